From an optimization exercise on the open Yosys and OpenROAD flow, aimed at small area and a short achievable clock period; shortcuts taken in it are not production practice. RTL that was checked went through simulation tests only; none was proved equivalent to the original. Runs are listed by start time; runs that overlapped did not see each other's results, and the first one shown may already differ from the original design. Some runs may be left out. An edit can pass the tests and still lose a function that they never use. Only the layout flow was run in runs 2 to 12, 17, 24, 27, 29, 30, 33, 35 to 41, 44 and 56 to 58; the RTL was not checked for function there. Power is estimated from default activity; no workload was simulated.

`design.v`:
```
module fp_normalizer (
  input [24:0] mantissa_temp,
  input [7:0] exp,
  output reg [22:0] normalized_mantissa,
  output reg [7:0] normalized_exp
);
  reg [22:0] zero_count;
  always @(*) begin
        if (mantissa_temp[24]) zero_count = 25;
        else if (mantissa_temp[23]) zero_count = 0;
        else if (mantissa_temp[22]) zero_count = 1;
        else if (mantissa_temp[21]) zero_count = 2;
        else if (mantissa_temp[20]) zero_count = 3;
        else if (mantissa_temp[19]) zero_count = 4;
        else if (mantissa_temp[18]) zero_count = 5;
        else if (mantissa_temp[17]) zero_count = 6;
        else if (mantissa_temp[16]) zero_count = 7;
        else if (mantissa_temp[15]) zero_count = 8;
        else if (mantissa_temp[14]) zero_count = 9;
        else if (mantissa_temp[13]) zero_count = 10;
        else if (mantissa_temp[12]) zero_count = 11;
        else if (mantissa_temp[11]) zero_count = 12;
        else if (mantissa_temp[10]) zero_count = 13;
        else if (mantissa_temp[9]) zero_count = 14;
        else if (mantissa_temp[8]) zero_count = 15;
        else if (mantissa_temp[7]) zero_count = 16;
        else if (mantissa_temp[6]) zero_count = 17;
        else if (mantissa_temp[5]) zero_count = 18;
        else if (mantissa_temp[4]) zero_count = 19;
        else if (mantissa_temp[3]) zero_count = 20;
        else if (mantissa_temp[2]) zero_count = 21;
        else if (mantissa_temp[1]) zero_count = 22;
        else if (mantissa_temp[0]) zero_count = 23;
        else zero_count = 24;  
    end
    always @(*) begin
      if (zero_count == 24) begin
        normalized_mantissa = 0;
        normalized_exp = 0;
      end
      else if (zero_count == 25) begin
        normalized_mantissa = mantissa_temp[23:1];
        normalized_exp = exp + 1;
      end
      else begin 
        normalized_mantissa = mantissa_temp << zero_count;
        normalized_exp = exp - zero_count;  
      end
    end
endmodule
`timescale 1ns / 1ps
module fpadd_pipelined (input clk,
                     input reset,
                     input [31:0]reg_A, 
                     input [31:0]reg_B,  
		     output reg[31:0] out);
	reg [31:0] A, B, result;						 
	reg max_num_sign, min_num_sign;					 
	reg [7:0] temp_exp_A, temp_exp_B;				 
	reg [7:0] max_num_exp, min_num_exp, exp;		 
	reg [22:0] temp_mantissa_A, temp_mantissa_B;	 
	reg [24:0] mantissa_temp, max_num_mantissa, min_num_mantissa, mantissa_B_shifted;	 
	reg [31:0] pipeline_A, pipeline_B;						 
	reg pipeline_max_num_sign, pipeline_min_num_sign;		 
	reg [7:0] pipeline_max_num_exp, pipeline_min_num_exp;	 
	reg [24:0] pipeline_mantissa_B_shifted, pipeline_max_num_mantissa;
	wire [22:0] normalized_mantissa;
	wire [7:0] normalized_exp;
	always @ (posedge clk or posedge reset)
		begin
			if (reset == 1'b1)
				begin
					A <= 32'b0;
					B <= 32'b0;
					out <= 32'b0;
				end
			else 
				begin
					A <= reg_A;
					B <= reg_B;
					out <= result;
				end
		end
	always@ (*)
		begin
			temp_exp_A = A[30:23];
			temp_exp_B = B[30:23];
	        temp_mantissa_A = A[22:0];
		    temp_mantissa_B = B[22:0];
			if (temp_exp_A > temp_exp_B || (temp_exp_A == temp_exp_B && temp_mantissa_A >= temp_mantissa_B)) 
				begin	 
					max_num_sign = A[31];
					min_num_sign = B[31];
					max_num_exp = A[30:23];
					min_num_exp = B[30:23];
					max_num_mantissa = {2'b01, A[22:0]};
					min_num_mantissa = {2'b01, B[22:0]};
				end
			else 
				begin																							 
					max_num_sign = B[31];
					min_num_sign = A[31];
					max_num_exp = B[30:23];
					min_num_exp = A[30:23];
					max_num_mantissa = {2'b01, B[22:0]};
					min_num_mantissa = {2'b01, A[22:0]};
				end
		end
	always @(*)
		begin
			mantissa_B_shifted = (min_num_mantissa >> (max_num_exp - min_num_exp));
		end
	always @(posedge clk or posedge reset)
		begin
			if (reset == 1'b1)
				begin
					pipeline_A <= 32'b0;
					pipeline_B <= 32'b0;
					pipeline_mantissa_B_shifted <= 25'b0;
					pipeline_max_num_mantissa <= 25'b0;
					pipeline_max_num_sign <= 1'b0;
					pipeline_min_num_sign <= 1'b0;
					pipeline_max_num_exp <= 8'b0;
					pipeline_min_num_exp <= 8'b0;
				end
			else
				begin
					pipeline_A <= A;
					pipeline_B <= B;
					pipeline_mantissa_B_shifted <= mantissa_B_shifted;
					pipeline_max_num_mantissa <= max_num_mantissa;
					pipeline_max_num_sign <= max_num_sign;
					pipeline_min_num_sign <= min_num_sign;
					pipeline_max_num_exp <= max_num_exp;
					pipeline_min_num_exp <= min_num_exp;
				end
		end
	always @(*)
		begin
			if (pipeline_max_num_sign == pipeline_min_num_sign)
				mantissa_temp = pipeline_max_num_mantissa + pipeline_mantissa_B_shifted;
			else
				mantissa_temp = pipeline_max_num_mantissa - pipeline_mantissa_B_shifted;
		end
	fp_normalizer fp_normalizer(.mantissa_temp(mantissa_temp),
								.exp(pipeline_max_num_exp),
								.normalized_mantissa(normalized_mantissa),
								.normalized_exp(normalized_exp));
	always @(*)
		begin
		 	if ((!pipeline_A && !pipeline_B) || (pipeline_max_num_exp == pipeline_min_num_exp && mantissa_temp == 0 && pipeline_max_num_sign != pipeline_min_num_sign))   
				result = 32'b0;
			else
				result = {pipeline_max_num_sign, normalized_exp, normalized_mantissa};
		end
endmodule
```
`constraint.sdc`:
```
create_clock -name core_clock -period 6.5 [get_ports {clk}]
set_input_delay 1.3000 -clock core_clock [delete_from_list [all_inputs] [get_ports {clk}]]
set_output_delay 1.3000 -clock core_clock [all_outputs]
set_load 0.01 [all_outputs]
```
`run.sh`:
```
#!/bin/bash
# synth_recipe.tcl (not shown) runs the flow's synth.tcl, then flattens the netlist and writes it again
# the make line also repeats each setting of config.mk as NAME=value (left out here)
make -C /OpenROAD-flow-scripts/flow DESIGN_CONFIG=/design/flow/config.mk WORK_HOME=/design/flow/orfs CLKGATE_MAP_FILE= SYNTH_SCRIPT=/design/flow/synth_recipe.tcl finish
```
`config.mk`:
```
export PLATFORM = sky130hd
export DESIGN_NAME = fpadd_pipelined
export DESIGN_NICKNAME = fpadd_pipelined
export VERILOG_FILES = /design/flow/design.v
export SDC_FILE = /design/flow/constraint.sdc
export NUM_CORES = 4
export LEC_CHECK = 0
export CAP_MARGIN = 20
export CORE_MARGIN = 2
export CORE_UTILIZATION = 40
export SLEW_MARGIN = 20
```
==> results of run 1 <==
-- cells in the mapped netlist (all sizes together), types with 13 or more instances --
cell / instances
dfrtp: 226
xnor2: 36
o21a: 13
a21oi: 96
a21o: 31
o22ai: 17
ha: 66
nand4: 15
or2: 15
a211oi: 21
o21ai: 44
a22oi: 13
nand2b: 15
mux2: 36
buf: 32
o211ai: 16
and2: 20
nor3: 41
nand3: 18
nor2: 116
xor2: 28
inv: 56
nor4: 22
mux2i: 97
clkbuf: 30
nand2: 76
-- layer usage --
layer	routed length, µm	share of wire [%]
met1	16800	44
met2	18100	48
met3	1440	3.8
met4	1640	4.3
met5	0	0
-- critical path: cells and delay by family (launching register included) --
family / cells / cell delay (ns)
compound gates: 11 / 2.04
buf+inv: 3 / 0.33
flops: 1 / 0.40
simple gates: 12 / 1.96
xor+xnor: 2 / 0.28
fa+ha+maj: 4 / 1.18
-- registers in the layout, indices dropped and copies added, names as in the netlist --
name,cells
A,32
B,32
out,32
pipeline_A,32
pipeline_B,32
pipeline_mantissa_B_shifted,24
pipeline_max_num_exp,8
pipeline_max_num_mantissa,24
pipeline_max_num_sign,1
pipeline_min_num_exp,8
pipeline_min_num_sign,1
-- worst paths after layout --
kind                                                startpoint        endpoint  cells past startpoint
worst min-delay path                                     B[13]  pipeline_B[13]                      0
min in group asynchronous                                reset          out[5]                      2
worst max-delay path            pipeline_mantissa_B_shifted[5]         out[29]                     32
max in group asynchronous                                reset   pipeline_B[7]                      3
worst max register to register  pipeline_mantissa_B_shifted[5]         out[29]                     32
worst min register to register                           B[13]  pipeline_B[13]                      0
-- layout make-up --
cell class	count	share of cell area, %
Timing Repair Buffer	187	10.1
Tap cell	448	3.38
Clock inverter	10	1.01
Inverter	56	1.29
Multi-Input combinational cell	999	46.2
Sequential cell	226	34.1
Clock buffer	32	3.91
-- cells in the final DEF (no fill, tap or decap), types with 15 or more instances in the layout --
cell type	instances
xor2_1	25
ha_1	63
and2_1	17
nand2_1	73
a21oi_1	88
clkbuf_16	23
nand3_1	17
inv_1	54
o21ai_0	32
nor3_1	37
o22ai_1	16
nor4_1	21
mux2_2	33
dfrtp_1	226
clkdlybuf4s50_1	97
a21o_1	30
a211oi_1	18
buf_4	85
nor2_1	112
nand2b_1	15
mux2i_1	97
xnor2_1	34
-- metrics by stage --
step | util [%] | setup WS, ns | hold WS, ns
4_1_cts | 48.5 | 0.00220 | 0.409
3_5_place_dp | 46.0 | -0.0611 | 0.390
3_3_place_gp | 46.0 | 0.101 | 0.381
2_1_floorplan | - | 0.00791 | 0.365
6_report | 49.6 | 0.214 | 0.403
5_1_grt | 49.6 | -0.0619 | 0.419
-- kinds of logic after synthesis --
family / Yosys count / share of synthesized area (%)
adders and majority gates: 68 / 6.38
xor gates and xnor gates: 64 / 4.38
AOI/OAI and AO/OA: 345 / 18.0
other: 1 / 0.0276
muxes: 140 / 11.3
and+or+nand+nor: 381 / 14.4
buffers and inverters: 118 / 3.76
DFF: 226 / 41.7
-- timing repair --
| action | in CTS | in global routing |
|---|---|---|
| hold endpoints to repair | 0 | 0 |
| setup endpoints to repair | 1 | 4 |
| setup buffers | 1 | 16 |
| pin swaps | 1 | 37 |
| resized for setup | 2 | 50 |
==> metrics.cfg, run 1 <==
[global_route]
grt_antenna_before_repair = 0
grt_max_degree = 122
grt_usage_pct = 21.4
grt_pass1_vias = 10900
grt_pass1_wl_um = 59700
busiest_layer = met2
grt_util_met3_pct = 2.34
grtUsageMet2_pct = 35.9
gr-total-overflow = 0
grt_use_met1_pct = 28.1

[timing]
post-route-min-period_ns = 6.29
max_freq_mhz = 159
slew_headroom_pct = 44.1
setup_violations = 0
final_max_slew_viol_count = 0
worst_pin_slew_ns = 0.838
hold_viol_final = 0
fin_crit_sh_pct = 96.7
fin_setup_tns_ns = 0
rsz0062_at_grt = yes
skew_ns = 0.0208

[placement]
placed_cells = 1899
port_buffers = 97
dpl.hpwl_um = 29700
place_area_um2 = 15400
gp_congestion = 0.932

[routing]
viasPerCell = 5.57
num_vias = 10900
finalWirelength_um = 37900
drt_iter0_drc = 654
antenna_left = 0
dr.pass1.iters = 5
drc = 0
wl_per_cell_um = 19.4

[critical_path]
reg2reg_slack_ns = 0.21
crit_top_cell = a21o_1
start_kind = flip-flop
required_ns = 6.92
cp-end-kind = flip-flop
max_stage_delay_ns = 0.41
cp_data_arrival_time_ns = 6.70
critPathKind = flip-flop to flip-flop
cp_max_fo = 6
cpMaxStageDelayCell = fa_1

[synthesis]
synth_top_area_share_pct = 41.7
synth_edf_count = 0
synthesis.area_um2 = 13600
synth_cell_types = 106
ys_warn_count = 2
ys_seq_elements = 226
netlist_instances = 1343
seq_area_frac_synth_pct = 41.7
synth_area_leader_cell = dfrtp_1
synthFlopType = dfrtp_1
ys_top_cells_by_area = dfrtp_1 (42%), mux2i_1 (7.2%), ha_1 (6.1%), a21oi_1 (3.5%), nor2_1 (3.2%)
async_reset_ff_share_pct = 100
post_synth.cell_area_avg_um2 = 10.1

[final_layout]
instances_no_fill = 1958
multi_input_area_um2 = 7670
seqCellArea_um2 = 5660
design_area_um2 = 16600
area_growth_pct = 22.3
layout-drive-gt1-share_pct = 17.2
fillers = 3030
antenna_cells = 0
nets = 1627

[clocking]
clkSinkCount = 226
cts-root-buf = clkbuf_16
cts.path.max_buffers = 3
clk_pin_slew_worst_paths_ns = 0.06
cts_buffers = 23
ctsHoldBuffers = 0
clk_latency_ns = 0.54
tritoncts = done
h-tree-depth = 1

[flow_run]
cap_violations = 0

[run_status]
status = no timing/DRC/antenna violations

[die]
io_pins = 98
die_area_um2 = 35400
core_area_um2 = 33400
die_h_um = 188
std_cell_rows = 67
start_util_pct = 40.6
die_w_um = 188

[hold_path]
hold_class = flip-flop to flip-flop

Power of run 1 is not shown: the default activity estimate is doubtful for this run.
==> run 2, diff against run 1 <==
==> design.v (replaced) <==
module fp_normalizer (
  input  [24:0] mantissa_temp,
  input  [7:0]  exp,
  output [22:0] normalized_mantissa,
  output [7:0]  normalized_exp
);
  reg [4:0] zero_count;
  integer i;
  always @(*) begin
    zero_count = 5'd0;
    for (i = 0; i < 25; i = i + 1)
      if (mantissa_temp[i]) zero_count = 5'd24 - i;
  end
  wire [24:0] shifted = mantissa_temp << zero_count;
  assign normalized_mantissa = shifted[23:1];
  assign normalized_exp = exp + 8'd1 - {3'b0, zero_count};
endmodule
module fpadd_pipelined (input clk,
                        input reset,
                        input [31:0] reg_A,
                        input [31:0] reg_B,
                        output reg [31:0] out);
  wire a_ge_b = reg_A[30:0] >= reg_B[30:0];
  wire [7:0] ea = reg_A[30:23];
  wire [7:0] eb = reg_B[30:23];
  wire [8:0] dab = {1'b0, ea} - {1'b0, eb};
  wire [7:0] dba = eb - ea;
  wire [7:0] d = dab[8] ? dba : dab[7:0];
  wire [4:0] s = d[4:0] | {5{|d[7:5]}};
  wire both_zero = ~|{reg_A, reg_B};
  reg        s0_sign, s0_sub, s0_zero;
  reg [7:0]  s0_exp;
  reg [22:0] s0_fmx, s0_fmn;
  reg [4:0]  s0_shift;
  always @(posedge clk or posedge reset)
    if (reset) s0_zero <= 1'b1;
    else       s0_zero <= both_zero;
  always @(posedge clk) begin
    s0_sign  <= a_ge_b ? reg_A[31] : reg_B[31];
    s0_sub   <= reg_A[31] ^ reg_B[31];
    s0_exp   <= a_ge_b ? ea : eb;
    s0_fmx   <= a_ge_b ? reg_A[22:0] : reg_B[22:0];
    s0_fmn   <= a_ge_b ? reg_B[22:0] : reg_A[22:0];
    s0_shift <= s;
  end
  wire [24:0] M = {2'b01, s0_fmx};
  wire [24:0] m = {2'b01, s0_fmn} >> s0_shift;
  wire [24:0] t = s0_sub ? M - m : M + m;
  reg        s1_sign, s1_zero;
  reg [7:0]  s1_exp;
  reg [24:0] s1_t;
  always @(posedge clk or posedge reset)
    if (reset) s1_zero <= 1'b1;
    else       s1_zero <= s0_zero;
  always @(posedge clk) begin
    s1_sign <= s0_sign;
    s1_exp  <= s0_exp;
    s1_t    <= t;
  end
  wire [22:0] frac;
  wire [7:0]  nexp;
  fp_normalizer fp_normalizer(.mantissa_temp(s1_t),
                              .exp(s1_exp),
                              .normalized_mantissa(frac),
                              .normalized_exp(nexp));
  wire res_zero = s1_zero | ~|s1_t;
  always @(posedge clk or posedge reset)
    if (reset)         out <= 32'b0;
    else if (res_zero) out <= 32'b0;
    else               out <= {s1_sign, nexp, frac};
endmodule
==> run 2 against run 1 <==
Net effect: still clean; critical path type unchanged; wire length fell by 35%; sequential cell count fell by 97; synthesized cell count fell by 23%.
==> metrics.cfg, run 2 <==
[routing]
antenna_left = 0  ; unchanged
drt_iter0_drc = 405  ; -38%
finalWirelength_um = 24800  ; -35%
num_vias = 7824  ; -28%
viasPerCell = 5.41  ; -2.9%
wl_per_cell_um = 17.1  ; -11%
drc = 0  ; unchanged
dr.pass1.iters = 5  ; unchanged

[critical_path]
timing.critical_path.buf_inv = 1  ; -2
r2r-end = s1_t[21]
start_kind = flip-flop
reg2reg_slack_ns = 1.00  ; +0.79 ns
cp_max_fo = 41  ; +35
crit_start = s0_shift[1]
cp_cell_sequence = mux2_2, mux4_2, nand2_1, o221ai_1, inv_1, ha_1, o21ai_0, ha_1, nor2b_1, o21a_1, o21ai_0, nand4bb_1, a41o_1, a21bo_2, o41a_1, a21o_1, a21oi_1, xnor2_1
cp-end-kind = flip-flop
cp_data_arrival_time_ns = 5.84  ; -0.86 ns
r2r-start = s0_shift[1]
worstRegToRegCells = 18  ; -44%
cpMaxStageDelayCell = dfxtp_2
path_delay_family = compound AO/OA/AOI/OAI gates
max_stage_delay_ns = 0.95  ; +0.54 ns
required_ns = 6.85  ; -0.07 ns
critPathKind = flip-flop to flip-flop

[global_route]
grt_antenna_before_repair = 0  ; unchanged
grt_usage_pct = 20.1  ; -1.3 points
grt_pass1_wl_um = 39200  ; -34%
gr-total-overflow = 0  ; unchanged
grt_max_degree = 51  ; -58%
grt_pass1_vias = 7359  ; -33%

[timing]
setup_violations = 0  ; unchanged
post-route-min-period_ns = 5.50  ; -0.787 ns
worst_pin_slew_ns = 0.981  ; +0.143 ns
fin_setup_tns_ns = 0  ; unchanged
fin_crit_sh_pct = 84.6  ; -12 points
rsz0062_at_grt = no
final_max_slew_viol_count = 0  ; unchanged
worst_slack_ns = 1.00  ; +0.787 ns
max_freq_mhz = 182  ; +14%
hold_viol_final = 0  ; unchanged
slew_headroom_pct = 34.5  ; -9.6 points
fin_hold_ws_ns = 0.328  ; -0.0749 ns
skew_ns = 0.0144  ; -0.00633 ns

[power_and_ir_drop]
p_leak_nw = 4.90

[clocking]
cts-resized-gates = 0  ; -2
h-tree-depth = 4  ; +3
clk_latency_ns = 0.42  ; -0.12 ns
clk_pin_slew_worst_paths_ns = 0.06  ; about the same
ctsHoldBuffers = 0  ; unchanged
cts_buffers = 17  ; -26%
clkSinkCount = 129  ; -43%
cts_setup_buffers = 0  ; -1
cts.path.max_buffers = 2  ; -1
cts-root-buf = clkbuf_16
tritoncts = done

[synthesis]
post_synth.cell_area_avg_um2 = 9.18  ; -9.1%
synth_edf_count = 0  ; unchanged
synth_cell_types = 78  ; -26%
synthesis.area_um2 = 9480  ; -30%
async_reset_ff_share_pct = 26.4  ; -74 points
ys_top_cells_by_area = dfxtp_1 (20%), ha_1 (9.6%), dfrtp_1 (8.4%), mux2_2 (8.0%), mux2i_1 (7.3%)
yosysMostFrequentCell = dfxtp_1
synth_common_cells = dfxtp_1 (95), nor2_1 (85), ha_1 (73), mux2i_1 (69), inv_1 (68)
synthFlopType = dfxtp_1
ys_warn_count = 2  ; unchanged
ys_seq_elements = 129  ; -43%
seq_area_frac_synth_pct = 29.1  ; -13 points
netlist_instances = 1032  ; -23%
synth_area_leader_cell = dfxtp_1
synth_top_area_share_pct = 20.1  ; -22 points

[hold_path]
hp-start = s0_sign
hold_class = flip-flop to flip-flop
min_to = s1_sign
worstHoldPathCells = 0  ; unchanged

[final_layout]
antenna_cells = 0  ; unchanged
final_cell_mix = clkdlybuf4s50_1 (97), dfxtp_1 (94), nor2_1 (85)
top_regs = out: 32 flops, s1_t: 25 flops
final_util_pct = 48.6  ; -1.0 points
largest_reg_flops = 32
top_register = out
instances_no_fill = 1445  ; -26%
nets = 1256  ; -23%
fillers = 2202  ; -27%
final_common_cell = clkdlybuf4s50_1
area_growth_pct = 19.6
layout-drive-gt1-share_pct = 13.8  ; -3.5 points
design_area_um2 = 11300  ; -32%

[die]
die_h_um = 158  ; -16%
die_w_um = 158  ; -16%
std_cell_rows = 56  ; -16%
die_area_um2 = 24900  ; -30%
io_pins = 98  ; unchanged
core_area_um2 = 23300  ; -30%
start_util_pct = 40.6  ; +0.059 points

[placement]
port_buffers = 97  ; unchanged
placed_cells = 1413  ; -26%
gp_congestion = 0.953  ; +2.3%
place_area_um2 = 10700  ; -30%
dpl.hpwl_um = 19900  ; -33%
dp_slack_ns = 1.05  ; +1.11 ns

[run_status]
status = no timing/DRC/antenna violations

[flow_run]
cap_violations = 0  ; unchanged

run 2: area by class of cell:
class,instances,area (µm²),area share [%]
clock buffer,18,450,3.97
clock inverter,14,159,1.40
inverter,73,274,2.42
multi-input combinational,785,6250,55.1
sequential,129,2760,24.3
tap,319,399,3.52
timing repair buffer,107,1050,9.23
run 2: cell families (layout without fill, tap and decap cells):
logic type	Yosys count	count (layout)	share of synthesized area (%)
xor+xnor	49	49	4.53
fa+ha+maj	77	77	10.5
compound gates	240	240	16.8
flops	129	129	29.1
simple gates	260	260	13.9
buf+inv	118	212	5.14
mux	159	159	20.1
run 2: report_power, final:
group          internal [mW]  switching, mW
logic                   1.23           1.31
registers               1.05          0.196
clock network          0.570          0.403
run 2: worst reg2reg max path: stages (launching register included):
cell	delay, ns
dfxtp_2	0.95
mux2_2	0.44
mux4_2	0.54
nand2_1	0.09
o221ai_1	0.15
inv_1	0.17
ha_1	0.24
o21ai_0	0.41
ha_1	0.32
nor2b_1	0.13
o21a_1	0.17
o21ai_0	0.27
nand4bb_1	0.17
a41o_1	0.30
a21bo_2	0.22
o41a_1	0.36
a21o_1	0.20
a21oi_1	0.17
xnor2_1	0.13
run 2: worst max path at each step:
stage / end / slack (ns) / depth (start not counted)
floorplan: s1_t[21] / 1.90 / 19
global placement: s1_t[21] / 1.12 / 18
finish: s1_t[21] / 1.00 / 18
global route: s1_t[22] / 0.63 / 18
detailed placement: s1_t[21] / 1.05 / 17
CTS: s1_t[21] / 1.0 / 17
run 2: layer usage:
metal | wire, µm | GRT usage [%]
met1 | 11800 | 26.9
met5 | 0 | 0
met3 | 1050 | 3.37
met4 | 292 | 4.76
met2 | 11700 | 33.7
==> run 3, diff against run 2 <==
--- a/config.mk
+++ b/config.mk
@@ -7,2 +7,3 @@
 export LEC_CHECK = 0
+export ABC_CLOCK_PERIOD_IN_PS = 3500
 export CAP_MARGIN = 20
@@ -10,2 +11,3 @@
 export CORE_UTILIZATION = 40
+export SETUP_SLACK_MARGIN = 2.5
 export SLEW_MARGIN = 20
==> run 3 against run 2 <==
Net effect: sequential share of layout area fell by 1.6 points; global-route usage rose by 0.95 points; register-to-register slack better by 0.92 ns; core utilization rose by 3.6 points; sequential power is essentially flat; area after synthesis unchanged; hold slack better by 0.0018 ns; non-clock buffer count grew 52; first-iteration DRC count increased by 40%; clock power down 3.4%; sequential cell count stayed put; highest routed layer unchanged.
==> metrics.cfg, run 3 <==
[run_status]
status = no timing/DRC/antenna violations

[routing]
finalWirelength_um = 26200  ; +5.7%
wl_per_cell_um = 17.5  ; +2.0%
antenna_left = 0  ; unchanged
viasPerCell = 5.53  ; +2.1%

[power_and_ir_drop]
p_leak_nw = 5.27  ; +7.7%
pg_seq_mw = 1.25  ; about the same
sw_frac_of_total_pct = 40.6  ; +0.44 points
combinationalPower_mw = 2.92  ; +15%
p_switching_mw = 2.07  ; +8.6%
combPwrFrac_pct = 57.2  ; +3.8 points
power.group.top = combinational cells
intPower_mw = 3.04  ; +6.6%

[final_layout]
nets = 1309  ; +4.2%
final_common_cell = dfxtp_1
top_regs = out: 32 flops, s1_t: 25 flops
layout-drive-gt1-share_pct = 23.1  ; +9.3 points
antenna_cells = 0  ; unchanged
instances_no_fill = 1498  ; +3.7%
seqCellArea_um2 = 2770  ; +0.45%
top_register = out
final_util_pct = 52.1  ; +3.6 points
largest_reg_flops = 32  ; unchanged

[global_route]
grt_pass1_wl_um = 41100  ; +4.9%
gr-total-overflow = 0  ; unchanged
grt_antenna_before_repair = 0  ; unchanged
grt_max_degree = 51  ; unchanged

[critical_path]
critPathKind = flip-flop to flip-flop
cpMaxStageDelayCell = mux4_2
r2r-start = s0_shift[1]
timing.critical_path.buf_inv = 2  ; +1
start_kind = flip-flop
cp_data_arrival_time_ns = 4.91  ; -0.93 ns
cp_max_fo = 7  ; -83%
path_delay_family = compound AO/OA/AOI/OAI gates
max_stage_delay_ns = 0.48  ; -0.47 ns

[die]
start_util_pct = 40.6  ; unchanged
core_area_um2 = 23300  ; unchanged

[synthesis]
seq_area_frac_synth_pct = 29.1  ; unchanged
ys_seq_elements = 129  ; unchanged
async_reset_ff_share_pct = 26.4  ; unchanged
synth_common_cells = dfxtp_1 (95), nor2_1 (85), ha_1 (73), mux2i_1 (69), inv_1 (68)
synth_area_leader_cell = dfxtp_1
ys_warn_count = 2  ; unchanged
synth_cell_types = 78  ; unchanged
post_synth.cell_area_avg_um2 = 9.18  ; unchanged
synth_mux_area_share_pct = 20.1  ; unchanged
synth_top_area_share_pct = 20.1  ; unchanged
synth_top_family_by_area = multiplexers
synth_compound_area_share_pct = 16.8  ; unchanged
synth_simple_gate_area_share_pct = 13.9  ; unchanged
synthesis.area_um2 = 9480  ; unchanged

[timing]
hold_viol_final = 0  ; unchanged
max_freq_mhz = 218  ; +20%
fin_setup_tns_ns = 0  ; unchanged
fin_crit_sh_pct = 70.4  ; -14 points
slew_headroom_pct = 52.0  ; +18 points
worst_slack_ns = 1.92  ; +0.921 ns

[placement]
dpl.hpwl_um = 19400  ; -2.3%
port_buffers = 97  ; unchanged
gp_congestion = 0.912  ; -4.2%
dp_slack_ns = 1.18  ; +0.131 ns

[clocking]
clk_pin_slew_worst_paths_ns = 0.07  ; about the same
h-tree-depth = 4  ; unchanged
clkSinkCount = 129  ; unchanged
clk_latency_ns = 0.42  ; about the same
tritoncts = done
ctsHoldBuffers = 0  ; unchanged
cts-root-buf = clkbuf_16

[hold_path]
hold_class = flip-flop to flip-flop
hp-start = s0_exp[4]

==> run 3: cell counts after synthesis <==
Identical to the previous run, type by type.
==> run 3: cell type report <==
class                           count  share of cell area [%]
Clock buffer                       18                    3.70
Tap cell                          319                    3.28
Timing Repair Buffer              159                    12.6
Inverter                           73                    2.31
Clock inverter                     14                    1.14
Timing Repair inverter              1                  0.0411
Multi-Input combinational cell    785                    54.1
Sequential cell                   129                    22.8
==> run 3: worst reg2reg max path: stages (launching register included) <==
cell and delay [ns]:
dfxtp_4 0.41, buf_6 0.16, mux2_1 0.38, mux4_2 0.48
nand2_1 0.14, o311ai_4 0.14, nand4bb_4 0.31, nor3_4 0.20
buf_4 0.15, a21oi_2 0.05, xor2_1 0.15, ha_1 0.31
o21a_1 0.14, o21ai_1 0.11, nand2b_1 0.09, a41o_1 0.25
a21bo_2 0.21, o41a_1 0.35, a21o_1 0.18, a21oi_2 0.14
xnor2_1 0.15
==> run 3: final timing paths <==
path	to	slack, ns	cells after the start
hold / removal	s1_exp[4]	0.33	0
hold reg to reg	s1_exp[4]	0.33	0
min in group asynchronous	out[29]	1.26	3
setup / recovery	s1_t[21]	1.92	20
max in group asynchronous	s0_zero	4.91	3
setup reg to reg	s1_t[21]	1.92	20
==> run 3: cell families (layout without fill, tap and decap cells) <==
| family | count (synthesis) | in the layout |
|---|---|---|
| buffers and inverters | 118 | 265 |
| XOR/XNOR | 49 | 49 |
| AND/OR/NAND/NOR | 260 | 260 |
| adder cells (fa/ha/maj) | 77 | 77 |
| multiplexers | 159 | 159 |
| flip-flops | 129 | 129 |
| AO/OA/AOI/OAI | 240 | 240 |
==> run 3: routing by layer <==
layer | up-vias | part of all wire [%] | global-route usage, %
li1 | 4026 | - | -
met1 | 3947 | 45 | 27.8
met2 | 277 | 48 | 34.5
met3 | 35 | 4.4 | 3.64
met4 | 0 | 2.2 | 7.53
met5 | - | 0 | 0
==> run 4, diff against run 3 <==
--- a/config.mk
+++ b/config.mk
@@ -7,3 +7,3 @@
 export LEC_CHECK = 0
-export ABC_CLOCK_PERIOD_IN_PS = 3500
+export ABC_AREA = 1
 export CAP_MARGIN = 20
@@ -11,3 +11,2 @@
 export CORE_UTILIZATION = 40
-export SETUP_SLACK_MARGIN = 2.5
 export SLEW_MARGIN = 20
==> run 4 against run 3 <==
Net effect: cell count grew 15%; clock skew down 0.00084 ns; count of clock-buffer cells in the layout up 1; power fell by 2.7%; sequential share of layout area rose by 2.3 points; sequential cell count unchanged; highest routed layer unchanged; largest cell class unchanged; cell area down 9.8%; synthesized cell count grew 31%.
==> metrics.cfg, run 4 <==
[timing]
final_max_slew_viol_count = 0
hold_viol_final = 0  ; unchanged
rsz0062_at_grt = no
fin_hold_ws_ns = 0.328
fin_crit_sh_pct = 82.1  ; +12 points
slew_headroom_pct = 33.5  ; -19 points
worst_pin_slew_ns = 0.997
post-route-min-period_ns = 5.34
setup_violations = 0
worst_slack_ns = 1.16  ; -0.761 ns
fin_setup_tns_ns = 0  ; unchanged
max_freq_mhz = 187  ; -14%

[critical_path]
required_ns = 6.80
start_kind = flip-flop
cp-end-kind = flip-flop
r2r-start = s0_shift[0]
max_stage_delay_ns = 0.97  ; +0.49 ns
r2r-end = s1_t[24]
critPathKind = flip-flop to flip-flop
reg2reg_slack_ns = 1.16  ; -0.76 ns
path_delay_family = compound AO/OA/AOI/OAI gates
timing.critical_path.buf_inv = 2  ; unchanged
cpMaxStageDelayCell = dfxtp_1
cp_max_fo = 25  ; +18
cp_data_arrival_time_ns = 5.64  ; +0.73 ns
crit_top_cell = nand2_1
worstRegToRegCells = 28  ; +40%

[power_and_ir_drop]
power.total_mw = 4.97
sw_frac_of_total_pct = 45.8  ; +5.2 points
seqPwrFrac_pct = 24.1
ir_worst_vdd_uv = 198
p_switching_mw = 2.28  ; +9.8%
combPwrFrac_pct = 57.3  ; about the same
pg_clk_mw = 0.926
intPower_mw = 2.69  ; -11%
p_leak_nw = 5.39  ; +2.2%
clkPwrFrac_pct = 18.6
pg_seq_mw = 1.20  ; -4%
power_density_nw_per_um2 = 453
power.group.top = combinational cells
combinationalPower_mw = 2.85  ; -2%

[routing]
wl_per_cell_um = 14.6  ; -16%
dr.pass1.iters = 5
finalWirelength_um = 25300  ; -3.3%
viasPerCell = 5.22  ; -5.6%
antenna_left = 0  ; unchanged

[synthesis]
synthesis.area_um2 = 9230  ; -2.6%
async_reset_ff_share_pct = 26.4  ; unchanged
netlist_instances = 1353
post_synth.cell_area_avg_um2 = 6.82  ; -26%
synth_edf_count = 0
synth_common_cells = nand2_1 (340), inv_1 (159), nand3_1 (125), nor2_1 (110), dfxtp_1 (95)
yosysMostFrequentCell = nand2_1
seq_area_frac_synth_pct = 29.9  ; +0.78 points
synth_top_area_share_pct = 20.6  ; +0.54 points
ys_seq_elements = 129  ; unchanged
ys_warn_count = 2  ; unchanged
ys_top_cells_by_area = dfxtp_1 (21%), nand2_1 (14%), ha_1 (9.9%), dfrtp_1 (8.7%), nand3_1 (6.8%)
synth_cell_types = 54  ; -31%
synthFlopType = dfxtp_1
synth_area_leader_cell = dfxtp_1

[global_route]
grt_max_degree = 101  ; +98%
grt_antenna_before_repair = 0  ; unchanged
grt_pass1_vias = 8239
grt_usage_pct = 21.3
grt_pass1_wl_um = 41100  ; about the same
gr-total-overflow = 0  ; unchanged

[clocking]
cts_setup_buffers = 0
clk_pin_slew_worst_paths_ns = 0.07  ; about the same
h-tree-depth = 4  ; unchanged
cts.path.max_buffers = 2
clkSinkCount = 129  ; unchanged
tritoncts = done
cts-resized-gates = 0
cts-root-buf = clkbuf_16
clk_latency_ns = 0.42  ; about the same
cts_buffers = 17
ctsHoldBuffers = 0  ; unchanged

[final_layout]
nets = 1573  ; +20%
layout-drive-gt1-share_pct = 4.99  ; -18 points
antenna_cells = 0  ; unchanged
final_util_pct = 48.5  ; -3.7 points
final_common_cell = nand2_1
top_regs = out: 32 flops, s1_t: 25 flops
top_register = out
largest_reg_flops = 32  ; unchanged

[run_status]
status = no timing/DRC/antenna violations

[hold_path]
hp-start = s0_exp[5]
hold_class = flip-flop to flip-flop
worstHoldPathCells = 0  ; unchanged
min_to = s1_exp[5]

[die]
die_w_um = 156
io_pins = 98
start_util_pct = 40.8  ; +0.15 points
std_cell_rows = 55
die_h_um = 156
core_area_um2 = 22600  ; -3.0%

[placement]
dp_slack_ns = 1.31  ; +0.127 ns
port_buffers = 97  ; unchanged
dpl.hpwl_um = 20500  ; +5.5%
gp_congestion = 0.913  ; about the same

[flow_run]
cap_violations = 0

-- run 4: cell types whose count changed in the layout (fill, tap and decap cells not counted), sizes merged, moves of 28 or more --
cell and delta:
buf -53, inv +91, mux2 -72, mux2i -61, nand2 +289, nand3 +117
nor2 +28, o21ai +66
-- run 4: per-stage QoR --
step | std cells | instance area, µm²
2_1_floorplan | 1353 | 9230
3_3_place_gp | 1696 | 10400
3_5_place_dp | 1696 | 10400
4_1_cts | 1728 | 11000
5_1_grt | 1728 | 11000
6_report | 1728 | 11000
-- run 4: logic make-up (layout without fill, tap and decap cells) --
logic type / Yosys count / count (layout) / synth area share, %
AO/OA/AOI/OAI: 240 / 240 / 14.6
multiplexers: 10 / 10 / 1.10
flip-flops: 129 / 129 / 29.9
adder cells (fa/ha/maj): 77 / 77 / 10.8
XOR/XNOR: 51 / 51 / 4.92
buffers and inverters: 211 / 301 / 9.38
AND/OR/NAND/NOR: 635 / 635 / 29.4
-- run 4: metal layers --
layer | global-route usage, % | part of all wire, % | routed length [µm] | vias to the layer above
li1 | - | - | - | 4614
met1 | 29.3 | 47 | 11900 | 4141
met2 | 35.4 | 47 | 11900 | 241
met3 | 3.47 | 4.9 | 1240 | 23
met4 | 4.63 | 1.0 | 256 | 0
met5 | 0 | 0 | 0 | -
-- run 4: worst max-delay path by stage --
| stage | start | end | slack (ns) | depth (start not counted) |
|---|---|---|---|---|
| detailed placement | s0_shift[0] | s1_t[24] | 1.31 | 28 |
| CTS | s0_shift[0] | s1_t[24] | 1.27 | 28 |
| floorplan | s0_shift[0] | s1_t[24] | 2.42 | 30 |
| global placement | s0_shift[0] | s1_t[24] | 1.43 | 28 |
| global route | s0_shift[0] | s1_t[24] | 0.67 | 30 |
| finish | s0_shift[0] | s1_t[24] | 1.16 | 28 |
-- run 4: layout make-up --
type                    count  area (µm²)
fillers                  2296       11700
clock inverters            13         115
inverters                 164         618
clock buffers              19         464
well taps                 285         357
flip-flops and latches    129        2760
repair buffers            105        1040
multi-input cells        1013        5620
==> run 5, diff against run 4 <==
--- a/design.v
+++ b/design.v
@@ -22,2 +22,3 @@
                         output reg [31:0] out);
+  localparam FINE = 3;
   wire a_ge_b = reg_A[30:0] >= reg_B[30:0];
@@ -30,6 +31,9 @@
   wire both_zero = ~|{reg_A, reg_B};
+  wire [22:0] fmn = a_ge_b ? reg_B[22:0] : reg_A[22:0];
+  wire [23:0] m0 = {1'b1, fmn} >> {s[4:FINE], {FINE{1'b0}}};
   reg        s0_sign, s0_sub, s0_zero;
   reg [7:0]  s0_exp;
-  reg [22:0] s0_fmx, s0_fmn;
-  reg [4:0]  s0_shift;
+  reg [22:0] s0_fmx;
+  reg [23:0] s0_m;
+  reg [FINE-1:0] s0_shift;
   always @(posedge clk or posedge reset)
@@ -42,8 +46,8 @@
     s0_fmx   <= a_ge_b ? reg_A[22:0] : reg_B[22:0];
-    s0_fmn   <= a_ge_b ? reg_B[22:0] : reg_A[22:0];
-    s0_shift <= s;
+    s0_m     <= m0;
+    s0_shift <= s[FINE-1:0];
   end
-  wire [24:0] M = {2'b01, s0_fmx};
-  wire [24:0] m = {2'b01, s0_fmn} >> s0_shift;
-  wire [24:0] t = s0_sub ? M - m : M + m;
+  wire [23:0] m = s0_m >> s0_shift;
+  wire [25:0] sum = {2'b01, s0_fmx, 1'b1} + {s0_sub, m ^ {24{s0_sub}}, s0_sub};
+  wire [24:0] t = sum[25:1];
   reg        s1_sign, s1_zero;
--- a/config.mk
+++ b/config.mk
@@ -7,3 +7,3 @@
 export LEC_CHECK = 0
-export ABC_AREA = 1
+export ABC_CLOCK_PERIOD_IN_PS = 3500
 export CAP_MARGIN = 20
@@ -11,2 +11,3 @@
 export CORE_UTILIZATION = 40
+export SETUP_SLACK_MARGIN = 2.5
 export SLEW_MARGIN = 20
==> run 5 against run 4 <==
Net effect: cell area up 4.7%; critical path depth shrank 13; sequential share of layout area is 1.3 points lower; sequential cell count shrank 1; combinational power is 14% lower; die area shrank 2.3%; wire length rose by 2.3%; core utilization up 3.9 points; via count is 12% lower; clock power increased by 3.5%.
==> metrics.cfg, run 5 <==
[run_status]
status = no timing/DRC/antenna violations

[final_layout]
largest_reg_flops = 32  ; unchanged
nets = 1293  ; -18%
top_register = out
layout-drive-gt1-share_pct = 13.0  ; +8.1 points
top_regs = out: 32 flops, s1_t: 25 flops, s0_m: 24 flops

[die]
start_util_pct = 41.0  ; +0.27 points
die_h_um = 154  ; -1.2%
core_area_um2 = 22000  ; -3.0%
io_pins = 98  ; unchanged

[flow_run]
cap_violations = 0  ; unchanged

[timing]
fin_crit_sh_pct = 61.3  ; -21 points
hold_viol_final = 0  ; unchanged
slew_headroom_pct = 51.9  ; +18 points
post-route-min-period_ns = 3.98  ; -1.36 ns
max_freq_mhz = 251  ; +34%
fin_setup_tns_ns = 0  ; unchanged
worst_pin_slew_ns = 0.714  ; -0.282 ns
final_max_slew_viol_count = 0  ; unchanged
rsz0062_at_grt = no

[placement]
port_buffers = 97  ; unchanged
placed_cells = 1386  ; -18%

[routing]
dr_wl_met2_um = 12000  ; +1.2%
finalWirelength_um = 25900  ; +2.3%
wl_per_cell_um = 17.9  ; +22%
dr_wl_met3_um = 1690  ; +36%
highest_layer = met5
dr.pass1.iters = 5  ; unchanged

[synthesis]
ys_seq_elements = 128  ; -0.78%
netlist_instances = 1040  ; -23%
ys_top_cells_by_area = dfxtp_1 (21%), mux2i_1 (11%), ha_1 (10%), dfrtp_1 (8.9%), a21oi_1 (4.0%)
synth_top_family_by_area = compound AO/OA/AOI/OAI gates
synth_mux_area_share_pct = 13.1  ; +12 points
synth_edf_count = 0  ; unchanged
synth_top_area_share_pct = 20.9  ; +0.28 points
synthXorXnorAreaFrac_pct = 5.87  ; +0.95 points
async_reset_ff_share_pct = 26.6  ; +0.21 points
synth_simple_gate_area_share_pct = 15.0  ; -14 points
post_synth.cell_area_avg_um2 = 8.66  ; +27%
synth_cell_types = 75  ; +39%
synthesis.area_um2 = 9010  ; -2.4%
ys_warn_count = 2  ; unchanged
seq_area_frac_synth_pct = 30.4  ; +0.50 points

[power_and_ir_drop]
ir_worst_vdd_uv = 184  ; -7.3%
power_density_nw_per_um2 = 401  ; -12%

[critical_path]
critPathKind = input port to flip-flop
max_stage_delay_ns = 0.52  ; -0.45 ns
cp_data_arrival_time_ns = 4.28  ; -1.36 ns
cpMaxStageDelayCell = clkdlybuf4s50_1
cp-end-kind = flip-flop
crit_top_cell = buf_4
cp_max_fo = 7  ; -72%

[global_route]
grt_antenna_before_repair = 1  ; +1
grt_max_degree = 40  ; -60%
grt_pass1_vias = 7534  ; -8.6%
grt_usage_pct = 21.5  ; +0.12 points
busiest_layer = met2
gr-total-overflow = 0  ; unchanged
grt_pass1_wl_um = 40200  ; -2.2%
grtUsageMet2_pct = 34.7  ; -0.72 points
grt_use_met1_pct = 27.9  ; -1.4 points

[clocking]
clkSinkCount = 128  ; -0.78%
cts-resized-gates = 33  ; +33
cts.path.max_buffers = 2  ; unchanged
h-tree-depth = 4  ; unchanged
clk_latency_ns = 0.43  ; about the same
cts_setup_buffers = 10  ; +10
tritoncts = done
clk_pin_slew_worst_paths_ns = 0.06  ; about the same
cts_buffers = 17  ; unchanged

[hold_path]
hold_class = flip-flop to flip-flop

## run 5: changes by cell type after synthesis, moves of 14 or more
cell | previous run | this run
nor2b_1 | 0 | 14
nor2_1 | 110 | 64
inv_1 | 159 | 66
xnor2_1 | 12 | 38
a21o_1 | 2 | 27
nand2_1 | 340 | 94
xor2_1 | 38 | 18
o21ai_1 | 27 | 2
and2_1 | 1 | 15
o21ai_0 | 85 | 64
nand3_1 | 125 | 15
mux2i_1 | 9 | 95
a211oi_1 | 6 | 29
## run 5: kinds of logic after synthesis
kind of cell | Yosys count
xor gates and xnor gates | 58
AOI/OAI and AO/OA | 269
and+or+nand+nor | 285
DFF | 128
buffers and inverters | 113
muxes | 112
adders and majority gates | 75
## run 5: where the power goes
| group | leakage [nW] | internal [mW] | switching (mW) |
|---|---|---|---|
| Sequential | 1.18 | 1.04 | 0.166 |
| Clock | 0.291 | 0.572 | 0.386 |
| Combinational | 3.73 | 1.12 | 1.32 |
| Total | 5.20 | 2.73 | 1.87 |
## run 5: metrics by stage
stage / worst slack [ns] / area, µm² / utilization, % / hold WS (ns)
after floorplan: 2.65 / 9010 / - / 0.310
after global placement: 1.62 / 10200 / 46.6 / 0.311
after detailed placement: 1.51 / 10200 / 46.6 / 0.312
after CTS: 2.51 / 11100 / 50.4 / 0.322
after global routing: 2.44 / 11500 / 52.3 / 0.330
final: 2.52 / 11500 / 52.3 / 0.323
## run 5: worst paths after layout
check	from	endpoint	slack, ns	cells after the start
max in group asynchronous	reset	s0_zero	4.91	3
setup reg to reg	s0_shift[0]	s1_t[23]	2.75	14
hold / removal	s0_exp[0]	s1_exp[0]	0.32	0
setup / recovery	reg_B[30]	s0_m[11]	2.52	15
hold reg to reg	s0_exp[0]	s1_exp[0]	0.32	0
min in group asynchronous	reset	out[30]	1.26	3
## run 5: final cells by class
cell class	count	area, µm²
Sequential cell	128	2740
Inverter	67	260
Multi-Input combinational cell	803	6200
Tap cell	280	350
Timing Repair Buffer	135	1340
Clock inverter	13	138
Fill cell	2045	10500
Clock buffer	19	464
==> run 6, diff against run 5 <==
--- a/design.v
+++ b/design.v
@@ -22,18 +22,15 @@
                         output reg [31:0] out);
-  localparam FINE = 3;
-  wire a_ge_b = reg_A[30:0] >= reg_B[30:0];
+  wire [31:0] cmp = {1'b0, reg_A[30:0]} - {1'b0, reg_B[30:0]};
+  wire a_ge_b = ~cmp[31];
   wire [7:0] ea = reg_A[30:23];
   wire [7:0] eb = reg_B[30:23];
-  wire [8:0] dab = {1'b0, ea} - {1'b0, eb};
-  wire [7:0] dba = eb - ea;
-  wire [7:0] d = dab[8] ? dba : dab[7:0];
+  wire [7:0] emx = a_ge_b ? ea : eb;
+  wire [7:0] emn = a_ge_b ? eb : ea;
+  wire [7:0] d = emx - emn;
   wire [4:0] s = d[4:0] | {5{|d[7:5]}};
   wire both_zero = ~|{reg_A, reg_B};
-  wire [22:0] fmn = a_ge_b ? reg_B[22:0] : reg_A[22:0];
-  wire [23:0] m0 = {1'b1, fmn} >> {s[4:FINE], {FINE{1'b0}}};
   reg        s0_sign, s0_sub, s0_zero;
   reg [7:0]  s0_exp;
-  reg [22:0] s0_fmx;
-  reg [23:0] s0_m;
-  reg [FINE-1:0] s0_shift;
+  reg [22:0] s0_fmx, s0_fmn;
+  reg [4:0]  s0_shift;
   always @(posedge clk or posedge reset)
@@ -44,8 +41,8 @@
     s0_sub   <= reg_A[31] ^ reg_B[31];
-    s0_exp   <= a_ge_b ? ea : eb;
+    s0_exp   <= emx;
     s0_fmx   <= a_ge_b ? reg_A[22:0] : reg_B[22:0];
-    s0_m     <= m0;
-    s0_shift <= s[FINE-1:0];
+    s0_fmn   <= a_ge_b ? reg_B[22:0] : reg_A[22:0];
+    s0_shift <= s;
   end
-  wire [23:0] m = s0_m >> s0_shift;
+  wire [23:0] m = {1'b1, s0_fmn} >> s0_shift;
   wire [25:0] sum = {2'b01, s0_fmx, 1'b1} + {s0_sub, m ^ {24{s0_sub}}, s0_sub};
==> run 6 against run 5 <==
Net effect: via count rose by 9.3%; count of clock-buffer cells in the layout unchanged; register-to-register slack got worse by 0.38 ns; critical path type is now flip-flop to flip-flop; critical endpoint is now s1_t[23].
==> metrics.cfg, run 6 <==
[run_status]
status = no timing/DRC/antenna violations

[synthesis]
netlist_instances = 1086  ; +4.4%
seq_area_frac_synth_pct = 30.1  ; -0.25 points
synth_simple_gate_area_share_pct = 17.7  ; +2.7 points
ys_seq_elements = 129  ; +0.78%
synthXorXnorAreaFrac_pct = 5.82  ; -0.050 points
synthesis.area_um2 = 9150  ; +1.6%
synth_edf_count = 0  ; unchanged
synth_top_family_by_area = compound AO/OA/AOI/OAI gates
ys_warn_count = 2  ; unchanged
synth_top_area_share_pct = 20.8  ; -0.10 points
post_synth.cell_area_avg_um2 = 8.43  ; -2.7%
ys_top_cells_by_area = dfxtp_1 (21%), ha_1 (8.9%), dfrtp_1 (8.7%), mux2_2 (5.5%), mux2i_1 (4.4%)

[power_and_ir_drop]
seqPwrFrac_pct = 26.6  ; +0.5 points
combPwrFrac_pct = 53.0  ; about the same
clkPwrFrac_pct = 20.4  ; -0.4 points
sw_frac_of_total_pct = 41.5  ; +0.77 points
power_density_nw_per_um2 = 389  ; -3.0%
p_switching_mw = 1.95  ; +4.3%
intPower_mw = 2.76  ; +1.1%

[clocking]
clk_pin_slew_worst_paths_ns = 0.06  ; about the same
clkSinkCount = 129  ; +0.78%
tritoncts = done
clk_latency_ns = 0.43  ; about the same
cts.path.max_buffers = 2  ; unchanged
h-tree-depth = 4  ; unchanged
cts_buffers = 17  ; unchanged

[global_route]
grt_pass1_vias = 8292  ; +10%
grt_use_met1_pct = 29.7  ; +1.8 points
grt_antenna_before_repair = 1  ; unchanged
grt_pass1_wl_um = 43000  ; +6.9%
busiest_layer = met2
grtUsageMet2_pct = 38.2  ; +3.5 points
grt_usage_pct = 22.5  ; +1.0 points

[routing]
highest_layer = met4
dr.pass1.iters = 5  ; unchanged
finalWirelength_um = 28000  ; +8.0%
dr_wl_met3_um = 1670  ; -0.89%

[timing]
rsz0062_at_grt = yes
slew_headroom_pct = 38.0  ; -14 points
final_max_slew_viol_count = 0  ; unchanged
post-route-min-period_ns = 4.13  ; +0.145 ns
worst_pin_slew_ns = 0.922  ; +0.208 ns
max_freq_mhz = 242  ; -3.5%
fin_hold_ws_ns = 0.319  ; -0.00420 ns
fin_crit_sh_pct = 63.5  ; +2.2 points
worst_slack_ns = 2.37  ; -0.145 ns
hold_viol_final = 0  ; unchanged

[die]
io_pins = 98  ; unchanged
core_area_um2 = 22600  ; +2.8%
start_util_pct = 40.5  ; -0.49 points
die_h_um = 155  ; +0.76%

[critical_path]
max_stage_delay_ns = 0.39  ; -0.13 ns
cp-end-kind = flip-flop
cpMaxStageDelayCell = or3_4
cp_data_arrival_time_ns = 4.43  ; +0.15 ns
cp_max_fo = 5  ; -2
reg2reg_slack_ns = 2.37  ; -0.38 ns
critPathKind = flip-flop to flip-flop

[final_layout]
largest_reg_flops = 32  ; unchanged
nets = 1355  ; +4.8%
fillers = 2088  ; +2.1%
top_register = out
design_area_um2 = 12100  ; +5.5%
seqCellArea_um2 = 2760  ; +0.96%
layout-drive-gt1-share_pct = 24.8  ; +12 points
area_growth_pct = 32.5

[placement]
place_area_um2 = 10300  ; +1.0%
port_buffers = 97  ; unchanged

[hold_path]
hold_class = flip-flop to flip-flop

[flow_run]
cap_violations = 0  ; unchanged

## run 6: cell types whose count changed after synthesis, moves of 8 or more
cell and change:
a211oi_1 +9, a21o_1 -8, clkbuf_1 +8, mux2_2 +35
mux2i_1 -55, nand2b_1 +9, nor2_1 +28, nor3_1 +9
o211ai_1 +11, o22a_1 -8, o22ai_1 +13, xor2_1 +10
## run 6: cells by family after synthesis
family	Yosys count
compound gates	291
buf+inv	114
xor+xnor	60
mux	92
flops	129
fa+ha+maj	66
simple gates	334
## run 6: worst paths after layout
| kind | startpoint | end | cells after the start |
|---|---|---|---|
| setup / recovery | s0_shift[0] | s1_t[23] | 18 |
| hold / removal | s0_exp[0] | s1_exp[0] | 0 |
| setup reg to reg | s0_shift[0] | s1_t[23] | 18 |
| hold reg to reg | s0_exp[0] | s1_exp[0] | 0 |
| max in group asynchronous | reset | s1_zero | 3 |
| min in group asynchronous | reset | out[9] | 3 |
## run 6: area by class of cell
type | count | share of cell area [%]
timing repair buffer | 165 | 12.7
sequential | 129 | 22.8
inverter | 64 | 2.16
tap | 285 | 2.94
multi-input combinational | 844 | 54.4
clock buffer | 19 | 3.92
clock inverter | 13 | 1.05
timing repair inverter | 2 | 0.103
## run 6: power groups by stage
| stage | clock network, mW | registers [mW] | logic, mW |
|---|---|---|---|
| floorplan | 0 | 1.24 | 1.57 |
| global placement | 0 | 1.27 | 2.22 |
| detailed placement | 0 | 1.27 | 2.22 |
| CTS | 0.982 | 1.25 | 2.34 |
| global route | 1.02 | 1.29 | 2.73 |
| finish | 0.961 | 1.26 | 2.50 |
## run 6: repair_timing
| item | CTS | global route |
|---|---|---|
| gates resized for setup | 117 | 181 |
| hold buffers | 0 | 0 |
| gates cloned | 3 | 2 |
| buffers inserted | 30 | 26 |
| pin swaps | 27 | 58 |
| setup endpoints to repair | 73 | 32 |
==> run 7, diff against run 6 <==
--- a/design.v
+++ b/design.v
@@ -22,18 +22,20 @@
                         output reg [31:0] out);
-  wire [31:0] cmp = {1'b0, reg_A[30:0]} - {1'b0, reg_B[30:0]};
-  wire a_ge_b = ~cmp[31];
+  localparam FINE = 3;
+  wire a_ge_b = reg_A[30:0] >= reg_B[30:0];
   wire [7:0] ea = reg_A[30:23];
   wire [7:0] eb = reg_B[30:23];
-  wire [7:0] emx = a_ge_b ? ea : eb;
-  wire [7:0] emn = a_ge_b ? eb : ea;
-  wire [7:0] d = emx - emn;
+  wire [8:0] dab = {1'b0, ea} - {1'b0, eb};
+  wire [7:0] dba = eb - ea;
+  wire [7:0] d = dab[8] ? dba : dab[7:0];
   wire [4:0] s = d[4:0] | {5{|d[7:5]}};
-  wire both_zero = ~|{reg_A, reg_B};
-  reg        s0_sign, s0_sub, s0_zero;
+  wire [22:0] fmn = a_ge_b ? reg_B[22:0] : reg_A[22:0];
+  wire [23:0] m0 = {1'b1, fmn} >> {s[4:FINE], {FINE{1'b0}}};
+  reg        s0_sign, s0_sub, s0_valid;
   reg [7:0]  s0_exp;
-  reg [22:0] s0_fmx, s0_fmn;
-  reg [4:0]  s0_shift;
+  reg [22:0] s0_fmx;
+  reg [23:0] s0_m;
+  reg [FINE-1:0] s0_shift;
   always @(posedge clk or posedge reset)
-    if (reset) s0_zero <= 1'b1;
-    else       s0_zero <= both_zero;
+    if (reset) s0_valid <= 1'b0;
+    else       s0_valid <= 1'b1;
   always @(posedge clk) begin
@@ -41,11 +43,11 @@
     s0_sub   <= reg_A[31] ^ reg_B[31];
-    s0_exp   <= emx;
+    s0_exp   <= a_ge_b ? ea : eb;
     s0_fmx   <= a_ge_b ? reg_A[22:0] : reg_B[22:0];
-    s0_fmn   <= a_ge_b ? reg_B[22:0] : reg_A[22:0];
-    s0_shift <= s;
+    s0_m     <= m0;
+    s0_shift <= s[FINE-1:0];
   end
-  wire [23:0] m = {1'b1, s0_fmn} >> s0_shift;
+  wire [23:0] m = s0_m >> s0_shift;
   wire [25:0] sum = {2'b01, s0_fmx, 1'b1} + {s0_sub, m ^ {24{s0_sub}}, s0_sub};
   wire [24:0] t = sum[25:1];
-  reg        s1_sign, s1_zero;
+  reg        s1_sign, s1_valid;
   reg [7:0]  s1_exp;
@@ -53,4 +55,4 @@
   always @(posedge clk or posedge reset)
-    if (reset) s1_zero <= 1'b1;
-    else       s1_zero <= s0_zero;
+    if (reset) s1_valid <= 1'b0;
+    else       s1_valid <= s0_valid;
   always @(posedge clk) begin
@@ -66,7 +68,11 @@
                               .normalized_exp(nexp));
-  wire res_zero = s1_zero | ~|s1_t;
+  wire low_zero = ~|s1_t[23:0];
+  wire res_zero = low_zero & (~s1_t[24] | (~s1_sign & ~|s1_exp));
+  wire se_zero  = ~s1_valid | res_zero;
   always @(posedge clk or posedge reset)
-    if (reset)         out <= 32'b0;
-    else if (res_zero) out <= 32'b0;
-    else               out <= {s1_sign, nexp, frac};
+    if (reset) out <= 32'b0;
+    else begin
+      out[31:23] <= se_zero ? 9'b0 : {s1_sign, nexp};
+      out[22:0]  <= s1_valid ? frac : 23'b0;
+    end
 endmodule
--- a/config.mk
+++ b/config.mk
@@ -7,3 +7,2 @@
 export LEC_CHECK = 0
-export ABC_CLOCK_PERIOD_IN_PS = 3500
 export CAP_MARGIN = 20
@@ -11,3 +10,3 @@
 export CORE_UTILIZATION = 40
-export SETUP_SLACK_MARGIN = 2.5
+export SETUP_SLACK_MARGIN = 3.0
 export SLEW_MARGIN = 20
==> run 7 against run 6 <==
Net effect: fmax increased by 11%; wire length increased by 5.5%; global-route usage increased by 1.3 points; first-iteration DRC count decreased by 13%; combinational power increased by 11%; cell area increased by 6.6%; area after synthesis increased by 0.87%; setup slack improved by 0.40 ns; non-clock buffer count increased by 20; synthesized cell count increased by 1.2%; sequential cell count decreased by 1; sequential power about the same; largest power group unchanged.
==> metrics.cfg, run 7 <==
[flow_run]
cap_violations = 0  ; unchanged

[placement]
placed_cells = 1434
port_buffers = 97  ; unchanged
gp_congestion = 0.910

[critical_path]
reg2reg_slack_ns = 2.78  ; +0.40 ns
worstRegToRegCells = 17  ; -1
critPathKind = flip-flop to flip-flop
cpMaxStageDelayCell = or3_4
crit_start = s0_shift[1]
endpoint = s1_t[23]
cp_max_fo = 5  ; unchanged
max_stage_delay_ns = 0.40  ; about the same
cp_data_arrival_time_ns = 4.02  ; -0.41 ns
cp-end-kind = flip-flop
r2r-start = s0_shift[1]
r2r-end = s1_t[23]

[global_route]
grt_antenna_before_repair = 0  ; -1
busiest_layer = met2
grt_util_met3_pct = 3.19
grt_pass1_vias = 8761  ; +5.7%
grt_usage_pct = 23.8  ; +1.3 points
grt_pass1_wl_um = 45700  ; +6.5%
grt_use_met1_pct = 28.1  ; -1.5 points

[clocking]
clk_latency_ns = 0.42  ; about the same
cts.path.max_buffers = 2  ; unchanged
clk_pin_slew_worst_paths_ns = 0.06  ; about the same
clkSinkCount = 128  ; -0.78%
cts_buffers = 17  ; unchanged
tritoncts = done

[timing]
fin_crit_sh_pct = 57.3  ; -6.2 points
hold_viol_final = 0  ; unchanged
slew_headroom_pct = 52.7  ; +15 points
rsz0062_at_grt = yes
post-route-min-period_ns = 3.72  ; -0.404 ns
final_max_slew_viol_count = 0  ; unchanged
worst_pin_slew_ns = 0.701  ; -0.221 ns
max_freq_mhz = 269  ; +11%

[power_and_ir_drop]
clkPwrFrac_pct = 19.2  ; -1.2 points
p_switching_mw = 2.07  ; +6.1%
combinationalPower_mw = 2.77  ; +11%
intPower_mw = 2.88  ; +4.5%
pg_clk_mw = 0.953  ; -0.8%
power.group.top = combinational cells
combPwrFrac_pct = 55.9  ; +2.9 points
pg_seq_mw = 1.23  ; about the same
sw_frac_of_total_pct = 41.8  ; +0.37 points
seqPwrFrac_pct = 24.9  ; -1.7 points

[run_status]
status = no timing/DRC/antenna violations

[synthesis]
ys_seq_elements = 128  ; -0.78%
synth_edf_count = 0  ; unchanged
synthesis.area_um2 = 9230  ; +0.87%
synth_top_area_share_pct = 20.4  ; -0.40 points
post_synth.cell_area_avg_um2 = 8.40  ; -0.32%
seq_area_frac_synth_pct = 29.6  ; -0.51 points
synth_cell_types = 78
ys_top_cells_by_area = dfxtp_1 (20%), ha_1 (9.9%), dfrtp_1 (9.2%), mux2i_1 (6.8%), o21ai_0 (4.1%)
netlist_instances = 1099  ; +1.2%
ys_warn_count = 2  ; unchanged

[routing]
finalWirelength_um = 29500  ; +5.5%
dr.pass1.iters = 6  ; +1

[final_layout]
area_growth_pct = 40.0
largest_reg_flops = 32  ; unchanged
top_register = out
layout-drive-gt1-share_pct = 28.1  ; +3.3 points
nets = 1402  ; +3.5%

[hold_path]
hp-start = s0_exp[2]
min_to = s1_exp[2]

[die]
core_area_um2 = 22600  ; +0.31%
start_util_pct = 40.8  ; +0.23 points
io_pins = 98  ; unchanged
die_h_um = 156  ; +0.43%

-- run 7: changes by cell type in the layout (fill, tap and decap cells not counted), moves of 8 or more --
cell / before / now
and3_1: 7 / 16
xor2_1: 28 / 15
buf_4: 60 / 69
nor2_1: 89 / 77
buf_2: 0 / 14
nor4_1: 22 / 9
dlymetal6s2s_1: 18 / 7
mux2i_1: 30 / 50
ha_2: 3 / 11
mux2_2: 41 / 19
a211oi_1: 32 / 22
-- run 7: layout make-up --
cell class | count | area (µm²)
fillers | 1971 | 9720
multi-input cells | 857 | 7250
flip-flops and latches | 128 | 2750
repair buffers | 185 | 1670
clock buffers | 22 | 507
well taps | 285 | 357
inverters | 71 | 289
clock inverters | 9 | 92.6
-- run 7: stage by stage --
stage	utilization, %	hold slack (ns)	instance area (µm²)	setup WS (ns)
final	57.1	0.325	12900	2.78
after CTS	55.3	0.326	12500	2.76
after global routing	57.1	0.331	12900	2.61
after global placement	46.5	0.312	10500	1.28
after detailed placement	46.5	0.312	10500	1.20
after floorplan	-	0.310	9440	2.62
-- run 7: cell families (layout without fill, tap and decap cells) --
logic type	Yosys count	count (layout)	synth area share (%)
xor gates and xnor gates	57	58	5.64
buffers and inverters	127	287	5.47
AOI/OAI and AO/OA	300	308	21.5
adders and majority gates	76	76	10.5
muxes	91	91	10.9
and+or+nand+nor	319	323	16.3
DFF	128	128	29.6
other	1	1	0.0406
-- run 7: per-layer routing --
layer  part of all wire (%)  wire length, µm
met1                     41            12100
met2                     50            14600
met3                    4.6             1370
met4                    4.7             1390
met5                      0                0
-- run 7: worst max-delay path, delay by kind of cell (launching register included) --
family	cells	cell delay [ns]
multiplexers	1	0.20
AND/OR/NAND/NOR	4	1.01
flip-flops	1	0.36
buffers and inverters	2	0.25
adder cells (fa/ha/maj)	1	0.21
AO/OA/AOI/OAI	7	1.24
XOR/XNOR	2	0.31
-- run 7: what timing repair did --
item                                    in CTS  in global routing
gates resized for setup                    261                122
hold buffers                                 0                  0
endpoints found under the setup margin      82                 60
pin swaps                                   72                 57
hold endpoints to repair                     0                  0
gates cloned                                14                  1
buffers inserted                            60                 17
==> run 8, diff against run 7 <==
--- a/design.v
+++ b/design.v
@@ -30,5 +30,6 @@
   wire [4:0] s = d[4:0] | {5{|d[7:5]}};
+  wire both_zero = ~|{reg_A, reg_B};
   wire [22:0] fmn = a_ge_b ? reg_B[22:0] : reg_A[22:0];
   wire [23:0] m0 = {1'b1, fmn} >> {s[4:FINE], {FINE{1'b0}}};
-  reg        s0_sign, s0_sub, s0_valid;
+  reg        s0_sign, s0_sub, s0_zero;
   reg [7:0]  s0_exp;
@@ -38,4 +39,4 @@
   always @(posedge clk or posedge reset)
-    if (reset) s0_valid <= 1'b0;
-    else       s0_valid <= 1'b1;
+    if (reset) s0_zero <= 1'b1;
+    else       s0_zero <= both_zero;
   always @(posedge clk) begin
@@ -51,3 +52,3 @@
   wire [24:0] t = sum[25:1];
-  reg        s1_sign, s1_valid;
+  reg        s1_sign, s1_zero;
   reg [7:0]  s1_exp;
@@ -55,4 +56,4 @@
   always @(posedge clk or posedge reset)
-    if (reset) s1_valid <= 1'b0;
-    else       s1_valid <= s0_valid;
+    if (reset) s1_zero <= 1'b1;
+    else       s1_zero <= s0_zero;
   always @(posedge clk) begin
@@ -68,11 +69,7 @@
                               .normalized_exp(nexp));
-  wire low_zero = ~|s1_t[23:0];
-  wire res_zero = low_zero & (~s1_t[24] | (~s1_sign & ~|s1_exp));
-  wire se_zero  = ~s1_valid | res_zero;
+  wire res_zero = s1_zero | ~|s1_t;
   always @(posedge clk or posedge reset)
-    if (reset) out <= 32'b0;
-    else begin
-      out[31:23] <= se_zero ? 9'b0 : {s1_sign, nexp};
-      out[22:0]  <= s1_valid ? frac : 23'b0;
-    end
+    if (reset)         out <= 32'b0;
+    else if (res_zero) out <= 32'b0;
+    else               out <= {s1_sign, nexp, frac};
 endmodule
==> run 8 against run 7 <==
Net effect: wire length is 2.5% lower; sequential cell count unchanged; via count down 5.5%; non-clock buffer count down 19; cell area fell by 3.6%; fmax grew 4.3%; sequential share of layout area is 0.73 points higher; combinational power fell by 2%; die area is 2.3% lower; critical path type is now input port to flip-flop; highest routed layer unchanged.
==> metrics.cfg, run 8 <==
[placement]
port_buffers = 97  ; unchanged
dpl.hpwl_um = 19700

[synthesis]
synth_cell_types = 75  ; -3.8%
synth_top_area_share_pct = 20.9  ; +0.50 points
netlist_instances = 1040  ; -5.4%
post_synth.cell_area_avg_um2 = 8.66  ; +3.1%
ys_seq_elements = 128  ; unchanged
ys_warn_count = 2  ; unchanged
synthesis.area_um2 = 9010  ; -2.4%
synth_edf_count = 0  ; unchanged
seq_area_frac_synth_pct = 30.4  ; +0.76 points
ys_top_cells_by_area = dfxtp_1 (21%), mux2i_1 (11%), ha_1 (10%), dfrtp_1 (8.9%), a21oi_1 (4.0%)

[critical_path]
critPathKind = input port to flip-flop
worstRegToRegCells = 16  ; -1
timing.critical_path.buf_inv = 3  ; +1
cp-end-kind = flip-flop
cpMaxStageDelayCell = o31a_1
max_stage_delay_ns = 0.41  ; about the same
required_ns = 6.81
path_delay_family = compound AO/OA/AOI/OAI gates
cp_data_arrival_time_ns = 3.88  ; -0.14 ns
critical_path_cell_count = 11  ; -6

[global_route]
grt_antenna_before_repair = 0  ; unchanged
gr-total-overflow = 0
grt_pass1_vias = 8030  ; -8.3%
busiest_layer = met2
grt_pass1_wl_um = 43300  ; -5.3%
grt_use_met1_pct = 29.9  ; +1.7 points
grt_util_met3_pct = 3.35  ; +0.16 points

[timing]
slew_headroom_pct = 48.8  ; -3.9 points
fin_crit_sh_pct = 55.0  ; -2.3 points
worst_pin_slew_ns = 0.761  ; +0.0597 ns
fin_hold_ws_ns = 0.326  ; +0.000856 ns
rsz0062_at_grt = yes
post-route-min-period_ns = 3.57  ; -0.152 ns
final_max_slew_viol_count = 0  ; unchanged

[power_and_ir_drop]
intPower_mw = 2.90  ; +0.72%
seqPwrFrac_pct = 25.0  ; about the same
clkPwrFrac_pct = 19.7  ; +0.5 points
power_density_nw_per_um2 = 395
sw_frac_of_total_pct = 41.0  ; -0.80 points
power.total_mw = 4.92
p_switching_mw = 2.02  ; -2.6%

[clocking]
cts-root-buf = clkbuf_16
clkSinkCount = 128  ; unchanged
clk_latency_ns = 0.42  ; about the same
cts.path.max_buffers = 2  ; unchanged
clk_pin_slew_worst_paths_ns = 0.06  ; about the same
h-tree-depth = 4
tritoncts = done
ctsHoldBuffers = 0  ; unchanged

[routing]
wl_met1_um = 12400  ; +2.3%
dr_wl_met2_um = 14100  ; -3.8%
finalWirelength_um = 28800  ; -2.5%
highest_layer = met4
dr_wl_met3_um = 1450  ; +5.8%
antenna_left = 0
dr.pass1.iters = 5  ; -1
drt_iter0_drc = 546

[final_layout]
top_register = out
final_util_pct = 56.7  ; -0.33 points
layout-drive-gt1-share_pct = 23.2  ; -4.9 points
area_growth_pct = 38.3
fillers = 1874  ; -4.9%

[die]
core_area_um2 = 22000  ; -3.0%
start_util_pct = 41.0  ; +0.26 points
io_pins = 98  ; unchanged
die_h_um = 154  ; -1.2%

[hold_path]
worstHoldPathCells = 0

[run_status]
status = no timing/DRC/antenna violations

[flow_run]
cap_violations = 0  ; unchanged

run 8: what timing repair did:
item                                    CTS  global route
resized for setup                       162           115
endpoints found under the setup margin   89            52
setup buffers                            38            14
pin swaps                                30            46
cloned                                   11             3
run 8: cell type report:
class	instances	area, µm²	share of cell area (%)
Clock buffer	19	454	3.65
Clock inverter	13	149	1.20
Inverter	67	274	2.20
Multi-Input combinational cell	808	6810	54.7
Sequential cell	128	2740	22.0
Tap cell	280	350	2.81
Timing Repair Buffer	166	1670	13.4
Timing Repair inverter	1	5.00	0.0402
run 8: kinds of logic (layout without fill, tap and decap cells):
| group | Yosys count | after routing | synth area share [%] |
|---|---|---|---|
| AND/OR/NAND/NOR | 285 | 288 | 15.0 |
| flip-flops | 128 | 128 | 30.4 |
| buffers and inverters | 113 | 266 | 5.28 |
| AO/OA/AOI/OAI | 269 | 274 | 19.7 |
| XOR/XNOR | 58 | 59 | 5.87 |
| adder cells (fa/ha/maj) | 75 | 75 | 10.7 |
| multiplexers | 112 | 112 | 13.1 |
run 8: power groups by stage:
stage          Combinational [mW]  Clock, mW  Sequential, mW
2_1_floorplan                1.66          0            1.22
3_3_place_gp                 2.32          0            1.22
3_5_place_dp                 2.33          0            1.22
4_1_cts                      2.52      0.984            1.21
5_1_grt                      2.95       1.01            1.26
6_report                     2.72      0.971            1.23
run 8: stage by stage:
step | instances | instance area [µm²] | setup WS [ns]
2_1_floorplan | 1040 | 9230 | 2.90
3_3_place_gp | 1384 | 10400 | 1.38
3_5_place_dp | 1384 | 10400 | 1.39
4_1_cts | 1465 | 11800 | 2.94
5_1_grt | 1482 | 12500 | 2.82
6_report | 1482 | 12500 | 2.93
run 8: worst paths after layout:
path	start	to	slack [ns]
max	reg_B[16]	s0_m[2]	2.93
min	s0_exp[2]	s1_exp[2]	0.33
max reg2reg	s0_shift[2]	s1_t[24]	2.97
min reg2reg	s0_exp[2]	s1_exp[2]	0.33
max in group asynchronous	reset	s0_zero	4.89
min in group asynchronous	reset	out[27]	1.27
==> run 9, diff against run 8 <==
--- a/config.mk
+++ b/config.mk
@@ -7,2 +7,3 @@
 export LEC_CHECK = 0
+export ABC_AREA = 1
 export CAP_MARGIN = 20
==> run 9 against run 8 <==
Net effect: sequential share of layout area rose by 0.82 points; register-to-register slack improved by 0.23 ns; largest power group unchanged; combinational power fell by 7%; highest routed layer unchanged; setup slack improved by 0.024 ns; wire length fell by 5.9%; still clean on timing, DRC and antenna.
==> metrics.cfg, run 9 <==
[critical_path]
reg2reg_slack_ns = 3.20  ; +0.23 ns
endpoint = s0_m[4]
max_stage_delay_ns = 0.38  ; -0.03 ns
path_delay_family = simple AND/OR/NAND/NOR gates
crit_start = reg_A[23]
timing.critical_path.buf_inv = 3  ; unchanged
r2r-start = s1_t[22]
worstRegToRegCells = 17  ; +1
critPathKind = input port to flip-flop
r2r-end = out[30]
cpMaxStageDelayCell = fa_2
critical_path_cell_count = 17  ; +6
cp-end-kind = flip-flop
required_ns = 6.83  ; +0.02 ns
cp_data_arrival_time_ns = 3.87  ; about the same

[power_and_ir_drop]
p_switching_mw = 2.01  ; -0.30%
seqPwrFrac_pct = 24.7  ; -0.3 points
power.total_mw = 4.61  ; -6.3%
sw_frac_of_total_pct = 43.7  ; +2.6 points
power_density_nw_per_um2 = 385  ; -2.7%
clkPwrFrac_pct = 20.5  ; +0.8 points

[clocking]
clk_latency_ns = 0.42  ; about the same
cts-root-buf = clkbuf_16
tritoncts = done
clk_pin_slew_worst_paths_ns = 0.07  ; about the same
cts.path.max_buffers = 2  ; unchanged
h-tree-depth = 4  ; unchanged
ctsHoldBuffers = 0  ; unchanged

[timing]
worst_slack_ns = 2.95  ; +0.0241 ns
post-route-min-period_ns = 3.55  ; -0.0241 ns
final_max_slew_viol_count = 0  ; unchanged
fin_setup_tns_ns = 0
fin_hold_ws_ns = 0.329  ; +0.00317 ns
worst_pin_slew_ns = 0.766  ; +0.00511 ns
rsz0062_at_grt = yes

[routing]
antenna_left = 0  ; unchanged
finalWirelength_um = 27100  ; -5.9%
drt_iter0_drc = 654  ; +20%
dr.pass1.iters = 5  ; unchanged

[global_route]
gr-total-overflow = 0  ; unchanged
grt_pass1_wl_um = 42600  ; -1.7%
grt_pass1_vias = 8661  ; +7.9%
grt_antenna_before_repair = 0  ; unchanged

[hold_path]
hp-start = s0_exp[7]
worstHoldPathCells = 0  ; unchanged
min_to = s1_exp[7]

[synthesis]
netlist_instances = 1278  ; +23%
ys_seq_elements = 128  ; unchanged
ys_warn_count = 2  ; unchanged
synthesis.area_um2 = 8870  ; -1.6%
ys_top_cells_by_area = dfxtp_1 (21%), nand2_1 (14%), ha_1 (10%), dfrtp_1 (9.0%), nand3_1 (6.9%)
post_synth.cell_area_avg_um2 = 6.94  ; -20%
synth_edf_count = 0  ; unchanged
synth_cell_types = 47  ; -37%

[die]
die_h_um = 153  ; -0.78%
io_pins = 98  ; unchanged
core_area_um2 = 21800  ; -0.62%

[final_layout]
final_common_cell = nand2_1
top_register = out
multi_input_area_um2 = 6100  ; -10%
layout-drive-gt1-share_pct = 17.9  ; -5.4 points
final_util_pct = 55.0  ; -1.8 points
design_area_um2 = 12000  ; -3.7%
instances_no_fill = 1719  ; +16%
fillers = 2054  ; +9.6%

[placement]
place_area_um2 = 10100  ; -2.7%
dp_slack_ns = 1.44  ; +0.0555 ns
placed_cells = 1615  ; +17%
dpl.hpwl_um = 19800  ; +0.23%

[flow_run]
cap_violations = 0  ; unchanged

[run_status]
status = no timing/DRC/antenna violations

## run 9: changes by cell type in the layout (fill, tap and decap cells not counted), moves of 13 or more
| cell | before | now |
|---|---|---|
| a211oi_1 | 23 | 1 |
| a21o_1 | 27 | 2 |
| and2_1 | 15 | 0 |
| inv_1 | 55 | 106 |
| mux2i_1 | 82 | 6 |
| nand2_1 | 91 | 311 |
| nand3_1 | 12 | 120 |
| o21ai_0 | 53 | 66 |
| o21ai_1 | 8 | 42 |
| xnor2_1 | 37 | 10 |
| xor2_1 | 17 | 46 |
## run 9: power by group through the flow
stage | sequential [mW] | clock, mW | combinational [mW]
global route | 1.16 | 0.987 | 2.82
floorplan | 1.18 | 0 | 1.53
global placement | 1.15 | 0 | 2.23
finish | 1.14 | 0.944 | 2.53
CTS | 1.14 | 0.954 | 2.40
detailed placement | 1.16 | 0 | 2.23
## run 9: logic make-up (layout without fill, tap and decap cells)
logic type | after synthesis | in the layout | share of synthesized area [%]
adder cells (fa/ha/maj) | 75 | 75 | 10.8
buffers and inverters | 181 | 336 | 8.07
multiplexers | 7 | 7 | 0.790
XOR/XNOR | 56 | 56 | 5.53
AND/OR/NAND/NOR | 582 | 588 | 28.2
flip-flops | 128 | 128 | 30.8
AO/OA/AOI/OAI | 249 | 249 | 15.7
## run 9: final cells by class
| type | instances | share of cell area (%) |
|---|---|---|
| repair inverters | 6 | 0.344 |
| repair buffers | 167 | 13.8 |
| clock buffers | 17 | 3.55 |
| inverters | 131 | 4.30 |
| clock inverters | 15 | 1.36 |
| well taps | 280 | 2.92 |
| multi-input cells | 975 | 50.9 |
| flip-flops and latches | 128 | 22.8 |
## run 9: routing by layer
metal | GRT usage [%] | routed length, µm | vias to the layer above
met5 | 0 | 0 | -
met4 | 7.14 | 578 | 0
met3 | 3.09 | 1150 | 41
met2 | 39.3 | 13500 | 261
met1 | 28.3 | 11800 | 4246
li1 | - | - | 4608
## run 9: timing repair
item                       in CTS  in global routing
pin swaps                      40                 48
setup endpoints to repair      86                 73
gates cloned                   14                  2
resized for setup             172                119
buffers inserted               37                 19
==> run 10, diff against run 9 <==
--- a/config.mk
+++ b/config.mk
@@ -7,3 +7,2 @@
 export LEC_CHECK = 0
-export ABC_AREA = 1
 export CAP_MARGIN = 20
@@ -11,3 +10,3 @@
 export CORE_UTILIZATION = 40
-export SETUP_SLACK_MARGIN = 3.0
+export SETUP_SLACK_MARGIN = 3.5
 export SLEW_MARGIN = 20
==> run 10 against run 9 <==
Net effect: via count shrank 0.14%; critical endpoint unchanged; fmax shrank 1.7%; core utilization grew 9.6 points; non-clock buffer count grew 75; still clean on timing, DRC and antenna; sequential cell count is the same.
==> metrics.cfg, run 10 <==
[global_route]
grt_pass1_wl_um = 46500  ; +9.3%
gr-total-overflow = 0  ; unchanged
grt_pass1_vias = 8900  ; +2.8%

[placement]
place_area_um2 = 10600  ; +4.5%
dp_slack_ns = 1.42  ; -0.0273 ns
placed_cells = 1381  ; -14%
dpl.hpwl_um = 19600  ; -0.97%

[clocking]
cts.path.max_buffers = 2  ; unchanged
h-tree-depth = 4  ; unchanged
ctsHoldBuffers = 0  ; unchanged
clk_pin_slew_worst_paths_ns = 0.06  ; about the same
clk_latency_ns = 0.42  ; about the same
tritoncts = done
cts-root-buf = clkbuf_16

[run_status]
status = no timing/DRC/antenna violations

[synthesis]
netlist_instances = 1040  ; -19%
synth_common_cells = mux2i_1 (95), dfxtp_1 (94), nand2_1 (94), a21oi_1 (72), ha_1 (72)
yosysMostFrequentCell = mux2i_1
synth_cell_types = 75  ; +60%
synth_edf_count = 0  ; unchanged
synthesis.area_um2 = 9010  ; +1.6%
post_synth.cell_area_avg_um2 = 8.66  ; +25%
ys_seq_elements = 128  ; unchanged
ys_warn_count = 2  ; unchanged
ys_top_cells_by_area = dfxtp_1 (21%), mux2i_1 (11%), ha_1 (10%), dfrtp_1 (8.9%), a21oi_1 (4.0%)

[critical_path]
path_delay_family = buffers and inverters
r2r-start = s0_shift[0]
start_kind = input port
required_ns = 6.81  ; -0.02 ns
worstRegToRegCells = 14  ; -3
reg2reg_slack_ns = 3.07  ; -0.13 ns
timing.critical_path.buf_inv = 5  ; +2
critPathKind = input port to flip-flop
cp-end-kind = flip-flop
cp_data_arrival_time_ns = 3.91  ; +0.04 ns
r2r-end = s1_t[23]
crit_start = reg_B[26]
max_stage_delay_ns = 0.30  ; -0.08 ns
cpMaxStageDelayCell = ha_1

[hold_path]
worstHoldPathCells = 0  ; unchanged
hold_class = flip-flop to flip-flop
hp-start = s0_exp[5]
min_to = s1_exp[5]

[timing]
worst_pin_slew_ns = 0.715  ; -0.0502 ns
fin_hold_ws_ns = 0.328  ; -0.000808 ns
fin_setup_tns_ns = 0  ; unchanged
rsz0062_at_grt = yes
final_max_slew_viol_count = 0  ; unchanged
fin_crit_sh_pct = 55.5
post-route-min-period_ns = 3.61  ; +0.0601 ns
worst_slack_ns = 2.89  ; -0.0601 ns

[final_layout]
instances_no_fill = 1558  ; -9.4%
top_register = out
final_util_pct = 64.5  ; +9.6 points
fillers = 1640  ; -20%
design_area_um2 = 14200  ; +18%
final_common_cell = buf_4
nets = 1406
layout-drive-gt1-share_pct = 40.7  ; +23 points
antenna_cells = 0

[power_and_ir_drop]
power.total_mw = 5.65  ; +22%
power_density_nw_per_um2 = 398  ; +3.6%

[die]
core_area_um2 = 22000  ; +0.62%
io_pins = 98  ; unchanged
die_h_um = 154  ; +0.78%

[routing]
drc = 0
dr.pass1.iters = 5  ; unchanged
finalWirelength_um = 32200  ; +19%
drt_iter0_drc = 625  ; -4.4%
antenna_left = 0  ; unchanged

[flow_run]
cap_violations = 0  ; unchanged

[run 10: cell count changes after synthesis, moves of 15 or more]
| cell | before | now |
|---|---|---|
| o21ai_0 | 116 | 64 |
| xnor2_1 | 10 | 38 |
| xor2_1 | 46 | 18 |
| nor2_1 | 81 | 64 |
| inv_1 | 127 | 66 |
| nand2_1 | 321 | 94 |
| and2_1 | 0 | 15 |
| mux2i_1 | 7 | 95 |
| a21o_1 | 2 | 27 |
| nand3_1 | 123 | 15 |
| a211oi_1 | 1 | 29 |
[run 10: layout make-up]
class	instances	area (µm²)	area share (%)
well taps	280	350	2.47
inverters	67	293	2.07
multi-input cells	808	7680	54.2
repair buffers	242	2450	17.3
flip-flops and latches	128	2770	19.5
clock buffers	18	429	3.03
repair inverters	1	6.26	0.0441
clock inverters	14	195	1.38
[run 10: worst max path at each step]
stage / depth (start not counted) / end / slack [ns]
detailed placement: 13 / s0_m[9] / 1.42
floorplan: 14 / s0_m[7] / 2.90
CTS: 15 / s0_m[9] / 3.09
global placement: 13 / s0_m[8] / 1.65
global route: 13 / s0_m[9] / 2.87
finish: 14 / s0_m[4] / 2.89
[run 10: timing repair]
item / 4_1_cts / 5_1_grt
cloned: 16 / 3
buffers inserted: 88 / 38
gates resized for setup: 401 / 173
setup endpoints to repair: 101 / 88
pin swaps: 76 / 76
[run 10: cell families after synthesis]
group	Yosys count	share of synthesized area, %
compound gates	269	19.7
fa+ha+maj	75	10.7
simple gates	285	15.0
flops	128	30.4
xor+xnor	58	5.87
buf+inv	113	5.28
mux	112	13.1
[run 10: where the power goes]
part	switching [mW]	leakage, nW	internal (mW)	total, mW
Combinational	1.71	4.64	1.66	3.37
Clock	0.395	0.306	0.620	1.01
Sequential	0.211	1.18	1.05	1.26
Total	2.31	6.13	3.33	5.65
[run 10: layer usage]
metal,vias to the layer above,part of all wire [%],global-route usage (%)
met5,-,0,0
met4,0,5.8,15.4
met3,139,6.0,3.75
met2,460,49,42.6
met1,4324,39,29.3
li1,4220,-,-
==> run 11, diff against run 10 <==
==> flow/run.sh (new file) <==
#!/bin/bash
# Standard layout with smaller port buffers, no CTS dummy loads and
# area/power recovery on non-critical gates after global routing.
bash standard.sh \
  "BUFFER_PORTS_ARGS=-buffer_cell sky130_fd_sc_hd__buf_1" \
  "CTS_ARGS=-sink_clustering_enable -repair_clock_nets -dont_use_dummy_load" \
  RECOVER_POWER=100 \
  finish > standard.log 2>&1
==> standard.sh (new file) <==
#!/bin/bash
# synth_recipe.tcl (not shown) runs the flow's synth.tcl, then flattens the netlist and writes it again
# the make line also repeats each setting of config.mk as NAME=value (left out here)
make -C /OpenROAD-flow-scripts/flow DESIGN_CONFIG=/design/flow/config.mk WORK_HOME=/design/flow/orfs CLKGATE_MAP_FILE= SYNTH_SCRIPT=/design/flow/synth_recipe.tcl "${@:-finish}"
--- a/config.mk
+++ b/config.mk
@@ -7,2 +7,3 @@
 export LEC_CHECK = 0
+export ABC_AREA = 1
 export CAP_MARGIN = 20
@@ -10,3 +11,3 @@
 export CORE_UTILIZATION = 40
-export SETUP_SLACK_MARGIN = 3.5
+export SETUP_SLACK_MARGIN = 3.0
 export SLEW_MARGIN = 20
removed: run.sh
==> run 11 against run 10 <==
Net effect: now fails the layout checks on max-capacitance violations, max-slew violations; largest power group unchanged; global-route usage is 3.8 points lower; via count is 2.5% lower; synthesized cell count is 23% higher; register-to-register slack worse by 1.2 ns; core utilization is 16 points lower; setup slack worse by 1.2 ns; hold slack worse by 0.0024 ns; cell count is 8.1% higher; critical endpoint is now s0_fmx[21].
==> metrics.cfg, run 11 <==
[placement]
gp_congestion = 0.986
placed_cells = 1614  ; +17%
port_buffers = 97
place_area_um2 = 9510  ; -10%
dpl.hpwl_um = 19500  ; -0.45%

[critical_path]
cp_data_arrival_time_ns = 4.93  ; +1.02 ns
start_kind = input port
cpMaxStageDelayCell = clkbuf_1
timing.critical_path.buf_inv = 4  ; -1
cp-end-kind = flip-flop
max_stage_delay_ns = 1.15  ; +0.85 ns
critPathKind = input port to flip-flop
cp_max_fo = 46
required_ns = 6.64  ; -0.17 ns
cp_cell_sequence = clkbuf_1, inv_1, ha_4, inv_1, nor3_1, nor3b_2, a21oi_1, nand3_1, clkbuf_1, o21ai_0
path_delay_family = buffers and inverters

[timing]
post-route-min-period_ns = 4.78  ; +1.18 ns
max_freq_mhz = 209
fin_hold_ws_ns = 0.326  ; -0.00242 ns
final_max_slew_viol_count = 35  ; +35
worst_pin_slew_ns = 1.74  ; +1.03 ns
setup_violations = 0
skew_ns = 0.0244
fin_crit_sh_pct = 73.6  ; +18 points
slew_headroom_pct = -16.2
rsz0062_at_grt = yes
hold_viol_final = 0
fin_setup_tns_ns = 0  ; unchanged

[synthesis]
synth_common_cells = nand2_1 (321), inv_1 (127), nand3_1 (123), o21ai_0 (116), dfxtp_1 (94)
post_synth.cell_area_avg_um2 = 6.94  ; -20%
synthesis.area_um2 = 8870  ; -1.6%
seq_area_frac_synth_pct = 30.8
synth_edf_count = 0  ; unchanged
synth_top_area_share_pct = 21.2
async_reset_ff_share_pct = 26.6
yosysMostFrequentCell = nand2_1
ys_seq_elements = 128  ; unchanged
synth_cell_types = 47  ; -37%
ys_warn_count = 2  ; unchanged
ys_top_cells_by_area = dfxtp_1 (21%), nand2_1 (14%), ha_1 (10%), dfrtp_1 (9.0%), nand3_1 (6.9%)
synthFlopType = dfxtp_1
netlist_instances = 1278  ; +23%
synth_area_leader_cell = dfxtp_1

[routing]
drc = 0  ; unchanged
dr.pass1.iters = 5  ; unchanged
viasPerCell = 5.29
highest_layer = met4
num_vias = 8912
dr_wl_met3_um = 1240  ; -36%
wl_per_cell_um = 15.1
dr_wl_met2_um = 11700  ; -27%
antenna_left = 0  ; unchanged
finalWirelength_um = 25400  ; -21%
wl_met1_um = 11500  ; -7.9%
drt_iter0_drc = 502  ; -20%

[die]
core_area_um2 = 21800  ; -0.62%
std_cell_rows = 54
die_w_um = 153
die_h_um = 153  ; -0.78%
io_pins = 98  ; unchanged
start_util_pct = 40.6
die_area_um2 = 23400

[final_layout]
design_area_um2 = 10500  ; -26%
largest_reg_flops = 32
final_cell_mix = nand2_1 (318), nand3_1 (122), inv_1 (121)
nets = 1547  ; +10%
instances_no_fill = 1684  ; +8.1%
top_register = out
antenna_cells = 0  ; unchanged
fillers = 2283  ; +39%
final_common_cell = nand2_1
area_growth_pct = 18.9
top_regs = out: 32 flops, s1_t: 25 flops, s0_m: 24 flops
layout-drive-gt1-share_pct = 10.1  ; -31 points

[global_route]
grt_pass1_vias = 8100  ; -9.0%
grt_max_degree = 93
gr-total-overflow = 0  ; unchanged
grt_usage_pct = 21.0
grt_antenna_before_repair = 1
grt_pass1_wl_um = 39900  ; -14%

[power_and_ir_drop]
power_density_nw_per_um2 = 392  ; -1.6%
p_leak_nw = 4.91
power.total_mw = 4.13  ; -27%
ir_worst_vdd_uv = 144

[clocking]
clk_pin_slew_worst_paths_ns = 0.05  ; about the same
cts_buffers = 17
ctsHoldBuffers = 0  ; unchanged
cts.path.max_buffers = 2  ; unchanged
h-tree-depth = 4  ; unchanged
clk_latency_ns = 0.42  ; about the same
clkSinkCount = 128
tritoncts = done
cts-root-buf = clkbuf_16

[run_status]
status = complete, but fails checks
violations = max-capacitance violations, max-slew violations

[flow_run]
cap_violations = 2  ; +2

[hold_path]
hold_class = flip-flop to flip-flop

## run 11: final cells by class
class | instances | area (µm²) | share of cell area, %
Timing Repair inverter | 6 | 40.0 | 0.380
Tap cell | 280 | 350 | 3.32
Timing Repair Buffer | 151 | 836 | 7.93
Multi-Input combinational cell | 971 | 5640 | 53.5
Sequential cell | 128 | 2740 | 25.9
Inverter | 131 | 512 | 4.85
Clock buffer | 17 | 425 | 4.04
## run 11: cells by family after synthesis
| kind of cell | after synthesis | synth area share [%] |
|---|---|---|
| buf+inv | 181 | 8.07 |
| simple gates | 582 | 28.2 |
| mux | 7 | 0.790 |
| fa+ha+maj | 75 | 10.8 |
| flops | 128 | 30.8 |
| compound gates | 249 | 15.7 |
| xor+xnor | 56 | 5.53 |
## run 11: stage by stage
step	worst slack, ns	utilization [%]
floorplan	2.89	-
detailed placement	1.97	43.6
finish	1.72	48.3
CTS	2.95	47.0
global route	1.39	48.3
global placement	1.98	43.6
## run 11: path summary, 6_finish.rpt
kind / from / to / slack (ns) / cells after the start
worst max-delay path: reg_A[29] / s0_fmx[21] / 1.72 / 10
worst min-delay path: s0_sign / s1_sign / 0.33 / 0
worst max register to register: s0_shift[0] / s1_t[24] / 1.88 / 19
worst min register to register: s0_sign / s1_sign / 0.33 / 0
max in group asynchronous: reset / out[18] / 4.01 / 3
min in group asynchronous: reset / out[29] / 1.45 / 3
## run 11: routing by layer
layer	GRT usage, %	vias to the layer above
li1	-	4531
met1	27.9	4036
met2	33.7	279
met3	3.29	66
met4	9.79	0
met5	0	-
## run 11: worst register-to-register path, delay by kind of cell (launching register included)
kind            cells  cell delay [ns]
simple gates        5             0.64
buf+inv             3             1.17
compound gates      9             1.70
fa+ha+maj           1             0.36
xor+xnor            1             0.20
flops               1             0.44
## run 11: where the power goes
group	internal, mW	total, mW	switching [mW]
clock network	0.449	0.733	0.284
registers	1.04	1.14	0.0945
logic	0.806	2.26	1.46
## run 11: what timing repair did
action	in CTS	in global routing
pin swaps	10	28
cloned	6	5
buffers inserted	14	28
setup endpoints to repair	77	63
gates resized for setup	51	71
==> run 12, diff against run 11 <==
==> flow/run.sh (replaced) <==
#!/bin/bash
# Standard layout with the smallest buffer on the ports and no CTS dummy loads.
bash standard.sh \
  "BUFFER_PORTS_ARGS=-buffer_cell sky130_fd_sc_hd__buf_1" \
  "CTS_ARGS=-sink_clustering_enable -repair_clock_nets -dont_use_dummy_load" \
  finish > standard.log 2>&1
==> run 12 against run 11 <==
Net effect: critical path depth is 8 higher; largest power group unchanged; via count is 0.17% lower; register-to-register slack better by 1.3 ns; the run now finishes clean; clock skew is 0.0010 ns higher; hold slack hardly changed; combinational power is 3% higher; sequential share of layout area is 0.45 points lower; area after synthesis stayed put; highest routed layer unchanged.
==> metrics.cfg, run 12 <==
[run_status]
status = no timing/DRC/antenna violations

[global_route]
grt_pass1_vias = 8100  ; unchanged
grt_pass1_wl_um = 39900  ; unchanged
grt_max_degree = 93  ; unchanged
gr-total-overflow = 0  ; unchanged

[critical_path]
cp-end-kind = flip-flop
reg2reg_slack_ns = 3.14  ; +1.26 ns
cp_cell_sequence = buf_8, inv_4, ha_4, fa_2, o21ai_4, nand2_2, nand2_4, nor2_2, a21oi_4, a31oi_2, xor2_1, nor3_2, inv_2, nor2_8, o211ai_1, o21ai_1, nand2_1, o31ai_1
critPathKind = input port to flip-flop
max_stage_delay_ns = 0.41  ; -0.74 ns
timing.critical_path.buf_inv = 3  ; -1

[final_layout]
final_common_cell = nand2_1
layout-drive-gt1-share_pct = 12.1  ; +2.0 points
top_register = out
antenna_cells = 0  ; unchanged
area_growth_pct = 21.2
largest_reg_flops = 32  ; unchanged
nets = 1547  ; unchanged
top_regs = out: 32 flops, s1_t: 25 flops, s0_m: 24 flops
final_cell_mix = nand2_1 (313), nand3_1 (121), inv_1 (120)

[synthesis]
ys_seq_elements = 128  ; unchanged
ys_top_cells_by_area = dfxtp_1 (21%), nand2_1 (14%), ha_1 (10%), dfrtp_1 (9.0%), nand3_1 (6.9%)
synth_mux_area_share_pct = 0.790  ; unchanged
seq_area_frac_synth_pct = 30.8  ; unchanged
synthesis.area_um2 = 8870  ; unchanged
synth_top_family_by_area = simple AND/OR/NAND/NOR gates
synth_compound_area_share_pct = 15.7  ; unchanged
synth_cell_types = 47  ; unchanged
synth_area_leader_cell = dfxtp_1
synth_simple_gate_area_share_pct = 28.2  ; unchanged
ys_warn_count = 2  ; unchanged
post_synth.cell_area_avg_um2 = 6.94  ; unchanged
synth_top_area_share_pct = 21.2  ; unchanged
synth_edf_count = 0  ; unchanged
netlist_instances = 1278  ; unchanged
yosysMostFrequentCell = nand2_1

[hold_path]
hp-start = s0_sign
hold_class = flip-flop to flip-flop

[clocking]
clkSinkCount = 128  ; unchanged
clk_pin_slew_worst_paths_ns = 0.04  ; about the same
tritoncts = done
cts.path.max_buffers = 2  ; unchanged
h-tree-depth = 4  ; unchanged
clk_latency_ns = 0.42  ; about the same

[placement]
dpl.hpwl_um = 19500  ; unchanged
gp_congestion = 0.986  ; unchanged
port_buffers = 97  ; unchanged
place_area_um2 = 9510  ; unchanged

[die]
io_pins = 98  ; unchanged
std_cell_rows = 54  ; unchanged
start_util_pct = 40.6  ; unchanged
die_area_um2 = 23400  ; unchanged
die_w_um = 153  ; unchanged
die_h_um = 153  ; unchanged
core_area_um2 = 21800  ; unchanged

[flow_run]
cap_violations = 0  ; -2

[timing]
rsz0062_at_grt = yes
max_freq_mhz = 280  ; +34%
skew_ns = 0.0255  ; +0.00103 ns
fin_setup_tns_ns = 0  ; unchanged
worst_pin_slew_ns = 0.768  ; -0.975 ns
fin_crit_sh_pct = 55.0  ; -19 points
post-route-min-period_ns = 3.58  ; -1.21 ns

[power_and_ir_drop]
power_density_nw_per_um2 = 390  ; -0.50%

[routing]
wl_per_cell_um = 15.1  ; about the same
viasPerCell = 5.28  ; -0.17%
drc = 0  ; unchanged
drt_iter0_drc = 517  ; +3.0%
dr.pass1.iters = 5  ; unchanged
antenna_left = 0  ; unchanged
num_vias = 8897  ; -0.17%

## run 12: final timing paths
kind	to	cells past startpoint
min in group asynchronous	out[29]	3
max	s0_m[2]	18
min reg2reg	s1_sign	0
min	s1_sign	0
max reg2reg	out[30]	22
max in group asynchronous	out[10]	3
## run 12: metal layers
metal  vias up  routed length (µm)  global-route usage, %
met5         -                   0                      0
met4         0                 950                   9.79
met1      4008               11500                   27.9
met3        65                1260                   3.29
met2       293               11700                   33.7
li1       4531                   -                      -
## run 12: final cells by class
cell class                 count  area, µm²  share of cell area [%]
clock buffer                  17        425                    3.96
inverter                     131        514                    4.79
multi-input combinational    971       5770                    53.7
sequential                   128       2740                    25.5
tap                          280        350                    3.26
timing repair buffer         151        905                    8.42
timing repair inverter         6       40.0                   0.373
## run 12: cell families (layout without fill, tap and decap cells)
| logic type | after synthesis | in the layout |
|---|---|---|
| flip-flops | 128 | 128 |
| multiplexers | 7 | 7 |
| buffers and inverters | 181 | 305 |
| XOR/XNOR | 56 | 56 |
| AND/OR/NAND/NOR | 582 | 584 |
| AO/OA/AOI/OAI | 249 | 249 |
| adder cells (fa/ha/maj) | 75 | 75 |
## run 12: report_power, final
group	internal (mW)	switching, mW
clock network	0.449	0.284
registers	1.04	0.0950
logic	0.832	1.49
total	2.32	1.87
## run 12: timing repair
action | 4_1_cts | 5_1_grt
hold endpoints to repair | 0 | 0
pin swaps | 10 | 28
resized for setup | 51 | 71
endpoints found under the setup margin | 77 | 63
cloned | 6 | 5
buffers inserted | 14 | 28
## run 12: per-stage QoR
stage          hold WS, ns  instances  total power, mW  setup slack, ns
6_report             0.326       1684             4.19             2.92
5_1_grt              0.330       1684             4.57             2.76
4_1_cts              0.327       1651             4.06             2.95
3_5_place_dp         0.312       1614             3.23             1.97
3_3_place_gp         0.310       1614             3.23             1.98
2_1_floorplan        0.310       1278             2.71             2.89
==> run 13, diff against run 12 <==
--- a/design.v
+++ b/design.v
@@ -3,3 +3,4 @@
   input  [7:0]  exp,
-  output [22:0] normalized_mantissa,
+  output [23:0] coarse_mantissa,
+  output        fine_shift,
   output [7:0]  normalized_exp
@@ -13,4 +14,5 @@
   end
-  wire [24:0] shifted = mantissa_temp << zero_count;
-  assign normalized_mantissa = shifted[23:1];
+  wire [24:0] shifted = mantissa_temp << {zero_count[4:1], 1'b0};
+  assign coarse_mantissa = shifted[23:0];
+  assign fine_shift = zero_count[0];
   assign normalized_exp = exp + 8'd1 - {3'b0, zero_count};
@@ -21,3 +23,3 @@
                         input [31:0] reg_B,
-                        output reg [31:0] out);
+                        output [31:0] out);
   localparam FINE = 3;
@@ -30,6 +32,5 @@
   wire [4:0] s = d[4:0] | {5{|d[7:5]}};
-  wire both_zero = ~|{reg_A, reg_B};
   wire [22:0] fmn = a_ge_b ? reg_B[22:0] : reg_A[22:0];
   wire [23:0] m0 = {1'b1, fmn} >> {s[4:FINE], {FINE{1'b0}}};
-  reg        s0_sign, s0_sub, s0_zero;
+  reg        s0_sign, s0_sub, s0_valid;
   reg [7:0]  s0_exp;
@@ -39,4 +40,4 @@
   always @(posedge clk or posedge reset)
-    if (reset) s0_zero <= 1'b1;
-    else       s0_zero <= both_zero;
+    if (reset) s0_valid <= 1'b0;
+    else       s0_valid <= 1'b1;
   always @(posedge clk) begin
@@ -52,3 +53,3 @@
   wire [24:0] t = sum[25:1];
-  reg        s1_sign, s1_zero;
+  reg        s1_sign, s1_valid;
   reg [7:0]  s1_exp;
@@ -56,4 +57,4 @@
   always @(posedge clk or posedge reset)
-    if (reset) s1_zero <= 1'b1;
-    else       s1_zero <= s0_zero;
+    if (reset) s1_valid <= 1'b0;
+    else       s1_valid <= s0_valid;
   always @(posedge clk) begin
@@ -63,3 +64,4 @@
   end
-  wire [22:0] frac;
+  wire [23:0] coarse;
+  wire        fine;
   wire [7:0]  nexp;
@@ -67,9 +69,25 @@
                               .exp(s1_exp),
-                              .normalized_mantissa(frac),
+                              .coarse_mantissa(coarse),
+                              .fine_shift(fine),
                               .normalized_exp(nexp));
-  wire res_zero = s1_zero | ~|s1_t;
+  wire low_zero = ~|s1_t[23:0];
+  wire res_zero = low_zero & (~s1_t[24] | (~s1_sign & ~|s1_exp));
+  wire se_zero  = ~s1_valid | res_zero;
+  reg        r2_sign, r2_fine;
+  reg [7:0]  r2_exp;
+  reg [23:0] r2_man;
   always @(posedge clk or posedge reset)
-    if (reset)         out <= 32'b0;
-    else if (res_zero) out <= 32'b0;
-    else               out <= {s1_sign, nexp, frac};
+    if (reset) begin
+      r2_sign <= 1'b0;
+      r2_exp  <= 8'b0;
+      r2_man  <= 24'b0;
+      r2_fine <= 1'b0;
+    end else begin
+      r2_sign <= se_zero ? 1'b0 : s1_sign;
+      r2_exp  <= se_zero ? 8'b0 : nexp;
+      r2_man  <= s1_valid ? coarse : 24'b0;
+      r2_fine <= fine;
+    end
+  wire [22:0] frac = r2_fine ? r2_man[22:0] : r2_man[23:1];
+  assign out = {r2_sign, r2_exp, frac};
 endmodule
==> flow/run.sh (replaced) <==
#!/bin/bash
# Standard layout (standard.sh) with the smallest buffer on the ports and
# no CTS dummy loads.
bash standard.sh \
  "BUFFER_PORTS_ARGS=-buffer_cell sky130_fd_sc_hd__buf_1" \
  "CTS_ARGS=-sink_clustering_enable -repair_clock_nets -dont_use_dummy_load " \
  finish > standard.log 2>&1
==> run 13 against run 12 <==
Net effect: largest cell class unchanged; cell count is 2.3% higher; sequential share of layout area is 0.44 points higher; non-clock buffer count is 16 lower; synthesized cell count is 3.8% higher; register-to-register slack better by 0.05 ns; setup slack better by 0.20 ns; largest power group unchanged.
==> metrics.cfg, run 13 <==
[global_route]
grt_pass1_wl_um = 40400  ; +1.2%
grt_util_met3_pct = 2.83  ; -0.46 points
busiest_layer = met2
grt_pass1_vias = 8165  ; +0.80%
grt_max_degree = 46  ; -51%
gr-total-overflow = 0  ; unchanged
grtUsageMet2_pct = 34.0  ; +0.32 points

[timing]
fin_setup_tns_ns = 0  ; unchanged
post-route-min-period_ns = 3.37  ; -0.204 ns
fin_crit_sh_pct = 51.9  ; -3.1 points
rsz0062_at_grt = yes
max_freq_mhz = 297  ; +6.1%
worst_pin_slew_ns = 0.701  ; -0.0676 ns

[routing]
num_vias = 8929  ; +0.36%
drt_iter0_drc = 653  ; +26%
wl_per_cell_um = 14.8  ; -1.6%
dr_wl_met2_um = 11800  ; +1.6%
highest_layer = met4
drc = 0  ; unchanged
dr.pass1.iters = 6  ; +1
dr_wl_met3_um = 1290  ; +1.7%

[final_layout]
final_cell_mix = nand2_1 (316), inv_1 (137), nand3_1 (108)
nets = 1581  ; +2.2%
area_growth_pct = 18.5
antenna_cells = 0  ; unchanged
top_regs = s1_t: 25 flops, r2_man: 24 flops, s0_m: 24 flops
instances_no_fill = 1722  ; +2.3%
top_register = s1_t

[die]
std_cell_rows = 55  ; +1.9%
core_area_um2 = 22400  ; +2.8%
io_pins = 98  ; unchanged
die_w_um = 155  ; +1.2%
start_util_pct = 40.5  ; -0.16 points

[power_and_ir_drop]
combPwrFrac_pct = 52.8  ; -2.6 points
intPower_mw = 2.33  ; +0.12%
pg_seq_mw = 1.23  ; +8%
sw_frac_of_total_pct = 44.4  ; -0.20 points
pg_clk_mw = 0.743  ; +1%
seqPwrFrac_pct = 29.4  ; +2.3 points
combinationalPower_mw = 2.21  ; -5%
p_switching_mw = 1.86  ; -0.69%
power_density_nw_per_um2 = 389  ; -0.38%

[synthesis]
synth_area_leader_cell = dfxtp_1
ys_seq_elements = 130  ; +1.6%
synthesis.area_um2 = 9080  ; +2.4%
synth_cell_types = 49  ; +4.3%
netlist_instances = 1327  ; +3.8%
ys_top_cells_by_area = dfxtp_1 (21%), nand2_1 (13%), ha_1 (10%), dfrtp_1 (9.9%), o21ai_0 (6.4%)
ys_warn_count = 2  ; unchanged
yosysMostFrequentCell = nand2_1

[run_status]
status = no timing/DRC/antenna violations

[hold_path]
hp-start = s0_exp[0]
hold_class = flip-flop to flip-flop
min_to = s1_exp[0]
worstHoldPathCells = 0  ; unchanged

[clocking]
clk_pin_slew_worst_paths_ns = 0.05  ; about the same
clk_latency_ns = 0.42  ; about the same
tritoncts = done
h-tree-depth = 4  ; unchanged

[placement]
dpl.hpwl_um = 19600  ; +0.55%
placed_cells = 1666  ; +3.2%
port_buffers = 97  ; unchanged
gp_congestion = 0.920  ; -6.6%

[critical_path]
max_stage_delay_ns = 0.41  ; about the same
critPathKind = input port to flip-flop
timing.critical_path.buf_inv = 4  ; +1
reg2reg_slack_ns = 3.19  ; +0.05 ns
r2r-end = s1_t[22]
worstRegToRegCells = 15  ; -32%
cp_cell_sequence = buf_1, inv_1, ha_1, nand2_2, inv_1, nand4_1, buf_4, a31oi_4, nor2_4, nand2_4, o21ai_0, o21ai_1, and2_1

[flow_run]
cap_violations = 0  ; unchanged

==> run 13: cell types whose count changed in the layout (fill, tap and decap cells not counted), moves of 7 or more <==
cell     previous run  this run
a21oi_1            56        81
buf_1              87        96
buf_2               7         0
buf_4              44        34
inv_1             120       137
nand3_1           121       108
nor2_1             77        98
nor3_1              6        14
nor4_1             20         6
o21ai_0            89       107
o22ai_1             8         0
==> run 13: stage by stage <==
stage / setup slack, ns / total power, mW / hold slack, ns / area (µm²)
floorplan: 3.00 / 2.67 / 0.310 / 9090
global placement: 1.48 / 3.20 / 0.311 / 9660
detailed placement: 1.47 / 3.20 / 0.313 / 9660
CTS: 3.00 / 4.02 / 0.327 / 10300
global route: 2.97 / 4.53 / 0.333 / 10800
finish: 3.13 / 4.18 / 0.324 / 10800
==> run 13: final cells by class <==
type	count	area [µm²]	share of cell area [%]
Inverter	148	578	5.37
Timing Repair inverter	5	32.5	0.302
Tap cell	285	357	3.31
Multi-Input combinational cell	1002	5890	54.7
Clock buffer	17	425	3.95
Timing Repair Buffer	135	687	6.39
Sequential cell	130	2790	25.9
==> run 13: kinds of logic after synthesis <==
family                   count (synthesis)  share of synthesized area [%]
AO/OA/AOI/OAI                          258                           15.4
XOR/XNOR                                57                           5.58
adder cells (fa/ha/maj)                 76                           10.7
buffers and inverters                  199                           8.46
flip-flops                             130                           30.6
multiplexers                            11                           1.25
other                                    1                         0.0413
AND/OR/NAND/NOR                        595                           27.9
==> run 13: how the worst max path moves through the flow <==
stage / startpoint / endpoint / slack (ns) / cells after the start
CTS: reg_A[23] / s0_m[9] / 3.00 / 16
finish: reg_A[24] / s0_m[1] / 3.13 / 13
global placement: reg_A[27] / s0_m[5] / 1.48 / 14
detailed placement: reg_A[27] / s0_m[6] / 1.47 / 14
floorplan: s0_shift[0] / s1_t[24] / 3.00 / 23
global route: s1_t[2] / r2_exp[7] / 2.97 / 36
==> run 13: repair_timing <==
item | 4_1_cts | 5_1_grt
gates cloned | 5 | 4
buffers inserted | 11 | 19
endpoints found under the setup margin | 75 | 27
pin swaps | 7 | 21
gates resized for setup | 31 | 62
==> run 14, diff against run 13 <==
==> flow/run.sh (replaced) <==
#!/bin/bash
# Standard layout (standard.sh) with the smallest buffer on the ports and
# no CTS dummy loads.
bash standard.sh \
  "BUFFER_PORTS_ARGS=-buffer_cell sky130_fd_sc_hd__buf_1" \
  "CTS_ARGS=-sink_clustering_enable -repair_clock_nets -dont_use_dummy_load -buf_list sky130_fd_sc_hd__clkbuf_4 -sink_clustering_size 10 -sink_clustering_max_diameter 40" \
  finish > standard.log 2>&1
==> run 14 against run 13 <==
Net effect: cell count unchanged; synthesized cell count did not move; hold slack better by 0.0098 ns; count of clock-buffer cells in the layout stayed put; power down 10%.
==> metrics.cfg, run 14 <==
[clocking]
clk_pin_slew_worst_paths_ns = 0.09  ; +0.04 ns
clk_latency_ns = 0.54  ; +0.12 ns
h-tree-depth = 4  ; unchanged
tritoncts = done

[placement]
placed_cells = 1666  ; unchanged
dp_slack_ns = 1.47  ; unchanged
gp_congestion = 0.920  ; unchanged
dpl.hpwl_um = 19600  ; unchanged
port_buffers = 97  ; unchanged
place_area_um2 = 9660  ; unchanged

[power_and_ir_drop]
combPwrFrac_pct = 57.5  ; +4.7 points
sw_frac_of_total_pct = 47.6  ; +3.3 points
clkPwrFrac_pct = 9.8
power_density_nw_per_um2 = 364  ; -6.3%
p_switching_mw = 1.79  ; -3.6%
ir_worst_vdd_uv = 132
intPower_mw = 1.97  ; -15%
seqPwrFrac_pct = 32.7  ; +3.3 points
power.total_mw = 3.75  ; -10%

[run_status]
status = no timing/DRC/antenna violations

[final_layout]
final_cell_mix = nand2_1 (320), inv_1 (139), nand3_1 (109)
fillers = 2377
area_growth_pct = 13.5
instances_no_fill = 1722  ; unchanged
nets = 1580  ; -0.063%
design_area_um2 = 10300  ; -4.2%
layout-drive-gt1-share_pct = 8.98
top_register = s1_t
top_regs = s1_t: 25 flops, r2_man: 24 flops, s0_m: 24 flops

[routing]
wl_per_cell_um = 14.7  ; -0.88%
dr.pass1.iters = 5  ; -1
finalWirelength_um = 25300
drc = 0  ; unchanged
num_vias = 8865  ; -0.72%
drt_iter0_drc = 605  ; -7.4%

[synthesis]
post_synth.cell_area_avg_um2 = 6.84
ys_seq_elements = 130  ; unchanged
synthXorXnorAreaFrac_pct = 5.58  ; unchanged
synth_top_family_by_area = simple AND/OR/NAND/NOR gates
synth_simple_gate_area_share_pct = 27.9  ; unchanged
ys_top_cells_by_area = dfxtp_1 (21%), nand2_1 (13%), ha_1 (10%), dfrtp_1 (9.9%), o21ai_0 (6.4%)
ys_warn_count = 2  ; unchanged
synth_mux_area_share_pct = 1.25  ; unchanged
synth_compound_area_share_pct = 15.4  ; unchanged
synth_fa_ha_area_share_pct = 10.7  ; unchanged
synth_area_leader_cell = dfxtp_1
synthesis.area_um2 = 9080  ; unchanged
synthFlopType = dfxtp_1
yosysMostFrequentCell = nand2_1

[timing]
worst_pin_slew_ns = 0.691  ; -0.00979 ns
rsz0062_at_grt = yes
worst_slack_ns = 3.11  ; -0.0221 ns
post-route-min-period_ns = 3.39  ; +0.0221 ns
fin_hold_ws_ns = 0.334  ; +0.00977 ns
fin_crit_sh_pct = 52.2  ; +0.34 points

[die]
start_util_pct = 40.5  ; unchanged
std_cell_rows = 55  ; unchanged
io_pins = 98  ; unchanged
die_w_um = 155  ; unchanged

[global_route]
grt_pass1_wl_um = 40200  ; -0.58%
gr-total-overflow = 0  ; unchanged
grt_pass1_vias = 8164  ; -0.012%
grt_max_degree = 46  ; unchanged

[critical_path]
worstRegToRegCells = 21  ; +6
endpoint = s0_m[9]
crit_start = reg_A[23]
critPathKind = input port to flip-flop
reg2reg_slack_ns = 3.19  ; about the same
r2r-end = s1_t[24]

[hold_path]
hold_class = flip-flop to flip-flop

[flow_run]
cap_violations = 0  ; unchanged

run 14: cell counts after synthesis:
Identical to the previous run, type by type.
run 14: worst min-delay path by stage:
stage / startpoint / end / slack, ns / cells past startpoint
after global routing: s0_exp[0] / s1_exp[0] / 0.35 / 0
after global placement: s0_exp[4] / s1_exp[4] / 0.31 / 0
after floorplan: s0_exp[0] / s1_exp[0] / 0.31 / 0
final: s0_exp[0] / s1_exp[0] / 0.33 / 0
after detailed placement: s0_exp[6] / s1_exp[6] / 0.31 / 0
after CTS: s0_exp[0] / s1_exp[0] / 0.34 / 0
run 14: cell type report:
class / count / area, µm² / area share (%)
repair buffers: 134 / 666 / 6.46
flip-flops and latches: 130 / 2790 / 27.1
repair inverters: 5 / 32.5 / 0.316
inverters: 148 / 577 / 5.60
multi-input cells: 1002 / 5760 / 55.8
clock buffers: 17 / 128 / 1.24
well taps: 285 / 357 / 3.46
diodes: 1 / 2.50 / 0.0243
run 14: worst max-delay path, stage by stage:
cell and delay, ns:
buf_1 0.16, inv_1 0.06, ha_1 0.25, fa_2 0.39, o21ai_2 0.18, nand2_2 0.14, nand2_4 0.15, nor2_2 0.05
o21a_1 0.20, nor3_2 0.21, nand2_4 0.14, nor2_8 0.18, nand2_4 0.13, clkinv_2 0.13, nand2_1 0.07, o21ai_1 0.09
run 14: what timing repair did:
| item | in CTS | in global routing |
|---|---|---|
| setup buffers | 11 | 18 |
| pin swaps | 7 | 19 |
| gates resized for setup | 29 | 34 |
| setup endpoints to repair | 75 | 24 |
| gates cloned | 6 | 3 |
run 14: power by group through the flow:
stage / sequential, mW / combinational (mW) / clock, mW
2_1_floorplan: 1.16 / 1.51 / 0
3_3_place_gp: 1.24 / 1.96 / 0
3_5_place_dp: 1.24 / 1.96 / 0
4_1_cts: 1.23 / 2.03 / 0.383
5_1_grt: 1.26 / 2.43 / 0.412
6_report: 1.23 / 2.16 / 0.368
run 14: routing by layer:
layer,track usage [%],up-vias,part of all wire [%]
li1,-,4565,-
met1,28.2,3974,47
met2,34.5,289,46
met3,2.91,37,5.4
met4,6.79,0,2.1
met5,0,-,0
==> run 15, diff against run 14 <==
==> flow/run.sh (replaced) <==
#!/bin/bash
# Standard layout (standard.sh) with the smallest buffer on the ports and
# no CTS dummy loads.
bash standard.sh \
  "BUFFER_PORTS_ARGS=-buffer_cell sky130_fd_sc_hd__buf_1" \
  "CTS_ARGS=-sink_clustering_enable -repair_clock_nets -dont_use_dummy_load -buf_list sky130_fd_sc_hd__clkbuf_8" \
  finish > standard.log 2>&1
==> run 15 against run 14 <==
Net effect: still clean; global-route usage is 0.066 points higher; count of clock-buffer cells in the layout stayed put; core utilization is 1.0 points higher; critical path depth stayed put; via count is 0.27% higher; setup slack better by 0.0025 ns; sequential share of layout area is 0.58 points lower; critical endpoint unchanged; largest cell class unchanged.
==> metrics.cfg, run 15 <==
[critical_path]
r2r-end = s1_t[24]
max_stage_delay_ns = 0.40  ; about the same
cp_cell_sequence = buf_1, inv_1, ha_1, fa_2, o21ai_4, nand2_4, nand2_4, nor2_2, o21a_1, nor3_2, nand2_4, nor2_8, nand2_4, clkinv_2, nand2_1, o21ai_1
path_delay_family = simple AND/OR/NAND/NOR gates
worstRegToRegCells = 21  ; unchanged
crit_top_cell = nand2_4
reg2reg_slack_ns = 3.21  ; +0.02 ns
timing.critical_path.buf_inv = 3  ; unchanged
critPathKind = input port to flip-flop
cpMaxStageDelayCell = fa_2

[hold_path]
min_to = s1_exp[0]
worstHoldPathCells = 0  ; unchanged
hold_class = flip-flop to flip-flop
hp-start = s0_exp[0]

[routing]
drt_iter0_drc = 678  ; +12%
dr.pass1.iters = 5  ; unchanged
wl_per_cell_um = 14.7  ; about the same
dr_wl_met3_um = 1330  ; -2.9%
finalWirelength_um = 25300  ; about the same
dr_wl_met2_um = 11600  ; -0.23%
num_vias = 8889  ; +0.27%
wl_met1_um = 11800  ; -0.15%
drc = 0  ; unchanged

[synthesis]
synthXorXnorAreaFrac_pct = 5.58  ; unchanged
synth_mux_area_share_pct = 1.25  ; unchanged
synth_top_family_by_area = simple AND/OR/NAND/NOR gates
yosysMostFrequentCell = nand2_1
synth_fa_ha_area_share_pct = 10.7  ; unchanged
ys_top_cells_by_area = dfxtp_1 (21%), nand2_1 (13%), ha_1 (10%), dfrtp_1 (9.9%), o21ai_0 (6.4%)
ys_seq_elements = 130  ; unchanged
synth_compound_area_share_pct = 15.4  ; unchanged
synth_cell_types = 49
synth_area_leader_cell = dfxtp_1
ys_warn_count = 2  ; unchanged
synthFlopType = dfxtp_1
synth_simple_gate_area_share_pct = 27.9  ; unchanged
post_synth.cell_area_avg_um2 = 6.84  ; unchanged

[timing]
worst_pin_slew_ns = 0.682  ; -0.00850 ns
fin_hold_ws_ns = 0.327  ; -0.00666 ns
post-route-min-period_ns = 3.39  ; -0.00247 ns
rsz0062_at_grt = yes

[final_layout]
top_regs = s1_t: 25 flops, r2_man: 24 flops, s0_m: 24 flops
layout-drive-gt1-share_pct = 9.88  ; +0.90 points
top_register = s1_t
fillers = 2364  ; -0.55%
final_cell_mix = nand2_1 (318), inv_1 (139), nand3_1 (109)
area_growth_pct = 16.0
nets = 1581  ; +0.063%
antenna_cells = 0  ; -1

[die]
die_w_um = 155  ; unchanged
std_cell_rows = 55  ; unchanged
start_util_pct = 40.5  ; unchanged
io_pins = 98  ; unchanged

[power_and_ir_drop]
power_density_nw_per_um2 = 372  ; +2.2%
ir_worst_vdd_uv = 158  ; +20%
power.total_mw = 3.92  ; +4.5%

[global_route]
busiest_layer = met2
grt_util_met3_pct = 2.83  ; -0.084 points
grt_pass1_vias = 8146  ; -0.22%
grt_pass1_wl_um = 40300  ; +0.22%
grt_use_met1_pct = 28.5  ; +0.23 points
gr-total-overflow = 0  ; unchanged

[clocking]
tritoncts = done
h-tree-depth = 4  ; unchanged
clk_latency_ns = 0.44  ; -0.10 ns
clk_pin_slew_worst_paths_ns = 0.06  ; -0.03 ns

[placement]
port_buffers = 97  ; unchanged
dpl.hpwl_um = 19600  ; unchanged
gp_congestion = 0.920  ; unchanged

[run_status]
status = no timing/DRC/antenna violations

[flow_run]
cap_violations = 0  ; unchanged

run 15: area by class of cell:
type	count	area (µm²)	share of cell area [%]
sequential	130	2790	26.5
tap	285	357	3.39
multi-input combinational	1001	5840	55.5
inverter	148	577	5.48
timing repair buffer	136	698	6.63
timing repair inverter	5	32.5	0.309
clock buffer	17	234	2.22
run 15: cell families after synthesis:
| group | Yosys count |
|---|---|
| XOR/XNOR | 57 |
| flip-flops | 130 |
| AND/OR/NAND/NOR | 595 |
| other | 1 |
| AO/OA/AOI/OAI | 258 |
| multiplexers | 11 |
| buffers and inverters | 199 |
| adder cells (fa/ha/maj) | 76 |
run 15: through the flow:
step	cells	setup slack, ns	cell area (µm²)
2_1_floorplan	1327	3.00	9090
3_3_place_gp	1666	1.48	9660
3_5_place_dp	1666	1.47	9660
4_1_cts	1699	3.01	10100
5_1_grt	1722	2.95	10500
6_report	1722	3.11	10500
run 15: how the worst max path moves through the flow:
stage | startpoint | endpoint | slack, ns | depth (start not counted)
floorplan | s0_shift[0] | s1_t[24] | 3.00 | 23
global route | s1_t[2] | r2_exp[7] | 2.95 | 36
detailed placement | reg_A[27] | s0_m[6] | 1.47 | 14
finish | reg_A[23] | s0_m[9] | 3.11 | 16
CTS | s0_shift[2] | s1_t[24] | 3.01 | 21
global placement | reg_A[27] | s0_m[5] | 1.48 | 14
run 15: report_power, final:
part           switching [mW]  total, mW  internal, mW  leakage, nW
Combinational            1.36       2.20         0.834         3.62
Clock                   0.266      0.496         0.230        0.122
Sequential              0.188       1.23          1.04         1.25
Total                    1.82       3.92          2.10         4.98
run 15: repair_timing:
| action | 4_1_cts | 5_1_grt |
|---|---|---|
| gates cloned | 5 | 3 |
| buffers inserted | 11 | 20 |
| resized for setup | 30 | 57 |
| setup endpoints to repair | 74 | 24 |
| pin swaps | 7 | 19 |
==> run 16, diff against run 15 <==
==> flow/run.sh (replaced) <==
#!/bin/bash
# Standard layout (standard.sh) with the smallest buffer on the ports and
# no CTS dummy loads.
bash standard.sh \
  "BUFFER_PORTS_ARGS=-buffer_cell sky130_fd_sc_hd__buf_1" \
  "CTS_ARGS=-sink_clustering_enable -repair_clock_nets -dont_use_dummy_load -buf_list sky130_fd_sc_hd__clkbuf_4 -sink_clustering_size 10 -sink_clustering_max_diameter 40" \
  finish > standard.log 2>&1
--- a/config.mk
+++ b/config.mk
@@ -10,3 +10,3 @@
 export CORE_MARGIN = 2
-export CORE_UTILIZATION = 40
+export CORE_UTILIZATION = 60
 export SETUP_SLACK_MARGIN = 3.0
==> run 16 against run 15 <==
Net effect: area after synthesis is the same; combinational power decreased by 3%; critical path depth unchanged; largest power group unchanged; highest routed layer unchanged; sequential share of layout area up 1.1 points; setup slack worse by 0.031 ns; critical path type unchanged.
==> metrics.cfg, run 16 <==
[hold_path]
hold_class = flip-flop to flip-flop
min_to = s1_exp[1]
hp-start = s0_exp[1]
worstHoldPathCells = 0  ; unchanged

[timing]
worst_pin_slew_ns = 0.868  ; +0.186 ns
fin_hold_ws_ns = 0.317  ; -0.0103 ns
rsz0062_at_grt = yes
hold_viol_final = 0
post-route-min-period_ns = 3.42  ; +0.0307 ns

[final_layout]
seqCellArea_um2 = 2800  ; +0.18%
final_cell_mix = nand2_1 (320), inv_1 (139), nand3_1 (110)
area_growth_pct = 11.5
top_register = s1_t
top_regs = s1_t: 25 flops, r2_man: 24 flops, s0_m: 24 flops
multi_input_area_um2 = 5700  ; -2.5%
layout-drive-gt1-share_pct = 8.74  ; -1.1 points
fillers = 1395  ; -41%

[power_and_ir_drop]
combPwrFrac_pct = 57.5  ; +1.5 points
sw_frac_of_total_pct = 47.2  ; +0.83 points
ir_worst_vdd_uv = 159  ; +0.50%
clkPwrFrac_pct = 9.4  ; -3.2 points
seqPwrFrac_pct = 33.1  ; +1.8 points
intPower_mw = 1.97  ; -6.5%
p_switching_mw = 1.76  ; -3.3%

[synthesis]
synth_top_family_by_area = simple AND/OR/NAND/NOR gates
post_synth.cell_area_avg_um2 = 6.84  ; unchanged
synth_simple_gate_area_share_pct = 27.9  ; unchanged
synth_cell_types = 49  ; unchanged
yosysMostFrequentCell = nand2_1
synth_mux_area_share_pct = 1.25  ; unchanged
ys_seq_elements = 130  ; unchanged
synth_area_leader_cell = dfxtp_1
synth_compound_area_share_pct = 15.4  ; unchanged
ys_top_cells_by_area = dfxtp_1 (21%), nand2_1 (13%), ha_1 (10%), dfrtp_1 (9.9%), o21ai_0 (6.4%)
ys_warn_count = 2  ; unchanged
synthFlopType = dfxtp_1
synth_fa_ha_area_share_pct = 10.7  ; unchanged
synthXorXnorAreaFrac_pct = 5.58  ; unchanged

[flow_run]
cap_violations = 0  ; unchanged

[clocking]
clk_latency_ns = 0.54  ; +0.10 ns
clk_pin_slew_worst_paths_ns = 0.09  ; +0.03 ns
h-tree-depth = 4  ; unchanged

[critical_path]
r2r-end = s1_t[24]
endpoint = s0_m[11]
cp_data_arrival_time_ns = 3.87
max_stage_delay_ns = 0.44  ; +0.04 ns
cpMaxStageDelayCell = ha_1
cp_cell_sequence = buf_1, inv_1, ha_1, nand2_1, nor2_2, nand2_2, nand2_4, nor2_2, o21a_1, nor3_2, nand2_4, nor2_8, nand2_4, clkinv_2, nand2_1, o21ai_1
crit_top_cell = nand2_4
reg2reg_slack_ns = 3.13  ; -0.08 ns
critPathKind = input port to flip-flop
worstRegToRegCells = 22  ; +4.8%
crit_start = reg_A[27]

[global_route]
grt_use_met1_pct = 39.0  ; +11 points
grt_util_met3_pct = 4.69  ; +1.9 points
grt_pass1_wl_um = 36700  ; -8.8%
gr-total-overflow = 0  ; unchanged
grt_pass1_vias = 7792  ; -4.3%
busiest_layer = met2

[routing]
finalWirelength_um = 23700  ; -6.3%
drt_iter0_drc = 720  ; +6.2%
num_vias = 8931  ; +0.47%
dr.pass1.iters = 6  ; +1
drc = 0  ; unchanged

[die]
io_pins = 98  ; unchanged
std_cell_rows = 44  ; -20%
die_w_um = 127  ; -18%

[placement]
dpl.hpwl_um = 18500  ; -5.8%
gp_congestion = 0.952  ; +3.5%
port_buffers = 97  ; unchanged

[run_status]
status = no timing/DRC/antenna violations

## run 16: cell families (layout without fill, tap and decap cells)
kind of cell / count (synthesis) / in the layout
AOI/OAI and AO/OA: 258 / 258
xor gates and xnor gates: 57 / 57
adders and majority gates: 76 / 76
buffers and inverters: 199 / 300
DFF: 130 / 130
muxes: 11 / 11
other: 1 / 2
and+or+nand+nor: 595 / 598
## run 16: layer usage
metal / wire, µm / vias up
li1: - / 4566
met1: 10800 / 3999
met2: 10900 / 320
met3: 1440 / 46
met4: 549 / 0
met5: 0 / -
## run 16: area by class of cell
cell class / count / share of cell area, %
multi-input cells: 1001 / 56.3
inverters: 148 / 5.71
repair buffers: 128 / 6.47
diodes: 1 / 0.0247
flip-flops and latches: 130 / 27.6
well taps: 184 / 2.27
clock buffers: 17 / 1.26
repair inverters: 7 / 0.395
## run 16: stage by stage
stage | power [mW] | worst slack, ns | area [µm²] | util, % | std cells
global route | 4.05 | 2.93 | 10100 | 69.2 | 1616
finish | 3.73 | 3.08 | 10100 | 69.2 | 1616
floorplan | 2.67 | 3.00 | 9090 | - | 1327
global placement | 3.14 | 2.10 | 9530 | 65.0 | 1564
detailed placement | 3.16 | 2.06 | 9530 | 65.0 | 1564
CTS | 3.54 | 2.93 | 9760 | 66.6 | 1590
## run 16: worst max-delay path, delay by kind of cell
kind / cells / cell delay, ns
fa+ha+maj: 1 / 0.44
compound gates: 2 / 0.31
simple gates: 10 / 1.49
buf+inv: 3 / 0.34
## run 16: timing repair
action / in CTS / in global routing
pin swaps: 2 / 13
setup buffers: 5 / 18
hold endpoints to repair: 0 / 0
endpoints found under the setup margin: 47 / 39
hold buffers: 0 / 0
resized for setup: 18 / 53
gates cloned: 4 / 7
## run 16: power groups by stage
stage	registers, mW	logic (mW)	clock network, mW
finish	1.23	2.14	0.350
global route	1.26	2.39	0.391
CTS	1.23	1.95	0.361
detailed placement	1.24	1.92	0
global placement	1.24	1.90	0
floorplan	1.16	1.51	0
==> run 17, diff against run 16 <==
--- a/design.v
+++ b/design.v
@@ -2,3 +2,3 @@
   input  [24:0] mantissa_temp,
-  input  [7:0]  exp,
+  input  [7:0]  exp1,
   output [23:0] coarse_mantissa,
@@ -17,3 +17,210 @@
   assign fine_shift = zero_count[0];
-  assign normalized_exp = exp + 8'd1 - {3'b0, zero_count};
+  assign normalized_exp = exp1 - {3'b0, zero_count};
+endmodule
+module fp_add8(input [7:0] a, input [7:0] b, input cin, output [7:0] s, output cout);
+  wire [8:0] g0, p0;
+  assign g0[0] = cin; assign p0[0] = 1'b0;
+  assign g0[8:1] = a & b; assign p0[8:1] = a ^ b;
+  wire g_0 = g0[1] | (p0[1] & g0[0]);
+  wire p_0 = p0[1] & p0[0];
+  wire g_1 = g0[3] | (p0[3] & g0[2]);
+  wire p_1 = p0[3] & p0[2];
+  wire g_2 = g0[5] | (p0[5] & g0[4]);
+  wire p_2 = p0[5] & p0[4];
+  wire g_3 = g0[7] | (p0[7] & g0[6]);
+  wire p_3 = p0[7] & p0[6];
+  wire g_4 = g_1 | (p_1 & g_0);
+  wire p_4 = p_1 & p_0;
+  wire g_5 = g_3 | (p_3 & g_2);
+  wire p_5 = p_3 & p_2;
+  wire g_6 = g_5 | (p_5 & g_4);
+  wire p_6 = p_5 & p_4;
+  wire g_7 = g_2 | (p_2 & g_4);
+  wire p_7 = p_2 & p_4;
+  wire g_8 = g0[2] | (p0[2] & g_0);
+  wire p_8 = p0[2] & p_0;
+  wire g_9 = g0[4] | (p0[4] & g_4);
+  wire p_9 = p0[4] & p_4;
+  wire g_10 = g0[6] | (p0[6] & g_7);
+  wire p_10 = p0[6] & p_7;
+  wire g_11 = g0[8] | (p0[8] & g_6);
+  wire p_11 = p0[8] & p_6;
+  assign s[0] = p0[1] ^ g0[0];
+  assign s[1] = p0[2] ^ g_0;
+  assign s[2] = p0[3] ^ g_8;
+  assign s[3] = p0[4] ^ g_4;
+  assign s[4] = p0[5] ^ g_9;
+  assign s[5] = p0[6] ^ g_7;
+  assign s[6] = p0[7] ^ g_10;
+  assign s[7] = p0[8] ^ g_6;
+  assign cout = g_11;
+endmodule
+module fp_cmp23(input [22:0] a, input [22:0] b, output ge, output eq);
+  wire [22:0] g0 = a & ~b;
+  wire [22:0] p0 = ~(a ^ b);
+  wire g_0 = g0[1] | (p0[1] & g0[0]);
+  wire p_0 = p0[1] & p0[0];
+  wire g_1 = g0[3] | (p0[3] & g0[2]);
+  wire p_1 = p0[3] & p0[2];
+  wire g_2 = g0[5] | (p0[5] & g0[4]);
+  wire p_2 = p0[5] & p0[4];
+  wire g_3 = g0[7] | (p0[7] & g0[6]);
+  wire p_3 = p0[7] & p0[6];
+  wire g_4 = g0[9] | (p0[9] & g0[8]);
+  wire p_4 = p0[9] & p0[8];
+  wire g_5 = g0[11] | (p0[11] & g0[10]);
+  wire p_5 = p0[11] & p0[10];
+  wire g_6 = g0[13] | (p0[13] & g0[12]);
+  wire p_6 = p0[13] & p0[12];
+  wire g_7 = g0[15] | (p0[15] & g0[14]);
+  wire p_7 = p0[15] & p0[14];
+  wire g_8 = g0[17] | (p0[17] & g0[16]);
+  wire p_8 = p0[17] & p0[16];
+  wire g_9 = g0[19] | (p0[19] & g0[18]);
+  wire p_9 = p0[19] & p0[18];
+  wire g_10 = g0[21] | (p0[21] & g0[20]);
+  wire p_10 = p0[21] & p0[20];
+  wire g_11 = g_1 | (p_1 & g_0);
+  wire p_11 = p_1 & p_0;
+  wire g_12 = g_3 | (p_3 & g_2);
+  wire p_12 = p_3 & p_2;
+  wire g_13 = g_5 | (p_5 & g_4);
+  wire p_13 = p_5 & p_4;
+  wire g_14 = g_7 | (p_7 & g_6);
+  wire p_14 = p_7 & p_6;
+  wire g_15 = g_9 | (p_9 & g_8);
+  wire p_15 = p_9 & p_8;
+  wire g_16 = g0[22] | (p0[22] & g_10);
+  wire p_16 = p0[22] & p_10;
+  wire g_17 = g_12 | (p_12 & g_11);
+  wire p_17 = p_12 & p_11;
+  wire g_18 = g_14 | (p_14 & g_13);
+  wire p_18 = p_14 & p_13;
+  wire g_19 = g_16 | (p_16 & g_15);
+  wire p_19 = p_16 & p_15;
+  wire g_20 = g_18 | (p_18 & g_17);
+  wire p_20 = p_18 & p_17;
+  wire g_21 = g_19 | (p_19 & g_20);
+  wire p_21 = p_19 & p_20;
+  assign ge = g_21 | p_21;
+  assign eq = p_21;
+endmodule
+module fp_add25(input [24:0] a, input [24:0] b, input cin, output [24:0] s, output cout);
+  wire [25:0] g0, p0;
+  assign g0[0] = cin; assign p0[0] = 1'b0;
+  assign g0[25:1] = a & b; assign p0[25:1] = a ^ b;
+  wire g_0 = g0[1] | (p0[1] & g0[0]);
+  wire p_0 = p0[1] & p0[0];
+  wire g_1 = g0[3] | (p0[3] & g0[2]);
+  wire p_1 = p0[3] & p0[2];
+  wire g_2 = g0[5] | (p0[5] & g0[4]);
+  wire p_2 = p0[5] & p0[4];
+  wire g_3 = g0[7] | (p0[7] & g0[6]);
+  wire p_3 = p0[7] & p0[6];
+  wire g_4 = g0[9] | (p0[9] & g0[8]);
+  wire p_4 = p0[9] & p0[8];
+  wire g_5 = g0[11] | (p0[11] & g0[10]);
+  wire p_5 = p0[11] & p0[10];
+  wire g_6 = g0[13] | (p0[13] & g0[12]);
+  wire p_6 = p0[13] & p0[12];
+  wire g_7 = g0[15] | (p0[15] & g0[14]);
+  wire p_7 = p0[15] & p0[14];
+  wire g_8 = g0[17] | (p0[17] & g0[16]);
+  wire p_8 = p0[17] & p0[16];
+  wire g_9 = g0[19] | (p0[19] & g0[18]);
+  wire p_9 = p0[19] & p0[18];
+  wire g_10 = g0[21] | (p0[21] & g0[20]);
+  wire p_10 = p0[21] & p0[20];
+  wire g_11 = g0[23] | (p0[23] & g0[22]);
+  wire p_11 = p0[23] & p0[22];
+  wire g_12 = g0[25] | (p0[25] & g0[24]);
+  wire p_12 = p0[25] & p0[24];
+  wire g_13 = g_1 | (p_1 & g_0);
+  wire p_13 = p_1 & p_0;
+  wire g_14 = g_3 | (p_3 & g_2);
+  wire p_14 = p_3 & p_2;
+  wire g_15 = g_5 | (p_5 & g_4);
+  wire p_15 = p_5 & p_4;
+  wire g_16 = g_7 | (p_7 & g_6);
+  wire p_16 = p_7 & p_6;
+  wire g_17 = g_9 | (p_9 & g_8);
+  wire p_17 = p_9 & p_8;
+  wire g_18 = g_11 | (p_11 & g_10);
+  wire p_18 = p_11 & p_10;
+  wire g_19 = g_14 | (p_14 & g_13);
+  wire p_19 = p_14 & p_13;
+  wire g_20 = g_16 | (p_16 & g_15);
+  wire p_20 = p_16 & p_15;
+  wire g_21 = g_18 | (p_18 & g_17);
+  wire p_21 = p_18 & p_17;
+  wire g_22 = g_20 | (p_20 & g_19);
+  wire p_22 = p_20 & p_19;
+  wire g_23 = g_21 | (p_21 & g_22);
+  wire p_23 = p_21 & p_22;
+  wire g_24 = g_15 | (p_15 & g_19);
+  wire p_24 = p_15 & p_19;
+  wire g_25 = g_17 | (p_17 & g_22);
+  wire p_25 = p_17 & p_22;
+  wire g_26 = g_2 | (p_2 & g_13);
+  wire p_26 = p_2 & p_13;
+  wire g_27 = g_4 | (p_4 & g_19);
+  wire p_27 = p_4 & p_19;
+  wire g_28 = g_6 | (p_6 & g_24);
+  wire p_28 = p_6 & p_24;
+  wire g_29 = g_8 | (p_8 & g_22);
+  wire p_29 = p_8 & p_22;
+  wire g_30 = g_10 | (p_10 & g_25);
+  wire p_30 = p_10 & p_25;
+  wire g_31 = g_12 | (p_12 & g_23);
+  wire p_31 = p_12 & p_23;
+  wire g_32 = g0[2] | (p0[2] & g_0);
+  wire p_32 = p0[2] & p_0;
+  wire g_33 = g0[4] | (p0[4] & g_13);
+  wire p_33 = p0[4] & p_13;
+  wire g_34 = g0[6] | (p0[6] & g_26);
+  wire p_34 = p0[6] & p_26;
+  wire g_35 = g0[8] | (p0[8] & g_19);
+  wire p_35 = p0[8] & p_19;
+  wire g_36 = g0[10] | (p0[10] & g_27);
+  wire p_36 = p0[10] & p_27;
+  wire g_37 = g0[12] | (p0[12] & g_24);
+  wire p_37 = p0[12] & p_24;
+  wire g_38 = g0[14] | (p0[14] & g_28);
+  wire p_38 = p0[14] & p_28;
+  wire g_39 = g0[16] | (p0[16] & g_22);
+  wire p_39 = p0[16] & p_22;
+  wire g_40 = g0[18] | (p0[18] & g_29);
+  wire p_40 = p0[18] & p_29;
+  wire g_41 = g0[20] | (p0[20] & g_25);
+  wire p_41 = p0[20] & p_25;
+  wire g_42 = g0[22] | (p0[22] & g_30);
+  wire p_42 = p0[22] & p_30;
+  wire g_43 = g0[24] | (p0[24] & g_23);
+  wire p_43 = p0[24] & p_23;
+  assign s[0] = p0[1] ^ g0[0];
+  assign s[1] = p0[2] ^ g_0;
+  assign s[2] = p0[3] ^ g_32;
+  assign s[3] = p0[4] ^ g_13;
+  assign s[4] = p0[5] ^ g_33;
+  assign s[5] = p0[6] ^ g_26;
+  assign s[6] = p0[7] ^ g_34;
+  assign s[7] = p0[8] ^ g_19;
+  assign s[8] = p0[9] ^ g_35;
+  assign s[9] = p0[10] ^ g_27;
+  assign s[10] = p0[11] ^ g_36;
+  assign s[11] = p0[12] ^ g_24;
+  assign s[12] = p0[13] ^ g_37;
+  assign s[13] = p0[14] ^ g_28;
+  assign s[14] = p0[15] ^ g_38;
+  assign s[15] = p0[16] ^ g_22;
+  assign s[16] = p0[17] ^ g_39;
+  assign s[17] = p0[18] ^ g_29;
+  assign s[18] = p0[19] ^ g_40;
+  assign s[19] = p0[20] ^ g_25;
+  assign s[20] = p0[21] ^ g_41;
+  assign s[21] = p0[22] ^ g_30;
+  assign s[22] = p0[23] ^ g_42;
+  assign s[23] = p0[24] ^ g_23;
+  assign s[24] = p0[25] ^ g_43;
+  assign cout = g_31;
 endmodule
@@ -25,8 +232,13 @@
   localparam FINE = 3;
-  wire a_ge_b = reg_A[30:0] >= reg_B[30:0];
   wire [7:0] ea = reg_A[30:23];
   wire [7:0] eb = reg_B[30:23];
-  wire [8:0] dab = {1'b0, ea} - {1'b0, eb};
-  wire [7:0] dba = eb - ea;
-  wire [7:0] d = dab[8] ? dba : dab[7:0];
+  wire [7:0] dab, dba;
+  wire cab, cba;
+  fp_add8 sub_ab(.a(ea), .b(~eb), .cin(1'b1), .s(dab), .cout(cab));
+  fp_add8 sub_ba(.a(eb), .b(~ea), .cin(1'b1), .s(dba), .cout(cba));
+  wire exp_eq = cab & cba;
+  wire frac_ge, frac_eq;
+  fp_cmp23 cmp_f(.a(reg_A[22:0]), .b(reg_B[22:0]), .ge(frac_ge), .eq(frac_eq));
+  wire a_ge_b = exp_eq ? frac_ge : cab;
+  wire [7:0] d = cab ? dab : dba;
   wire [4:0] s = d[4:0] | {5{|d[7:5]}};
@@ -51,6 +263,8 @@
   wire [23:0] m = s0_m >> s0_shift;
-  wire [25:0] sum = {2'b01, s0_fmx, 1'b1} + {s0_sub, m ^ {24{s0_sub}}, s0_sub};
-  wire [24:0] t = sum[25:1];
-  reg        s1_sign, s1_valid;
-  reg [7:0]  s1_exp;
+  wire [24:0] t;
+  wire t_cout;
+  fp_add25 add_t(.a({2'b01, s0_fmx}), .b({s0_sub, m ^ {24{s0_sub}}}), .cin(s0_sub),
+                 .s(t), .cout(t_cout));
+  reg        s1_sign, s1_valid, s1_ezero;
+  reg [7:0]  s1_exp1;
   reg [24:0] s1_t;
@@ -60,5 +274,6 @@
   always @(posedge clk) begin
-    s1_sign <= s0_sign;
-    s1_exp  <= s0_exp;
-    s1_t    <= t;
+    s1_sign  <= s0_sign;
+    s1_exp1  <= s0_exp + 8'd1;
+    s1_ezero <= ~|s0_exp;
+    s1_t     <= t;
   end
@@ -68,3 +283,3 @@
   fp_normalizer fp_normalizer(.mantissa_temp(s1_t),
-                              .exp(s1_exp),
+                              .exp1(s1_exp1),
                               .coarse_mantissa(coarse),
@@ -73,3 +288,3 @@
   wire low_zero = ~|s1_t[23:0];
-  wire res_zero = low_zero & (~s1_t[24] | (~s1_sign & ~|s1_exp));
+  wire res_zero = low_zero & (~s1_t[24] | (~s1_sign & s1_ezero));
   wire se_zero  = ~s1_valid | res_zero;
--- a/config.mk
+++ b/config.mk
@@ -10,3 +10,3 @@
 export CORE_MARGIN = 2
-export CORE_UTILIZATION = 60
+export CORE_UTILIZATION = 40
 export SETUP_SLACK_MARGIN = 3.0
==> run 17 against run 16 <==
Net effect: still clean; area after synthesis down 2.3%; cell area decreased by 0.32%; sequential power hardly changed; setup slack gained 0.010 ns; hold slack improved by 0.029 ns; critical path type unchanged; largest cell class unchanged; largest power group unchanged.
==> metrics.cfg, run 17 <==
[final_layout]
area_share_nonclk_buffers_pct = 6.07  ; -0.40 points
top_regs = s1_t: 25 flops, r2_man: 24 flops, s0_m: 24 flops
multi_input_area_um2 = 5460  ; -4.1%
antenna_cells = 1  ; unchanged
seqCellArea_um2 = 2820  ; +1.0%
area_growth_pct = 13.7
final_cell_mix = nand2_1 (290), inv_1 (156), buf_1 (93)
design_area_um2 = 10100  ; -0.32%
final_util_pct = 46.3  ; -23 points
clkCellAreaFrac_pct = 1.26  ; +0.0041 points
instances_no_fill = 1620  ; +0.25%
clkbuf_count = 17  ; unchanged
nets = 1494
inv_count = 179  ; +15%
layout-drive-gt1-share_pct = 10.2  ; +1.5 points
multi_input_gates = 889  ; -11%
dominant-cell-class = multi-input combinational cells
design.seq.count = 131  ; +0.77%
multi_input_area_share_pct = 54.1  ; -2.1 points

[power_and_ir_drop]
power.group.top = combinational cells
pg_seq_mw = 1.24  ; about the same
intPower_mw = 1.82  ; -7.6%
power_density_nw_per_um2 = 335
ir_worst_vdd_uv = 112  ; -30%
clkPwrFrac_pct = 11.1  ; +1.7 points
combinationalPower_mw = 1.77  ; -17%
combPwrFrac_pct = 52.4  ; -5.1 points
sw_frac_of_total_pct = 46.2  ; -0.93 points
seqPwrFrac_pct = 36.5  ; +3.4 points

[critical_path]
max_stage_delay_ns = 0.44  ; about the same
path_delay_family = simple AND/OR/NAND/NOR gates
critPathKind = input port to flip-flop
cp_data_arrival_time_ns = 3.86  ; about the same
cpMaxStageDelayCell = fa_2
cp_cell_sequence = buf_1, inv_1, ha_2, nand2_1, nor2_2, a2111oi_4, fa_2, nor2_2, nand4_1, nand2_8, buf_4, nand2_1, o21ai_1, o22ai_1, nand2_1, o21ai_1
crit_top_cell = nand2_1

[clocking]
h-tree-depth = 4  ; unchanged
clk_latency_ns = 0.55  ; about the same
ctsHoldBuffers = 0  ; unchanged
cts_setup_buffers = 8  ; +3

[die]
std_cell_rows = 54  ; +23%
die_w_um = 153  ; +20%
nWellTaps = 280  ; +52%
io_pins = 98  ; unchanged

[placement]
placed_cells = 1577  ; +0.83%
place_area_um2 = 9490  ; -0.37%
port_buffers = 97  ; unchanged
gp_congestion = 0.897  ; -5.8%
dp_slack_ns = 1.86  ; -0.205 ns

[timing]
worst_pin_slew_ns = 0.754  ; -0.114 ns
fin_hold_ws_ns = 0.345  ; +0.0289 ns
hold_viol_final = 0  ; unchanged
worst_slack_ns = 3.09  ; +0.0103 ns
rsz0062_at_grt = yes
post-route-min-period_ns = 3.41  ; -0.0103 ns

[global_route]
grt_pass1_wl_um = 36800  ; about the same
grt_pass1_vias = 7539  ; -3.2%

[synthesis]
synthFlopType = dfxtp_1
synth_cell_types = 51  ; +4.1%
ys_seq_elements = 131  ; +0.77%
ys_top_cells_by_area = dfxtp_1 (21%), nand2_1 (12%), dfrtp_1 (10%), ha_1 (9.4%), inv_1 (7.1%)
yosysMostFrequentCell = nand2_1
post_synth.cell_area_avg_um2 = 7.15  ; +4.5%
ys_warn_count = 2  ; unchanged
synth_area_leader_cell = dfxtp_1

[routing]
drt_iter0_drc = 452  ; -37%
dr.pass1.iters = 5  ; -1
drc = 0  ; unchanged
num_vias = 8258  ; -7.5%

[run_status]
status = no timing/DRC/antenna violations

[hold_path]
hold_class = flip-flop to flip-flop

## run 17: cell count changes after synthesis, moves of 8 or more
cell / previous run / this run
a21oi_1: 89 / 60
o21ai_1: 18 / 4
inv_1: 144 / 168
or2_2: 9 / 1
fa_1: 3 / 20
buf_1: 10 / 1
buf_2: 5 / 18
nor2_1: 100 / 85
nand3_1: 110 / 91
o22ai_1: 0 / 14
clkbuf_1: 33 / 23
nand2_1: 325 / 295
## run 17: path summary, 6_finish.rpt
check                           slack (ns)        start  cells after the start    endpoint
worst max register to register        3.19  s0_shift[0]                     23    s1_t[22]
min in group asynchronous             0.79        reset                      3   r2_man[1]
worst min-delay path                  0.35      s0_sign                      0     s1_sign
worst max-delay path                  3.09    reg_A[29]                     16     s0_m[4]
max in group asynchronous             5.37        reset                      3  r2_man[23]
worst min register to register        0.35      s0_sign                      0     s1_sign
## run 17: cells by family (layout without fill, tap and decap cells)
family | Yosys count | in the layout | share of synthesized area, %
xor+xnor | 48 | 48 | 4.74
buf+inv | 223 | 319 | 10.1
fa+ha+maj | 87 | 87 | 14.0
simple gates | 518 | 520 | 24.8
other cells | 1 | 2 | 0.0423
mux | 6 | 6 | 0.691
compound gates | 227 | 227 | 14.1
flops | 131 | 131 | 31.6
## run 17: worst reg2reg max path, stage by stage, from the launching register on
cell	delay, ns
dfxtp_4	0.45
buf_4	0.16
buf_4	0.13
nand2_1	0.05
nand2_1	0.08
inv_1	0.04
nand2_1	0.04
o21ai_0	0.11
o21ai_0	0.21
xor2_1	0.17
buf_4	0.15
inv_1	0.04
ha_1	0.28
nand2_1	0.05
nor2_1	0.14
nand2_2	0.08
nand3_4	0.09
nand2_2	0.08
nand2_4	0.09
nand2_1	0.06
nand2_1	0.09
a21oi_2	0.07
fa_1	0.40
xnor2_1	0.13
## run 17: per-layer routing
layer	vias up	GRT usage, %	share of wire [%]
li1	4205	-	-
met1	3763	24.9	44
met2	257	33.2	49
met3	33	3.01	4.7
met4	0	6.35	1.9
met5	-	0	0
==> run 18: too many edits to list; what changed since run 17 <==
design.v: 308 -> 436 lines; modules unchanged: 3
  fp_add8: edited, 38 -> 56 lines
  fp_add25: edited, 119 -> 229 lines, shown in part
==> module fp_add8 as of run 18 <==
module fp_add8(input [7:0] a, input [7:0] b, input cin, output [7:0] s, output cout);
  wire [8:0] g0, p0;
  assign g0[0] = cin; assign p0[0] = 1'b0;
  assign g0[8:1] = a & b; assign p0[8:1] = a ^ b;
  wire g_0 = g0[1] | (p0[1] & g0[0]);
  wire p_0 = p0[1] & p0[0];
  wire g_1 = g0[2] | (p0[2] & g0[1]);
  wire p_1 = p0[2] & p0[1];
  wire g_2 = g0[3] | (p0[3] & g0[2]);
  wire p_2 = p0[3] & p0[2];
  wire g_3 = g0[4] | (p0[4] & g0[3]);
  wire p_3 = p0[4] & p0[3];
  wire g_4 = g0[5] | (p0[5] & g0[4]);
  wire p_4 = p0[5] & p0[4];
  wire g_5 = g0[6] | (p0[6] & g0[5]);
  wire p_5 = p0[6] & p0[5];
  wire g_6 = g0[7] | (p0[7] & g0[6]);
  wire p_6 = p0[7] & p0[6];
  wire g_7 = g0[8] | (p0[8] & g0[7]);
  wire p_7 = p0[8] & p0[7];
  wire g_8 = g_1 | (p_1 & g0[0]);
  wire p_8 = p_1 & p0[0];
  wire g_9 = g_2 | (p_2 & g_0);
  wire p_9 = p_2 & p_0;
  wire g_10 = g_3 | (p_3 & g_1);
  wire p_10 = p_3 & p_1;
  wire g_11 = g_4 | (p_4 & g_2);
  wire p_11 = p_4 & p_2;
  wire g_12 = g_5 | (p_5 & g_3);
  wire p_12 = p_5 & p_3;
  wire g_13 = g_6 | (p_6 & g_4);
  wire p_13 = p_6 & p_4;
  wire g_14 = g_7 | (p_7 & g_5);
  wire p_14 = p_7 & p_5;
  wire g_15 = g_10 | (p_10 & g0[0]);
  wire p_15 = p_10 & p0[0];
  wire g_16 = g_11 | (p_11 & g_0);
  wire p_16 = p_11 & p_0;
  wire g_17 = g_12 | (p_12 & g_8);
  wire p_17 = p_12 & p_8;
  wire g_18 = g_13 | (p_13 & g_9);
  wire p_18 = p_13 & p_9;
  wire g_19 = g_14 | (p_14 & g_10);
  wire p_19 = p_14 & p_10;
  wire g_20 = g_19 | (p_19 & g0[0]);
  wire p_20 = p_19 & p0[0];
  assign s[0] = p0[1] ^ g0[0];
  assign s[1] = p0[2] ^ g_0;
  assign s[2] = p0[3] ^ g_8;
  assign s[3] = p0[4] ^ g_9;
  assign s[4] = p0[5] ^ g_15;
  assign s[5] = p0[6] ^ g_16;
  assign s[6] = p0[7] ^ g_17;
  assign s[7] = p0[8] ^ g_18;
  assign cout = g_20;
endmodule
==> module fp_add25 as of run 18, first 49 of 229 lines <==
module fp_add25(input [24:0] a, input [24:0] b, input cin, output [24:0] s, output cout);
  wire [25:0] g0, p0;
  assign g0[0] = cin; assign p0[0] = 1'b0;
  assign g0[25:1] = a & b; assign p0[25:1] = a ^ b;
  wire g_0 = g0[1] | (p0[1] & g0[0]);
  wire p_0 = p0[1] & p0[0];
  wire g_1 = g0[2] | (p0[2] & g0[1]);
  wire p_1 = p0[2] & p0[1];
  wire g_2 = g0[3] | (p0[3] & g0[2]);
  wire p_2 = p0[3] & p0[2];
  wire g_3 = g0[4] | (p0[4] & g0[3]);
  wire p_3 = p0[4] & p0[3];
  wire g_4 = g0[5] | (p0[5] & g0[4]);
  wire p_4 = p0[5] & p0[4];
  wire g_5 = g0[6] | (p0[6] & g0[5]);
  wire p_5 = p0[6] & p0[5];
  wire g_6 = g0[7] | (p0[7] & g0[6]);
  wire p_6 = p0[7] & p0[6];
  wire g_7 = g0[8] | (p0[8] & g0[7]);
  wire p_7 = p0[8] & p0[7];
  wire g_8 = g0[9] | (p0[9] & g0[8]);
  wire p_8 = p0[9] & p0[8];
  wire g_9 = g0[10] | (p0[10] & g0[9]);
  wire p_9 = p0[10] & p0[9];
  wire g_10 = g0[11] | (p0[11] & g0[10]);
  wire p_10 = p0[11] & p0[10];
  wire g_11 = g0[12] | (p0[12] & g0[11]);
  wire p_11 = p0[12] & p0[11];
  wire g_12 = g0[13] | (p0[13] & g0[12]);
  wire p_12 = p0[13] & p0[12];
  wire g_13 = g0[14] | (p0[14] & g0[13]);
  wire p_13 = p0[14] & p0[13];
  wire g_14 = g0[15] | (p0[15] & g0[14]);
  wire p_14 = p0[15] & p0[14];
  wire g_15 = g0[16] | (p0[16] & g0[15]);
  wire p_15 = p0[16] & p0[15];
  wire g_16 = g0[17] | (p0[17] & g0[16]);
  wire p_16 = p0[17] & p0[16];
  wire g_17 = g0[18] | (p0[18] & g0[17]);
  wire p_17 = p0[18] & p0[17];
  wire g_18 = g0[19] | (p0[19] & g0[18]);
  wire p_18 = p0[19] & p0[18];
  wire g_19 = g0[20] | (p0[20] & g0[19]);
  wire p_19 = p0[20] & p0[19];
  wire g_20 = g0[21] | (p0[21] & g0[20]);
  wire p_20 = p0[21] & p0[20];
  wire g_21 = g0[22] | (p0[22] & g0[21]);
  wire p_21 = p0[22] & p0[21];
  wire g_22 = g0[23] | (p0[23] & g0[22]);
==> run 18 against run 17 <==
Net effect: sequential cell count did not move; first-iteration DRC count up 16%; via count grew 3.8%; count of clock-buffer cells in the layout stayed put; core utilization fell by 1.6 points; cell area fell by 0.22%; largest cell class unchanged; largest power group unchanged.
==> metrics.cfg, run 18 <==
[clocking]
clk_pin_slew_worst_paths_ns = 0.10
h-tree-depth = 4  ; unchanged
clkSinkCount = 131
cts_buffers = 17
clk_latency_ns = 0.53  ; -0.02 ns
cts.path.max_buffers = 2
ctsHoldBuffers = 0  ; unchanged
cts-root-buf = clkbuf_4
tritoncts = done

[synthesis]
synth_area_leader_cell = dfxtp_1
ys_top_cells_by_area = dfxtp_1 (21%), nand2_1 (13%), dfrtp_1 (9.8%), ha_1 (9.4%), o21ai_0 (7.0%)
synth_edf_count = 0
yosysMostFrequentCell = nand2_1
netlist_instances = 1337
synthesis.area_um2 = 9180
synth_top_area_share_pct = 20.7
synth_common_cells = nand2_1 (330), inv_1 (156), o21ai_0 (129), nor2_1 (98)
ys_seq_elements = 131  ; unchanged
ys_warn_count = 2  ; unchanged
post_synth.cell_area_avg_um2 = 6.86  ; -4.0%
seq_area_frac_synth_pct = 30.5
async_reset_ff_share_pct = 27.5
synthFlopType = dfxtp_1
synth_cell_types = 51  ; unchanged

[global_route]
grt_pass1_vias = 8033  ; +6.6%
gr-total-overflow = 0
grt_usage_pct = 19.3
grt_max_degree = 93
grt_pass1_wl_um = 37800  ; +2.8%
grtUsageMet2_pct = 34.5  ; +1.3 points
grt_antenna_before_repair = 1
busiest_layer = met2
grt_use_met1_pct = 24.0  ; -0.89 points
grt_util_met3_pct = 3.09  ; +0.087 points

[critical_path]
required_ns = 6.93
r2r-start = s0_shift[0]
critPathKind = input port to flip-flop
start_kind = input port
r2r-end = s1_t[24]
cp_max_fo = 8
reg2reg_slack_ns = 3.25  ; +0.06 ns
cp_data_arrival_time_ns = 3.79  ; -0.07 ns
worstRegToRegCells = 16  ; -30%
cp-end-kind = flip-flop

[timing]
max_freq_mhz = 298
setup_violations = 0
skew_ns = 0.0408
fin_hold_ws_ns = 0.333  ; -0.0126 ns
fin_setup_tns_ns = 0
rsz0062_at_grt = yes
hold_viol_final = 0  ; unchanged
worst_slack_ns = 3.14  ; +0.0571 ns
final_max_slew_viol_count = 0
fin_crit_sh_pct = 51.6
post-route-min-period_ns = 3.36  ; -0.0571 ns
worst_pin_slew_ns = 0.855  ; +0.101 ns
slew_headroom_pct = 42.8

[routing]
viasPerCell = 5.03
num_vias = 8569  ; +3.8%
dr_wl_met3_um = 957  ; -11%
drc = 0  ; unchanged
wl_met1_um = 10400  ; +2.4%
dr_wl_met2_um = 11500  ; +1.2%
drt_iter0_drc = 524  ; +16%
finalWirelength_um = 23300
highest_layer = met4
wl_per_cell_um = 13.7
antenna_left = 0
dr.pass1.iters = 7  ; +2

[power_and_ir_drop]
power_density_nw_per_um2 = 369  ; +10%
ir_worst_vdd_uv = 106  ; -5.8%
p_leak_nw = 4.92

[final_layout]
area_growth_pct = 9.76
top_register = s1_t
nets = 1559  ; +4.4%
final_common_cell = nand2_1
final_cell_mix = nand2_1 (329), inv_1 (153), o21ai_0 (124)
largest_reg_flops = 25
layout-drive-gt1-share_pct = 6.48  ; -3.7 points
final_util_pct = 44.6  ; -1.6 points
top_regs = s1_t: 25 flops, r2_man: 24 flops, s0_m: 24 flops

[hold_path]
hold_class = flip-flop to flip-flop
worstHoldPathCells = 0  ; unchanged
min_to = s1_sign
hp-start = s0_sign

[die]
start_util_pct = 40.7
core_area_um2 = 22600
die_area_um2 = 24200
die_h_um = 155
std_cell_rows = 55  ; +1.9%
die_w_um = 155  ; +1.6%
io_pins = 98  ; unchanged

[placement]
port_buffers = 97  ; unchanged
gp_congestion = 0.864  ; -3.7%
dp_slack_ns = 1.92  ; +0.0638 ns
dpl.hpwl_um = 18400

[run_status]
status = no timing/DRC/antenna violations

[flow_run]
cap_violations = 0

-- run 18: power by group --
group | total (mW) | switching (mW) | internal [mW] | leakage (nW)
Sequential | 1.25 | 0.196 | 1.05 | 1.25
Combinational | 2.11 | 1.35 | 0.763 | 3.59
Clock | 0.361 | 0.242 | 0.119 | 0.0782
-- run 18: critical path, stage by stage --
cell and delay, ns:
buf_1 0.10, inv_1 0.06, ha_1 0.21, inv_1 0.07, fa_1 0.37, inv_1 0.11, a21oi_2 0.07, o21ai_2 0.11
a21oi_4 0.14, inv_4 0.12, nand2_1 0.07, nand2_2 0.11, xor2_4 0.23, inv_2 0.14, nor2_8 0.17, inv_2 0.13
o31ai_1 0.27
-- run 18: layout make-up --
type	instances	area, µm²
diodes	1	2.50
flip-flops and latches	131	2820
repair inverters	3	20.0
inverters	160	614
clock buffers	17	128
repair buffers	114	538
well taps	285	357
fillers	2423	12500
multi-input cells	994	5600
-- run 18: repair_timing --
| action | in CTS | in global routing |
|---|---|---|
| gates resized for setup | 12 | 30 |
| setup endpoints to repair | 60 | 32 |
| buffers inserted | 3 | 7 |
| cloned | 2 | 3 |
| pin swaps | 1 | 7 |
-- run 18: metrics by stage --
stage | instance area (µm²) | power [mW] | std cells
5_1_grt | 10100 | 4.09 | 1705
3_5_place_dp | 9690 | 3.29 | 1672
2_1_floorplan | 9180 | 2.77 | 1337
4_1_cts | 9880 | 3.67 | 1694
6_report | 10100 | 3.72 | 1705
3_3_place_gp | 9690 | 3.28 | 1672
-- run 18: cells by family after synthesis --
logic type	Yosys count	share of synthesized area, %
and+or+nand+nor	561	25.6
DFF	131	30.5
other	1	0.0409
buffers and inverters	213	9.29
adders and majority gates	72	10.1
xor gates and xnor gates	63	6.22
AOI/OAI and AO/OA	286	17.1
muxes	10	1.13
-- run 18: worst max path at each step --
stage | from | end | cells past startpoint
floorplan | reg_A[26] | s0_m[0] | 16
global placement | reg_B[23] | s0_m[1] | 15
detailed placement | reg_B[23] | s0_m[1] | 15
CTS | s0_shift[0] | s1_t[20] | 19
global route | s1_t[2] | r2_exp[6] | 33
finish | reg_B[23] | s0_m[6] | 17
==> run 19, diff against run 18 <==
--- a/config.mk
+++ b/config.mk
@@ -11,3 +11,3 @@
 export CORE_UTILIZATION = 40
-export SETUP_SLACK_MARGIN = 3.0
+export SETUP_SLACK_MARGIN = 2.8
 export SLEW_MARGIN = 20
==> run 19 against run 18 <==
Net effect: register-to-register slack worse by 0.18 ns; area after synthesis unchanged; core utilization down 0.65 points; cell count down 0.41%.
==> metrics.cfg, run 19 <==
[power_and_ir_drop]
power_density_nw_per_um2 = 369  ; -0.16%
seqPwrFrac_pct = 34.0  ; +0.4 points
p_leak_nw = 4.88  ; -0.81%
combPwrFrac_pct = 56.2  ; -0.5 points
intPower_mw = 1.90  ; -1.6%

[synthesis]
seq_area_frac_synth_pct = 30.5  ; unchanged
ys_warn_count = 2  ; unchanged
yosysMostFrequentCell = nand2_1
synthesis.area_um2 = 9180  ; unchanged
synth_edf_count = 0  ; unchanged
async_reset_ff_share_pct = 27.5  ; unchanged
synth_mux_area_share_pct = 1.13  ; unchanged
synth_top_area_share_pct = 20.7  ; unchanged
synth_top_family_by_area = simple AND/OR/NAND/NOR gates
synthXorXnorAreaFrac_pct = 6.22  ; unchanged
synth_simple_gate_area_share_pct = 25.6  ; unchanged
netlist_instances = 1337  ; unchanged
synth_compound_area_share_pct = 17.1  ; unchanged
synth_common_cells = nand2_1 (330), inv_1 (156), o21ai_0 (129), nor2_1 (98)
synthFlopType = dfxtp_1
ys_seq_elements = 131  ; unchanged

[routing]
wl_per_cell_um = 13.5  ; -1.7%
viasPerCell = 5.01  ; -0.38%
antenna_left = 0  ; unchanged
finalWirelength_um = 22800  ; -2.1%
dr.pass1.iters = 7  ; unchanged

[final_layout]
seq_area_share_pct = 28.3  ; +0.32 points
final_util_pct = 44.0  ; -0.65 points
area_share_nonclk_buffers_pct = 4.66  ; -0.68 points
inv_count = 163  ; unchanged
clkCellAreaFrac_pct = 1.29  ; +0.019 points
nets = 1552  ; -0.45%
final_common_cell = nand2_1
design_area_um2 = 9930  ; -1.5%
area_growth_pct = 8.17
seqCellArea_um2 = 2810  ; -0.31%
top_register = s1_t
multi_input_gates = 993  ; -0.10%
top_regs = s1_t: 25 flops, r2_man: 24 flops, s0_m: 24 flops
dominant-cell-class = multi-input combinational cells

[timing]
setup_violations = 0  ; unchanged
fin_crit_sh_pct = 53.7  ; +2.0 points
fin_hold_ws_ns = 0.333  ; -0.0000140 ns
final_max_slew_viol_count = 0  ; unchanged
max_freq_mhz = 287  ; -3.8%
post-route-min-period_ns = 3.49  ; +0.132 ns

[clocking]
tritoncts = done
clkSinkCount = 131  ; unchanged
clk_pin_slew_worst_paths_ns = 0.10  ; about the same
cts_buffers = 17  ; unchanged
cts-root-buf = clkbuf_4
cts.path.max_buffers = 2  ; unchanged

[die]
core_area_um2 = 22600  ; unchanged
die_w_um = 155  ; unchanged
die_area_um2 = 24200  ; unchanged
start_util_pct = 40.7  ; unchanged
nWellTaps = 285  ; unchanged

[placement]
dpl.hpwl_um = 18400  ; unchanged
gp_congestion = 0.864  ; unchanged

[critical_path]
reg2reg_slack_ns = 3.07  ; -0.18 ns
required_ns = 6.93  ; about the same
cp_max_fo = 15  ; +7
start_kind = input port
cp_data_arrival_time_ns = 3.92  ; +0.13 ns
critPathKind = input port to flip-flop
cp-end-kind = flip-flop

[global_route]
grt_pass1_wl_um = 37700  ; -0.35%
grt_antenna_before_repair = 1  ; unchanged
grt_max_degree = 93  ; unchanged
grt_pass1_vias = 7997  ; -0.45%

[run_status]
status = no timing/DRC/antenna violations

-- run 19: layer usage --
metal / GRT usage (%) / wire length, µm / vias up
met5: 0 / 0 / -
met4: 5.11 / 411 / 0
met3: 3.04 / 851 / 30
met2: 34.3 / 11200 / 201
met1: 24.0 / 10400 / 3765
li1: - / - / 4505
-- run 19: metrics by stage --
step / cells / power [mW] / setup WS (ns)
6_report: 1698 / 3.66 / 3.01
5_1_grt: 1698 / 4.03 / 2.79
3_5_place_dp: 1672 / 3.29 / 1.92
2_1_floorplan: 1337 / 2.77 / 3.07
4_1_cts: 1690 / 3.67 / 2.80
3_3_place_gp: 1672 / 3.28 / 1.99
-- run 19: cells by family after synthesis --
family	count (synthesis)
AND/OR/NAND/NOR	561
flip-flops	131
adder cells (fa/ha/maj)	72
XOR/XNOR	63
multiplexers	10
buffers and inverters	213
AO/OA/AOI/OAI	286
other	1
-- run 19: critical path: stages --
cell and delay [ns]:
buf_1 0.10, inv_1 0.06, ha_1 0.39, a21o_1 0.25, a21oi_2 0.12, o21ai_2 0.11, a21oi_4 0.32, inv_4 0.11
nand2_1 0.09, nand2_2 0.08, xor2_4 0.22, inv_2 0.10, nor2_8 0.24, inv_2 0.15, o31ai_1 0.27
-- run 19: path summary, 6_finish.rpt --
kind | startpoint | end | cells past startpoint
max | reg_A[26] | s0_m[6] | 15
min reg2reg | s0_sign | s1_sign | 0
max in group asynchronous | reset | r2_man[23] | 3
min | s0_sign | s1_sign | 0
max reg2reg | s0_shift[0] | s1_t[20] | 19
min in group asynchronous | reset | r2_man[8] | 3
-- run 19: timing repair --
item	in CTS	in global routing
setup endpoints to repair	33	28
resized for setup	8	12
gates cloned	1	2
pin swaps	0	1
buffers inserted	0	5
-- run 19: power by group through the flow --
stage	registers, mW	clock network (mW)	logic [mW]
4_1_cts	1.24	0.378	2.05
6_report	1.24	0.360	2.05
3_3_place_gp	1.26	0	2.02
5_1_grt	1.28	0.417	2.34
3_5_place_dp	1.26	0	2.03
2_1_floorplan	1.17	0	1.60
==> run 20, diff against run 19 <==
==> flow/run.sh (replaced) <==
#!/bin/bash
# Standard layout (standard.sh) with the smallest buffer on the ports and
# no CTS dummy loads.
bash standard.sh \
  "BUFFER_PORTS_ARGS=-buffer_cell sky130_fd_sc_hd__buf_1" \
  "CTS_ARGS=-sink_clustering_enable -repair_clock_nets -dont_use_dummy_load -buf_list sky130_fd_sc_hd__clkbuf_4 -sink_clustering_size 8 -sink_clustering_max_diameter 30" \
  finish > standard.log 2>&1
--- a/config.mk
+++ b/config.mk
@@ -11,3 +11,3 @@
 export CORE_UTILIZATION = 40
-export SETUP_SLACK_MARGIN = 2.8
+export SETUP_SLACK_MARGIN = 3.0
 export SLEW_MARGIN = 20
==> run 20 against run 19 <==
Net effect: cell count up 0.41%; first-iteration DRC count rose by 16%; core utilization up 0.65 points; sequential power hardly changed; power increased by 1.6%; critical path type unchanged; highest routed layer unchanged.
==> metrics.cfg, run 20 <==
[critical_path]
cp_cell_sequence = buf_1, inv_1, ha_1, inv_1, fa_1, inv_1, a21oi_2, o21ai_2, a21oi_4, inv_4, nand2_1, nand2_2, xor2_4, inv_2, nor2_8, inv_2, o31ai_1
timing.critical_path.buf_inv = 7  ; +2
path_delay_family = buffers and inverters
cp-end-kind = flip-flop
crit_top_cell = inv_1
max_stage_delay_ns = 0.37  ; -0.02 ns
cpMaxStageDelayCell = fa_1
start_kind = input port
cp_max_fo = 8  ; -7

[synthesis]
synth_top_area_share_pct = 20.7  ; unchanged
yosysMostFrequentCell = nand2_1
synthesis.area_um2 = 9180  ; unchanged
ys_seq_elements = 131  ; unchanged
synth_common_cells = nand2_1 (330), inv_1 (156), o21ai_0 (129), nor2_1 (98)
async_reset_ff_share_pct = 27.5  ; unchanged
netlist_instances = 1337  ; unchanged
ys_warn_count = 2  ; unchanged
seq_area_frac_synth_pct = 30.5  ; unchanged

[routing]
dr_wl_met3_um = 957  ; +12%
viasPerCell = 5.03  ; +0.39%
highest_layer = met4
antenna_left = 0  ; unchanged
wl_met1_um = 10400  ; +0.28%
finalWirelength_um = 23300  ; +2.1%
dr.pass1.iters = 7  ; unchanged
dr_wl_met2_um = 11500  ; +2.7%

[final_layout]
area_growth_pct = 9.76
instances_no_fill = 1705  ; +0.41%
top_regs = s1_t: 25 flops, r2_man: 24 flops, s0_m: 24 flops
design_area_um2 = 10100  ; +1.5%
seqCellArea_um2 = 2820  ; +0.31%
final_util_pct = 44.6  ; +0.65 points

[power_and_ir_drop]
power.group.top = combinational cells
power_density_nw_per_um2 = 369  ; +0.16%
intPower_mw = 1.94  ; +1.7%
p_leak_nw = 4.92  ; +0.81%
power.total_mw = 3.72  ; +1.6%
combPwrFrac_pct = 56.7  ; +0.5 points
seqPwrFrac_pct = 33.6  ; -0.4 points
pg_seq_mw = 1.25  ; about the same
pg_clk_mw = 0.361  ; about the same
combinationalPower_mw = 2.11  ; +3%

[global_route]
grt_util_met3_pct = 3.09  ; +0.056 points
grt_use_met1_pct = 24.0  ; unchanged
grt_pass1_wl_um = 37800  ; +0.35%
grt_pass1_vias = 8033  ; +0.45%
busiest_layer = met2
grtUsageMet2_pct = 34.5  ; +0.19 points
grt_max_degree = 93  ; unchanged
grt_antenna_before_repair = 1  ; unchanged

[clocking]
cts-root-buf = clkbuf_4
tritoncts = done
clkSinkCount = 131  ; unchanged
cts_buffers = 17  ; unchanged
clk_pin_slew_worst_paths_ns = 0.10  ; about the same
cts.path.max_buffers = 2  ; unchanged

[timing]
post-route-min-period_ns = 3.36  ; -0.132 ns
final_max_slew_viol_count = 0  ; unchanged
max_freq_mhz = 298  ; +3.9%
worst_slack_ns = 3.14  ; +0.132 ns
fin_hold_ws_ns = 0.333  ; +0.0000140 ns
setup_violations = 0  ; unchanged
fin_crit_sh_pct = 51.6  ; -2.0 points

[die]
core_area_um2 = 22600  ; unchanged
start_util_pct = 40.7  ; unchanged
die_area_um2 = 24200  ; unchanged
die_w_um = 155  ; unchanged

[placement]
placed_cells = 1672  ; unchanged
gp_congestion = 0.864  ; unchanged
dpl.hpwl_um = 18400  ; unchanged

[run_status]
status = no timing/DRC/antenna violations

==> run 20: cell counts after synthesis <==
No cell type changed its count.
==> run 20: worst reg2reg max path, stage by stage (launching register included) <==
cell and delay [ns]:
dfxtp_4 0.37, buf_12 0.14, clkinvlp_4 0.16, buf_4 0.18, nand2_1 0.07, nand2_1 0.04, o21ai_0 0.25, mux2i_1 0.14
xor2_1 0.17, ha_1 0.40, nand2_1 0.11, nor4_1 0.47, nand3_1 0.14, nand3_1 0.14, a21oi_1 0.08, mux2_2 0.29
inv_1 0.05
==> run 20: repair_timing <==
| action | in CTS | in global routing |
|---|---|---|
| endpoints found under the setup margin | 60 | 32 |
| pin swaps | 1 | 7 |
| setup buffers | 3 | 7 |
| resized for setup | 12 | 30 |
| cloned | 2 | 3 |
| hold buffers | 0 | 0 |
==> run 20: layout make-up <==
class,instances,area share [%]
multi-input combinational,994,55.6
sequential,131,28.0
inverter,160,6.10
timing repair buffer,114,5.34
tap,285,3.54
clock buffer,17,1.27
timing repair inverter,3,0.199
antenna,1,0.0248
==> run 20: cells by family (layout without fill, tap and decap cells) <==
kind of cell | after synthesis | in the layout | synth area share (%)
buf+inv | 213 | 294 | 9.29
simple gates | 561 | 562 | 25.6
mux | 10 | 10 | 1.13
compound gates | 286 | 286 | 17.1
xor+xnor | 63 | 63 | 6.22
fa+ha+maj | 72 | 72 | 10.1
flops | 131 | 131 | 30.5
other cells | 1 | 2 | 0.0409
==> run 20: worst paths after layout <==
| check | start | to | slack, ns | depth (start not counted) |
|---|---|---|---|---|
| setup reg to reg | s0_shift[0] | s1_t[24] | 3.25 | 16 |
| hold / removal | s0_sign | s1_sign | 0.33 | 0 |
| hold reg to reg | s0_sign | s1_sign | 0.33 | 0 |
| min in group asynchronous | reset | r2_man[8] | 0.81 | 3 |
| setup / recovery | reg_B[23] | s0_m[6] | 3.14 | 17 |
| max in group asynchronous | reset | r2_man[23] | 5.33 | 3 |
==> run 21, diff against run 20 <==
==> flow/run.sh (replaced) <==
#!/bin/bash
# Standard layout (standard.sh) with the smallest buffer on the ports and
# no CTS dummy loads.
bash standard.sh \
  "BUFFER_PORTS_ARGS=-buffer_cell sky130_fd_sc_hd__buf_1" \
  "CTS_ARGS=-sink_clustering_enable -repair_clock_nets -dont_use_dummy_load -buf_list sky130_fd_sc_hd__clkbuf_4 -root_buf sky130_fd_sc_hd__clkbuf_8" \
  finish > standard.log 2>&1
==> run 21 against run 20 <==
Net effect: sequential share of layout area shrank 0.24 points; area after synthesis unchanged; register-to-register slack better by 0.02 ns; wire length is 1.4% higher; via count grew 0.64%; clock skew is 0.0023 ns lower; power rose by 0.87%; still clean; setup slack got worse by 0.052 ns; cell area up 0.87%; global-route usage about the same; hold slack barely moved; combinational power hardly changed.
==> metrics.cfg, run 21 <==
[final_layout]
final_cell_mix = nand2_1 (329), inv_1 (153), o21ai_0 (121)
top_regs = s1_t: 25 flops, r2_man: 24 flops, s0_m: 24 flops
instances_no_fill = 1709  ; +0.23%
final_util_pct = 45.0  ; +0.39 points
top_register = s1_t
final_common_cell = nand2_1
antenna_cells = 0  ; -1
largest_reg_flops = 25
layout-drive-gt1-share_pct = 6.88
fillers = 2418
nets = 1564
area_growth_pct = 10.7

[synthesis]
synth_cell_types = 51
synth_top_area_share_pct = 20.7  ; unchanged
ys_seq_elements = 131  ; unchanged
synth_area_leader_cell = dfxtp_1
post_synth.cell_area_avg_um2 = 6.86
synthFlopType = dfxtp_1
seq_area_frac_synth_pct = 30.5  ; unchanged
synthesis.area_um2 = 9180  ; unchanged
ys_top_cells_by_area = dfxtp_1 (21%), nand2_1 (13%), dfrtp_1 (9.8%), ha_1 (9.4%), o21ai_0 (7.0%)
netlist_instances = 1337  ; unchanged
async_reset_ff_share_pct = 27.5  ; unchanged
synth_common_cells = nand2_1 (330), inv_1 (156), o21ai_0 (129), nor2_1 (98)
synth_edf_count = 0
ys_warn_count = 2  ; unchanged
yosysMostFrequentCell = nand2_1

[global_route]
grt_antenna_before_repair = 0  ; -1
grt_usage_pct = 19.3
grt_pass1_wl_um = 37800  ; about the same
grt_max_degree = 93  ; unchanged
grt_pass1_vias = 8030  ; -0.037%
gr-total-overflow = 0

[clocking]
tritoncts = done
clk_latency_ns = 0.43
cts.path.max_buffers = 2  ; unchanged
clkSinkCount = 131  ; unchanged
clk_pin_slew_worst_paths_ns = 0.09  ; about the same
cts-root-buf = clkbuf_8
cts_buffers = 17  ; unchanged
h-tree-depth = 4

[placement]
port_buffers = 97
dp_slack_ns = 1.92
placed_cells = 1672  ; unchanged
gp_congestion = 0.864  ; unchanged
dpl.hpwl_um = 18400  ; unchanged

[timing]
post-route-min-period_ns = 3.41  ; +0.0523 ns
worst_slack_ns = 3.09  ; -0.0523 ns
hold_viol_final = 0
final_max_slew_viol_count = 0  ; unchanged
fin_crit_sh_pct = 52.4  ; +0.80 points
worst_pin_slew_ns = 0.830
setup_violations = 0  ; unchanged
rsz0062_at_grt = yes
skew_ns = 0.0385
max_freq_mhz = 293  ; -1.5%
slew_headroom_pct = 44.5
fin_setup_tns_ns = 0

[power_and_ir_drop]
power_density_nw_per_um2 = 369  ; about the same
sw_frac_of_total_pct = 47.8
p_switching_mw = 1.79
combPwrFrac_pct = 56.8  ; about the same
p_leak_nw = 4.96  ; +0.73%
clkPwrFrac_pct = 9.9
intPower_mw = 1.96  ; +1.1%
power.total_mw = 3.75  ; +0.87%
ir_worst_vdd_uv = 106
seqPwrFrac_pct = 33.3  ; -0.3 points

[hold_path]
min_to = s1_sign
hold_class = flip-flop to flip-flop
worstHoldPathCells = 0  ; unchanged
hp-start = s0_sign

[critical_path]
cp-end-kind = flip-flop
cp_max_fo = 23  ; +15
crit_start = reg_B[19]
r2r-start = s0_shift[0]
reg2reg_slack_ns = 3.27  ; +0.02 ns
worstRegToRegCells = 18  ; +2
critPathKind = input port to flip-flop
required_ns = 6.76
start_kind = input port
cp_data_arrival_time_ns = 3.67
r2r-end = s1_t[20]
endpoint = s0_m[10]

[die]
std_cell_rows = 55
die_w_um = 155  ; unchanged
core_area_um2 = 22600  ; unchanged
die_area_um2 = 24200  ; unchanged
die_h_um = 155
start_util_pct = 40.7  ; unchanged
io_pins = 98

[routing]
wl_per_cell_um = 13.8
drt_iter0_drc = 498
num_vias = 8624
drc = 0
viasPerCell = 5.05  ; +0.41%
antenna_left = 0  ; unchanged
dr.pass1.iters = 6  ; -1
finalWirelength_um = 23700  ; +1.4%

[flow_run]
cap_violations = 0

[run_status]
status = no timing/DRC/antenna violations

run 21: routing by layer:
metal | routed length [µm] | up-vias | track usage [%]
li1 | - | 4532 | -
met5 | 0 | - | 0
met3 | 974 | 32 | 3.04
met4 | 393 | 0 | 5.33
met2 | 11800 | 212 | 34.5
met1 | 10500 | 3848 | 24.0
run 21: cell families after synthesis:
family / Yosys count / synth area share [%]
multiplexers: 10 / 1.13
AND/OR/NAND/NOR: 561 / 25.6
buffers and inverters: 213 / 9.29
AO/OA/AOI/OAI: 286 / 17.1
flip-flops: 131 / 30.5
adder cells (fa/ha/maj): 72 / 10.1
other: 1 / 0.0409
XOR/XNOR: 63 / 6.22
run 21: area by class of cell:
| cell class | instances | area [µm²] | area share [%] |
|---|---|---|---|
| repair buffers | 119 | 611 | 6.01 |
| multi-input cells | 994 | 5610 | 55.2 |
| flip-flops and latches | 131 | 2820 | 27.7 |
| inverters | 160 | 614 | 6.05 |
| repair inverters | 3 | 20.0 | 0.197 |
| well taps | 285 | 357 | 3.51 |
| clock buffers | 17 | 134 | 1.32 |
run 21: power groups by stage:
stage / combinational (mW) / sequential (mW) / clock, mW
floorplan: 1.60 / 1.17 / 0
global placement: 2.02 / 1.26 / 0
detailed placement: 2.03 / 1.26 / 0
CTS: 2.06 / 1.24 / 0.387
global route: 2.41 / 1.28 / 0.425
finish: 2.13 / 1.25 / 0.372
run 21: through the flow:
stage / hold slack (ns) / area (µm²)
finish: 0.333 / 10200
global route: 0.353 / 10200
CTS: 0.333 / 9900
detailed placement: 0.312 / 9690
global placement: 0.314 / 9690
floorplan: 0.310 / 9180
run 21: critical path: stages:
cell and delay, ns:
buf_1 0.11, inv_1 0.06, ha_1 0.28, a21oi_1 0.15, o21ai_0 0.10, a211oi_1 0.44
nand3_1 0.25, o21ai_4 0.35, buf_12 0.21, nand2_1 0.05, o21ai_0 0.19, o22ai_1 0.16
run 21: timing repair:
item                                    CTS  global route
buffers inserted                          4             9
gates cloned                              2             5
hold endpoints to repair                  0             0
hold buffers                              0             0
endpoints found under the setup margin   59            35
pin swaps                                 3             7
resized for setup                        13            33
==> run 22, diff against run 21 <==
==> flow/run.sh (replaced) <==
#!/bin/bash
# Standard layout (standard.sh) with the smallest buffer on the ports and
# no CTS dummy loads.
bash standard.sh \
  "BUFFER_PORTS_ARGS=-buffer_cell sky130_fd_sc_hd__buf_1" \
  "CTS_ARGS=-sink_clustering_enable -repair_clock_nets -dont_use_dummy_load -buf_list sky130_fd_sc_hd__clkbuf_4 sky130_fd_sc_hd__clkbuf_8" \
  finish > standard.log 2>&1
==> run 22 against run 21 <==
Net effect: the flow now stops in 4_1_cts; synthesized cell count did not move; area after synthesis did not move.
==> metrics.cfg, run 22 <==
[synthesis]
post_synth.cell_area_avg_um2 = 6.86  ; unchanged
synth_common_cells = nand2_1 (330), inv_1 (156), o21ai_0 (129), nor2_1 (98)
seq_area_frac_synth_pct = 30.5  ; unchanged
ys_top_cells_by_area = dfxtp_1 (21%), nand2_1 (13%), dfrtp_1 (9.8%), ha_1 (9.4%), o21ai_0 (7.0%)
ys_warn_count = 2  ; unchanged
synth_area_leader_cell = dfxtp_1
synth_cell_types = 51  ; unchanged
synthesis.area_um2 = 9180  ; unchanged
async_reset_ff_share_pct = 27.5  ; unchanged
netlist_instances = 1337  ; unchanged
synth_top_area_share_pct = 20.7  ; unchanged
yosysMostFrequentCell = nand2_1
synthFlopType = dfxtp_1
ys_seq_elements = 131  ; unchanged
synth_edf_count = 0  ; unchanged

[die]
die_h_um = 155  ; unchanged
start_util_pct = 40.7  ; unchanged
io_pins = 98  ; unchanged
std_cell_rows = 55  ; unchanged
die_w_um = 155  ; unchanged

[placement]
port_buffers = 97  ; unchanged
dpl.hpwl_um = 18400  ; unchanged
gp_congestion = 0.864  ; unchanged

[run_status]
haltStage = 4_1_cts
status = did not finish
error_line = [ERROR STA-0564] clock_tree_synthesis positional arguments not supported.

## run 22: cell counts after synthesis
Identical to the previous run, type by type.
## run 22: kinds of logic after synthesis
group,after synthesis,synth area share [%]
AOI/OAI and AO/OA,286,17.1
xor gates and xnor gates,63,6.22
adders and majority gates,72,10.1
buffers and inverters,213,9.29
DFF,131,30.5
muxes,10,1.13
other,1,0.0409
and+or+nand+nor,561,25.6
## run 22: through the flow
step / utilization (%) / cell area (µm²) / hold slack [ns] / instances / setup slack (ns)
floorplan: - / 9180 / 0.310 / 1337 / 3.07
global placement: 42.9 / 9690 / 0.314 / 1672 / 1.99
detailed placement: 42.9 / 9690 / 0.312 / 1672 / 1.92
## run 22: worst min-delay path by stage
| stage | endpoint | cells past startpoint |
|---|---|---|
| after floorplan | s1_sign | 0 |
| after global placement | s1_sign | 0 |
| after detailed placement | s1_sign | 0 |
==> run 23, diff against run 22 <==
==> flow/run.sh (replaced) <==
#!/bin/bash
# Standard layout (standard.sh) with the smallest buffer on the ports and
# no CTS dummy loads.
bash standard.sh \
  "BUFFER_PORTS_ARGS=-buffer_cell sky130_fd_sc_hd__buf_1" \
  "CTS_ARGS=-sink_clustering_enable -repair_clock_nets -dont_use_dummy_load -buf_list sky130_fd_sc_hd__clkbuf_4 -root_buf sky130_fd_sc_hd__clkbuf_8" \
  finish > standard.log 2>&1
--- a/config.mk
+++ b/config.mk
@@ -11,2 +11,3 @@
 export CORE_UTILIZATION = 40
+export PLACE_DENSITY = 0.75
 export SETUP_SLACK_MARGIN = 3.0
==> run 23 against run 22 <==
Net effect: now clean on timing, DRC and antenna; area after synthesis is the same; synthesized cell count is the same.
==> metrics.cfg, run 23 <==
[run_status]
status = no timing/DRC/antenna violations

[critical_path]
timing.critical_path.buf_inv = 7
cp_cell_sequence = buf_1, inv_2, ha_4, inv_1, fa_1, inv_2, a21oi_2, o21ai_2, a21oi_4, buf_4, buf_4, nand2_1, nand2_1, nor2_2, nand2_4, nor2_8, inv_2, o31ai_1
reg2reg_slack_ns = 3.18
cp_max_fo = 8
crit_top_cell = inv_2
worstRegToRegCells = 20
critPathKind = input port to flip-flop
path_delay_family = buffers and inverters
required_ns = 6.81
start_kind = input port
cp-end-kind = flip-flop
r2r-end = s1_t[20]
cpMaxStageDelayCell = fa_1
max_stage_delay_ns = 0.38
cp_data_arrival_time_ns = 3.72
r2r-start = s0_shift[0]

[die]
die_h_um = 155  ; unchanged
core_area_um2 = 22600
io_pins = 98  ; unchanged
std_cell_rows = 55  ; unchanged
start_util_pct = 40.7  ; unchanged
die_area_um2 = 24200
die_w_um = 155  ; unchanged

[final_layout]
final_common_cell = nand2_1
final_cell_mix = nand2_1 (329), inv_1 (151), o21ai_0 (120)
antenna_cells = 0
area_growth_pct = 12.0
multi_input_area_um2 = 5640
final_util_pct = 45.5
top_register = s1_t
seqCellArea_um2 = 2820
instances_no_fill = 1719
fillers = 2284
layout-drive-gt1-share_pct = 8.44
top_regs = s1_t: 25 flops, r2_man: 24 flops, s0_m: 24 flops
largest_reg_flops = 25
nets = 1574

[routing]
wl_met1_um = 10100
antenna_left = 0
num_vias = 8747
viasPerCell = 5.09
highest_layer = met4
dr_wl_met3_um = 1050
dr_wl_met2_um = 10600
drc = 0
finalWirelength_um = 22500
wl_per_cell_um = 13.1
drt_iter0_drc = 602
dr.pass1.iters = 6

[global_route]
busiest_layer = met2
grt_use_met1_pct = 23.9
grt_max_degree = 50
gr-total-overflow = 0
grt_usage_pct = 18.5
grt_antenna_before_repair = 0
grt_pass1_wl_um = 36800
grt_pass1_vias = 7965
grtUsageMet2_pct = 31.1
grt_util_met3_pct = 2.92

[synthesis]
synth_common_cells = nand2_1 (330), inv_1 (156), o21ai_0 (129), nor2_1 (98)
seq_area_frac_synth_pct = 30.5  ; unchanged
yosysMostFrequentCell = nand2_1
synth_top_area_share_pct = 20.7  ; unchanged
synthesis.area_um2 = 9180  ; unchanged
ys_warn_count = 2  ; unchanged
synth_area_leader_cell = dfxtp_1
ys_seq_elements = 131  ; unchanged
synth_edf_count = 0  ; unchanged
post_synth.cell_area_avg_um2 = 6.86  ; unchanged
ys_top_cells_by_area = dfxtp_1 (21%), nand2_1 (13%), dfrtp_1 (9.8%), ha_1 (9.4%), o21ai_0 (7.0%)
synthFlopType = dfxtp_1
netlist_instances = 1337  ; unchanged
synth_cell_types = 51  ; unchanged
async_reset_ff_share_pct = 27.5  ; unchanged

[timing]
fin_crit_sh_pct = 52.3
setup_violations = 0
hold_viol_final = 0
final_max_slew_viol_count = 0
fin_setup_tns_ns = 0
post-route-min-period_ns = 3.40
skew_ns = 0.0420
max_freq_mhz = 294
slew_headroom_pct = 53.0
worst_pin_slew_ns = 0.703
rsz0062_at_grt = yes

[clocking]
clkSinkCount = 131
clk_pin_slew_worst_paths_ns = 0.10
cts_buffers = 17
cts.path.max_buffers = 2
h-tree-depth = 4
tritoncts = done
cts-root-buf = clkbuf_8
clk_latency_ns = 0.43

[flow_run]
cap_violations = 0

[placement]
port_buffers = 97  ; unchanged
gp_congestion = 0.915  ; +5.9%
dpl.hpwl_um = 17200  ; -6.6%
placed_cells = 1672  ; unchanged

[power_and_ir_drop]
p_leak_nw = 5.02
power_density_nw_per_um2 = 367
ir_worst_vdd_uv = 145
power.total_mw = 3.77

[hold_path]
hp-start = s0_sign
min_to = s1_sign
worstHoldPathCells = 0
hold_class = flip-flop to flip-flop

run 23: cell counts after synthesis:
Identical to the previous run, type by type.
run 23: logic make-up after synthesis:
group | count (synthesis) | share of synthesized area (%)
flip-flops | 131 | 30.5
other | 1 | 0.0409
AND/OR/NAND/NOR | 561 | 25.6
adder cells (fa/ha/maj) | 72 | 10.1
multiplexers | 10 | 1.13
XOR/XNOR | 63 | 6.22
AO/OA/AOI/OAI | 286 | 17.1
buffers and inverters | 213 | 9.29
run 23: worst max-delay path by stage:
stage / end / depth (start not counted) / slack [ns] / from
floorplan: s0_m[0] / 16 / 3.07 / reg_A[26]
global placement: s0_m[0] / 15 / 2.16 / reg_B[23]
detailed placement: s0_m[0] / 15 / 2.02 / reg_B[23]
CTS: s1_t[24] / 19 / 3.01 / s0_shift[0]
global route: s1_t[20] / 20 / 2.89 / s0_shift[0]
finish: s0_m[0] / 18 / 3.10 / reg_B[23]
run 23: repair_timing:
item                       4_1_cts  5_1_grt
hold buffers                     0        0
setup endpoints to repair       62       33
gates cloned                     3        5
setup buffers                    4       18
pin swaps                        2       15
gates resized for setup         12       46
run 23: report_power, final:
part	leakage (nW)	switching, mW	total (mW)	internal (mW)
Clock	0.0808	0.245	0.373	0.128
Combinational	3.69	1.35	2.15	0.800
Sequential	1.25	0.191	1.25	1.05
run 23: cell type report:
class,instances,share of cell area [%]
Clock buffer,17,1.30
Inverter,160,5.98
Multi-Input combinational cell,994,54.8
Sequential cell,131,27.4
Tap cell,285,3.47
Timing Repair Buffer,128,6.78
Timing Repair inverter,4,0.243
run 23: stage by stage:
| step | instance area [µm²] | setup WS, ns | hold WS (ns) |
|---|---|---|---|
| 3_5_place_dp | 9690 | 2.02 | 0.316 |
| 4_1_cts | 9930 | 3.01 | 0.341 |
| 2_1_floorplan | 9180 | 3.07 | 0.310 |
| 6_report | 10300 | 3.10 | 0.341 |
| 3_3_place_gp | 9690 | 2.16 | 0.318 |
| 5_1_grt | 10300 | 2.89 | 0.351 |
==> run 24, diff against run 23 <==
--- a/design.v
+++ b/design.v
@@ -360,2 +360,4 @@
   localparam FINE = 3;
+  localparam DSEL = 0;
+  localparam [7:0] EXP_ADJ = 8'd1;
   wire [7:0] ea = reg_A[30:23];
@@ -370,3 +372,3 @@
   wire a_ge_b = exp_eq ? frac_ge : cab;
-  wire [7:0] d = cab ? dab : dba;
+  wire [7:0] d = (DSEL ? a_ge_b : cab) ? dab : dba;
   wire [4:0] s = d[4:0] | {5{|d[7:5]}};
@@ -403,3 +405,3 @@
     s1_sign  <= s0_sign;
-    s1_exp1  <= s0_exp + 8'd1;
+    s1_exp1  <= s0_exp + EXP_ADJ;
     s1_ezero <= ~|s0_exp;
@@ -418,19 +420,11 @@
   wire se_zero  = ~s1_valid | res_zero;
-  reg        r2_sign, r2_fine;
-  reg [7:0]  r2_exp;
-  reg [23:0] r2_man;
+  wire [22:0] frac = fine ? coarse[22:0] : coarse[23:1];
+  reg [31:0] out_r;
   always @(posedge clk or posedge reset)
-    if (reset) begin
-      r2_sign <= 1'b0;
-      r2_exp  <= 8'b0;
-      r2_man  <= 24'b0;
-      r2_fine <= 1'b0;
-    end else begin
-      r2_sign <= se_zero ? 1'b0 : s1_sign;
-      r2_exp  <= se_zero ? 8'b0 : nexp;
-      r2_man  <= s1_valid ? coarse : 24'b0;
-      r2_fine <= fine;
+    if (reset) out_r <= 32'b0;
+    else begin
+      out_r[31:23] <= se_zero ? 9'b0 : {s1_sign, nexp};
+      out_r[22:0]  <= s1_valid ? frac : 23'b0;
     end
-  wire [22:0] frac = r2_fine ? r2_man[22:0] : r2_man[23:1];
-  assign out = {r2_sign, r2_exp, frac};
+  assign out = out_r;
 endmodule
==> flow/run.sh (replaced) <==
#!/bin/bash
# Standard layout (standard.sh) with the smallest buffer on the ports and
# no CTS dummy loads.
bash standard.sh \
  "BUFFER_PORTS_ARGS=-buffer_cell sky130_fd_sc_hd__buf_1" \
  "CTS_ARGS=-sink_clustering_enable -repair_clock_nets -dont_use_dummy_load -buf_list {sky130_fd_sc_hd__clkbuf_4 sky130_fd_sc_hd__clkbuf_8}" \
  finish > standard.log 2>&1
--- a/config.mk
+++ b/config.mk
@@ -11,3 +11,2 @@
 export CORE_UTILIZATION = 40
-export PLACE_DENSITY = 0.75
 export SETUP_SLACK_MARGIN = 3.0
==> run 24 against run 23 <==
Net effect: non-clock buffer count grew 10; hold slack lost 0.0064 ns; cell area grew 4.7%; die area grew 1.5%.
==> metrics.cfg, run 24 <==
[synthesis]
synthFlopType = dfxtp_1
netlist_instances = 1399  ; +4.6%
synth_simple_gate_area_share_pct = 28.9  ; +3.3 points
synthesis.area_um2 = 9320  ; +1.5%
synth_cell_types = 51  ; unchanged
yosysMostFrequentCell = nand2_1
ys_top_cells_by_area = dfxtp_1 (20%), nand2_1 (15%), ha_1 (9.3%), dfrtp_1 (9.1%), inv_1 (6.7%)
async_reset_ff_share_pct = 26.4  ; -1.1 points
post_synth.cell_area_avg_um2 = 6.66  ; -3.0%
synth_mux_area_share_pct = 0.980  ; -0.15 points
synth_top_family_by_area = simple AND/OR/NAND/NOR gates
synth_top_area_share_pct = 20.4  ; -0.31 points
synth_common_cells = nand2_1 (382), inv_1 (166), nand3_1 (122), o21ai_0 (116), dfxtp_1 (95)
synth_compound_area_share_pct = 15.0  ; -2.1 points
synth_fa_ha_area_share_pct = 9.91  ; -0.15 points

[power_and_ir_drop]
ir_worst_vdd_uv = 130  ; -11%
power.total_mw = 3.99  ; +5.7%
power_density_nw_per_um2 = 370  ; +0.96%

[clocking]
cts-root-buf = clkbuf_8
tritoncts = done
h-tree-depth = 4  ; unchanged

[timing]
worst_slack_ns = 3.04  ; -0.0581 ns
post-route-min-period_ns = 3.46  ; +0.0581 ns
slew_headroom_pct = 28.1  ; -25 points
setup_violations = 0  ; unchanged
hold_viol_final = 0  ; unchanged
fin_crit_sh_pct = 53.2  ; +0.89 points
rsz0062_at_grt = yes
worst_pin_slew_ns = 1.07  ; +0.367 ns
skew_ns = 0.0367  ; -0.00536 ns

[routing]
drt_iter0_drc = 420  ; -30%
drc = 0  ; unchanged
finalWirelength_um = 24200  ; +7.8%
viasPerCell = 5.01  ; -1.5%
num_vias = 9115  ; +4.2%
wl_per_cell_um = 13.3  ; +2.0%

[placement]
dpl.hpwl_um = 18500  ; +7.3%
placed_cells = 1762  ; +5.4%
dp_slack_ns = 1.99  ; -0.0273 ns
port_buffers = 97  ; unchanged
gp_congestion = 0.915  ; about the same

[final_layout]
layout-drive-gt1-share_pct = 9.57  ; +1.1 points
area_growth_pct = 15.6
instances_no_fill = 1818  ; +5.8%
final_common_cell = nand2_1
top_register = out_r
final_cell_mix = nand2_1 (377), inv_1 (157), nand3_1 (121)
largest_reg_flops = 32  ; +28%
nets = 1645  ; +4.5%
top_regs = out_r: 32 flops, s1_t: 25 flops, s0_m: 24 flops
final_util_pct = 47.3  ; +1.7 points
antenna_cells = 0  ; unchanged

[die]
std_cell_rows = 55  ; unchanged
core_area_um2 = 22800  ; +0.91%
io_pins = 98  ; unchanged
die_w_um = 157  ; +0.74%
die_h_um = 157  ; +0.74%
die_area_um2 = 24500  ; +1.5%

[critical_path]
critPathKind = input port to flip-flop
cp_max_fo = 30  ; +22
crit_start = reg_A[23]
required_ns = 6.83  ; +0.02 ns
start_kind = input port
cp-end-kind = flip-flop

[global_route]
grt_antenna_before_repair = 0  ; unchanged
grt_pass1_wl_um = 38500  ; +4.6%
gr-total-overflow = 0  ; unchanged
grt_usage_pct = 19.4  ; +0.89 points

[flow_run]
cap_violations = 0  ; unchanged

[hold_path]
hold_class = flip-flop to flip-flop

[run_status]
status = no timing/DRC/antenna violations

run 24: metal layers:
metal  share of wire (%)  up-vias  track usage [%]
li1                    -     4752                -
met1                  45     4070             24.8
met2                  48      251             33.5
met3                 4.4       42             3.10
met4                 2.4        0             6.33
met5                   0        -                0
run 24: kinds of logic after synthesis:
logic type	after synthesis
AOI/OAI and AO/OA	254
xor gates and xnor gates	62
adders and majority gates	72
buffers and inverters	229
DFF	129
muxes	9
other	1
and+or+nand+nor	643
run 24: final cells by class:
cell class                 count  area, µm²  share of cell area, %
timing repair buffer         138        762                   7.08
multi-input combinational   1044       5910                   54.9
sequential                   129       2760                   25.7
tap                          313        392                   3.64
timing repair inverter         6       42.5                  0.395
inverter                     171        657                   6.10
clock buffer                  17        234                   2.17
run 24: power by group:
| group | switching (mW) | internal (mW) |
|---|---|---|
| logic | 1.49 | 0.847 |
| clock network | 0.254 | 0.229 |
| registers | 0.134 | 1.03 |
run 24: worst paths after layout:
check | end | slack, ns | cells past startpoint
setup / recovery | s0_m[1] | 3.04 | 17
setup reg to reg | s1_t[24] | 3.11 | 21
hold / removal | s1_sign | 0.33 | 0
hold reg to reg | s1_sign | 0.33 | 0
min in group asynchronous | out_r[28] | 0.92 | 3
max in group asynchronous | out_r[31] | 5.27 | 3
run 24: through the flow:
step,instance area (µm²),hold slack [ns]
after floorplan,9320,0.310
after global placement,9900,0.317
after detailed placement,9900,0.323
after CTS,10300,0.337
after global routing,10800,0.341
final,10800,0.334
run 24: timing repair:
action / in CTS / in global routing
cloned: 5 / 6
hold buffers: 0 / 0
buffers inserted: 4 / 24
pin swaps: 4 / 22
gates resized for setup: 21 / 75
hold endpoints to repair: 0 / 0
setup endpoints to repair: 52 / 35
run 24: worst max-delay path, cell delays in order:
cell	delay (ns)
clkbuf_2	0.12
inv_2	0.06
ha_2	0.17
inv_1	0.05
fa_1	0.37
nand2_1	0.07
inv_1	0.06
o211ai_1	0.24
nand2_1	0.09
o211ai_1	0.10
nand4_1	0.28
nand2_8	0.19
buf_16	0.17
nand2_1	0.06
o21ai_0	0.19
or2_0	0.18
nand2_1	0.07
==> run 25, diff against run 24 <==
--- a/design.v
+++ b/design.v
@@ -360,4 +360,2 @@
   localparam FINE = 3;
-  localparam DSEL = 0;
-  localparam [7:0] EXP_ADJ = 8'd1;
   wire [7:0] ea = reg_A[30:23];
@@ -372,3 +370,3 @@
   wire a_ge_b = exp_eq ? frac_ge : cab;
-  wire [7:0] d = (DSEL ? a_ge_b : cab) ? dab : dba;
+  wire [7:0] d = cab ? dab : dba;
   wire [4:0] s = d[4:0] | {5{|d[7:5]}};
@@ -405,3 +403,3 @@
     s1_sign  <= s0_sign;
-    s1_exp1  <= s0_exp + EXP_ADJ;
+    s1_exp1  <= s0_exp + 8'd1;
     s1_ezero <= ~|s0_exp;
@@ -420,11 +418,19 @@
   wire se_zero  = ~s1_valid | res_zero;
-  wire [22:0] frac = fine ? coarse[22:0] : coarse[23:1];
-  reg [31:0] out_r;
+  reg        r2_sign, r2_fine;
+  reg [7:0]  r2_exp;
+  reg [23:0] r2_man;
   always @(posedge clk or posedge reset)
-    if (reset) out_r <= 32'b0;
-    else begin
-      out_r[31:23] <= se_zero ? 9'b0 : {s1_sign, nexp};
-      out_r[22:0]  <= s1_valid ? frac : 23'b0;
+    if (reset) begin
+      r2_sign <= 1'b0;
+      r2_exp  <= 8'b0;
+      r2_man  <= 24'b0;
+      r2_fine <= 1'b0;
+    end else begin
+      r2_sign <= se_zero ? 1'b0 : s1_sign;
+      r2_exp  <= se_zero ? 8'b0 : nexp;
+      r2_man  <= s1_valid ? coarse : 24'b0;
+      r2_fine <= fine;
     end
-  assign out = out_r;
+  wire [22:0] frac = r2_fine ? r2_man[22:0] : r2_man[23:1];
+  assign out = {r2_sign, r2_exp, frac};
 endmodule
--- a/flow/run.sh
+++ b/flow/run.sh
@@ -1,5 +1,8 @@
 #!/bin/bash
-# Standard layout (standard.sh) with the smallest buffer on the ports and
-# no CTS dummy loads.
+# Standard layout (standard.sh) with three changes: the synthesis uses
+# flow/abc.script for ABC, the ports get the smallest buffer, and CTS adds
+# no dummy loads.
+export MY_ABC_SCRIPT=$PWD/flow/abc.script
 bash standard.sh \
+  SYNTH_SCRIPT=$PWD/flow/synth.tcl \
   "BUFFER_PORTS_ARGS=-buffer_cell sky130_fd_sc_hd__buf_1" \
==> flow/abc.script (new file) <==
strash
dch -f
map -a
topo
stime -c
buffer -c
upsize -c
dnsize -c
==> flow/synth.tcl (new file) <==
# synth_recipe.tcl (the standard synthesis) with ABC's script replaced by
# flow/abc.script; everything else, registers included, is unchanged.
proc synth {args} { yosys synth -nofsm -noshare {*}$args }
rename source _orig_source
proc source {args} {
  set r [uplevel 1 [list _orig_source {*}$args]]
  if {[string match *synth_preamble.tcl [lindex $args end]]} {
    set i [lsearch -exact $::abc_args -script]
    lset ::abc_args [expr {$i + 1}] $::env(MY_ABC_SCRIPT)
    puts "ABC script replaced: $::abc_args"
  }
  return $r
}
source $::env(SCRIPTS_DIR)/synth.tcl
rename source {}
rename _orig_source source
# left out here: clear keep_hierarchy, flatten, clean up, hide names made inside functions, write 1_2_yosys.v
==> run 25 against run 24 <==
Net effect: still clean; area after synthesis shrank 7.0%; core utilization is 3.8 points higher; hold slack better by 0.012 ns; critical path type unchanged; critical endpoint is now s0_m[9].
==> metrics.cfg, run 25 <==
[run_status]
status = no timing/DRC/antenna violations

[die]
die_area_um2 = 22900  ; -6.8%
std_cell_rows = 53  ; -3.6%
start_util_pct = 41.0
io_pins = 98  ; unchanged
die_h_um = 151  ; -3.5%
core_area_um2 = 21200  ; -7.1%
die_w_um = 151  ; -3.5%

[global_route]
grt_util_met3_pct = 3.98  ; +0.87 points
busiest_layer = met2
grt_max_degree = 50
gr-total-overflow = 0  ; unchanged
grtUsageMet2_pct = 35.0  ; +1.6 points
grt_pass1_vias = 7627
grt_usage_pct = 20.2  ; +0.74 points
grt_pass1_wl_um = 36200  ; -6.1%
grt_use_met1_pct = 25.0  ; +0.25 points
grt_antenna_before_repair = 0  ; unchanged

[final_layout]
final_common_cell = nand2_1
final_util_pct = 51.1  ; +3.8 points
largest_reg_flops = 25  ; -22%
design_area_um2 = 10800  ; +0.38%
layout-drive-gt1-share_pct = 17.8  ; +8.2 points
top_regs = s1_t: 25 flops, r2_man: 24 flops, s0_m: 24 flops
nets = 1527  ; -7.2%
area_growth_pct = 24.7
top_register = s1_t
antenna_cells = 0  ; unchanged
final_cell_mix = nand2_1 (224), inv_1 (135), nor2_1 (131)

[routing]
antenna_left = 0
drt_iter0_drc = 328  ; -22%
wl_met1_um = 10600  ; -2.6%
num_vias = 8331  ; -8.6%
dr_wl_met3_um = 820  ; -24%
highest_layer = met4
drc = 0  ; unchanged
dr.pass1.iters = 5
viasPerCell = 5.01  ; about the same
wl_per_cell_um = 14.1  ; +5.4%
dr_wl_met2_um = 11600  ; -1.5%
finalWirelength_um = 23400  ; -3.6%

[timing]
setup_violations = 0  ; unchanged
fin_crit_sh_pct = 58.7  ; +5.5 points
skew_ns = 0.0340  ; -0.00266 ns
max_freq_mhz = 262
slew_headroom_pct = 56.9  ; +29 points
final_max_slew_viol_count = 0
post-route-min-period_ns = 3.82  ; +0.356 ns
hold_viol_final = 0  ; unchanged
rsz0062_at_grt = yes
worst_pin_slew_ns = 0.647  ; -0.423 ns
fin_setup_tns_ns = 0
fin_hold_ws_ns = 0.346  ; +0.0122 ns

[clocking]
cts-root-buf = clkbuf_8
clkSinkCount = 131
clk_latency_ns = 0.45
h-tree-depth = 4  ; unchanged
tritoncts = done
cts.path.max_buffers = 2
clk_pin_slew_worst_paths_ns = 0.08
ctsHoldBuffers = 0  ; unchanged
cts_buffers = 17

[synthesis]
yosysMostFrequentCell = nand2_1
synth_edf_count = 0
synthFlopType = dfxtp_1
ys_seq_elements = 131
ys_warn_count = 2
synth_area_leader_cell = dfxtp_1
synth_cell_types = 55  ; +7.8%
synthesis.area_um2 = 8670  ; -7.0%
async_reset_ff_share_pct = 27.5  ; +1.1 points
netlist_instances = 1232  ; -12%
ys_top_cells_by_area = dfxtp_1 (22%), nand2_1 (11%), dfrtp_1 (10%), ha_1 (10%), nor2_1 (6.3%)
synth_top_area_share_pct = 21.9  ; +1.5 points
seq_area_frac_synth_pct = 32.3
synth_common_cells = nand2_1 (247), nor2_1 (146), inv_1 (143), o21ai_0 (108), dfxtp_1 (95)
post_synth.cell_area_avg_um2 = 7.03  ; +5.6%

[critical_path]
critPathKind = input port to flip-flop
crit_top_cell = nand2_1
start_kind = input port
cpMaxStageDelayCell = fa_2
cp_data_arrival_time_ns = 4.18
max_stage_delay_ns = 0.33  ; -0.04 ns
required_ns = 6.86  ; +0.03 ns
cp-end-kind = flip-flop
cp_max_fo = 6  ; -80%

[hold_path]
hold_class = flip-flop to flip-flop

[power_and_ir_drop]
power_density_nw_per_um2 = 365  ; -1.6%
power.total_mw = 3.94  ; -1.2%
ir_worst_vdd_uv = 145  ; +12%
p_leak_nw = 5.02

[placement]
dpl.hpwl_um = 17300  ; -6.3%
port_buffers = 97  ; unchanged
place_area_um2 = 9290  ; -6.1%
gp_congestion = 0.921  ; +0.68%

[flow_run]
cap_violations = 0  ; unchanged

==> run 25: logic make-up (layout without fill, tap and decap cells) <==
family,Yosys count,after routing,share of synthesized area (%)
other,1,1,0.0433
buffers and inverters,201,356,9.04
XOR/XNOR,61,61,6.17
AO/OA/AOI/OAI,289,289,19.2
AND/OR/NAND/NOR,475,475,22.3
adder cells (fa/ha/maj),72,72,10.7
multiplexers,2,2,0.245
flip-flops,131,131,32.3
==> run 25: worst max-delay path: cells and delay by family <==
kind / cells / cell delay, ns
AO/OA/AOI/OAI: 4 / 0.60
XOR/XNOR: 1 / 0.20
adder cells (fa/ha/maj): 2 / 0.45
buffers and inverters: 7 / 0.56
AND/OR/NAND/NOR: 11 / 1.05
==> run 25: what timing repair did <==
item,in CTS,in global routing
setup buffers,51,21
endpoints found under the setup margin,64,47
gates cloned,7,1
resized for setup,87,100
pin swaps,23,51
hold endpoints to repair,0,0
==> run 25: final timing paths <==
path                             start        end  slack, ns  depth (start not counted)
setup / recovery             reg_B[23]    s0_m[9]       2.68                         25
hold / removal                 s0_sign    s1_sign       0.35                          0
setup reg to reg           s0_shift[1]   s1_t[24]       2.88                         33
hold reg to reg                s0_sign    s1_sign       0.35                          0
max in group asynchronous        reset    r2_fine       5.25                          3
min in group asynchronous        reset  r2_man[4]       0.91                          3
==> run 25: report_power, final <==
part / leakage (nW) / switching (mW) / total [mW] / internal (mW)
clock network: 0.122 / 0.259 / 0.488 / 0.229
registers: 1.25 / 0.178 / 1.23 / 1.05
logic: 3.64 / 1.30 / 2.22 / 0.921
==> run 25: final cells by class <==
class                           count  area [µm²]
Tap cell                          275         344
Sequential cell                   131        2820
Clock buffer                       17         234
Inverter                          152         624
Timing Repair inverter              5        33.8
Fill cell                        2073       10300
Multi-Input combinational cell    900        5550
Timing Repair Buffer              182        1210
==> run 25: stage by stage <==
step | instances | setup WS, ns
after floorplan | 1232 | 2.74
after global placement | 1565 | 1.95
after detailed placement | 1565 | 1.84
after CTS | 1640 | 2.81
after global routing | 1662 | 2.51
final | 1662 | 2.68
==> run 26, diff against run 25 <==
==> flow/run.sh (replaced) <==
#!/bin/bash
# Standard layout (standard.sh) with the smallest buffer on the ports and
# no CTS dummy loads.
bash standard.sh \
  "BUFFER_PORTS_ARGS=-buffer_cell sky130_fd_sc_hd__buf_1" \
  "CTS_ARGS=-sink_clustering_enable -repair_clock_nets -dont_use_dummy_load -buf_list {sky130_fd_sc_hd__clkbuf_4 sky130_fd_sc_hd__clkbuf_8}" \
  finish > standard.log 2>&1
removed: flow/abc.script
removed: flow/synth.tcl
==> run 26 against run 25 <==
Net effect: still clean on timing, DRC and antenna; critical path depth fell by 8; fmax up 14%; first-iteration DRC count increased by 33%; setup slack better by 0.46 ns; synthesized cell count is 8.5% higher; via count increased by 2.8%; non-clock buffer count is 66 lower; critical path type unchanged.
==> metrics.cfg, run 26 <==
[synthesis]
synth_area_leader_cell = dfxtp_1
ys_seq_elements = 131  ; unchanged
synthFlopType = dfxtp_1
synth_top_area_share_pct = 20.7  ; -1.2 points
ys_top_cells_by_area = dfxtp_1 (21%), nand2_1 (13%), dfrtp_1 (9.8%), ha_1 (9.4%), o21ai_0 (7.0%)
netlist_instances = 1337  ; +8.5%
synth_edf_count = 0  ; unchanged
synthesis.area_um2 = 9180  ; +5.9%
synth_common_cells = nand2_1 (330), inv_1 (156), o21ai_0 (129), nor2_1 (98)
ys_warn_count = 2  ; unchanged
seq_area_frac_synth_pct = 30.5  ; -1.8 points

[critical_path]
crit_top_cell = inv_1
timing.critical_path.buf_inv = 5  ; -2
required_ns = 6.85  ; about the same
path_delay_family = simple AND/OR/NAND/NOR gates
cp_max_fo = 7  ; +1
cp_data_arrival_time_ns = 3.70  ; -0.48 ns
critPathKind = input port to flip-flop

[clocking]
h-tree-depth = 4  ; unchanged
ctsHoldBuffers = 0  ; unchanged
clk_pin_slew_worst_paths_ns = 0.06  ; -0.02 ns
tritoncts = done
clkSinkCount = 131  ; unchanged
cts.path.max_buffers = 2  ; unchanged

[die]
io_pins = 98  ; unchanged
die_area_um2 = 24200  ; +5.7%
start_util_pct = 40.7  ; -0.31 points
die_h_um = 155  ; +2.8%
std_cell_rows = 55  ; +3.8%
core_area_um2 = 22600  ; +6.7%

[final_layout]
layout-drive-gt1-share_pct = 6.54  ; -11 points
final_util_pct = 45.3  ; -5.8 points
final_cell_mix = nand2_1 (329), inv_1 (153), o21ai_0 (123)
fillers = 2408  ; +16%
antenna_cells = 0  ; unchanged
final_common_cell = nand2_1
top_register = s1_t
seqCellArea_um2 = 2810  ; -0.18%
top_regs = s1_t: 25 flops, r2_man: 24 flops, s0_m: 24 flops

[global_route]
gr-total-overflow = 0  ; unchanged
grt_use_met1_pct = 24.0  ; -1.0 points
grt_pass1_wl_um = 38000  ; +5.0%
grtUsageMet2_pct = 34.5  ; -0.57 points
grt_util_met3_pct = 3.06  ; -0.91 points
grt_max_degree = 93  ; +86%

[power_and_ir_drop]
sw_frac_of_total_pct = 46.8  ; +2.7 points
seqPwrFrac_pct = 32.3  ; +1.1 points
power.group.top = combinational cells
intPower_mw = 2.06  ; -6.4%
p_leak_nw = 4.98  ; -0.68%
pg_seq_mw = 1.25  ; about the same
combinationalPower_mw = 2.13  ; -4%
power_density_nw_per_um2 = 378  ; +3.8%

[timing]
rsz0062_at_grt = yes
final_max_slew_viol_count = 0  ; unchanged
fin_crit_sh_pct = 51.6  ; -7.1 points
setup_violations = 0  ; unchanged
fin_setup_tns_ns = 0  ; unchanged
hold_viol_final = 0  ; unchanged
fin_hold_ws_ns = 0.326  ; -0.0200 ns
slew_headroom_pct = 44.0  ; -13 points
skew_ns = 0.0258  ; -0.00824 ns

[placement]
gp_congestion = 0.864  ; -6.3%

[flow_run]
cap_violations = 0  ; unchanged

[run_status]
status = no timing/DRC/antenna violations

[routing]
dr.pass1.iters = 5  ; unchanged
drc = 0  ; unchanged
num_vias = 8565  ; +2.8%
finalWirelength_um = 23700  ; +1.6%
viasPerCell = 5.02  ; +0.16%

[hold_path]
hp-start = s0_sign

==> run 26: cell count changes in the layout (fill, tap and decap cells not counted), moves of 21 or more <==
cell | previous run | this run
o21ai_0 | 86 | 123
nand2_1 | 224 | 329
nand3_1 | 26 | 84
a31oi_1 | 27 | 6
buf_4 | 60 | 13
nor2_1 | 131 | 98
==> run 26: cell families after synthesis <==
family          Yosys count  share of synthesized area (%)
xor+xnor                 63                           6.22
fa+ha+maj                72                           10.1
other cells               1                         0.0409
flops                   131                           30.5
compound gates          286                           17.1
simple gates            561                           25.6
mux                      10                           1.13
buf+inv                 213                           9.29
==> run 26: repair_timing <==
action,in CTS,in global routing
gates cloned,2,5
gates resized for setup,12,30
buffers inserted,4,6
endpoints found under the setup margin,59,36
pin swaps,2,7
==> run 26: routing by layer <==
| layer | share of wire (%) | vias up |
|---|---|---|
| met3 | 4.0 | 33 |
| met5 | 0 | - |
| li1 | - | 4521 |
| met2 | 49 | 201 |
| met4 | 1.8 | 0 |
| met1 | 45 | 3810 |
==> run 26: worst paths after layout <==
kind / end / slack, ns / cells after the start
worst max-delay path: s0_m[10] / 3.15 / 17
max in group asynchronous: r2_man[23] / 5.26 / 3
min in group asynchronous: r2_man[8] / 0.91 / 3
worst min-delay path: s1_sign / 0.33 / 0
worst max register to register: s1_t[20] / 3.21 / 16
worst min register to register: s1_sign / 0.33 / 0
==> run 26: stage by stage <==
step / power, mW / area [µm²] / setup WS [ns] / instances
finish: 3.87 / 10200 / 3.15 / 1706
global route: 4.24 / 10200 / 2.94 / 1706
CTS: 3.81 / 10000 / 2.98 / 1695
detailed placement: 3.29 / 9690 / 1.92 / 1672
global placement: 3.28 / 9690 / 1.99 / 1672
floorplan: 2.77 / 9180 / 3.07 / 1337
==> run 26: layout make-up <==
class	instances	area share [%]
tap	285	3.48
timing repair inverter	3	0.196
inverter	160	6.03
multi-input combinational	994	54.8
clock buffer	17	2.29
timing repair buffer	116	5.75
sequential	131	27.5
==> run 27, diff against run 26 <==
--- a/design.v
+++ b/design.v
@@ -359,3 +359,4 @@
                         output [31:0] out);
-  localparam FINE = 3;
+  localparam FINE = 4;
+  localparam DSEL = 0;
   wire [7:0] ea = reg_A[30:23];
@@ -370,3 +371,3 @@
   wire a_ge_b = exp_eq ? frac_ge : cab;
-  wire [7:0] d = cab ? dab : dba;
+  wire [7:0] d = (DSEL ? a_ge_b : cab) ? dab : dba;
   wire [4:0] s = d[4:0] | {5{|d[7:5]}};
==> run 27 against run 26 <==
Net effect: critical path type is now flip-flop to flip-flop; sequential cell count increased by 1; die area increased by 1.9%; area after synthesis increased by 2.0%; clock skew increased by 0.016 ns; combinational power increased by 2%; still clean on timing, DRC and antenna.
==> metrics.cfg, run 27 <==
[synthesis]
post_synth.cell_area_avg_um2 = 6.76
ys_top_cells_by_area = dfxtp_1 (21%), nand2_1 (14%), dfrtp_1 (9.6%), ha_1 (9.2%), o21ai_0 (6.4%)
synthesis.area_um2 = 9360  ; +2.0%
ys_warn_count = 2  ; unchanged
synthFlopType = dfxtp_1
ys_seq_elements = 132  ; +0.76%
synth_common_cells = nand2_1 (358), inv_1 (155), o21ai_0 (120), nor2_1 (115), nand3_1 (108)
async_reset_ff_share_pct = 27.3
synth_cell_types = 59
netlist_instances = 1384  ; +3.5%
yosysMostFrequentCell = nand2_1
seq_area_frac_synth_pct = 30.2  ; -0.38 points
synth_edf_count = 0  ; unchanged
synth_top_area_share_pct = 20.5  ; -0.19 points
synth_area_leader_cell = dfxtp_1

[final_layout]
design_area_um2 = 10600  ; +3.2%
top_register = s1_t
nets = 1612
layout-drive-gt1-share_pct = 8.15  ; +1.6 points
antenna_cells = 0  ; unchanged
final_common_cell = nand2_1
largest_reg_flops = 25
final_cell_mix = nand2_1 (355), inv_1 (152), nor2_1 (114)
fillers = 2398  ; -0.42%
final_util_pct = 46.4  ; +1.0 points
area_growth_pct = 12.9
instances_no_fill = 1785  ; +4.6%
top_regs = s1_t: 25 flops, r2_man: 24 flops, s0_m: 24 flops

[routing]
viasPerCell = 5.00  ; -0.35%
wl_per_cell_um = 13.9
finalWirelength_um = 24800  ; +4.6%
antenna_left = 0
drt_iter0_drc = 569
dr.pass1.iters = 5  ; unchanged
num_vias = 8930  ; +4.3%
drc = 0  ; unchanged

[power_and_ir_drop]
p_leak_nw = 5.09  ; +2.1%
power.group.top = combinational cells
combinationalPower_mw = 2.18  ; +2%
clkPwrFrac_pct = 12.6
combPwrFrac_pct = 55.1
power.total_mw = 3.95  ; +2.1%
ir_worst_vdd_uv = 146
pg_clk_mw = 0.499
sw_frac_of_total_pct = 47.4  ; +0.56 points
p_switching_mw = 1.87
intPower_mw = 2.08  ; +1.0%
pg_seq_mw = 1.27  ; about the same
seqPwrFrac_pct = 32.2  ; about the same
power_density_nw_per_um2 = 374  ; -1.1%

[clocking]
clk_latency_ns = 0.45
clk_pin_slew_worst_paths_ns = 0.07  ; about the same
clkSinkCount = 132  ; +0.76%
ctsHoldBuffers = 0  ; unchanged
cts_buffers = 17
cts-resized-gates = 22  ; +10
cts_setup_buffers = 4  ; unchanged
h-tree-depth = 4  ; unchanged
cts-root-buf = clkbuf_8
cts.path.max_buffers = 2  ; unchanged
tritoncts = done

[timing]
fin_hold_ws_ns = 0.346  ; +0.0197 ns
rsz0062_at_grt = yes
setup_violations = 0  ; unchanged
worst_slack_ns = 3.19  ; +0.0406 ns
hold_viol_final = 0  ; unchanged
post-route-min-period_ns = 3.31
max_freq_mhz = 302
worst_pin_slew_ns = 0.743
skew_ns = 0.0418  ; +0.0160 ns
fin_setup_tns_ns = 0  ; unchanged
fin_crit_sh_pct = 50.9  ; -0.63 points
slew_headroom_pct = 50.0  ; +6.0 points
final_max_slew_viol_count = 0  ; unchanged

[critical_path]
critPathKind = flip-flop to flip-flop
cp_max_fo = 29  ; +22
required_ns = 6.82  ; -0.03 ns
cp_data_arrival_time_ns = 3.63  ; -0.07 ns
start_kind = flip-flop
cp-end-kind = flip-flop

[placement]
place_area_um2 = 9920  ; +2.3%
dp_slack_ns = 2.06  ; +0.144 ns
port_buffers = 97
dpl.hpwl_um = 19700
placed_cells = 1747  ; +4.5%
gp_congestion = 0.897  ; +3.9%

[die]
die_w_um = 157
std_cell_rows = 55  ; unchanged
die_h_um = 157  ; +0.96%
start_util_pct = 41.1  ; +0.43 points
die_area_um2 = 24600  ; +1.9%
io_pins = 98  ; unchanged
core_area_um2 = 22800  ; +0.91%

[global_route]
grt_pass1_wl_um = 40300  ; +6.2%
grt_antenna_before_repair = 0
grt_pass1_vias = 8208
grt_usage_pct = 20.5
grt_max_degree = 46  ; -51%
gr-total-overflow = 0  ; unchanged

[hold_path]
hold_class = flip-flop to flip-flop

[run_status]
status = no timing/DRC/antenna violations

[flow_run]
cap_violations = 0  ; unchanged

[run 27: worst max-delay path, cell delays in order (launching register included)]
cell and delay [ns]:
dfxtp_1 0.34, buf_8 0.21, clkinvlp_4 0.18, o21ai_0 0.28, o21ai_0 0.15, o21ai_1 0.24
xor2_1 0.18, ha_2 0.35, a21oi_1 0.17, inv_1 0.08, a31oi_4 0.20, o21ai_4 0.11
nand3_1 0.09, nand3_1 0.14, a21oi_1 0.20, o21ai_0 0.11, o21ai_0 0.09, inv_1 0.05
[run 27: final timing paths]
| kind | from | endpoint | slack [ns] | cells past startpoint |
|---|---|---|---|---|
| worst max register to register | s0_shift[1] | s1_t[24] | 3.19 | 17 |
| worst min-delay path | s0_valid | s1_valid | 0.35 | 0 |
| min in group asynchronous | reset | r2_man[20] | 0.91 | 3 |
| worst max-delay path | s0_shift[1] | s1_t[24] | 3.19 | 17 |
| max in group asynchronous | reset | r2_fine | 5.24 | 3 |
| worst min register to register | s0_valid | s1_valid | 0.35 | 0 |
[run 27: per-layer routing]
| layer | global-route usage (%) | wire (µm) |
|---|---|---|
| met1 | 26.7 | 11400 |
| met2 | 34.8 | 12000 |
| met3 | 2.70 | 837 |
| met4 | 7.43 | 582 |
| met5 | 0 | 0 |
[run 27: cell families after synthesis]
family / count (synthesis) / synth area share [%]
simple gates: 634 / 28.6
compound gates: 258 / 15.4
buf+inv: 219 / 9.41
flops: 132 / 30.2
fa+ha+maj: 72 / 9.87
xor+xnor: 61 / 5.71
mux: 7 / 0.815
other cells: 1 / 0.0401
[run 27: area by class of cell]
| cell class | count | area [µm²] | share of cell area (%) |
|---|---|---|---|
| timing repair buffer | 121 | 576 | 5.45 |
| clock buffer | 17 | 234 | 2.22 |
| tap | 313 | 392 | 3.71 |
| sequential | 132 | 2840 | 26.9 |
| multi-input combinational | 1035 | 5860 | 55.4 |
| timing repair inverter | 3 | 22.5 | 0.213 |
| inverter | 164 | 644 | 6.10 |
==> run 28, diff against run 27 <==
--- a/design.v
+++ b/design.v
@@ -359,4 +359,3 @@
                         output [31:0] out);
-  localparam FINE = 4;
-  localparam DSEL = 0;
+  localparam FINE = 3;
   wire [7:0] ea = reg_A[30:23];
@@ -371,3 +370,3 @@
   wire a_ge_b = exp_eq ? frac_ge : cab;
-  wire [7:0] d = (DSEL ? a_ge_b : cab) ? dab : dba;
+  wire [7:0] d = cab ? dab : dba;
   wire [4:0] s = d[4:0] | {5{|d[7:5]}};
--- a/config.mk
+++ b/config.mk
@@ -13 +13,2 @@
 export SLEW_MARGIN = 20
+export TNS_END_PERCENT = 10
==> run 28 against run 27 <==
Net effect: still clean on timing, DRC and antenna; setup slack worse by 0.035 ns; sequential power about the same; cell count down 4.5%; critical path type is now input port to flip-flop; critical endpoint is now s0_m[10]; largest power group unchanged.
==> metrics.cfg, run 28 <==
[clocking]
cts-root-buf = clkbuf_8
cts_buffers = 17  ; unchanged
clk_pin_slew_worst_paths_ns = 0.06  ; about the same
cts.path.max_buffers = 2  ; unchanged
tritoncts = done
clkSinkCount = 131  ; -0.76%

[timing]
skew_ns = 0.0252  ; -0.0165 ns
max_freq_mhz = 299  ; -1.0%
slew_headroom_pct = 43.9  ; -6.1 points
worst_pin_slew_ns = 0.839  ; +0.0957 ns
setup_violations = 0  ; unchanged
post-route-min-period_ns = 3.35  ; +0.0350 ns
rsz0062_at_grt = yes

[critical_path]
max_stage_delay_ns = 0.42  ; +0.07 ns
reg2reg_slack_ns = 3.20  ; about the same
r2r-end = s1_t[20]
crit_start = reg_B[19]
critical_path_cell_count = 12  ; -5
cp_data_arrival_time_ns = 3.64  ; about the same
cp-end-kind = flip-flop
worstRegToRegCells = 16  ; -1
crit_top_cell = o21ai_0
critPathKind = input port to flip-flop
start_kind = input port
cp_cell_sequence = buf_1, inv_1, ha_1, a21oi_1, o21ai_0, a211oi_1, nand3_1, o21ai_4, buf_12, nand2_1, o21ai_0, o22ai_1
endpoint = s0_m[10]
r2r-start = s0_shift[2]

[final_layout]
largest_reg_flops = 25  ; unchanged
fillers = 2412  ; +0.58%
final_cell_mix = nand2_1 (329), inv_1 (153), o21ai_0 (123)
final_common_cell = nand2_1
layout-drive-gt1-share_pct = 6.34  ; -1.8 points
seqCellArea_um2 = 2810  ; -0.88%
area_growth_pct = 11.1

[synthesis]
synth_common_cells = nand2_1 (330), inv_1 (156), o21ai_0 (129), nor2_1 (98)
synth_cell_types = 51  ; -14%
seq_area_frac_synth_pct = 30.5  ; +0.38 points
synth_edf_count = 0  ; unchanged
synth_compound_area_share_pct = 17.1  ; +1.7 points
yosysMostFrequentCell = nand2_1
synthXorXnorAreaFrac_pct = 6.22  ; +0.51 points
post_synth.cell_area_avg_um2 = 6.86  ; +1.5%
netlist_instances = 1337  ; -3.4%
synth_top_family_by_area = simple AND/OR/NAND/NOR gates
ys_top_cells_by_area = dfxtp_1 (21%), nand2_1 (13%), dfrtp_1 (9.8%), ha_1 (9.4%), o21ai_0 (7.0%)
synthesis.area_um2 = 9180  ; -2.0%
async_reset_ff_share_pct = 27.5  ; +0.21 points
ys_warn_count = 2  ; unchanged
synthFlopType = dfxtp_1
synth_simple_gate_area_share_pct = 25.6  ; -3.0 points
synth_mux_area_share_pct = 1.13  ; +0.32 points

[run_status]
status = no timing/DRC/antenna violations

[routing]
drc = 0  ; unchanged
finalWirelength_um = 23500  ; -5.4%
antenna_left = 0  ; unchanged
wl_per_cell_um = 13.8  ; -0.95%
num_vias = 8590  ; -3.8%
viasPerCell = 5.04  ; +0.71%

[placement]
port_buffers = 97  ; unchanged
dpl.hpwl_um = 18400  ; -6.4%

[global_route]
grt_pass1_vias = 8058  ; -1.8%
grt_antenna_before_repair = 0  ; unchanged
grt_usage_pct = 19.4  ; -1.2 points
gr-total-overflow = 0  ; unchanged

[die]
start_util_pct = 40.7  ; -0.43 points
std_cell_rows = 55  ; unchanged
die_w_um = 155  ; -0.96%
die_h_um = 155  ; -0.96%
die_area_um2 = 24200  ; -1.9%

[power_and_ir_drop]
power.total_mw = 3.85  ; -2.5%

[hold_path]
hold_class = flip-flop to flip-flop

run 28: repair_timing:
item	4_1_cts	5_1_grt
buffers inserted	4	6
resized for setup	12	26
endpoints found under the setup margin	59	36
gates cloned	2	4
hold buffers	0	0
pin swaps	2	7
run 28: worst min-delay path by stage:
| stage | startpoint | to | cells after the start |
|---|---|---|---|
| after detailed placement | s0_sign | s1_sign | 0 |
| after global placement | s0_sign | s1_sign | 0 |
| final | s0_sign | s1_sign | 0 |
| after floorplan | s0_sign | s1_sign | 0 |
| after CTS | s0_sign | s1_sign | 0 |
| after global routing | s0_valid | s1_valid | 0 |
run 28: power breakdown:
group / leakage, nW / internal [mW] / total, mW / switching, mW
Combinational: 3.60 / 0.768 / 2.11 / 1.35
Clock: 0.122 / 0.229 / 0.487 / 0.258
Sequential: 1.25 / 1.05 / 1.25 / 0.196
run 28: cell type report:
type,instances,area share [%]
Inverter,160,6.05
Multi-Input combinational cell,994,54.8
Sequential cell,131,27.6
Clock buffer,17,2.30
Tap cell,285,3.50
Timing Repair inverter,3,0.196
Timing Repair Buffer,115,5.52
run 28: stage by stage:
step	cell area [µm²]	cells	hold slack [ns]	utilization [%]	setup slack, ns
global route	10200	1705	0.349	45.1	2.94
floorplan	9180	1337	0.310	-	3.07
detailed placement	9690	1672	0.312	42.9	1.92
global placement	9690	1672	0.314	42.9	1.99
finish	10200	1705	0.326	45.1	3.15
CTS	10000	1695	0.327	44.3	2.98
run 28: logic make-up (layout without fill, tap and decap cells):
kind of cell               count (synthesis)  in the layout
buffers and inverters                    213            295
DFF                                      131            131
other                                      1              1
adders and majority gates                 72             72
and+or+nand+nor                          561            562
muxes                                     10             10
AOI/OAI and AO/OA                        286            286
xor gates and xnor gates                  63             63
run 28: per-layer routing:
layer  global-route usage (%)  vias to the layer above  wire length [µm]
met5                        0                        -                 0
met4                     6.07                        0               480
met3                     3.06                       38              1060
met2                     34.5                      236             11500
met1                     24.0                     3794             10500
li1                         -                     4522                 -
==> run 29, diff against run 28 <==
--- a/design.v
+++ b/design.v
@@ -360,2 +360,4 @@
   localparam FINE = 3;
+  localparam DSEL = 0;
+  localparam [7:0] EXP_ADJ = 8'd1;
   wire [7:0] ea = reg_A[30:23];
@@ -371,3 +373,4 @@
   wire [7:0] d = cab ? dab : dba;
-  wire [4:0] s = d[4:0] | {5{|d[7:5]}};
+  wire [4:0] s = d[4:0];
+  wire big = |d[7:5];
   wire [22:0] fmn = a_ge_b ? reg_B[22:0] : reg_A[22:0];
@@ -379,2 +382,3 @@
   reg [FINE-1:0] s0_shift;
+  reg        s0_big;
   always @(posedge clk or posedge reset)
@@ -389,4 +393,5 @@
     s0_shift <= s[FINE-1:0];
+    s0_big   <= big;
   end
-  wire [23:0] m = s0_m >> s0_shift;
+  wire [23:0] m = (s0_m >> s0_shift) & {24{~s0_big}};
   wire [24:0] t;
@@ -403,3 +408,3 @@
     s1_sign  <= s0_sign;
-    s1_exp1  <= s0_exp + 8'd1;
+    s1_exp1  <= s0_exp + EXP_ADJ;
     s1_ezero <= ~|s0_exp;
==> run 29 against run 28 <==
Net effect: power is 3.0% higher; sequential share of layout area is 0.45 points lower; hold slack better by 0.0072 ns; wire length is 1.8% higher; clock skew is 0.0019 ns higher; setup slack worse by 0.073 ns; cell area is 2.3% higher; count of clock-buffer cells in the layout stayed put; die area is 0.34% lower; largest power group unchanged.
==> metrics.cfg, run 29 <==
[final_layout]
design_area_um2 = 10400  ; +2.3%
final_common_cell = nand2_1
layout-drive-gt1-share_pct = 9.27  ; +2.9 points
fillers = 2393  ; -0.79%
largest_reg_flops = 25  ; unchanged
instances_no_fill = 1719  ; +0.82%
seqCellArea_um2 = 2830  ; +0.67%
area_growth_pct = 14.1

[clocking]
cts_buffers = 17  ; unchanged
clk_pin_slew_worst_paths_ns = 0.07  ; about the same
tritoncts = done
cts-root-buf = clkbuf_8
ctsHoldBuffers = 0  ; unchanged
cts.path.max_buffers = 2  ; unchanged
clkSinkCount = 132  ; +0.76%

[timing]
slew_headroom_pct = 43.6  ; -0.26 points
rsz0062_at_grt = yes
fin_hold_ws_ns = 0.334  ; +0.00717 ns
post-route-min-period_ns = 3.42  ; +0.0734 ns
worst_slack_ns = 3.08  ; -0.0734 ns
max_freq_mhz = 292  ; -2.1%

[synthesis]
yosysMostFrequentCell = nand2_1
synthesis.area_um2 = 9140  ; -0.35%
netlist_instances = 1325  ; -0.90%
seq_area_frac_synth_pct = 30.9  ; +0.33 points
synthFlopType = dfxtp_1
async_reset_ff_share_pct = 27.3  ; -0.21 points
synth_cell_types = 59  ; +16%
ys_top_cells_by_area = dfxtp_1 (21%), nand2_1 (14%), dfrtp_1 (9.9%), ha_1 (9.4%), inv_1 (6.9%)
synth_common_cells = nand2_1 (335), inv_1 (169), o21ai_0 (126), dfxtp_1 (96), nand3_1 (85)
post_synth.cell_area_avg_um2 = 6.90  ; +0.55%
synth_edf_count = 0  ; unchanged

[routing]
dr_wl_met3_um = 1320  ; +25%
dr_wl_met2_um = 11300  ; -2.0%
finalWirelength_um = 23900  ; +1.8%
wl_per_cell_um = 13.9  ; +1.0%
highest_layer = met4
viasPerCell = 5.11  ; +1.5%
antenna_left = 0  ; unchanged
num_vias = 8790  ; +2.3%
drc = 0  ; unchanged

[power_and_ir_drop]
sw_frac_of_total_pct = 46.6  ; -0.099 points
seqPwrFrac_pct = 33.1  ; +0.6 points
combPwrFrac_pct = 54.4  ; -0.5 points
intPower_mw = 2.12  ; +3.1%
clkPwrFrac_pct = 12.4  ; -0.2 points
power.total_mw = 3.97  ; +3.0%

[critical_path]
cp_cell_sequence = buf_1, inv_1, ha_2, inv_1, fa_1, and2_1, nor2_1, nor2_2, nand2_2, nand2_2, nand2_4, nand2_1, inv_1, nand4_1, buf_4, nand2_8, buf_4, clkinvlp_4, o21ai_0
max_stage_delay_ns = 0.34  ; -0.08 ns
start_kind = input port
cp_data_arrival_time_ns = 3.77  ; +0.13 ns
crit_top_cell = inv_1
critPathKind = input port to flip-flop
cp-end-kind = flip-flop

[global_route]
grt_util_met3_pct = 3.01  ; -0.056 points
grt_antenna_before_repair = 1  ; +1
grt_pass1_vias = 8033  ; -0.31%
grtUsageMet2_pct = 32.7  ; -1.8 points
grt_usage_pct = 19.6  ; +0.28 points
busiest_layer = met2
grt_use_met1_pct = 26.3  ; +2.4 points

[die]
start_util_pct = 40.5  ; -0.14 points
die_h_um = 155  ; -0.17%
die_area_um2 = 24100  ; -0.34%

[placement]
placed_cells = 1661  ; -0.66%
dpl.hpwl_um = 18300  ; -0.53%
dp_slack_ns = 1.85  ; -0.0685 ns
port_buffers = 97  ; unchanged
place_area_um2 = 9650  ; -0.45%

[run_status]
status = no timing/DRC/antenna violations

[hold_path]
hold_class = flip-flop to flip-flop

-- run 29: cell types whose count changed after synthesis, moves of 5 or more --
cell / previous run / this run
nand2_1: 330 / 335
o21a_1: 3 / 9
clkbuf_1: 27 / 20
o31ai_1: 9 / 2
inv_1: 156 / 169
o22ai_1: 7 / 21
nor2_1: 98 / 78
a21oi_1: 95 / 84
mux2i_1: 7 / 2
-- run 29: cell type report --
class,instances,share of cell area [%]
timing repair inverter,4,0.264
sequential,132,27.2
clock buffer,17,2.24
multi-input combinational,971,53.8
inverter,173,6.49
tap,285,3.42
timing repair buffer,137,6.65
-- run 29: what timing repair did --
item / 4_1_cts / 5_1_grt
endpoints found under the setup margin: 71 / 63
pin swaps: 3 / 12
buffers inserted: 13 / 22
gates cloned: 5 / 1
resized for setup: 17 / 57
-- run 29: power by group through the flow --
| stage | registers [mW] | clock network [mW] | logic (mW) |
|---|---|---|---|
| floorplan | 1.22 | 0 | 1.56 |
| global placement | 1.32 | 0 | 1.96 |
| detailed placement | 1.32 | 0 | 1.97 |
| CTS | 1.31 | 0.508 | 2.03 |
| global route | 1.35 | 0.536 | 2.44 |
| finish | 1.31 | 0.492 | 2.16 |
-- run 29: cells by family (layout without fill, tap and decap cells) --
family	after synthesis	count (layout)	share of synthesized area, %
AO/OA/AOI/OAI	289	289	17.7
XOR/XNOR	60	60	6.03
adder cells (fa/ha/maj)	72	72	10.1
buffers and inverters	224	331	10.0
flip-flops	132	132	30.9
multiplexers	3	3	0.342
other	1	1	0.0410
AND/OR/NAND/NOR	544	546	24.9
-- run 29: path summary, 6_finish.rpt --
check | from | slack [ns] | endpoint | cells after the start
min reg2reg | s0_sign | 0.33 | s1_sign | 0
max | reg_B[23] | 3.08 | s0_fmx[6] | 19
min in group asynchronous | reset | 0.91 | r2_man[9] | 3
min | s0_sign | 0.33 | s1_sign | 0
max in group asynchronous | reset | 5.24 | r2_fine | 3
max reg2reg | s0_shift[0] | 3.18 | s1_t[24] | 16
==> run 30, diff against run 29 <==
--- a/design.v
+++ b/design.v
@@ -75,2 +75,22 @@
 endmodule
+module fp_cmp8(input [7:0] a, input [7:0] b, output ge, output eq);
+  wire [7:0] g0 = a & ~b;
+  wire [7:0] p0 = ~(a ^ b);
+  wire g_0 = g0[1] | (p0[1] & g0[0]);
+  wire p_0 = p0[1] & p0[0];
+  wire g_1 = g0[3] | (p0[3] & g0[2]);
+  wire p_1 = p0[3] & p0[2];
+  wire g_2 = g0[5] | (p0[5] & g0[4]);
+  wire p_2 = p0[5] & p0[4];
+  wire g_3 = g0[7] | (p0[7] & g0[6]);
+  wire p_3 = p0[7] & p0[6];
+  wire g_4 = g_1 | (p_1 & g_0);
+  wire p_4 = p_1 & p_0;
+  wire g_5 = g_3 | (p_3 & g_2);
+  wire p_5 = p_3 & p_2;
+  wire g_6 = g_5 | (p_5 & g_4);
+  wire p_6 = p_5 & p_4;
+  assign ge = g_6 | p_6;
+  assign eq = p_6;
+endmodule
 module fp_cmp23(input [22:0] a, input [22:0] b, output ge, output eq);
@@ -368,9 +388,12 @@
   fp_add8 sub_ba(.a(eb), .b(~ea), .cin(1'b1), .s(dba), .cout(cba));
-  wire exp_eq = cab & cba;
+  wire exp_ge, exp_eq;
+  fp_cmp8 cmp_e(.a(ea), .b(eb), .ge(exp_ge), .eq(exp_eq));
   wire frac_ge, frac_eq;
   fp_cmp23 cmp_f(.a(reg_A[22:0]), .b(reg_B[22:0]), .ge(frac_ge), .eq(frac_eq));
-  wire a_ge_b = exp_eq ? frac_ge : cab;
-  wire [7:0] d = cab ? dab : dba;
+  wire a_ge_b = exp_eq ? frac_ge : exp_ge;
+  wire [7:0] d = exp_ge ? dab : dba;
   wire [4:0] s = d[4:0];
   wire big = |d[7:5];
+  wire [7:0] d_hi = exp_le ? dba : dab;
+  wire exp_le = ~exp_ge | exp_eq;
   wire [22:0] fmn = a_ge_b ? reg_B[22:0] : reg_A[22:0];
@@ -383,2 +406,4 @@
   reg        s0_big;
+  reg [FINE-1:0] s0_shift_hi;
+  reg        s0_big_hi;
   always @(posedge clk or posedge reset)
@@ -394,4 +419,9 @@
     s0_big   <= big;
+    s0_shift_hi <= d_hi[FINE-1:0];
+    s0_big_hi <= |d_hi[7:5];
   end
-  wire [23:0] m = (s0_m >> s0_shift) & {24{~s0_big}};
+  wire [23:0] m_lo = s0_m >> s0_shift;
+  wire [23:0] m_hi = s0_m >> s0_shift_hi;
+  wire [23:0] m_sh = {m_hi[23:12], m_lo[11:0]};
+  wire [23:0] m = m_sh & {{12{~s0_big_hi}}, {12{~s0_big}}};
   wire [24:0] t;
==> run 30 against run 29 <==
Net effect: still clean on timing, DRC and antenna; sequential power about the same; register-to-register slack better by 0.11 ns; clock power grew 3%; synthesized cell count increased by 3.6%; sequential share of layout area is 0.70 points higher; count of clock-buffer cells in the layout stayed put; power is 3.2% lower; non-clock buffer count fell by 29; hold slack worse by 0.0055 ns; first-iteration DRC count is 7.8% lower; clock skew grew 0.0081 ns; critical endpoint is now s0_m[2]; largest cell class unchanged.
==> metrics.cfg, run 30 <==
[run_status]
status = no timing/DRC/antenna violations

[die]
die_area_um2 = 24700  ; +2.6%
std_cell_rows = 56
start_util_pct = 40.4  ; -0.15 points
die_h_um = 157  ; +1.3%

[global_route]
grt_antenna_before_repair = 0  ; -1
busiest_layer = met2
grtUsageMet2_pct = 35.6  ; +2.9 points
grt_usage_pct = 20.4  ; +0.74 points
grt_use_met1_pct = 25.3  ; -1.0 points
grt_util_met3_pct = 2.78  ; -0.23 points
grt_pass1_vias = 8162  ; +1.6%

[synthesis]
synthFlopType = dfxtp_1
synth_area_leader_cell = dfxtp_1
seq_area_frac_synth_pct = 30.7  ; -0.16 points
ys_top_cells_by_area = dfxtp_1 (21%), nand2_1 (13%), dfrtp_1 (9.6%), ha_1 (9.1%), inv_1 (6.9%)
netlist_instances = 1373  ; +3.6%
synth_common_cells = nand2_1 (326), inv_1 (172), nand3_1 (124), o21ai_0 (108)
async_reset_ff_share_pct = 26.7  ; -0.61 points
synthesis.area_um2 = 9390  ; +2.7%
synth_edf_count = 0  ; unchanged
post_synth.cell_area_avg_um2 = 6.84  ; -0.92%
synth_cell_types = 57  ; -3.4%
yosysMostFrequentCell = nand2_1

[placement]
dp_slack_ns = 2.30  ; +0.451 ns
port_buffers = 97  ; unchanged
placed_cells = 1748  ; +5.2%
dpl.hpwl_um = 19800  ; +8.2%

[critical_path]
critPathKind = input port to flip-flop
cp-end-kind = flip-flop
cp_data_arrival_time_ns = 3.72  ; -0.05 ns
start_kind = input port
r2r-start = s1_t[1]
crit_start = reg_A[26]

[timing]
final_max_slew_viol_count = 0
worst_slack_ns = 3.14  ; +0.0623 ns
fin_hold_ws_ns = 0.328  ; -0.00547 ns
rsz0062_at_grt = yes
post-route-min-period_ns = 3.36  ; -0.0623 ns
slew_headroom_pct = 49.8  ; +6.2 points

[power_and_ir_drop]
combinationalPower_mw = 2.00  ; -7%
pg_seq_mw = 1.33  ; about the same
ir_worst_vdd_uv = 140
clkPwrFrac_pct = 13.2  ; +0.8 points
combPwrFrac_pct = 52.2  ; -2.2 points
power.group.top = combinational cells
power.total_mw = 3.84  ; -3.2%
intPower_mw = 2.03  ; -3.9%
pg_clk_mw = 0.505  ; +3%
sw_frac_of_total_pct = 47.0  ; +0.36 points
seqPwrFrac_pct = 34.6  ; +1.5 points

[clocking]
cts_setup_buffers = 0  ; -13
ctsHoldBuffers = 0  ; unchanged
cts-root-buf = clkbuf_8
cts-resized-gates = 4  ; -13
cts_buffers = 17  ; unchanged
clkSinkCount = 135  ; +2.3%
cts.path.max_buffers = 2  ; unchanged
clk_pin_slew_worst_paths_ns = 0.06  ; about the same

[routing]
finalWirelength_um = 24500  ; +2.5%
viasPerCell = 4.97  ; -2.8%
drc = 0  ; unchanged
num_vias = 8793  ; +0.034%
antenna_left = 0  ; unchanged

[hold_path]
hp-start = s0_sign
hold_class = flip-flop to flip-flop

[final_layout]
layout-drive-gt1-share_pct = 4.96  ; -4.3 points
instances_no_fill = 1770  ; +3.0%
area_growth_pct = 10.4
final_common_cell = nand2_1
largest_reg_flops = 25  ; unchanged

==> run 30: cell types whose count changed after synthesis, moves of 5 or more <==
cell,delta
inv_2,+6
nor2_1,+21
o211ai_1,+12
o21ai_0,-18
a21oi_1,+15
nand3_1,+39
o22ai_1,-13
o21a_1,-5
xor2_1,+5
nand2_1,-9
==> run 30: worst max-delay path, stage by stage <==
cell	delay, ns
buf_1	0.10
inv_1	0.06
ha_1	0.40
a21oi_1	0.19
o21ai_1	0.12
nand2_1	0.09
o211ai_2	0.09
nor2_2	0.13
clkinv_2	0.23
o21ai_4	0.30
inv_2	0.08
nor2_4	0.23
buf_4	0.18
nand3_1	0.12
nand3_1	0.11
==> run 30: final cells by class <==
| class | instances | area, µm² |
|---|---|---|
| multi-input combinational | 1010 | 5690 |
| sequential | 135 | 2890 |
| inverter | 181 | 689 |
| fill | 2515 | 12900 |
| tap | 319 | 399 |
| timing repair buffer | 108 | 470 |
| clock buffer | 17 | 234 |
==> run 30: metal layers <==
metal	vias to the layer above	routed length [µm]
met5	-	0
met4	0	824
met3	49	817
met2	193	11900
met1	3916	11000
li1	4635	-
==> run 30: path summary, 6_finish.rpt <==
path                         endpoint  slack [ns]  cells after the start
min                           s1_sign        0.33                      0
max in group asynchronous     r2_fine        5.24                      3
max                           s0_m[2]        3.14                     15
min reg2reg                   s1_sign        0.33                      0
max reg2reg                 r2_exp[6]        3.29                     32
min in group asynchronous  r2_man[23]        0.91                      3
==> run 30: cell families (layout without fill, tap and decap cells) <==
| logic type | Yosys count | in the layout | share of synthesized area (%) |
|---|---|---|---|
| AO/OA/AOI/OAI | 273 | 273 | 16.3 |
| XOR/XNOR | 64 | 64 | 5.97 |
| adder cells (fa/ha/maj) | 71 | 71 | 9.70 |
| buffers and inverters | 229 | 306 | 9.88 |
| flip-flops | 135 | 135 | 30.7 |
| multiplexers | 7 | 7 | 0.760 |
| other | 1 | 1 | 0.0399 |
| AND/OR/NAND/NOR | 593 | 594 | 26.6 |
==> run 31, diff against run 30 <==
--- a/design.v
+++ b/design.v
@@ -75,22 +75,2 @@
 endmodule
-module fp_cmp8(input [7:0] a, input [7:0] b, output ge, output eq);
-  wire [7:0] g0 = a & ~b;
-  wire [7:0] p0 = ~(a ^ b);
-  wire g_0 = g0[1] | (p0[1] & g0[0]);
-  wire p_0 = p0[1] & p0[0];
-  wire g_1 = g0[3] | (p0[3] & g0[2]);
-  wire p_1 = p0[3] & p0[2];
-  wire g_2 = g0[5] | (p0[5] & g0[4]);
-  wire p_2 = p0[5] & p0[4];
-  wire g_3 = g0[7] | (p0[7] & g0[6]);
-  wire p_3 = p0[7] & p0[6];
-  wire g_4 = g_1 | (p_1 & g_0);
-  wire p_4 = p_1 & p_0;
-  wire g_5 = g_3 | (p_3 & g_2);
-  wire p_5 = p_3 & p_2;
-  wire g_6 = g_5 | (p_5 & g_4);
-  wire p_6 = p_5 & p_4;
-  assign ge = g_6 | p_6;
-  assign eq = p_6;
-endmodule
 module fp_cmp23(input [22:0] a, input [22:0] b, output ge, output eq);
@@ -380,4 +360,2 @@
   localparam FINE = 3;
-  localparam DSEL = 0;
-  localparam [7:0] EXP_ADJ = 8'd1;
   wire [7:0] ea = reg_A[30:23];
@@ -388,12 +366,8 @@
   fp_add8 sub_ba(.a(eb), .b(~ea), .cin(1'b1), .s(dba), .cout(cba));
-  wire exp_ge, exp_eq;
-  fp_cmp8 cmp_e(.a(ea), .b(eb), .ge(exp_ge), .eq(exp_eq));
+  wire exp_eq = cab & cba;
   wire frac_ge, frac_eq;
   fp_cmp23 cmp_f(.a(reg_A[22:0]), .b(reg_B[22:0]), .ge(frac_ge), .eq(frac_eq));
-  wire a_ge_b = exp_eq ? frac_ge : exp_ge;
-  wire [7:0] d = exp_ge ? dab : dba;
-  wire [4:0] s = d[4:0];
-  wire big = |d[7:5];
-  wire [7:0] d_hi = exp_le ? dba : dab;
-  wire exp_le = ~exp_ge | exp_eq;
+  wire a_ge_b = exp_eq ? frac_ge : cab;
+  wire [7:0] d = cab ? dab : dba;
+  wire [4:0] s = d[4:0] | {5{|d[7:5]}};
   wire [22:0] fmn = a_ge_b ? reg_B[22:0] : reg_A[22:0];
@@ -405,5 +379,2 @@
   reg [FINE-1:0] s0_shift;
-  reg        s0_big;
-  reg [FINE-1:0] s0_shift_hi;
-  reg        s0_big_hi;
   always @(posedge clk or posedge reset)
@@ -418,10 +389,4 @@
     s0_shift <= s[FINE-1:0];
-    s0_big   <= big;
-    s0_shift_hi <= d_hi[FINE-1:0];
-    s0_big_hi <= |d_hi[7:5];
   end
-  wire [23:0] m_lo = s0_m >> s0_shift;
-  wire [23:0] m_hi = s0_m >> s0_shift_hi;
-  wire [23:0] m_sh = {m_hi[23:12], m_lo[11:0]};
-  wire [23:0] m = m_sh & {{12{~s0_big_hi}}, {12{~s0_big}}};
+  wire [23:0] m = s0_m >> s0_shift;
   wire [24:0] t;
@@ -438,3 +403,3 @@
     s1_sign  <= s0_sign;
-    s1_exp1  <= s0_exp + EXP_ADJ;
+    s1_exp1  <= s0_exp + 8'd1;
     s1_ezero <= ~|s0_exp;
--- a/config.mk
+++ b/config.mk
@@ -8,2 +8,3 @@
 export ABC_AREA = 1
+export ABC_CLOCK_PERIOD_IN_PS = 3000
 export CAP_MARGIN = 20
==> run 31 against run 30 <==
Net effect: critical path type unchanged; non-clock buffer count is 7 higher; power rose by 0.38%; still clean on timing, DRC and antenna; clock power down 4%; via count down 2.3%.
==> metrics.cfg, run 31 <==
[routing]
antenna_left = 0  ; unchanged
wl_per_cell_um = 13.8
viasPerCell = 5.04  ; +1.4%
finalWirelength_um = 23500  ; -4.2%
num_vias = 8590  ; -2.3%

[timing]
worst_slack_ns = 3.15  ; +0.0111 ns
rsz0062_at_grt = yes
post-route-min-period_ns = 3.35  ; -0.0111 ns
worst_pin_slew_ns = 0.839
fin_hold_ws_ns = 0.326  ; -0.00169 ns
setup_violations = 0
final_max_slew_viol_count = 0  ; unchanged
slew_headroom_pct = 43.9  ; -5.9 points

[critical_path]
cp_cell_sequence = buf_1, inv_1, ha_1, a21oi_1, o21ai_0, a211oi_1, nand3_1, o21ai_4, buf_12, nand2_1, o21ai_0, o22ai_1
r2r-end = s1_t[20]
max_stage_delay_ns = 0.42  ; +0.02 ns
start_kind = input port
cp-end-kind = flip-flop
cp_data_arrival_time_ns = 3.64  ; -0.08 ns
crit_top_cell = o21ai_0
cpMaxStageDelayCell = a211oi_1
reg2reg_slack_ns = 3.20  ; -0.09 ns
r2r-start = s0_shift[2]
worstRegToRegCells = 16  ; -50%

[final_layout]
fillers = 2412  ; -4.1%
area_growth_pct = 11.1
layout-drive-gt1-share_pct = 6.34  ; +1.4 points
largest_reg_flops = 25  ; unchanged
nets = 1560
instances_no_fill = 1705  ; -3.7%
final_common_cell = nand2_1

[clocking]
clkSinkCount = 131  ; -3.0%
cts_buffers = 17  ; unchanged
cts-root-buf = clkbuf_8
cts.path.max_buffers = 2  ; unchanged

[synthesis]
seq_area_frac_synth_pct = 30.5  ; -0.17 points
synth_simple_gate_area_share_pct = 25.6  ; -0.98 points
synthesis.area_um2 = 9180  ; -2.3%
synthFlopType = dfxtp_1
post_synth.cell_area_avg_um2 = 6.86  ; +0.38%
synth_top_family_by_area = simple AND/OR/NAND/NOR gates
synth_compound_area_share_pct = 17.1  ; +0.76 points
async_reset_ff_share_pct = 27.5  ; +0.81 points
synthXorXnorAreaFrac_pct = 6.22  ; +0.25 points
synth_cell_types = 51  ; -11%
yosysMostFrequentCell = nand2_1
synth_top_area_share_pct = 20.7
synth_common_cells = nand2_1 (330), inv_1 (156), o21ai_0 (129), nor2_1 (98)
ys_top_cells_by_area = dfxtp_1 (21%), nand2_1 (13%), dfrtp_1 (9.8%), ha_1 (9.4%), o21ai_0 (7.0%)
synth_edf_count = 0  ; unchanged
synth_area_leader_cell = dfxtp_1
synth_mux_area_share_pct = 1.13  ; +0.37 points
synth_fa_ha_area_share_pct = 10.1  ; +0.36 points

[global_route]
grt_antenna_before_repair = 0  ; unchanged
grt_pass1_vias = 8058  ; -1.3%
grt_usage_pct = 19.4  ; -1.0 points

[hold_path]
min_to = s1_sign
worstHoldPathCells = 0  ; unchanged
hold_class = flip-flop to flip-flop
hp-start = s0_sign

[die]
die_area_um2 = 24200  ; -2.2%
std_cell_rows = 55  ; -1.8%
start_util_pct = 40.7  ; +0.30 points
die_h_um = 155  ; -1.1%

[placement]
placed_cells = 1672  ; -4.3%
port_buffers = 97  ; unchanged
dp_slack_ns = 1.92  ; -0.383 ns
dpl.hpwl_um = 18400  ; -7.1%

[power_and_ir_drop]
power.total_mw = 3.85  ; +0.38%
ir_worst_vdd_uv = 106  ; -24%

[run_status]
status = no timing/DRC/antenna violations

[run 31: power breakdown]
group	leakage (nW)	switching [mW]	internal (mW)	total, mW
sequential	1.25	0.196	1.05	1.25
clock	0.122	0.258	0.229	0.487
combinational	3.60	1.35	0.768	2.11
total	4.97	1.80	2.05	3.85
[run 31: cell type report]
| cell class | count | area, µm² | area share [%] |
|---|---|---|---|
| clock buffers | 17 | 234 | 2.30 |
| flip-flops and latches | 131 | 2810 | 27.6 |
| repair inverters | 3 | 20.0 | 0.196 |
| well taps | 285 | 357 | 3.50 |
| multi-input cells | 994 | 5590 | 54.8 |
| inverters | 160 | 617 | 6.05 |
| repair buffers | 115 | 563 | 5.52 |
[run 31: metal layers]
layer  GRT usage [%]  up-vias  part of all wire, %
met2            34.5      236                   49
met4            6.07        0                  2.0
met5               0        -                    0
li1                -     4522                    -
met3            3.06       38                  4.5
met1            24.0     3794                   45
[run 31: critical path, delay by kind of cell]
kind | cells | cell delay (ns)
adder cells (fa/ha/maj) | 1 | 0.28
buffers and inverters | 3 | 0.39
AO/OA/AOI/OAI | 6 | 1.33
AND/OR/NAND/NOR | 2 | 0.30
[run 31: logic make-up after synthesis]
group	Yosys count
compound gates	286
buf+inv	213
mux	10
xor+xnor	63
other cells	1
simple gates	561
fa+ha+maj	72
flops	131
[run 31: what timing repair did]
| action | 4_1_cts | 5_1_grt |
|---|---|---|
| endpoints found under the setup margin | 59 | 36 |
| buffers inserted | 4 | 6 |
| hold endpoints to repair | 0 | 0 |
| hold buffers | 0 | 0 |
| pin swaps | 2 | 7 |
| gates resized for setup | 12 | 26 |
| cloned | 2 | 4 |
[run 31: worst max-delay path by stage]
stage	cells after the start	start	endpoint
global route	20	s0_shift[0]	s1_t[20]
finish	12	reg_B[19]	s0_m[10]
CTS	17	s0_shift[0]	s1_t[20]
global placement	15	reg_B[23]	s0_m[1]
floorplan	16	reg_A[26]	s0_m[0]
detailed placement	15	reg_B[23]	s0_m[1]
==> run 32, diff against run 31 <==
--- a/config.mk
+++ b/config.mk
@@ -8,3 +8,2 @@
 export ABC_AREA = 1
-export ABC_CLOCK_PERIOD_IN_PS = 3000
 export CAP_MARGIN = 20
@@ -12,3 +11,3 @@
 export CORE_UTILIZATION = 40
-export SETUP_SLACK_MARGIN = 3.0
+export SETUP_SLACK_MARGIN = 3.1
 export SLEW_MARGIN = 20
==> run 32 against run 31 <==
Net effect: cell area grew 2.0%; sequential cell count is the same; highest routed layer unchanged; synthesized cell count is the same; combinational power grew 5%; wire length shrank 0.33%.
==> metrics.cfg, run 32 <==
[run_status]
status = no timing/DRC/antenna violations

[timing]
setup_violations = 0  ; unchanged
final_max_slew_viol_count = 0  ; unchanged
fin_hold_ws_ns = 0.322  ; -0.00428 ns
rsz0062_at_grt = yes
slew_headroom_pct = 50.2  ; +6.3 points
max_freq_mhz = 299
fin_setup_tns_ns = 0
fin_crit_sh_pct = 51.4
worst_pin_slew_ns = 0.744  ; -0.0948 ns
skew_ns = 0.0262
post-route-min-period_ns = 3.34  ; -0.00729 ns
hold_viol_final = 0

[placement]
port_buffers = 97  ; unchanged
gp_congestion = 0.891
placed_cells = 1672  ; unchanged
dpl.hpwl_um = 18200  ; -1.4%

[final_layout]
top_register = s1_t
top_regs = s1_t: 25 flops, r2_man: 24 flops, s0_m: 24 flops
antenna_cells = 0
final_cell_mix = nand2_1 (329), inv_1 (153), o21ai_0 (112)
final_util_pct = 46.1
largest_reg_flops = 25  ; unchanged
final_common_cell = nand2_1
instances_no_fill = 1716  ; +0.65%
area_growth_pct = 13.3
nets = 1571  ; +0.71%
layout-drive-gt1-share_pct = 8.39  ; +2.0 points

[critical_path]
required_ns = 6.84
r2r-start = s0_shift[0]
crit_top_cell = inv_1
start_kind = input port
path_delay_family = buffers and inverters
cp_max_fo = 8
reg2reg_slack_ns = 3.26  ; +0.06 ns
critPathKind = input port to flip-flop
timing.critical_path.buf_inv = 7  ; +4
max_stage_delay_ns = 0.35  ; -0.07 ns
cpMaxStageDelayCell = fa_1
cp_cell_sequence = buf_1, inv_1, ha_2, inv_1, fa_1, inv_1, a21oi_2, o21ai_2, a21oi_4, inv_4, nand2_1, nand2_2, xor2_4, inv_2, nor2_8, inv_2, o31ai_1
cp_data_arrival_time_ns = 3.68  ; +0.04 ns
cp-end-kind = flip-flop
r2r-end = s1_t[24]
worstRegToRegCells = 18  ; +2

[hold_path]
hp-start = s0_sign
min_to = s1_sign
worstHoldPathCells = 0  ; unchanged
hold_class = flip-flop to flip-flop

[die]
die_area_um2 = 24200  ; unchanged
die_w_um = 155
core_area_um2 = 22600
die_h_um = 155  ; unchanged
start_util_pct = 40.7  ; unchanged
std_cell_rows = 55  ; unchanged
io_pins = 98

[clocking]
clkSinkCount = 131  ; unchanged
clk_pin_slew_worst_paths_ns = 0.07
clk_latency_ns = 0.45
cts.path.max_buffers = 2  ; unchanged
ctsHoldBuffers = 0  ; unchanged
cts-root-buf = clkbuf_8
h-tree-depth = 4
tritoncts = done
cts_buffers = 17  ; unchanged

[synthesis]
seq_area_frac_synth_pct = 30.5  ; unchanged
netlist_instances = 1337
yosysMostFrequentCell = nand2_1
synth_cell_types = 51  ; unchanged
async_reset_ff_share_pct = 27.5  ; unchanged
synth_common_cells = nand2_1 (330), inv_1 (156), o21ai_0 (129), nor2_1 (98)
synth_simple_gate_area_share_pct = 25.6  ; unchanged
synth_area_leader_cell = dfxtp_1
synth_mux_area_share_pct = 1.13  ; unchanged
synth_fa_ha_area_share_pct = 10.1  ; unchanged
synthXorXnorAreaFrac_pct = 6.22  ; unchanged
synth_top_area_share_pct = 20.7  ; unchanged
ys_seq_elements = 131
synth_compound_area_share_pct = 17.1  ; unchanged
ys_top_cells_by_area = dfxtp_1 (21%), nand2_1 (13%), dfrtp_1 (9.8%), ha_1 (9.4%), o21ai_0 (7.0%)
synth_edf_count = 0  ; unchanged
synthFlopType = dfxtp_1
post_synth.cell_area_avg_um2 = 6.86  ; unchanged
synthesis.area_um2 = 9180  ; unchanged
synth_top_family_by_area = simple AND/OR/NAND/NOR gates
ys_warn_count = 2

[routing]
dr.pass1.iters = 6
drt_iter0_drc = 449
antenna_left = 0  ; unchanged
num_vias = 8597  ; +0.081%
wl_per_cell_um = 13.6  ; -0.97%
finalWirelength_um = 23400  ; -0.33%
drc = 0
viasPerCell = 5.01  ; -0.56%

[global_route]
grt_pass1_vias = 7986  ; -0.89%
gr-total-overflow = 0
grt_max_degree = 80
grt_pass1_wl_um = 37600
grt_antenna_before_repair = 0  ; unchanged
grt_usage_pct = 19.1  ; -0.22 points

[power_and_ir_drop]
p_leak_nw = 5.05
ir_worst_vdd_uv = 127  ; +20%
power.total_mw = 3.94  ; +2.4%
power_density_nw_per_um2 = 379

[flow_run]
cap_violations = 0

==> run 32: logic make-up after synthesis <==
group / after synthesis
AOI/OAI and AO/OA: 286
xor gates and xnor gates: 63
adders and majority gates: 72
buffers and inverters: 213
DFF: 131
muxes: 10
other: 1
and+or+nand+nor: 561
==> run 32: per-layer routing <==
layer	wire length, µm	global-route usage (%)	part of all wire [%]
met1	10600	23.8	45
met2	11400	33.2	49
met3	741	2.92	3.2
met5	0	0	0
met4	677	7.60	2.9
==> run 32: worst max-delay path by stage <==
stage | from | to | slack, ns | depth (start not counted)
after floorplan | reg_B[23] | s0_m[0] | 3.12 | 18
final | reg_B[23] | s0_m[4] | 3.16 | 17
after global placement | reg_A[23] | s0_m[8] | 2.20 | 15
after detailed placement | reg_B[23] | s0_m[8] | 2.14 | 16
after CTS | s1_t[1] | r2_exp[6] | 3.08 | 32
after global routing | s1_t[2] | r2_exp[6] | 2.92 | 33
==> run 32: power by group <==
part           internal, mW  switching, mW  leakage, nW
Clock                 0.229          0.261        0.122
Sequential             1.06          0.192         1.25
Combinational         0.812           1.39         3.68
Total                  2.10           1.85         5.05
==> run 32: metrics by stage <==
| stage | instance area, µm² | worst slack [ns] |
|---|---|---|
| after floorplan | 9200 | 3.12 |
| after global placement | 9730 | 2.20 |
| after detailed placement | 9730 | 2.14 |
| after CTS | 10100 | 3.08 |
| after global routing | 10400 | 2.92 |
| final | 10400 | 3.16 |
==> run 32: layout make-up <==
cell class,count,area [µm²]
tap,285,357
clock buffer,17,234
fill,2369,12200
inverter,160,614
sequential,131,2820
timing repair inverter,3,20.0
timing repair buffer,126,646
multi-input combinational,994,5710
==> run 32: what timing repair did <==
item	in CTS	in global routing
resized for setup	16	51
gates cloned	3	3
endpoints found under the hold margin	0	0
buffers inserted	4	17
setup endpoints to repair	57	41
pin swaps	4	14
==> run 33, diff against run 32 <==
--- a/design.v
+++ b/design.v
@@ -75,5 +75,5 @@
 endmodule
-module fp_cmp23(input [22:0] a, input [22:0] b, output ge, output eq);
-  wire [22:0] g0 = a & ~b;
-  wire [22:0] p0 = ~(a ^ b);
+module fp_cmp31(input [30:0] a, input [30:0] b, output ge, output ge_hi);
+  wire [30:0] g0 = a & ~b;
+  wire [30:0] p0 = a | ~b;
   wire g_0 = g0[1] | (p0[1] & g0[0]);
@@ -122,4 +122,18 @@
   wire p_21 = p_19 & p_20;
-  assign ge = g_21 | p_21;
-  assign eq = p_21;
+  wire g_22 = g0[24] | (p0[24] & g0[23]);
+  wire p_22 = p0[24] & p0[23];
+  wire g_23 = g0[26] | (p0[26] & g0[25]);
+  wire p_23 = p0[26] & p0[25];
+  wire g_24 = g0[28] | (p0[28] & g0[27]);
+  wire p_24 = p0[28] & p0[27];
+  wire g_25 = g0[30] | (p0[30] & g0[29]);
+  wire p_25 = p0[30] & p0[29];
+  wire g_26 = g_23 | (p_23 & g_22);
+  wire p_26 = p_23 & p_22;
+  wire g_27 = g_25 | (p_25 & g_24);
+  wire p_27 = p_25 & p_24;
+  wire g_28 = g_27 | (p_27 & g_26);
+  wire p_28 = p_27 & p_26;
+  assign ge_hi = g_28 | p_28;
+  assign ge = g_28 | (p_28 & (g_21 | p_21));
 endmodule
@@ -360,2 +374,4 @@
   localparam FINE = 3;
+  localparam DSEL = 0;
+  localparam [7:0] EXP_ADJ = 8'd1;
   wire [7:0] ea = reg_A[30:23];
@@ -366,8 +382,7 @@
   fp_add8 sub_ba(.a(eb), .b(~ea), .cin(1'b1), .s(dba), .cout(cba));
-  wire exp_eq = cab & cba;
-  wire frac_ge, frac_eq;
-  fp_cmp23 cmp_f(.a(reg_A[22:0]), .b(reg_B[22:0]), .ge(frac_ge), .eq(frac_eq));
-  wire a_ge_b = exp_eq ? frac_ge : cab;
-  wire [7:0] d = cab ? dab : dba;
-  wire [4:0] s = d[4:0] | {5{|d[7:5]}};
+  wire a_ge_b, exp_ge;
+  fp_cmp31 cmp_ab(.a(reg_A[30:0]), .b(reg_B[30:0]), .ge(a_ge_b), .ge_hi(exp_ge));
+  wire [7:0] d = exp_ge ? dab : dba;
+  wire [4:0] s = d[4:0];
+  wire big = |d[7:5];
   wire [22:0] fmn = a_ge_b ? reg_B[22:0] : reg_A[22:0];
@@ -379,2 +394,3 @@
   reg [FINE-1:0] s0_shift;
+  reg        s0_big;
   always @(posedge clk or posedge reset)
@@ -389,4 +405,5 @@
     s0_shift <= s[FINE-1:0];
+    s0_big   <= big;
   end
-  wire [23:0] m = s0_m >> s0_shift;
+  wire [23:0] m = (s0_m >> s0_shift) & {24{~s0_big}};
   wire [24:0] t;
@@ -403,3 +420,3 @@
     s1_sign  <= s0_sign;
-    s1_exp1  <= s0_exp + 8'd1;
+    s1_exp1  <= s0_exp + EXP_ADJ;
     s1_ezero <= ~|s0_exp;
--- a/config.mk
+++ b/config.mk
@@ -11,3 +11,3 @@
 export CORE_UTILIZATION = 40
-export SETUP_SLACK_MARGIN = 3.1
+export SETUP_SLACK_MARGIN = 3.0
 export SLEW_MARGIN = 20
==> run 33 against run 32 <==
Net effect: die area decreased by 1.9%; highest routed layer unchanged; still clean; power shrank 1.3%; synthesized cell count rose by 0.52%; clock power grew 0.8%; core utilization fell by 0.51 points.
==> metrics.cfg, run 33 <==
[timing]
hold_viol_final = 0  ; unchanged
post-route-min-period_ns = 3.35  ; +0.0124 ns
slew_headroom_pct = 56.5  ; +6.3 points
rsz0062_at_grt = yes
setup_violations = 0  ; unchanged
fin_crit_sh_pct = 51.6  ; +0.19 points
final_max_slew_viol_count = 0  ; unchanged
fin_setup_tns_ns = 0  ; unchanged

[routing]
dr_wl_met2_um = 11000  ; -3.5%
dr.pass1.iters = 5  ; -1
wl_per_cell_um = 14.1  ; +3.3%
viasPerCell = 5.09  ; +1.7%
finalWirelength_um = 24200  ; +3.2%
wl_met1_um = 11600  ; +9.7%
dr_wl_met3_um = 1230  ; +66%
antenna_left = 0  ; unchanged
drt_iter0_drc = 563  ; +25%

[global_route]
grt_usage_pct = 20.7  ; +1.5 points
grtUsageMet2_pct = 33.5  ; +0.34 points
grt_pass1_vias = 8132  ; +1.8%
busiest_layer = met2
gr-total-overflow = 0  ; unchanged
grt_util_met3_pct = 3.07  ; +0.15 points
grt_use_met1_pct = 28.8  ; +4.9 points
grt_max_degree = 67  ; -16%

[critical_path]
timing.critical_path.buf_inv = 3  ; -4
required_ns = 6.78  ; -0.06 ns
crit_top_cell = nand2_1
max_stage_delay_ns = 0.52  ; +0.17 ns
r2r-end = s1_t[18]
cp_data_arrival_time_ns = 3.63  ; -0.05 ns
start_kind = input port
critical_path_cell_count = 15  ; -2
r2r-start = s0_shift[0]
cp-end-kind = flip-flop

[placement]
dpl.hpwl_um = 19000  ; +4.8%
port_buffers = 97  ; unchanged

[die]
die_area_um2 = 23700  ; -1.9%
start_util_pct = 41.0  ; +0.32 points
io_pins = 98  ; unchanged
std_cell_rows = 54  ; -1.8%
core_area_um2 = 22000  ; -2.7%

[run_status]
status = no timing/DRC/antenna violations

[clocking]
cts.path.max_buffers = 2  ; unchanged
cts-root-buf = clkbuf_8
clk_pin_slew_worst_paths_ns = 0.06  ; about the same
h-tree-depth = 4  ; unchanged
cts_setup_buffers = 1  ; -3
clkSinkCount = 132  ; +0.76%

[power_and_ir_drop]
sw_frac_of_total_pct = 47.4  ; +0.56 points
seqPwrFrac_pct = 33.9  ; +2.3 points
p_leak_nw = 4.87  ; -3.6%
combPwrFrac_pct = 53.4  ; -2.5 points
power_density_nw_per_um2 = 389  ; +2.6%

[hold_path]
hold_class = flip-flop to flip-flop
worstHoldPathCells = 0  ; unchanged

[final_layout]
final_common_cell = nand2_1
top_register = s1_t
nets = 1551  ; -1.3%
fillers = 2283  ; -3.6%
top_regs = s1_t: 25 flops, r2_man: 24 flops, s0_m: 24 flops
final_cell_mix = nand2_1 (355), inv_1 (147), buf_1 (97)
layout-drive-gt1-share_pct = 7.18  ; -1.2 points

[synthesis]
synth_top_area_share_pct = 21.4  ; +0.63 points
synthesis.area_um2 = 9000  ; -1.9%
yosysMostFrequentCell = nand2_1
synth_edf_count = 0  ; unchanged
post_synth.cell_area_avg_um2 = 6.69  ; -2.5%
ys_seq_elements = 132  ; +0.76%
synthFlopType = dfxtp_1

[flow_run]
cap_violations = 0  ; unchanged

-- run 33: cell types whose count changed in the layout (fill, tap and decap cells not counted), sizes merged, moves of 6 or more --
cell / previous run / this run
nand2: 338 / 366
ha: 69 / 46
o21ai: 146 / 128
buf: 123 / 117
o31ai: 9 / 2
o22ai: 7 / 28
nand3: 84 / 96
-- run 33: final cells by class --
cell class,instances,area [µm²],area share [%]
Timing Repair Buffer,117,524,5.24
Multi-Input combinational cell,997,5380,53.8
Tap cell,280,350,3.50
Clock buffer,17,234,2.34
Inverter,165,642,6.42
Timing Repair inverter,6,37.5,0.375
Sequential cell,132,2830,28.3
-- run 33: per-stage QoR --
| stage | power, mW | setup WS (ns) | hold slack (ns) | cells | area, µm² |
|---|---|---|---|---|---|
| final | 3.89 | 3.15 | 0.332 | 1714 | 10000 |
| after global routing | 4.27 | 2.91 | 0.340 | 1714 | 10000 |
| after CTS | 3.84 | 2.91 | 0.332 | 1697 | 9780 |
| after detailed placement | 3.32 | 2.26 | 0.317 | 1676 | 9490 |
| after global placement | 3.33 | 2.24 | 0.316 | 1676 | 9490 |
| after floorplan | 2.80 | 3.15 | 0.310 | 1344 | 9000 |
-- run 33: logic make-up (layout without fill, tap and decap cells) --
logic type | after synthesis | count (layout) | synth area share [%]
AND/OR/NAND/NOR | 597 | 597 | 27.8
AO/OA/AOI/OAI | 284 | 284 | 17.4
buffers and inverters | 215 | 305 | 9.80
flip-flops | 132 | 132 | 31.4
XOR/XNOR | 63 | 63 | 6.13
adder cells (fa/ha/maj) | 49 | 49 | 7.06
multiplexers | 3 | 3 | 0.348
other | 1 | 1 | 0.0417
-- run 33: power groups by stage --
stage | logic (mW) | registers, mW | clock network [mW]
finish | 2.08 | 1.32 | 0.494
global route | 2.37 | 1.36 | 0.540
CTS | 2.01 | 1.32 | 0.511
detailed placement | 1.99 | 1.33 | 0
global placement | 2.00 | 1.33 | 0
floorplan | 1.58 | 1.22 | 0
==> run 34, diff against run 33 <==
--- a/design.v
+++ b/design.v
@@ -387,2 +387,4 @@
   wire big = |d[7:5];
+  wire [7:0] d_hi = exp_le ? dba : dab;
+  wire exp_le = cba;
   wire [22:0] fmn = a_ge_b ? reg_B[22:0] : reg_A[22:0];
@@ -395,2 +397,4 @@
   reg        s0_big;
+  reg [FINE-1:0] s0_shift_hi;
+  reg        s0_big_hi;
   always @(posedge clk or posedge reset)
@@ -406,4 +410,9 @@
     s0_big   <= big;
+    s0_shift_hi <= d_hi[FINE-1:0];
+    s0_big_hi <= |d_hi[7:5];
   end
-  wire [23:0] m = (s0_m >> s0_shift) & {24{~s0_big}};
+  wire [23:0] m_lo = s0_m >> s0_shift;
+  wire [23:0] m_hi = s0_m >> s0_shift_hi;
+  wire [23:0] m_sh = {m_hi[23:12], m_lo[11:0]};
+  wire [23:0] m = m_sh & {{12{~s0_big_hi}}, {12{~s0_big}}};
   wire [24:0] t;
==> run 34 against run 33 <==
Net effect: still clean on timing, DRC and antenna; power is 2.9% higher; clock skew rose by 0.0033 ns; sequential cell count rose by 3; first-iteration DRC count shrank 31%; area after synthesis rose by 2.1%; clock power is 4% higher; fmax grew 0.86%; synthesized cell count is 1.8% higher; combinational power grew 2%; register-to-register slack improved by 0.03 ns; sequential power up 4%; critical path type is now flip-flop to flip-flop; largest cell class unchanged; highest routed layer unchanged.
==> metrics.cfg, run 34 <==
[run_status]
status = no timing/DRC/antenna violations

[critical_path]
cp-end-kind = flip-flop
required_ns = 6.84  ; +0.06 ns
cp_max_fo = 5
cpMaxStageDelayCell = dfxtp_1
max_stage_delay_ns = 0.50  ; -0.02 ns
crit_top_cell = nand2_1
cp_data_arrival_time_ns = 3.66  ; +0.03 ns
start_kind = flip-flop
critPathKind = flip-flop to flip-flop

[synthesis]
synth_edf_count = 0  ; unchanged
seq_area_frac_synth_pct = 31.4
netlist_instances = 1368
ys_warn_count = 2
synth_common_cells = nand2_1 (352), inv_1 (159), o21ai_0 (112), nor2_1 (103), dfxtp_1 (99)
ys_seq_elements = 135  ; +2.3%
synthFlopType = dfxtp_1
async_reset_ff_share_pct = 26.7
yosysMostFrequentCell = nand2_1
synthesis.area_um2 = 9190  ; +2.1%
ys_top_cells_by_area = dfxtp_1 (22%), nand2_1 (14%), dfrtp_1 (9.8%), inv_1 (6.5%), ha_1 (6.3%)
synth_cell_types = 53
synth_top_area_share_pct = 21.6  ; +0.21 points
post_synth.cell_area_avg_um2 = 6.72  ; +0.32%
synth_area_leader_cell = dfxtp_1

[routing]
drc = 0
wl_per_cell_um = 14.1  ; -0.11%
dr.pass1.iters = 5  ; unchanged
antenna_left = 0  ; unchanged
num_vias = 8764
drt_iter0_drc = 387  ; -31%
viasPerCell = 5.07  ; -0.53%
finalWirelength_um = 24400  ; +0.82%

[final_layout]
final_util_pct = 44.7
layout-drive-gt1-share_pct = 5.33  ; -1.9 points
largest_reg_flops = 25
antenna_cells = 0
top_regs = s1_t: 25 flops, r2_man: 24 flops, s0_m: 24 flops
final_cell_mix = nand2_1 (351), inv_1 (157), o21ai_0 (108)
final_common_cell = nand2_1
top_register = s1_t
nets = 1562  ; +0.71%
area_growth_pct = 9.78

[global_route]
grt_max_degree = 50  ; -25%
grtUsageMet2_pct = 33.6  ; +0.039 points
busiest_layer = met2
grt_pass1_wl_um = 38900
grt_antenna_before_repair = 0
gr-total-overflow = 0  ; unchanged
grt_use_met1_pct = 26.0  ; -2.8 points
grt_pass1_vias = 7928  ; -2.5%
grt_usage_pct = 20.1  ; -0.57 points
grt_util_met3_pct = 3.19  ; +0.12 points

[power_and_ir_drop]
p_leak_nw = 4.83  ; -0.85%
power.total_mw = 4.01  ; +2.9%
power_density_nw_per_um2 = 397  ; +2.0%
ir_worst_vdd_uv = 136

[placement]
dpl.hpwl_um = 19800  ; +4.1%
port_buffers = 97  ; unchanged
dp_slack_ns = 2.58  ; +0.320 ns
gp_congestion = 0.916

[timing]
worst_pin_slew_ns = 0.670
skew_ns = 0.0301
setup_violations = 0  ; unchanged
fin_setup_tns_ns = 0  ; unchanged
slew_headroom_pct = 55.3  ; -1.3 points
rsz0062_at_grt = yes
fin_crit_sh_pct = 51.1  ; -0.44 points
worst_slack_ns = 3.18  ; +0.0284 ns
post-route-min-period_ns = 3.32  ; -0.0284 ns
fin_hold_ws_ns = 0.347  ; +0.0155 ns
max_freq_mhz = 301
final_max_slew_viol_count = 0  ; unchanged
hold_viol_final = 0  ; unchanged

[hold_path]
hold_class = flip-flop to flip-flop

[die]
die_h_um = 156
io_pins = 98  ; unchanged
start_util_pct = 40.7  ; -0.27 points
die_w_um = 156
die_area_um2 = 24200  ; +2.1%
core_area_um2 = 22600  ; +2.8%
std_cell_rows = 55  ; +1.9%

[clocking]
cts-root-buf = clkbuf_8
clkSinkCount = 135  ; +2.3%
clk_pin_slew_worst_paths_ns = 0.07  ; about the same
cts_buffers = 17
h-tree-depth = 4  ; unchanged
clk_latency_ns = 0.44
ctsHoldBuffers = 0
tritoncts = done
cts.path.max_buffers = 2  ; unchanged

[flow_run]
cap_violations = 0  ; unchanged

## run 34: worst paths after layout
kind,from,endpoint,slack (ns),depth (start not counted)
max in group asynchronous,reset,s0_valid,5.25,3
max,s1_t[1],r2_exp[6],3.18,32
min,s0_valid,s1_valid,0.35,0
min reg2reg,s0_valid,s1_valid,0.35,0
min in group asynchronous,reset,r2_sign,0.92,3
max reg2reg,s1_t[1],r2_exp[6],3.18,32
## run 34: kinds of logic after synthesis
family,after synthesis,share of synthesized area (%)
AO/OA/AOI/OAI,305,18.8
XOR/XNOR,63,6.01
adder cells (fa/ha/maj),49,6.92
buffers and inverters,222,9.59
flip-flops,135,31.4
multiplexers,5,0.558
other,1,0.0408
AND/OR/NAND/NOR,588,26.7
## run 34: cell type report
cell class	instances	area, µm²
inverter	172	656
clock buffer	17	234
timing repair inverter	1	5.00
fill	2392	12500
sequential	135	2890
timing repair buffer	109	467
multi-input combinational	1011	5480
tap	285	357
## run 34: routing by layer
layer	up-vias	part of all wire, %
met5	-	0
met3	42	3.9
met1	3880	47
met4	0	3.0
met2	220	46
li1	4622	-
## run 34: power by group
part / leakage (nW) / switching [mW] / internal, mW / total (mW)
registers: 1.29 / 0.262 / 1.11 / 1.37
clock network: 0.122 / 0.282 / 0.230 / 0.512
logic: 3.41 / 1.37 / 0.754 / 2.13
total: 4.83 / 1.92 / 2.09 / 4.01
## run 34: worst max-delay path, delay by kind of cell (launching register included)
| family | cells | cell delay (ns) |
|---|---|---|
| buf+inv | 1 | 0.06 |
| compound gates | 4 | 0.58 |
| flops | 1 | 0.50 |
| simple gates | 25 | 1.50 |
| fa+ha+maj | 2 | 0.60 |
## run 34: repair_timing
action                     CTS  global route
buffers inserted             0             6
setup endpoints to repair   15            40
resized for setup            4            18
gates cloned                 0             1
pin swaps                    0             1
## run 34: through the flow
stage | instances | cell area, µm²
after floorplan | 1368 | 9190
after global placement | 1706 | 9720
after global routing | 1730 | 10100
after CTS | 1723 | 9970
after detailed placement | 1706 | 9720
final | 1730 | 10100
==> run 35, diff against run 34 <==
--- a/design.v
+++ b/design.v
@@ -2,3 +2,3 @@
   input  [24:0] mantissa_temp,
-  input  [7:0]  exp1,
+  input  [7:0]  exp1m31,
   output [23:0] coarse_mantissa,
@@ -17,3 +17,3 @@
   assign fine_shift = zero_count[0];
-  assign normalized_exp = exp1 - {3'b0, zero_count};
+  assign normalized_exp = exp1m31 + {3'b0, ~zero_count};
 endmodule
@@ -375,3 +375,3 @@
   localparam DSEL = 0;
-  localparam [7:0] EXP_ADJ = 8'd1;
+  localparam [7:0] EXP_ADJ = 8'd1 - 8'd31;
   wire [7:0] ea = reg_A[30:23];
@@ -437,3 +437,3 @@
   fp_normalizer fp_normalizer(.mantissa_temp(s1_t),
-                              .exp1(s1_exp1),
+                              .exp1m31(s1_exp1),
                               .coarse_mantissa(coarse),
==> run 35 against run 34 <==
Net effect: fmax shrank 2.8%; sequential cell count is the same; critical path type is now input port to flip-flop; setup slack lost 0.094 ns; highest routed layer unchanged; critical endpoint is now s0_m[6]; core utilization shrank 0.34 points; still clean on timing, DRC and antenna; hold slack lost 0.0054 ns; via count shrank 2.7%; global-route usage shrank 1.4 points; wire length shrank 8.5%; count of clock-buffer cells in the layout is the same; cell count shrank 0.52%; largest power group unchanged; non-clock buffer count shrank 4; area after synthesis shrank 0.16%.
==> metrics.cfg, run 35 <==
[power_and_ir_drop]
power.total_mw = 3.83  ; -4.5%
power_density_nw_per_um2 = 382  ; -3.8%

[timing]
max_freq_mhz = 293  ; -2.8%
fin_hold_ws_ns = 0.342  ; -0.00544 ns
post-route-min-period_ns = 3.42  ; +0.0943 ns
fin_setup_tns_ns = 0  ; unchanged
setup_violations = 0  ; unchanged
hold_viol_final = 0  ; unchanged
skew_ns = 0.0212  ; -0.00885 ns
worst_slack_ns = 3.08  ; -0.0943 ns
fin_crit_sh_pct = 52.6  ; +1.5 points
worst_pin_slew_ns = 0.599  ; -0.0710 ns
final_max_slew_viol_count = 0  ; unchanged

[placement]
port_buffers = 97  ; unchanged
dpl.hpwl_um = 18400  ; -7.1%
dp_slack_ns = 2.26  ; -0.329 ns

[clocking]
cts-root-buf = clkbuf_8
clkSinkCount = 135  ; unchanged
tritoncts = done
cts.path.max_buffers = 2  ; unchanged
cts_buffers = 17  ; unchanged
clk_pin_slew_worst_paths_ns = 0.07  ; about the same
ctsHoldBuffers = 0  ; unchanged
clk_latency_ns = 0.45  ; about the same
h-tree-depth = 4  ; unchanged

[synthesis]
netlist_instances = 1363  ; -0.37%
ys_top_cells_by_area = dfxtp_1 (22%), nand2_1 (15%), dfrtp_1 (9.8%), o21ai_0 (6.9%), inv_1 (6.5%)
synth_fa_ha_area_share_pct = 6.79  ; -0.13 points
synthesis.area_um2 = 9170  ; -0.16%
post_synth.cell_area_avg_um2 = 6.73  ; +0.20%
synth_edf_count = 0  ; unchanged
synth_compound_area_share_pct = 19.5  ; +0.64 points
synth_mux_area_share_pct = 0.682  ; +0.12 points
synthFlopType = dfxtp_1
seq_area_frac_synth_pct = 31.4  ; +0.051 points
yosysMostFrequentCell = nand2_1
ys_seq_elements = 135  ; unchanged
synthXorXnorAreaFrac_pct = 5.54  ; -0.47 points
synth_simple_gate_area_share_pct = 26.2  ; -0.53 points
synth_top_area_share_pct = 21.6  ; +0.035 points
async_reset_ff_share_pct = 26.7  ; unchanged
synth_common_cells = nand2_1 (359), inv_1 (159), o21ai_0 (126), nor2_1 (124), dfxtp_1 (99)
synth_top_family_by_area = simple AND/OR/NAND/NOR gates

[routing]
drt_iter0_drc = 329  ; -15%
viasPerCell = 4.96  ; -2.2%
num_vias = 8528  ; -2.7%
finalWirelength_um = 22300  ; -8.5%
antenna_left = 0  ; unchanged

[global_route]
grt_pass1_wl_um = 36300  ; -6.6%
grt_usage_pct = 18.7  ; -1.4 points
gr-total-overflow = 0  ; unchanged
grt_antenna_before_repair = 0  ; unchanged
grt_pass1_vias = 7708  ; -2.8%

[final_layout]
top_register = s1_t
design_area_um2 = 10000  ; -0.77%
top_regs = s1_t: 25 flops, r2_man: 24 flops, s0_m: 24 flops
largest_reg_flops = 25  ; unchanged
fillers = 2416  ; +1.0%
nets = 1552  ; -0.64%
antenna_cells = 0  ; unchanged

[hold_path]
hold_class = flip-flop to flip-flop
worstHoldPathCells = 0  ; unchanged

[die]
die_w_um = 155  ; about the same
start_util_pct = 40.6  ; -0.067 points
die_h_um = 155  ; about the same
die_area_um2 = 24200  ; -0.16%

[flow_run]
cap_violations = 0  ; unchanged

[critical_path]
worstRegToRegCells = 19  ; -41%
cp-end-kind = flip-flop
start_kind = input port

[run_status]
status = no timing/DRC/antenna violations

==> run 35: timing repair <==
item,4_1_cts,5_1_grt
setup buffers,0,3
endpoints found under the setup margin,36,28
gates resized for setup,4,17
pin swaps,0,1
==> run 35: cell type report <==
cell class	count	area, µm²	share of cell area (%)
Multi-Input combinational cell	1005	5430	54.3
Sequential cell	135	2890	28.9
Inverter	174	659	6.59
Timing Repair Buffer	105	432	4.31
Tap cell	285	357	3.56
Clock buffer	17	234	2.34
==> run 35: critical path, cell delays in order <==
cell and delay [ns]:
buf_1 0.20, inv_1 0.12, fa_1 0.46, o221ai_1 0.30, a21oi_4 0.15, nand2_2 0.17
inv_2 0.06, o21ai_1 0.07, nand2_1 0.18, nand2_4 0.22, inv_2 0.12, o211ai_1 0.21
nand3_1 0.16
==> run 35: routing by layer <==
metal	track usage, %	wire length [µm]	up-vias
met5	0	0	-
met2	33.0	10800	174
li1	-	-	4575
met1	23.0	10200	3746
met4	6.51	508	0
met3	3.12	736	33
==> run 35: final timing paths <==
check | start | endpoint | slack (ns)
setup reg to reg | s0_shift_hi[0] | s1_t[21] | 3.33
setup / recovery | reg_A[24] | s0_m[6] | 3.08
hold / removal | s0_valid | s1_valid | 0.34
hold reg to reg | s0_valid | s1_valid | 0.34
max in group asynchronous | reset | r2_fine | 5.26
min in group asynchronous | reset | r2_man[16] | 0.91
==> run 35: power breakdown <==
part	internal, mW	switching, mW	total [mW]
Clock	0.229	0.269	0.498
Combinational	0.716	1.29	2.00
Sequential	1.11	0.218	1.32
Total	2.05	1.78	3.83
==> run 35: metrics by stage <==
step / util (%) / std cells
2_1_floorplan: - / 1363
3_3_place_gp: 42.9 / 1701
3_5_place_dp: 42.9 / 1701
4_1_cts: 44.0 / 1718
5_1_grt: 44.3 / 1721
6_report: 44.3 / 1721
==> run 36, diff against run 35 <==
--- a/design.v
+++ b/design.v
@@ -2,3 +2,3 @@
   input  [24:0] mantissa_temp,
-  input  [7:0]  exp1m31,
+  input  [7:0]  exp1,
   output [23:0] coarse_mantissa,
@@ -7,9 +7,5 @@
 );
-  reg [4:0] zero_count;
-  integer i;
-  always @(*) begin
-    zero_count = 5'd0;
-    for (i = 0; i < 25; i = i + 1)
-      if (mantissa_temp[i]) zero_count = 5'd24 - i;
-  end
+  wire [4:0] zero_count;
+  wire any_one;
+  fp_lzc32 lzc(.x({mantissa_temp, 7'h7f}), .z(zero_count), .v(any_one));
   wire [24:0] shifted = mantissa_temp << {zero_count[4:1], 1'b0};
@@ -17,3 +13,3 @@
   assign fine_shift = zero_count[0];
-  assign normalized_exp = exp1m31 + {3'b0, ~zero_count};
+  assign normalized_exp = exp1 - {3'b0, zero_count};
 endmodule
@@ -368,2 +364,68 @@
 endmodule
+module fp_lzc32(input [31:0] x, output [4:0] z, output v);
+  wire v0_0 = x[1] | x[0];
+  wire [0:0] z0_0 = ~x[1];
+  wire v0_1 = x[3] | x[2];
+  wire [0:0] z0_1 = ~x[3];
+  wire v0_2 = x[5] | x[4];
+  wire [0:0] z0_2 = ~x[5];
+  wire v0_3 = x[7] | x[6];
+  wire [0:0] z0_3 = ~x[7];
+  wire v0_4 = x[9] | x[8];
+  wire [0:0] z0_4 = ~x[9];
+  wire v0_5 = x[11] | x[10];
+  wire [0:0] z0_5 = ~x[11];
+  wire v0_6 = x[13] | x[12];
+  wire [0:0] z0_6 = ~x[13];
+  wire v0_7 = x[15] | x[14];
+  wire [0:0] z0_7 = ~x[15];
+  wire v0_8 = x[17] | x[16];
+  wire [0:0] z0_8 = ~x[17];
+  wire v0_9 = x[19] | x[18];
+  wire [0:0] z0_9 = ~x[19];
+  wire v0_10 = x[21] | x[20];
+  wire [0:0] z0_10 = ~x[21];
+  wire v0_11 = x[23] | x[22];
+  wire [0:0] z0_11 = ~x[23];
+  wire v0_12 = x[25] | x[24];
+  wire [0:0] z0_12 = ~x[25];
+  wire v0_13 = x[27] | x[26];
+  wire [0:0] z0_13 = ~x[27];
+  wire v0_14 = x[29] | x[28];
+  wire [0:0] z0_14 = ~x[29];
+  wire v0_15 = x[31] | x[30];
+  wire [0:0] z0_15 = ~x[31];
+  wire v1_0 = v0_1 | v0_0;
+  wire [1:0] z1_0 = v0_1 ? {1'b0, z0_1} : {1'b1, z0_0};
+  wire v1_1 = v0_3 | v0_2;
+  wire [1:0] z1_1 = v0_3 ? {1'b0, z0_3} : {1'b1, z0_2};
+  wire v1_2 = v0_5 | v0_4;
+  wire [1:0] z1_2 = v0_5 ? {1'b0, z0_5} : {1'b1, z0_4};
+  wire v1_3 = v0_7 | v0_6;
+  wire [1:0] z1_3 = v0_7 ? {1'b0, z0_7} : {1'b1, z0_6};
+  wire v1_4 = v0_9 | v0_8;
+  wire [1:0] z1_4 = v0_9 ? {1'b0, z0_9} : {1'b1, z0_8};
+  wire v1_5 = v0_11 | v0_10;
+  wire [1:0] z1_5 = v0_11 ? {1'b0, z0_11} : {1'b1, z0_10};
+  wire v1_6 = v0_13 | v0_12;
+  wire [1:0] z1_6 = v0_13 ? {1'b0, z0_13} : {1'b1, z0_12};
+  wire v1_7 = v0_15 | v0_14;
+  wire [1:0] z1_7 = v0_15 ? {1'b0, z0_15} : {1'b1, z0_14};
+  wire v2_0 = v1_1 | v1_0;
+  wire [2:0] z2_0 = v1_1 ? {1'b0, z1_1} : {1'b1, z1_0};
+  wire v2_1 = v1_3 | v1_2;
+  wire [2:0] z2_1 = v1_3 ? {1'b0, z1_3} : {1'b1, z1_2};
+  wire v2_2 = v1_5 | v1_4;
+  wire [2:0] z2_2 = v1_5 ? {1'b0, z1_5} : {1'b1, z1_4};
+  wire v2_3 = v1_7 | v1_6;
+  wire [2:0] z2_3 = v1_7 ? {1'b0, z1_7} : {1'b1, z1_6};
+  wire v3_0 = v2_1 | v2_0;
+  wire [3:0] z3_0 = v2_1 ? {1'b0, z2_1} : {1'b1, z2_0};
+  wire v3_1 = v2_3 | v2_2;
+  wire [3:0] z3_1 = v2_3 ? {1'b0, z2_3} : {1'b1, z2_2};
+  wire v4_0 = v3_1 | v3_0;
+  wire [4:0] z4_0 = v3_1 ? {1'b0, z3_1} : {1'b1, z3_0};
+  assign z = z4_0;
+  assign v = v4_0;
+endmodule
 module fpadd_pipelined (input clk,
@@ -375,3 +437,3 @@
   localparam DSEL = 0;
-  localparam [7:0] EXP_ADJ = 8'd1 - 8'd31;
+  localparam [7:0] EXP_ADJ = 8'd1;
   wire [7:0] ea = reg_A[30:23];
@@ -437,3 +499,3 @@
   fp_normalizer fp_normalizer(.mantissa_temp(s1_t),
-                              .exp1m31(s1_exp1),
+                              .exp1(s1_exp1),
                               .coarse_mantissa(coarse),
==> run 36 against run 35 <==
Net effect: critical path depth up 6; area after synthesis rose by 2.7%; fmax is 3.9% higher; synthesized cell count increased by 5.5%; clock power rose by 1%; cell area is 3.0% higher; setup slack improved by 0.13 ns; hold slack gained 0.034 ns; critical endpoint is now s0_m[2]; largest cell class unchanged.
==> metrics.cfg, run 36 <==
[timing]
setup_violations = 0  ; unchanged
post-route-min-period_ns = 3.29  ; -0.127 ns
hold_viol_final = 0  ; unchanged
max_freq_mhz = 304  ; +3.9%
skew_ns = 0.0404  ; +0.0192 ns
worst_slack_ns = 3.21  ; +0.127 ns
final_max_slew_viol_count = 0  ; unchanged
fin_setup_tns_ns = 0  ; unchanged
fin_crit_sh_pct = 50.6  ; -2.0 points
worst_pin_slew_ns = 0.869  ; +0.269 ns

[critical_path]
cpMaxStageDelayCell = nand2_4
cp_cell_sequence = buf_1, inv_1, ha_1, inv_1, fa_1, inv_1, nand2_1, nand2_1, nand2_1, nand2_1, nor2_2, nand2_4, inv_2, nand2_1, nand2_2, nand2_1, inv_1, nand3_1, nand3_1
r2r-start = s1_t[22]
endpoint = s0_m[2]
cp-end-kind = flip-flop
crit_start = reg_B[23]
r2r-end = r2_exp[7]
max_stage_delay_ns = 0.24  ; -0.22 ns
worstRegToRegCells = 15  ; -4
reg2reg_slack_ns = 3.27  ; -0.06 ns
crit_top_cell = nand2_1
start_kind = input port

[synthesis]
synthesis.area_um2 = 9420  ; +2.7%
synthFlopType = dfxtp_1
ys_top_cells_by_area = dfxtp_1 (21%), nand2_1 (14%), dfrtp_1 (9.6%), nand3_1 (8.4%), inv_1 (7.0%)
synth_common_cells = nand2_1 (363), inv_1 (175), nand3_1 (159), o21ai_0 (113), nor2_1 (107)
seq_area_frac_synth_pct = 30.6  ; -0.82 points
async_reset_ff_share_pct = 26.7  ; unchanged
synth_top_area_share_pct = 21.0  ; -0.56 points
post_synth.cell_area_avg_um2 = 6.55  ; -2.7%
ys_seq_elements = 135  ; unchanged

[final_layout]
area_share_nonclk_buffers_pct = 4.23  ; -0.079 points
multi_input_gates = 1068  ; +6.3%
largest_reg_flops = 25  ; unchanged
multi_input_area_um2 = 5660  ; +4.1%
top_regs = s1_t: 25 flops, r2_man: 24 flops, s0_m: 24 flops
design.seq.count = 135  ; unchanged
clkCellAreaFrac_pct = 2.27  ; -0.069 points
seqCellArea_um2 = 2890  ; -0.22%
num-nonclk-buffers = 104  ; -0.95%
seq_area_share_pct = 28.0  ; -0.91 points
dominant-cell-class = multi-input combinational cells
clkbuf_count = 17  ; unchanged
fillers = 2564  ; +6.1%
design_area_um2 = 10300  ; +3.0%
top_register = s1_t
final_util_pct = 44.3  ; about the same
multi_input_area_share_pct = 54.9  ; +0.57 points

[global_route]
grt_util_met3_pct = 3.22  ; +0.10 points
grt_antenna_before_repair = 0  ; unchanged
gr-total-overflow = 0  ; unchanged
grt_usage_pct = 20.5  ; +1.9 points
grt_use_met1_pct = 26.0  ; +3.0 points
busiest_layer = met2

[clocking]
clk_latency_ns = 0.46  ; about the same
clkSinkCount = 135  ; unchanged
tritoncts = done
cts-root-buf = clkbuf_8
ctsHoldBuffers = 0  ; unchanged
h-tree-depth = 4  ; unchanged
clk_pin_slew_worst_paths_ns = 0.08  ; about the same
cts.path.max_buffers = 2  ; unchanged

[die]
die_area_um2 = 24800  ; +2.6%
start_util_pct = 40.5  ; -0.15 points
nWellTaps = 319  ; +12%

[routing]
viasPerCell = 5.03  ; +1.5%
antenna_left = 0  ; unchanged

[hold_path]
hp-start = s0_valid
hold_class = flip-flop to flip-flop

[run_status]
status = no timing/DRC/antenna violations

[power_and_ir_drop]
power_density_nw_per_um2 = 401  ; +4.9%

[run 36: cell count changes in the layout (fill, tap and decap cells not counted), moves of 8 or more]
cell,previous run,this run
nand3_1,45,159
a21oi_1,79,99
nor2_1,124,105
inv_1,158,175
o21ai_0,124,109
o21ai_1,29,14
o211ai_1,21,8
nand3b_1,0,10
o22ai_1,19,9
nor3_1,11,19
[run 36: per-layer routing]
metal	part of all wire (%)	wire (µm)
met5	0	0
met4	2.6	654
met3	3.7	917
met2	48	11900
met1	46	11300
[run 36: cell families after synthesis]
| logic type | Yosys count | synth area share [%] |
|---|---|---|
| adder cells (fa/ha/maj) | 49 | 6.75 |
| other | 1 | 0.0398 |
| AND/OR/NAND/NOR | 690 | 31.6 |
| buffers and inverters | 239 | 10.2 |
| XOR/XNOR | 59 | 5.49 |
| multiplexers | 4 | 0.438 |
| AO/OA/AOI/OAI | 261 | 14.9 |
| flip-flops | 135 | 30.6 |
[run 36: through the flow]
stage	power, mW	cells
floorplan	3.03	1438
global placement	3.58	1803
finish	4.13	1828
detailed placement	3.59	1803
CTS	4.14	1826
global route	4.54	1828
[run 36: report_power, final]
part / switching [mW] / internal, mW
Sequential: 0.247 / 1.12
Clock: 0.275 / 0.230
Combinational: 1.47 / 0.789
Total: 1.99 / 2.14
[run 36: critical path, delay by kind of cell]
family / cells / cell delay (ns)
and+or+nand+nor: 11 / 1.34
adders and majority gates: 2 / 0.38
buffers and inverters: 6 / 0.66
[run 36: timing repair]
item                                   CTS  global route
resized for setup                        7            15
pin swaps                                3             2
endpoints found under the hold margin    0             0
setup endpoints to repair               60            27
gates cloned                             2             2
buffers inserted                         4             0
[run 36: how the worst min path moves through the flow]
stage,endpoint,slack (ns),cells after the start
2_1_floorplan,s1_sign,0.31,0
4_1_cts,s1_valid,0.38,0
3_5_place_dp,s1_valid,0.34,0
3_3_place_gp,s1_valid,0.33,0
6_report,s1_valid,0.38,0
5_1_grt,s1_valid,0.38,0
==> run 37, diff against run 36 <==
--- a/design.v
+++ b/design.v
@@ -2,3 +2,3 @@
   input  [24:0] mantissa_temp,
-  input  [7:0]  exp1,
+  input  [7:0]  exp1m31,
   output [23:0] coarse_mantissa,
@@ -13,3 +13,3 @@
   assign fine_shift = zero_count[0];
-  assign normalized_exp = exp1 - {3'b0, zero_count};
+  assign normalized_exp = exp1m31 + {3'b0, ~zero_count};
 endmodule
@@ -437,3 +437,3 @@
   localparam DSEL = 0;
-  localparam [7:0] EXP_ADJ = 8'd1;
+  localparam [7:0] EXP_ADJ = 8'd1 - 8'd31;
   wire [7:0] ea = reg_A[30:23];
@@ -499,3 +499,3 @@
   fp_normalizer fp_normalizer(.mantissa_temp(s1_t),
-                              .exp1(s1_exp1),
+                              .exp1m31(s1_exp1),
                               .coarse_mantissa(coarse),
==> run 37 against run 36 <==
Net effect: still clean on timing, DRC and antenna; count of clock-buffer cells in the layout stayed put; cell count increased by 1.8%; clock skew fell by 0.0024 ns; non-clock buffer count grew 4; register-to-register slack hardly changed.
==> metrics.cfg, run 37 <==
[die]
start_util_pct = 40.4  ; -0.041 points
die_h_um = 158
core_area_um2 = 23300
std_cell_rows = 56
io_pins = 98
die_w_um = 158
die_area_um2 = 24800  ; +0.20%

[clocking]
cts_buffers = 17
clk_latency_ns = 0.45  ; about the same
clkSinkCount = 135  ; unchanged
cts-root-buf = clkbuf_8
ctsHoldBuffers = 0  ; unchanged
cts.path.max_buffers = 2  ; unchanged
h-tree-depth = 4  ; unchanged
tritoncts = done
clk_pin_slew_worst_paths_ns = 0.08  ; about the same

[global_route]
grt_usage_pct = 20.5  ; -0.065 points
gr-total-overflow = 0  ; unchanged
grt_pass1_wl_um = 40300
grt_antenna_before_repair = 0  ; unchanged
grt_pass1_vias = 8422
grt_max_degree = 80

[final_layout]
layout-drive-gt1-share_pct = 5.06
design_area_um2 = 10400  ; +0.85%
multi_input_area_um2 = 5610  ; -0.88%
seqCellArea_um2 = 2890  ; unchanged
antenna_cells = 0
top_regs = s1_t: 25 flops, r2_man: 24 flops, s0_m: 24 flops
instances_no_fill = 1861  ; +1.8%
final_cell_mix = nand2_1 (399), inv_1 (185), nor2_1 (145)
fillers = 2530  ; -1.3%
area_growth_pct = 10.2
top_register = s1_t
nets = 1658
final_common_cell = nand2_1
largest_reg_flops = 25  ; unchanged
final_util_pct = 44.6  ; +0.24 points

[critical_path]
cp_cell_sequence = buf_1, inv_1, ha_1, inv_1, fa_1, inv_1, nand2_1, a21oi_1, nor2_1, nand2_1, buf_8, inv_1, o21ai_1, nand2_2, nor2_4, buf_4, nand3_1, nand2_1, nor2_1
worstRegToRegCells = 16  ; +1
max_stage_delay_ns = 0.38  ; +0.14 ns
cpMaxStageDelayCell = fa_1
path_delay_family = simple AND/OR/NAND/NOR gates
start_kind = input port
r2r-end = s1_t[19]
cp_max_fo = 31
r2r-start = s0_shift_hi[0]
reg2reg_slack_ns = 3.28  ; about the same
timing.critical_path.buf_inv = 7  ; +1
cp-end-kind = flip-flop
crit_top_cell = inv_1
critPathKind = input port to flip-flop
required_ns = 6.83

[timing]
hold_viol_final = 0  ; unchanged
post-route-min-period_ns = 3.33  ; +0.0373 ns
fin_hold_ws_ns = 0.312
fin_crit_sh_pct = 51.2  ; +0.57 points
setup_violations = 0  ; unchanged
final_max_slew_viol_count = 0  ; unchanged
rsz0062_at_grt = yes
fin_setup_tns_ns = 0  ; unchanged
worst_pin_slew_ns = 0.811  ; -0.0573 ns
skew_ns = 0.0380  ; -0.00238 ns
slew_headroom_pct = 45.7
worst_slack_ns = 3.17  ; -0.0373 ns
max_freq_mhz = 301  ; -1.1%

[power_and_ir_drop]
power.total_mw = 4.17  ; +0.96%
power_density_nw_per_um2 = 401  ; +0.11%
p_leak_nw = 5.19

[routing]
dr.pass1.iters = 9
highest_layer = met4
wl_per_cell_um = 13.5
dr_wl_met3_um = 809  ; -12%
dr_wl_met2_um = 12600  ; +5.8%
viasPerCell = 4.95  ; -1.6%
drt_iter0_drc = 431
wl_met1_um = 11400  ; +0.32%
antenna_left = 0  ; unchanged
num_vias = 9210

[placement]
placed_cells = 1835  ; +1.8%
gp_congestion = 0.915
dp_slack_ns = 2.54
port_buffers = 97
place_area_um2 = 9990
dpl.hpwl_um = 20500

[synthesis]
synth_edf_count = 0
post_synth.cell_area_avg_um2 = 6.46  ; -1.4%
yosysMostFrequentCell = nand2_1
async_reset_ff_share_pct = 26.7  ; unchanged
ys_top_cells_by_area = dfxtp_1 (21%), nand2_1 (16%), dfrtp_1 (9.5%), inv_1 (7.4%), o21ai_0 (7.3%)
synth_common_cells = nand2_1 (399), inv_1 (187), nor2_1 (145), o21ai_0 (137), dfxtp_1 (99)
synth_area_leader_cell = dfxtp_1
seq_area_frac_synth_pct = 30.5  ; -0.061 points
ys_seq_elements = 135  ; unchanged
synthFlopType = dfxtp_1
synth_top_area_share_pct = 21.0  ; -0.042 points
synth_cell_types = 50
synthesis.area_um2 = 9440  ; +0.20%

[hold_path]
min_to = s1_sign
hold_class = flip-flop to flip-flop
worstHoldPathCells = 0  ; unchanged
hp-start = s0_sign

[run_status]
status = no timing/DRC/antenna violations

## run 37: changes by cell type after synthesis, sizes merged, moves of 4 or more
cell / change
a21oi: -25
nand2: +40
clkbuf: -4
nor2: +39
inv: +13
nor3: -8
o21ai: +34
nand3: -65
a31oi: +5
nand3b: -8
o31ai: -4
## run 37: worst max-delay path by stage
stage,start,to,slack [ns],cells past startpoint
final,reg_B[23],s0_m[3],3.17,19
after global routing,s1_t[7],r2_exp[7],2.94,13
after CTS,s0_shift[1],s1_t[16],2.98,14
after detailed placement,reg_B[23],s0_m[5],2.54,20
after global placement,reg_B[23],s0_m[5],2.59,18
after floorplan,reg_A[23],s0_m[7],3.30,14
## run 37: what timing repair did
action,in CTS,in global routing
setup buffers,0,6
gates cloned,1,2
gates resized for setup,4,26
endpoints found under the setup margin,8,54
pin swaps,0,3
## run 37: routing by layer
metal | global-route usage (%) | vias to the layer above
met4 | 7.53 | 0
met5 | 0 | -
met2 | 36.6 | 194
li1 | - | 4839
met1 | 25.3 | 4152
met3 | 2.44 | 25
## run 37: cell type report
type,instances,area share [%]
multi-input combinational,1079,53.9
sequential,135,27.8
inverter,200,7.29
timing repair buffer,108,4.73
tap,319,3.84
clock buffer,17,2.25
timing repair inverter,3,0.217
## run 37: where the power goes
| part | leakage, nW | switching [mW] | internal [mW] | total [mW] |
|---|---|---|---|---|
| Sequential | 1.29 | 0.240 | 1.12 | 1.36 |
| Combinational | 3.78 | 1.50 | 0.804 | 2.30 |
| Clock | 0.122 | 0.279 | 0.230 | 0.509 |
## run 37: logic make-up after synthesis
| group | count (synthesis) | share of synthesized area (%) |
|---|---|---|
| simple gates | 689 | 30.5 |
| xor+xnor | 59 | 5.48 |
| compound gates | 279 | 16.0 |
| mux | 3 | 0.331 |
| flops | 135 | 30.5 |
| buf+inv | 247 | 10.5 |
| fa+ha+maj | 48 | 6.60 |
| other cells | 1 | 0.0397 |
==> run 38, diff against run 37 <==
--- a/design.v
+++ b/design.v
@@ -2,3 +2,3 @@
   input  [24:0] mantissa_temp,
-  input  [7:0]  exp1m31,
+  input  [7:0]  exp1,
   output [23:0] coarse_mantissa,
@@ -7,5 +7,9 @@
 );
-  wire [4:0] zero_count;
-  wire any_one;
-  fp_lzc32 lzc(.x({mantissa_temp, 7'h7f}), .z(zero_count), .v(any_one));
+  reg [4:0] zero_count;
+  integer i;
+  always @(*) begin
+    zero_count = 5'd0;
+    for (i = 0; i < 25; i = i + 1)
+      if (mantissa_temp[i]) zero_count = 5'd24 - i;
+  end
   wire [24:0] shifted = mantissa_temp << {zero_count[4:1], 1'b0};
@@ -13,3 +17,3 @@
   assign fine_shift = zero_count[0];
-  assign normalized_exp = exp1m31 + {3'b0, ~zero_count};
+  assign normalized_exp = exp1 - {3'b0, zero_count};
 endmodule
@@ -364,68 +368,2 @@
 endmodule
-module fp_lzc32(input [31:0] x, output [4:0] z, output v);
-  wire v0_0 = x[1] | x[0];
-  wire [0:0] z0_0 = ~x[1];
-  wire v0_1 = x[3] | x[2];
-  wire [0:0] z0_1 = ~x[3];
-  wire v0_2 = x[5] | x[4];
-  wire [0:0] z0_2 = ~x[5];
-  wire v0_3 = x[7] | x[6];
-  wire [0:0] z0_3 = ~x[7];
-  wire v0_4 = x[9] | x[8];
-  wire [0:0] z0_4 = ~x[9];
-  wire v0_5 = x[11] | x[10];
-  wire [0:0] z0_5 = ~x[11];
-  wire v0_6 = x[13] | x[12];
-  wire [0:0] z0_6 = ~x[13];
-  wire v0_7 = x[15] | x[14];
-  wire [0:0] z0_7 = ~x[15];
-  wire v0_8 = x[17] | x[16];
-  wire [0:0] z0_8 = ~x[17];
-  wire v0_9 = x[19] | x[18];
-  wire [0:0] z0_9 = ~x[19];
-  wire v0_10 = x[21] | x[20];
-  wire [0:0] z0_10 = ~x[21];
-  wire v0_11 = x[23] | x[22];
-  wire [0:0] z0_11 = ~x[23];
-  wire v0_12 = x[25] | x[24];
-  wire [0:0] z0_12 = ~x[25];
-  wire v0_13 = x[27] | x[26];
-  wire [0:0] z0_13 = ~x[27];
-  wire v0_14 = x[29] | x[28];
-  wire [0:0] z0_14 = ~x[29];
-  wire v0_15 = x[31] | x[30];
-  wire [0:0] z0_15 = ~x[31];
-  wire v1_0 = v0_1 | v0_0;
-  wire [1:0] z1_0 = v0_1 ? {1'b0, z0_1} : {1'b1, z0_0};
-  wire v1_1 = v0_3 | v0_2;
-  wire [1:0] z1_1 = v0_3 ? {1'b0, z0_3} : {1'b1, z0_2};
-  wire v1_2 = v0_5 | v0_4;
-  wire [1:0] z1_2 = v0_5 ? {1'b0, z0_5} : {1'b1, z0_4};
-  wire v1_3 = v0_7 | v0_6;
-  wire [1:0] z1_3 = v0_7 ? {1'b0, z0_7} : {1'b1, z0_6};
-  wire v1_4 = v0_9 | v0_8;
-  wire [1:0] z1_4 = v0_9 ? {1'b0, z0_9} : {1'b1, z0_8};
-  wire v1_5 = v0_11 | v0_10;
-  wire [1:0] z1_5 = v0_11 ? {1'b0, z0_11} : {1'b1, z0_10};
-  wire v1_6 = v0_13 | v0_12;
-  wire [1:0] z1_6 = v0_13 ? {1'b0, z0_13} : {1'b1, z0_12};
-  wire v1_7 = v0_15 | v0_14;
-  wire [1:0] z1_7 = v0_15 ? {1'b0, z0_15} : {1'b1, z0_14};
-  wire v2_0 = v1_1 | v1_0;
-  wire [2:0] z2_0 = v1_1 ? {1'b0, z1_1} : {1'b1, z1_0};
-  wire v2_1 = v1_3 | v1_2;
-  wire [2:0] z2_1 = v1_3 ? {1'b0, z1_3} : {1'b1, z1_2};
-  wire v2_2 = v1_5 | v1_4;
-  wire [2:0] z2_2 = v1_5 ? {1'b0, z1_5} : {1'b1, z1_4};
-  wire v2_3 = v1_7 | v1_6;
-  wire [2:0] z2_3 = v1_7 ? {1'b0, z1_7} : {1'b1, z1_6};
-  wire v3_0 = v2_1 | v2_0;
-  wire [3:0] z3_0 = v2_1 ? {1'b0, z2_1} : {1'b1, z2_0};
-  wire v3_1 = v2_3 | v2_2;
-  wire [3:0] z3_1 = v2_3 ? {1'b0, z2_3} : {1'b1, z2_2};
-  wire v4_0 = v3_1 | v3_0;
-  wire [4:0] z4_0 = v3_1 ? {1'b0, z3_1} : {1'b1, z3_0};
-  assign z = z4_0;
-  assign v = v4_0;
-endmodule
 module fpadd_pipelined (input clk,
@@ -437,3 +375,3 @@
   localparam DSEL = 0;
-  localparam [7:0] EXP_ADJ = 8'd1 - 8'd31;
+  localparam [7:0] EXP_ADJ = 8'd1;
   wire [7:0] ea = reg_A[30:23];
@@ -452,3 +390,3 @@
   wire [22:0] fmn = a_ge_b ? reg_B[22:0] : reg_A[22:0];
-  wire [23:0] m0 = {1'b1, fmn} >> {s[4:FINE], {FINE{1'b0}}};
+  wire [23:0] m0 = {1'b1, fmn} >> s[4-FINE:0];
   reg        s0_sign, s0_sub, s0_valid;
@@ -470,9 +408,9 @@
     s0_m     <= m0;
-    s0_shift <= s[FINE-1:0];
+    s0_shift <= s[4:5-FINE];
     s0_big   <= big;
-    s0_shift_hi <= d_hi[FINE-1:0];
+    s0_shift_hi <= d_hi[4:5-FINE];
     s0_big_hi <= |d_hi[7:5];
   end
-  wire [23:0] m_lo = s0_m >> s0_shift;
-  wire [23:0] m_hi = s0_m >> s0_shift_hi;
+  wire [23:0] m_lo = s0_m >> {s0_shift, {5-FINE{1'b0}}};
+  wire [23:0] m_hi = s0_m >> {s0_shift_hi, {5-FINE{1'b0}}};
   wire [23:0] m_sh = {m_hi[23:12], m_lo[11:0]};
@@ -499,3 +437,3 @@
   fp_normalizer fp_normalizer(.mantissa_temp(s1_t),
-                              .exp1m31(s1_exp1),
+                              .exp1(s1_exp1),
                               .coarse_mantissa(coarse),
==> run 38 against run 37 <==
Net effect: register-to-register slack got worse by 0.07 ns; cell count fell by 6.1%; hold slack improved by 0.020 ns; sequential share of layout area rose by 0.59 points; count of clock-buffer cells in the layout did not move; cell area fell by 1.3%; area after synthesis fell by 1.9%; power fell by 4.9%; sequential cell count rose by 1; first-iteration DRC count rose by 17%; clock skew rose by 0.0084 ns; wire length fell by 4.4%.
==> metrics.cfg, run 38 <==
[run_status]
status = no timing/DRC/antenna violations

[synthesis]
synth_edf_count = 0  ; unchanged
yosysMostFrequentCell = nand2_1
async_reset_ff_share_pct = 26.5  ; -0.20 points
synth_top_area_share_pct = 21.6  ; +0.61 points
synth_fa_ha_area_share_pct = 6.86  ; +0.26 points
synth_mux_area_share_pct = 0.567  ; +0.24 points
synth_compound_area_share_pct = 15.2  ; -0.79 points
ys_top_cells_by_area = dfxtp_1 (22%), nand2_1 (12%), nand3_1 (11%), dfrtp_1 (9.7%), inv_1 (6.6%)
synthFlopType = dfxtp_1
synthXorXnorAreaFrac_pct = 6.24  ; +0.77 points
synth_simple_gate_area_share_pct = 30.2  ; -0.25 points
synth_common_cells = nand2_1 (306), nand3_1 (196), inv_1 (164), nor2_1 (103), o21ai_0 (103)
synth_top_family_by_area = simple AND/OR/NAND/NOR gates
synth_area_leader_cell = dfxtp_1
ys_seq_elements = 136  ; +0.74%

[critical_path]
timing.critical_path.buf_inv = 4  ; -3
max_stage_delay_ns = 0.38  ; about the same
cp_cell_sequence = buf_1, inv_1, ha_1, fa_1, nand2_1, nand2_1, a2111oi_4, buf_12, nand3_1, nand2_8, clkinv_8, nor2_1, nand3_1, nand3_1
cp-end-kind = flip-flop
reg2reg_slack_ns = 3.21  ; -0.07 ns
cp_max_fo = 26  ; -16%
crit_start = reg_B[23]
start_kind = input port
worstRegToRegCells = 17  ; +1
path_delay_family = simple AND/OR/NAND/NOR gates
crit_top_cell = nand3_1
r2r-end = s1_t[21]

[routing]
num_vias = 9011  ; -2.2%
drt_iter0_drc = 504  ; +17%
highest_layer = met4
antenna_left = 0  ; unchanged

[timing]
max_freq_mhz = 295  ; -1.7%
worst_pin_slew_ns = 0.740  ; -0.0711 ns
final_max_slew_viol_count = 0  ; unchanged
skew_ns = 0.0465  ; +0.00843 ns
fin_crit_sh_pct = 52.1  ; +0.90 points
rsz0062_at_grt = yes
slew_headroom_pct = 50.6  ; +4.9 points

[final_layout]
antenna_cells = 0  ; unchanged
final_cell_mix = nand2_1 (305), nand3_1 (196), inv_1 (163)
layout-drive-gt1-share_pct = 4.92  ; -0.14 points
nets = 1580  ; -4.7%
multi_input_area_um2 = 5560  ; -0.83%
seqCellArea_um2 = 2910  ; +0.78%
top_regs = s1_t: 25 flops, r2_man: 24 flops, s0_m: 24 flops
area_growth_pct = 10.8
final_common_cell = nand2_1
fillers = 2431  ; -3.9%

[clocking]
clk_pin_slew_worst_paths_ns = 0.07  ; about the same
clk_latency_ns = 0.45  ; about the same
h-tree-depth = 4  ; unchanged
cts.path.max_buffers = 2  ; unchanged
clkSinkCount = 136  ; +0.74%

[placement]
dp_slack_ns = 1.94  ; -0.606 ns
gp_congestion = 0.920  ; +0.61%

[die]
core_area_um2 = 22700  ; -2.7%
std_cell_rows = 55  ; -1.8%
die_w_um = 156  ; -0.91%
die_h_um = 156  ; -0.91%

[power_and_ir_drop]
power_density_nw_per_um2 = 387  ; -3.7%
seqPwrFrac_pct = 34.1  ; +1.4 points
p_switching_mw = 1.86  ; -7.9%
intPower_mw = 2.11  ; -2.2%
combPwrFrac_pct = 53.5  ; -1.6 points
p_leak_nw = 4.94  ; -4.9%

[global_route]
busiest_layer = met2
grt_pass1_wl_um = 38700  ; -3.9%
gr-total-overflow = 0  ; unchanged
grt_antenna_before_repair = 1  ; +1

[hold_path]
hold_class = flip-flop to flip-flop

[run 38: repair_timing]
| action | CTS | global route |
|---|---|---|
| buffers inserted | 0 | 13 |
| gates cloned | 1 | 1 |
| resized for setup | 9 | 22 |
| setup endpoints to repair | 61 | 36 |
| pin swaps | 1 | 1 |
[run 38: worst register-to-register path, cell delays in order, from the launching register on]
cell and delay (ns):
dfxtp_1 0.31, buf_4 0.27, clkinvlp_4 0.21, buf_4 0.17, buf_4 0.13, o21ai_0 0.14, o22ai_1 0.09, nand2_1 0.07
o21ai_0 0.11, xor2_1 0.16, ha_1 0.34, a21oi_1 0.22, o21ai_0 0.10, o21bai_2 0.22, a31oi_1 0.33, nor3_1 0.09
nor2_1 0.15, xnor2_1 0.12
[run 38: power by group through the flow]
stage	clock (mW)	sequential [mW]	combinational, mW
floorplan	0	1.25	1.61
global placement	0	1.36	2.04
detailed placement	0	1.36	2.04
CTS	0.510	1.35	2.06
global route	0.543	1.39	2.41
finish	0.493	1.35	2.12
[run 38: how the worst min path moves through the flow]
stage	endpoint	from	cells past startpoint
global placement	s1_sign	s0_sign	0
CTS	s1_sign	s0_sign	0
detailed placement	s1_sign	s0_sign	0
finish	s1_sign	s0_sign	0
floorplan	s1_sign	s0_sign	0
global route	s1_sign	s0_sign	0
[run 38: metrics by stage]
step           utilization [%]  instances  area [µm²]  hold slack (ns)  total power [mW]
6_report                  45.2       1748       10300            0.332              3.97
5_1_grt                   45.2       1748       10300            0.350              4.34
4_1_cts                   44.4       1734       10100            0.336              3.91
3_5_place_dp              43.2       1716        9800            0.319              3.40
3_3_place_gp              43.2       1716        9800            0.313              3.40
2_1_floorplan                -       1377        9260            0.310              2.86
[run 38: final cells by class]
type	instances	area share, %
clock buffers	17	2.28
inverters	172	6.46
repair inverters	1	0.0488
flip-flops and latches	136	28.3
well taps	285	3.47
repair buffers	117	5.21
multi-input cells	1020	54.2
==> run 39, diff against run 38 <==
--- a/design.v
+++ b/design.v
@@ -7,9 +7,5 @@
 );
-  reg [4:0] zero_count;
-  integer i;
-  always @(*) begin
-    zero_count = 5'd0;
-    for (i = 0; i < 25; i = i + 1)
-      if (mantissa_temp[i]) zero_count = 5'd24 - i;
-  end
+  wire [4:0] zero_count;
+  wire any_one;
+  fp_lzc32 lzc(.x({mantissa_temp, 7'h7f}), .z(zero_count), .v(any_one));
   wire [24:0] shifted = mantissa_temp << {zero_count[4:1], 1'b0};
@@ -368,2 +364,68 @@
 endmodule
+module fp_lzc32(input [31:0] x, output [4:0] z, output v);
+  wire v0_0 = x[1] | x[0];
+  wire [0:0] z0_0 = ~x[1];
+  wire v0_1 = x[3] | x[2];
+  wire [0:0] z0_1 = ~x[3];
+  wire v0_2 = x[5] | x[4];
+  wire [0:0] z0_2 = ~x[5];
+  wire v0_3 = x[7] | x[6];
+  wire [0:0] z0_3 = ~x[7];
+  wire v0_4 = x[9] | x[8];
+  wire [0:0] z0_4 = ~x[9];
+  wire v0_5 = x[11] | x[10];
+  wire [0:0] z0_5 = ~x[11];
+  wire v0_6 = x[13] | x[12];
+  wire [0:0] z0_6 = ~x[13];
+  wire v0_7 = x[15] | x[14];
+  wire [0:0] z0_7 = ~x[15];
+  wire v0_8 = x[17] | x[16];
+  wire [0:0] z0_8 = ~x[17];
+  wire v0_9 = x[19] | x[18];
+  wire [0:0] z0_9 = ~x[19];
+  wire v0_10 = x[21] | x[20];
+  wire [0:0] z0_10 = ~x[21];
+  wire v0_11 = x[23] | x[22];
+  wire [0:0] z0_11 = ~x[23];
+  wire v0_12 = x[25] | x[24];
+  wire [0:0] z0_12 = ~x[25];
+  wire v0_13 = x[27] | x[26];
+  wire [0:0] z0_13 = ~x[27];
+  wire v0_14 = x[29] | x[28];
+  wire [0:0] z0_14 = ~x[29];
+  wire v0_15 = x[31] | x[30];
+  wire [0:0] z0_15 = ~x[31];
+  wire v1_0 = v0_1 | v0_0;
+  wire [1:0] z1_0 = v0_1 ? {1'b0, z0_1} : {1'b1, z0_0};
+  wire v1_1 = v0_3 | v0_2;
+  wire [1:0] z1_1 = v0_3 ? {1'b0, z0_3} : {1'b1, z0_2};
+  wire v1_2 = v0_5 | v0_4;
+  wire [1:0] z1_2 = v0_5 ? {1'b0, z0_5} : {1'b1, z0_4};
+  wire v1_3 = v0_7 | v0_6;
+  wire [1:0] z1_3 = v0_7 ? {1'b0, z0_7} : {1'b1, z0_6};
+  wire v1_4 = v0_9 | v0_8;
+  wire [1:0] z1_4 = v0_9 ? {1'b0, z0_9} : {1'b1, z0_8};
+  wire v1_5 = v0_11 | v0_10;
+  wire [1:0] z1_5 = v0_11 ? {1'b0, z0_11} : {1'b1, z0_10};
+  wire v1_6 = v0_13 | v0_12;
+  wire [1:0] z1_6 = v0_13 ? {1'b0, z0_13} : {1'b1, z0_12};
+  wire v1_7 = v0_15 | v0_14;
+  wire [1:0] z1_7 = v0_15 ? {1'b0, z0_15} : {1'b1, z0_14};
+  wire v2_0 = v1_1 | v1_0;
+  wire [2:0] z2_0 = v1_1 ? {1'b0, z1_1} : {1'b1, z1_0};
+  wire v2_1 = v1_3 | v1_2;
+  wire [2:0] z2_1 = v1_3 ? {1'b0, z1_3} : {1'b1, z1_2};
+  wire v2_2 = v1_5 | v1_4;
+  wire [2:0] z2_2 = v1_5 ? {1'b0, z1_5} : {1'b1, z1_4};
+  wire v2_3 = v1_7 | v1_6;
+  wire [2:0] z2_3 = v1_7 ? {1'b0, z1_7} : {1'b1, z1_6};
+  wire v3_0 = v2_1 | v2_0;
+  wire [3:0] z3_0 = v2_1 ? {1'b0, z2_1} : {1'b1, z2_0};
+  wire v3_1 = v2_3 | v2_2;
+  wire [3:0] z3_1 = v2_3 ? {1'b0, z2_3} : {1'b1, z2_2};
+  wire v4_0 = v3_1 | v3_0;
+  wire [4:0] z4_0 = v3_1 ? {1'b0, z3_1} : {1'b1, z3_0};
+  assign z = z4_0;
+  assign v = v4_0;
+endmodule
 module fpadd_pipelined (input clk,
==> run 39 against run 38 <==
Net effect: combinational power increased by 5%; sequential share of layout area decreased by 0.32 points; first-iteration DRC count is 22% higher; clock skew decreased by 0.017 ns; critical path depth fell by 1; fmax is 1.8% higher; setup slack gained 0.060 ns; die area grew 2.1%; synthesized cell count grew 3.8%; critical endpoint is now s0_sign.
==> metrics.cfg, run 39 <==
[timing]
skew_ns = 0.0298  ; -0.0167 ns
fin_crit_sh_pct = 51.2  ; -0.92 points
fin_hold_ws_ns = 0.331  ; -0.00138 ns
final_max_slew_viol_count = 0  ; unchanged
rsz0062_at_grt = yes
max_freq_mhz = 301  ; +1.8%
worst_pin_slew_ns = 0.904  ; +0.164 ns
slew_headroom_pct = 39.1  ; -12 points

[synthesis]
synthesis.area_um2 = 9460
synthFlopType = dfxtp_1
async_reset_ff_share_pct = 26.5  ; unchanged
synth_common_cells = nand2_1 (355), nand3_1 (200), inv_1 (156), nor2_1 (116), o21ai_0 (107)
ys_seq_elements = 136  ; unchanged
ys_top_cells_by_area = dfxtp_1 (21%), nand2_1 (14%), nand3_1 (11%), dfrtp_1 (9.5%), inv_1 (6.2%)
synth_area_leader_cell = dfxtp_1
synth_top_area_share_pct = 21.2  ; -0.46 points
synth_edf_count = 0  ; unchanged
yosysMostFrequentCell = nand2_1

[power_and_ir_drop]
p_leak_nw = 4.98  ; +0.85%
p_switching_mw = 1.98  ; +6.5%
intPower_mw = 2.13  ; +1.0%
power_density_nw_per_um2 = 396  ; +2.5%
combPwrFrac_pct = 54.3  ; +0.8 points
seqPwrFrac_pct = 33.6  ; -0.5 points
ir_worst_vdd_uv = 119
clkPwrFrac_pct = 12.1

[critical_path]
reg2reg_slack_ns = 3.20  ; about the same
max_stage_delay_ns = 0.37  ; about the same
cp_max_fo = 23  ; -12%
timing.critical_path.buf_inv = 4  ; unchanged
start_kind = input port
r2r-end = s1_t[24]
worstRegToRegCells = 20  ; +3
crit_start = reg_B[23]
cp_cell_sequence = buf_1, inv_1, ha_1, fa_1, inv_1, o21ai_0, nand2_1, nand3_1, a21oi_4, nand2_4, nand2_8, buf_4, mux2_2
path_delay_family = simple AND/OR/NAND/NOR gates

[final_layout]
final_common_cell = nand2_1
fillers = 2533  ; +4.2%
top_regs = s1_t: 25 flops, r2_man: 24 flops, s0_m: 24 flops
final_cell_mix = nand2_1 (354), nand3_1 (200), inv_1 (154)
instances_no_fill = 1822  ; +4.2%
seqCellArea_um2 = 2910  ; about the same
nets = 1620  ; +2.5%
layout-drive-gt1-share_pct = 4.39  ; -0.53 points
area_growth_pct = 9.64
final_util_pct = 44.5  ; -0.74 points
multi_input_area_um2 = 5760  ; +3.5%
antenna_cells = 0  ; unchanged

[hold_path]
hold_class = flip-flop to flip-flop
hp-start = s0_sign
worstHoldPathCells = 0  ; unchanged
min_to = s1_sign

[clocking]
clkSinkCount = 136  ; unchanged
clk_pin_slew_worst_paths_ns = 0.07  ; about the same
h-tree-depth = 4  ; unchanged
clk_latency_ns = 0.46  ; about the same
cts.path.max_buffers = 2  ; unchanged

[placement]
gp_congestion = 0.950  ; +3.3%
placed_cells = 1797  ; +4.7%

[die]
die_w_um = 158  ; +1.1%
die_h_um = 158  ; +1.1%
std_cell_rows = 56  ; +1.8%
core_area_um2 = 23300  ; +2.7%

[routing]
num_vias = 9259  ; +2.8%
antenna_left = 0  ; unchanged
wl_per_cell_um = 13.9
drt_iter0_drc = 614  ; +22%

[global_route]
grt_antenna_before_repair = 0  ; -1
grt_pass1_wl_um = 40400  ; +4.3%
gr-total-overflow = 0  ; unchanged

[run_status]
status = no timing/DRC/antenna violations

[run 39: cell count changes in the layout (fill, tap and decap cells not counted), moves of 6 or more]
cell     change
nor2_1      +14
buf_4       -10
nand2_1     +49
inv_1        -9
o21ai_0      +6
o21ai_1      -6
a21oi_1      +7
[run 39: per-stage QoR]
| step | power [mW] | instance area (µm²) | setup WS, ns |
|---|---|---|---|
| floorplan | 3.00 | 9460 | 3.37 |
| detailed placement | 3.57 | 10000 | 2.15 |
| global placement | 3.57 | 10000 | 2.18 |
| global route | 4.49 | 10400 | 2.90 |
| finish | 4.11 | 10400 | 3.17 |
| CTS | 4.09 | 10300 | 2.93 |
[run 39: kinds of logic after synthesis]
| kind of cell | after synthesis | share of synthesized area, % |
|---|---|---|
| XOR/XNOR | 63 | 5.83 |
| AND/OR/NAND/NOR | 719 | 33.0 |
| multiplexers | 5 | 0.555 |
| other | 1 | 0.0396 |
| flip-flops | 136 | 30.7 |
| AO/OA/AOI/OAI | 241 | 14.0 |
| buffers and inverters | 215 | 9.24 |
| adder cells (fa/ha/maj) | 49 | 6.72 |
[run 39: layer usage]
metal	share of wire, %	track usage [%]	vias to the layer above	routed length, µm
met2	48	34.4	261	12100
met1	45	26.5	4137	11400
li1	-	-	4823	-
met4	2.5	7.45	0	631
met3	4.5	3.01	38	1130
met5	0	0	-	0
[run 39: cell type report]
cell class                      count  area share, %
Multi-Input combinational cell   1080           55.5
Sequential cell                   136           28.0
Inverter                          160           5.86
Timing Repair Buffer              109           4.46
Tap cell                          319           3.85
Clock buffer                       17           2.26
Timing Repair inverter              1         0.0724
[run 39: power by group through the flow]
stage	sequential [mW]	clock (mW)	combinational, mW
global placement	1.40	0	2.17
global route	1.41	0.549	2.53
detailed placement	1.40	0	2.17
CTS	1.38	0.518	2.20
finish	1.38	0.499	2.23
floorplan	1.28	0	1.72
[run 39: what timing repair did]
item | in CTS | in global routing
pin swaps | 0 | 2
gates resized for setup | 4 | 15
buffers inserted | 1 | 4
cloned | 1 | 2
setup endpoints to repair | 49 | 58
==> run 40, diff against run 39 <==
==> design.v (replaced) <==
module fp_normalizer (
  input  [24:0] mantissa_temp,
  input  [7:0]  exp1,
  output [23:0] coarse_mantissa,
  output        fine_shift,
  output [7:0]  normalized_exp
);
  reg [4:0] zero_count;
  integer i;
  always @(*) begin
    zero_count = 5'd0;
    for (i = 0; i < 25; i = i + 1)
      if (mantissa_temp[i]) zero_count = 5'd24 - i;
  end
  wire [24:0] shifted = mantissa_temp << {zero_count[4:1], 1'b0};
  assign coarse_mantissa = shifted[23:0];
  assign fine_shift = zero_count[0];
  assign normalized_exp = exp1 - {3'b0, zero_count};
endmodule
module fp_add8(input [7:0] a, input [7:0] b, input cin, output [7:0] s, output cout);
  wire [8:0] g0, p0;
  assign g0[0] = cin; assign p0[0] = 1'b0;
  assign g0[8:1] = a & b; assign p0[8:1] = a ^ b;
  wire g_0 = g0[1] | (p0[1] & g0[0]);
  wire p_0 = p0[1] & p0[0];
  wire g_1 = g0[2] | (p0[2] & g0[1]);
  wire p_1 = p0[2] & p0[1];
  wire g_2 = g0[3] | (p0[3] & g0[2]);
  wire p_2 = p0[3] & p0[2];
  wire g_3 = g0[4] | (p0[4] & g0[3]);
  wire p_3 = p0[4] & p0[3];
  wire g_4 = g0[5] | (p0[5] & g0[4]);
  wire p_4 = p0[5] & p0[4];
  wire g_5 = g0[6] | (p0[6] & g0[5]);
  wire p_5 = p0[6] & p0[5];
  wire g_6 = g0[7] | (p0[7] & g0[6]);
  wire p_6 = p0[7] & p0[6];
  wire g_7 = g0[8] | (p0[8] & g0[7]);
  wire p_7 = p0[8] & p0[7];
  wire g_8 = g_1 | (p_1 & g0[0]);
  wire p_8 = p_1 & p0[0];
  wire g_9 = g_2 | (p_2 & g_0);
  wire p_9 = p_2 & p_0;
  wire g_10 = g_3 | (p_3 & g_1);
  wire p_10 = p_3 & p_1;
  wire g_11 = g_4 | (p_4 & g_2);
  wire p_11 = p_4 & p_2;
  wire g_12 = g_5 | (p_5 & g_3);
  wire p_12 = p_5 & p_3;
  wire g_13 = g_6 | (p_6 & g_4);
  wire p_13 = p_6 & p_4;
  wire g_14 = g_7 | (p_7 & g_5);
  wire p_14 = p_7 & p_5;
  wire g_15 = g_10 | (p_10 & g0[0]);
  wire p_15 = p_10 & p0[0];
  wire g_16 = g_11 | (p_11 & g_0);
  wire p_16 = p_11 & p_0;
  wire g_17 = g_12 | (p_12 & g_8);
  wire p_17 = p_12 & p_8;
  wire g_18 = g_13 | (p_13 & g_9);
  wire p_18 = p_13 & p_9;
  wire g_19 = g_14 | (p_14 & g_10);
  wire p_19 = p_14 & p_10;
  wire g_20 = g_19 | (p_19 & g0[0]);
  wire p_20 = p_19 & p0[0];
  assign s[0] = p0[1] ^ g0[0];
  assign s[1] = p0[2] ^ g_0;
  assign s[2] = p0[3] ^ g_8;
  assign s[3] = p0[4] ^ g_9;
  assign s[4] = p0[5] ^ g_15;
  assign s[5] = p0[6] ^ g_16;
  assign s[6] = p0[7] ^ g_17;
  assign s[7] = p0[8] ^ g_18;
  assign cout = g_20;
endmodule
module fp_cmp31(input [30:0] a, input [30:0] b, output ge, output ge_hi);
  wire [30:0] g0 = a & ~b;
  wire [30:0] p0 = a | ~b;
  wire g_0 = g0[1] | (p0[1] & g0[0]);
  wire p_0 = p0[1] & p0[0];
  wire g_1 = g0[3] | (p0[3] & g0[2]);
  wire p_1 = p0[3] & p0[2];
  wire g_2 = g0[5] | (p0[5] & g0[4]);
  wire p_2 = p0[5] & p0[4];
  wire g_3 = g0[7] | (p0[7] & g0[6]);
  wire p_3 = p0[7] & p0[6];
  wire g_4 = g0[9] | (p0[9] & g0[8]);
  wire p_4 = p0[9] & p0[8];
  wire g_5 = g0[11] | (p0[11] & g0[10]);
  wire p_5 = p0[11] & p0[10];
  wire g_6 = g0[13] | (p0[13] & g0[12]);
  wire p_6 = p0[13] & p0[12];
  wire g_7 = g0[15] | (p0[15] & g0[14]);
  wire p_7 = p0[15] & p0[14];
  wire g_8 = g0[17] | (p0[17] & g0[16]);
  wire p_8 = p0[17] & p0[16];
  wire g_9 = g0[19] | (p0[19] & g0[18]);
  wire p_9 = p0[19] & p0[18];
  wire g_10 = g0[21] | (p0[21] & g0[20]);
  wire p_10 = p0[21] & p0[20];
  wire g_11 = g_1 | (p_1 & g_0);
  wire p_11 = p_1 & p_0;
  wire g_12 = g_3 | (p_3 & g_2);
  wire p_12 = p_3 & p_2;
  wire g_13 = g_5 | (p_5 & g_4);
  wire p_13 = p_5 & p_4;
  wire g_14 = g_7 | (p_7 & g_6);
  wire p_14 = p_7 & p_6;
  wire g_15 = g_9 | (p_9 & g_8);
  wire p_15 = p_9 & p_8;
  wire g_16 = g0[22] | (p0[22] & g_10);
  wire p_16 = p0[22] & p_10;
  wire g_17 = g_12 | (p_12 & g_11);
  wire p_17 = p_12 & p_11;
  wire g_18 = g_14 | (p_14 & g_13);
  wire p_18 = p_14 & p_13;
  wire g_19 = g_16 | (p_16 & g_15);
  wire p_19 = p_16 & p_15;
  wire g_20 = g_18 | (p_18 & g_17);
  wire p_20 = p_18 & p_17;
  wire g_21 = g_19 | (p_19 & g_20);
  wire p_21 = p_19 & p_20;
  wire g_22 = g0[24] | (p0[24] & g0[23]);
  wire p_22 = p0[24] & p0[23];
  wire g_23 = g0[26] | (p0[26] & g0[25]);
  wire p_23 = p0[26] & p0[25];
  wire g_24 = g0[28] | (p0[28] & g0[27]);
  wire p_24 = p0[28] & p0[27];
  wire g_25 = g0[30] | (p0[30] & g0[29]);
  wire p_25 = p0[30] & p0[29];
  wire g_26 = g_23 | (p_23 & g_22);
  wire p_26 = p_23 & p_22;
  wire g_27 = g_25 | (p_25 & g_24);
  wire p_27 = p_25 & p_24;
  wire g_28 = g_27 | (p_27 & g_26);
  wire p_28 = p_27 & p_26;
  assign ge_hi = g_28 | p_28;
  assign ge = g_28 | (p_28 & (g_21 | p_21));
endmodule
module fp_add25(input [24:0] a, input [24:0] b, input cin, output [24:0] s, output cout);
  wire [25:0] g0, p0;
  assign g0[0] = cin; assign p0[0] = 1'b0;
  assign g0[25:1] = a & b; assign p0[25:1] = a ^ b;
  wire g_0 = g0[1] | (p0[1] & g0[0]);
  wire p_0 = p0[1] & p0[0];
  wire g_1 = g0[3] | (p0[3] & g0[2]);
  wire p_1 = p0[3] & p0[2];
  wire g_2 = g0[5] | (p0[5] & g0[4]);
  wire p_2 = p0[5] & p0[4];
  wire g_3 = g0[7] | (p0[7] & g0[6]);
  wire p_3 = p0[7] & p0[6];
  wire g_4 = g0[9] | (p0[9] & g0[8]);
  wire p_4 = p0[9] & p0[8];
  wire g_5 = g0[11] | (p0[11] & g0[10]);
  wire p_5 = p0[11] & p0[10];
  wire g_6 = g0[13] | (p0[13] & g0[12]);
  wire p_6 = p0[13] & p0[12];
  wire g_7 = g0[15] | (p0[15] & g0[14]);
  wire p_7 = p0[15] & p0[14];
  wire g_8 = g0[17] | (p0[17] & g0[16]);
  wire p_8 = p0[17] & p0[16];
  wire g_9 = g0[19] | (p0[19] & g0[18]);
  wire p_9 = p0[19] & p0[18];
  wire g_10 = g0[21] | (p0[21] & g0[20]);
  wire p_10 = p0[21] & p0[20];
  wire g_11 = g0[23] | (p0[23] & g0[22]);
  wire p_11 = p0[23] & p0[22];
  wire g_12 = g0[25] | (p0[25] & g0[24]);
  wire p_12 = p0[25] & p0[24];
  wire g_13 = g0[2] | (p0[2] & g_0);
  wire p_13 = p0[2] & p_0;
  wire g_14 = g_1 | (p_1 & g_0);
  wire p_14 = p_1 & p_0;
  wire g_15 = g0[6] | (p0[6] & g_2);
  wire p_15 = p0[6] & p_2;
  wire g_16 = g_3 | (p_3 & g_2);
  wire p_16 = p_3 & p_2;
  wire g_17 = g0[10] | (p0[10] & g_4);
  wire p_17 = p0[10] & p_4;
  wire g_18 = g_5 | (p_5 & g_4);
  wire p_18 = p_5 & p_4;
  wire g_19 = g0[14] | (p0[14] & g_6);
  wire p_19 = p0[14] & p_6;
  wire g_20 = g_7 | (p_7 & g_6);
  wire p_20 = p_7 & p_6;
  wire g_21 = g0[18] | (p0[18] & g_8);
  wire p_21 = p0[18] & p_8;
  wire g_22 = g_9 | (p_9 & g_8);
  wire p_22 = p_9 & p_8;
  wire g_23 = g0[22] | (p0[22] & g_10);
  wire p_23 = p0[22] & p_10;
  wire g_24 = g_11 | (p_11 & g_10);
  wire p_24 = p_11 & p_10;
  wire g_25 = g0[4] | (p0[4] & g_14);
  wire p_25 = p0[4] & p_14;
  wire g_26 = g_2 | (p_2 & g_14);
  wire p_26 = p_2 & p_14;
  wire g_27 = g_15 | (p_15 & g_14);
  wire p_27 = p_15 & p_14;
  wire g_28 = g_16 | (p_16 & g_14);
  wire p_28 = p_16 & p_14;
  wire g_29 = g0[12] | (p0[12] & g_18);
  wire p_29 = p0[12] & p_18;
  wire g_30 = g_6 | (p_6 & g_18);
  wire p_30 = p_6 & p_18;
  wire g_31 = g_19 | (p_19 & g_18);
  wire p_31 = p_19 & p_18;
  wire g_32 = g_20 | (p_20 & g_18);
  wire p_32 = p_20 & p_18;
  wire g_33 = g0[20] | (p0[20] & g_22);
  wire p_33 = p0[20] & p_22;
  wire g_34 = g_10 | (p_10 & g_22);
  wire p_34 = p_10 & p_22;
  wire g_35 = g_23 | (p_23 & g_22);
  wire p_35 = p_23 & p_22;
  wire g_36 = g_24 | (p_24 & g_22);
  wire p_36 = p_24 & p_22;
  wire g_37 = g0[8] | (p0[8] & g_28);
  wire p_37 = p0[8] & p_28;
  wire g_38 = g_4 | (p_4 & g_28);
  wire p_38 = p_4 & p_28;
  wire g_39 = g_17 | (p_17 & g_28);
  wire p_39 = p_17 & p_28;
  wire g_40 = g_18 | (p_18 & g_28);
  wire p_40 = p_18 & p_28;
  wire g_41 = g_29 | (p_29 & g_28);
  wire p_41 = p_29 & p_28;
  wire g_42 = g_30 | (p_30 & g_28);
  wire p_42 = p_30 & p_28;
  wire g_43 = g_31 | (p_31 & g_28);
  wire p_43 = p_31 & p_28;
  wire g_44 = g_32 | (p_32 & g_28);
  wire p_44 = p_32 & p_28;
  wire g_45 = g0[24] | (p0[24] & g_36);
  wire p_45 = p0[24] & p_36;
  wire g_46 = g_12 | (p_12 & g_36);
  wire p_46 = p_12 & p_36;
  wire g_47 = g0[16] | (p0[16] & g_44);
  wire p_47 = p0[16] & p_44;
  wire g_48 = g_8 | (p_8 & g_44);
  wire p_48 = p_8 & p_44;
  wire g_49 = g_21 | (p_21 & g_44);
  wire p_49 = p_21 & p_44;
  wire g_50 = g_22 | (p_22 & g_44);
  wire p_50 = p_22 & p_44;
  wire g_51 = g_33 | (p_33 & g_44);
  wire p_51 = p_33 & p_44;
  wire g_52 = g_34 | (p_34 & g_44);
  wire p_52 = p_34 & p_44;
  wire g_53 = g_35 | (p_35 & g_44);
  wire p_53 = p_35 & p_44;
  wire g_54 = g_36 | (p_36 & g_44);
  wire p_54 = p_36 & p_44;
  wire g_55 = g_45 | (p_45 & g_44);
  wire p_55 = p_45 & p_44;
  wire g_56 = g_46 | (p_46 & g_44);
  wire p_56 = p_46 & p_44;
  assign s[0] = p0[1] ^ g0[0];
  assign s[1] = p0[2] ^ g_0;
  assign s[2] = p0[3] ^ g_13;
  assign s[3] = p0[4] ^ g_14;
  assign s[4] = p0[5] ^ g_25;
  assign s[5] = p0[6] ^ g_26;
  assign s[6] = p0[7] ^ g_27;
  assign s[7] = p0[8] ^ g_28;
  assign s[8] = p0[9] ^ g_37;
  assign s[9] = p0[10] ^ g_38;
  assign s[10] = p0[11] ^ g_39;
  assign s[11] = p0[12] ^ g_40;
  assign s[12] = p0[13] ^ g_41;
  assign s[13] = p0[14] ^ g_42;
  assign s[14] = p0[15] ^ g_43;
  assign s[15] = p0[16] ^ g_44;
  assign s[16] = p0[17] ^ g_47;
  assign s[17] = p0[18] ^ g_48;
  assign s[18] = p0[19] ^ g_49;
  assign s[19] = p0[20] ^ g_50;
  assign s[20] = p0[21] ^ g_51;
  assign s[21] = p0[22] ^ g_52;
  assign s[22] = p0[23] ^ g_53;
  assign s[23] = p0[24] ^ g_54;
  assign s[24] = p0[25] ^ g_55;
  assign cout = g_56;
endmodule
module fpadd_pipelined (input clk,
                        input reset,
                        input [31:0] reg_A,
                        input [31:0] reg_B,
                        output [31:0] out);
  localparam FINE = 3;
  localparam DSEL = 0;
  localparam [7:0] EXP_ADJ = 8'd1;
  wire [7:0] ea = reg_A[30:23];
  wire [7:0] eb = reg_B[30:23];
  wire [7:0] dab, dba;
  wire cab, cba;
  fp_add8 sub_ab(.a(ea), .b(~eb), .cin(1'b1), .s(dab), .cout(cab));
  fp_add8 sub_ba(.a(eb), .b(~ea), .cin(1'b1), .s(dba), .cout(cba));
  wire a_ge_b, exp_ge;
  fp_cmp31 cmp_ab(.a(reg_A[30:0]), .b(reg_B[30:0]), .ge(a_ge_b), .ge_hi(exp_ge));
  wire [7:0] d = exp_ge ? dab : dba;
  wire [4:0] s = d[4:0];
  wire big = |d[7:5];
  wire [7:0] d_hi = exp_le ? dba : dab;
  wire exp_le = cba;
  wire [22:0] fmn = a_ge_b ? reg_B[22:0] : reg_A[22:0];
  wire [23:0] m0 = {1'b1, fmn} >> {s[4:FINE], {FINE{1'b0}}};
  reg        s0_sign, s0_sub, s0_valid;
  reg [7:0]  s0_exp;
  reg [22:0] s0_fmx;
  reg [23:0] s0_m;
  reg [FINE-1:0] s0_shift;
  reg        s0_big;
  reg [FINE-1:0] s0_shift_hi;
  reg        s0_big_hi;
  always @(posedge clk or posedge reset)
    if (reset) s0_valid <= 1'b0;
    else       s0_valid <= 1'b1;
  always @(posedge clk) begin
    s0_sign  <= a_ge_b ? reg_A[31] : reg_B[31];
    s0_sub   <= reg_A[31] ^ reg_B[31];
    s0_exp   <= a_ge_b ? ea : eb;
    s0_fmx   <= a_ge_b ? reg_A[22:0] : reg_B[22:0];
    s0_m     <= m0;
    s0_shift <= s[FINE-1:0];
    s0_big   <= big;
    s0_shift_hi <= d_hi[FINE-1:0];
    s0_big_hi <= |d_hi[7:5];
  end
  wire [23:0] m_lo = s0_m >> s0_shift;
  wire [23:0] m_hi = s0_m >> s0_shift_hi;
  wire [23:0] m_sh = {m_hi[23:12], m_lo[11:0]};
  wire [23:0] m = m_sh & {{12{~s0_big_hi}}, {12{~s0_big}}};
  wire [24:0] t;
  wire t_cout;
  fp_add25 add_t(.a({2'b01, s0_fmx}), .b({s0_sub, m ^ {24{s0_sub}}}), .cin(s0_sub),
                 .s(t), .cout(t_cout));
  reg        s1_sign, s1_valid, s1_ezero;
  reg [7:0]  s1_exp1;
  reg [24:0] s1_t;
  always @(posedge clk or posedge reset)
    if (reset) s1_valid <= 1'b0;
    else       s1_valid <= s0_valid;
  always @(posedge clk) begin
    s1_sign  <= s0_sign;
    s1_exp1  <= s0_exp + EXP_ADJ;
    s1_ezero <= ~|s0_exp;
    s1_t     <= t;
  end
  wire [23:0] coarse;
  wire        fine;
  wire [7:0]  nexp;
  fp_normalizer fp_normalizer(.mantissa_temp(s1_t),
                              .exp1(s1_exp1),
                              .coarse_mantissa(coarse),
                              .fine_shift(fine),
                              .normalized_exp(nexp));
  wire low_zero = ~|s1_t[23:0];
  wire res_zero = low_zero & (~s1_t[24] | (~s1_sign & s1_ezero));
  wire se_zero  = ~s1_valid | res_zero;
  reg        r2_sign, r2_fine;
  reg [7:0]  r2_exp;
  reg [23:0] r2_man;
  always @(posedge clk or posedge reset)
    if (reset) begin
      r2_sign <= 1'b0;
      r2_exp  <= 8'b0;
      r2_man  <= 24'b0;
      r2_fine <= 1'b0;
    end else begin
      r2_sign <= se_zero ? 1'b0 : s1_sign;
      r2_exp  <= se_zero ? 8'b0 : nexp;
      r2_man  <= s1_valid ? coarse : 24'b0;
      r2_fine <= fine;
    end
  wire [22:0] frac = r2_fine ? r2_man[22:0] : r2_man[23:1];
  assign out = {r2_sign, r2_exp, frac};
endmodule
==> run 40 against run 39 <==
Net effect: still clean; core utilization about the same; clock power decreased by 1%; synthesized cell count decreased by 7.1%; count of clock-buffer cells in the layout unchanged; largest power group unchanged; first-iteration DRC count decreased by 11%.
==> metrics.cfg, run 40 <==
[synthesis]
synth_common_cells = nand2_1 (346), inv_1 (161), o21ai_0 (121), nor2_1 (111), dfxtp_1 (99)
synth_area_leader_cell = dfxtp_1
ys_warn_count = 2
synthesis.area_um2 = 9060  ; -4.2%
post_synth.cell_area_avg_um2 = 6.83
ys_top_cells_by_area = dfxtp_1 (22%), nand2_1 (14%), dfrtp_1 (9.9%), o21ai_0 (6.7%), inv_1 (6.7%)
async_reset_ff_share_pct = 26.7  ; +0.20 points
synth_edf_count = 0  ; unchanged
synthFlopType = dfxtp_1
synth_cell_types = 56
synth_top_area_share_pct = 21.9  ; +0.71 points
ys_seq_elements = 135  ; -0.74%
seq_area_frac_synth_pct = 31.8
yosysMostFrequentCell = nand2_1

[final_layout]
top_regs = s1_t: 25 flops, r2_man: 24 flops, s0_m: 24 flops
layout-drive-gt1-share_pct = 6.26  ; +1.9 points
final_util_pct = 44.5  ; about the same
fillers = 2364  ; -6.7%
nets = 1525  ; -5.9%
area_growth_pct = 10.1
instances_no_fill = 1690  ; -7.2%
design_area_um2 = 9980  ; -3.8%
top_register = s1_t
final_common_cell = nand2_1
antenna_cells = 0  ; unchanged
largest_reg_flops = 25
final_cell_mix = nand2_1 (346), inv_1 (161), o21ai_0 (119)

[critical_path]
start_kind = input port
worstRegToRegCells = 11  ; -45%
cp_max_fo = 8  ; -65%
max_stage_delay_ns = 0.48  ; +0.11 ns
crit_top_cell = nand2_2
crit_start = reg_A[24]
cp_data_arrival_time_ns = 3.75
timing.critical_path.buf_inv = 4  ; unchanged
r2r-start = s0_sub
cp_cell_sequence = buf_1, inv_1, fa_1, o31ai_2, a21oi_4, nand2_2, clkinv_2, nand2_1, nand2_2, nor2_4, inv_2, o22ai_1
endpoint = s0_m[11]
reg2reg_slack_ns = 3.23  ; +0.03 ns
cpMaxStageDelayCell = fa_1
path_delay_family = simple AND/OR/NAND/NOR gates
critical_path_cell_count = 12
r2r-end = s1_t[16]

[clocking]
ctsHoldBuffers = 0
tritoncts = done
h-tree-depth = 4  ; unchanged
cts.path.max_buffers = 2  ; unchanged
clk_latency_ns = 0.44  ; -0.02 ns
clkSinkCount = 135  ; -0.74%
clk_pin_slew_worst_paths_ns = 0.06  ; about the same

[power_and_ir_drop]
intPower_mw = 2.05  ; -4.0%
power.total_mw = 3.85  ; -6.4%
ir_worst_vdd_uv = 139  ; +16%
p_switching_mw = 1.80  ; -8.9%
power_density_nw_per_um2 = 386  ; -2.6%
clkPwrFrac_pct = 12.8  ; +0.7 points
p_leak_nw = 4.83  ; -3.1%
seqPwrFrac_pct = 34.4  ; +0.8 points
combPwrFrac_pct = 52.7  ; -1.6 points

[routing]
wl_per_cell_um = 13.2  ; -5.3%
finalWirelength_um = 22200
highest_layer = met4
dr_wl_met3_um = 932  ; -17%
antenna_left = 0  ; unchanged
num_vias = 8447  ; -8.8%
dr_wl_met2_um = 10400  ; -15%
drt_iter0_drc = 547  ; -11%
wl_met1_um = 10500  ; -8.0%

[global_route]
grt_antenna_before_repair = 0  ; unchanged
grt_max_degree = 123
grt_pass1_wl_um = 35400  ; -12%
grt_pass1_vias = 7430
gr-total-overflow = 0  ; unchanged
grt_usage_pct = 18.4

[timing]
max_freq_mhz = 295  ; -1.8%
slew_headroom_pct = 61.3  ; +22 points
setup_violations = 0
rsz0062_at_grt = yes
hold_viol_final = 0
final_max_slew_viol_count = 0  ; unchanged
fin_crit_sh_pct = 52.1  ; +0.92 points
worst_pin_slew_ns = 0.581  ; -0.323 ns
post-route-min-period_ns = 3.39
fin_hold_ws_ns = 0.329  ; -0.00207 ns
skew_ns = 0.0198  ; -0.0100 ns
worst_slack_ns = 3.11  ; -0.0597 ns

[placement]
gp_congestion = 0.864  ; -9.1%
placed_cells = 1667  ; -7.2%
port_buffers = 97
dp_slack_ns = 2.38  ; +0.229 ns
place_area_um2 = 9570  ; -4.3%

[die]
core_area_um2 = 22400  ; -3.9%
die_h_um = 155  ; -2.1%
die_w_um = 155  ; -2.1%
io_pins = 98
std_cell_rows = 55  ; -1.8%
die_area_um2 = 23900

[run_status]
status = no timing/DRC/antenna violations

[hold_path]
worstHoldPathCells = 0  ; unchanged
min_to = s1_sign
hp-start = s0_sign
hold_class = flip-flop to flip-flop

==> run 40: cell types whose count changed in the layout (fill, tap and decap cells not counted), sizes merged, moves of 4 or more <==
cell	change
a211oi	+4
a21oi	-25
buf	-4
fa	+4
inv	+17
nand2	-4
nand3	-120
nand4	-8
nor2	-5
o211ai	+22
o21ai	+22
o22ai	+11
xor2	-7
==> run 40: per-layer routing <==
metal,GRT usage (%),vias up
met3,2.86,35
met2,31.3,227
met4,6.31,0
met1,23.7,3721
met5,0,-
li1,-,4464
==> run 40: repair_timing <==
item                       in CTS  in global routing
pin swaps                       0                  3
gates resized for setup         4                 26
setup endpoints to repair      43                 29
cloned                          0                  1
buffers inserted                0                  5
==> run 40: power groups by stage <==
stage / Sequential, mW / Clock, mW / Combinational [mW]
after floorplan: 1.23 / 0 / 1.60
after global placement: 1.34 / 0 / 1.94
after detailed placement: 1.34 / 0 / 1.96
after CTS: 1.33 / 0.511 / 1.97
after global routing: 1.37 / 0.540 / 2.32
final: 1.33 / 0.493 / 2.03
==> run 40: final cells by class <==
type / count / area, µm² / share of cell area (%)
Multi-Input combinational cell: 973 / 5410 / 54.2
Sequential cell: 135 / 2890 / 29.0
Inverter: 175 / 663 / 6.65
Timing Repair Buffer: 105 / 424 / 4.25
Tap cell: 285 / 357 / 3.57
Clock buffer: 17 / 234 / 2.35
==> run 40: logic make-up after synthesis <==
| group | after synthesis | synth area share, % |
|---|---|---|
| buf+inv | 221 | 9.91 |
| fa+ha+maj | 52 | 7.76 |
| simple gates | 585 | 27.2 |
| compound gates | 274 | 17.3 |
| flops | 135 | 31.8 |
| other cells | 1 | 0.0414 |
| xor+xnor | 54 | 5.22 |
| mux | 6 | 0.690 |
==> run 41, diff against run 40 <==
--- a/design.v
+++ b/design.v
@@ -169,116 +169,90 @@
   wire p_12 = p0[25] & p0[24];
-  wire g_13 = g0[2] | (p0[2] & g_0);
-  wire p_13 = p0[2] & p_0;
-  wire g_14 = g_1 | (p_1 & g_0);
-  wire p_14 = p_1 & p_0;
-  wire g_15 = g0[6] | (p0[6] & g_2);
-  wire p_15 = p0[6] & p_2;
-  wire g_16 = g_3 | (p_3 & g_2);
-  wire p_16 = p_3 & p_2;
-  wire g_17 = g0[10] | (p0[10] & g_4);
-  wire p_17 = p0[10] & p_4;
-  wire g_18 = g_5 | (p_5 & g_4);
-  wire p_18 = p_5 & p_4;
-  wire g_19 = g0[14] | (p0[14] & g_6);
-  wire p_19 = p0[14] & p_6;
-  wire g_20 = g_7 | (p_7 & g_6);
-  wire p_20 = p_7 & p_6;
-  wire g_21 = g0[18] | (p0[18] & g_8);
-  wire p_21 = p0[18] & p_8;
-  wire g_22 = g_9 | (p_9 & g_8);
-  wire p_22 = p_9 & p_8;
-  wire g_23 = g0[22] | (p0[22] & g_10);
-  wire p_23 = p0[22] & p_10;
-  wire g_24 = g_11 | (p_11 & g_10);
-  wire p_24 = p_11 & p_10;
-  wire g_25 = g0[4] | (p0[4] & g_14);
-  wire p_25 = p0[4] & p_14;
-  wire g_26 = g_2 | (p_2 & g_14);
-  wire p_26 = p_2 & p_14;
-  wire g_27 = g_15 | (p_15 & g_14);
-  wire p_27 = p_15 & p_14;
-  wire g_28 = g_16 | (p_16 & g_14);
-  wire p_28 = p_16 & p_14;
-  wire g_29 = g0[12] | (p0[12] & g_18);
-  wire p_29 = p0[12] & p_18;
-  wire g_30 = g_6 | (p_6 & g_18);
-  wire p_30 = p_6 & p_18;
-  wire g_31 = g_19 | (p_19 & g_18);
-  wire p_31 = p_19 & p_18;
-  wire g_32 = g_20 | (p_20 & g_18);
-  wire p_32 = p_20 & p_18;
-  wire g_33 = g0[20] | (p0[20] & g_22);
-  wire p_33 = p0[20] & p_22;
-  wire g_34 = g_10 | (p_10 & g_22);
-  wire p_34 = p_10 & p_22;
-  wire g_35 = g_23 | (p_23 & g_22);
-  wire p_35 = p_23 & p_22;
-  wire g_36 = g_24 | (p_24 & g_22);
-  wire p_36 = p_24 & p_22;
-  wire g_37 = g0[8] | (p0[8] & g_28);
-  wire p_37 = p0[8] & p_28;
-  wire g_38 = g_4 | (p_4 & g_28);
-  wire p_38 = p_4 & p_28;
-  wire g_39 = g_17 | (p_17 & g_28);
-  wire p_39 = p_17 & p_28;
-  wire g_40 = g_18 | (p_18 & g_28);
-  wire p_40 = p_18 & p_28;
-  wire g_41 = g_29 | (p_29 & g_28);
-  wire p_41 = p_29 & p_28;
-  wire g_42 = g_30 | (p_30 & g_28);
-  wire p_42 = p_30 & p_28;
-  wire g_43 = g_31 | (p_31 & g_28);
-  wire p_43 = p_31 & p_28;
-  wire g_44 = g_32 | (p_32 & g_28);
-  wire p_44 = p_32 & p_28;
-  wire g_45 = g0[24] | (p0[24] & g_36);
-  wire p_45 = p0[24] & p_36;
-  wire g_46 = g_12 | (p_12 & g_36);
-  wire p_46 = p_12 & p_36;
-  wire g_47 = g0[16] | (p0[16] & g_44);
-  wire p_47 = p0[16] & p_44;
-  wire g_48 = g_8 | (p_8 & g_44);
-  wire p_48 = p_8 & p_44;
-  wire g_49 = g_21 | (p_21 & g_44);
-  wire p_49 = p_21 & p_44;
-  wire g_50 = g_22 | (p_22 & g_44);
-  wire p_50 = p_22 & p_44;
-  wire g_51 = g_33 | (p_33 & g_44);
-  wire p_51 = p_33 & p_44;
-  wire g_52 = g_34 | (p_34 & g_44);
-  wire p_52 = p_34 & p_44;
-  wire g_53 = g_35 | (p_35 & g_44);
-  wire p_53 = p_35 & p_44;
-  wire g_54 = g_36 | (p_36 & g_44);
-  wire p_54 = p_36 & p_44;
-  wire g_55 = g_45 | (p_45 & g_44);
-  wire p_55 = p_45 & p_44;
-  wire g_56 = g_46 | (p_46 & g_44);
-  wire p_56 = p_46 & p_44;
+  wire g_13 = g_1 | (p_1 & g_0);
+  wire p_13 = p_1 & p_0;
+  wire g_14 = g_3 | (p_3 & g_2);
+  wire p_14 = p_3 & p_2;
+  wire g_15 = g_5 | (p_5 & g_4);
+  wire p_15 = p_5 & p_4;
+  wire g_16 = g_7 | (p_7 & g_6);
+  wire p_16 = p_7 & p_6;
+  wire g_17 = g_9 | (p_9 & g_8);
+  wire p_17 = p_9 & p_8;
+  wire g_18 = g_11 | (p_11 & g_10);
+  wire p_18 = p_11 & p_10;
+  wire g_19 = g_14 | (p_14 & g_13);
+  wire p_19 = p_14 & p_13;
+  wire g_20 = g_16 | (p_16 & g_15);
+  wire p_20 = p_16 & p_15;
+  wire g_21 = g_18 | (p_18 & g_17);
+  wire p_21 = p_18 & p_17;
+  wire g_22 = g_20 | (p_20 & g_19);
+  wire p_22 = p_20 & p_19;
+  wire g_23 = g_21 | (p_21 & g_22);
+  wire p_23 = p_21 & p_22;
+  wire g_24 = g_15 | (p_15 & g_19);
+  wire p_24 = p_15 & p_19;
+  wire g_25 = g_17 | (p_17 & g_22);
+  wire p_25 = p_17 & p_22;
+  wire g_26 = g_2 | (p_2 & g_13);
+  wire p_26 = p_2 & p_13;
+  wire g_27 = g_4 | (p_4 & g_19);
+  wire p_27 = p_4 & p_19;
+  wire g_28 = g_6 | (p_6 & g_24);
+  wire p_28 = p_6 & p_24;
+  wire g_29 = g_8 | (p_8 & g_22);
+  wire p_29 = p_8 & p_22;
+  wire g_30 = g_10 | (p_10 & g_25);
+  wire p_30 = p_10 & p_25;
+  wire g_31 = g_12 | (p_12 & g_23);
+  wire p_31 = p_12 & p_23;
+  wire g_32 = g0[2] | (p0[2] & g_0);
+  wire p_32 = p0[2] & p_0;
+  wire g_33 = g0[4] | (p0[4] & g_13);
+  wire p_33 = p0[4] & p_13;
+  wire g_34 = g0[6] | (p0[6] & g_26);
+  wire p_34 = p0[6] & p_26;
+  wire g_35 = g0[8] | (p0[8] & g_19);
+  wire p_35 = p0[8] & p_19;
+  wire g_36 = g0[10] | (p0[10] & g_27);
+  wire p_36 = p0[10] & p_27;
+  wire g_37 = g0[12] | (p0[12] & g_24);
+  wire p_37 = p0[12] & p_24;
+  wire g_38 = g0[14] | (p0[14] & g_28);
+  wire p_38 = p0[14] & p_28;
+  wire g_39 = g0[16] | (p0[16] & g_22);
+  wire p_39 = p0[16] & p_22;
+  wire g_40 = g0[18] | (p0[18] & g_29);
+  wire p_40 = p0[18] & p_29;
+  wire g_41 = g0[20] | (p0[20] & g_25);
+  wire p_41 = p0[20] & p_25;
+  wire g_42 = g0[22] | (p0[22] & g_30);
+  wire p_42 = p0[22] & p_30;
+  wire g_43 = g0[24] | (p0[24] & g_23);
+  wire p_43 = p0[24] & p_23;
   assign s[0] = p0[1] ^ g0[0];
   assign s[1] = p0[2] ^ g_0;
-  assign s[2] = p0[3] ^ g_13;
-  assign s[3] = p0[4] ^ g_14;
-  assign s[4] = p0[5] ^ g_25;
+  assign s[2] = p0[3] ^ g_32;
+  assign s[3] = p0[4] ^ g_13;
+  assign s[4] = p0[5] ^ g_33;
   assign s[5] = p0[6] ^ g_26;
-  assign s[6] = p0[7] ^ g_27;
-  assign s[7] = p0[8] ^ g_28;
-  assign s[8] = p0[9] ^ g_37;
-  assign s[9] = p0[10] ^ g_38;
-  assign s[10] = p0[11] ^ g_39;
-  assign s[11] = p0[12] ^ g_40;
-  assign s[12] = p0[13] ^ g_41;
-  assign s[13] = p0[14] ^ g_42;
-  assign s[14] = p0[15] ^ g_43;
-  assign s[15] = p0[16] ^ g_44;
-  assign s[16] = p0[17] ^ g_47;
-  assign s[17] = p0[18] ^ g_48;
-  assign s[18] = p0[19] ^ g_49;
-  assign s[19] = p0[20] ^ g_50;
-  assign s[20] = p0[21] ^ g_51;
-  assign s[21] = p0[22] ^ g_52;
-  assign s[22] = p0[23] ^ g_53;
-  assign s[23] = p0[24] ^ g_54;
-  assign s[24] = p0[25] ^ g_55;
-  assign cout = g_56;
+  assign s[6] = p0[7] ^ g_34;
+  assign s[7] = p0[8] ^ g_19;
+  assign s[8] = p0[9] ^ g_35;
+  assign s[9] = p0[10] ^ g_27;
+  assign s[10] = p0[11] ^ g_36;
+  assign s[11] = p0[12] ^ g_24;
+  assign s[12] = p0[13] ^ g_37;
+  assign s[13] = p0[14] ^ g_28;
+  assign s[14] = p0[15] ^ g_38;
+  assign s[15] = p0[16] ^ g_22;
+  assign s[16] = p0[17] ^ g_39;
+  assign s[17] = p0[18] ^ g_29;
+  assign s[18] = p0[19] ^ g_40;
+  assign s[19] = p0[20] ^ g_25;
+  assign s[20] = p0[21] ^ g_41;
+  assign s[21] = p0[22] ^ g_30;
+  assign s[22] = p0[23] ^ g_42;
+  assign s[23] = p0[24] ^ g_23;
+  assign s[24] = p0[25] ^ g_43;
+  assign cout = g_31;
 endmodule
==> run 41 against run 40 <==
Net effect: via count decreased by 0.82%; critical path depth increased by 6; core utilization increased by 0.28 points; cell area increased by 1.3%; cell count decreased by 0.53%; first-iteration DRC count decreased by 21%; area after synthesis increased by 0.98%; sequential cell count unchanged; clock skew increased by 0.013 ns; sequential power about the same; sequential share of layout area decreased by 0.32 points; combinational power increased by 5%; critical path type unchanged.
==> metrics.cfg, run 41 <==
[run_status]
status = no timing/DRC/antenna violations

[final_layout]
area_growth_pct = 10.4
top_register = s1_t
largest_reg_flops = 25  ; unchanged
final_common_cell = nand2_1
instances_no_fill = 1681  ; -0.53%
nets = 1523  ; -0.13%
layout-drive-gt1-share_pct = 6.95  ; +0.69 points
final_cell_mix = nand2_1 (323), inv_1 (185), buf_1 (97)

[synthesis]
synth_cell_types = 57  ; +1.8%
post_synth.cell_area_avg_um2 = 6.96  ; +2.0%
synthFlopType = dfxtp_1
synth_top_area_share_pct = 21.7  ; -0.21 points
async_reset_ff_share_pct = 26.7  ; unchanged
synth_area_leader_cell = dfxtp_1
synthesis.area_um2 = 9150  ; +0.98%
synth_edf_count = 0  ; unchanged
ys_warn_count = 2  ; unchanged
seq_area_frac_synth_pct = 31.5  ; -0.31 points

[timing]
worst_pin_slew_ns = 0.892  ; +0.312 ns
max_freq_mhz = 298  ; +1.1%
final_max_slew_viol_count = 0  ; unchanged
skew_ns = 0.0329  ; +0.0132 ns
slew_headroom_pct = 39.9  ; -21 points
setup_violations = 0  ; unchanged
hold_viol_final = 0  ; unchanged
fin_hold_ws_ns = 0.325  ; -0.00438 ns
fin_crit_sh_pct = 51.5  ; -0.55 points

[routing]
drt_iter0_drc = 432  ; -21%
antenna_left = 0  ; unchanged
wl_met1_um = 10400  ; -0.55%
dr_wl_met3_um = 919  ; -1.4%
wl_per_cell_um = 13.5  ; +2.7%
drc = 0
dr_wl_met2_um = 10800  ; +4.4%
num_vias = 8378  ; -0.82%
highest_layer = met4
finalWirelength_um = 22700  ; +2.1%

[power_and_ir_drop]
power_density_nw_per_um2 = 394  ; +2.2%
ir_worst_vdd_uv = 133  ; -3.8%
p_leak_nw = 4.99  ; +3.5%
power.total_mw = 3.98  ; +3.5%

[placement]
dp_slack_ns = 2.32  ; -0.0524 ns
placed_cells = 1650  ; -1.0%
place_area_um2 = 9640  ; +0.65%
gp_congestion = 0.938  ; +8.5%
port_buffers = 97  ; unchanged

[clocking]
tritoncts = done
ctsHoldBuffers = 0  ; unchanged
clk_latency_ns = 0.45  ; about the same
h-tree-depth = 4  ; unchanged
clkSinkCount = 135  ; unchanged
cts.path.max_buffers = 2  ; unchanged

[die]
die_area_um2 = 24100  ; +0.95%
die_h_um = 155  ; +0.48%
io_pins = 98  ; unchanged
die_w_um = 155  ; +0.48%

[global_route]
gr-total-overflow = 0  ; unchanged
grt_pass1_vias = 7546  ; +1.6%
grt_use_met1_pct = 24.4  ; +0.70 points
grt_util_met3_pct = 2.87  ; +0.011 points
busiest_layer = met2
grt_pass1_wl_um = 36400  ; +2.8%
grt_antenna_before_repair = 0  ; unchanged
grtUsageMet2_pct = 31.6  ; +0.22 points
grt_usage_pct = 18.7  ; +0.31 points

[critical_path]
start_kind = input port
cp_data_arrival_time_ns = 3.66  ; -0.09 ns
cp_max_fo = 11  ; +3
reg2reg_slack_ns = 3.20  ; -0.03 ns

[hold_path]
hold_class = flip-flop to flip-flop

## run 41: cell count changes after synthesis, sizes merged, moves of 6 or more
cell	previous run	this run
nor3	16	8
fa	7	14
o21ai	139	124
nand2	356	340
xor2	48	41
nor2	114	92
inv	172	193
xnor2	6	12
nand3	81	99
nand4	3	10
o211ai	31	19
## run 41: cell type report
class / count / area [µm²]
fillers: 2379 / 12500
multi-input cells: 936 / 5370
flip-flops and latches: 135 / 2900
inverters: 196 / 748
repair buffers: 111 / 489
well taps: 285 / 357
clock buffers: 17 / 234
repair inverters: 1 / 7.51
## run 41: what timing repair did
action	in CTS	in global routing
gates resized for setup	8	30
pin swaps	0	5
gates cloned	0	2
buffers inserted	0	12
endpoints found under the setup margin	33	51
## run 41: final timing paths
kind	start	endpoint	depth (start not counted)
min in group asynchronous	reset	r2_man[19]	3
setup / recovery	reg_B[23]	s0_m[7]	18
hold reg to reg	s0_sign	s1_sign	0
hold / removal	s0_sign	s1_sign	0
setup reg to reg	s0_shift[0]	s1_t[21]	17
max in group asynchronous	reset	r2_fine	3
## run 41: kinds of logic after synthesis
family	Yosys count	share of synthesized area [%]
multiplexers	6	0.670
buffers and inverters	245	10.8
flip-flops	135	31.5
adder cells (fa/ha/maj)	59	9.21
AO/OA/AOI/OAI	254	16.1
other	1	0.0410
XOR/XNOR	53	5.07
AND/OR/NAND/NOR	562	26.6
## run 41: critical path, stage by stage
cell and delay (ns):
buf_1 0.10, inv_1 0.06, ha_1 0.15, inv_1 0.05, fa_1 0.38, nor2_1 0.12
nor2_1 0.05, nor2_1 0.08, o21ai_1 0.06, o211a_1 0.20, nand2_4 0.17, o21ai_1 0.11
nand2_2 0.11, inv_2 0.06, nor2_4 0.27, nand2_1 0.09, nor2_1 0.20, a21oi_1 0.08
## run 41: report_power, final
part / switching [mW] / leakage, nW / internal (mW) / total (mW)
sequential: 0.235 / 1.29 / 1.12 / 1.35
combinational: 1.36 / 3.58 / 0.774 / 2.13
clock: 0.264 / 0.122 / 0.229 / 0.493
==> run 42, diff against run 41 <==
==> design.v: back to that of run 34 <==
--- a/config.mk
+++ b/config.mk
@@ -11,2 +11,3 @@
 export CORE_UTILIZATION = 40
+export GPL_ROUTABILITY_DRIVEN = 0
 export SETUP_SLACK_MARGIN = 3.0
==> run 42 against run 41 <==
Net effect: core utilization down 0.16 points; largest cell class unchanged; wire length rose by 6.9%; critical path depth is 7 lower; still clean on timing, DRC and antenna; hold slack improved by 0.027 ns; cell area shrank 0.36%.
==> metrics.cfg, run 42 <==
[final_layout]
layout-drive-gt1-share_pct = 5.47  ; -1.5 points
nets = 1562  ; +2.6%
top_regs = s1_t: 25 flops, r2_man: 24 flops, s0_m: 24 flops
area_growth_pct = 9.55
final_cell_mix = nand2_1 (351), inv_1 (157), o21ai_0 (110)
antenna_cells = 0
instances_no_fill = 1730  ; +2.9%
top_register = s1_t
largest_reg_flops = 25  ; unchanged
final_common_cell = nand2_1

[routing]
wl_per_cell_um = 14.0  ; +3.9%
drt_iter0_drc = 542  ; +25%
finalWirelength_um = 24300  ; +6.9%
num_vias = 8815  ; +5.2%
antenna_left = 0  ; unchanged

[synthesis]
synthesis.area_um2 = 9190  ; +0.38%
synthXorXnorAreaFrac_pct = 6.01  ; +0.93 points
synth_mux_area_share_pct = 0.558  ; -0.11 points
post_synth.cell_area_avg_um2 = 6.72  ; -3.5%
synth_fa_ha_area_share_pct = 6.92  ; -2.3 points
ys_warn_count = 2  ; unchanged
synth_common_cells = nand2_1 (352), inv_1 (159), o21ai_0 (112), nor2_1 (103), dfxtp_1 (99)
synth_top_area_share_pct = 21.6  ; -0.083 points
async_reset_ff_share_pct = 26.7  ; unchanged
synthFlopType = dfxtp_1
seq_area_frac_synth_pct = 31.4  ; -0.12 points
synth_top_family_by_area = simple AND/OR/NAND/NOR gates
synth_simple_gate_area_share_pct = 26.7  ; +0.13 points
synth_cell_types = 53  ; -7.0%
synth_compound_area_share_pct = 18.8  ; +2.7 points
synth_area_leader_cell = dfxtp_1

[power_and_ir_drop]
ir_worst_vdd_uv = 147  ; +10%
p_leak_nw = 4.82  ; -3.5%
power_density_nw_per_um2 = 398  ; +1.0%

[global_route]
grt_antenna_before_repair = 0  ; unchanged
grt_use_met1_pct = 26.3  ; +1.9 points
grt_util_met3_pct = 3.03  ; +0.16 points
grt_usage_pct = 20.0  ; +1.3 points
grt_pass1_vias = 7966  ; +5.6%
gr-total-overflow = 0  ; unchanged
grtUsageMet2_pct = 33.8  ; +2.3 points
busiest_layer = met2
grt_pass1_wl_um = 39000  ; +7.1%

[die]
io_pins = 98  ; unchanged
die_w_um = 156  ; +0.19%
die_area_um2 = 24200  ; +0.37%

[placement]
port_buffers = 97  ; unchanged
placed_cells = 1706  ; +3.4%

[hold_path]
hp-start = s0_sign
hold_class = flip-flop to flip-flop

[critical_path]
max_stage_delay_ns = 0.51  ; +0.13 ns
cp_max_fo = 77  ; +66
r2r-start = s0_shift_hi[0]
timing.critical_path.buf_inv = 3  ; -1
cp_cell_sequence = buf_1, ha_1, inv_1, fa_1, o31ai_1, a21oi_2, nand2_2, buf_4, o21ai_0, nor2_1, a21oi_1
crit_start = reg_A[23]
path_delay_family = compound AO/OA/AOI/OAI gates
cpMaxStageDelayCell = buf_4

[clocking]
clk_latency_ns = 0.45  ; about the same
h-tree-depth = 4  ; unchanged
cts.path.max_buffers = 2  ; unchanged
clkSinkCount = 135  ; unchanged
tritoncts = done

[timing]
setup_violations = 0  ; unchanged
max_freq_mhz = 303  ; +1.6%
fin_crit_sh_pct = 50.8  ; -0.79 points
skew_ns = 0.0298  ; -0.00316 ns
hold_viol_final = 0  ; unchanged
slew_headroom_pct = 56.6  ; +17 points
worst_pin_slew_ns = 0.651  ; -0.242 ns

[run_status]
status = no timing/DRC/antenna violations

run 42: path summary, 6_finish.rpt:
check / end / slack (ns) / cells after the start
setup / recovery: s0_m[7] / 3.20 / 11
hold / removal: s1_sign / 0.35 / 0
setup reg to reg: s1_t[20] / 3.27 / 19
hold reg to reg: s1_sign / 0.35 / 0
max in group asynchronous: r2_fine / 5.25 / 3
min in group asynchronous: r2_man[18] / 0.92 / 3
run 42: through the flow:
step | setup slack (ns) | area, µm² | hold WS (ns) | total power, mW | utilization (%)
floorplan | 3.26 | 9190 | 0.310 | 2.90 | -
detailed placement | 2.65 | 9720 | 0.316 | 3.47 | 43.1
finish | 3.20 | 10100 | 0.352 | 4.01 | 44.6
global route | 2.94 | 10100 | 0.375 | 4.37 | 44.6
global placement | 2.75 | 9720 | 0.312 | 3.46 | 43.1
CTS | 2.98 | 9970 | 0.358 | 3.99 | 44.2
run 42: metal layers:
metal / share of wire, % / vias to the layer above
met4: 1.9 / 0
met2: 47 / 234
li1: - / 4621
met1: 47 / 3932
met3: 4.3 / 28
met5: 0 / -
run 42: repair_timing:
item,CTS,global route
hold buffers,0,0
resized for setup,4,15
buffers inserted,0,6
cloned,0,1
hold endpoints to repair,0,0
pin swaps,0,1
setup endpoints to repair,13,17
run 42: cells by family (layout without fill, tap and decap cells):
kind of cell | after synthesis | after routing
compound gates | 305 | 305
xor+xnor | 63 | 63
fa+ha+maj | 49 | 49
buf+inv | 222 | 299
flops | 135 | 135
mux | 5 | 5
other cells | 1 | 1
simple gates | 588 | 588
run 42: layout make-up:
class                           count  area [µm²]
Tap cell                          285         357
Fill cell                        2405       12500
Sequential cell                   135        2890
Multi-Input combinational cell   1011        5460
Inverter                          172         659
Timing Repair Buffer              109         454
Timing Repair inverter              1        5.00
Clock buffer                       17         234
run 42: power breakdown:
part / switching, mW / internal, mW
Sequential: 0.255 / 1.11
Clock: 0.284 / 0.230
Combinational: 1.38 / 0.750
==> run 43, diff against run 42 <==
--- a/config.mk
+++ b/config.mk
@@ -11,3 +11,3 @@
 export CORE_UTILIZATION = 40
-export GPL_ROUTABILITY_DRIVEN = 0
+export PLACE_DENSITY = 0.5
 export SETUP_SLACK_MARGIN = 3.0
==> run 43 against run 42 <==
Net effect: power grew 1.2%; clock skew grew 0.013 ns; first-iteration DRC count shrank 1.5%; clock power is essentially flat; register-to-register slack lost 0.03 ns; global-route usage grew 1.6 points; critical path depth grew 1; largest power group unchanged.
==> metrics.cfg, run 43 <==
[global_route]
grt_util_met3_pct = 2.83  ; -0.19 points
grt_use_met1_pct = 29.4  ; +3.1 points
grt_usage_pct = 21.6  ; +1.6 points
grtUsageMet2_pct = 36.4  ; +2.5 points
busiest_layer = met2
gr-total-overflow = 0  ; unchanged
grt_antenna_before_repair = 0  ; unchanged
grt_pass1_vias = 8114  ; +1.9%

[critical_path]
critical_path_cell_count = 12  ; +1
timing.critical_path.buf_inv = 4  ; +1
cp_max_fo = 43  ; -44%
reg2reg_slack_ns = 3.24  ; -0.03 ns
max_stage_delay_ns = 0.43  ; -0.08 ns
worstRegToRegCells = 23  ; +4
r2r-start = s1_t[5]
cp_cell_sequence = buf_1, inv_1, ha_1, nor4_2, nand4_1, inv_1, nand2_1, nand2_4, inv_2, or2_1, nand2_1, o22ai_1
r2r-end = r2_exp[7]

[routing]
antenna_left = 0  ; unchanged
highest_layer = met4
wl_met1_um = 12500  ; +11%
dr_wl_met2_um = 12000  ; +5.0%
num_vias = 8711  ; -1.2%
dr_wl_met3_um = 767  ; -26%
drt_iter0_drc = 534  ; -1.5%
finalWirelength_um = 25700  ; +5.7%
wl_per_cell_um = 14.8  ; +5.7%

[synthesis]
synthFlopType = dfxtp_1
post_synth.cell_area_avg_um2 = 6.72  ; unchanged
synth_common_cells = nand2_1 (352), inv_1 (159), o21ai_0 (112), nor2_1 (103), dfxtp_1 (99)
async_reset_ff_share_pct = 26.7  ; unchanged
synth_cell_types = 53  ; unchanged
synth_area_leader_cell = dfxtp_1
seq_area_frac_synth_pct = 31.4  ; unchanged
synthesis.area_um2 = 9190  ; unchanged

[timing]
skew_ns = 0.0430  ; +0.0132 ns
setup_violations = 0  ; unchanged
fin_hold_ws_ns = 0.338  ; -0.0143 ns
max_freq_mhz = 305  ; +0.72%
fin_crit_sh_pct = 50.4  ; -0.36 points
slew_headroom_pct = 48.5  ; -8.1 points
worst_pin_slew_ns = 0.772  ; +0.121 ns
hold_viol_final = 0  ; unchanged

[power_and_ir_drop]
intPower_mw = 2.10  ; +0.84%
ir_worst_vdd_uv = 123  ; -16%
combPwrFrac_pct = 53.6  ; +0.4 points
power_density_nw_per_um2 = 402  ; +0.83%
sw_frac_of_total_pct = 48.1  ; +0.17 points
seqPwrFrac_pct = 33.7  ; -0.3 points
clkPwrFrac_pct = 12.6  ; -0.2 points

[die]
die_area_um2 = 24200  ; unchanged
io_pins = 98  ; unchanged

[hold_path]
hold_class = flip-flop to flip-flop
min_to = s1_sign
worstHoldPathCells = 0  ; unchanged
hp-start = s0_sign

[final_layout]
top_register = s1_t
instances_no_fill = 1730  ; unchanged
top_regs = s1_t: 25 flops, r2_man: 24 flops, s0_m: 24 flops
antenna_cells = 0  ; unchanged
area_growth_pct = 9.93
final_cell_mix = nand2_1 (351), inv_1 (158), o21ai_0 (110)
layout-drive-gt1-share_pct = 5.95  ; +0.48 points
nets = 1562  ; unchanged
largest_reg_flops = 25  ; unchanged

[clocking]
tritoncts = done
clk_latency_ns = 0.46  ; about the same
clkSinkCount = 135  ; unchanged
h-tree-depth = 4  ; unchanged

[placement]
port_buffers = 97  ; unchanged
placed_cells = 1707  ; +0.059%

[run_status]
status = no timing/DRC/antenna violations

run 43: cell count changes in the layout (fill, tap and decap cells not counted), sizes merged:
| cell | before | now |
|---|---|---|
| clkinvlp | 4 | 1 |
| buf | 109 | 110 |
| clkinv | 0 | 1 |
| inv | 169 | 170 |
run 43: logic make-up (layout without fill, tap and decap cells):
logic type,Yosys count,in the layout,synth area share (%)
XOR/XNOR,63,63,6.01
multiplexers,5,5,0.558
other,1,1,0.0408
AO/OA/AOI/OAI,305,305,18.8
buffers and inverters,222,299,9.59
adder cells (fa/ha/maj),49,49,6.92
flip-flops,135,135,31.4
AND/OR/NAND/NOR,588,588,26.7
run 43: what timing repair did:
item                                    CTS  global route
endpoints found under the setup margin   11            47
buffers inserted                          0             6
resized for setup                         5            24
pin swaps                                 0             5
run 43: how the worst max path moves through the flow:
stage               startpoint        end  slack [ns]
global route           s1_t[5]  r2_exp[7]        2.83
finish               reg_A[30]   s0_m[14]        3.22
global placement     reg_A[30]    s0_m[6]        2.55
detailed placement   reg_A[30]   s0_m[14]        2.49
floorplan            reg_B[23]   s0_m[11]        3.26
CTS                    s1_t[1]  r2_exp[7]        2.97
run 43: final cells by class:
cell class	count	area, µm²
Fill cell	2474	12500
Multi-Input combinational cell	1011	5490
Tap cell	285	357
Sequential cell	135	2900
Timing Repair Buffer	110	465
Inverter	172	654
Clock buffer	17	234
run 43: stage by stage:
stage	setup slack [ns]	instance area (µm²)	util, %	total power, mW
2_1_floorplan	3.26	9190	-	2.90
3_3_place_gp	2.55	9730	43.1	3.51
3_5_place_dp	2.49	9730	43.1	3.51
4_1_cts	2.97	9980	44.2	4.04
5_1_grt	2.83	10100	44.7	4.44
6_report	3.22	10100	44.7	4.06
run 43: power groups by stage:
| stage | sequential, mW | clock [mW] | combinational [mW] |
|---|---|---|---|
| after floorplan | 1.25 | 0 | 1.66 |
| after global placement | 1.39 | 0 | 2.12 |
| after detailed placement | 1.39 | 0 | 2.12 |
| after CTS | 1.37 | 0.527 | 2.15 |
| after global routing | 1.41 | 0.562 | 2.47 |
| final | 1.37 | 0.513 | 2.17 |
==> run 44, diff against run 43 <==
--- a/design.v
+++ b/design.v
@@ -3,2 +3,4 @@
   input  [7:0]  exp1,
+  input         flush,
+  output        exp_borrow,
   output [23:0] coarse_mantissa,
@@ -14,6 +16,8 @@
   end
-  wire [24:0] shifted = mantissa_temp << {zero_count[4:1], 1'b0};
+  wire [24:0] shifted = mantissa_temp << {zero_count[4:3] | {2{flush}}, zero_count[2:1], 1'b0};
   assign coarse_mantissa = shifted[23:0];
   assign fine_shift = zero_count[0];
-  assign normalized_exp = exp1 - {3'b0, zero_count};
+  wire [5:0] exp_lo = {1'b0, exp1[4:0]} - {1'b0, zero_count};
+  assign normalized_exp = {exp1[7:5], exp_lo[4:0]};
+  assign exp_borrow = exp_lo[5];
 endmodule
@@ -436,2 +440,3 @@
   wire [7:0]  nexp;
+  wire        nexp_b;
   fp_normalizer fp_normalizer(.mantissa_temp(s1_t),
@@ -440,2 +445,4 @@
                               .fine_shift(fine),
+                              .flush(~s1_valid),
+                              .exp_borrow(nexp_b),
                               .normalized_exp(nexp));
@@ -446,2 +453,3 @@
   reg [7:0]  r2_exp;
+  reg        r2_eb;   
   reg [23:0] r2_man;
@@ -451,2 +459,3 @@
       r2_exp  <= 8'b0;
+      r2_eb   <= 1'b0;
       r2_man  <= 24'b0;
@@ -456,3 +465,4 @@
       r2_exp  <= se_zero ? 8'b0 : nexp;
-      r2_man  <= s1_valid ? coarse : 24'b0;
+      r2_eb   <= se_zero ? 1'b0 : nexp_b;
+      r2_man  <= coarse;
       r2_fine <= fine;
@@ -460,3 +470,3 @@
   wire [22:0] frac = r2_fine ? r2_man[22:0] : r2_man[23:1];
-  assign out = {r2_sign, r2_exp, frac};
+  assign out = {r2_sign, r2_exp[7:5] - {2'b0, r2_eb}, r2_exp[4:0], frac};
 endmodule
--- a/config.mk
+++ b/config.mk
@@ -11,3 +11,2 @@
 export CORE_UTILIZATION = 40
-export PLACE_DENSITY = 0.5
 export SETUP_SLACK_MARGIN = 3.0
==> run 44 against run 43 <==
Net effect: still clean; power is 4.4% lower; sequential power is 4% lower; non-clock buffer count is 3 lower; core utilization is 0.32 points lower; critical endpoint is now s0_m[4]; largest power group unchanged.
==> metrics.cfg, run 44 <==
[timing]
hold_viol_final = 0  ; unchanged
worst_pin_slew_ns = 0.819  ; +0.0468 ns
setup_violations = 0  ; unchanged
post-route-min-period_ns = 3.37
final_max_slew_viol_count = 0
fin_setup_tns_ns = 0
fin_hold_ws_ns = 0.328  ; -0.0101 ns
worst_slack_ns = 3.13  ; -0.0993 ns
max_freq_mhz = 296  ; -2.9%
slew_headroom_pct = 45.2  ; -3.3 points
rsz0062_at_grt = yes
skew_ns = 0.0355  ; -0.00748 ns
fin_crit_sh_pct = 51.9  ; +1.5 points

[global_route]
busiest_layer = met2
grt_use_met1_pct = 23.3  ; -6.1 points
grt_pass1_vias = 7835  ; -3.4%
grt_usage_pct = 18.8  ; -2.8 points
grt_antenna_before_repair = 0  ; unchanged
gr-total-overflow = 0  ; unchanged
grt_pass1_wl_um = 36900
grt_util_met3_pct = 2.89  ; +0.056 points
grtUsageMet2_pct = 33.6  ; -2.8 points
grt_max_degree = 69

[flow_run]
cap_violations = 0

[die]
std_cell_rows = 55
io_pins = 98  ; unchanged
die_w_um = 156
start_util_pct = 40.7
die_h_um = 156
die_area_um2 = 24200  ; about the same
core_area_um2 = 22600

[run_status]
status = no timing/DRC/antenna violations

[critical_path]
r2r-start = s0_shift[1]
r2r-end = s1_t[20]
cp_data_arrival_time_ns = 3.73
critPathKind = input port to flip-flop
worstRegToRegCells = 15  ; -35%
cp-end-kind = flip-flop
required_ns = 6.86
crit_start = reg_A[24]
reg2reg_slack_ns = 3.28  ; +0.04 ns
cp_max_fo = 9  ; -79%
start_kind = input port
endpoint = s0_m[4]

[hold_path]
hold_class = flip-flop to flip-flop

[placement]
place_area_um2 = 9670  ; -0.64%
port_buffers = 97  ; unchanged
gp_congestion = 0.880
dpl.hpwl_um = 18500
placed_cells = 1683  ; -1.4%
dp_slack_ns = 2.12  ; -0.366 ns

[synthesis]
async_reset_ff_share_pct = 27.2  ; +0.54 points
ys_warn_count = 2
ys_top_cells_by_area = dfxtp_1 (22%), nand2_1 (13%), dfrtp_1 (10%), inv_1 (6.8%), o21ai_0 (6.6%)
synth_edf_count = 0
synthesis.area_um2 = 9190  ; about the same
synth_cell_types = 52  ; -1.9%
post_synth.cell_area_avg_um2 = 6.82  ; +1.5%
seq_area_frac_synth_pct = 31.6  ; +0.26 points
synth_common_cells = nand2_1 (325), inv_1 (166), o21ai_0 (121), nor2_1 (100), dfxtp_1 (99)
synth_top_area_share_pct = 21.6
synth_area_leader_cell = dfxtp_1
ys_seq_elements = 136
synthFlopType = dfxtp_1
netlist_instances = 1348
yosysMostFrequentCell = nand2_1

[final_layout]
instances_no_fill = 1706  ; -1.4%
top_regs = s1_t: 25 flops, r2_man: 24 flops, s0_m: 24 flops
area_growth_pct = 9.12
layout-drive-gt1-share_pct = 4.93  ; -1.0 points
nets = 1540  ; -1.4%
final_common_cell = nand2_1
antenna_cells = 0  ; unchanged
final_util_pct = 44.4  ; -0.32 points
top_register = s1_t
largest_reg_flops = 25  ; unchanged
fillers = 2411  ; -2.5%
design_area_um2 = 10000  ; -0.71%
final_cell_mix = nand2_1 (325), inv_1 (164), o21ai_0 (117)

[routing]
viasPerCell = 5.00
dr_wl_met2_um = 11200  ; -7.0%
drt_iter0_drc = 464  ; -13%
drc = 0
antenna_left = 0  ; unchanged
dr.pass1.iters = 5
highest_layer = met4
dr_wl_met3_um = 852  ; +11%
num_vias = 8532  ; -2.1%
wl_met1_um = 10500  ; -16%
finalWirelength_um = 22900  ; -11%
wl_per_cell_um = 13.4  ; -9.4%

[clocking]
clk_pin_slew_worst_paths_ns = 0.08
cts_buffers = 17
tritoncts = done
ctsHoldBuffers = 0
cts.path.max_buffers = 2
clkSinkCount = 136  ; +0.74%
h-tree-depth = 4  ; unchanged
clk_latency_ns = 0.43  ; -0.03 ns
cts-root-buf = clkbuf_8

[power_and_ir_drop]
power.total_mw = 3.88  ; -4.4%
p_leak_nw = 4.80
power_density_nw_per_um2 = 387  ; -3.7%
ir_worst_vdd_uv = 133  ; +8.2%

[run 44: worst min-delay path by stage]
stage	slack, ns	endpoint	startpoint	cells after the start
final	0.33	s1_sign	s0_sign	0
after global routing	0.36	s1_sign	s0_sign	0
after CTS	0.33	s1_sign	s0_sign	0
after detailed placement	0.31	s1_sign	s0_sign	0
after global placement	0.31	s1_sign	s0_sign	0
after floorplan	0.31	s1_sign	s0_sign	0
[run 44: final cells by class]
cell class	count	area (µm²)	share of cell area (%)
Clock buffer	17	234	2.33
Sequential cell	136	2920	29.1
Inverter	173	658	6.56
Tap cell	285	357	3.56
Multi-Input combinational cell	988	5410	53.9
Timing Repair Buffer	107	455	4.54
[run 44: critical path, cell delays in order]
cell	delay, ns
buf_1	0.20
inv_1	0.13
fa_1	0.46
nor2_1	0.12
nor2_1	0.04
nor2_1	0.11
o21ai_1	0.07
o211a_1	0.24
nand2_2	0.21
o21ai_1	0.09
nand2_1	0.12
inv_1	0.09
nor2_4	0.14
buf_12	0.13
o211ai_1	0.14
o211ai_1	0.12
[run 44: kinds of logic after synthesis]
| family | after synthesis | synth area share [%] |
|---|---|---|
| DFF | 136 | 31.6 |
| adders and majority gates | 51 | 7.19 |
| and+or+nand+nor | 565 | 25.6 |
| AOI/OAI and AO/OA | 303 | 18.9 |
| xor gates and xnor gates | 62 | 5.91 |
| buffers and inverters | 225 | 10.1 |
| other | 1 | 0.0408 |
| muxes | 5 | 0.558 |
[run 44: repair_timing]
action	in CTS	in global routing
gates cloned	0	1
setup buffers	0	5
endpoints found under the setup margin	34	31
resized for setup	5	18
pin swaps	0	2
[run 44: report_power, final]
| part | switching [mW] | leakage, nW | total, mW | internal (mW) |
|---|---|---|---|---|
| Clock | 0.258 | 0.122 | 0.488 | 0.230 |
| Sequential | 0.213 | 1.30 | 1.32 | 1.11 |
| Combinational | 1.34 | 3.38 | 2.07 | 0.730 |
==> run 45, diff against run 44 <==
--- a/design.v
+++ b/design.v
@@ -4,3 +4,2 @@
   input         flush,
-  output        exp_borrow,
   output [23:0] coarse_mantissa,
@@ -19,5 +18,3 @@
   assign fine_shift = zero_count[0];
-  wire [5:0] exp_lo = {1'b0, exp1[4:0]} - {1'b0, zero_count};
-  assign normalized_exp = {exp1[7:5], exp_lo[4:0]};
-  assign exp_borrow = exp_lo[5];
+  assign normalized_exp = exp1 - {3'b0, zero_count};
 endmodule
@@ -440,3 +437,2 @@
   wire [7:0]  nexp;
-  wire        nexp_b;
   fp_normalizer fp_normalizer(.mantissa_temp(s1_t),
@@ -446,3 +442,2 @@
                               .flush(~s1_valid),
-                              .exp_borrow(nexp_b),
                               .normalized_exp(nexp));
@@ -453,3 +448,2 @@
   reg [7:0]  r2_exp;
-  reg        r2_eb;   
   reg [23:0] r2_man;
@@ -459,3 +453,2 @@
       r2_exp  <= 8'b0;
-      r2_eb   <= 1'b0;
       r2_man  <= 24'b0;
@@ -465,3 +458,2 @@
       r2_exp  <= se_zero ? 8'b0 : nexp;
-      r2_eb   <= se_zero ? 1'b0 : nexp_b;
       r2_man  <= coarse;
@@ -470,3 +462,3 @@
   wire [22:0] frac = r2_fine ? r2_man[22:0] : r2_man[23:1];
-  assign out = {r2_sign, r2_exp[7:5] - {2'b0, r2_eb}, r2_exp[4:0], frac};
+  assign out = {r2_sign, r2_exp, frac};
 endmodule
==> run 45 against run 44 <==
Net effect: setup slack improved by 0.049 ns; area after synthesis fell by 0.39%; highest routed layer is now met5; critical endpoint is now s0_m[2]; synthesized cell count decreased by 0.15%; still clean.
==> metrics.cfg, run 45 <==
[global_route]
grt_pass1_vias = 7915  ; +1.0%
grt_max_degree = 78  ; +13%
grt_pass1_wl_um = 38800  ; +5.0%
grt_usage_pct = 20.1  ; +1.3 points
busiest_layer = met2

[synthesis]
synthesis.area_um2 = 9150  ; -0.39%
synth_common_cells = nand2_1 (352), inv_1 (163), o21ai_0 (117), nor2_1 (100), dfxtp_1 (99)
synth_top_area_share_pct = 21.7  ; +0.085 points
ys_top_cells_by_area = dfxtp_1 (22%), nand2_1 (14%), dfrtp_1 (9.8%), inv_1 (6.7%), o21ai_0 (6.4%)
async_reset_ff_share_pct = 26.7  ; -0.54 points
synth_cell_types = 48  ; -7.7%
synthFlopType = dfxtp_1
ys_warn_count = 2  ; unchanged
yosysMostFrequentCell = nand2_1
seq_area_frac_synth_pct = 31.5  ; -0.15 points

[timing]
worst_pin_slew_ns = 0.701  ; -0.118 ns
fin_setup_tns_ns = 0  ; unchanged
fin_crit_sh_pct = 51.2  ; -0.75 points
final_max_slew_viol_count = 0  ; unchanged
max_freq_mhz = 301  ; +1.5%
setup_violations = 0  ; unchanged
post-route-min-period_ns = 3.33  ; -0.0487 ns
slew_headroom_pct = 53.0  ; +7.7 points
skew_ns = 0.0302  ; -0.00530 ns
hold_viol_final = 0  ; unchanged
rsz0062_at_grt = yes

[routing]
wl_per_cell_um = 14.3  ; +6.1%
viasPerCell = 5.03  ; +0.62%
wl_met1_um = 11300  ; +7.5%
dr.pass1.iters = 5  ; unchanged
antenna_left = 0  ; unchanged
drt_iter0_drc = 438  ; -5.6%
finalWirelength_um = 24300  ; +5.9%
highest_layer = met5
drc = 0  ; unchanged
num_vias = 8575  ; +0.50%

[final_layout]
layout-drive-gt1-share_pct = 5.57  ; +0.64 points
top_regs = s1_t: 25 flops, r2_man: 24 flops, s0_m: 24 flops
multi_input_area_um2 = 5380  ; -0.46%
seqCellArea_um2 = 2890  ; -0.73%
antenna_cells = 0  ; unchanged
nets = 1536  ; -0.26%

[clocking]
cts.path.max_buffers = 2  ; unchanged
cts_buffers = 17  ; unchanged
clkSinkCount = 135  ; -0.74%
ctsHoldBuffers = 0  ; unchanged
cts-root-buf = clkbuf_8
clk_latency_ns = 0.44  ; about the same

[critical_path]
r2r-end = s1_t[20]
cp-end-kind = flip-flop
required_ns = 6.85  ; about the same
cp_data_arrival_time_ns = 3.67  ; -0.06 ns
worstRegToRegCells = 19  ; +4
start_kind = input port
r2r-start = s0_shift[1]
crit_start = reg_B[23]
critPathKind = input port to flip-flop

[die]
die_w_um = 155  ; -0.19%
die_h_um = 155  ; -0.19%
std_cell_rows = 55  ; unchanged
die_area_um2 = 24100  ; -0.39%

[power_and_ir_drop]
p_leak_nw = 4.75  ; -0.98%
ir_worst_vdd_uv = 123  ; -7.8%
power_density_nw_per_um2 = 387  ; +0.13%

[flow_run]
cap_violations = 0  ; unchanged

[hold_path]
hp-start = s0_sign
worstHoldPathCells = 0  ; unchanged

[placement]
dpl.hpwl_um = 19800  ; +6.9%
dp_slack_ns = 2.68  ; +0.558 ns
port_buffers = 97  ; unchanged

[run_status]
status = no timing/DRC/antenna violations

==> run 45: cell types whose count changed after synthesis, sizes merged, moves of 5 or more <==
cell    previous run  this run
nand3             95        49
nand2            336       364
o21ai            142       162
o211ai            36        29
inv              169       174
==> run 45: final cells by class <==
class                           instances  area share, %
Tap cell                              285           3.58
Sequential cell                       135           29.1
Clock buffer                           17           2.35
Multi-Input combinational cell        989           54.1
Inverter                              174           6.69
Timing Repair inverter                  1         0.0754
Timing Repair Buffer                  103           4.11
==> run 45: metrics by stage <==
stage / cell area (µm²) / hold slack (ns) / std cells / util, %
after global placement: 9640 / 0.312 / 1683 / 42.7
final: 9950 / 0.337 / 1704 / 44.1
after CTS: 9880 / 0.338 / 1700 / 43.8
after detailed placement: 9640 / 0.315 / 1683 / 42.7
after global routing: 9950 / 0.343 / 1704 / 44.1
after floorplan: 9150 / 0.310 / 1346 / -
==> run 45: worst max-delay path, stage by stage <==
cell	delay (ns)
buf_1	0.11
inv_1	0.08
ha_1	0.19
inv_1	0.06
fa_1	0.40
o21a_1	0.21
o21a_2	0.21
nand2_2	0.08
buf_4	0.51
o21ai_0	0.24
o211ai_1	0.26
==> run 45: cell families after synthesis <==
logic type	synth area share [%]
AOI/OAI and AO/OA	19.7
muxes	0.998
buffers and inverters	9.98
and+or+nand+nor	24.8
DFF	31.5
other	0.0410
adders and majority gates	6.94
xor gates and xnor gates	6.03
==> run 45: worst max path at each step <==
stage	endpoint	depth (start not counted)
final	s0_m[2]	11
after global routing	r2_exp[6]	33
after CTS	s1_t[20]	21
after detailed placement	s1_t[20]	21
after global placement	s0_big_hi	12
after floorplan	s0_big_hi	12
==> run 45: repair_timing <==
action | 4_1_cts | 5_1_grt
endpoints found under the hold margin | 0 | 0
gates cloned | 0 | 1
buffers inserted | 0 | 3
gates resized for setup | 3 | 17
pin swaps | 0 | 1
setup endpoints to repair | 11 | 17
==> run 45: where the power goes <==
group	switching [mW]	internal (mW)	leakage (nW)
Sequential	0.215	1.09	1.29
Clock	0.274	0.230	0.122
Combinational	1.33	0.712	3.34
==> run 46, diff against run 45 <==
--- a/config.mk
+++ b/config.mk
@@ -11,2 +11,3 @@
 export CORE_UTILIZATION = 40
+export GPL_ROUTABILITY_DRIVEN = 0
 export SETUP_SLACK_MARGIN = 3.0
==> run 46 against run 45 <==
Net effect: first-iteration DRC count is 11% lower; cell count stayed put; sequential power hardly changed; core utilization hardly changed; sequential cell count stayed put; synthesized cell count stayed put; register-to-register slack hardly changed; area after synthesis stayed put; sequential share of layout area hardly changed; die area stayed put; highest routed layer is now met4.
==> metrics.cfg, run 46 <==
[die]
die_area_um2 = 24100  ; unchanged
start_util_pct = 40.6
core_area_um2 = 22600
io_pins = 98
die_w_um = 155  ; unchanged
die_h_um = 155  ; unchanged
std_cell_rows = 55  ; unchanged

[synthesis]
seq_area_frac_synth_pct = 31.5  ; unchanged
synthFlopType = dfxtp_1
post_synth.cell_area_avg_um2 = 6.80
ys_top_cells_by_area = dfxtp_1 (22%), nand2_1 (14%), dfrtp_1 (9.8%), inv_1 (6.7%), o21ai_0 (6.4%)
ys_warn_count = 2  ; unchanged
synth_top_area_share_pct = 21.7  ; unchanged
synth_area_leader_cell = dfxtp_1
synthesis.area_um2 = 9150  ; unchanged
netlist_instances = 1346
ys_seq_elements = 135
yosysMostFrequentCell = nand2_1
async_reset_ff_share_pct = 26.7  ; unchanged
synth_edf_count = 0
synth_cell_types = 48  ; unchanged
synth_common_cells = nand2_1 (352), inv_1 (163), o21ai_0 (117), nor2_1 (100), dfxtp_1 (99)

[final_layout]
final_common_cell = nand2_1
nets = 1536  ; unchanged
fillers = 2421
largest_reg_flops = 25
top_regs = s1_t: 25 flops, r2_man: 24 flops, s0_m: 24 flops
top_register = s1_t
layout-drive-gt1-share_pct = 5.36  ; -0.21 points
instances_no_fill = 1704  ; unchanged
final_util_pct = 44.1  ; about the same
antenna_cells = 0  ; unchanged
area_growth_pct = 8.69
final_cell_mix = nand2_1 (352), inv_1 (161), o21ai_0 (113)

[routing]
dr_wl_met3_um = 857
drt_iter0_drc = 391  ; -11%
wl_met1_um = 10900  ; -3.9%
finalWirelength_um = 23400  ; -3.9%
drc = 0  ; unchanged
dr_wl_met2_um = 11200
num_vias = 8561  ; -0.16%
dr.pass1.iters = 7  ; +2
wl_per_cell_um = 13.7  ; -3.9%
highest_layer = met4
antenna_left = 0  ; unchanged
viasPerCell = 5.02  ; -0.16%

[clocking]
clkSinkCount = 135  ; unchanged
tritoncts = done
ctsHoldBuffers = 0  ; unchanged
cts_buffers = 17  ; unchanged
clk_pin_slew_worst_paths_ns = 0.06
cts-root-buf = clkbuf_8
cts.path.max_buffers = 2  ; unchanged
h-tree-depth = 4
clk_latency_ns = 0.45  ; about the same

[global_route]
grt_usage_pct = 19.6  ; -0.48 points
grt_pass1_wl_um = 38000  ; -1.9%
grt_pass1_vias = 7902  ; -0.16%
gr-total-overflow = 0
grt_antenna_before_repair = 0
grt_max_degree = 63  ; -19%

[critical_path]
start_kind = input port
timing.critical_path.buf_inv = 3  ; -1
max_stage_delay_ns = 0.39  ; -0.12 ns
critPathKind = input port to flip-flop
cpMaxStageDelayCell = a21oi_1
cp_data_arrival_time_ns = 3.72  ; +0.05 ns
cp-end-kind = flip-flop
path_delay_family = compound AO/OA/AOI/OAI gates
cp_cell_sequence = buf_1, inv_1, ha_1, inv_1, fa_1, nand2_1, a21oi_1, o21ai_0, a21oi_1, o21ai_0, nand2_1, a21oi_1, o21ai_0
cp_max_fo = 6
required_ns = 6.80  ; -0.05 ns

[placement]
port_buffers = 97  ; unchanged
dp_slack_ns = 2.34  ; -0.336 ns
placed_cells = 1683  ; unchanged
dpl.hpwl_um = 19100  ; -3.4%

[timing]
skew_ns = 0.0397  ; +0.00955 ns
rsz0062_at_grt = yes
hold_viol_final = 0  ; unchanged
worst_slack_ns = 3.08
fin_setup_tns_ns = 0  ; unchanged
post-route-min-period_ns = 3.42  ; +0.0927 ns
worst_pin_slew_ns = 0.659  ; -0.0412 ns
fin_crit_sh_pct = 52.6  ; +1.4 points
setup_violations = 0  ; unchanged
final_max_slew_viol_count = 0  ; unchanged
max_freq_mhz = 293  ; -2.7%
slew_headroom_pct = 55.7  ; +2.8 points

[power_and_ir_drop]
ir_worst_vdd_uv = 150  ; +22%
power_density_nw_per_um2 = 384  ; -0.78%
p_leak_nw = 4.76  ; about the same

[flow_run]
cap_violations = 0  ; unchanged

[run_status]
status = no timing/DRC/antenna violations

[hold_path]
hold_class = flip-flop to flip-flop

## run 46: cell families after synthesis
group / synth area share, %
xor gates and xnor gates: 6.03
adders and majority gates: 6.94
AOI/OAI and AO/OA: 19.7
other: 0.0410
buffers and inverters: 9.98
muxes: 0.998
and+or+nand+nor: 24.8
DFF: 31.5
## run 46: final cells by class
cell class                 count  area [µm²]  area share (%)
sequential                   135        2890            29.1
inverter                     174         666            6.69
tap                          285         357            3.58
clock buffer                  17         234            2.35
timing repair buffer         103         422            4.24
timing repair inverter         1        7.51          0.0755
multi-input combinational    989        5370            54.0
## run 46: routing by layer
layer  GRT usage, %  up-vias
li1               -     4522
met1           24.7     3805
met2           34.1      206
met3           3.26       28
met4           6.38        0
met5              0        -
## run 46: worst paths after layout
kind,depth (start not counted),endpoint,start,slack (ns)
max in group asynchronous,3,r2_fine,reset,5.24
worst min-delay path,0,s1_sign,s0_sign,0.34
worst min register to register,0,s1_sign,s0_sign,0.34
worst max register to register,19,r2_exp[7],s1_t[2],3.23
worst max-delay path,13,s0_big_hi,reg_A[23],3.08
min in group asynchronous,3,r2_man[6],reset,0.91
## run 46: timing repair
item	in CTS	in global routing
gates resized for setup	7	16
cloned	1	0
endpoints found under the setup margin	35	40
buffers inserted	0	3
## run 46: through the flow
stage	hold slack, ns	total power [mW]	instance area (µm²)
3_3_place_gp	0.315	3.31	9640
2_1_floorplan	0.310	2.82	9150
4_1_cts	0.337	3.83	9900
5_1_grt	0.354	4.20	9950
3_5_place_dp	0.323	3.32	9640
6_report	0.336	3.82	9950
## run 46: worst register-to-register path, delay by kind of cell, from the launching register on
family,cells,cell delay (ns)
AOI/OAI and AO/OA,4,0.87
xor gates and xnor gates,1,0.17
adders and majority gates,1,0.41
buffers and inverters,5,0.59
DFF,1,0.40
and+or+nand+nor,8,0.69
## run 46: where the power goes
part	internal, mW	leakage, nW	switching [mW]
sequential	1.09	1.29	0.205
combinational	0.711	3.35	1.32
clock	0.229	0.122	0.264
total	2.03	4.76	1.79
==> run 47, diff against run 46 <==
==> flow/run.sh (replaced) <==
#!/bin/bash
# Standard layout (standard.sh) with the smallest buffer on the ports and
# no CTS dummy loads.
bash standard.sh \
  "BUFFER_PORTS_ARGS=-buffer_cell sky130_fd_sc_hd__buf_1" \
  "CTS_ARGS=-sink_clustering_enable -repair_clock_nets -dont_use_dummy_load -buf_list sky130_fd_sc_hd__clkbuf_4 -sink_clustering_size 6 -sink_clustering_max_diameter 25 -sink_clustering_levels 2" \
  finish > standard.log 2>&1
--- a/config.mk
+++ b/config.mk
@@ -11,3 +11,2 @@
 export CORE_UTILIZATION = 40
-export GPL_ROUTABILITY_DRIVEN = 0
 export SETUP_SLACK_MARGIN = 3.0
==> run 47 against run 46 <==
Net effect: still clean; area after synthesis did not move; sequential share of layout area increased by 0.34 points; power fell by 2.5%; fmax increased by 4.7%; core utilization decreased by 0.52 points; cell count did not move; global-route usage grew 0.47 points; non-clock buffer count down 1; clock power shrank 23%; critical path type unchanged; critical endpoint unchanged; largest cell class unchanged; largest power group unchanged.
==> metrics.cfg, run 47 <==
[timing]
worst_pin_slew_ns = 0.655  ; -0.00456 ns
worst_slack_ns = 3.23  ; +0.153 ns
post-route-min-period_ns = 3.27  ; -0.153 ns
rsz0062_at_grt = yes
hold_viol_final = 0  ; unchanged
fin_setup_tns_ns = 0  ; unchanged
max_freq_mhz = 306  ; +4.7%
final_max_slew_viol_count = 0  ; unchanged
skew_ns = 0.0429  ; +0.00319 ns
setup_violations = 0  ; unchanged

[critical_path]
cp_data_arrival_time_ns = 3.67  ; -0.05 ns
max_stage_delay_ns = 0.44  ; +0.05 ns
critPathKind = input port to flip-flop
cp_max_fo = 6  ; unchanged
cp_cell_sequence = buf_1, inv_1, ha_1, inv_1, fa_1, nand2_1, a21oi_1, o21ai_0, a21oi_1, o21ai_0, nand2_1, a21oi_1, o21ai_0
required_ns = 6.90  ; +0.10 ns
timing.critical_path.buf_inv = 3  ; unchanged
cpMaxStageDelayCell = a21oi_1
crit_start = reg_A[23]
reg2reg_slack_ns = 3.25  ; +0.02 ns

[placement]
placed_cells = 1683  ; unchanged
place_area_um2 = 9640  ; unchanged
port_buffers = 97  ; unchanged

[die]
core_area_um2 = 22600  ; unchanged
io_pins = 98  ; unchanged
die_w_um = 155  ; unchanged
die_area_um2 = 24100  ; unchanged

[routing]
drt_iter0_drc = 438  ; +12%
dr.pass1.iters = 5  ; -2
dr_wl_met3_um = 965  ; +13%
wl_per_cell_um = 14.3  ; +4.1%
wl_met1_um = 11300  ; +3.7%
viasPerCell = 5.03  ; +0.14%
highest_layer = met4
num_vias = 8573  ; +0.14%

[final_layout]
top_register = s1_t
nets = 1535  ; -0.065%
final_cell_mix = nand2_1 (352), inv_1 (161), o21ai_0 (114)
top_regs = s1_t: 25 flops, r2_man: 24 flops, s0_m: 24 flops
design_area_um2 = 9830  ; -1.2%
layout-drive-gt1-share_pct = 5.43  ; +0.074 points
final_common_cell = nand2_1
final_util_pct = 43.6  ; -0.52 points
instances_no_fill = 1704  ; unchanged
largest_reg_flops = 25  ; unchanged

[global_route]
grt_pass1_wl_um = 38800  ; +2.1%

[hold_path]
hold_class = flip-flop to flip-flop
hp-start = s0_sign

[clocking]
cts.path.max_buffers = 2  ; unchanged
h-tree-depth = 4  ; unchanged
cts-root-buf = clkbuf_4
clk_pin_slew_worst_paths_ns = 0.09  ; +0.03 ns
cts_buffers = 17  ; unchanged
ctsHoldBuffers = 0  ; unchanged
clkSinkCount = 135  ; unchanged
tritoncts = done

[power_and_ir_drop]
clkPwrFrac_pct = 10.2  ; -2.7 points
sw_frac_of_total_pct = 48.5  ; +1.7 points
power_density_nw_per_um2 = 379  ; -1.4%
combPwrFrac_pct = 54.8  ; +1.6 points
ir_worst_vdd_uv = 112  ; -25%
intPower_mw = 1.92  ; -5.6%

[synthesis]
synth_area_leader_cell = dfxtp_1
seq_area_frac_synth_pct = 31.5  ; unchanged
ys_warn_count = 2  ; unchanged
synth_cell_types = 48  ; unchanged
synthesis.area_um2 = 9150  ; unchanged
yosysMostFrequentCell = nand2_1
post_synth.cell_area_avg_um2 = 6.80  ; unchanged

[run_status]
status = no timing/DRC/antenna violations

[flow_run]
cap_violations = 0  ; unchanged

## run 47: cell counts after synthesis
Identical to the previous run, type by type.
## run 47: kinds of logic after synthesis
family / Yosys count / share of synthesized area, %
flops: 135 / 31.5
mux: 9 / 0.998
buf+inv: 222 / 9.98
simple gates: 550 / 24.8
other cells: 1 / 0.0410
xor+xnor: 63 / 6.03
fa+ha+maj: 49 / 6.94
compound gates: 317 / 19.7
## run 47: repair_timing
action	CTS	global route
endpoints found under the hold margin	0	0
cloned	0	1
gates resized for setup	3	17
pin swaps	0	1
setup buffers	0	2
setup endpoints to repair	12	14
## run 47: power by group through the flow
| stage | sequential, mW | combinational (mW) | clock [mW] |
|---|---|---|---|
| after CTS | 1.30 | 2.02 | 0.394 |
| after global placement | 1.32 | 2.01 | 0 |
| after floorplan | 1.21 | 1.61 | 0 |
| after detailed placement | 1.32 | 2.01 | 0 |
| final | 1.30 | 2.04 | 0.379 |
| after global routing | 1.34 | 2.31 | 0.426 |
## run 47: final timing paths
path                               to  cells after the start
min in group asynchronous  r2_man[20]                      3
setup / recovery            s0_big_hi                     13
hold reg to reg               s1_sign                      0
hold / removal                s1_sign                      0
max in group asynchronous     r2_sign                      3
setup reg to reg             s1_t[20]                     21
## run 47: area by class of cell
type	count	area (µm²)	area share, %
clock buffer	17	128	1.30
timing repair inverter	1	7.51	0.0763
inverter	174	666	6.77
antenna	1	2.50	0.0254
multi-input combinational	989	5380	54.7
timing repair buffer	102	399	4.06
sequential	135	2890	29.4
tap	285	357	3.63
## run 47: stage by stage
step	power (mW)	hold slack (ns)
CTS	3.72	0.351
global placement	3.33	0.312
detailed placement	3.34	0.315
global route	4.08	0.354
finish	3.72	0.351
floorplan	2.82	0.310
## run 47: layer usage
| layer | vias up | global-route usage (%) |
|---|---|---|
| li1 | 4523 | - |
| met1 | 3789 | 25.8 |
| met2 | 216 | 34.5 |
| met3 | 45 | 3.31 |
| met4 | 0 | 6.12 |
| met5 | - | 0 |
==> run 48, diff against run 47 <==
==> flow/run.sh (replaced) <==
#!/bin/bash
# Standard layout (standard.sh) with the smallest buffer on the ports and
# no CTS dummy loads.
bash standard.sh \
  "BUFFER_PORTS_ARGS=-buffer_cell sky130_fd_sc_hd__buf_1" \
  "CTS_ARGS=-sink_clustering_enable -repair_clock_nets -dont_use_dummy_load -buf_list {sky130_fd_sc_hd__clkbuf_2 sky130_fd_sc_hd__clkbuf_4} -root_buf sky130_fd_sc_hd__clkbuf_8" \
  finish > standard.log 2>&1
==> run 48 against run 47 <==
Net effect: clock power up 2%; cell area is essentially flat; sequential share of layout area hardly changed; first-iteration DRC count shrank 3.4%; critical path depth fell by 2; cell count hardly changed; area after synthesis is the same; via count decreased by 0.31%; highest routed layer unchanged; hold slack worse by 0.00053 ns; setup slack worse by 0.065 ns; still clean; combinational power about the same; die area unchanged.
==> metrics.cfg, run 48 <==
[critical_path]
worstRegToRegCells = 21  ; unchanged
critPathKind = input port to flip-flop
crit_start = reg_B[23]
cp_max_fo = 77  ; +71
reg2reg_slack_ns = 3.25  ; about the same
cp_data_arrival_time_ns = 3.67  ; about the same
r2r-start = s0_shift_hi[0]
required_ns = 6.84  ; -0.06 ns
cp-end-kind = flip-flop

[power_and_ir_drop]
power_density_nw_per_um2 = 379  ; +0.13%
p_leak_nw = 4.71
ir_worst_vdd_uv = 110  ; -2.2%

[synthesis]
synth_compound_area_share_pct = 19.7  ; unchanged
synth_top_family_by_area = simple AND/OR/NAND/NOR gates
synthesis.area_um2 = 9150  ; unchanged
ys_warn_count = 2  ; unchanged
synth_edf_count = 0
synthXorXnorAreaFrac_pct = 6.03  ; unchanged
synth_top_area_share_pct = 21.7
seq_area_frac_synth_pct = 31.5  ; unchanged
synth_simple_gate_area_share_pct = 24.8  ; unchanged
synth_common_cells = nand2_1 (352), inv_1 (163), o21ai_0 (117), nor2_1 (100), dfxtp_1 (99)
ys_seq_elements = 135
netlist_instances = 1346
yosysMostFrequentCell = nand2_1
synth_mux_area_share_pct = 0.998  ; unchanged
synthFlopType = dfxtp_1
async_reset_ff_share_pct = 26.7
synth_cell_types = 48  ; unchanged
synth_fa_ha_area_share_pct = 6.94  ; unchanged
synth_area_leader_cell = dfxtp_1
post_synth.cell_area_avg_um2 = 6.80  ; unchanged

[clocking]
clkSinkCount = 135  ; unchanged
clk_latency_ns = 0.43
cts-root-buf = clkbuf_8
tritoncts = done
cts_buffers = 17  ; unchanged
cts.path.max_buffers = 2  ; unchanged
h-tree-depth = 4  ; unchanged
clk_pin_slew_worst_paths_ns = 0.11  ; +0.02 ns

[routing]
dr_wl_met3_um = 948  ; -1.8%
wl_met1_um = 11300  ; +0.33%
drt_iter0_drc = 423  ; -3.4%
dr.pass1.iters = 4  ; -1
drc = 0
antenna_left = 0
highest_layer = met4
viasPerCell = 5.02  ; -0.26%
dr_wl_met2_um = 11600
wl_per_cell_um = 14.3  ; about the same
finalWirelength_um = 24300
num_vias = 8546  ; -0.31%

[final_layout]
design_area_um2 = 9840  ; about the same
area_growth_pct = 7.50
fillers = 2440
top_regs = s1_t: 25 flops, r2_man: 24 flops, s0_m: 24 flops
largest_reg_flops = 25  ; unchanged
layout-drive-gt1-share_pct = 5.50  ; +0.071 points
top_register = s1_t
final_cell_mix = nand2_1 (352), inv_1 (161), o21ai_0 (115)
final_common_cell = nand2_1
antenna_cells = 0  ; -1
nets = 1535  ; unchanged

[placement]
place_area_um2 = 9640  ; unchanged
dpl.hpwl_um = 19800
gp_congestion = 0.907
dp_slack_ns = 2.68
port_buffers = 97  ; unchanged

[global_route]
grt_pass1_vias = 7907
gr-total-overflow = 0
grt_pass1_wl_um = 38800  ; unchanged
grt_antenna_before_repair = 0
grtUsageMet2_pct = 34.5  ; unchanged
grt_use_met1_pct = 25.8  ; unchanged
grt_max_degree = 78
grt_usage_pct = 20.1
grt_util_met3_pct = 3.31  ; unchanged
busiest_layer = met2

[run_status]
status = no timing/DRC/antenna violations

[hold_path]
hold_class = flip-flop to flip-flop
worstHoldPathCells = 0  ; unchanged
hp-start = s0_sign

[timing]
post-route-min-period_ns = 3.33  ; +0.0649 ns
skew_ns = 0.0410  ; -0.00193 ns
rsz0062_at_grt = yes
worst_pin_slew_ns = 0.687  ; +0.0326 ns
fin_crit_sh_pct = 51.2
final_max_slew_viol_count = 0  ; unchanged
hold_viol_final = 0  ; unchanged
max_freq_mhz = 300  ; -1.9%
worst_slack_ns = 3.17  ; -0.0649 ns
setup_violations = 0  ; unchanged
slew_headroom_pct = 53.9
fin_setup_tns_ns = 0  ; unchanged

[die]
core_area_um2 = 22600  ; unchanged
die_w_um = 155  ; unchanged
io_pins = 98  ; unchanged
die_h_um = 155
die_area_um2 = 24100  ; unchanged
start_util_pct = 40.6
std_cell_rows = 55

[flow_run]
cap_violations = 0  ; unchanged

[run 48: cell counts after synthesis]
Identical to the previous run, type by type.
[run 48: repair_timing]
item / in CTS / in global routing
buffers inserted: 0 / 2
pin swaps: 0 / 1
setup endpoints to repair: 11 / 17
hold buffers: 0 / 0
resized for setup: 3 / 17
cloned: 0 / 1
[run 48: power breakdown]
group	switching (mW)	total (mW)	internal (mW)
registers	0.213	1.30	1.09
logic	1.33	2.04	0.710
clock network	0.258	0.386	0.128
total	1.80	3.73	1.93
[run 48: metrics by stage]
step | utilization [%] | total power, mW | cells | hold slack (ns)
after floorplan | - | 2.82 | 1346 | 0.310
after global placement | 42.7 | 3.33 | 1683 | 0.312
after detailed placement | 42.7 | 3.34 | 1683 | 0.315
after CTS | 43.3 | 3.73 | 1700 | 0.350
after global routing | 43.6 | 4.09 | 1703 | 0.354
final | 43.6 | 3.73 | 1703 | 0.351
[run 48: worst max-delay path: stages]
cell and delay [ns]:
buf_1 0.11, inv_1 0.08, ha_1 0.19, inv_1 0.06
fa_1 0.40, o21a_1 0.21, o21a_2 0.21, nand2_2 0.08
buf_4 0.51, o21ai_0 0.24, o211ai_1 0.25
[run 48: cells by family after synthesis]
logic type	after synthesis
multiplexers	9
flip-flops	135
AND/OR/NAND/NOR	550
buffers and inverters	222
other	1
XOR/XNOR	63
adder cells (fa/ha/maj)	49
AO/OA/AOI/OAI	317
[run 48: final timing paths]
kind                                   end
max in group asynchronous          r2_sign
worst min-delay path               s1_sign
worst min register to register     s1_sign
worst max-delay path               s0_m[2]
min in group asynchronous       r2_man[20]
worst max register to register    s1_t[20]
[run 48: area by class of cell]
class	instances	area [µm²]	area share [%]
clock buffer	17	134	1.36
inverter	174	666	6.76
multi-input combinational	989	5380	54.7
sequential	135	2890	29.4
tap	285	357	3.62
timing repair buffer	102	399	4.06
timing repair inverter	1	7.51	0.0763
==> run 49, diff against run 48 <==
==> flow/run.sh (replaced) <==
#!/bin/bash
# Standard layout (standard.sh) with the smallest buffer on the ports and
# no CTS dummy loads.
bash standard.sh \
  "BUFFER_PORTS_ARGS=-buffer_cell sky130_fd_sc_hd__buf_1" \
  "CTS_ARGS=-sink_clustering_enable -repair_clock_nets -dont_use_dummy_load -buf_list sky130_fd_sc_hd__clkbuf_4 -root_buf sky130_fd_sc_hd__clkbuf_8 -sink_clustering_max_diameter 20" \
  finish > standard.log 2>&1
==> run 49 against run 48 <==
Net effect: cell area unchanged; area after synthesis unchanged; synthesized cell count unchanged; critical endpoint unchanged.
==> metrics.cfg, run 49 <==
[run_status]
status = no timing/DRC/antenna violations

[clocking]
cts.path.max_buffers = 2  ; unchanged
cts_buffers = 17  ; unchanged
cts-root-buf = clkbuf_8
h-tree-depth = 4  ; unchanged
clkSinkCount = 135  ; unchanged
ctsHoldBuffers = 0  ; unchanged
clk_pin_slew_worst_paths_ns = 0.11  ; about the same
tritoncts = done
clk_latency_ns = 0.43  ; about the same

[critical_path]
cp_cell_sequence = buf_1, inv_1, ha_1, inv_1, fa_1, o21a_1, o21a_2, nand2_2, buf_4, o21ai_0, o211ai_1
path_delay_family = compound AO/OA/AOI/OAI gates
r2r-start = s0_shift_hi[0]
start_kind = input port
cp_max_fo = 77  ; unchanged
max_stage_delay_ns = 0.51  ; about the same
required_ns = 6.84  ; about the same
cp_data_arrival_time_ns = 3.67  ; about the same
cpMaxStageDelayCell = buf_4
timing.critical_path.buf_inv = 4  ; unchanged
crit_start = reg_B[23]
cp-end-kind = flip-flop
critPathKind = input port to flip-flop
crit_top_cell = inv_1

[synthesis]
netlist_instances = 1346  ; unchanged
synth_edf_count = 0  ; unchanged
synth_common_cells = nand2_1 (352), inv_1 (163), o21ai_0 (117), nor2_1 (100), dfxtp_1 (99)
synth_area_leader_cell = dfxtp_1
ys_seq_elements = 135  ; unchanged
ys_top_cells_by_area = dfxtp_1 (22%), nand2_1 (14%), dfrtp_1 (9.8%), inv_1 (6.7%), o21ai_0 (6.4%)
seq_area_frac_synth_pct = 31.5  ; unchanged
synth_cell_types = 48  ; unchanged
synthesis.area_um2 = 9150  ; unchanged
yosysMostFrequentCell = nand2_1
synth_top_area_share_pct = 21.7  ; unchanged
post_synth.cell_area_avg_um2 = 6.80  ; unchanged
synthFlopType = dfxtp_1
async_reset_ff_share_pct = 26.7  ; unchanged
ys_warn_count = 2  ; unchanged

[global_route]
grt_usage_pct = 20.1  ; unchanged
gr-total-overflow = 0  ; unchanged
grt_antenna_before_repair = 0  ; unchanged
grt_pass1_wl_um = 38800  ; unchanged
grt_pass1_vias = 7907  ; unchanged
grt_max_degree = 78  ; unchanged

[final_layout]
final_common_cell = nand2_1
design_area_um2 = 9840  ; unchanged
final_cell_mix = nand2_1 (352), inv_1 (161), o21ai_0 (115)
final_util_pct = 43.6  ; unchanged
nets = 1535  ; unchanged
top_regs = s1_t: 25 flops, r2_man: 24 flops, s0_m: 24 flops
largest_reg_flops = 25  ; unchanged
instances_no_fill = 1703  ; unchanged
antenna_cells = 0  ; unchanged
top_register = s1_t
layout-drive-gt1-share_pct = 5.50  ; unchanged
area_growth_pct = 7.50  ; unchanged

[timing]
hold_viol_final = 0  ; unchanged
max_freq_mhz = 300  ; unchanged
rsz0062_at_grt = yes
fin_crit_sh_pct = 51.2  ; unchanged
setup_violations = 0  ; unchanged
skew_ns = 0.0410  ; unchanged
fin_setup_tns_ns = 0  ; unchanged
worst_pin_slew_ns = 0.687  ; unchanged
post-route-min-period_ns = 3.33  ; unchanged
final_max_slew_viol_count = 0  ; unchanged
slew_headroom_pct = 53.9  ; unchanged

[power_and_ir_drop]
p_leak_nw = 4.71  ; unchanged
power_density_nw_per_um2 = 379  ; unchanged
power.total_mw = 3.73  ; unchanged
ir_worst_vdd_uv = 110  ; unchanged

[routing]
num_vias = 8546  ; unchanged
drc = 0  ; unchanged
finalWirelength_um = 24300  ; unchanged
dr.pass1.iters = 4  ; unchanged
antenna_left = 0  ; unchanged
drt_iter0_drc = 423  ; unchanged
viasPerCell = 5.02  ; unchanged
wl_per_cell_um = 14.3  ; unchanged

[placement]
gp_congestion = 0.907  ; unchanged
dpl.hpwl_um = 19800  ; unchanged
port_buffers = 97  ; unchanged
placed_cells = 1683  ; unchanged
place_area_um2 = 9640  ; unchanged

[die]
die_h_um = 155  ; unchanged
std_cell_rows = 55  ; unchanged
die_w_um = 155  ; unchanged
core_area_um2 = 22600  ; unchanged
die_area_um2 = 24100  ; unchanged
start_util_pct = 40.6  ; unchanged
io_pins = 98  ; unchanged

[hold_path]
hp-start = s0_sign
hold_class = flip-flop to flip-flop

[flow_run]
cap_violations = 0  ; unchanged

==> run 49: cell counts in the layout (fill, tap and decap cells not counted) <==
No cell type changed its count.
==> run 49: layer usage <==
layer	routed length [µm]	share of wire (%)	vias up	GRT usage [%]
met5	0	0	-	0
met4	472	1.9	0	6.12
met3	948	3.9	41	3.31
met2	11600	48	223	34.5
met1	11300	47	3763	25.8
li1	-	-	4519	-
==> run 49: timing repair <==
action | in CTS | in global routing
gates cloned | 0 | 1
gates resized for setup | 3 | 17
endpoints found under the setup margin | 11 | 17
pin swaps | 0 | 1
setup buffers | 0 | 2
==> run 49: power by group <==
group	switching (mW)	internal (mW)
registers	0.213	1.09
logic	1.33	0.710
clock network	0.258	0.128
==> run 49: cell type report <==
type,instances,area (µm²)
Timing Repair Buffer,102,399
Clock buffer,17,134
Fill cell,2440,12700
Inverter,174,666
Multi-Input combinational cell,989,5380
Tap cell,285,357
Sequential cell,135,2890
Timing Repair inverter,1,7.51
==> run 49: cell families after synthesis <==
logic type	synth area share [%]
AND/OR/NAND/NOR	24.8
AO/OA/AOI/OAI	19.7
buffers and inverters	9.98
flip-flops	31.5
XOR/XNOR	6.03
adder cells (fa/ha/maj)	6.94
multiplexers	0.998
other	0.0410
==> run 49: final timing paths <==
path	depth (start not counted)	to	slack (ns)
worst max-delay path	11	s0_m[2]	3.17
worst min-delay path	0	s1_sign	0.35
worst max register to register	21	s1_t[20]	3.25
max in group asynchronous	3	r2_sign	5.24
worst min register to register	0	s1_sign	0.35
min in group asynchronous	3	r2_man[20]	0.92
==> run 49: per-stage QoR <==
step | setup slack (ns) | hold WS (ns)
after CTS | 2.99 | 0.350
after global placement | 2.64 | 0.312
after floorplan | 3.28 | 0.310
final | 3.17 | 0.351
after global routing | 2.92 | 0.354
after detailed placement | 2.68 | 0.315
==> run 50, diff against run 49 <==
==> flow/run.sh (replaced) <==
#!/bin/bash
# Standard layout (standard.sh) with the smallest buffer on the ports and
# no CTS dummy loads.
bash standard.sh \
  "BUFFER_PORTS_ARGS=-buffer_cell sky130_fd_sc_hd__buf_1" \
  "CTS_ARGS=-sink_clustering_enable -repair_clock_nets -dont_use_dummy_load -buf_list {sky130_fd_sc_hd__clkbuf_4 sky130_fd_sc_hd__clkbuf_8}" \
  finish > standard.log 2>&1
--- a/config.mk
+++ b/config.mk
@@ -8,3 +8,3 @@
 export ABC_AREA = 1
-export CAP_MARGIN = 20
+export CAP_MARGIN = 10
 export CORE_MARGIN = 2
@@ -12,3 +12,3 @@
 export SETUP_SLACK_MARGIN = 3.0
-export SLEW_MARGIN = 20
+export SLEW_MARGIN = 10
 export TNS_END_PERCENT = 10
==> run 50 against run 49 <==
Net effect: area after synthesis stayed put; synthesized cell count stayed put; first-iteration DRC count is 3.5% higher; clock skew is 0.011 ns lower; hold slack worse by 0.013 ns; register-to-register slack worse by 0.03 ns; sequential share of layout area is 0.33 points lower; setup slack better by 0.0041 ns; non-clock buffer count is 1 higher; sequential cell count stayed put.
==> metrics.cfg, run 50 <==
[clocking]
cts-root-buf = clkbuf_8
tritoncts = done
clkSinkCount = 135  ; unchanged
clk_pin_slew_worst_paths_ns = 0.07  ; -0.04 ns
ctsHoldBuffers = 0  ; unchanged
cts_buffers = 17  ; unchanged
clk_latency_ns = 0.44  ; about the same

[die]
die_h_um = 155  ; unchanged
io_pins = 98  ; unchanged

[placement]
port_buffers = 97  ; unchanged
dpl.hpwl_um = 19800  ; unchanged
dp_slack_ns = 2.68  ; unchanged
place_area_um2 = 9640  ; unchanged
placed_cells = 1683  ; unchanged
gp_congestion = 0.907  ; unchanged

[routing]
num_vias = 8575  ; +0.34%
drt_iter0_drc = 438  ; +3.5%
wl_per_cell_um = 14.3  ; about the same
antenna_left = 0  ; unchanged
dr.pass1.iters = 5  ; +1
viasPerCell = 5.03  ; +0.28%

[flow_run]
cap_violations = 0  ; unchanged

[critical_path]
cp_cell_sequence = buf_1, inv_1, ha_1, inv_1, fa_1, o21a_1, o21a_2, nand2_2, buf_4, o21ai_0, o211ai_1
required_ns = 6.85  ; about the same
worstRegToRegCells = 19  ; -9.5%
reg2reg_slack_ns = 3.22  ; -0.03 ns
r2r-end = s1_t[20]
max_stage_delay_ns = 0.51  ; about the same
cp_max_fo = 77  ; unchanged
r2r-start = s0_shift[1]
cp-end-kind = flip-flop
cp_data_arrival_time_ns = 3.67  ; about the same

[hold_path]
hold_class = flip-flop to flip-flop
hp-start = s0_sign

[power_and_ir_drop]
sw_frac_of_total_pct = 47.2  ; -1.1 points
clkPwrFrac_pct = 13.1  ; +2.8 points
p_switching_mw = 1.82  ; +0.78%
ir_worst_vdd_uv = 123  ; +12%
power.total_mw = 3.85  ; +3.2%
combPwrFrac_pct = 53.0  ; -1.7 points
p_leak_nw = 4.75  ; +0.99%

[synthesis]
seq_area_frac_synth_pct = 31.5  ; unchanged
yosysMostFrequentCell = nand2_1
ys_warn_count = 2  ; unchanged
synthFlopType = dfxtp_1
synth_common_cells = nand2_1 (352), inv_1 (163), o21ai_0 (117), nor2_1 (100), dfxtp_1 (99)
synth_edf_count = 0  ; unchanged
netlist_instances = 1346  ; unchanged
ys_seq_elements = 135  ; unchanged

[timing]
skew_ns = 0.0302  ; -0.0108 ns
rsz0062_at_grt = yes
worst_slack_ns = 3.17  ; +0.00414 ns
worst_pin_slew_ns = 0.701  ; +0.0132 ns
fin_hold_ws_ns = 0.337  ; -0.0134 ns
slew_headroom_pct = 53.0  ; -0.89 points
post-route-min-period_ns = 3.33  ; -0.00414 ns
max_freq_mhz = 301  ; +0.12%
fin_setup_tns_ns = 0  ; unchanged

[final_layout]
top_regs = s1_t: 25 flops, r2_man: 24 flops, s0_m: 24 flops
final_util_pct = 44.1  ; +0.49 points
final_cell_mix = nand2_1 (352), inv_1 (161), o21ai_0 (115)
area_growth_pct = 8.71
nets = 1536  ; +0.065%
instances_no_fill = 1704  ; +0.059%
largest_reg_flops = 25  ; unchanged
top_register = s1_t

[global_route]
grt_pass1_wl_um = 38800  ; -0.12%
grt_antenna_before_repair = 1  ; +1
grt_pass1_vias = 7915  ; +0.10%
grt_max_degree = 78  ; unchanged

[run_status]
status = no timing/DRC/antenna violations

[run 50: power by group through the flow]
stage                     clock [mW]  combinational, mW  sequential (mW)
after global routing           0.556               2.32             1.34
after global placement             0               2.01             1.32
after floorplan                    0               1.61             1.21
after detailed placement           0               2.01             1.32
final                          0.503               2.04             1.31
after CTS                      0.520               2.02             1.31
[run 50: final cells by class]
type                    count  area [µm²]
repair inverters            1        7.51
clock buffers              17         234
multi-input cells         989        5380
repair buffers            103         409
inverters                 174         666
well taps                 285         357
flip-flops and latches    135        2890
fillers                  2426       12600
[run 50: worst max-delay path: cells and delay by family]
family                   cells  cell delay [ns]
adder cells (fa/ha/maj)      2             0.59
AO/OA/AOI/OAI                4             0.92
AND/OR/NAND/NOR              1             0.08
buffers and inverters        4             0.76
[run 50: repair_timing]
item	CTS	global route
buffers inserted	0	3
endpoints found under the setup margin	11	17
pin swaps	0	1
resized for setup	3	17
gates cloned	0	1
[run 50: worst max-delay path by stage]
stage                         startpoint        end  slack [ns]
after detailed placement  s0_shift_hi[0]   s1_t[20]        2.68
after global routing             s1_t[2]  r2_exp[6]        2.91
after CTS                 s0_shift_hi[0]   s1_t[20]        2.99
after global placement         reg_B[23]  s0_big_hi        2.64
final                          reg_B[23]    s0_m[2]        3.17
after floorplan                reg_A[23]  s0_big_hi        3.28
[run 50: cell families (layout without fill, tap and decap cells)]
family	after synthesis	count (layout)	synth area share, %
AO/OA/AOI/OAI	317	317	19.7
XOR/XNOR	63	63	6.03
adder cells (fa/ha/maj)	49	49	6.94
buffers and inverters	222	295	9.98
flip-flops	135	135	31.5
multiplexers	9	9	0.998
other	1	1	0.0410
AND/OR/NAND/NOR	550	550	24.8
[run 50: metal layers]
layer / track usage (%) / vias to the layer above / share of wire (%)
met5: 0 / - / 0.029
met4: 7.08 / 2 / 2.1
met3: 3.59 / 42 / 3.9
met2: 34.1 / 221 / 47
met1: 25.6 / 3791 / 47
li1: - / 4519 / -
==> run 51, diff against run 50 <==
--- a/config.mk
+++ b/config.mk
@@ -8,7 +8,7 @@
 export ABC_AREA = 1
-export CAP_MARGIN = 10
+export CAP_MARGIN = 20
 export CORE_MARGIN = 2
 export CORE_UTILIZATION = 40
-export SETUP_SLACK_MARGIN = 3.0
-export SLEW_MARGIN = 10
+export SETUP_SLACK_MARGIN = 2.9
+export SLEW_MARGIN = 20
 export TNS_END_PERCENT = 10
==> run 51 against run 50 <==
Net effect: wire length hardly changed; setup slack worse by 0.055 ns; register-to-register slack worse by 0.10 ns; first-iteration DRC count is 5.3% higher; hold slack worse by 0.0015 ns; core utilization is 0.23 points lower; area after synthesis stayed put; via count is 0.26% lower; die area stayed put; non-clock buffer count is 3 lower; critical path type is now flip-flop to flip-flop.
==> metrics.cfg, run 51 <==
[clocking]
ctsHoldBuffers = 0  ; unchanged
clk_latency_ns = 0.44  ; about the same
tritoncts = done
clk_pin_slew_worst_paths_ns = 0.07  ; about the same
clkSinkCount = 135  ; unchanged
cts_buffers = 17  ; unchanged
cts-root-buf = clkbuf_8
cts_setup_buffers = 0  ; unchanged

[timing]
fin_hold_ws_ns = 0.336  ; -0.00147 ns
worst_pin_slew_ns = 0.679  ; -0.0219 ns
worst_slack_ns = 3.12  ; -0.0548 ns
post-route-min-period_ns = 3.38  ; +0.0548 ns
skew_ns = 0.0280  ; -0.00217 ns
fin_setup_tns_ns = 0  ; unchanged
max_freq_mhz = 296  ; -1.6%
slew_headroom_pct = 54.4  ; +1.5 points
rsz0062_at_grt = yes

[critical_path]
cp_cell_sequence = clkinvlp_4, xor2_1, ha_1, nand3_1, nand2_1, nand3_1, o21ai_2, a21oi_1, o21ai_1, nand3_1, nand2_1, nand2_1, nand2_1, xor2_1
timing.critical_path.buf_inv = 1  ; -3
cp_max_fo = 10  ; -87%
worstRegToRegCells = 14  ; -5
max_stage_delay_ns = 0.75  ; +0.24 ns
path_delay_family = flip-flops
r2r-start = s0_sub
cp-end-kind = flip-flop
reg2reg_slack_ns = 3.12  ; -0.10 ns
cp_data_arrival_time_ns = 3.75  ; +0.08 ns
r2r-end = s1_t[20]

[placement]
port_buffers = 97  ; unchanged
gp_congestion = 0.907  ; unchanged
placed_cells = 1683  ; unchanged
dpl.hpwl_um = 19800  ; unchanged
place_area_um2 = 9640  ; unchanged
dp_slack_ns = 2.68  ; unchanged

[die]
io_pins = 98  ; unchanged
die_h_um = 155  ; unchanged

[final_layout]
instances_no_fill = 1701  ; -0.18%
area_growth_pct = 8.15
nets = 1533  ; -0.20%
seqCellArea_um2 = 2890  ; -0.13%
multi_input_area_um2 = 5370  ; -0.35%
fillers = 2433  ; +0.29%
top_regs = s1_t: 25 flops, r2_man: 24 flops, s0_m: 24 flops
final_util_pct = 43.9  ; -0.23 points
largest_reg_flops = 25  ; unchanged

[routing]
wl_per_cell_um = 14.3  ; about the same
num_vias = 8553  ; -0.26%
drt_iter0_drc = 461  ; +5.3%
viasPerCell = 5.03  ; about the same
dr.pass1.iters = 5  ; unchanged

[synthesis]
yosysMostFrequentCell = nand2_1
ys_seq_elements = 135  ; unchanged
synth_cell_types = 48
synthFlopType = dfxtp_1
ys_warn_count = 2  ; unchanged
synth_edf_count = 0  ; unchanged
netlist_instances = 1346  ; unchanged

[global_route]
grt_antenna_before_repair = 1  ; unchanged
grt_pass1_vias = 7915  ; unchanged
grt_max_degree = 78  ; unchanged
grt_pass1_wl_um = 38800  ; unchanged

[flow_run]
cap_violations = 0  ; unchanged

[power_and_ir_drop]
p_switching_mw = 1.81  ; -0.22%
ir_worst_vdd_uv = 124  ; +0.76%
combPwrFrac_pct = 52.9  ; about the same
p_leak_nw = 4.74  ; -0.26%
clkPwrFrac_pct = 13.1  ; about the same
power.total_mw = 3.84  ; -0.33%
sw_frac_of_total_pct = 47.3  ; +0.054 points

[run_status]
status = no timing/DRC/antenna violations

[hold_path]
hp-start = s0_sign

-- run 51: cell counts after synthesis --
Identical to the previous run, type by type.
-- run 51: area by class of cell --
class,instances,area share (%)
Clock buffer,17,2.36
Inverter,174,6.66
Multi-Input combinational cell,989,54.2
Sequential cell,135,29.2
Tap cell,285,3.60
Timing Repair Buffer,100,3.91
Timing Repair inverter,1,0.0758
-- run 51: worst max path at each step --
stage	start	endpoint	slack (ns)
floorplan	reg_A[23]	s0_big_hi	3.28
detailed placement	s0_shift_hi[0]	s1_t[20]	2.68
CTS	s1_t[2]	r2_exp[7]	2.89
global placement	reg_B[23]	s0_big_hi	2.64
finish	s0_sub	s1_t[20]	3.12
global route	s1_t[2]	r2_exp[6]	2.77
-- run 51: cells by family (layout without fill, tap and decap cells) --
| family | after synthesis | in the layout | share of synthesized area [%] |
|---|---|---|---|
| simple gates | 550 | 550 | 24.8 |
| xor+xnor | 63 | 63 | 6.03 |
| other cells | 1 | 1 | 0.0410 |
| fa+ha+maj | 49 | 49 | 6.94 |
| flops | 135 | 135 | 31.5 |
| buf+inv | 222 | 292 | 9.98 |
| mux | 9 | 9 | 0.998 |
| compound gates | 317 | 317 | 19.7 |
-- run 51: what timing repair did --
action | 4_1_cts | 5_1_grt
pin swaps | 0 | 1
gates resized for setup | 2 | 7
setup endpoints to repair | 6 | 9
cloned | 0 | 1
-- run 51: power by group through the flow --
stage	sequential (mW)	combinational (mW)	clock, mW
final	1.30	2.03	0.503
after global routing	1.34	2.30	0.556
after CTS	1.31	2.02	0.520
after detailed placement	1.32	2.01	0
after global placement	1.32	2.01	0
after floorplan	1.21	1.61	0
-- run 51: metal layers --
| layer | GRT usage, % | share of wire, % |
|---|---|---|
| met5 | 0 | 0.029 |
| met4 | 7.08 | 2.3 |
| met3 | 3.59 | 4.1 |
| met2 | 34.1 | 47 |
| met1 | 25.6 | 46 |
==> run 52, diff against run 51 <==
==> flow/run.sh (replaced) <==
#!/bin/bash
# Standard layout (standard.sh) with the smallest buffer on the ports and
# no CTS dummy loads.
bash standard.sh \
  "BUFFER_PORTS_ARGS=-buffer_cell sky130_fd_sc_hd__buf_1" \
  "CTS_ARGS=-sink_clustering_enable -repair_clock_nets -dont_use_dummy_load -buf_list {sky130_fd_sc_hd__clkbuf_4 sky130_fd_sc_hd__clkbuf_8}" REMOVE_ABC_BUFFERS=1 \
  finish > standard.log 2>&1
--- a/config.mk
+++ b/config.mk
@@ -11,3 +11,3 @@
 export CORE_UTILIZATION = 40
-export SETUP_SLACK_MARGIN = 2.9
+export SETUP_SLACK_MARGIN = 3.0
 export SLEW_MARGIN = 20
==> run 52 against run 51 <==
Net effect: clock skew increased by 0.0020 ns; area after synthesis unchanged; synthesized cell count unchanged; global-route usage decreased by 1.4 points; core utilization increased by 0.42 points; hold slack got worse by 0.0052 ns.
==> metrics.cfg, run 52 <==
[synthesis]
ys_warn_count = 2  ; unchanged
synth_cell_types = 48  ; unchanged
async_reset_ff_share_pct = 26.7
ys_seq_elements = 135  ; unchanged
synthFlopType = dfxtp_1
netlist_instances = 1346  ; unchanged
synth_common_cells = nand2_1 (352), inv_1 (163), o21ai_0 (117), nor2_1 (100), dfxtp_1 (99)
yosysMostFrequentCell = nand2_1

[timing]
worst_pin_slew_ns = 0.654  ; -0.0247 ns
fin_setup_tns_ns = 0  ; unchanged
slew_headroom_pct = 56.1  ; +1.7 points
worst_slack_ns = 3.19  ; +0.0702 ns
skew_ns = 0.0300  ; +0.00201 ns
rsz0062_at_grt = yes
post-route-min-period_ns = 3.31  ; -0.0702 ns
max_freq_mhz = 302  ; +2.1%

[placement]
dpl.hpwl_um = 18200  ; -8.0%
place_area_um2 = 9640  ; unchanged
gp_congestion = 0.913  ; +0.63%
port_buffers = 97  ; unchanged
dp_slack_ns = 2.33  ; -0.352 ns

[global_route]
grt_max_degree = 69  ; -12%
grt_util_met3_pct = 2.67  ; -0.92 points
grt_antenna_before_repair = 0  ; -1
grt_pass1_vias = 7700  ; -2.7%
grt_use_met1_pct = 22.7  ; -2.9 points
grt_pass1_wl_um = 36500  ; -5.8%
grtUsageMet2_pct = 34.1  ; -0.063 points
busiest_layer = met2

[clocking]
tritoncts = done
cts-root-buf = clkbuf_8
clk_latency_ns = 0.45  ; about the same
clk_pin_slew_worst_paths_ns = 0.07  ; about the same
ctsHoldBuffers = 0  ; unchanged
cts_buffers = 17  ; unchanged
clkSinkCount = 135  ; unchanged

[critical_path]
worstRegToRegCells = 19  ; +5
path_delay_family = compound AO/OA/AOI/OAI gates
cp-end-kind = flip-flop
max_stage_delay_ns = 0.37  ; -0.38 ns
cp_cell_sequence = buf_1, inv_1, ha_1, inv_1, fa_1, nand2_1, a21oi_1, o21ai_0, a21oi_1, o21ai_0, nand2_1, a21oi_2, o21ai_0
critPathKind = input port to flip-flop
r2r-end = s1_t[20]
reg2reg_slack_ns = 3.26  ; +0.14 ns
timing.critical_path.buf_inv = 3  ; +2
cp_data_arrival_time_ns = 3.62  ; -0.13 ns
r2r-start = s0_shift[1]

[final_layout]
largest_reg_flops = 25  ; unchanged
nets = 1542  ; +0.59%
top_regs = s1_t: 25 flops, r2_man: 24 flops, s0_m: 24 flops
final_util_pct = 44.3  ; +0.42 points
area_growth_pct = 9.19

[hold_path]
hp-start = s0_sign

[flow_run]
cap_violations = 0  ; unchanged

[routing]
viasPerCell = 4.92  ; -2.1%
dr_wl_met2_um = 10900  ; -4.3%
drt_iter0_drc = 417  ; -9.5%
finalWirelength_um = 22400
dr.pass1.iters = 6  ; +1
num_vias = 8420  ; -1.6%
dr_wl_met3_um = 777  ; -21%
wl_per_cell_um = 13.1  ; -8.0%
highest_layer = met4

[die]
io_pins = 98  ; unchanged
die_h_um = 155  ; unchanged

[power_and_ir_drop]
sw_frac_of_total_pct = 46.4  ; -0.87 points
ir_worst_vdd_uv = 129  ; +4.3%
combPwrFrac_pct = 53.0  ; about the same
p_switching_mw = 1.77  ; -2.5%
clkPwrFrac_pct = 13.0  ; about the same

[run_status]
status = no timing/DRC/antenna violations

## run 52: worst reg2reg max path, cell delays in order (launching register included)
cell and delay [ns]:
dfxtp_4 0.46, clkinvlp_4 0.20, clkbuf_2 0.19, nand2_1 0.07, o21ai_0 0.11, a21oi_1 0.15, nand2_1 0.09, xor2_1 0.14
ha_1 0.37, nand2_1 0.13, a21oi_1 0.05, a211oi_1 0.22, o21ai_2 0.14, a21oi_1 0.24, o21ai_1 0.12, nand3_1 0.09
nand2_1 0.08, nand2_1 0.07, nand2_1 0.06, xor2_1 0.14
## run 52: cells by family after synthesis
kind of cell	count (synthesis)	synth area share, %
AOI/OAI and AO/OA	317	19.7
xor gates and xnor gates	63	6.03
adders and majority gates	49	6.94
buffers and inverters	222	9.98
DFF	135	31.5
muxes	9	0.998
other	1	0.0410
and+or+nand+nor	550	24.8
## run 52: worst max-delay path by stage
| stage | startpoint | endpoint | slack, ns | cells after the start |
|---|---|---|---|---|
| after floorplan | reg_B[23] | s0_m[6] | 2.66 | 11 |
| after global placement | reg_A[23] | s0_m[6] | 2.39 | 12 |
| after CTS | reg_B[23] | s0_m[6] | 2.79 | 13 |
| after detailed placement | reg_B[23] | s0_m[6] | 2.33 | 13 |
| after global routing | s1_t[1] | r2_exp[7] | 2.86 | 19 |
| final | reg_A[23] | s0_big_hi | 3.19 | 13 |
## run 52: power by group through the flow
stage | clock (mW) | combinational (mW) | sequential, mW
floorplan | 0 | 1.50 | 1.25
global placement | 0 | 1.97 | 1.31
detailed placement | 0 | 1.99 | 1.31
CTS | 0.515 | 2.00 | 1.29
global route | 0.549 | 2.30 | 1.33
finish | 0.497 | 2.02 | 1.30
## run 52: cell type report
type / count / area [µm²]
multi-input combinational: 989 / 5370
tap: 285 / 357
fill: 2406 / 12600
timing repair buffer: 109 / 464
clock buffer: 17 / 234
inverter: 174 / 666
sequential: 135 / 2890
timing repair inverter: 1 / 7.51
## run 52: repair_timing
item | in CTS | in global routing
setup endpoints to repair | 30 | 42
cloned | 0 | 1
setup buffers | 0 | 9
resized for setup | 3 | 18
pin swaps | 0 | 1
==> run 53, diff against run 52 <==
==> flow/run.sh (replaced) <==
#!/bin/bash
# Standard layout (standard.sh) with the smallest buffer on the ports and
# no CTS dummy loads.
bash standard.sh \
  "BUFFER_PORTS_ARGS=-buffer_cell sky130_fd_sc_hd__buf_1" \
  "CTS_ARGS=-sink_clustering_enable -repair_clock_nets -dont_use_dummy_load -buf_list {sky130_fd_sc_hd__clkbuf_4 sky130_fd_sc_hd__clkbuf_8}" SKIP_GATE_CLONING=1 \
  finish > standard.log 2>&1
==> run 53 against run 52 <==
Net effect: still clean on timing, DRC and antenna; global-route usage rose by 1.4 points; clock power rose by 1%; sequential power barely moved; hold slack improved by 0.0055 ns; setup slack got worse by 0.0077 ns; register-to-register slack barely moved; wire length rose by 8.6%; clock skew barely moved; count of clock-buffer cells in the layout did not move; critical path type unchanged; critical endpoint is now s0_m[2]; largest power group unchanged.
==> metrics.cfg, run 53 <==
[final_layout]
layout-drive-gt1-share_pct = 5.70
final_util_pct = 44.3  ; about the same
nets = 1539  ; -0.19%
final_cell_mix = nand2_1 (352), inv_1 (161), o21ai_0 (115)
area_growth_pct = 9.12  ; about the same
largest_reg_flops = 25  ; unchanged
antenna_cells = 0
final_common_cell = nand2_1
top_regs = s1_t: 25 flops, r2_man: 24 flops, s0_m: 24 flops
top_register = s1_t

[die]
io_pins = 98  ; unchanged
core_area_um2 = 22600
die_area_um2 = 24100
die_w_um = 155
std_cell_rows = 55
die_h_um = 155  ; unchanged
start_util_pct = 40.6

[synthesis]
netlist_instances = 1346  ; unchanged
synth_common_cells = nand2_1 (352), inv_1 (163), o21ai_0 (117), nor2_1 (100), dfxtp_1 (99)
synthesis.area_um2 = 9150
synth_area_leader_cell = dfxtp_1
post_synth.cell_area_avg_um2 = 6.80
ys_top_cells_by_area = dfxtp_1 (22%), nand2_1 (14%), dfrtp_1 (9.8%), inv_1 (6.7%), o21ai_0 (6.4%)
synth_edf_count = 0
seq_area_frac_synth_pct = 31.5
synth_cell_types = 48  ; unchanged
yosysMostFrequentCell = nand2_1
async_reset_ff_share_pct = 26.7  ; unchanged
ys_warn_count = 2  ; unchanged
synth_top_area_share_pct = 21.7
synthFlopType = dfxtp_1
ys_seq_elements = 135  ; unchanged

[clocking]
cts_buffers = 17  ; unchanged
cts.path.max_buffers = 2
clkSinkCount = 135  ; unchanged
h-tree-depth = 4
cts-root-buf = clkbuf_8
tritoncts = done
ctsHoldBuffers = 0  ; unchanged
clk_pin_slew_worst_paths_ns = 0.07  ; about the same
clk_latency_ns = 0.44  ; about the same

[routing]
highest_layer = met5
antenna_left = 0
wl_met1_um = 11200
wl_per_cell_um = 14.3  ; +8.8%
dr_wl_met3_um = 1070  ; +37%
finalWirelength_um = 24400  ; +8.6%
dr_wl_met2_um = 11600  ; +5.5%
drc = 0
num_vias = 8618  ; +2.4%
drt_iter0_drc = 466  ; +12%
viasPerCell = 5.05  ; +2.5%
dr.pass1.iters = 5  ; -1

[critical_path]
critPathKind = input port to flip-flop
start_kind = input port
required_ns = 6.85
cp-end-kind = flip-flop
cp_data_arrival_time_ns = 3.66  ; +0.04 ns
reg2reg_slack_ns = 3.25  ; about the same
cp_max_fo = 77

[global_route]
grt_antenna_before_repair = 1  ; +1
gr-total-overflow = 0
grt_pass1_wl_um = 38800  ; +6.2%
grt_usage_pct = 20.1
grt_max_degree = 78  ; +13%
grt_pass1_vias = 7915  ; +2.8%

[timing]
hold_viol_final = 0
max_freq_mhz = 301  ; -0.23%
fin_crit_sh_pct = 51.1
post-route-min-period_ns = 3.32  ; +0.00767 ns
skew_ns = 0.0299  ; -0.0000985 ns
fin_setup_tns_ns = 0  ; unchanged
fin_hold_ws_ns = 0.336
final_max_slew_viol_count = 0
slew_headroom_pct = 55.7  ; -0.39 points
rsz0062_at_grt = yes
worst_pin_slew_ns = 0.660  ; +0.00580 ns
setup_violations = 0

[flow_run]
cap_violations = 0  ; unchanged

[power_and_ir_drop]
ir_worst_vdd_uv = 122  ; -5.2%
power_density_nw_per_um2 = 386
p_leak_nw = 4.78
power.total_mw = 3.86

[run_status]
status = no timing/DRC/antenna violations

[hold_path]
hold_class = flip-flop to flip-flop

[placement]
gp_congestion = 0.907  ; -0.62%
port_buffers = 97  ; unchanged
dpl.hpwl_um = 19800  ; +8.7%

[run 53: cell counts after synthesis]
No cell type changed its count.
[run 53: cell type report]
type	count	area (µm²)
multi-input cells	989	5380
inverters	174	666
flip-flops and latches	135	2890
clock buffers	17	234
fillers	2429	12600
well taps	285	357
repair buffers	107	455
[run 53: logic make-up after synthesis]
kind of cell / share of synthesized area, %
DFF: 31.5
xor gates and xnor gates: 6.03
and+or+nand+nor: 24.8
buffers and inverters: 9.98
adders and majority gates: 6.94
muxes: 0.998
AOI/OAI and AO/OA: 19.7
other: 0.0410
[run 53: metal layers]
| metal | track usage (%) | vias up |
|---|---|---|
| met5 | 0 | - |
| met4 | 7.08 | 2 |
| met3 | 3.59 | 44 |
| met2 | 34.1 | 237 |
| met1 | 25.6 | 3808 |
| li1 | - | 4527 |
[run 53: final timing paths]
check                       startpoint          to  cells after the start
setup / recovery             reg_B[23]     s0_m[2]                     11
hold reg to reg                s0_sign     s1_sign                      0
setup reg to reg           s0_shift[1]    s1_t[20]                     18
min in group asynchronous        reset  r2_man[20]                      3
max in group asynchronous        reset     r2_fine                      3
hold / removal                 s0_sign     s1_sign                      0
[run 53: repair_timing]
action	CTS	global route
pin swaps	0	1
endpoints found under the setup margin	11	17
gates resized for setup	3	15
setup buffers	0	7
[run 53: stage by stage]
| stage | std cells | worst slack [ns] | area (µm²) |
|---|---|---|---|
| 2_1_floorplan | 1346 | 3.28 | 9150 |
| 3_3_place_gp | 1683 | 2.64 | 9640 |
| 3_5_place_dp | 1683 | 2.68 | 9640 |
| 4_1_cts | 1700 | 2.99 | 9880 |
| 5_1_grt | 1707 | 2.91 | 9990 |
| 6_report | 1707 | 3.18 | 9990 |
[run 53: where the power goes]
part           leakage, nW  internal [mW]  switching (mW)
clock                0.122          0.230           0.272
combinational         3.37          0.718            1.34
sequential            1.29           1.09           0.214
[run 53: critical path: stages]
cell	delay, ns
buf_1	0.11
inv_1	0.08
ha_1	0.19
inv_1	0.06
fa_1	0.40
o21a_1	0.21
o21a_2	0.21
nand2_2	0.08
buf_4	0.51
o21ai_0	0.24
o211ai_1	0.26
==> run 54, diff against run 53 <==
==> flow/run.sh (replaced) <==
#!/bin/bash
# Standard layout (standard.sh) with the smallest buffer on the ports and
# no CTS dummy loads.
bash standard.sh \
  "BUFFER_PORTS_ARGS=-buffer_cell sky130_fd_sc_hd__buf_1" \
  "CTS_ARGS=-sink_clustering_enable -repair_clock_nets -dont_use_dummy_load -buf_list {sky130_fd_sc_hd__clkbuf_4 sky130_fd_sc_hd__clkbuf_8}" \
  finish > standard.log 2>&1
--- a/config.mk
+++ b/config.mk
@@ -7,3 +7,3 @@
 export LEC_CHECK = 0
-export ABC_AREA = 1
+export ABC_AREA = 0
 export CAP_MARGIN = 20
==> run 54 against run 53 <==
Net effect: still clean; die area increased by 2.9%; global-route usage decreased by 0.26 points; cell count decreased by 12%; area after synthesis increased by 3.0%; hold slack got worse by 0.0081 ns; cell area increased by 11%; highest routed layer is now met4.
==> metrics.cfg, run 54 <==
[critical_path]
r2r-start = s0_shift[1]
cp_data_arrival_time_ns = 3.86  ; +0.20 ns
endpoint = s0_m[2]
cp_cell_sequence = clkbuf_2, ha_4, inv_4, fa_2, o21bai_1, a21oi_2, o41ai_4, a211oi_4, buf_12, mux2i_4, xnor2_4, clkbuf_16, mux2i_1, a2bb2oi_1, mux2i_1
cpMaxStageDelayCell = mux2i_4
cp_max_fo = 8  ; -90%
crit_top_cell = mux2i_1
cp-end-kind = flip-flop
required_ns = 6.81  ; -0.04 ns
reg2reg_slack_ns = 3.07  ; -0.18 ns
r2r-end = s1_t[17]

[clocking]
clkSinkCount = 135  ; unchanged
clk_pin_slew_worst_paths_ns = 0.07  ; about the same
tritoncts = done
clk_latency_ns = 0.44  ; about the same
cts_buffers = 17  ; unchanged

[synthesis]
synth_edf_count = 0  ; unchanged
synthesis.area_um2 = 9420  ; +3.0%
post_synth.cell_area_avg_um2 = 8.94  ; +31%
yosysMostFrequentCell = dfxtp_1
synth_top_area_share_pct = 21.0  ; -0.62 points
synth_common_cells = dfxtp_1 (99), mux2i_1 (85), nor2_1 (80), inv_1 (70), a21oi_1 (66)
ys_top_cells_by_area = dfxtp_1 (21%), dfrtp_1 (9.6%), mux2i_1 (9.0%), ha_1 (6.1%), mux2_2 (5.3%)
seq_area_frac_synth_pct = 30.6  ; -0.90 points
netlist_instances = 1054  ; -22%
async_reset_ff_share_pct = 26.7  ; unchanged

[power_and_ir_drop]
p_switching_mw = 1.74  ; -4.5%
power_density_nw_per_um2 = 373  ; -3.5%
clkPwrFrac_pct = 12.1  ; -0.9 points
p_leak_nw = 4.78  ; +0.15%
seqPwrFrac_pct = 34.5  ; +0.7 points
combPwrFrac_pct = 53.4  ; +0.2 points

[final_layout]
fillers = 2288  ; -5.8%
top_register = s1_t
final_common_cell = buf_1
area_growth_pct = 17.7
layout-drive-gt1-share_pct = 17.8  ; +12 points
nets = 1292  ; -16%
final_cell_mix = buf_1 (95), dfxtp_1 (94), mux2i_1 (77)
largest_reg_flops = 25  ; unchanged
top_regs = s1_t: 25 flops, r2_man: 24 flops, s0_m: 24 flops

[routing]
drt_iter0_drc = 421  ; -9.7%
drc = 0  ; unchanged
dr.pass1.iters = 5  ; unchanged
wl_per_cell_um = 16.9  ; +18%
finalWirelength_um = 25200  ; +3.6%
antenna_left = 0  ; unchanged
num_vias = 8101  ; -6.0%

[timing]
max_freq_mhz = 282  ; -6.6%
hold_viol_final = 0  ; unchanged
final_max_slew_viol_count = 0  ; unchanged
worst_slack_ns = 2.95  ; -0.233 ns
rsz0062_at_grt = yes
fin_hold_ws_ns = 0.328  ; -0.00815 ns
fin_setup_tns_ns = 0  ; unchanged
setup_violations = 0  ; unchanged

[die]
core_area_um2 = 23300  ; +3.4%
std_cell_rows = 56  ; +1.8%
start_util_pct = 40.4  ; -0.16 points
die_w_um = 157  ; +1.4%

[placement]
port_buffers = 97  ; unchanged
gp_congestion = 0.891  ; -1.8%
dp_slack_ns = 1.70  ; -0.978 ns

[global_route]
grt_antenna_before_repair = 0  ; -1
grt_usage_pct = 19.8  ; -0.26 points
grt_max_degree = 83  ; +6.4%

[hold_path]
worstHoldPathCells = 0  ; unchanged
hp-start = s0_sign
min_to = s1_sign

[flow_run]
cap_violations = 0  ; unchanged

[run_status]
status = no timing/DRC/antenna violations

## run 54: worst max-delay path: cells and delay by family
family,cells,cell delay (ns)
xor+xnor,1,0.20
mux,3,0.58
fa+ha+maj,2,0.36
compound gates,5,0.88
buf+inv,4,0.53
## run 54: logic make-up (layout without fill, tap and decap cells)
logic type | count (synthesis) | after routing | share of synthesized area (%)
XOR/XNOR | 63 | 66 | 6.13
AND/OR/NAND/NOR | 267 | 267 | 13.5
other | 1 | 1 | 0.0398
AO/OA/AOI/OAI | 270 | 270 | 19.1
adder cells (fa/ha/maj) | 53 | 53 | 7.17
buffers and inverters | 121 | 239 | 5.70
multiplexers | 144 | 144 | 17.8
flip-flops | 135 | 135 | 30.6
## run 54: what timing repair did
action | 4_1_cts | 5_1_grt
buffers inserted | 17 | 23
gates resized for setup | 34 | 55
cloned | 3 | 4
hold buffers | 0 | 0
endpoints found under the setup margin | 80 | 61
pin swaps | 11 | 31
## run 54: area by class of cell
type	count	area [µm²]	share of cell area [%]
clock buffer	17	234	2.11
inverter	73	295	2.66
multi-input combinational	801	6370	57.4
sequential	135	2900	26.1
timing repair buffer	149	903	8.14
tap	319	399	3.60
## run 54: per-layer routing
metal	global-route usage (%)	part of all wire, %	wire, µm
met4	7.19	3.4	851
met5	0	0	0
met2	33.1	47	11800
met1	25.8	45	11400
met3	3.25	4.7	1190
## run 54: through the flow
stage	total power, mW	utilization [%]	instances	area (µm²)
floorplan	2.87	-	1054	9480
global placement	3.34	43.1	1430	10000
detailed placement	3.35	43.1	1430	10000
CTS	3.96	45.5	1467	10600
global route	4.43	47.5	1494	11100
finish	4.14	47.5	1494	11100
## run 54: power groups by stage
| stage | combinational, mW | sequential [mW] | clock, mW |
|---|---|---|---|
| 6_report | 2.21 | 1.43 | 0.500 |
| 2_1_floorplan | 1.60 | 1.28 | 0 |
| 5_1_grt | 2.43 | 1.46 | 0.544 |
| 3_3_place_gp | 1.91 | 1.43 | 0 |
| 3_5_place_dp | 1.92 | 1.43 | 0 |
| 4_1_cts | 2.04 | 1.41 | 0.513 |
==> run 55, diff against run 54 <==
--- a/config.mk
+++ b/config.mk
@@ -7,3 +7,3 @@
 export LEC_CHECK = 0
-export ABC_AREA = 0
+export ABC_AREA = 1
 export CAP_MARGIN = 20
@@ -13,2 +13 @@
 export SLEW_MARGIN = 20
-export TNS_END_PERCENT = 10
==> run 55 against run 54 <==
Net effect: global-route usage rose by 0.26 points; critical path type unchanged; critical path depth shrank 4; synthesized cell count grew 28%; power decreased by 6.1%; sequential power fell by 8%; combinational power shrank 6%; cell area is 9.8% lower; clock skew about the same.
==> metrics.cfg, run 55 <==
[synthesis]
post_synth.cell_area_avg_um2 = 6.80  ; -24%
synth_fa_ha_area_share_pct = 6.94  ; -0.23 points
synth_simple_gate_area_share_pct = 24.8  ; +11 points
ys_top_cells_by_area = dfxtp_1 (22%), nand2_1 (14%), dfrtp_1 (9.8%), inv_1 (6.7%), o21ai_0 (6.4%)
async_reset_ff_share_pct = 26.7  ; unchanged
synth_mux_area_share_pct = 0.998  ; -17 points
synth_compound_area_share_pct = 19.7  ; +0.62 points
netlist_instances = 1346  ; +28%
seq_area_frac_synth_pct = 31.5  ; +0.90 points
synth_edf_count = 0  ; unchanged
synth_common_cells = nand2_1 (352), inv_1 (163), o21ai_0 (117), nor2_1 (100), dfxtp_1 (99)
synthXorXnorAreaFrac_pct = 6.03  ; -0.11 points
yosysMostFrequentCell = nand2_1

[die]
core_area_um2 = 22600  ; -3.3%
std_cell_rows = 55  ; -1.8%
start_util_pct = 40.6  ; +0.16 points

[run_status]
status = no timing/DRC/antenna violations

[final_layout]
final_common_cell = nand2_1
instances_no_fill = 1709  ; +14%
largest_reg_flops = 25  ; unchanged
final_util_pct = 44.4  ; -3.2 points
seqCellArea_um2 = 2900  ; about the same
multi_input_area_um2 = 5400  ; -15%
design_area_um2 = 10000  ; -9.8%
top_register = s1_t
nets = 1541  ; +19%
antenna_cells = 0
layout-drive-gt1-share_pct = 6.18  ; -12 points
top_regs = s1_t: 25 flops, r2_man: 24 flops, s0_m: 24 flops
fillers = 2420  ; +5.8%
final_cell_mix = nand2_1 (352), inv_1 (161), o21ai_0 (114)

[placement]
gp_congestion = 0.907  ; +1.9%
port_buffers = 97  ; unchanged
dp_slack_ns = 2.68  ; +0.978 ns
placed_cells = 1683  ; +18%

[critical_path]
cpMaxStageDelayCell = buf_4
crit_top_cell = inv_1
cp_max_fo = 77  ; +69
cp_data_arrival_time_ns = 3.66  ; -0.20 ns
r2r-start = s0_shift[1]
cp_cell_sequence = buf_1, inv_1, ha_1, inv_1, fa_1, o21a_1, o21a_2, nand2_2, buf_4, o21ai_0, o211ai_1
cp-end-kind = flip-flop

[global_route]
grt_max_degree = 78  ; -6.0%
grt_antenna_before_repair = 1  ; +1
grt_usage_pct = 20.1  ; +0.26 points

[power_and_ir_drop]
pg_clk_mw = 0.504  ; +0.8%
power_density_nw_per_um2 = 388  ; +4.1%
pg_seq_mw = 1.31  ; -8%
seqPwrFrac_pct = 33.6  ; -0.9 points
p_leak_nw = 4.78  ; -0.13%
power.group.top = combinational cells
combinationalPower_mw = 2.08  ; -6%
clkPwrFrac_pct = 13.0  ; +0.9 points
p_switching_mw = 1.84  ; +5.5%
power.total_mw = 3.89  ; -6.1%

[routing]
finalWirelength_um = 24400  ; -3.2%
antenna_left = 0  ; unchanged
dr.pass1.iters = 5  ; unchanged
wl_per_cell_um = 14.3  ; -15%

[timing]
skew_ns = 0.0299
fin_setup_tns_ns = 0  ; unchanged
hold_viol_final = 0  ; unchanged
worst_slack_ns = 3.19  ; +0.241 ns
rsz0062_at_grt = no
setup_violations = 0  ; unchanged
fin_hold_ws_ns = 0.338  ; +0.00967 ns
final_max_slew_viol_count = 0  ; unchanged

[flow_run]
cap_violations = 0  ; unchanged

[clocking]
clkSinkCount = 135  ; unchanged
ctsHoldBuffers = 0  ; unchanged

[hold_path]
hp-start = s0_sign

run 55: changes by cell type after synthesis, sizes merged, moves of 22 or more:
cell	previous run	this run
nor2	80	103
xnor2	35	10
a211oi	27	4
a21o	24	0
mux2	44	1
inv	71	174
o21ai	60	162
o211ai	7	29
nand2	56	364
xor2	28	53
mux2i	86	8
run 55: final cells by class:
cell class,count,area share (%)
tap,285,3.56
timing repair buffer,108,4.46
inverter,174,6.65
multi-input combinational,989,54.0
timing repair inverter,1,0.0750
clock buffer,17,2.34
sequential,135,28.9
run 55: logic make-up after synthesis:
family          after synthesis
mux                           9
flops                       135
xor+xnor                     63
simple gates                550
fa+ha+maj                    49
other cells                   1
compound gates              317
buf+inv                     222
run 55: path summary, 6_finish.rpt:
| check | to | slack (ns) | depth (start not counted) |
|---|---|---|---|
| worst max register to register | s1_t[20] | 3.27 | 19 |
| worst min-delay path | s1_sign | 0.34 | 0 |
| max in group asynchronous | r2_fine | 5.26 | 3 |
| min in group asynchronous | r2_man[20] | 0.91 | 3 |
| worst min register to register | s1_sign | 0.34 | 0 |
| worst max-delay path | s0_m[2] | 3.19 | 11 |
run 55: repair_timing:
| action | CTS | global route |
|---|---|---|
| pin swaps | 0 | 2 |
| buffers inserted | 0 | 8 |
| gates resized for setup | 3 | 24 |
| gates cloned | 0 | 1 |
| hold endpoints to repair | 0 | 0 |
| endpoints found under the setup margin | 11 | 17 |
run 55: worst max-delay path: cells and delay by family:
family | cells | cell delay [ns]
compound gates | 4 | 0.91
buf+inv | 4 | 0.76
fa+ha+maj | 2 | 0.59
simple gates | 1 | 0.08
run 55: routing by layer:
| layer | vias to the layer above | global-route usage (%) | part of all wire, % | routed length (µm) |
|---|---|---|---|---|
| met5 | - | 0 | 0.029 | 7 |
| li1 | 4531 | - | - | - |
| met3 | 43 | 3.59 | 3.9 | 952 |
| met4 | 2 | 7.08 | 2.1 | 524 |
| met1 | 3805 | 25.6 | 47 | 11400 |
| met2 | 214 | 34.1 | 47 | 11600 |
==> run 56, diff against run 55 <==
--- a/design.v
+++ b/design.v
@@ -446,19 +446,11 @@
   wire se_zero  = ~s1_valid | res_zero;
-  reg        r2_sign, r2_fine;
-  reg [7:0]  r2_exp;
-  reg [23:0] r2_man;
+  wire [22:0] frac = fine ? coarse[22:0] : coarse[23:1];
+  reg [31:0] out_r;
   always @(posedge clk or posedge reset)
-    if (reset) begin
-      r2_sign <= 1'b0;
-      r2_exp  <= 8'b0;
-      r2_man  <= 24'b0;
-      r2_fine <= 1'b0;
-    end else begin
-      r2_sign <= se_zero ? 1'b0 : s1_sign;
-      r2_exp  <= se_zero ? 8'b0 : nexp;
-      r2_man  <= coarse;
-      r2_fine <= fine;
+    if (reset) out_r <= 32'b0;
+    else begin
+      out_r[31:23] <= se_zero ? 9'b0 : {s1_sign, nexp};
+      out_r[22:0]  <= frac;
     end
-  wire [22:0] frac = r2_fine ? r2_man[22:0] : r2_man[23:1];
-  assign out = {r2_sign, r2_exp, frac};
+  assign out = out_r;
 endmodule
--- a/config.mk
+++ b/config.mk
@@ -13 +13,2 @@
 export SLEW_MARGIN = 20
+export TNS_END_PERCENT = 10
==> run 56 against run 55 <==
Net effect: clock skew increased by 0.0037 ns; synthesized cell count increased by 1.5%; cell count increased by 1.7%; setup slack got worse by 0.083 ns; sequential cell count decreased by 2; fmax decreased by 2.5%; global-route usage decreased by 0.99 points; cell area increased by 2.3%; count of clock-buffer cells in the layout unchanged; sequential share of layout area decreased by 1.2 points; first-iteration DRC count decreased by 6.3%; register-to-register slack about the same; largest power group unchanged.
==> metrics.cfg, run 56 <==
[run_status]
status = no timing/DRC/antenna violations

[timing]
setup_violations = 0  ; unchanged
final_max_slew_viol_count = 0  ; unchanged
skew_ns = 0.0336  ; +0.00369 ns
fin_setup_tns_ns = 0  ; unchanged
worst_slack_ns = 3.11  ; -0.0833 ns
rsz0062_at_grt = yes
hold_viol_final = 0  ; unchanged

[synthesis]
synth_edf_count = 0  ; unchanged
netlist_instances = 1366  ; +1.5%
yosysMostFrequentCell = nand2_1
ys_top_cells_by_area = dfxtp_1 (21%), nand2_1 (16%), dfrtp_1 (9.2%), nand3_1 (7.7%), ha_1 (6.2%)
async_reset_ff_share_pct = 25.6  ; -1.1 points
seq_area_frac_synth_pct = 30.7  ; -0.83 points
synthesis.area_um2 = 9240
post_synth.cell_area_avg_um2 = 6.76  ; -0.56%
synth_common_cells = nand2_1 (401), nand3_1 (142), inv_1 (137), dfxtp_1 (99), o21ai_0 (98)

[global_route]
grt_antenna_before_repair = 0  ; -1
busiest_layer = met2
grt_max_degree = 69  ; -12%
grt_util_met3_pct = 2.97  ; -0.62 points
grt_use_met1_pct = 23.7  ; -1.9 points
grtUsageMet2_pct = 33.2  ; -0.89 points
grt_usage_pct = 19.1  ; -0.99 points

[critical_path]
cp_cell_sequence = buf_1, inv_1, ha_1, inv_1, fa_1, o21ai_1, a31oi_4, nand2_4, mux2i_2, xor2_4, nand2_1, inv_1, nand3_1, nand3_1
crit_top_cell = inv_1
path_delay_family = adder cells
cp-end-kind = flip-flop
cp_data_arrival_time_ns = 3.79  ; +0.13 ns
cp_max_fo = 9  ; -88%
timing.critical_path.buf_inv = 4  ; unchanged
cpMaxStageDelayCell = fa_1

[final_layout]
nets = 1570  ; +1.9%
layout-drive-gt1-share_pct = 8.12  ; +1.9 points
top_register = out_r
final_common_cell = nand2_1
instances_no_fill = 1738  ; +1.7%
final_cell_mix = nand2_1 (396), nand3_1 (141), inv_1 (135)
largest_reg_flops = 32  ; +28%
antenna_cells = 0  ; unchanged
top_regs = out_r: 32 flops, s1_t: 25 flops, s0_m: 24 flops
design_area_um2 = 10200  ; +2.3%

[routing]
finalWirelength_um = 22800  ; -6.8%
dr_wl_met3_um = 801  ; -16%
antenna_left = 0  ; unchanged
drc = 0
drt_iter0_drc = 419
wl_met1_um = 10500  ; -8.1%
dr.pass1.iters = 8  ; +3
dr_wl_met2_um = 10900  ; -5.4%
viasPerCell = 5.02
wl_per_cell_um = 13.1  ; -8.4%
highest_layer = met4

[hold_path]
hold_class = flip-flop to flip-flop

[die]
die_area_um2 = 24300
core_area_um2 = 22600  ; +0.31%
die_h_um = 156
start_util_pct = 40.8  ; +0.25 points
std_cell_rows = 55  ; unchanged

[clocking]
h-tree-depth = 4
clkSinkCount = 133  ; -1.5%
ctsHoldBuffers = 0  ; unchanged
clk_latency_ns = 0.46

[placement]
place_area_um2 = 9720
port_buffers = 97  ; unchanged
dp_slack_ns = 2.16  ; -0.521 ns
gp_congestion = 0.921  ; +1.6%
placed_cells = 1704  ; +1.2%

[flow_run]
cap_violations = 0  ; unchanged

[power_and_ir_drop]
power_density_nw_per_um2 = 416  ; +7.1%
p_leak_nw = 5.01  ; +4.9%

run 56: cell types whose count changed after synthesis, sizes merged, moves of 6 or more:
cell    previous run  this run
inv              174       151
nand2            364       407
nor2             103        97
o21ai            162       111
o211ai            29        18
a21oi             82        58
nand3             49       143
run 56: timing repair:
| item | in CTS | in global routing |
|---|---|---|
| gates resized for setup | 7 | 36 |
| pin swaps | 0 | 8 |
| gates cloned | 0 | 2 |
| setup buffers | 0 | 15 |
| endpoints found under the setup margin | 26 | 41 |
| endpoints found under the hold margin | 0 | 0 |
run 56: layout make-up:
cell class	instances	area (µm²)
Tap cell	285	357
Clock buffer	17	234
Fill cell	2367	12400
Sequential cell	133	2840
Timing Repair Buffer	117	543
Multi-Input combinational cell	1032	5680
Inverter	154	586
run 56: final timing paths:
check / from / end / slack [ns] / depth (start not counted)
min in group asynchronous: reset / out_r[31] / 0.90 / 3
hold / removal: s0_sign / s1_sign / 0.32 / 0
max in group asynchronous: reset / out_r[15] / 5.30 / 3
hold reg to reg: s0_sign / s1_sign / 0.32 / 0
setup reg to reg: s0_shift_hi[0] / s1_t[16] / 3.28 / 22
setup / recovery: reg_B[23] / s0_m[5] / 3.11 / 14
run 56: stage by stage:
stage	power (mW)	hold slack, ns	utilization [%]
5_1_grt	4.68	0.318	45.2
2_1_floorplan	3.06	0.310	-
6_report	4.26	0.316	45.2
3_5_place_dp	3.58	0.320	42.9
3_3_place_gp	3.57	0.315	42.9
4_1_cts	4.09	0.317	44.1
run 56: where the power goes:
group	total, mW	switching [mW]	internal, mW
combinational	2.48	1.60	0.881
clock	0.495	0.266	0.229
sequential	1.28	0.168	1.11
total	4.26	2.04	2.22
run 56: logic make-up after synthesis:
group / count (synthesis) / share of synthesized area, %
AND/OR/NAND/NOR: 678 / 30.9
AO/OA/AOI/OAI: 237 / 15.8
buffers and inverters: 203 / 9.25
flip-flops: 133 / 30.7
XOR/XNOR: 61 / 5.95
adder cells (fa/ha/maj): 49 / 6.88
multiplexers: 4 / 0.515
other: 1 / 0.0406
==> run 57, diff against run 56 <==
--- a/design.v
+++ b/design.v
@@ -375,3 +375,3 @@
   localparam FINE = 3;
-  localparam DSEL = 0;
+  localparam DSEL = 1;
   localparam [7:0] EXP_ADJ = 8'd1;
@@ -385,3 +385,3 @@
   fp_cmp31 cmp_ab(.a(reg_A[30:0]), .b(reg_B[30:0]), .ge(a_ge_b), .ge_hi(exp_ge));
-  wire [7:0] d = exp_ge ? dab : dba;
+  wire [7:0] d = a_ge_b ? dab : dba;
   wire [4:0] s = d[4:0];
@@ -446,11 +446,19 @@
   wire se_zero  = ~s1_valid | res_zero;
-  wire [22:0] frac = fine ? coarse[22:0] : coarse[23:1];
-  reg [31:0] out_r;
+  reg        r2_sign, r2_fine;
+  reg [7:0]  r2_exp;
+  reg [23:0] r2_man;
   always @(posedge clk or posedge reset)
-    if (reset) out_r <= 32'b0;
-    else begin
-      out_r[31:23] <= se_zero ? 9'b0 : {s1_sign, nexp};
-      out_r[22:0]  <= frac;
+    if (reset) begin
+      r2_sign <= 1'b0;
+      r2_exp  <= 8'b0;
+      r2_man  <= 24'b0;
+      r2_fine <= 1'b0;
+    end else begin
+      r2_sign <= se_zero ? 1'b0 : s1_sign;
+      r2_exp  <= se_zero ? 8'b0 : nexp;
+      r2_man  <= coarse;
+      r2_fine <= fine;
     end
-  assign out = out_r;
+  wire [22:0] frac = r2_fine ? r2_man[22:0] : r2_man[23:1];
+  assign out = {r2_sign, r2_exp, frac};
 endmodule
==> run 57 against run 56 <==
Net effect: fmax up 2.3%; first-iteration DRC count is 20% lower; sequential share of layout area is 0.84 points higher; area after synthesis fell by 0.92%; wire length grew 2.0%; die area fell by 0.90%; cell area decreased by 1.2%; critical endpoint is now s0_m[13].
==> metrics.cfg, run 57 <==
[die]
die_area_um2 = 24100  ; -0.90%
start_util_pct = 40.5  ; -0.25 points
die_h_um = 155  ; -0.45%

[routing]
highest_layer = met4
wl_per_cell_um = 13.4  ; +2.4%
finalWirelength_um = 23200  ; +2.0%
antenna_left = 0  ; unchanged
drt_iter0_drc = 337  ; -20%
viasPerCell = 4.95  ; -1.5%
dr_wl_met2_um = 11700  ; +7.2%
wl_met1_um = 10300  ; -1.4%
drc = 0  ; unchanged

[clocking]
clkSinkCount = 135  ; +1.5%
tritoncts = done
ctsHoldBuffers = 0  ; unchanged
h-tree-depth = 4  ; unchanged
clk_latency_ns = 0.46  ; about the same

[hold_path]
hp-start = s0_valid
hold_class = flip-flop to flip-flop
min_to = s1_valid

[synthesis]
seq_area_frac_synth_pct = 31.5  ; +0.83 points
async_reset_ff_share_pct = 26.7  ; +1.1 points
synth_common_cells = nand2_1 (369), inv_1 (148), o21ai_0 (132), nor2_1 (122), dfxtp_1 (99)
synth_simple_gate_area_share_pct = 26.4  ; -4.5 points
synth_top_family_by_area = simple AND/OR/NAND/NOR gates
netlist_instances = 1356  ; -0.73%
synthesis.area_um2 = 9150  ; -0.92%
synth_compound_area_share_pct = 18.3  ; +2.5 points
synth_fa_ha_area_share_pct = 6.94  ; +0.064 points
synth_edf_count = 0  ; unchanged
ys_top_cells_by_area = dfxtp_1 (22%), nand2_1 (15%), dfrtp_1 (9.8%), o21ai_0 (7.2%), ha_1 (6.3%)
post_synth.cell_area_avg_um2 = 6.75  ; -0.19%
synth_mux_area_share_pct = 0.998  ; +0.48 points
yosysMostFrequentCell = nand2_1

[placement]
gp_congestion = 0.920  ; -0.13%
place_area_um2 = 9600  ; -1.2%
port_buffers = 97  ; unchanged

[power_and_ir_drop]
intPower_mw = 2.05  ; -7.9%
seqPwrFrac_pct = 33.8  ; +3.7 points
power.total_mw = 3.83  ; -10%
p_leak_nw = 4.86  ; -3.0%
p_switching_mw = 1.78  ; -13%
sw_frac_of_total_pct = 46.5  ; -1.3 points
power_density_nw_per_um2 = 378  ; -9.0%
combPwrFrac_pct = 53.1  ; -5.2 points

[global_route]
grt_use_met1_pct = 23.9  ; +0.19 points
grt_max_degree = 51  ; -26%
grt_util_met3_pct = 2.51  ; -0.47 points
grtUsageMet2_pct = 33.9  ; +0.68 points
grt_usage_pct = 19.0  ; -0.042 points
grt_antenna_before_repair = 0  ; unchanged

[final_layout]
fillers = 2397  ; +1.3%
layout-drive-gt1-share_pct = 6.22  ; -1.9 points
largest_reg_flops = 25  ; -22%
instances_no_fill = 1732  ; -0.35%
final_common_cell = nand2_1
top_regs = s1_t: 25 flops, r2_man: 24 flops, s0_m: 24 flops
design_area_um2 = 10100  ; -1.2%
antenna_cells = 0  ; unchanged
final_cell_mix = nand2_1 (368), inv_1 (146), o21ai_0 (127)

[critical_path]
worstRegToRegCells = 12  ; -45%
reg2reg_slack_ns = 3.22  ; -0.06 ns
r2r-end = s1_t[23]
r2r-start = s0_sub
start_kind = input port
cp_data_arrival_time_ns = 3.67  ; -0.12 ns

[timing]
skew_ns = 0.0401  ; +0.00657 ns
final_max_slew_viol_count = 0  ; unchanged
hold_viol_final = 0  ; unchanged
setup_violations = 0  ; unchanged

[run_status]
status = no timing/DRC/antenna violations

[run 57: worst max path at each step]
stage	start	to	slack, ns
5_1_grt	s1_t[3]	r2_exp[7]	2.89
4_1_cts	s1_t[2]	r2_exp[7]	2.87
3_5_place_dp	reg_A[24]	s0_m[2]	2.07
6_report	reg_B[23]	s0_m[13]	3.18
3_3_place_gp	reg_A[24]	s0_m[2]	2.11
2_1_floorplan	s0_shift_hi[0]	s1_t[24]	3.24
[run 57: what timing repair did]
item | CTS | global route
buffers inserted | 5 | 14
pin swaps | 4 | 3
setup endpoints to repair | 47 | 42
cloned | 3 | 3
resized for setup | 6 | 21
[run 57: critical path, stage by stage]
cell	delay, ns
buf_1	0.10
inv_1	0.06
ha_1	0.20
inv_1	0.07
fa_1	0.18
nor2_1	0.05
a211oi_1	0.17
nor2_1	0.10
a2111oi_4	0.33
buf_6	0.19
nand2_8	0.16
o21ai_4	0.18
o21ai_2	0.18
nor2_4	0.23
nand2_1	0.07
o21ai_0	0.08
[run 57: per-stage QoR]
step | utilization, % | worst slack (ns)
final | 44.8 | 3.18
after global routing | 44.8 | 2.89
after floorplan | - | 3.24
after global placement | 42.5 | 2.11
after CTS | 44.0 | 2.87
after detailed placement | 42.5 | 2.07
[run 57: power by group through the flow]
| stage | clock, mW | combinational, mW | sequential, mW |
|---|---|---|---|
| CTS | 0.515 | 1.98 | 1.30 |
| global placement | 0 | 1.93 | 1.31 |
| floorplan | 0 | 1.57 | 1.21 |
| global route | 0.549 | 2.33 | 1.33 |
| detailed placement | 0 | 1.95 | 1.31 |
| finish | 0.501 | 2.03 | 1.29 |
[run 57: final cells by class]
| cell class | instances | area (µm²) | share of cell area [%] |
|---|---|---|---|
| tap | 285 | 357 | 3.52 |
| timing repair buffer | 118 | 538 | 5.32 |
| clock buffer | 17 | 234 | 2.31 |
| inverter | 159 | 612 | 6.05 |
| sequential | 135 | 2890 | 28.6 |
| multi-input combinational | 1016 | 5470 | 54.1 |
| timing repair inverter | 2 | 12.5 | 0.124 |
==> run 58, diff against run 57 <==
--- a/design.v
+++ b/design.v
@@ -374,4 +374,4 @@
                         output [31:0] out);
-  localparam FINE = 3;
-  localparam DSEL = 1;
+  localparam FINE = 4;
+  localparam DSEL = 0;
   localparam [7:0] EXP_ADJ = 8'd1;
@@ -385,3 +385,3 @@
   fp_cmp31 cmp_ab(.a(reg_A[30:0]), .b(reg_B[30:0]), .ge(a_ge_b), .ge_hi(exp_ge));
-  wire [7:0] d = a_ge_b ? dab : dba;
+  wire [7:0] d = exp_ge ? dab : dba;
   wire [4:0] s = d[4:0];
==> run 58 against run 57 <==
Net effect: largest power group unchanged; still clean on timing, DRC and antenna; combinational power about the same; critical path type unchanged; power increased by 1.9%; highest routed layer unchanged; area after synthesis rose by 3.0%; clock skew is 0.0044 ns lower; critical path depth is 4 lower.
==> metrics.cfg, run 58 <==
[run_status]
status = no timing/DRC/antenna violations

[timing]
max_freq_mhz = 294
hold_viol_final = 0  ; unchanged
post-route-min-period_ns = 3.40
setup_violations = 0  ; unchanged
worst_slack_ns = 3.10  ; -0.0837 ns
skew_ns = 0.0357  ; -0.00440 ns

[synthesis]
yosysMostFrequentCell = nand2_1
synth_fa_ha_area_share_pct = 6.74  ; -0.20 points
synth_top_family_by_area = simple AND/OR/NAND/NOR gates
synth_common_cells = nand2_1 (367), inv_1 (168), o21ai_0 (143), nor2_1 (107), dfxtp_1 (101)
synth_mux_area_share_pct = 0.544  ; -0.45 points
synth_compound_area_share_pct = 18.8  ; +0.49 points
seq_area_frac_synth_pct = 31.0  ; -0.49 points
netlist_instances = 1413  ; +4.2%
synthesis.area_um2 = 9430  ; +3.0%
post_synth.cell_area_avg_um2 = 6.67  ; -1.1%
ys_top_cells_by_area = dfxtp_1 (21%), nand2_1 (15%), dfrtp_1 (9.6%), o21ai_0 (7.6%), inv_1 (6.7%)
synth_simple_gate_area_share_pct = 26.9  ; +0.50 points
async_reset_ff_share_pct = 26.3  ; -0.39 points
synth_edf_count = 0  ; unchanged

[final_layout]
multi_input_area_um2 = 5730  ; +4.6%
final_cell_mix = nand2_1 (367), inv_1 (168), o21ai_0 (131)
final_common_cell = nand2_1
fillers = 2464  ; +2.8%
antenna_cells = 0  ; unchanged
top_regs = s1_t: 25 flops, r2_man: 24 flops, s0_m: 24 flops
seqCellArea_um2 = 2930  ; +1.3%
largest_reg_flops = 25  ; unchanged
layout-drive-gt1-share_pct = 5.20  ; -1.0 points

[critical_path]
max_stage_delay_ns = 0.44  ; +0.11 ns
reg2reg_slack_ns = 3.16  ; -0.06 ns
start_kind = input port
crit_top_cell = inv_1
cp_data_arrival_time_ns = 3.73  ; +0.06 ns
cpMaxStageDelayCell = fa_1
critical_path_cell_count = 12  ; -4
endpoint = s0_m[7]
path_delay_family = compound AO/OA/AOI/OAI gates
cp-end-kind = flip-flop
crit_start = reg_A[24]
r2r-end = s1_t[20]
cp_cell_sequence = buf_1, inv_1, fa_1, o21ai_0, a21boi_2, nand2_2, nand2_1, o21ai_2, xor2_4, inv_1, a21oi_1, o21ai_1
r2r-start = s0_shift_hi[0]
worstRegToRegCells = 22  ; +10
timing.critical_path.buf_inv = 3  ; -1

[clocking]
tritoncts = done
clkSinkCount = 137  ; +1.5%
ctsHoldBuffers = 0  ; unchanged
h-tree-depth = 4  ; unchanged
clk_latency_ns = 0.46  ; about the same

[routing]
viasPerCell = 5.09  ; +2.9%
drt_iter0_drc = 653  ; +94%
wl_per_cell_um = 14.2  ; +6.0%
antenna_left = 0  ; unchanged
finalWirelength_um = 25600  ; +10%
drc = 0  ; unchanged

[global_route]
grt_max_degree = 92  ; +80%
grt_antenna_before_repair = 1  ; +1

[placement]
gp_congestion = 0.922  ; +0.17%
port_buffers = 97  ; unchanged
dp_slack_ns = 2.22  ; +0.143 ns

[die]
die_area_um2 = 24800  ; +2.9%
start_util_pct = 40.4  ; -0.14 points
die_h_um = 158  ; +1.5%
die_w_um = 158

[power_and_ir_drop]
p_leak_nw = 4.91  ; +0.89%
power.total_mw = 3.90  ; +1.9%
ir_worst_vdd_uv = 163
power_density_nw_per_um2 = 374  ; -1.3%

[hold_path]
hold_class = flip-flop to flip-flop

[run 58: timing repair]
action,CTS,global route
resized for setup,14,43
endpoints found under the setup margin,60,65
setup buffers,1,1
pin swaps,1,4
cloned,0,3
[run 58: power by group]
| group | internal [mW] | switching (mW) | total, mW |
|---|---|---|---|
| Sequential | 1.10 | 0.241 | 1.34 |
| Clock | 0.230 | 0.276 | 0.506 |
| Combinational | 0.717 | 1.34 | 2.05 |
| Total | 2.05 | 1.85 | 3.90 |
[run 58: area by class of cell]
| cell class | instances | area share, % |
|---|---|---|
| Clock buffer | 17 | 2.24 |
| Inverter | 175 | 6.39 |
| Multi-Input combinational cell | 1047 | 54.8 |
| Sequential cell | 137 | 28.1 |
| Tap cell | 319 | 3.82 |
| Timing Repair Buffer | 105 | 4.64 |
[run 58: logic make-up (layout without fill, tap and decap cells)]
logic type               after synthesis  after routing
buffers and inverters                230            297
other                                  1              1
adder cells (fa/ha/maj)               49             49
flip-flops                           137            137
multiplexers                           5              5
AO/OA/AOI/OAI                        313            313
XOR/XNOR                              65             66
AND/OR/NAND/NOR                      613            613
[run 58: worst min path at each step]
stage	start	endpoint	depth (start not counted)
2_1_floorplan	s0_sign	s1_sign	0
3_3_place_gp	s0_valid	s1_valid	0
3_5_place_dp	s0_valid	s1_valid	0
4_1_cts	s0_valid	s1_valid	0
5_1_grt	s0_valid	s1_valid	0
6_report	s0_valid	s1_valid	0
[run 58: layer usage]
layer | part of all wire, % | global-route usage, % | vias to the layer above
li1 | - | - | 4750
met1 | 48 | 28.4 | 4115
met2 | 45 | 33.8 | 260
met3 | 5.2 | 3.28 | 40
met4 | 2.0 | 6.28 | 0
met5 | 0 | 0 | -
[run 58: stage by stage]
step                hold slack (ns)  cells  utilization, %  instance area [µm²]
floorplan                     0.310   1413               -                 9430
global placement              0.332   1778            42.6                 9950
detailed placement            0.335   1778            42.6                 9950
CTS                           0.353   1796            43.8                10200
global route                  0.362   1800            44.8                10400
finish                        0.351   1800            44.8                10400
==> run 59, diff against run 58 <==
--- a/design.v
+++ b/design.v
@@ -374,3 +374,3 @@
                         output [31:0] out);
-  localparam FINE = 4;
+  localparam FINE = 3;
   localparam DSEL = 0;
==> flow/run.sh (replaced) <==
#!/bin/bash
# Standard layout (standard.sh) with the smallest buffer on the ports and
# no CTS dummy loads.
bash standard.sh \
  "BUFFER_PORTS_ARGS=-buffer_cell sky130_fd_sc_hd__buf_1" \
  "CTS_ARGS=-sink_clustering_enable -repair_clock_nets -dont_use_dummy_load -buf_list sky130_fd_sc_hd__clkbuf_4 -root_buf sky130_fd_sc_hd__clkbuf_8 -sink_buffer_max_cap_derate 0.6" \
  finish > standard.log 2>&1
==> run 59 against run 58 <==
Net effect: still clean on timing, DRC and antenna; clock power decreased by 24%; synthesized cell count decreased by 4.7%; non-clock buffer count decreased by 3; core utilization decreased by 1.2 points; cell count decreased by 5.4%; via count decreased by 6.8%; sequential share of layout area increased by 1.3 points; wire length decreased by 5.1%.
==> metrics.cfg, run 59 <==
[run_status]
status = no timing/DRC/antenna violations

[clocking]
clk_latency_ns = 0.43  ; -0.03 ns
tritoncts = done
cts_buffers = 17
h-tree-depth = 4  ; unchanged
clkSinkCount = 135  ; -1.5%

[placement]
gp_congestion = 0.907  ; -1.6%
place_area_um2 = 9640  ; -3.1%
dp_slack_ns = 2.68  ; +0.462 ns
port_buffers = 97  ; unchanged
placed_cells = 1683  ; -5.3%

[power_and_ir_drop]
p_leak_nw = 4.71  ; -4.1%
power.total_mw = 3.73  ; -4.3%
power_density_nw_per_um2 = 379  ; +1.5%
ir_worst_vdd_uv = 110  ; -33%

[timing]
skew_ns = 0.0410  ; +0.00524 ns
fin_hold_ws_ns = 0.351  ; -0.000448 ns
max_freq_mhz = 300  ; +2.1%
post-route-min-period_ns = 3.33  ; -0.0709 ns
worst_slack_ns = 3.17  ; +0.0709 ns
setup_violations = 0  ; unchanged
hold_viol_final = 0  ; unchanged

[final_layout]
multi_input_area_um2 = 5380  ; -6.0%
layout-drive-gt1-share_pct = 5.50  ; +0.30 points
antenna_cells = 0  ; unchanged
final_common_cell = nand2_1
final_util_pct = 43.6  ; -1.2 points
top_regs = s1_t: 25 flops, r2_man: 24 flops, s0_m: 24 flops
seqCellArea_um2 = 2890  ; -1.3%
design_area_um2 = 9840  ; -5.8%
final_cell_mix = nand2_1 (352), inv_1 (161), o21ai_0 (115)
instances_no_fill = 1703  ; -5.4%
largest_reg_flops = 25  ; unchanged

[synthesis]
synth_common_cells = nand2_1 (352), inv_1 (163), o21ai_0 (117), nor2_1 (100), dfxtp_1 (99)
ys_top_cells_by_area = dfxtp_1 (22%), nand2_1 (14%), dfrtp_1 (9.8%), inv_1 (6.7%), o21ai_0 (6.4%)
post_synth.cell_area_avg_um2 = 6.80  ; +1.9%
synthesis.area_um2 = 9150  ; -2.9%
ys_warn_count = 2
yosysMostFrequentCell = nand2_1
netlist_instances = 1346  ; -4.7%
synth_edf_count = 0  ; unchanged
ys_seq_elements = 135

[die]
die_area_um2 = 24100  ; -2.8%
die_w_um = 155  ; -1.4%
start_util_pct = 40.6  ; +0.15 points
die_h_um = 155  ; -1.4%
io_pins = 98

[global_route]
grt_max_degree = 78  ; -15%
grt_use_met1_pct = 25.8  ; -2.6 points
grt_util_met3_pct = 3.31  ; +0.038 points
busiest_layer = met2
grtUsageMet2_pct = 34.5  ; +0.75 points
grt_antenna_before_repair = 0  ; -1

[critical_path]
reg2reg_slack_ns = 3.25  ; +0.09 ns
crit_start = reg_B[23]
endpoint = s0_m[2]
start_kind = input port
worstRegToRegCells = 21  ; -4.5%
r2r-start = s0_shift_hi[0]
cp_data_arrival_time_ns = 3.67  ; -0.06 ns
r2r-end = s1_t[20]
cp-end-kind = flip-flop

[routing]
finalWirelength_um = 24300  ; -5.1%
wl_per_cell_um = 14.3  ; +0.33%
drt_iter0_drc = 423  ; -35%
antenna_left = 0  ; unchanged
viasPerCell = 5.02  ; -1.4%
drc = 0  ; unchanged
num_vias = 8546

[hold_path]
hold_class = flip-flop to flip-flop
hp-start = s0_sign

-- run 59: cell types whose count changed in the layout (fill, tap and decap cells not counted), sizes merged, moves of 4 or more --
cell,before,now
o22ai,3,21
mux2i,4,8
nor2,107,103
a21oi,86,82
nand2,372,364
xor2,58,53
nand3,94,49
-- run 59: report_power, final --
| group | switching (mW) | internal (mW) | leakage [nW] |
|---|---|---|---|
| sequential | 0.213 | 1.09 | 1.29 |
| combinational | 1.33 | 0.710 | 3.34 |
| clock | 0.258 | 0.128 | 0.0808 |
| total | 1.80 | 1.93 | 4.71 |
-- run 59: critical path, cell delays in order --
cell and delay (ns):
buf_1 0.11, inv_1 0.08, ha_1 0.19, inv_1 0.06, fa_1 0.40, o21a_1 0.21
o21a_2 0.21, nand2_2 0.08, buf_4 0.51, o21ai_0 0.24, o211ai_1 0.25
-- run 59: worst min path at each step --
stage	end	slack (ns)	cells past startpoint
2_1_floorplan	s1_sign	0.31	0
3_3_place_gp	s1_sign	0.31	0
3_5_place_dp	s1_sign	0.32	0
4_1_cts	s1_sign	0.35	0
5_1_grt	s1_sign	0.35	0
6_report	s1_sign	0.35	0
-- run 59: repair_timing --
| item | CTS | global route |
|---|---|---|
| pin swaps | 0 | 1 |
| setup endpoints to repair | 11 | 17 |
| gates resized for setup | 3 | 17 |
| gates cloned | 0 | 1 |
| buffers inserted | 0 | 2 |
-- run 59: cells by family after synthesis --
group | synth area share [%]
muxes | 0.998
DFF | 31.5
and+or+nand+nor | 24.8
AOI/OAI and AO/OA | 19.7
adders and majority gates | 6.94
other | 0.0410
buffers and inverters | 9.98
xor gates and xnor gates | 6.03
-- run 59: area by class of cell --
class,instances,area share (%)
clock buffers,17,1.36
inverters,174,6.76
multi-input cells,989,54.7
flip-flops and latches,135,29.4
well taps,285,3.62
repair buffers,102,4.06
repair inverters,1,0.0763
-- run 59: layer usage --
layer	up-vias	routed length [µm]
met3	41	948
met2	223	11600
met4	0	472
met5	-	0
met1	3763	11300
li1	4519	-
==> run 60, diff against run 59 <==
==> flow/run.sh (replaced) <==
#!/bin/bash
# Standard layout (standard.sh) with the smallest buffer on the ports and
# no CTS dummy loads.
bash standard.sh \
  "BUFFER_PORTS_ARGS=-buffer_cell sky130_fd_sc_hd__buf_1" \
  "CTS_ARGS=-sink_clustering_enable -repair_clock_nets -dont_use_dummy_load -buf_list sky130_fd_sc_hd__clkbuf_4 -root_buf sky130_fd_sc_hd__clkbuf_8 -sink_buffer_max_cap_derate 0.4" \
  finish > standard.log 2>&1
==> run 60 against run 59 <==
Net effect: still clean; critical path depth unchanged; non-clock buffer count is the same; via count stayed put; first-iteration DRC count stayed put; cell count stayed put; sequential cell count did not move; critical endpoint unchanged.
==> metrics.cfg, run 60 <==
[global_route]
grt_usage_pct = 20.1
grt_pass1_wl_um = 38800
grt_max_degree = 78  ; unchanged
gr-total-overflow = 0
grt_pass1_vias = 7907
grt_antenna_before_repair = 0  ; unchanged

[final_layout]
seqCellArea_um2 = 2890  ; unchanged
antenna_cells = 0  ; unchanged
final_cell_mix = nand2_1 (352), inv_1 (161), o21ai_0 (115)
design_area_um2 = 9840  ; unchanged
final_util_pct = 43.6  ; unchanged
area_growth_pct = 7.50
largest_reg_flops = 25  ; unchanged
final_common_cell = nand2_1
nets = 1535
instances_no_fill = 1703  ; unchanged
top_register = s1_t
fillers = 2440
multi_input_area_um2 = 5380  ; unchanged
top_regs = s1_t: 25 flops, r2_man: 24 flops, s0_m: 24 flops
layout-drive-gt1-share_pct = 5.50  ; unchanged

[critical_path]
cpMaxStageDelayCell = buf_4
cp_data_arrival_time_ns = 3.67  ; about the same
required_ns = 6.84
cp-end-kind = flip-flop
r2r-start = s0_shift_hi[0]
timing.critical_path.buf_inv = 4  ; unchanged
crit_start = reg_B[23]
crit_top_cell = inv_1
critPathKind = input port to flip-flop
max_stage_delay_ns = 0.51  ; about the same
path_delay_family = compound AO/OA/AOI/OAI gates
start_kind = input port
cp_max_fo = 77
cp_cell_sequence = buf_1, inv_1, ha_1, inv_1, fa_1, o21a_1, o21a_2, nand2_2, buf_4, o21ai_0, o211ai_1
reg2reg_slack_ns = 3.25  ; about the same

[die]
std_cell_rows = 55
die_h_um = 155  ; unchanged
core_area_um2 = 22600
io_pins = 98  ; unchanged
die_w_um = 155  ; unchanged
start_util_pct = 40.6  ; unchanged
die_area_um2 = 24100  ; unchanged

[clocking]
cts.path.max_buffers = 2
clk_pin_slew_worst_paths_ns = 0.11
clkSinkCount = 135  ; unchanged
h-tree-depth = 4  ; unchanged
cts_buffers = 17  ; unchanged
tritoncts = done
clk_latency_ns = 0.43  ; about the same
ctsHoldBuffers = 0
cts-root-buf = clkbuf_8

[flow_run]
cap_violations = 0

[routing]
antenna_left = 0  ; unchanged
drt_iter0_drc = 423  ; unchanged
dr.pass1.iters = 4
num_vias = 8546  ; unchanged
viasPerCell = 5.02  ; unchanged
drc = 0  ; unchanged
wl_per_cell_um = 14.3  ; unchanged
finalWirelength_um = 24300  ; unchanged

[synthesis]
synth_fa_ha_area_share_pct = 6.94  ; unchanged
synth_area_leader_cell = dfxtp_1
ys_seq_elements = 135  ; unchanged
post_synth.cell_area_avg_um2 = 6.80  ; unchanged
synth_mux_area_share_pct = 0.998  ; unchanged
synth_simple_gate_area_share_pct = 24.8  ; unchanged
netlist_instances = 1346  ; unchanged
synth_edf_count = 0  ; unchanged
synth_top_area_share_pct = 21.7
synth_compound_area_share_pct = 19.7  ; unchanged
synthXorXnorAreaFrac_pct = 6.03  ; unchanged
synth_common_cells = nand2_1 (352), inv_1 (163), o21ai_0 (117), nor2_1 (100), dfxtp_1 (99)
yosysMostFrequentCell = nand2_1
async_reset_ff_share_pct = 26.7
seq_area_frac_synth_pct = 31.5
synth_cell_types = 48
synthFlopType = dfxtp_1
synthesis.area_um2 = 9150  ; unchanged
ys_warn_count = 2  ; unchanged
ys_top_cells_by_area = dfxtp_1 (22%), nand2_1 (14%), dfrtp_1 (9.8%), inv_1 (6.7%), o21ai_0 (6.4%)
synth_top_family_by_area = simple AND/OR/NAND/NOR gates

[placement]
dp_slack_ns = 2.68  ; unchanged
place_area_um2 = 9640  ; unchanged
dpl.hpwl_um = 19800
port_buffers = 97  ; unchanged
gp_congestion = 0.907  ; unchanged
placed_cells = 1683  ; unchanged

[timing]
setup_violations = 0  ; unchanged
fin_setup_tns_ns = 0
hold_viol_final = 0  ; unchanged
max_freq_mhz = 300  ; unchanged
post-route-min-period_ns = 3.33  ; unchanged
rsz0062_at_grt = yes
skew_ns = 0.0410  ; unchanged
worst_pin_slew_ns = 0.687
worst_slack_ns = 3.17  ; unchanged
fin_crit_sh_pct = 51.2
fin_hold_ws_ns = 0.351  ; unchanged
final_max_slew_viol_count = 0
slew_headroom_pct = 53.9

[run_status]
status = no timing/DRC/antenna violations

[power_and_ir_drop]
power.total_mw = 3.73  ; unchanged
ir_worst_vdd_uv = 110  ; unchanged
p_leak_nw = 4.71  ; unchanged
power_density_nw_per_um2 = 379  ; unchanged

[hold_path]
hp-start = s0_sign
hold_class = flip-flop to flip-flop

-- run 60: cell counts in the layout (fill, tap and decap cells not counted) --
No cell type changed its count.
-- run 60: kinds of logic (layout without fill, tap and decap cells) --
| family | Yosys count | in the layout |
|---|---|---|
| xor gates and xnor gates | 63 | 63 |
| and+or+nand+nor | 550 | 550 |
| DFF | 135 | 135 |
| muxes | 9 | 9 |
| adders and majority gates | 49 | 49 |
| AOI/OAI and AO/OA | 317 | 317 |
| other | 1 | 1 |
| buffers and inverters | 222 | 294 |
-- run 60: repair_timing --
item / in CTS / in global routing
cloned: 0 / 1
pin swaps: 0 / 1
setup buffers: 0 / 2
setup endpoints to repair: 11 / 17
resized for setup: 3 / 17
-- run 60: cell type report --
type,instances,area share [%]
clock buffers,17,1.36
inverters,174,6.76
multi-input cells,989,54.7
flip-flops and latches,135,29.4
well taps,285,3.62
repair buffers,102,4.06
repair inverters,1,0.0763
-- run 60: final timing paths --
path,endpoint,cells past startpoint
max,s0_m[2],11
min in group asynchronous,r2_man[20],3
min reg2reg,s1_sign,0
max reg2reg,s1_t[20],21
min,s1_sign,0
max in group asynchronous,r2_sign,3
-- run 60: where the power goes --
part,internal [mW],switching [mW]
Combinational,0.710,1.33
Clock,0.128,0.258
Sequential,1.09,0.213
Total,1.93,1.80
-- run 60: layer usage --
layer	up-vias	global-route usage [%]	wire length, µm
met5	-	0	0
met4	0	6.12	472
met3	41	3.31	948
met2	223	34.5	11600
met1	3763	25.8	11300
li1	4519	-	-

static timing again, ports no longer ideal:
Ports are ideal in the flow. The routed layouts listed here were re-timed in OpenROAD.
Step 1, drivers: a clkbuf_16 drives clk and a buf_2 each remaining input, both assumed.
Step 2 moves the port delays by t, midway between the first and last clock arrival at a register: inputs arrive t later, outputs are due t later. That takes back most of the time a late clock gives input paths.
a / b / c = ideal / step 1 / step 2; a / b = the first two.
run | t, ns | setup slack, ns | worst slew at a driven data input, ns
run 1 | 0.575 | 0.214 / 0.214 / 0.214 | 0.04
run 2 | 0.463 | 1.001 / 1.001 / 1.001 | 0.04
run 3 | 0.467 | 1.923 / 1.923 / 1.923 | 0.04
run 4 | 0.461 | 1.161 / 1.161 / 1.161 | 0.04
run 5 | 0.468 | 2.517 / 2.536 / 2.068 | 0.04
run 6 | 0.463 | 2.372 / 2.372 / 2.197 | 0.06
run 7 | 0.458 | 2.776 / 2.776 / 2.464 | 0.06
run 8 | 0.468 | 2.928 / 2.955 / 2.487 | 0.05
run 9 | 0.465 | 2.952 / 2.952 / 2.487 | 0.05
run 10 | 0.463 | 2.892 / 2.913 / 2.450 | 0.06
run 11 | 0.451 | 1.717 / 1.736 / 1.286 | 0.05
run 12 | 0.451 | 2.923 / 2.913 / 2.462 | 0.05
run 13 | 0.450 | 3.127 / 3.145 / 2.695 | 0.04
run 14 | 0.558 | 3.105 / 3.116 / 2.558 | 0.04
run 15 | 0.468 | 3.108 / 3.114 / 2.646 | 0.04
run 16 | 0.556 | 3.077 / 3.091 / 2.535 | 0.04
run 17 | 0.570 | 3.087 / 3.104 / 2.534 | 0.03
run 18 | 0.555 | 3.144 / 3.160 / 2.605 | 0.04
run 19 | 0.553 | 3.013 / 3.033 / 2.480 | 0.04
run 20 | 0.555 | 3.144 / 3.160 / 2.605 | 0.04
run 21 | 0.448 | 3.092 / 3.103 / 2.656 | 0.04
run 23 | 0.450 | 3.098 / 3.122 / 2.672 | 0.03
run 24 | 0.464 | 3.040 / 3.055 / 2.592 | 0.04
run 25 | 0.471 | 2.684 / 2.672 / 2.201 | 0.06
run 26 | 0.476 | 3.148 / 3.170 / 2.695 | 0.04
run 27 | 0.467 | 3.189 / 3.189 / 2.771 | 0.04
run 28 | 0.474 | 3.154 / 3.167 / 2.693 | 0.04
run 29 | 0.474 | 3.080 / 3.101 / 2.627 | 0.04
run 30 | 0.471 | 3.143 / 3.159 / 2.689 | 0.03
run 31 | 0.474 | 3.154 / 3.167 / 2.693 | 0.04
run 32 | 0.477 | 3.161 / 3.178 / 2.701 | 0.04
run 33 | 0.475 | 3.149 / 3.153 / 2.695 | 0.04
run 34 | 0.468 | 3.177 / 3.177 / 2.768 | 0.04
run 35 | 0.482 | 3.083 / 3.089 / 2.607 | 0.04
run 36 | 0.480 | 3.210 / 3.229 / 2.750 | 0.03
run 37 | 0.478 | 3.173 / 3.197 / 2.719 | 0.04
run 38 | 0.479 | 3.114 / 3.138 / 2.660 | 0.04
run 39 | 0.475 | 3.174 / 3.186 / 2.711 | 0.04
run 40 | 0.468 | 3.114 / 3.107 / 2.639 | 0.04
run 41 | 0.473 | 3.150 / 3.171 / 2.698 | 0.04
run 42 | 0.474 | 3.201 / 3.216 / 2.742 | 0.05
run 43 | 0.480 | 3.224 / 3.236 / 2.766 | 0.03
run 44 | 0.455 | 3.125 / 3.144 / 2.690 | 0.03
run 45 | 0.467 | 3.174 / 3.184 / 2.718 | 0.05
run 46 | 0.470 | 3.081 / 3.088 / 2.618 | 0.04
run 47 | 0.571 | 3.235 / 3.240 / 2.669 | 0.05
run 48 | 0.448 | 3.170 / 3.179 / 2.732 | 0.05
run 49 | 0.448 | 3.170 / 3.179 / 2.732 | 0.05
run 50 | 0.467 | 3.174 / 3.184 / 2.718 | 0.05
run 51 | 0.471 | 3.119 / 3.119 / 2.667 | 0.05
run 52 | 0.473 | 3.189 / 3.206 / 2.733 | 0.04
run 53 | 0.466 | 3.182 / 3.192 / 2.726 | 0.05
run 54 | 0.474 | 2.949 / 2.927 / 2.454 | 0.06
run 55 | 0.469 | 3.189 / 3.201 / 2.732 | 0.05
run 56 | 0.478 | 3.106 / 3.121 / 2.643 | 0.03
run 57 | 0.472 | 3.183 / 3.193 / 2.721 | 0.03
run 58 | 0.480 | 3.099 / 3.115 / 2.635 | 0.04
run 59 | 0.448 | 3.170 / 3.179 / 2.732 | 0.05
run 60 | 0.448 | 3.170 / 3.179 / 2.732 | 0.05
For run 47, which loses most, drivers alone change the setup slack by +0.005 ns; drivers and shift together by -0.566 ns.
